What follows belongs to an exercise in optimizing a design on an open flow for small area, a short achievable clock period and few clock cycles per item; a production flow would make more cautious choices.
At most, simulation tests tie the RTL to the original design; equivalence was not proved.
The runs stand in the order in which they began. Some may have run side by side, so a run need not build on the results above it, and the first need not be the original design.
Some runs may be left out. An edit can pass the tests and still lose a function that they never use.
Only the layout flow was run in runs 3 to 5, 10, 18 to 20, 22, 24, 26, 28, 29, 39, 41, 45, 46 and 48 to 50; the RTL was not checked for function there.
Power and IR drop assume default switching activity.

===== design/flow/design.v =====
`timescale 1ns / 1ps
module decimal_to_bcd #(
    parameter INPUT_WIDTH = 14,
    parameter DECIMAL_DIGITS = 4
)(
    input wire clk_i,
    input wire rst_i,
    input wire start_i,
    input wire [INPUT_WIDTH-1 : 0] binary_i,
    output reg [DECIMAL_DIGITS*4-1 : 0] bcd_o,
    output reg done_o
);
localparam integer W = INPUT_WIDTH + DECIMAL_DIGITS*4 + 4;
reg [W-1:0] sr;
integer i, d;
always @(*) begin
    sr = {{(W-INPUT_WIDTH){1'b0}}, binary_i};
    for (i = 0; i < INPUT_WIDTH; i = i + 1) begin
        for (d = 0; d <= DECIMAL_DIGITS; d = d + 1) begin
            if (sr[INPUT_WIDTH + d*4 +: 4] > 4)
                sr[INPUT_WIDTH + d*4 +: 4] = sr[INPUT_WIDTH + d*4 +: 4] + 4'd3;
        end
        sr = sr << 1;
    end
end
always @(posedge clk_i) begin
    bcd_o <= sr[INPUT_WIDTH +: DECIMAL_DIGITS*4];
end
always @(posedge clk_i or posedge rst_i) begin
    if (rst_i) done_o <= 1'b0;
    else       done_o <= start_i;
end
endmodule

===== design/flow/run.sh =====
#!/bin/bash
# synth_recipe.tcl (not shown) runs the flow's synth.tcl, then flattens the netlist and writes it again
# the make line also repeats each setting of config.mk as NAME=value (left out here)
make -C /OpenROAD-flow-scripts/flow DESIGN_CONFIG=/design/flow/config.mk WORK_HOME=/design/flow/orfs CLKGATE_MAP_FILE= SYNTH_SCRIPT=/design/flow/synth_recipe.tcl finish

===== design/flow/config.mk =====
export PLATFORM = sky130hd
export DESIGN_NAME = decimal_to_bcd
export DESIGN_NICKNAME = decimal_to_bcd
export VERILOG_FILES = /design/flow/design.v
export SDC_FILE = /design/flow/constraint.sdc
export NUM_CORES = 4
export LEC_CHECK = 0
export CAP_MARGIN = 20
export CORE_MARGIN = 2
export CORE_UTILIZATION = 40
export SLEW_MARGIN = 20

===== design/flow/constraint.sdc =====
create_clock -name core_clock -period 10.0 [get_ports {clk_i}]
set_input_delay 2.0000 -clock core_clock [delete_from_list [all_inputs] [get_ports {clk_i}]]
set_output_delay 2.0000 -clock core_clock [all_outputs]
set_load 0.01 [all_outputs]

==> results of run 1 <==
==> registers in the layout, summed over array words and instances, names as in the netlist <==
name,flops
bcd_o,16
done_o,1
==> worst max-delay path: cells and delay by family <==
| kind | cells | cell delay [ns] |
|---|---|---|
| AND/OR/NAND/NOR | 5 | 1.57 |
| AO/OA/AOI/OAI | 9 | 2.40 |
| adder cells (fa/ha/maj) | 6 | 1.43 |
| XOR/XNOR | 3 | 1.12 |
| multiplexers | 1 | 0.21 |
| buffers and inverters | 5 | 0.90 |
==> power groups by stage <==
stage                     logic (mW)  registers [mW]  clock network [mW]
after CTS                       1.33           0.120              0.0839
after global placement          1.29           0.120                   0
after global routing            1.50           0.122              0.0886
after floorplan                 1.01           0.137                   0
final                           1.35           0.120              0.0810
after detailed placement        1.33           0.122                   0
==> synthesized netlist by cell type, types with 5 or more instances <==
cell type and n:
a2111oi_0 7, a211o_1 8, a211oi_1 14, a21o_1 7, a21oi_1 41, a221oi_1 9, a22oi_1 11, a311oi_1 6
a31oi_1 20, a32oi_1 5, and3_1 6, and4_1 5, buf_2 16, buf_4 5, clkbuf_1 35, dfxtp_1 16
ha_1 23, inv_1 26, mux2_2 5, mux2i_1 22, nand2_1 48, nand2b_1 7, nand3_1 27, nand4_1 14
nor2_1 56, nor3_1 32, nor4_1 10, o211ai_1 16, o21ai_0 29, o21ai_1 7, o22ai_1 8, o32a_1 5
o32ai_1 6, xnor2_1 17
==> layer usage <==
| metal | share of wire | global-route usage |
|---|---|---|
| met5 | 0 | 0 |
| met4 | 0.013 | 0.0350 |
| met3 | 0.056 | 0.0213 |
| met2 | 0.47 | 0.349 |
| met1 | 0.47 | 0.297 |
==> logic make-up (layout without fill, tap and decap cells) <==
| kind of cell | Yosys count | count (layout) | synth area share |
|---|---|---|---|
| adders and majority gates | 24 | 24 | 0.0622 |
| DFF | 17 | 17 | 0.0718 |
| muxes | 28 | 28 | 0.0599 |
| and+or+nand+nor | 236 | 236 | 0.249 |
| xor gates and xnor gates | 24 | 24 | 0.0541 |
| buffers and inverters | 86 | 98 | 0.0768 |
| AOI/OAI and AO/OA | 269 | 269 | 0.426 |
==> layout make-up <==
type	instances	area share
multi-input cells	581	0.761
repair buffers	65	0.106
flip-flops and latches	17	0.0639
well taps	147	0.0341
inverters	29	0.0202
clock buffers	3	0.0139
clock inverters	1	0.000927
==> layout by cell type, fill, tap and decap left out, types with 6 or more instances in the layout <==
master,instances
a2111oi_0,7
a211o_1,8
a211oi_1,13
a21o_1,7
a21oi_1,41
a221oi_1,9
a22oi_1,11
a311oi_1,6
a31oi_1,20
and3_1,6
buf_4,32
clkdlybuf4s50_1,33
dfxtp_1,16
ha_1,22
inv_1,26
mux2i_1,22
nand2_1,48
nand2b_1,7
nand3_1,27
nand4_1,14
nor2_1,56
nor3_1,32
nor4_1,10
o211ai_1,16
o21ai_0,29
o21ai_1,7
o22ai_1,8
o32ai_1,6
xnor2_1,16
==> path summary, 6_finish.rpt <==
check                             start        end  slack [ns]  cells after the start
max                        binary_i[12]  bcd_o[14]        0.54                     29
min                               rst_i     done_o        1.89                      2
max in group asynchronous         rst_i     done_o        8.03                      2
min in group core_clock         start_i     done_o        2.20                      1
==> repair_timing <==
action,CTS,global route
gates resized for setup,0,6
hold buffers,0,0
setup endpoints to repair,0,11
endpoints found under the hold margin,0,0
==> per-stage QoR <==
step           worst slack [ns]  hold slack (ns)  std cells   util
2_1_floorplan              1.20             1.73        684      -
3_5_place_dp             0.0703             2.15        839  0.447
6_report                  0.542             1.89        843  0.455
3_3_place_gp              0.271             2.14        839  0.447
5_1_grt                 0.00494             1.89        843  0.455
4_1_cts                   0.263             1.88        843  0.454
==> summary.txt, run 1 <==
Outcome:
- The flow ran to the end and the layout has no timing, DRC or antenna violations.

Power:
- Of the total power, the share spent switching nets is 0.528.
- IR analysis of the VDD net gives a maximum drop of 0.151 mV.
- In this run the power spent charging and discharging nets is 0.819 mW.
- The share of total power dissipated in sequential elements is 0.077.
- The clock share of power is 0.052.
- The total power of the final layout is 1.55 mW.
- Of the total power, combinational logic draws 0.870.
- The total internal power is 0.732 mW.
- The static leakage power is 2.01 nW.
- For this design the ratio of total power to cell area is 287 nW/um^2.

Synthesis:
- The most used flip-flop cell after synthesis is dfxtp_1.
- Sorting the synthesized cells by area gives the leading types as dfxtp_1 (6.7%), ha_1 (6.0%), mux2i_1 (4.6%).
- The synthesized design contains 0 enable-type register cells.
- The mean cell area of the mapped netlist is 7.03 um^2.
- The total of flip-flops plus latches after synthesis is 17.
- The post-synthesis cell type with the largest combined area is dfxtp_1.
- For this run, asynchronously set or reset flops after synthesis account for 0.0588.
- After technology mapping, the gate count stands at 684.
- The post-synthesis instance area is 4810 um^2.
- The number of nets in the synthesized netlist is 724.
- The total of warnings raised by yosys is 1.
- The fraction of synthesized cell area taken by the top area cell type is 0.0666.
- Of the synthesized area, sequential elements account for 0.0718.
- The number of library cell types mapped by synthesis is 94.

Worst setup path:
- The arrival time of the worst setup path is 9.64 ns.
- By startpoint and endpoint, the worst setup path is classified as input port to register.
- Along the worst path, the maximum fanout reaches 11.
- The slowest cell on the critical path is or4_1.
- The required time of the critical path is 10.18 ns.
- Counting stages on the worst path, the most repeated cell is ha_1.
- The startpoint type of the worst setup path is an input port.
- The critical path endpoint category is a register.
- For this run, the slowest stage of the critical path takes 0.64 ns.

STA:
- The tightest slew margin relative to the limit is 0.425.
- The final critical path time including I/O delays and setup is 9.46 ns.
- The final number of hold-violating endpoints came to 0.
- Setup repair after global routing left no endpoint under its margin.
- The final count of negative-setup-slack endpoints is 0.
- The setup TNS is 0 ns.
- The count of pins over their slew limit is 0.
- Based on the critical path, the design can be clocked at up to 106 MHz.
- The part of the cycle the worst path needs is 0.946.
- The measured slew at the worst slew-check pin is 0.861 ns.

Layout:
- 0 antenna diodes ended up in the layout.
- The final-layout fill cell count is 1196.
- The post-synthesis to final-layout area growth is 12.4%.
- The total area of multi-input combinational cells is 4110 um^2.
- The number of nets in the finished design is 737.
- The ratio of cells with drive above 1 in the final layout is 0.108.
- Across the whole layout, storage elements account for 345 um^2.
- The total non-filler cell area in the finished layout is 5400 um^2.

Route:
- For this run, the detailed router's first-pass iteration total came to 5.
- The routed layout has 5580 vias.
- Dividing the detail-routed via count by the number of cells gives 6.62.
- The count of nets left with antenna violations once routing finished came out at 0.
- The average routed wire per standard cell is 16.8 um.
- The post-route DRC violation count is 0.
- The routed wire length is 14100 um.
- The iteration-0 DRC count of the detailed router is 620.

CTS:
- The longest clock path from root to sink contains 2 buffers.
- The TritonCTS clock tree is done.
- The number of buffers added for setup after CTS is 0.
- The clock slew at the register clock pins of the worst setup and hold paths is 0.05 ns.
- In this run, CTS created clock tree buffers numbering 3.
- The TritonCTS sink count is 17.
- Clock tree synthesis selected as its root buffer the cell clkbuf_16.
- CTS built an H-tree with a depth of 1.

Floorplan:
- From bottom edge to top edge, the die measures 114 um.
- For this configuration, the core starts out at a cell density of 0.405.
- The number of primary I/O pins is 34.
- The placeable core area is 11900 um^2.
- The die outline area is 12900 um^2.
- The floorplan step set the die width to 114 um.
- The number of cell rows is 40.

Placed design:
- The placer congestion estimate is 0.931.
- In this run the cell area measured after placement is 5300 um^2.
- The count of buffers inserted at the top-level ports is 33.
- The HPWL reported at the end of detailed placement is 10600 um.

Global routing:
- The first global-routing pass estimated 23400 um of wire.
- The number of antenna violations at the first check in global routing is 0.
- The all-layer global routing usage is 0.209.
- Entering global routing, the biggest net connects 20 pins.
- The number of global-route vias before repair is 4897.
- The remaining global-route overflow is 0.

Job:
- The max-capacitance violation count is 0.

Hold path:
- The path category of the worst min-delay check is input port to async pin.
Testbench counts, summed over its fixed seeds: cycles 2,048, items 2,048.
==> run 2: changes to the inputs <==
==> design/flow/design.v (replaced) <==
`timescale 1ns / 1ps
module decimal_to_bcd #(
    parameter INPUT_WIDTH = 14,
    parameter DECIMAL_DIGITS = 4
)(
    input wire clk_i,
    input wire rst_i,
    input wire start_i,
    input wire [INPUT_WIDTH-1 : 0] binary_i,
    output reg [DECIMAL_DIGITS*4-1 : 0] bcd_o,
    output reg done_o
);
localparam integer W = INPUT_WIDTH + DECIMAL_DIGITS*4 + 4;
reg [INPUT_WIDTH-1:0] binary_val;
always @(posedge clk_i) begin
    binary_val <= binary_i;
end
always @(posedge clk_i or posedge rst_i) begin
    if (rst_i) done_o <= 1'b0;
    else       done_o <= start_i;
end
reg [W-1:0] sr;
integer i, d;
always @(*) begin
    sr = {{(W-INPUT_WIDTH){1'b0}}, binary_val};
    for (i = 0; i < INPUT_WIDTH; i = i + 1) begin
        for (d = 0; d <= DECIMAL_DIGITS; d = d + 1) begin
            if (sr[INPUT_WIDTH + d*4 +: 4] > 4)
                sr[INPUT_WIDTH + d*4 +: 4] = sr[INPUT_WIDTH + d*4 +: 4] + 4'd3;
        end
        sr = sr << 1;
    end
    bcd_o = sr[INPUT_WIDTH +: DECIMAL_DIGITS*4];
end
endmodule
==> run 2 against run 1 <==
Cell area fell by 1.9%. Sequential cell count fell by 2. Die area decreased by 7.6%. Count of clock-buffer cells in the layout unchanged. Total power increased by 22%. Sequential share of layout area is 0.56 points lower. Via count shrank 17%. Final cell count shrank 9.6%. Fmax is 1.4% lower. Worst setup slack got worse by 0.13 ns.
==> summary.txt, run 2 <==
Synthesis:
- In the synthesized netlist the async set-or-reset flop fraction comes to 0.0667.
- For this run, the register share of the synthesized area comes to 0.0689.
- By area the synthesized netlist is led by ha_1 (7.9%), dfxtp_1 (6.3%), nor2_1 (4.9%).
- Synthesis handed over a netlist of 579 instances.
- Yosys mapped the design onto 102 distinct sky130hd cell types.
- In the post-synthesis netlist, the cell with the most instances is nor2_1.
- The flip-flop cell with the highest count after synthesis is dfxtp_1.
- Averaged over all synthesized cells, the footprint is 7.65 um^2.
- The fraction of synthesized cell area taken by the top area cell type is 0.0791.
- The total of warnings raised by yosys is 1.
- The count of flip-flops with a built-in enable after synthesis is 0.
- In this run, synthesis produced a sequential element count of 15.
- By count the netlist is led by nor2_1 (58), a21oi_1 (37), nand2_1 (36), ha_1 (28), o21ai_0 (28).
- The number of nets in the synthesized netlist is 624.
- In this run the cell area of the synthesized design comes to 4430 um^2.
- Of all cell types, the one taking the most synthesized area is ha_1.

STA:
- The final number of hold-violating endpoints came to 0.
- The part of the cycle the worst path needs is 0.959.
- For the final routed database, the setup TNS stands at 0 ns.
- The final critical path time including I/O delays and setup is 9.59 ns.
- The tightest slew margin relative to the limit is 0.489.
- At the pin with the least slew margin, the transition time is 0.765 ns.
- The fmax is 104 MHz.
- The final count of negative-setup-slack endpoints is 0.
- The count of pins over their slew limit was 0.
- In the post-route analysis, the smallest setup slack over all paths is 0.407 ns.

Worst setup path:
- The critical path endpoint category is an output pin.
- The critical path contains buffers and inverters numbering 7 combined.
- STA puts the critical path data required time at 8.00 ns.
- The largest stage delay on the critical path is 0.55 ns.
- The most critical setup path has its startpoint at binary_val[11].
- At the worst endpoint, the arrival time is 7.59 ns.
- The largest individual stage delay along the critical path comes from the cell clkdlybuf4s50_1.
- In this run the number of cells on the critical path is 33.
- The kind of cell with the highest combined delay along the critical path is compound AO/OA/AOI/OAI gates.
- In this run the worst setup path terminates at bcd_o[2].
- The class of the most critical setup path is register to output pin.
- Of all nets on the critical path, the largest fanout is 7.
- The startpoint type of the worst setup path is a register.
- The library cell appearing most often on the critical path is nor2_1.

Floorplan:
- The initial core utilization is 0.408.
- The core region is 10800 um^2.
- Measured along the x axis, the die boundary spans 109 um.
- The number of primary I/O pins is 34.
- The number of cell rows is 38.
- The die covers 11900 um^2.
- The vertical extent of the die is 109 um.

Global routing:
- After global routing the overflow that remains totals 0.
- The number of antenna violations at the first check in global routing came to 0.
- The all-layer global routing usage is 0.199.
- The wire length of the first global-routing pass is 20000 um.
- Entering global routing, the biggest net connects 22 pins.
- The number of global-route vias before repair is 4305.

Layout:
- The leading cell type in the layout, fill and taps excluded is nor2_1.
- The finished layout holds 762 standard cells, fillers aside.
- Leaving out fill and tap cells, the most frequent cells in the layout are nor2_1 (56), buf_4 (38), nand2_1 (36).
- The largest registers in the layout are binary_val x14, done_o x1.
- The final-layout fill cell count is 1071.
- The ratio of cells with drive above 1 in the final layout is 0.235.
- The post-synthesis to final-layout area growth is 19.6%.
- The register ranked first by flip-flop count is binary_val.
- The flip-flop count of the largest register after layout is 14.
- For this run, the post-layout net count is 668.
- The antenna diode count is 0.

Route:
- The post-route DRC violation count is 0.
- Summing over every cut layer, the via total after detailed routing is 4613.
- The count of TritonRoute iterations in the first routing pass is 5.
- The residual antenna-violating net count after detailed routing is 0.
- The routed design has 11900 um of wire.
- Using the TritonRoute via totals, the vias-per-cell ratio works out to 6.05.
- Dividing the detail-routed wire length by the instance count gives 15.6 um.
- The first routing iteration left 314 violations.

Power:
- The proportion of total power due to net switching is 0.498.
- The share of total power dissipated in the clock network is 0.029.
- The static leakage power is 2.04 nW.
- The ratio of total power to cell area is 357 nW/um^2.
- The switching component of the power is 0.942 mW.
- Cell internal power was estimated by the tool at 0.951 mW.
- Of the total power, combinational logic draws 0.933.
- The share of total power dissipated in sequential elements is 0.038.
- The worst-case IR drop observed on VDD is 0.347 mV.
- The total power of the final layout is 1.89 mW.

CTS:
- The number of buffers on the longest clock path is 2.
- Clock-pin slew was measured on the worst setup and hold paths at 0.08 ns.
- The number of buffers inserted during clock tree synthesis is 3.
- TritonCTS built the clock tree.
- The clock drives 15 sinks.
- The root cell of the clock tree is clkbuf_8.
- In this run the number of H-tree levels came out at 1.

Placed design:
- Once placement completed, the tool counted placed cells totaling 753.
- At the placement stage, the worst setup path has a slack of 0.0334 ns.
- The HPWL reported at the end of detailed placement is 8810 um.
- The placer congestion estimate is 0.930.
- Port buffering added 33 buffers.

Outcome:
- The flow ran to the end and the layout has no timing, DRC or antenna violations.

Hold path:
- The min-delay analysis places its worst path in the category input port to async pin.

Job:
- The max-capacitance violation count is 0.
run 2: per-layer routing:
metal  GRT usage  wire length [um]
met4      0.0307               112
met1       0.279              5640
met3      0.0221               478
met2       0.335              5680
met5           0                 0
run 2: cell families after synthesis:
kind of cell / synth area share
xor+xnor: 0.0667
fa+ha+maj: 0.0791
flops: 0.0689
buf+inv: 0.0619
simple gates: 0.247
compound gates: 0.391
mux: 0.0856
run 2: stage by stage:
step           hold WS (ns)  utilization  instance area, um^2
2_1_floorplan          1.73            -                 4430
3_3_place_gp           2.14        0.462                 5010
3_5_place_dp           2.15        0.462                 5010
4_1_cts                1.86        0.472                 5120
5_1_grt                1.87        0.489                 5300
6_report               1.87        0.489                 5300
run 2: power by group through the flow:
stage | clock network [mW] | logic [mW] | registers (mW)
after CTS | 0.0570 | 1.75 | 0.0706
after floorplan | 0 | 1.17 | 0.0665
after global routing | 0.0599 | 1.94 | 0.0721
after detailed placement | 0 | 1.73 | 0.0719
after global placement | 0 | 1.70 | 0.0719
final | 0.0550 | 1.77 | 0.0712
run 2: worst min path at each step:
stage | start | slack [ns] | to | cells past startpoint
floorplan | rst_i | 1.73 | done_o | 1
global placement | rst_i | 2.14 | done_o | 2
detailed placement | rst_i | 2.15 | done_o | 2
CTS | rst_i | 1.86 | done_o | 2
global route | rst_i | 1.87 | done_o | 2
finish | rst_i | 1.87 | done_o | 2
run 2: area by class of cell:
cell class | instances | area (um^2) | share of cell area
clock buffer | 3 | 41.3 | 0.00780
clock inverter | 1 | 5.00 | 0.000945
inverter | 28 | 105 | 0.0198
multi-input combinational | 504 | 4040 | 0.763
sequential | 15 | 309 | 0.0584
tap | 140 | 175 | 0.0331
timing repair buffer | 71 | 618 | 0.117
run 2: timing repair:
action / in CTS / in global routing
setup endpoints to repair: 3 / 15
gates resized for setup: 12 / 27
setup buffers: 2 / 3
hold buffers: 0 / 0
pin swaps: 1 / 7
Testbench counts for the RTL of run 2, summed over its fixed seeds: cycles 2,048, items 2,048.
==> run 3: changes to the inputs <==
==> design/flow/design.v (replaced) <==
`timescale 1ns / 1ps
module decimal_to_bcd #(
    parameter INPUT_WIDTH = 14,
    parameter DECIMAL_DIGITS = 4
)(
    input wire clk_i,
    input wire rst_i,
    input wire start_i,
    input wire [INPUT_WIDTH-1 : 0] binary_i,
    output reg [DECIMAL_DIGITS*4-1 : 0] bcd_o,
    output reg done_o
);
function [3:0] add3;
    input [3:0] d;
    begin
        add3[3] = d[3] | (d[2] & (d[1] | d[0]));
        add3[2] = (d[3] & d[0]) | (d[2] & ~d[1] & ~d[0]);
        add3[1] = (d[1] & (~d[2] | d[0])) | (d[3] & ~d[0]);
        add3[0] = (~d[3] & ~d[2] & d[0]) | (d[2] & d[1] & ~d[0]) | (d[3] & ~d[0]);
    end
endfunction
function [23:0] front;
    input [13:0] b;
    reg [29:0] sr;
    integer i, d;
    begin
        sr = {16'd0, b};
        for (i = 0; i < 6; i = i + 1) begin
            for (d = 0; d < 4; d = d + 1)
                sr[14 + d*4 +: 4] = add3(sr[14 + d*4 +: 4]);
            sr = sr << 1;
        end
        front = sr[29:6];
    end
endfunction
function [15:0] back;
    input [23:0] s;
    reg [29:0] sr;
    integer i, d;
    begin
        sr = {s, 6'd0};
        for (i = 6; i < 14; i = i + 1) begin
            for (d = 0; d < 4; d = d + 1)
                sr[14 + d*4 +: 4] = add3(sr[14 + d*4 +: 4]);
            sr = sr << 1;
        end
        back = sr[29:14];
    end
endfunction
wire [23:0] front_w = front(binary_i);
reg  [14:0] mid;
always @(posedge clk_i) begin
    mid <= front_w[14:0];
end
always @(posedge clk_i or posedge rst_i) begin
    if (rst_i) done_o <= 1'b0;
    else       done_o <= start_i;
end
always @(*) begin
    bcd_o = back({{(24-15){1'b0}}, mid});
end
endmodule
--- a/design/flow/config.mk
+++ b/design/flow/config.mk
@@ -5,6 +5,7 @@
 export SDC_FILE = /design/flow/constraint.sdc
 export NUM_CORES = 4
 export LEC_CHECK = 0
+export ABC_AREA = 1
 export CAP_MARGIN = 20
 export CORE_MARGIN = 2
 export CORE_UTILIZATION = 40
==> run 3 against run 2 <==
Synthesized area fell by 46%. Sequential power rose by 3.7%. Fmax grew 81%. Final cell count decreased by 29%. Die area is 44% lower. Combinational power down 68%. Non-clock buffer count is 38 lower. Clock power down 14%. Core utilization is essentially flat. Worst setup slack better by 4.3 ns. Critical path type unchanged. Highest routed layer unchanged.
==> summary.txt, run 3 <==
Outcome:
- The flow ran to the end and the layout has no timing, DRC or antenna violations.

Route:
- Wires add up to 4850 um.
- For this block, the initial DRC count from the detailed router was 100.
- The count of TritonRoute iterations in the first routing pass is 4.
- The total number of vias is 2601.
- The average routed wire per standard cell is 8.93 um.
- After detailed routing, the number of remaining DRC violations is 0.
- The residual antenna-violating net count after detailed routing is 0.
- In the routed layout, each cell is associated on average with a via count of 4.79.

STA:
- The count of pins over their slew limit is 0.
- The final number of hold-violating endpoints is 0.
- The setup TNS is 0 ns.
- The measured slew at the worst slew-check pin is 0.392 ns.
- Setup repair after global routing left no endpoint under its margin.
- Setup violations remaining at the end of the flow were counted as 0.
- The final worst setup slack is 4.69 ns.
- Headroom to the max-slew limit came out at 0.736.
- The fmax is 188 MHz.
- The clock period could shrink to 5.31 ns.
- Dividing the final minimum period by the clock period gives 0.531.

Placed design:
- The congestion estimate from routability-driven global placement came to 0.844.
- The worst setup timing slack at the placement stage is 4.93 ns.
- The count of buffers inserted at the top-level ports is 33.
- The HPWL reported at the end of detailed placement is 4190 um.
- The number of placed instances, taps included, is 539.

Power:
- IR analysis of the VDD net gives a maximum drop of 0.174 mV.
- Dividing total power by cell area gives a power density of 243 nW/um^2.
- The static leakage power is 1.50 nW.

Floorplan:
- The horizontal die dimension is 81.4 um.
- In this run the vertical extent of the chip is 81.4 um.
- The floorplan step defined a core boundary enclosing 5850 um^2.
- The initial core utilization is 0.410.
- The die outline area is 6630 um^2.
- Row generation in the floorplan step produced 28 rows.
- The number of primary I/O pins is 34.

Worst setup path:
- STA puts the critical path data required time at 8.00 ns.
- The arrival time of the worst setup path is 3.31 ns.
- The class of the most critical setup path is register to output pin.
- The critical path endpoint category is an output pin.
- STA classifies the critical path startpoint as a register.
- Of all nets on the critical path, the largest fanout is 6.

Layout:
- The number of antenna diodes in the final layout is 0.
- The register with the most flip-flops in the layout has 15 of them.
- Counting flops per register, the top entry is mid.
- In the final design database the tool counted 486 nets.
- The post-synthesis to final-layout area growth is 19.2%.
- In the layout the commonest cells are nand2_1 (129), nand3_1 (56), inv_1 (53).
- The final cell count without fillers is 543.
- The end-of-flow core utilization is 0.489.
- The library cell used most frequently in the layout, excluding fill and tap cells, is nand2_1.
- In the final layout, the registers with the most flip-flops are mid x15, done_o x1.
- The ratio of cells with drive above 1 in the final layout is 0.214.

Synthesis:
- The number of nets in the synthesized netlist is 449.
- Of all cell types, the one taking the most synthesized area is nand2_1.
- Ranked by total cell area, the synthesized netlist is headed by nand2_1 (20%), dfxtp_1 (13%), nand3_1 (12%).
- The total of flip-flops plus latches after synthesis is 16.
- The mapped netlist covers 2400 um^2.
- Of all flip-flops after synthesis, the portion carrying an async set or reset was 0.0625.
- For this run, the number of Yosys warnings is 1.
- The most frequent cell after synthesis is nand2_1.
- The number of cells produced by synthesis is 432.
- Each instance of the synthesized netlist takes up on average 5.55 um^2.
- Counting instances in the post-synthesis netlist gives the leading cell types as nand2_1 (129), nand3_1 (56), inv_1 (53), nand2_2 (38), nor2_1 (28).
- The count of flip-flops with a built-in enable after synthesis is 0.
- The post-synthesis sequential area ratio is 0.136.
- The number of library cell types mapped by synthesis is 27.
- Of the post-synthesis cell area, the dominant cell type holds 0.202.
- The flip-flop cell with the highest count after synthesis is dfxtp_1.

Global routing:
- Entering global routing, the biggest net connects 10 pins.
- The number of antenna violations at the first check in global routing is 0.
- The all-layer global routing usage is 0.164.
- The number of global-route vias before repair is 2353.
- The first global-routing pass estimated 9250 um of wire.
- For this run the aggregate overflow at the end of global routing stands at 0.

CTS:
- Hold repair after CTS inserted 0 buffers.
- The maximum level of the CTS H-tree is 1.
- The number of buffers inserted during clock tree synthesis is 3.
- The number of buffers on the longest clock path is 2.
- The post-cts repair resize count is 0.
- Once the clock tree was built, the setup fixing pass inserted 0 buffers.
- CTS placed an instance of clkbuf_8 at the clock tree root.
- After clock tree synthesis, the clock-pin slew on the worst setup and hold paths is 0.06 ns.
- TritonCTS built the clock tree.
- The TritonCTS sink count is 16.

Job:
- Max-cap violations in this run came to 0.

Hold path:
- The worst hold path belongs to the class input port to async pin.
## run 3: cell families after synthesis
family | Yosys count | share of synthesized area
buffers and inverters | 67 | 0.106
and+or+nand+nor | 299 | 0.618
AOI/OAI and AO/OA | 50 | 0.140
DFF | 16 | 0.136
## run 3: layout make-up
class                      count  area [um^2]
inverter                      66          248
sequential                    16          325
timing repair buffer          33          330
multi-input combinational    349         1820
tap                           75         93.8
clock buffer                   4         45.0
fill                         640         2990
## run 3: worst max path at each step
stage                      to     from  slack [ns]
floorplan           bcd_o[15]   mid[8]        5.69
global placement    bcd_o[15]   mid[8]        4.95
detailed placement  bcd_o[15]   mid[8]        4.93
CTS                 bcd_o[15]   mid[8]        4.67
global route        bcd_o[15]  mid[12]        4.20
finish              bcd_o[15]   mid[8]        4.69
## run 3: metal layers
metal  up-vias  GRT usage  part of all wire
met4         0     0.0203            0.0033
met2        27      0.289              0.46
met5         -          0                 0
met1      1107      0.225              0.52
met3         2    0.00879             0.019
li1       1465          -                 -
## run 3: worst max-delay path, cell delays in order, from the launching register on
cell,delay (ns)
dfxtp_1,0.42
inv_2,0.09
nand2_1,0.08
nand2_2,0.07
nand2_4,0.10
nor2_1,0.06
nor2_2,0.12
nand3_1,0.12
a21oi_2,0.24
nand2_1,0.10
nand2_2,0.11
nand2_1,0.08
nand2_1,0.07
nand2_2,0.08
inv_1,0.08
nor2_1,0.06
nand2_1,0.09
nand3_2,0.12
o21ai_2,0.20
nand3b_1,0.12
o21ai_1,0.13
clkdlybuf4s50_1,0.54
## run 3: per-stage QoR
step | power [mW] | area (um^2) | hold WS, ns
floorplan | 0.475 | 2400 | 1.73
global placement | 0.644 | 2820 | 2.14
detailed placement | 0.648 | 2820 | 2.15
CTS | 0.698 | 2860 | 1.89
global route | 0.776 | 2860 | 1.90
finish | 0.694 | 2860 | 1.89
## run 3: power by group
part	switching [mW]	internal, mW	total, mW
Sequential	0.00519	0.0686	0.0738
Combinational	0.335	0.238	0.573
Clock	0.0193	0.0281	0.0474
Total	0.359	0.335	0.694
==> run 4: changes to the inputs <==
--- a/design/flow/design.v
+++ b/design/flow/design.v
@@ -19,27 +19,27 @@
         add3[0] = (~d[3] & ~d[2] & d[0]) | (d[2] & d[1] & ~d[0]) | (d[3] & ~d[0]);
     end
 endfunction
-function [23:0] front;
+function [21:0] front;
     input [13:0] b;
     reg [29:0] sr;
     integer i, d;
     begin
         sr = {16'd0, b};
-        for (i = 0; i < 6; i = i + 1) begin
+        for (i = 0; i < 8; i = i + 1) begin
             for (d = 0; d < 4; d = d + 1)
                 sr[14 + d*4 +: 4] = add3(sr[14 + d*4 +: 4]);
             sr = sr << 1;
         end
-        front = sr[29:6];
+        front = sr[29:8];
     end
 endfunction
 function [15:0] back;
-    input [23:0] s;
+    input [21:0] s;
     reg [29:0] sr;
     integer i, d;
     begin
-        sr = {s, 6'd0};
-        for (i = 6; i < 14; i = i + 1) begin
+        sr = {s, 8'd0};
+        for (i = 8; i < 14; i = i + 1) begin
             for (d = 0; d < 4; d = d + 1)
                 sr[14 + d*4 +: 4] = add3(sr[14 + d*4 +: 4]);
             sr = sr << 1;
@@ -47,16 +47,16 @@
         back = sr[29:14];
     end
 endfunction
-wire [23:0] front_w = front(binary_i);
-reg  [14:0] mid;
+wire [21:0] front_w = front(binary_i);
+reg  [15:0] mid;
 always @(posedge clk_i) begin
-    mid <= front_w[14:0];
+    mid <= front_w[15:0];
 end
 always @(posedge clk_i or posedge rst_i) begin
     if (rst_i) done_o <= 1'b0;
     else       done_o <= start_i;
 end
 always @(*) begin
-    bcd_o = back({{(24-15){1'b0}}, mid});
+    bcd_o = back({{(22-16){1'b0}}, mid});
 end
 endmodule
==> run 4 against run 3 <==
Worst setup slack better by 0.50 ns. Sequential cell count up 1. Largest cell class unchanged. Wire length down 12%. Still clean on timing, DRC and antenna. Global-route usage up 0.063 points. Sequential share of layout area up 2.6 points. Final cell count down 8.3%. Via count down 8.4%. Highest routed layer unchanged. Sequential power up 14%. Hold slack worse by 0.0056 ns. Combinational power down 5.4%. Critical path depth down 4.
==> summary.txt, run 4 <==
Layout:
- The flip-flop count of the largest register after layout is 16.
- The final-layout fill cell count is 535.
- Counting flops per register, the top entry is mid.
- The library cell used most frequently in the layout, excluding fill and tap cells, is nand2_1.
- Excluding fillers, the count of instances in the completed layout stands at 498.
- The number of antenna diodes in the final layout is 0.
- In the final layout, the registers with the most flip-flops are mid x16, done_o x1.
- The number of nets in the finished design is 449.
- In the layout the commonest cells are nand2_1 (149), inv_1 (54), nand3_1 (50).
- The area growth from synthesis to layout is 22.4%.
- The ratio of cells with drive above 1 in the final layout is 0.0673.

STA:
- The final number of hold-violating endpoints was 0.
- The final count of negative-setup-slack endpoints is 0.
- Setup repair after global routing left no endpoint under its margin.
- The tightest slew margin relative to the limit is 0.733.
- The final critical path time including I/O delays and setup is 4.81 ns.
- Dividing the final minimum period by the clock period gives 0.481.
- For the pin with the worst max-slew slack, the measured transition is 0.396 ns.
- The fmax is 208 MHz.
- The count of pins over their slew limit was 0.
- The setup TNS is 0 ns.

CTS:
- TritonCTS built the clock tree.
- The TritonCTS sink count is 17.
- The number of buffers added for setup after CTS is 0.
- The number of buffers inserted during clock tree synthesis is 3.
- CTS built an H-tree with a depth of 1.
- The number of hold buffers added after CTS was 0.
- The number of buffers on the longest clock path is 2.
- After clock tree synthesis, the clock-pin slew on the worst setup and hold paths is 0.07 ns.
- Gates resized during post-CTS repair numbered 0.
- The cell sitting at the root of the clock tree is a clkbuf_8.

Placed design:
- The count of buffers added on input and output ports is 33.
- The HPWL reported at the end of detailed placement is 3670 um.
- The instance count after placement with tap cells included is 494.
- At the end of routability-driven placement, the weighted congestion stood at 0.806.

Synthesis:
- The mean cell area of the mapped netlist is 5.12 um^2.
- In this run the cell area of the synthesized design comes to 2020 um^2.
- By count the netlist is led by nand2_1 (149), inv_1 (54), nand3_1 (50), nor2_1 (43), dfxtp_1 (16).
- The most common cell in the synthesized netlist is nand2_1.
- Summed over all instances, the cell type with the most area after synthesis is nand2_1.
- The post-synthesis sequential area ratio is 0.171.
- In this run, synthesis inferred 0 flip-flops with an integrated enable.
- In the synthesized netlist the dominant register cell turns out to be dfxtp_1.
- The number of library cell types mapped by synthesis is 26.
- The fraction of synthesis flops using an asynchronous set or reset pin is 0.0588.
- Synthesis produced 395 cells.
- Yosys attributes the largest share of cell area to nand2_1 (28%), dfxtp_1 (16%), nand3_1 (12%).
- The total of flip-flops plus latches after synthesis is 17.
- Of the post-synthesis cell area, the dominant cell type holds 0.277.
- The total of warnings raised by yosys is 1.
- The number of nets in the synthesized netlist is 412.

Floorplan:
- The placeable core area is 4790 um^2.
- The initial utilization of the core area, before any placement, comes to 0.422.
- The number of cell rows is 25.
- From bottom edge to top edge, the die measures 75.1 um.
- The floorplan step defined a die boundary enclosing 5640 um^2.
- In this run the horizontal extent of the chip is 75.1 um.
- 34 I/O pins were placed.

Route:
- In this run, the number of DRC markers left after iteration 0 of detailed routing was 68.
- After detailed routing, the number of vias per cell comes to 4.78.
- In this run the remaining antenna-violating nets after routing total 0.
- For this run, the detailed router's first-pass iteration total came to 4.
- The routed wire length is 4250 um.
- For this run, design rule violations remaining after detail routing come to 0.
- The routed layout has 2382 vias.
- In the final routed layout, each cell accounts on average for 8.52 um.

Power:
- The clock share of power is 0.074.
- Of the total power, the share spent switching nets is 0.501.
- The static leakage power is 1.35 nW.
- The combinational power share is 0.801.
- Dividing total power by cell area gives a power density of 274 nW/um^2.
- The switching component of the power is 0.339 mW.
- The total internal power is 0.337 mW.
- VDD sags by at most 0.120 mV.
- The sequential share of power is 0.125.

Worst setup path:
- The worst setup path is captured at an output pin.
- Of all nets on the critical path, the largest fanout is 5.
- The startpoint type of the worst setup path is a register.
- The arrival time of the worst setup path is 2.81 ns.
- The required time of the critical path is 8.00 ns.
- The class of the most critical setup path is register to output pin.

Global routing:
- The maximum number of pins on one net before global-route repair is 10.
- The number of antenna violations at the first check in global routing came to 0.
- Summed over all layers, the global routing overflow is 0.
- The number of global-route vias before repair is 2029.
- The all-layer global routing usage is 0.164.
- The wire length of the first global-routing pass is 7730 um.

Hold path:
- The path class of the tightest hold or removal check is input port to async pin.

Outcome:
- The flow ran to the end and the layout has no timing, DRC or antenna violations.

Job:
- The max-capacitance violation count is 0.
[run 4: layer usage]
metal / GRT usage / share of wire / vias up
li1: - / - / 1337
met1: 0.219 / 0.51 / 1006
met2: 0.289 / 0.46 / 34
met3: 0.0120 / 0.023 / 5
met4: 0.0357 / 0.0090 / 0
met5: 0 / 0 / -
[run 4: area by class of cell]
type	instances	area, um^2	share of cell area
clock buffer	4	45.0	0.0182
tap	67	83.8	0.0339
sequential	17	345	0.140
inverter	57	214	0.0865
timing repair buffer	33	330	0.134
multi-input combinational	320	1450	0.588
[run 4: kinds of logic (layout without fill, tap and decap cells)]
logic type      Yosys count  after routing  synth area share
compound gates           50             50             0.145
buf+inv                  58             94             0.110
flops                    17             17             0.171
simple gates            270            270             0.575
[run 4: worst paths after layout]
path,from,endpoint,cells after the start
min in group core_clock,binary_i[5],mid[5],1
max in group asynchronous,rst_i,done_o,2
worst max-delay path,mid[6],bcd_o[13],17
worst min-delay path,rst_i,done_o,2
[run 4: through the flow]
step | hold slack, ns | util | power (mW) | area, um^2 | setup slack, ns
2_1_floorplan | 1.73 | - | 0.447 | 2020 | 6.16
3_3_place_gp | 2.15 | 0.507 | 0.631 | 2430 | 5.44
3_5_place_dp | 2.15 | 0.507 | 0.632 | 2430 | 5.44
4_1_cts | 1.88 | 0.517 | 0.684 | 2470 | 5.16
5_1_grt | 1.90 | 0.517 | 0.762 | 2470 | 4.78
6_report | 1.88 | 0.517 | 0.676 | 2470 | 5.19
[run 4: worst max-delay path, cell delays in order, from the launching register on]
cell             delay, ns
dfxtp_1               0.39
nor2_1                0.07
nand2_1               0.08
nand2_1               0.07
nand2_1               0.10
inv_1                 0.06
nor2_2                0.13
nand2_2               0.10
o21ai_2               0.21
nand3_1               0.12
nand2_1               0.11
nand2_1               0.11
nor2_1                0.12
nand2_1               0.08
nand2_2               0.10
nand3_1               0.09
nand3_1               0.08
clkdlybuf4s50_1       0.53
[run 4: power groups by stage]
| stage | registers [mW] | clock network, mW | logic [mW] |
|---|---|---|---|
| 5_1_grt | 0.0865 | 0.0546 | 0.620 |
| 2_1_floorplan | 0.0844 | 0 | 0.363 |
| 6_report | 0.0844 | 0.0499 | 0.542 |
| 3_5_place_dp | 0.0860 | 0 | 0.546 |
| 4_1_cts | 0.0845 | 0.0521 | 0.547 |
| 3_3_place_gp | 0.0860 | 0 | 0.545 |
==> run 5: changes to the inputs <==
--- a/design/flow/design.v
+++ b/design/flow/design.v
@@ -19,27 +19,27 @@
         add3[0] = (~d[3] & ~d[2] & d[0]) | (d[2] & d[1] & ~d[0]) | (d[3] & ~d[0]);
     end
 endfunction
-function [21:0] front;
+function [17:0] front;
     input [13:0] b;
     reg [29:0] sr;
     integer i, d;
     begin
         sr = {16'd0, b};
-        for (i = 0; i < 8; i = i + 1) begin
+        for (i = 0; i < 12; i = i + 1) begin
             for (d = 0; d < 4; d = d + 1)
                 sr[14 + d*4 +: 4] = add3(sr[14 + d*4 +: 4]);
             sr = sr << 1;
         end
-        front = sr[29:8];
+        front = sr[29:12];
     end
 endfunction
 function [15:0] back;
-    input [21:0] s;
+    input [17:0] s;
     reg [29:0] sr;
     integer i, d;
     begin
-        sr = {s, 8'd0};
-        for (i = 8; i < 14; i = i + 1) begin
+        sr = {s, 12'd0};
+        for (i = 12; i < 14; i = i + 1) begin
             for (d = 0; d < 4; d = d + 1)
                 sr[14 + d*4 +: 4] = add3(sr[14 + d*4 +: 4]);
             sr = sr << 1;
@@ -47,16 +47,16 @@
         back = sr[29:14];
     end
 endfunction
-wire [21:0] front_w = front(binary_i);
-reg  [15:0] mid;
+wire [17:0] front_w = front(binary_i);
+reg  [16:0] mid;
 always @(posedge clk_i) begin
-    mid <= front_w[15:0];
+    mid <= front_w[16:0];
 end
 always @(posedge clk_i or posedge rst_i) begin
     if (rst_i) done_o <= 1'b0;
     else       done_o <= start_i;
 end
 always @(*) begin
-    bcd_o = back({{(22-16){1'b0}}, mid});
+    bcd_o = back({{(18-17){1'b0}}, mid});
 end
 endmodule
==> run 5 against run 4 <==
Count of clock-buffer cells in the layout stayed put. Sequential share of layout area hardly changed. Fmax is 2.8% higher. Sequential cell count is 1 higher. Critical path type is now input port to register. Highest routed layer unchanged.
==> summary.txt, run 5 <==
Synthesis:
- Of the post-synthesis cell area, the dominant cell type holds 0.217.
- In the synthesized netlist the dominant register cell turns out to be dfxtp_1.
- The fraction of synthesis flops using an asynchronous set or reset pin is 0.0556.
- Synthesis produced 406 cells.
- The share of the Yosys chip area taken by registers is 0.169.
- The post-synthesis cell type with the largest combined area is nand2_1.
- The total of flip-flops plus latches after synthesis is 18.
- The post-synthesis instance area is 2160 um^2.
- The number of nets in the synthesized netlist is 423.
- In this run, synthesis inferred 0 flip-flops with an integrated enable.
- Yosys attributes the largest share of cell area to nand2_1 (22%), dfxtp_1 (16%), nand3_1 (12%).
- After synthesis, the most frequently instantiated cells are nand2_1 (125), inv_1 (63), nand3_1 (53), nor2_1 (41).
- The most frequent cell after synthesis is nand2_1.
- The mean cell area of the mapped netlist is 5.32 um^2.
- For this run, the number of Yosys warnings is 1.
- Counting distinct cell types in the post-synthesis netlist gives 27.

Layout:
- The final cell count without fillers is 512.
- The register with the most flip-flops in the layout has 17 of them.
- The ratio of cells with drive above 1 in the final layout is 0.113.
- The end-of-flow core utilization is 0.507.
- The post-synthesis to final-layout area growth is 21.6%.
- After filler insertion, the fill cell instance count of the layout stands at 513.
- Leaving out fill and tap cells, the most frequent cells in the layout are nand2_1 (125), inv_1 (63), nand3_1 (53).
- The number of nets in the finished design is 460.
- The repair_antennas step left the layout with diodes totalling 0.
- mid holds more flip-flops than any other register.
- The largest registers in the layout are mid x17, done_o x1.
- The leading cell type in the layout, fill and taps excluded is nand2_1.

CTS:
- The post-cts repair resize count is 0.
- For this design, the sink count on the clock tree is 18.
- TritonCTS built the clock tree.
- The number of buffers inserted during clock tree synthesis is 3.
- The clock slew at the register clock pins of the worst setup and hold paths is 0.07 ns.
- The maximum level of the CTS H-tree is 1.
- The number of buffers added for setup after CTS is 0.
- The number of hold buffers added after CTS was 0.
- Counting along the longest clock path gives a buffer depth of 2.
- The root buffer cell chosen for the clock tree is clkbuf_8.

Floorplan:
- The number of primary I/O pins is 34.
- The horizontal die dimension is 77.5 um.
- From bottom edge to top edge, the die measures 77.5 um.
- For this configuration, the core starts out at a cell density of 0.418.
- The floorplan step defined a die boundary enclosing 6000 um^2.
- The number of cell rows is 26.
- In this run the standard cell core region covers 5170 um^2.

Power:
- The static leakage power is 1.44 nW.
- Dividing total power by cell area gives a power density of 230 nW/um^2.
- The combinational power share is 0.718.
- Of the total power, registers draw 0.186.
- Of the total power, the share spent switching nets is 0.474.
- The internal portion of the total power is 0.317 mW.
- The clock share of power is 0.096.
- The switching component of the power is 0.286 mW.
- VDD sags by at most 0.122 mV.

Worst setup path:
- STA classifies the critical path startpoint as an input port.
- The arrival time of the worst setup path is 4.82 ns.
- The class of the most critical setup path is input port to register.
- The required time of the critical path is 10.14 ns.
- The buffers plus inverters on the worst setup path is 4.
- The library cell appearing most often on the critical path is nand2_1.
- The largest stage delay on the critical path is 0.59 ns.
- The critical path endpoint category is a register.
- Among all stages on the critical path, the largest delay is contributed by clkdlybuf4s50_1.
- Of all nets on the critical path, the largest fanout is 7.
- Broken down by cell family, the worst path's largest delay share belongs to simple AND/OR/NAND/NOR gates.

STA:
- Headroom to the max-slew limit came out at 0.747.
- The count of pins over their slew limit is 0.
- Static timing analysis puts the maximum clock frequency at 214 MHz.
- For the pin with the worst max-slew slack, the measured transition is 0.379 ns.
- Setup total negative slack on the finished layout was measured at 0 ns.
- Setup repair after global routing left no endpoint under its margin.
- The part of the cycle the worst path needs is 0.468.
- The final number of hold-violating endpoints is 0.
- The final critical path time including I/O delays and setup is 4.68 ns.
- The final count of negative-setup-slack endpoints is 0.
- Setup slack closes at 5.32 ns.

Placed design:
- Detailed placement finished with a half-perimeter wire length of 3910 um.
- The worst setup timing slack at the placement stage is 5.07 ns.
- The number of placed instances, taps included, is 508.
- During placement, the flow inserted port buffers numbering 33.
- The congestion estimate from routability-driven global placement came to 0.920.

Global routing:
- Entering global routing, the biggest net connects 11 pins.
- The number of antenna violations at the first check in global routing was 0.
- In the global route stage, overall resource usage came out at 0.164.
- The wire length of the first global-routing pass is 8580 um.
- The number of global-route vias before repair is 2182.
- The remaining global-route overflow is 0.

Route:
- The residual antenna-violating net count after detailed routing is 0.
- Using the TritonRoute via totals, the vias-per-cell ratio works out to 4.72.
- The total number of vias is 2417.
- In the final routed layout, each cell accounts on average for 8.95 um.
- For this block, the routed nets add up to 4580 um of wire.
- The count of TritonRoute iterations in the first routing pass is 4.
- The iteration-0 DRC count of the detailed router is 78.
- For this run, design rule violations remaining after detail routing come to 0.

Job:
- The max-capacitance violation count is 0.

Outcome:
- The flow ran to the end and the layout has no timing, DRC or antenna violations.

Hold path:
- In this run the worst hold path is classified as input port to async pin.
## run 5: final timing paths
check | from | to | slack, ns | depth (start not counted)
worst max-delay path | binary_i[13] | mid[7] | 5.32 | 26
worst min-delay path | rst_i | done_o | 1.89 | 2
max in group asynchronous | rst_i | done_o | 8.02 | 2
min in group core_clock | binary_i[2] | mid[2] | 2.19 | 1
## run 5: power groups by stage
stage / Clock [mW] / Combinational (mW) / Sequential, mW
2_1_floorplan: 0 / 0.292 / 0.109
3_3_place_gp: 0 / 0.433 / 0.113
3_5_place_dp: 0 / 0.433 / 0.114
4_1_cts: 0.0609 / 0.434 / 0.112
5_1_grt: 0.0633 / 0.496 / 0.114
6_report: 0.0581 / 0.433 / 0.112
## run 5: cells by family after synthesis
logic type             after synthesis  share of synthesized area
buffers and inverters               78                      0.138
DFF                                 18                      0.169
AOI/OAI and AO/OA                   47                      0.133
and+or+nand+nor                    263                      0.560
## run 5: through the flow
stage | power, mW | cell area, um^2 | hold slack [ns]
6_report | 0.603 | 2630 | 1.89
3_3_place_gp | 0.545 | 2570 | 2.15
4_1_cts | 0.607 | 2630 | 1.89
5_1_grt | 0.674 | 2630 | 1.91
3_5_place_dp | 0.547 | 2570 | 2.15
2_1_floorplan | 0.401 | 2160 | 1.73
## run 5: final cells by class
class / count / area [um^2] / share of cell area
well taps: 70 / 87.6 / 0.0334
flip-flops and latches: 18 / 365 / 0.139
inverters: 77 / 290 / 0.111
multi-input cells: 310 / 1500 / 0.570
clock buffers: 4 / 55.1 / 0.0210
repair buffers: 33 / 330 / 0.126
## run 5: metal layers
layer,track usage,share of wire,up-vias
met1,0.227,0.55,1008
met3,0.0140,0.019,4
met2,0.281,0.43,35
met4,0.0321,0.0072,0
met5,0,0,-
li1,-,-,1370
==> run 6: changes to the inputs <==
--- a/design/flow/design.v
+++ b/design/flow/design.v
@@ -19,27 +19,27 @@
         add3[0] = (~d[3] & ~d[2] & d[0]) | (d[2] & d[1] & ~d[0]) | (d[3] & ~d[0]);
     end
 endfunction
-function [17:0] front;
+function [19:0] front;
     input [13:0] b;
     reg [29:0] sr;
     integer i, d;
     begin
         sr = {16'd0, b};
-        for (i = 0; i < 12; i = i + 1) begin
+        for (i = 0; i < 10; i = i + 1) begin
             for (d = 0; d < 4; d = d + 1)
                 sr[14 + d*4 +: 4] = add3(sr[14 + d*4 +: 4]);
             sr = sr << 1;
         end
-        front = sr[29:12];
+        front = sr[29:10];
     end
 endfunction
 function [15:0] back;
-    input [17:0] s;
+    input [19:0] s;
     reg [29:0] sr;
     integer i, d;
     begin
-        sr = {s, 12'd0};
-        for (i = 12; i < 14; i = i + 1) begin
+        sr = {s, 10'd0};
+        for (i = 10; i < 14; i = i + 1) begin
             for (d = 0; d < 4; d = d + 1)
                 sr[14 + d*4 +: 4] = add3(sr[14 + d*4 +: 4]);
             sr = sr << 1;
@@ -47,7 +47,7 @@
         back = sr[29:14];
     end
 endfunction
-wire [17:0] front_w = front(binary_i);
+wire [19:0] front_w = front(binary_i);
 reg  [16:0] mid;
 always @(posedge clk_i) begin
     mid <= front_w[16:0];
@@ -57,6 +57,6 @@
     else       done_o <= start_i;
 end
 always @(*) begin
-    bcd_o = back({{(18-17){1'b0}}, mid});
+    bcd_o = back({{(20-17){1'b0}}, mid});
 end
 endmodule
==> run 6 against run 5 <==
Worst setup slack lost 0.12 ns. Still clean. Sequential share of layout area grew 1.1 points. Largest cell class unchanged. Critical path type is now register to output pin. Largest power group unchanged. Via count shrank 5.8%. Fmax shrank 2.6%. Wire length shrank 11%. Highest routed layer unchanged. Synthesized area shrank 8.6%. Total power grew 8.5%. Synthesized cell count shrank 6.4%.
==> summary.txt, run 6 <==
Outcome:
- The flow ran to the end and the layout has no timing, DRC or antenna violations.

STA:
- Setup repair after global routing left no endpoint under its margin.
- Adding up every negative setup slack in the final design gives 0 ns.
- The tightest hold path in the finished design has a slack of 1.88 ns.
- The final number of hold-violating endpoints is 0.
- In the post-route analysis, the smallest setup slack over all paths is 5.20 ns.
- The tightest slew margin relative to the limit is 0.684.
- The part of the cycle the worst path needs is 0.480.
- Derived from the worst setup path, the maximum achievable clock frequency is 208 MHz.
- The measured slew at the worst slew-check pin is 0.470 ns.
- The count of pins over their slew limit is 0.
- The worst path in the final design needs a cycle of 4.80 ns, including I/O delays and setup.
- The final count of negative-setup-slack endpoints is 0.

CTS:
- The longest clock path from root to sink contains 2 buffers.
- The number of hold buffers added after CTS was 0.
- Clock-pin slew was measured on the worst setup and hold paths at 0.06 ns.
- The cell sitting at the root of the clock tree is a clkbuf_8.
- CTS built an H-tree with a depth of 1.
- The number of buffers inserted during clock tree synthesis is 3.
- For this design, the sink count on the clock tree is 18.
- Buffers added to address setup during post-CTS repair amount to 0.
- The TritonCTS clock tree is done.
- After clock tree synthesis, the repair step resized 0 gates.

Synthesis:
- The share of the Yosys chip area taken by registers is 0.185.
- A synthesized cell averages 5.19 um^2.
- The synthesized design contains 18 register bits.
- The number of cells produced by synthesis is 380.
- Counting instances in the post-synthesis netlist gives the leading cell types as nand2_1 (87), inv_1 (83), nor2_1 (45), nand3_1 (34), a21oi_1 (23).
- The most frequent cell after synthesis is nand2_1.
- When the netlist entered floorplanning its net count stood at 397.
- The number of library cell types mapped by synthesis is 23.
- The most used flip-flop cell after synthesis is dfxtp_1.
- In this run, synthesis inferred 0 flip-flops with an integrated enable.
- The total of warnings raised by yosys is 1.
- The fraction of synthesized cell area taken by the top area cell type is 0.172.
- The post-synthesis instance area is 1970 um^2.
- By area the synthesized netlist is led by dfxtp_1 (17%), nand2_1 (17%), inv_1 (16%).
- The post-synthesis cell type with the largest combined area is dfxtp_1.
- The fraction of synthesis flops using an asynchronous set or reset pin is 0.0556.

Worst setup path:
- STA classifies the critical path startpoint as a register.
- The arrival time of the worst setup path is 2.80 ns.
- The maximum net fanout on the critical path is 4.
- STA classifies the critical path endpoint as an output pin.
- The required time of the critical path is 8.00 ns.
- The critical path in this run is classified as register to output pin.
- Tracing the worst setup path back leads to its startpoint at mid[6].

Power:
- The total power of the final layout is 0.654 mW.
- Across the VDD grid, the largest voltage drop is 0.163 mV.
- The static leakage power is 1.32 nW.
- The ratio of total power to cell area is 269 nW/um^2.

Layout:
- In the layout the commonest cells are nand2_1 (87), inv_1 (83), nor2_1 (45).
- The register ranked first by flip-flop count is mid.
- The total non-filler cell area in the finished layout is 2430 um^2.
- For this run, the share of the core covered by cells in the final layout is 0.512.
- After the last flow step, the layout net total stands at 434.
- The flip-flop count of the largest register after layout is 17.
- The number of antenna diodes in the final layout is 0.
- The area growth from synthesis to layout is 23.4%.
- The ratio of cells with drive above 1 in the final layout is 0.0721.
- In the final layout, the registers with the most flip-flops are mid x17, done_o x1.
- The filler cells instantiated in the layout total 514.
- The final cell count without fillers is 483.
- Leaving out fill and tap cells, the most frequent cell in the layout is nand2_1.

Global routing:
- The maximum number of pins on one net before global-route repair is 11.
- The wire length of the first global-routing pass is 7260 um.
- The routing usage on met3 is 0.00813.
- Summed over all layers, the global routing overflow is 0.
- The busiest layer in global routing is met2.
- In the global route stage, overall resource usage came out at 0.157.
- The number of antenna violations at the first check in global routing is 0.
- In the global route stage, met2 resource usage came out at 0.283.
- The number of global-route vias before repair is 1946.
- In the global route stage, met1 resource usage came out at 0.205.

Job:
- The max-capacitance violation count is 0.

Route:
- For this run, the detailed router's first-pass iteration total came to 4.
- The iteration-0 DRC count of the detailed router is 64.
- After detailed routing, the number of vias per cell comes to 4.72.
- The count of nets left with antenna violations once routing finished came out at 0.
- The total number of vias is 2278.
- For this run, design rule violations remaining after detail routing come to 0.
- The routed wire length is 4070 um.
- The average routed wire per standard cell is 8.43 um.

Floorplan:
- The die is 74.2 um wide.
- The number of primary I/O pins is 34.
- The core region is 4750 um^2.
- The die is 74.2 um tall.
- The initial core utilization is 0.415.
- The floorplan step defined a die boundary enclosing 5510 um^2.
- The number of cell rows is 25.

Hold path:
- In this run the worst hold path is classified as input port to async pin.

Placed design:
- Routability-driven placement finished with a final weighted congestion of 0.890.
- Summing all placed instances gives a cell area of 2380 um^2.
- Port buffering added 33 buffers.
- The worst setup timing slack at the placement stage is 5.48 ns.
- The wire-length estimate of the detail-placed layout is 3510 um.
- In this run, placement finished with an instance count of 479.
[run 6: cell count changes after synthesis, moves of 5 or more]
cell     before  now
nor2_4        5    0
inv_2        11    6
a21oi_1      17   23
nand2_1     125   87
nand3_2       6    0
inv_1        63   83
nor3_1        6   14
o22ai_1       4   10
nand3_1      53   34
[run 6: logic make-up (layout without fill, tap and decap cells)]
kind of cell           after synthesis  count (layout)  share of synthesized area
AOI/OAI and AO/OA                   61              61                      0.171
buffers and inverters               91             127                      0.175
DFF                                 18              18                      0.185
and+or+nand+nor                    210             210                      0.469
[run 6: routing by layer]
metal	vias up	wire length [um]
met5	-	0
met4	0	39
met3	2	60
met2	27	1930
met1	970	2050
li1	1279	-
[run 6: report_power, final]
group	switching [mW]	internal, mW	total (mW)
registers	0.0109	0.0873	0.0981
logic	0.275	0.223	0.498
clock network	0.0230	0.0349	0.0579
[run 6: critical path: stages (launching register included)]
cell             delay, ns
dfxtp_1               0.31
inv_1                 0.07
nor2_1                0.05
inv_1                 0.07
nor2_1                0.04
nor3_1                0.20
inv_1                 0.11
o31ai_1               0.42
inv_1                 0.12
nor2_1                0.12
o21ai_0               0.12
inv_1                 0.12
nand2_1               0.09
o211ai_1              0.16
clkdlybuf4s50_1       0.55
[run 6: final cells by class]
class	instances	area, um^2	area share
multi-input combinational	271	1260	0.518
tap	67	83.8	0.0344
timing repair buffer	33	330	0.136
sequential	18	365	0.150
clock buffer	4	55.1	0.0226
inverter	90	338	0.139
[run 6: final timing paths]
path	end	cells after the start
worst min-delay path	done_o	2
max in group asynchronous	done_o	2
worst max-delay path	bcd_o[9]	14
min in group core_clock	done_o	1
Testbench counts for the RTL of run 6, summed over its fixed seeds: cycles 2,048, items 2,048.
==> run 7: changes to the inputs <==
==> design/flow/flow/run.sh (new file) <==
#!/bin/bash
# Own layout flow: the standard layout (standard.sh) with
#  - synthesis run through ORFS's own synth script, but with the ABC area
#    script replaced by flow/abc_area.script (combinational mapping only;
#    registers and their names are the standard synthesis's),
#  - the port buffers made from a fast small buffer instead of the default,
set -euo pipefail
W=$(pwd)
BUF=${BUF:-sky130_fd_sc_hd__buf_2}
MARGIN=${MARGIN:-0}
rm -rf "$W/scripts_mod"
cp -r "$FLOW_HOME/scripts" "$W/scripts_mod"
cp "$W/flow/abc_area.script" "$W/scripts_mod/abc_area.script"
bash standard.sh SCRIPTS_DIR="$W/scripts_mod" ABC_AREA=1 synth > "$W/synth.log" 2>&1
bash standard.sh "BUFFER_PORTS_ARGS=-buffer_cell $BUF" SETUP_SLACK_MARGIN=$MARGIN finish > "$W/layout.log" 2>&1
==> design/flow/flow/abc_area.script (new file) <==
strash
balance -l
resub -K 6 -l
rewrite -l
resub -K 6 -N 2 -l
refactor -l
resub -K 8 -l
balance -l
resub -K 8 -N 2 -l
rewrite -l
resub -K 10 -l
rewrite -z -l
resub -K 10 -N 2 -l
balance -l
resub -K 12 -l
refactor -z -l
resub -K 12 -N 2 -l
rewrite -z -l
balance -l
balance -l
resub -K 6 -l
rewrite -l
resub -K 6 -N 2 -l
refactor -l
resub -K 8 -l
balance -l
resub -K 8 -N 2 -l
rewrite -l
resub -K 10 -l
rewrite -z -l
resub -K 10 -N 2 -l
balance -l
resub -K 12 -l
refactor -z -l
resub -K 12 -N 2 -l
rewrite -z -l
balance -l
dch -f
map -a
topo
stime -c
==> design/flow/standard.sh (new file) <==
#!/bin/bash
# synth_recipe.tcl (not shown) runs the flow's synth.tcl, then flattens the netlist and writes it again
# the make line also repeats each setting of config.mk as NAME=value (left out here)
make -C /OpenROAD-flow-scripts/flow DESIGN_CONFIG=/design/flow/config.mk WORK_HOME=/design/flow/orfs CLKGATE_MAP_FILE= SYNTH_SCRIPT=/design/flow/synth_recipe.tcl "${@:-finish}"
removed: design/flow/run.sh
==> run 7 against run 6 <==
Synthesized area shrank 23%. Final cell count down 27%. Total power fell by 16%. Global-route usage is 2.3 points lower. Fmax is 28% lower. Still clean on timing, DRC and antenna. Sequential cell count is the same. Critical endpoint is now mid[6]. Sequential share of layout area grew 5.4 points. Worst setup slack worse by 1.9 ns. Count of clock-buffer cells in the layout did not move.
==> summary.txt, run 7 <==
CTS:
- The count of hold-fix buffers inserted at cts is 0.
- Clock-pin slew was measured on the worst setup and hold paths at 0.06 ns.
- Counting along the longest clock path gives a buffer depth of 2.
- The number of buffers inserted during clock tree synthesis is 3.
- The clock net in this run drives a total of 18 sinks.
- The maximum level of the CTS H-tree is 1.
- TritonCTS built the clock tree.
- The root cell of the clock tree is clkbuf_8.
- Gates resized during post-CTS repair numbered 0.
- Post-CTS timing repair inserted 0 buffers for setup.

Layout:
- The finished cells cover 1790 um^2.
- The ratio of cells with drive above 1 in the final layout is 0.145.
- The final layout contains 322 nets.
- Registers take 365 um^2.
- The top cell types in the final layout, fill and taps aside, are nand2_1 (62), clkinv_1 (59), nor2_1 (36).
- The final-layout fill cell count is 399.
- The antenna diode count is 0.
- The largest registers in the layout are mid x17, done_o x1.
- The flip-flop count of the largest register after layout is 17.
- The register ranked first by flip-flop count is mid.
- The total area of multi-input combinational cells is 925 um^2.
- The post-synthesis to final-layout area growth is 18.0%.
- The leading cell type in the layout, fill and taps excluded is nand2_1.

Synthesis:
- Of all flip-flops after synthesis, the portion carrying an async set or reset was 0.0556.
- The count of flip-flops with a built-in enable after synthesis is 0.
- Synthesis produced 268 cells.
- The post-synthesis sequential area ratio is 0.241.
- The mean cell area of the mapped netlist is 5.67 um^2.
- dfxtp_1 takes more of the synthesized area than any other cell.
- Yosys attributes the largest share of cell area to dfxtp_1 (22%), nand2_1 (15%), clkinv_1 (15%).
- The number of nets in the synthesized netlist is 285.
- Sorting the synthesized cells by how often they occur yields nand2_1 (62), clkinv_1 (59), nor2_1 (36), o21ai_0 (27), a21oi_1 (20).
- The flip-flop cell with the highest count after synthesis is dfxtp_1.
- The total of flip-flops plus latches after synthesis is 18.
- The most frequent cell after synthesis is nand2_1.
- Synthesis instantiated 25 different standard cells from the library.
- For this run, the number of Yosys warnings is 1.
- The fraction of synthesized cell area taken by the top area cell type is 0.224.
- The cell area that synthesis handed to floorplanning was 1520 um^2.

STA:
- The count of pins over their slew limit was 0.
- The setup TNS is 0 ns.
- Setup violations remaining at the end of the flow were counted as 0.
- The final number of hold-violating endpoints came to 0.
- In the finished design, the share of the clock period the worst path needs comes to 0.670.
- For the pin with the worst max-slew slack, the measured transition is 0.396 ns.
- Headroom to the max-slew limit came out at 0.733.
- For this run, the top clock speed supported by timing is 149 MHz.
- The final critical path time including I/O delays and setup is 6.70 ns.
- Setup repair after global routing left no endpoint under its margin.

Global routing:
- The wire length of the first global-routing pass is 4820 um.
- The number of global-route vias before repair is 1253.
- Entering global routing, the biggest net connects 11 pins.
- The number of antenna violations at the first check in global routing is 0.
- Across every metal layer, demand over resource in global routing totals 0.134.
- For this run the aggregate overflow at the end of global routing stands at 0.

Worst setup path:
- The source of the critical timing path is binary_i[13].
- The largest individual stage delay along the critical path comes from the cell o21ai_0.
- The worst setup path is captured at a register.
- The critical path is of the input port to register type.
- STA classifies the critical path startpoint as an input port.
- In this run the worst setup path terminates at mid[6].
- The maximum net fanout on the critical path is 6.
- For this run, the slowest stage of the critical path takes 0.36 ns.
- STA puts the critical path data required time at 10.14 ns.
- The arrival time of the worst setup path is 6.84 ns.
- The library cell appearing most often on the critical path is nand2_1.
- The buffers plus inverters on the worst setup path is 6.
- On the critical path the largest part of the delay comes from compound AO/OA/AOI/OAI gates.
- The logic depth of the worst setup path including buffers is 39.

Placed design:
- The HPWL reported at the end of detailed placement is 2360 um.
- During placement, the flow inserted port buffers numbering 33.
- Summing all placed instances gives a cell area of 1740 um^2.
- The placer congestion estimate is 0.768.

Route:
- The average routed wire per standard cell is 7.70 um.
- The iteration-0 DRC count of the detailed router is 44.
- The post-route DRC violation count is 0.
- The total number of vias is 1621.
- In this run the remaining antenna-violating nets after routing total 0.
- The routed wire length is 2710 um.
- The count of TritonRoute iterations in the first routing pass is 4.
- The via count normalized by instance count is 4.61.

Job:
- The max-capacitance violation count is 0.

Power:
- The worst-case IR drop observed on VDD is 0.0788 mV.
- In this run the static leakage power is 0.805 nW.
- The ratio of total power to cell area is 307 nW/um^2.

Floorplan:
- The die outline area is 4310 um^2.
- 34 I/O pins were placed.
- The floorplan step set the die height to 65.6 um.
- The initial core utilization is 0.415.
- The die is 65.6 um wide.
- The placeable core area is 3660 um^2.
- The floorplan has 22 rows.

Outcome:
- The flow ran to the end and the layout has no timing, DRC or antenna violations.

Hold path:
- The path category of the worst min-delay check is input port to async pin.
## run 7: cell count changes after synthesis, moves of 6 or more
| cell | previous run | this run |
|---|---|---|
| xor2_1 | 0 | 7 |
| nor2_1 | 45 | 36 |
| inv_2 | 6 | 0 |
| inv_1 | 83 | 0 |
| nand4_1 | 9 | 0 |
| nor2_2 | 7 | 0 |
| nand3_1 | 34 | 2 |
| o21ai_0 | 16 | 27 |
| nand2_2 | 12 | 0 |
| nor3_1 | 14 | 3 |
| clkinv_1 | 1 | 59 |
| nand2_1 | 87 | 62 |
## run 7: cell type report
class / instances / share of cell area
multi-input combinational: 190 / 0.516
sequential: 18 / 0.204
inverter: 59 / 0.124
timing repair buffer: 33 / 0.0922
tap: 48 / 0.0335
clock buffer: 4 / 0.0307
## run 7: stage by stage
| stage | setup slack, ns | cells | total power, mW | util | hold slack, ns |
|---|---|---|---|---|---|
| 5_1_grt | 2.59 | 352 | 0.623 | 0.489 | 1.56 |
| 6_report | 3.30 | 352 | 0.551 | 0.489 | 1.57 |
| 3_5_place_dp | 3.00 | 348 | 0.499 | 0.474 | 1.83 |
| 4_1_cts | 3.27 | 352 | 0.557 | 0.489 | 1.56 |
| 3_3_place_gp | 3.11 | 348 | 0.500 | 0.474 | 1.83 |
| 2_1_floorplan | 3.77 | 268 | 0.393 | - | 1.72 |
## run 7: where the power goes
group          switching, mW  internal (mW)
combinational          0.243          0.152
sequential            0.0118         0.0877
clock                 0.0214         0.0349
## run 7: routing by layer
metal | routed length, um | track usage
met1 | 1440 | 0.185
met3 | 60 | 0.0103
met4 | 27 | 0.0547
met5 | 0 | 0
met2 | 1190 | 0.213
## run 7: how the worst min path moves through the flow
| stage | to | depth (start not counted) |
|---|---|---|
| finish | done_o | 2 |
| global route | done_o | 2 |
| CTS | done_o | 2 |
| floorplan | done_o | 1 |
| detailed placement | done_o | 2 |
| global placement | done_o | 2 |
## run 7: kinds of logic (layout without fill, tap and decap cells)
group,after synthesis,after routing,share of synthesized area
AND/OR/NAND/NOR,108,108,0.280
XOR/XNOR,8,8,0.0461
AO/OA/AOI/OAI,73,73,0.275
buffers and inverters,60,96,0.151
flip-flops,18,18,0.241
multiplexers,1,1,0.00741
==> run 8: changes to the inputs <==
--- a/design/flow/flow/run.sh
+++ b/design/flow/flow/run.sh
@@ -7,7 +7,7 @@
 set -euo pipefail
 W=$(pwd)
 BUF=${BUF:-sky130_fd_sc_hd__buf_2}
-MARGIN=${MARGIN:-0}
+MARGIN=${MARGIN:-6}
 rm -rf "$W/scripts_mod"
 cp -r "$FLOW_HOME/scripts" "$W/scripts_mod"
 cp "$W/flow/abc_area.script" "$W/scripts_mod/abc_area.script"
==> run 8 against run 7 <==
Still clean on timing, DRC and antenna. Clock power is 14% higher. Sequential cell count is the same. Total power grew 110%. Cell area up 96%. Die area did not move. Combinational power is 140% higher. Global-route usage rose by 15 points. Core utilization up 47 points. Non-clock buffer count up 102.
==> summary.txt, run 8 <==
Worst setup path:
- The critical path is of the input port to register type.
- The maximum net fanout on the critical path is 4.
- Tracing the worst setup path back leads to its startpoint at binary_i[11].
- The worst setup path is captured at a register.
- STA classifies the critical path startpoint as an input port.
- The largest individual stage delay along the critical path comes from the cell a21oi_1.
- Data on the critical path arrives at its endpoint at 6.55 ns.
- The required time of the critical path is 10.17 ns.
- In this design, the stage delay of the slowest critical-path cell is 0.44 ns.

Global routing:
- Entering global routing, the biggest net connects 11 pins.
- For this run the aggregate overflow at the end of global routing stands at 0.
- The number of antenna violations at the first check in global routing is 0.
- In the global route stage, overall resource usage came out at 0.287.
- The wire length of the first global-routing pass is 9580 um.
- The number of global-route vias before repair came to 2217.

CTS:
- Clock tree synthesis found a total of 18 sinks.
- The TritonCTS clock tree is done.
- Buffers inserted during clock tree synthesis total 3.
- In this run the clock root is driven by a clkbuf_8.
- Counting along the longest clock path gives a buffer depth of 2.
- In this run the number of H-tree levels came out at 1.
- For this design, the CTS-stage hold fixing added 0 buffers.
- The clock slew at the register clock pins of the worst setup and hold paths is 0.08 ns.

STA:
- The worst hold slack is 1.57 ns.
- After routing, the total negative slack on setup checks comes to 0 ns.
- Setup repair after global routing could not meet its margin everywhere.
- The final count of negative-setup-slack endpoints is 0.
- The count of pins over their slew limit came to 0.
- The final critical path time including I/O delays and setup is 6.38 ns.
- The fmax is 157 MHz.
- In this run the tightest slew margin relative to its limit is 0.468.
- After layout, the worst setup slack is 3.62 ns.
- The final number of hold-violating endpoints is 0.
- The measured slew at the worst slew-check pin is 0.797 ns.
- In the finished design, the share of the clock period the worst path needs comes to 0.638.

Job:
- The max-capacitance violation count is 0.

Layout:
- The post-synthesis to final-layout area growth is 131%.
- The final cell count without fillers is 454.
- Once layout is complete, the utilization of the core stands at 0.957.
- Leaving out fill and tap cells, the most frequent cells in the layout are buf_4 (78), buf_2 (28), clkinv_1 (27), nand2_1 (27), buf_6 (27).
- The flip-flop count of the largest register after layout is 17.
- The register cell area after layout is 375 um^2.
- The number of antenna diodes in the final layout is 0.
- The number of nets in the finished design is 424.
- The total non-filler cell area in the finished layout is 3500 um^2.
- The filler cells instantiated in the layout total 88.
- Counting flops per register, the top entry is mid.
- The largest registers in the layout are mid x17, done_o x1.
- Leaving out fill and tap cells, the most frequent cell in the layout is buf_4.
- The ratio of cells with drive above 1 in the final layout is 0.727.
- The total area of multi-input combinational cells is 1660 um^2.

Synthesis:
- For this run, the register share of the synthesized area comes to 0.241.
- Summed over all instances, the cell type with the most area after synthesis is dfxtp_1.
- The count of flip-flops with a built-in enable after synthesis is 0.
- In this run, distinct cell masters in the synthesized netlist total 25.
- By count the netlist is led by nand2_1 (62), clkinv_1 (59), nor2_1 (36), o21ai_0 (27), a21oi_1 (20).
- Each instance of the synthesized netlist takes up on average 5.67 um^2.
- The total of flip-flops plus latches after synthesis is 18.
- The post-synthesis instance area is 1520 um^2.
- The number of nets in the synthesized netlist is 285.
- The fraction of synthesis flops using an asynchronous set or reset pin is 0.0556.
- By area the synthesized netlist is led by dfxtp_1 (22%), nand2_1 (15%), clkinv_1 (15%).
- Of the post-synthesis cell area, the dominant cell type holds 0.224.
- The most frequent cell after synthesis is nand2_1.
- The total of warnings raised by yosys is 1.
- The flip-flop cell with the highest count after synthesis is dfxtp_1.
- The number of cells produced by synthesis is 268.

Floorplan:
- The initial core utilization is 0.415.
- The floorplan step set the die height to 65.6 um.
- The placeable core area is 3660 um^2.
- The number of primary I/O pins is 34.
- The number of cell rows is 22.
- The horizontal die dimension is 65.6 um.
- The die covers 4310 um^2.

Placed design:
- The placer congestion estimate is 0.721.
- OpenSTA, run right after detailed placement, puts the worst setup slack at 3.35 ns.
- Including well taps, the total number of placed cells is 348.
- The count of buffers inserted at the top-level ports is 33.
- The HPWL reported at the end of detailed placement is 2590 um.
- The placed instances occupy a cell area of 1990 um^2.

Route:
- The routed wire length is 9580 um.
- Before antenna repair, the detailed router went through 5 iterations.
- The total number of vias is 2683.
- The iteration-0 DRC count of the detailed router is 271.
- The count of nets left with antenna violations once routing finished came out at 0.
- The post-route DRC violation count is 0.
- The via count normalized by instance count is 5.91.
- The average routed wire per standard cell is 21.1 um.

Power:
- The peak supply drop is 0.138 mV.
- In this run the power density over the cells is 325 nW/um^2.
- The total power of the final layout is 1.14 mW.
- The static leakage power is 1.59 nW.

Outcome:
- The run finished with no timing, DRC or antenna violations.

Hold path:
- In this run the worst hold path is classified as input port to async pin.
-- run 8: worst max path at each step --
stage / to / slack [ns] / cells past startpoint
floorplan: mid[9] / 3.94 / 38
global placement: mid[9] / 3.39 / 39
detailed placement: mid[9] / 3.35 / 39
CTS: mid[9] / 4.39 / 38
global route: mid[9] / 3.58 / 37
finish: mid[9] / 3.62 / 37
-- run 8: cell type report --
cell class	count	area share
multi-input combinational	190	0.474
timing repair buffer	135	0.304
sequential	18	0.107
inverter	59	0.0821
tap	48	0.0171
clock buffer	4	0.0157
-- run 8: worst max-delay path: cells and delay by family --
kind	cells	cell delay, ns
AOI/OAI and AO/OA	8	1.38
buffers and inverters	10	1.07
muxes	1	0.19
xor gates and xnor gates	1	0.14
and+or+nand+nor	17	1.75
-- run 8: kinds of logic after synthesis --
logic type / after synthesis / synth area share
and+or+nand+nor: 108 / 0.280
AOI/OAI and AO/OA: 73 / 0.275
buffers and inverters: 60 / 0.151
DFF: 18 / 0.241
xor gates and xnor gates: 8 / 0.0461
muxes: 1 / 0.00741
-- run 8: report_power, final --
group	internal (mW)	switching, mW
registers	0.0888	0.0238
logic	0.438	0.524
clock network	0.0352	0.0289
-- run 8: timing repair --
| action | 4_1_cts | 5_1_grt |
|---|---|---|
| setup endpoints to repair | 27 | 27 |
| setup buffers | 78 | 24 |
| gates resized for setup | 129 | 68 |
| pin swaps | 62 | 48 |
-- run 8: per-layer routing --
layer  wire (um)  track usage  vias to the layer above
li1            -            -                     1143
met1        3360        0.303                     1270
met2        4730        0.545                      203
met3         696       0.0240                       67
met4         798        0.164                        0
met5           0            0                        -
==> run 9: changes to the inputs <==
==> design/flow/flow/abc_area.script (replaced) <==
strash
balance -l
resub -K 6 -l
rewrite -l
resub -K 6 -N 2 -l
refactor -l
resub -K 8 -l
balance -l
resub -K 8 -N 2 -l
rewrite -l
resub -K 10 -l
rewrite -z -l
resub -K 10 -N 2 -l
balance -l
resub -K 12 -l
refactor -z -l
resub -K 12 -N 2 -l
rewrite -z -l
balance -l
dch -f
map
topo
stime -c
==> run 9 against run 8 <==
Still clean. Total power decreased by 20%. Synthesized cell count increased by 12%. Global-route usage decreased by 7.6 points. Cell area decreased by 13%. Fmax increased by 33%. Core utilization decreased by 19 points. Sequential cell count unchanged. Largest cell class unchanged.
==> summary.txt, run 9 <==
Outcome:
- The run finished with no timing, DRC or antenna violations.

STA:
- Setup violations remaining at the end of the flow were counted as 0.
- For the final routed database, the setup TNS stands at 0 ns.
- The routed design could run at a clock period as short as 4.79 ns.
- The count of pins over their slew limit is 0.
- In the finished design, the share of the clock period the worst path needs comes to 0.479.
- Derived from the worst setup path, the maximum achievable clock frequency is 209 MHz.
- Setup repair after global routing could not meet its margin everywhere.
- The final number of hold-violating endpoints is 0.
- The measured slew at the worst slew-check pin is 0.496 ns.
- Measured against its own limit, the worst slew margin works out to 0.667.

Floorplan:
- The placeable core area is 3970 um^2.
- The initial core utilization is 0.416.
- In this run the core area contains 23 standard-cell rows.
- The number of primary I/O pins is 34.
- The die is 68.2 um tall.
- The die outline area is 4660 um^2.
- The horizontal die dimension is 68.2 um.

Worst setup path:
- The worst setup path is launched from an input port.
- In this design, the stage delay of the slowest critical-path cell is 0.23 ns.
- Walking the worst path, the cells encountered are buf_12, clkinv_8, nand4_1, nand2_2, nor2_2, clkinv_1, nor2_2, o211ai_1, a21oi_2, o22ai_2, nand2_1, o211ai_1, a21oi_2, o22ai_2, nand2_2, o211ai_1, a21oi_2, o22ai_2, a21oi_2, o21ai_2, a21oi_2, o22ai_1.
- In this run the worst path has a maximum fanout of 7.
- The worst setup path is captured at a register.
- The required time of the critical path is 10.14 ns.
- The critical path in this run is classified as input port to register.
- The slowest cell on the critical path is a21oi_2.
- The library cell appearing most often on the critical path is a21oi_2.
- Data on the critical path arrives at its endpoint at 4.93 ns.

Synthesis:
- The count of flip-flops with a built-in enable after synthesis is 0.
- The netlist uses 26 different library cells.
- For this run, the number of Yosys warnings is 1.
- A synthesized cell averages 5.52 um^2.
- The synthesized design contains 18 register bits.
- The fraction of synthesis flops using an asynchronous set or reset pin is 0.0556.
- The most used flip-flop cell after synthesis is dfxtp_1.
- Synthesis produced a netlist whose cell count is 299.
- In the post-synthesis netlist, the biggest area contributors are dfxtp_1 (21%), clkinv_1 (15%), nand2_1 (15%).
- The post-synthesis cell type with the largest combined area is dfxtp_1.
- The post-synthesis instance area is 1650 um^2.
- The fraction of synthesized cell area taken by the top area cell type is 0.206.
- Sorting the synthesized cells by how often they occur yields clkinv_1 (67), nand2_1 (67), nor2_1 (39), a21oi_1 (28), o21ai_0 (22).
- The number of nets handed over by synthesis was 316.
- The post-synthesis sequential area ratio is 0.221.

Power:
- The static leakage power is 1.35 nW.
- Across the VDD grid, the largest voltage drop is 0.118 mV.
- The total power of the final layout is 0.907 mW.
- In this run the power density over the cells is 297 nW/um^2.

Route:
- The residual antenna-violating net count after detailed routing is 0.
- The pre-antenna-repair detailed-routing pass consisted of 5 iterations.
- The post-route DRC violation count is 0.
- The average routed wire per standard cell is 12.4 um.
- Dividing the detail-routed via count by the number of cells gives 5.13.
- The iteration-0 DRC count of the detailed router is 73.
- The routed layout has 2272 vias.
- The routed design has 5520 um of wire.

Layout:
- Measured on the finished design, the core utilization comes to 0.769.
- In the layout the commonest cells are buf_4 (53), nand2_1 (47), clkinv_1 (45).
- The final layout contains 411 nets.
- The largest registers in the layout are mid x17, done_o x1.
- The register cell area after layout is 375 um^2.
- The post-synthesis to final-layout area growth is 85.1%.
- Of the cells placed in the final design, the portion with a size suffix greater than 1 is 0.565.
- The final-layout fill cell count is 292.
- The multi-input combinational cells in the finished layout cover a total of 1570 um^2.
- The register with the most flip-flops in the layout has 17 of them.
- The repair_antennas step left the layout with diodes totalling 0.
- The library cell used most frequently in the layout, excluding fill and tap cells, is buf_4.
- The register ranked first by flip-flop count is mid.

CTS:
- Clock-pin slew was measured on the worst setup and hold paths at 0.07 ns.
- TritonCTS built the clock tree.
- The maximum level of the CTS H-tree is 1.
- Counting every sink on the clock net gives 18.
- The number of buffers on the longest clock path is 2.
- The root cell of the clock tree is clkbuf_8.
- The number of buffers inserted during clock tree synthesis is 3.
- The count of hold-fix buffers inserted at cts is 0.

Job:
- The max-capacitance violation count is 0.

Global routing:
- The maximum number of pins on one net before global-route repair is 11.
- The number of antenna violations at the first check in global routing is 0.
- The number of global-route vias before repair was 2003.
- The all-layer global routing usage is 0.211.
- The remaining global-route overflow is 0.
- The first global-routing pass estimated 7670 um of wire.

Hold path:
- The path category of the worst min-delay check is input port to async pin.

Placed design:
- The count of buffers inserted at the top-level ports is 33.
- After legalization and detailed placement, the total HPWL measured 2990 um.
- At the end of routability-driven placement, the weighted congestion stood at 0.858.
-- run 9: kinds of logic (layout without fill, tap and decap cells) --
family	Yosys count	after routing	synth area share
xor+xnor	6	6	0.0318
simple gates	128	128	0.313
buf+inv	68	162	0.157
compound gates	79	79	0.277
flops	18	18	0.221
-- run 9: worst max-delay path: cells and delay by family --
family	cells	cell delay, ns
buf+inv	3	0.31
compound gates	13	1.80
simple gates	6	0.82
-- run 9: cell type report --
cell class / instances / area share
timing repair buffer: 91 / 0.221
inverter: 67 / 0.104
multi-input combinational: 213 / 0.514
clock buffer: 4 / 0.0180
sequential: 18 / 0.123
tap: 50 / 0.0205
-- run 9: power breakdown --
group	total (mW)	internal [mW]	switching, mW
Combinational	0.744	0.342	0.402
Clock	0.0581	0.0350	0.0232
Sequential	0.105	0.0876	0.0171
Total	0.907	0.465	0.442
-- run 9: layer usage --
layer	GRT usage	part of all wire	routed length (um)	up-vias
met1	0.214	0.36	2000	1047
met4	0.0750	0.028	155	0
met5	0	0	0	-
met2	0.431	0.59	3240	49
li1	-	-	-	1161
met3	0.0230	0.022	120	15
-- run 9: stage by stage --
step | area [um^2] | hold WS (ns) | setup slack [ns] | cells
after floorplan | 1850 | 1.72 | 5.32 | 299
after global placement | 2070 | 1.83 | 4.83 | 381
after detailed placement | 2070 | 1.83 | 4.70 | 381
after CTS | 2840 | 1.56 | 5.33 | 432
after global routing | 3050 | 1.56 | 4.99 | 443
final | 3050 | 1.56 | 5.21 | 443
-- run 9: path summary, 6_finish.rpt --
| path | to | depth (start not counted) | from |
|---|---|---|---|
| max | mid[6] | 22 | binary_i[11] |
| min | done_o | 2 | rst_i |
| max in group asynchronous | done_o | 2 | rst_i |
| min in group core_clock | mid[3] | 1 | binary_i[3] |
-- run 9: timing repair --
item,CTS,global route
gates resized for setup,99,41
cloned,0,0
pin swaps,40,40
endpoints found under the setup margin,27,27
setup buffers,47,11
==> run 10: changes to the inputs <==
--- a/design/flow/design.v
+++ b/design/flow/design.v
@@ -19,27 +19,27 @@
         add3[0] = (~d[3] & ~d[2] & d[0]) | (d[2] & d[1] & ~d[0]) | (d[3] & ~d[0]);
     end
 endfunction
-function [19:0] front;
+function [17:0] front;
     input [13:0] b;
     reg [29:0] sr;
     integer i, d;
     begin
         sr = {16'd0, b};
-        for (i = 0; i < 10; i = i + 1) begin
+        for (i = 0; i < 12; i = i + 1) begin
             for (d = 0; d < 4; d = d + 1)
                 sr[14 + d*4 +: 4] = add3(sr[14 + d*4 +: 4]);
             sr = sr << 1;
         end
-        front = sr[29:10];
+        front = sr[29:12];
     end
 endfunction
 function [15:0] back;
-    input [19:0] s;
+    input [17:0] s;
     reg [29:0] sr;
     integer i, d;
     begin
-        sr = {s, 10'd0};
-        for (i = 10; i < 14; i = i + 1) begin
+        sr = {s, 12'd0};
+        for (i = 12; i < 14; i = i + 1) begin
             for (d = 0; d < 4; d = d + 1)
                 sr[14 + d*4 +: 4] = add3(sr[14 + d*4 +: 4]);
             sr = sr << 1;
@@ -47,7 +47,7 @@
         back = sr[29:14];
     end
 endfunction
-wire [19:0] front_w = front(binary_i);
+wire [17:0] front_w = front(binary_i);
 reg  [16:0] mid;
 always @(posedge clk_i) begin
     mid <= front_w[16:0];
@@ -57,6 +57,6 @@
     else       done_o <= start_i;
 end
 always @(*) begin
-    bcd_o = back({{(20-17){1'b0}}, mid});
+    bcd_o = back({{(18-17){1'b0}}, mid});
 end
 endmodule
--- a/design/flow/flow/run.sh
+++ b/design/flow/flow/run.sh
@@ -7,7 +7,7 @@
 set -euo pipefail
 W=$(pwd)
 BUF=${BUF:-sky130_fd_sc_hd__buf_2}
-MARGIN=${MARGIN:-6}
+MARGIN=${MARGIN:-0}
 rm -rf "$W/scripts_mod"
 cp -r "$FLOW_HOME/scripts" "$W/scripts_mod"
 cp "$W/flow/abc_area.script" "$W/scripts_mod/abc_area.script"
==> design/flow/flow/abc_area.script (replaced) <==
strash
dch
map -B 0.9
topo
buffer -c
upsize -c
dnsize -c
==> run 10 against run 9 <==
Worst setup slack improved by 0.47 ns. Via count rose by 6.9%. First-iteration DRC count grew 59%. Total power shrank 39%. Non-clock buffer count shrank 58. Critical path depth is 1 lower. Critical path type unchanged. Combinational power decreased by 49%.
==> summary.txt, run 10 <==
Outcome:
- The flow ran to the end and the layout has no timing, DRC or antenna violations.

Layout:
- The number of nets in the finished design is 460.
- The largest registers in the layout are mid x17, done_o x1.
- The final-layout fill cell count is 556.
- The flip-flop count of the largest register after layout is 17.
- The register ranked first by flip-flop count is mid.
- The library cells used most frequently in the layout, excluding fill and tap cells, are nand2_1 (125), inv_1 (63), nand3_1 (53).
- The post-synthesis to final-layout area growth is 13.9%.
- In the final layout, the share of cells above drive strength 1 is 0.188.
- The library cell used most frequently in the layout, excluding fill and tap cells, is nand2_1.
- The antenna diode count is 0.

Placed design:
- Routability-driven placement finished with a final weighted congestion of 0.911.
- The worst setup timing slack at the placement stage is 5.47 ns.
- The HPWL reported at the end of detailed placement is 3810 um.
- The count of buffers inserted at the top-level ports is 33.

Power:
- The static leakage power is 1.45 nW.
- The peak supply drop is 0.0996 mV.
- The share of total power dissipated in sequential elements is 0.202.
- Of the total power, the clock network draws 0.104.
- The combinational power share is 0.694.
- Of the total power, the share spent switching nets is 0.514.
- The total power of the final layout is 0.552 mW.
- For this design the ratio of total power to cell area is 224 nW/um^2.
- Internal power comes to 0.268 mW.
- The switching component of the power is 0.284 mW.

STA:
- The final critical path time including I/O delays and setup is 4.32 ns.
- The setup TNS is 0 ns.
- In this run the tightest slew margin relative to its limit is 0.753.
- Setup violations remaining at the end of the flow were counted as 0.
- The final number of hold-violating endpoints came to 0.
- Static timing analysis puts the maximum clock frequency at 232 MHz.
- Setup repair after global routing left no endpoint under its margin.
- At the pin with the least slew margin, the transition time is 0.366 ns.
- The count of pins over their slew limit is 0.
- Hold is met by 1.58 ns.
- The final worst setup slack is 5.68 ns.
- In the finished design, the share of the clock period the worst path needs comes to 0.432.

Synthesis:
- Of the post-synthesis cell area, the dominant cell type holds 0.217.
- Averaged over all synthesized cells, the footprint is 5.32 um^2.
- Counting flops with a built-in enable in the synthesized netlist gives 0.
- For this run, the number of Yosys warnings is 1.
- The post-synthesis cell type with the largest combined area is nand2_1.
- Counting every instance in the synthesized netlist gives 406.
- Ranked by total cell area, the synthesized netlist is headed by nand2_1 (22%), dfxtp_1 (16%), nand3_1 (12%).
- Of all flip-flops after synthesis, the portion carrying an async set or reset was 0.0556.
- After synthesis the cells add up to 2160 um^2.
- Among all flip-flop cells after synthesis, the most frequent one is dfxtp_1.
- By count the netlist is led by nand2_1 (125), inv_1 (63), nand3_1 (53), nor2_1 (41).
- Synthesis instantiated 27 different standard cells from the library.
- The share of the Yosys chip area taken by registers is 0.169.
- The most frequent cell after synthesis is nand2_1.
- The total of flip-flops plus latches after synthesis is 18.
- When the netlist entered floorplanning its net count stood at 423.

Route:
- The residual antenna-violating net count after detailed routing is 0.
- For this run, the detailed router's first-pass iteration total came to 4.
- The total number of vias is 2428.
- The average routed wire per standard cell is 8.71 um.
- The iteration-0 DRC count of the detailed router is 116.
- After detailed routing, the total wire length is 4460 um.
- After detailed routing, the number of remaining DRC violations is 0.
- Using the TritonRoute via totals, the vias-per-cell ratio works out to 4.74.

CTS:
- The TritonCTS clock tree is done.
- The number of buffers inserted during clock tree synthesis is 3.
- No sink is reached through more buffers than the 2 on the longest clock path.
- Gates resized during post-CTS repair numbered 0.
- The clock slew at the register clock pins of the worst setup and hold paths is 0.06 ns.
- The number of setup buffers added after CTS is 0.
- The clock net in this run drives a total of 18 sinks.
- In this run the number of H-tree levels came out at 1.
- The root cell of the clock tree is clkbuf_8.
- The count of hold-fix buffers inserted at cts is 0.

Worst setup path:
- Along the worst path, the maximum fanout reaches 6.
- At the worst endpoint, the required time is 10.14 ns.
- The arrival time of the worst setup path is 4.45 ns.
- The worst setup path is of the input port to register kind.
- The startpoint type of the worst setup path is an input port.
- The critical path endpoint category is a register.

Floorplan:
- The number of cell rows is 26.
- The floorplan step defined a die boundary enclosing 6000 um^2.
- The vertical extent of the die is 77.5 um.
- The die is 77.5 um wide.
- The region available for standard cell placement spans 5170 um^2.
- In this run the count of I/O pins placed on the die edge is 34.
- For this configuration, the core starts out at a cell density of 0.418.

Global routing:
- The number of global-route vias before repair is 2153.
- The maximum number of pins on one net before global-route repair is 11.
- For this run, the total global-route usage over all layers was measured as 0.156.
- The number of antenna violations at the first check in global routing came to 0.
- The remaining global-route overflow is 0.
- The wire length of the first global-routing pass is 8340 um.

Job:
- Max-cap violations in this run came to 0.

Hold path:
- In this run the worst hold path is classified as input port to async pin.
[run 10: cell types whose count changed after synthesis, moves of 12 or more]
cell,delta
nand2_1,+58
clkinv_1,-65
nand2_2,+12
inv_1,+63
nand3_1,+41
[run 10: critical path: stages]
cell and delay (ns):
buf_2 0.13, inv_1 0.12, nand4_1 0.16, nand2_1 0.17
nand2_1 0.11, nor2_2 0.18, nor2_4 0.07, nand3_1 0.12
nand2_1 0.07, o21ai_1 0.16, nand2_1 0.13, nand3_1 0.15
nand3_2 0.13, o21ai_4 0.23, nand2_1 0.11, nand2_1 0.08
nand2_2 0.07, nand2_1 0.09, inv_2 0.03, nand2_1 0.05
nand3_1 0.06
[run 10: worst paths after layout]
check / start / to / slack (ns) / cells after the start
max: binary_i[12] / mid[7] / 5.68 / 21
min in group core_clock: binary_i[1] / mid[1] / 1.85 / 1
min: rst_i / done_o / 1.58 / 2
max in group asynchronous: rst_i / done_o / 8.32 / 2
[run 10: through the flow]
step | cell area (um^2) | cells | util
final | 2460 | 512 | 0.476
after global routing | 2460 | 512 | 0.476
after CTS | 2460 | 512 | 0.476
after detailed placement | 2400 | 508 | 0.465
after global placement | 2400 | 508 | 0.465
after floorplan | 2160 | 406 | -
[run 10: logic make-up (layout without fill, tap and decap cells)]
kind of cell / Yosys count / count (layout) / synth area share
flops: 18 / 18 / 0.169
compound gates: 47 / 47 / 0.133
buf+inv: 78 / 114 / 0.138
simple gates: 263 / 263 / 0.560
[run 10: area by class of cell]
type                            count  area [um^2]  share of cell area
Multi-Input combinational cell    310         1500               0.608
Sequential cell                    18          365               0.149
Inverter                           77          290               0.118
Timing Repair Buffer               33          165              0.0671
Tap cell                           70         87.6              0.0356
Clock buffer                        4         55.1              0.0224
[run 10: routing by layer]
layer	wire, um	track usage	up-vias	share of wire
li1	-	-	1366	-
met1	2460	0.220	1010	0.55
met2	1840	0.264	50	0.41
met3	130	0.00814	2	0.029
met4	29	0.0321	0	0.0065
met5	0	0	-	0
[run 10: power groups by stage]
stage               clock network, mW  registers (mW)  logic, mW
floorplan                           0           0.109      0.292
global placement                    0           0.113      0.380
detailed placement                  0           0.113      0.383
CTS                            0.0600           0.111      0.384
global route                   0.0623           0.115      0.442
finish                         0.0571           0.112      0.383
==> run 11: changes to the inputs <==
--- a/design/flow/design.v
+++ b/design/flow/design.v
@@ -19,27 +19,27 @@
         add3[0] = (~d[3] & ~d[2] & d[0]) | (d[2] & d[1] & ~d[0]) | (d[3] & ~d[0]);
     end
 endfunction
-function [17:0] front;
+function [19:0] front;
     input [13:0] b;
     reg [29:0] sr;
     integer i, d;
     begin
         sr = {16'd0, b};
-        for (i = 0; i < 12; i = i + 1) begin
+        for (i = 0; i < 10; i = i + 1) begin
             for (d = 0; d < 4; d = d + 1)
                 sr[14 + d*4 +: 4] = add3(sr[14 + d*4 +: 4]);
             sr = sr << 1;
         end
-        front = sr[29:12];
+        front = sr[29:10];
     end
 endfunction
 function [15:0] back;
-    input [17:0] s;
+    input [19:0] s;
     reg [29:0] sr;
     integer i, d;
     begin
-        sr = {s, 12'd0};
-        for (i = 12; i < 14; i = i + 1) begin
+        sr = {s, 10'd0};
+        for (i = 10; i < 14; i = i + 1) begin
             for (d = 0; d < 4; d = d + 1)
                 sr[14 + d*4 +: 4] = add3(sr[14 + d*4 +: 4]);
             sr = sr << 1;
@@ -47,7 +47,7 @@
         back = sr[29:14];
     end
 endfunction
-wire [17:0] front_w = front(binary_i);
+wire [19:0] front_w = front(binary_i);
 reg  [16:0] mid;
 always @(posedge clk_i) begin
     mid <= front_w[16:0];
@@ -57,6 +57,6 @@
     else       done_o <= start_i;
 end
 always @(*) begin
-    bcd_o = back({{(18-17){1'b0}}, mid});
+    bcd_o = back({{(20-17){1'b0}}, mid});
 end
 endmodule
==> run 11 against run 10 <==
Cell area shrank 7.7%. Hold slack lost 0.011 ns. Synthesized cell count shrank 6.4%. Largest cell class unchanged. Combinational power grew 13%.
==> summary.txt, run 11 <==
Outcome:
- The flow ran to the end and the layout has no timing, DRC or antenna violations.

STA:
- Across all hold checks on the routed design, the worst slack comes to 1.57 ns.
- Summed over all failing endpoints, the final setup total negative slack is 0 ns.
- The final number of hold-violating endpoints is 0.
- Measured against its own limit, the worst slew margin works out to 0.657.
- The fmax is 224 MHz.
- For the pin with the worst max-slew slack, the measured transition is 0.510 ns.
- The final count of negative-setup-slack endpoints is 0.
- The count of pins over their slew limit is 0.
- Dividing the final minimum period by the clock period gives 0.447.
- For the finished layout, the period the worst path requires is 4.47 ns.
- Setup repair after global routing left no endpoint under its margin.

Route:
- The first routing iteration left 74 violations.
- For this block, the via count after detailed routing is 2261.
- After detailed routing, the number of remaining DRC violations is 0.
- The average routed wire per standard cell is 8.24 um.
- Once detail routing completed, the nets flagged for antenna violations numbered 0.
- The final layout contains routed wiring with a total length of 3980 um.
- The first TritonRoute pass finished after 4 iterations.
- In the routed layout, each cell is associated on average with a via count of 4.68.

CTS:
- For this design, the CTS-stage hold fixing added 0 buffers.
- The TritonCTS clock tree is done.
- After clock tree synthesis, the clock-pin slew on the worst setup and hold paths is 0.06 ns.
- Buffers inserted during clock tree synthesis total 3.
- The number of buffers on the longest clock path is 2.
- Post-CTS timing repair inserted 0 buffers for setup.
- The TritonCTS sink count is 18.
- The number of gates resized after CTS was 0.
- The root cell of the clock tree is clkbuf_8.
- The maximum level of the CTS H-tree is 1.

Floorplan:
- The floorplan step defined a core boundary enclosing 4750 um^2.
- From bottom edge to top edge, the die measures 74.2 um.
- The initial core utilization is 0.415.
- The die is 74.2 um wide.
- The die outline area is 5510 um^2.
- The number of primary I/O pins is 34.
- After floorplanning, the core was divided into 25 placement rows.

Synthesis:
- The cell area that synthesis handed to floorplanning was 1970 um^2.
- After synthesis, the most frequently instantiated cells are nand2_1 (87), inv_1 (83), nor2_1 (45), nand3_1 (34), a21oi_1 (23).
- nand2_1 is the most common cell in the netlist.
- After synthesis, the mean cell area works out to 5.19 um^2.
- Synthesis produced a netlist with a net count of 397.
- For this run, the leading register cell type out of synthesis is dfxtp_1.
- The fraction of synthesized cell area taken by the top area cell type is 0.172.
- The count of flip-flops with a built-in enable after synthesis is 0.
- Yosys attributes the largest share of cell area to dfxtp_1 (17%), nand2_1 (17%), inv_1 (16%).
- The number of different library cells used by synthesis comes to 23.
- The post-synthesis sequential area ratio is 0.185.
- For this run, asynchronously set or reset flops after synthesis account for 0.0556.
- The post-synthesis cell type with the largest combined area is dfxtp_1.
- Synthesis handed over a netlist of 380 instances.
- The total of warnings raised by yosys is 1.
- Counting flops and latches in the post-synthesis netlist gives 18.

Global routing:
- The total overflow left after global routing is 0.
- The wire length of the first global-routing pass is 6790 um.
- The number of antenna violations at the first check in global routing is 0.
- The all-layer global routing usage is 0.147.
- The number of global-route vias before repair is 1842.
- Entering global routing, the biggest net connects 11 pins.

Worst setup path:
- In this design, the critical path's most frequently occurring cell is inv_1.
- The source of the critical timing path is mid[6].
- The startpoint type of the worst setup path is a register.
- The slowest cell on the critical path is o31ai_1.
- STA classifies the critical path endpoint as an output pin.
- The worst setup path is of the register to output pin kind.
- Data arrives at the worst endpoint at 2.47 ns.
- For this run, the slowest stage of the critical path takes 0.45 ns.
- The maximum net fanout on the critical path is 4.
- Traced cell by cell, the critical path runs through inv_1, nor2_1, inv_1, nor2_1, nor3_1, inv_1, o31ai_1, inv_1, nor2_1, o21ai_0, inv_1, nand2_1, o211ai_1, buf_2.
- Data on the critical path is required at its endpoint by 8.00 ns.

Layout:
- In the layout the commonest cells are nand2_1 (87), inv_1 (83), nor2_1 (45).
- The register with the most flip-flops in the layout has 17 of them.
- The antenna diode count is 0.
- The library cell used most frequently in the layout, excluding fill and tap cells, is nand2_1.
- Ranked by flip-flop count, first place goes to mid.
- The largest registers in the layout are mid x17, done_o x1.
- The final cell count without fillers is 483.
- The ratio of cells with drive above 1 in the final layout is 0.151.
- From synthesis to final layout, the design area changed by 15.0%.
- The number of nets in the finished design is 434.

Hold path:
- The worst hold path belongs to the class input port to async pin.

Power:
- Power spread over the standard cell area amounts to 258 nW/um^2.
- For this design the static power due to leakage is 1.33 nW.
- The peak supply drop is 0.126 mV.
- The total power of the final layout is 0.586 mW.

Placed design:
- After legalization and detailed placement, the total HPWL measured 3420 um.
- The count of buffers inserted at the top-level ports is 33.
- The instance count after placement with tap cells included is 479.
- The congestion estimate from routability-driven global placement came to 0.835.

Job:
- The tool flagged a number of max-cap violations equal to 0.
==> run 11: changes by cell type in the layout (fill, tap and decap cells not counted), sizes merged, moves of 2 or more <==
cell    previous run  this run
nand2            138        99
nand3             59        34
inv               74        89
nor3               6        14
o22ai              4        10
a21oi             18        23
o211ai             1         5
clkinv             3         1
nor2              50        52
o21a               2         0
==> run 11: worst paths after layout <==
| path | endpoint | slack, ns |
|---|---|---|
| worst max-delay path | bcd_o[9] | 5.53 |
| worst min-delay path | done_o | 1.57 |
| max in group asynchronous | done_o | 8.34 |
| min in group core_clock | mid[3] | 1.85 |
==> run 11: final cells by class <==
| class | instances | area (um^2) |
|---|---|---|
| clock buffers | 4 | 55.1 |
| fillers | 543 | 2480 |
| inverters | 90 | 338 |
| multi-input cells | 271 | 1260 |
| flip-flops and latches | 18 | 365 |
| well taps | 67 | 83.8 |
| repair buffers | 33 | 165 |
==> run 11: logic make-up after synthesis <==
kind of cell	count (synthesis)	synth area share
AOI/OAI and AO/OA	61	0.171
buffers and inverters	91	0.175
DFF	18	0.185
and+or+nand+nor	210	0.469
==> run 11: power breakdown <==
| part | switching (mW) | internal (mW) |
|---|---|---|
| clock network | 0.0217 | 0.0349 |
| logic | 0.275 | 0.157 |
| registers | 0.0103 | 0.0873 |
| total | 0.307 | 0.279 |
==> run 11: layer usage <==
| metal | vias up | track usage | share of wire |
|---|---|---|---|
| met4 | 0 | 0.0476 | 0.015 |
| met1 | 959 | 0.189 | 0.50 |
| met5 | - | 0 | 0 |
| met2 | 25 | 0.260 | 0.47 |
| met3 | 5 | 0.0122 | 0.018 |
| li1 | 1272 | - | - |
==> run 11: worst max-delay path, delay by kind of cell (launching register included) <==
kind,cells,cell delay [ns]
buffers and inverters,6,0.64
DFF,1,0.31
AOI/OAI and AO/OA,3,0.74
and+or+nand+nor,5,0.51
==> run 11: through the flow <==
stage	utilization	setup WS, ns	cell area, um^2
floorplan	-	6.20	1970
global placement	0.466	5.91	2210
detailed placement	0.466	5.82	2210
CTS	0.477	5.54	2270
global route	0.477	5.31	2270
finish	0.477	5.53	2270
Testbench counts for the RTL of run 11, summed over its fixed seeds: cycles 2,048, items 2,048.
==> run 12: changes to the inputs <==
--- a/design/flow/flow/run.sh
+++ b/design/flow/flow/run.sh
@@ -7,7 +7,7 @@
 set -euo pipefail
 W=$(pwd)
 BUF=${BUF:-sky130_fd_sc_hd__buf_2}
-MARGIN=${MARGIN:-0}
+MARGIN=${MARGIN:-5.8}
 rm -rf "$W/scripts_mod"
 cp -r "$FLOW_HOME/scripts" "$W/scripts_mod"
 cp "$W/flow/abc_area.script" "$W/scripts_mod/abc_area.script"
==> run 12 against run 11 <==
Wire length is 22% higher. Sequential power is 8% higher. Hold slack worse by 0.00072 ns. Non-clock buffer count is 17 higher. Global-route usage is 0.34 points higher. Worst setup slack better by 0.22 ns. Final cell count is 3.5% higher. Critical path type unchanged. Critical endpoint is now bcd_o[4]. Largest cell class unchanged.
==> summary.txt, run 12 <==
Worst setup path:
- The critical path starts at mid[7].
- The largest stage delay on the critical path is 0.36 ns.
- The maximum net fanout on the critical path is 3.
- The critical path is of the register to output pin type.
- The startpoint type of the worst setup path is a register.
- The arrival time of the worst setup path is 2.25 ns.

Layout:
- The antenna diode count is 0.
- After the last flow step, the layout net total stands at 451.
- The total non-filler cell area in the finished layout is 2810 um^2.
- The register ranked first by flip-flop count is mid.
- The ratio of cells with drive above 1 in the final layout is 0.416.
- The library cell used most frequently in the layout, excluding fill and tap cells, is nand2_1.
- In the final layout, the registers with the most flip-flops are mid x17, done_o x1.
- The register with the most flip-flops in the layout has 17 of them.

Route:
- The highest metal layer with signal wires is met4.
- In the routed design, unresolved DRC markers number 0.
- Wire segments on met3 add up to 61 um in the final route.
- The met1 routed wirelength after detailed routing is 2120 um.
- Before antenna repair, the detailed router went through 4 iterations.

CTS:
- The number of buffers inserted during clock tree synthesis is 3.
- The clock slew at the register clock pins of the worst setup and hold paths is 0.06 ns.
- The TritonCTS clock tree is done.
- No sink is reached through more buffers than the 2 on the longest clock path.
- The clock drives 18 sinks.
- CTS placed an instance of clkbuf_8 at the clock tree root.

Job:
- The max-capacitance violation count is 0.

Synthesis:
- By area the synthesized netlist is led by dfxtp_1 (17%), nand2_1 (17%), inv_1 (16%).
- The mean cell area of the mapped netlist is 5.19 um^2.
- Counting flops with a built-in enable in the synthesized netlist gives 0.
- The most frequent cell after synthesis is nand2_1.
- After synthesis the netlist holds a flip-flop and latch count of 18.
- The post-synthesis sequential area ratio is 0.185.
- Counting every net in the synthesized netlist gives 397.
- Summed over all instances, the cell type with the most area after synthesis is dfxtp_1.
- The number of library cell types mapped by synthesis is 23.

Floorplan:
- The placeable core area is 4750 um^2.
- The die outline area is 5510 um^2.
- The initial utilization of the core area, before any placement, comes to 0.415.
- During I/O placement, the number of pins put on the boundary was 34.

Placed design:
- Detailed placement ended at an HPWL of 3420 um.
- OpenSTA, run right after detailed placement, puts the worst setup slack at 5.82 ns.
- The placer congestion estimate is 0.835.
- The post-place instance area is 2210 um^2.
- In this run the tool buffered the top-level ports with 33 buffer cells.

STA:
- In the final timing run, aggregate negative setup slack is 0 ns.
- Setup repair after global routing could not meet its margin everywhere.
- The final critical path time including I/O delays and setup is 4.25 ns.
- The final number of hold-violating endpoints came to 0.
- The final worst setup slack is 5.75 ns.
- Dividing the final minimum period by the clock period gives 0.425.
- The count of pins over their slew limit is 0.
- The tightest slew margin relative to the limit is 0.754.
- At the pin with the least slew margin, the transition time is 0.366 ns.
- Setup violations remaining at the end of the flow were counted as 0.
- The fmax is 236 MHz.

Global routing:
- In the global route stage, met2 resource usage came out at 0.266.
- met2 is the most crowded layer.
- In the global route stage, met3 resource usage came out at 0.0122.
- For this run, the total global-route usage over all layers was measured as 0.150.
- Entering global routing, the biggest net connects 11 pins.
- The number of global-route vias before repair came to 1869.
- The number of antenna violations at the first check in global routing is 0.
- The wire length of the first global-routing pass is 6940 um.
- After global routing the overflow that remains totals 0.

Power:
- Of the total power, the share spent switching nets is 0.524.
- Across the VDD grid, the largest voltage drop is 0.162 mV.
- The total internal power is 0.374 mW.
- In this run the power spent charging and discharging nets is 0.412 mW.
- The sequential share of power is 0.134.
- The share of total power dissipated in combinational logic is 0.794.

Outcome:
- The run finished with no timing, DRC or antenna violations.
==> run 12: changes by cell type in the layout (fill, tap and decap cells not counted), moves of 8 or more <==
cell and delta:
inv_1 -27, nor2_1 -26, inv_2 +24, nor2_2 +17, buf_4 +15, a21oi_1 -11, nor3_1 -11, o21ai_0 -11
nor2_4 +9, a21oi_2 +8, dfxtp_1 -8
==> run 12: timing repair <==
action | in CTS | in global routing
endpoints found under the hold margin | 0 | 0
resized for setup | 17 | 124
setup endpoints to repair | 15 | 15
cloned | 0 | 0
hold buffers | 0 | 0
setup buffers | 0 | 17
pin swaps | 1 | 39
==> run 12: power groups by stage <==
stage	Clock (mW)	Combinational, mW	Sequential (mW)
4_1_cts	0.0586	0.452	0.0981
5_1_grt	0.0624	0.691	0.106
2_1_floorplan	0	0.323	0.0966
3_3_place_gp	0	0.427	0.0988
6_report	0.0570	0.624	0.105
3_5_place_dp	0	0.432	0.0992
==> run 12: layout make-up <==
cell class | count | area, um^2 | area share
tap | 67 | 83.8 | 0.0299
timing repair buffer | 50 | 300 | 0.107
clock buffer | 4 | 55.1 | 0.0196
multi-input combinational | 271 | 1640 | 0.584
sequential | 18 | 383 | 0.136
inverter | 90 | 345 | 0.123
==> run 12: worst max-delay path, delay by kind of cell (launching register included) <==
family | cells | cell delay (ns)
buffers and inverters | 6 | 0.72
AND/OR/NAND/NOR | 5 | 0.66
flip-flops | 1 | 0.36
AO/OA/AOI/OAI | 2 | 0.25
==> run 12: stage by stage <==
stage	util	hold slack [ns]	power [mW]	cells
after global routing	0.590	1.57	0.859	500
after floorplan	-	1.73	0.420	380
after CTS	0.492	1.56	0.608	483
after global placement	0.466	1.83	0.526	479
final	0.590	1.57	0.786	500
after detailed placement	0.466	1.84	0.531	479
==> run 12: final timing paths <==
path | endpoint | slack (ns)
setup / recovery | bcd_o[4] | 5.75
hold / removal | done_o | 1.57
max in group asynchronous | done_o | 8.34
min in group core_clock | mid[3] | 1.85
==> run 12: cell families after synthesis <==
family,count (synthesis),share of synthesized area
AOI/OAI and AO/OA,61,0.171
buffers and inverters,91,0.175
DFF,18,0.185
and+or+nand+nor,210,0.469
==> run 13: changes to the inputs <==
--- a/design/flow/flow/run.sh
+++ b/design/flow/flow/run.sh
@@ -7,7 +7,7 @@
 set -euo pipefail
 W=$(pwd)
 BUF=${BUF:-sky130_fd_sc_hd__buf_2}
-MARGIN=${MARGIN:-5.8}
+MARGIN=${MARGIN:-0}
 rm -rf "$W/scripts_mod"
 cp -r "$FLOW_HOME/scripts" "$W/scripts_mod"
 cp "$W/flow/abc_area.script" "$W/scripts_mod/abc_area.script"
--- a/design/flow/config.mk
+++ b/design/flow/config.mk
@@ -9,4 +9,6 @@
 export CAP_MARGIN = 20
 export CORE_MARGIN = 2
 export CORE_UTILIZATION = 40
+export CTS_CLUSTER_DIAMETER = 100
+export CTS_CLUSTER_SIZE = 30
 export SLEW_MARGIN = 20
==> run 13 against run 12 <==
Core utilization decreased by 11 points. Non-clock buffer count decreased by 17. Count of clock-buffer cells in the layout unchanged. Clock power about the same. Sequential share of layout area increased by 2.4 points. Cell area decreased by 19%. Final cell count decreased by 3.4%. Via count decreased by 7.2%. Critical path type unchanged. Largest power group unchanged.
==> summary.txt, run 13 <==
Outcome:
- The run finished with no timing, DRC or antenna violations.

Layout:
- The register with the most flip-flops in the final layout is mid.
- At the end of the flow, the number of nets in the layout was 434.
- 0 antenna diodes ended up in the layout.
- The largest registers in the layout are mid x17, done_o x1.
- The top cell types in the final layout, fill and taps aside, are nand2_1 (87), inv_1 (83), nor2_1 (45).
- The post-synthesis to final-layout area growth is 15.0%.
- The flip-flop count of the largest register after layout is 17.
- Leaving out fill and tap cells, the most frequent cell in the layout is nand2_1.
- In the final layout, the share of cells above drive strength 1 is 0.151.

Power:
- In this run the power spent charging and discharging nets is 0.307 mW.
- The share of total power dissipated in sequential elements is 0.166.
- Of the total power, the share spent switching nets is 0.524.
- The clock share of power is 0.097.
- Cell internal power was estimated by the tool at 0.279 mW.
- The combinational power share is 0.737.
- Dividing total power by cell area gives a power density of 258 nW/um^2.
- The peak supply drop is 0.126 mV.
- The analysis attributes to cell leakage a power of 1.33 nW.

Synthesis:
- Averaged over all synthesized cells, the footprint is 5.19 um^2.
- The flip-flop cell with the highest count after synthesis is dfxtp_1.
- In this run, synthesis inferred 0 flip-flops with an integrated enable.
- For this run, the number of Yosys warnings is 1.
- The total of flip-flops plus latches after synthesis is 18.
- By area, the combinational part of the netlist is dominated by simple AND/OR/NAND/NOR gates.
- The most frequent cell after synthesis is nand2_1.
- Counting instances in the post-synthesis netlist gives the leading cell types as nand2_1 (87), inv_1 (83), nor2_1 (45), nand3_1 (34), a21oi_1 (23).
- Measured against the total synthesized area, the mux share comes to 0.
- The post-synthesis sequential area ratio is 0.185.
- The number of nets in the synthesized netlist is 397.
- The cell count after synthesis came out at 380.
- Summing every instance area after synthesis gives 1970 um^2.
- The compound-gate portion of the synthesized area was 0.171.
- Of the total synthesized cell area, the portion taken by AND, OR, NAND and NOR gates is 0.469.
- Of the total synthesized cell area, the portion taken by full adders, half adders and majority gates is 0.
- The number of library cell types mapped by synthesis is 23.
- The fraction of synthesized cell area taken by the top area cell type is 0.172.
- Of the total synthesized cell area, the portion taken by XOR and XNOR cells is 0.
- In the synthesized netlist the async set-or-reset flop fraction comes to 0.0556.
- After synthesis, the cell types taking the most area are dfxtp_1 (17%), nand2_1 (17%), inv_1 (16%).
- The post-synthesis cell type with the largest combined area is dfxtp_1.

Worst setup path:
- For the worst setup path, the data required time is 8.00 ns.
- Walking the worst path, the cells encountered are inv_1, nor2_1, inv_1, nor2_1, nor3_1, inv_1, o31ai_1, inv_1, nor2_1, o21ai_0, inv_1, nand2_1, o211ai_1, buf_2.
- In this run the worst path has a maximum fanout of 4.
- At the worst endpoint, the arrival time is 2.47 ns.
- In this design, the stage delay of the slowest critical-path cell is 0.45 ns.
- The critical path endpoint category is an output pin.
- The buffers plus inverters on the worst setup path is 6.
- The kind of cell adding the most delay to the critical path is compound AO/OA/AOI/OAI gates.
- The setup path with the least slack is of type register to output pin.
- The startpoint type of the worst setup path is a register.
- Counting stages on the worst path, the most repeated cell is inv_1.
- The slowest cell on the critical path is o31ai_1.

STA:
- In this run the tightest slew margin relative to its limit is 0.657.
- Of the available clock period, the critical path in the final layout requires 0.447.
- For the pin with the worst max-slew slack, the measured transition is 0.510 ns.
- The worst hold slack is 1.57 ns.
- Setup violations remaining at the end of the flow were counted as 0.
- Derived from the worst setup path, the maximum achievable clock frequency is 224 MHz.
- The count of pins over their slew limit was 0.
- Setup repair after global routing left no endpoint under its margin.
- The final number of hold-violating endpoints is 0.
- The setup TNS is 0 ns.
- The final critical path time including I/O delays and setup is 4.47 ns.

CTS:
- The TritonCTS sink count is 18.
- The cell sitting at the root of the clock tree is a clkbuf_8.
- The clock slew at the register clock pins of the worst setup and hold paths is 0.06 ns.
- The number of gates resized after CTS was 0.
- In this run the number of H-tree levels came out at 1.
- The number of buffers on the longest clock path is 2.
- The number of buffers inserted during clock tree synthesis is 3.
- The number of hold buffers added after CTS was 0.
- The number of buffers added for setup after CTS is 0.
- TritonCTS built the clock tree.

Floorplan:
- From left edge to right edge, the die measures 74.2 um.
- The die covers 5510 um^2.
- The initialized floorplan defines 25 standard-cell rows.
- 34 I/O pins were placed.
- The initial core utilization is 0.415.
- The vertical extent of the die is 74.2 um.
- The placeable core area is 4750 um^2.

Route:
- After detailed routing, the number of vias per cell comes to 4.68.
- The average routed wire per standard cell is 8.24 um.
- The routed layout has 2261 vias.
- The iteration-0 DRC count of the detailed router is 74.
- The post-route DRC violation count is 0.
- The detail route stage leaves a number of antenna-violating nets equal to 0.
- For this block, the routed nets add up to 3980 um of wire.
- The count of TritonRoute iterations in the first routing pass is 4.

Global routing:
- The all-layer global routing usage is 0.147.
- The wire length of the first global-routing pass is 6790 um.
- The number of antenna violations at the first check in global routing is 0.
- Entering global routing, the biggest net connects 11 pins.
- The number of global-route vias before repair is 1842.
- The remaining global-route overflow is 0.

Placed design:
- The HPWL reported at the end of detailed placement is 3420 um.
- The placer congestion estimate is 0.835.
- The count of buffers inserted at the top-level ports is 33.

Job:
- The max-capacitance violation count is 0.

Hold path:
- The path class of the tightest hold or removal check is input port to async pin.
-- run 13: cell counts after synthesis --
Identical to the previous run, type by type.
-- run 13: per-stage QoR --
stage               setup slack [ns]  power (mW)  utilization  cell area [um^2]  instances
floorplan                       6.20       0.420            -              1970        380
global placement                5.91       0.526        0.466              2210        479
detailed placement              5.82       0.531        0.466              2210        479
CTS                             5.54       0.589        0.477              2270        483
global route                    5.31       0.662        0.477              2270        483
finish                          5.53       0.586        0.477              2270        483
-- run 13: final timing paths --
kind,end,from,cells past startpoint
worst max-delay path,bcd_o[9],mid[6],14
worst min-delay path,done_o,rst_i,2
min in group core_clock,mid[3],binary_i[3],1
max in group asynchronous,done_o,rst_i,2
-- run 13: power by group through the flow --
stage / Combinational [mW] / Sequential [mW] / Clock (mW)
6_report: 0.432 / 0.0976 / 0.0567
5_1_grt: 0.500 / 0.0995 / 0.0625
3_3_place_gp: 0.427 / 0.0988 / 0
3_5_place_dp: 0.432 / 0.0992 / 0
2_1_floorplan: 0.323 / 0.0966 / 0
4_1_cts: 0.433 / 0.0976 / 0.0586
-- run 13: final cells by class --
cell class              count  area, um^2
clock buffers               4        55.1
fillers                   543        2480
inverters                  90         338
multi-input cells         271        1260
flip-flops and latches     18         365
well taps                  67        83.8
repair buffers             33         165
-- run 13: cell families after synthesis --
logic type / count (synthesis)
AOI/OAI and AO/OA: 61
buffers and inverters: 91
DFF: 18
and+or+nand+nor: 210
-- run 13: layer usage --
layer,GRT usage,up-vias,wire length (um)
li1,-,1272,-
met1,0.189,959,1990
met2,0.260,25,1860
met3,0.0122,5,70
met4,0.0476,0,61
met5,0,-,0
==> run 14: changes to the inputs <==
--- a/design/flow/config.mk
+++ b/design/flow/config.mk
@@ -8,7 +8,8 @@
 export ABC_AREA = 1
 export CAP_MARGIN = 20
 export CORE_MARGIN = 2
-export CORE_UTILIZATION = 40
+export CORE_UTILIZATION = 70
 export CTS_CLUSTER_DIAMETER = 100
 export CTS_CLUSTER_SIZE = 30
+export PLACE_DENSITY = 0.8
 export SLEW_MARGIN = 20
==> run 14 against run 13 <==
Count of clock-buffer cells in the layout unchanged. Global-route usage increased by 11 points. Non-clock buffer count unchanged. Fmax decreased by 1.7%. Sequential share of layout area increased by 0.47 points. Die area decreased by 41%. Sequential power about the same. Clock power decreased by 23%. Final cell count decreased by 7.5%. Via count increased by 2.7%. Synthesized area unchanged. Hold slack got worse by 0.050 ns. Critical path type unchanged. Critical endpoint unchanged. Largest power group unchanged.
==> summary.txt, run 14 <==
Outcome:
- The run finished with no timing, DRC or antenna violations.

Placed design:
- The HPWL reported at the end of detailed placement is 3350 um.
- Once placement finished, the instance area stood at 2170 um^2.
- Including well taps, the total number of placed cells is 443.
- In this run the tool buffered the top-level ports with 33 buffer cells.
- The placer congestion estimate is 0.778.

Layout:
- From synthesis to final layout, the design area changed by 11.8%.
- The register with the most flip-flops in the layout has 17 of them.
- The ratio of cells with drive above 1 in the final layout is 0.151.
- The library cell used most frequently in the layout, excluding fill and tap cells, is nand2_1.
- The repair_antennas step left the layout with diodes totalling 0.
- The final-layout fill cell count is 220.
- Summing all non-filler instances in the final layout gives an area of 2210 um^2.
- More flip-flops sit in one register than any other, and that register is mid.
- The net count of the finished layout is 434.
- Summing all multi-input logic gate instances after layout gives 1260 um^2.
- The final cell count without fillers is 447.
- The largest registers in the layout are mid x17, done_o x1.
- The register cell area after layout is 365 um^2.
- The top cell types in the final layout, fill and taps aside, are nand2_1 (87), inv_1 (83), nor2_1 (45).

STA:
- Setup violations remaining at the end of the flow were counted as 0.
- The worst pin sits at a relative slew slack of 0.671.
- For this run, the top clock speed supported by timing is 220 MHz.
- Setup repair after global routing left no endpoint under its margin.
- The final critical path time including I/O delays and setup is 4.54 ns.
- The measured slew at the worst slew-check pin is 0.490 ns.
- The count of pins over their slew limit is 0.
- The final number of hold-violating endpoints is 0.
- The part of the cycle the worst path needs is 0.454.
- For the final routed database, the setup TNS stands at 0 ns.

Synthesis:
- The count of flip-flops with a built-in enable after synthesis is 0.
- In the post-synthesis netlist, the cell with the most instances is nand2_1.
- Ranked by total cell area, the synthesized netlist is headed by dfxtp_1 (17%), nand2_1 (17%), inv_1 (16%).
- The number of nets handed over by synthesis was 397.
- After synthesis the cells add up to 1970 um^2.
- The average instance in the mapped netlist occupies 5.19 um^2.
- Of the synthesized area, sequential elements account for 0.185.
- dfxtp_1 takes more of the synthesized area than any other cell.
- Synthesis handed over a netlist of 380 instances.
- In the synthesized netlist, the cells that appear most often are nand2_1 (87), inv_1 (83), nor2_1 (45), nand3_1 (34), a21oi_1 (23).
- Counting distinct cell types in the post-synthesis netlist gives 23.
- After synthesis the netlist holds a flip-flop and latch count of 18.
- The most used flip-flop cell after synthesis is dfxtp_1.
- The fraction of synthesis flops using an asynchronous set or reset pin is 0.0556.
- The total of warnings raised by yosys is 1.
- The fraction of synthesized cell area taken by the top area cell type is 0.172.

CTS:
- The tree is rooted in a clkbuf_4.
- The post-cts repair resize count is 0.
- In this run the post-CTS setup repair buffer count came out at 0.
- The TritonCTS sink count is 18.
- The number of buffers inserted during clock tree synthesis is 3.
- For this design, the CTS-stage hold fixing added 0 buffers.
- CTS built an H-tree with a depth of 1.
- The TritonCTS clock tree is done.
- In this run the deepest clock path goes through 2 buffers.
- The clock slew at the register clock pins of the worst setup and hold paths is 0.10 ns.

Route:
- In the final routed layout, each cell accounts on average for 8.91 um.
- The routed design has 3980 um of wire.
- In this run, the number of DRC markers left after iteration 0 of detailed routing was 86.
- The count of nets left with antenna violations once routing finished came out at 0.
- Dividing the detail-routed via count by the number of cells gives 5.19.
- The detailed router placed 2321 vias in this run.
- The count of TritonRoute iterations in the first routing pass is 4.
- The post-route DRC violation count is 0.

Global routing:
- The maximum number of pins on one net before global-route repair is 11.
- The number of antenna violations at the first check in global routing was 0.
- Global routing finished with a remaining overflow of 0.
- The number of global-route vias before repair is 1945.
- For this run, the total global-route usage over all layers was measured as 0.255.
- The wire length of the first global-routing pass is 7050 um.

Power:
- For this design the static power due to leakage is 1.32 nW.
- The peak supply drop is 0.330 mV.
- The ratio of total power to cell area is 261 nW/um^2.

Floorplan:
- The vertical extent of the die is 57.1 um.
- The number of cell rows is 19.
- The placeable core area is 2710 um^2.
- The number of primary I/O pins is 34.
- The horizontal die dimension is 57.1 um.
- The initial core utilization is 0.728.
- The die covers 3260 um^2.

Job:
- The tool flagged a number of max-cap violations equal to 0.

Worst setup path:
- The worst setup path is captured at an output pin.
- STA puts the critical path data arrival time at 2.54 ns.
- STA puts the critical path data required time at 8.00 ns.
- The critical path is of the register to output pin type.
- Of all nets on the critical path, the largest fanout is 4.
- The startpoint type of the worst setup path is a register.

Hold path:
- The path category of the worst min-delay check is input port to async pin.
-- run 14: cell types whose count changed in the layout (fill, tap and decap cells not counted) --
cell,previous run,this run
clkbuf_4,0,3
clkbuf_8,4,1
-- run 14: cell families (layout without fill, tap and decap cells) --
kind of cell | count (synthesis) | count (layout) | share of synthesized area
buffers and inverters | 91 | 127 | 0.175
flip-flops | 18 | 18 | 0.185
AND/OR/NAND/NOR | 210 | 210 | 0.469
AO/OA/AOI/OAI | 61 | 61 | 0.171
-- run 14: worst paths after layout --
path / slack (ns) / from / cells past startpoint / endpoint
min in group core_clock: 1.80 / binary_i[4] / 1 / mid[4]
max in group asynchronous: 8.39 / rst_i / 2 / done_o
min: 1.52 / rst_i / 2 / done_o
max: 5.46 / mid[6] / 14 / bcd_o[9]
-- run 14: final cells by class --
class / count / area share
multi-input combinational: 271 / 0.572
sequential: 18 / 0.166
inverter: 90 / 0.153
timing repair buffer: 33 / 0.0749
tap: 31 / 0.0176
clock buffer: 4 / 0.0164
-- run 14: report_power, final --
part	switching, mW	leakage (nW)	total, mW	internal [mW]
Clock	0.0214	0.0210	0.0436	0.0222
Combinational	0.278	1.15	0.435	0.157
Sequential	0.0106	0.154	0.0978	0.0872
Total	0.310	1.32	0.576	0.266
-- run 14: per-stage QoR --
stage | hold WS, ns | utilization | setup slack (ns) | total power [mW]
CTS | 1.51 | 0.814 | 5.49 | 0.575
detailed placement | 1.84 | 0.801 | 5.83 | 0.531
finish | 1.52 | 0.814 | 5.46 | 0.576
floorplan | 1.73 | - | 6.20 | 0.420
global route | 1.51 | 0.814 | 5.20 | 0.644
global placement | 1.83 | 0.801 | 5.96 | 0.517
-- run 14: worst max-delay path, stage by stage, from the launching register on --
cell and delay (ns):
dfxtp_1 0.33, inv_1 0.07, nor2_1 0.06, inv_1 0.07
nor2_1 0.04, nor3_1 0.21, inv_1 0.12, o31ai_1 0.44
inv_1 0.12, nor2_1 0.12, o21ai_0 0.13, inv_1 0.13
nand2_1 0.10, o211ai_1 0.16, buf_2 0.15
-- run 14: routing by layer --
metal	track usage	wire length [um]	part of all wire
met4	0.0831	48	0.012
met3	0.0136	102	0.026
met5	0	0	0
met2	0.466	1950	0.49
met1	0.318	1880	0.47
==> run 15: changes to the inputs <==
--- a/design/flow/flow/run.sh
+++ b/design/flow/flow/run.sh
@@ -8,8 +8,9 @@
 W=$(pwd)
 BUF=${BUF:-sky130_fd_sc_hd__buf_2}
 MARGIN=${MARGIN:-0}
+CTS="-sink_clustering_enable -repair_clock_nets -dont_use_dummy_load -root_buf sky130_fd_sc_hd__clkbuf_8 -buf_list sky130_fd_sc_hd__clkbuf_8 -sink_clustering_size 30 -sink_clustering_max_diameter 200"
 rm -rf "$W/scripts_mod"
 cp -r "$FLOW_HOME/scripts" "$W/scripts_mod"
 cp "$W/flow/abc_area.script" "$W/scripts_mod/abc_area.script"
 bash standard.sh SCRIPTS_DIR="$W/scripts_mod" ABC_AREA=1 synth > "$W/synth.log" 2>&1
-bash standard.sh "BUFFER_PORTS_ARGS=-buffer_cell $BUF" SETUP_SLACK_MARGIN=$MARGIN finish > "$W/layout.log" 2>&1
+bash standard.sh "BUFFER_PORTS_ARGS=-buffer_cell $BUF" "CTS_ARGS=$CTS" SETUP_SLACK_MARGIN=$MARGIN finish > "$W/layout.log" 2>&1
--- a/design/flow/config.mk
+++ b/design/flow/config.mk
@@ -8,8 +8,5 @@
 export ABC_AREA = 1
 export CAP_MARGIN = 20
 export CORE_MARGIN = 2
-export CORE_UTILIZATION = 70
-export CTS_CLUSTER_DIAMETER = 100
-export CTS_CLUSTER_SIZE = 30
-export PLACE_DENSITY = 0.8
+export CORE_UTILIZATION = 40
 export SLEW_MARGIN = 20
==> run 15 against run 14 <==
Fmax rose by 1.7%. Global-route usage shrank 11 points. Sequential cell count stayed put. Non-clock buffer count is the same. Worst setup slack improved by 0.077 ns. Critical endpoint unchanged. Largest cell class unchanged. Highest routed layer unchanged.
==> summary.txt, run 15 <==
Outcome:
- The flow ran to the end and the layout has no timing, DRC or antenna violations.

CTS:
- Hold repair after CTS inserted 0 buffers.
- The number of buffers on the longest clock path is 2.
- The number of buffers added for setup after CTS is 0.
- TritonCTS created 3 clock buffers.
- The root cell of the clock tree is clkbuf_8.
- In this run the number of H-tree levels came out at 1.
- TritonCTS built the clock tree.
- The TritonCTS sink count is 18.
- The post-cts repair resize count is 0.
- Clock-pin slew was measured on the worst setup and hold paths at 0.06 ns.

STA:
- Setup total negative slack on the finished layout was measured at 0 ns.
- Measured against its own limit, the worst slew margin works out to 0.657.
- The final critical path time including I/O delays and setup is 4.47 ns.
- For the pin with the worst max-slew slack, the measured transition is 0.510 ns.
- In the finished design, the share of the clock period the worst path needs comes to 0.447.
- The final number of hold-violating endpoints is 0.
- Based on the critical path, the design can be clocked at up to 224 MHz.
- Setup violations remaining at the end of the flow were counted as 0.
- Setup repair after global routing left no endpoint under its margin.
- The count of pins over their slew limit was 0.

Job:
- The tool flagged a number of max-cap violations equal to 0.

Route:
- The iteration-0 DRC count of the detailed router is 77.
- For this run, design rule violations remaining after detail routing come to 0.
- The detail route stage leaves a number of antenna-violating nets equal to 0.
- Using the TritonRoute via totals, the vias-per-cell ratio works out to 4.68.
- The average routed wire per standard cell is 8.27 um.
- The total number of vias is 2258.
- For this run, the detailed router's first-pass iteration total came to 4.
- The routed wire length is 3990 um.

Layout:
- The area growth from synthesis to layout is 14.3%.
- Summing all multi-input logic gate instances after layout gives 1260 um^2.
- The largest registers in the layout are mid x17, done_o x1.
- The number of nets in the finished design is 434.
- The register cell area after layout is 365 um^2.
- The final-layout fill cell count is 543.
- The register with the most flip-flops in the final layout is mid.
- The ratio of cells with drive above 1 in the final layout is 0.149.
- The flip-flop count of the largest register after layout is 17.
- In the layout the commonest cells are nand2_1 (87), inv_1 (83), nor2_1 (45).
- The number of antenna diodes in the final layout is 0.
- The leading cell type in the layout, fill and taps excluded is nand2_1.

Synthesis:
- The most frequent cell after synthesis is nand2_1.
- Synthesis produced a netlist with a net count of 397.
- The number of library cell types mapped by synthesis is 23.
- By count the netlist is led by nand2_1 (87), inv_1 (83), nor2_1 (45), nand3_1 (34), a21oi_1 (23).
- The total of warnings raised by yosys is 1.
- The largest total area in the synthesized netlist belongs to dfxtp_1.
- The fraction of synthesis flops using an asynchronous set or reset pin is 0.0556.
- For this run, the leading register cell type out of synthesis is dfxtp_1.
- Of the synthesized area, sequential elements account for 0.185.
- Synthesis inferred 18 register bits.
- By area the synthesized netlist is led by dfxtp_1 (17%), nand2_1 (17%), inv_1 (16%).
- The count of flip-flops with a built-in enable after synthesis is 0.
- Synthesis produced 380 cells.
- After synthesis, the mean cell area works out to 5.19 um^2.
- The fraction of synthesized cell area taken by the top area cell type is 0.172.
- In this run the cell area of the synthesized design comes to 1970 um^2.

Worst setup path:
- The worst setup path is captured at an output pin.
- STA puts the critical path data required time at 8.00 ns.
- The kind of cell adding the most delay to the critical path is compound AO/OA/AOI/OAI gates.
- In this run the worst path has a maximum fanout of 4.
- The largest stage delay on the critical path is 0.45 ns.
- Counting both buffers and inverters, the worst setup path holds a total of 6.
- The startpoint type of the worst setup path is a register.
- The class of the most critical setup path is register to output pin.
- Walking the worst path, the cells encountered are inv_1, nor2_1, inv_1, nor2_1, nor3_1, inv_1, o31ai_1, inv_1, nor2_1, o21ai_0, inv_1, nand2_1, o211ai_1, buf_2.
- The slowest cell on the critical path is o31ai_1.
- The arrival time of the worst setup path is 2.47 ns.
- The cell that appears most often on the critical path is inv_1.

Floorplan:
- The number of primary I/O pins is 34.
- In this run the standard cell core region covers 4750 um^2.
- The die outline area is 5510 um^2.
- The number of cell rows is 25.
- The initial core utilization is 0.415.
- The vertical extent of the die is 74.2 um.
- The horizontal die dimension is 74.2 um.

Placed design:
- The placer congestion estimate is 0.835.
- The wire-length estimate of the detail-placed layout is 3420 um.
- The count of buffers added on input and output ports is 33.

Power:
- The total power of the final layout is 0.577 mW.
- The peak supply drop is 0.126 mV.
- The static leakage power is 1.33 nW.
- In this run the power density over the cells is 256 nW/um^2.

Global routing:
- The number of antenna violations at the first check in global routing is 0.
- The number of global-route vias before repair came to 1843.
- In the global route stage, overall resource usage came out at 0.147.
- The first global-routing pass estimated 6790 um of wire.
- For this run the aggregate overflow at the end of global routing stands at 0.
- The maximum number of pins on one net before global-route repair is 11.

Hold path:
- The path class of the tightest hold or removal check is input port to async pin.
## run 15: routing by layer
| layer | vias to the layer above | track usage | routed length (um) |
|---|---|---|---|
| met5 | - | 0 | 0 |
| met4 | 0 | 0.0536 | 64 |
| met3 | 5 | 0.0122 | 70 |
| met2 | 25 | 0.259 | 1850 |
| met1 | 956 | 0.189 | 2000 |
| li1 | 1272 | - | - |
## run 15: worst max path at each step
stage	from	end	slack, ns	cells past startpoint
finish	mid[6]	bcd_o[9]	5.53	14
global route	mid[8]	bcd_o[7]	5.31	13
CTS	mid[6]	bcd_o[9]	5.53	14
detailed placement	mid[6]	bcd_o[9]	5.82	14
global placement	mid[6]	bcd_o[9]	5.91	14
floorplan	mid[6]	bcd_o[9]	6.20	13
## run 15: cell families after synthesis
| logic type | after synthesis | share of synthesized area |
|---|---|---|
| compound gates | 61 | 0.171 |
| buf+inv | 91 | 0.175 |
| flops | 18 | 0.185 |
| simple gates | 210 | 0.469 |
## run 15: stage by stage
step	hold WS [ns]	util	instance area [um^2]	setup slack, ns	std cells
6_report	1.57	0.474	2260	5.53	482
5_1_grt	1.57	0.474	2260	5.31	482
4_1_cts	1.56	0.474	2260	5.53	482
3_5_place_dp	1.84	0.466	2210	5.82	479
3_3_place_gp	1.83	0.466	2210	5.91	479
2_1_floorplan	1.73	-	1970	6.20	380
## run 15: where the power goes
part	internal [mW]	switching, mW	leakage (nW)
combinational	0.157	0.275	1.15
sequential	0.0873	0.0103	0.154
clock	0.0267	0.0205	0.0216
total	0.271	0.306	1.33
## run 15: area by class of cell
cell class | instances | share of cell area
Inverter | 90 | 0.150
Tap cell | 67 | 0.0372
Multi-Input combinational cell | 271 | 0.560
Sequential cell | 18 | 0.162
Clock buffer | 3 | 0.0183
Timing Repair Buffer | 33 | 0.0732
==> run 16: changes to the inputs <==
--- a/design/flow/flow/run.sh
+++ b/design/flow/flow/run.sh
@@ -8,7 +8,7 @@
 W=$(pwd)
 BUF=${BUF:-sky130_fd_sc_hd__buf_2}
 MARGIN=${MARGIN:-0}
-CTS="-sink_clustering_enable -repair_clock_nets -dont_use_dummy_load -root_buf sky130_fd_sc_hd__clkbuf_8 -buf_list sky130_fd_sc_hd__clkbuf_8 -sink_clustering_size 30 -sink_clustering_max_diameter 200"
+CTS="-sink_clustering_enable -repair_clock_nets -dont_use_dummy_load -sink_clustering_size 30 -sink_clustering_max_diameter 200"
 rm -rf "$W/scripts_mod"
 cp -r "$FLOW_HOME/scripts" "$W/scripts_mod"
 cp "$W/flow/abc_area.script" "$W/scripts_mod/abc_area.script"
==> run 16 against run 15 <==
Wire length is the same. Die area stayed put. Largest cell class unchanged. Sequential cell count unchanged. Global-route usage did not move. Fmax stayed put. Count of clock-buffer cells in the layout stayed put. Critical path depth is the same. Critical path type unchanged. Critical endpoint unchanged.
==> summary.txt, run 16 <==
Synthesis:
- After synthesis, the netlist uses 23 different library cells.
- Sorting the synthesized cells by how often they occur yields nand2_1 (87), inv_1 (83), nor2_1 (45), nand3_1 (34), a21oi_1 (23).
- Synthesis handed over a netlist of 380 instances.
- The flip-flop cell with the highest count after synthesis is dfxtp_1.
- The count of flip-flops with a built-in enable after synthesis is 0.
- The total of flip-flops plus latches after synthesis is 18.
- Summed over all instances, the cell type with the most area after synthesis is dfxtp_1.
- Of the post-synthesis cell area, the dominant cell type holds 0.172.
- The post-synthesis instance area is 1970 um^2.
- The post-synthesis sequential area ratio is 0.185.
- The most frequent cell after synthesis is nand2_1.
- The fraction of synthesis flops using an asynchronous set or reset pin is 0.0556.
- Yosys attributes the largest share of cell area to dfxtp_1 (17%), nand2_1 (17%), inv_1 (16%).
- The total of warnings raised by yosys is 1.
- The mean cell area of the mapped netlist is 5.19 um^2.
- The number of nets in the synthesized netlist is 397.

STA:
- Setup violations remaining at the end of the flow were counted as 0.
- The setup TNS is 0 ns.
- The fmax is 224 MHz.
- Of the available clock period, the critical path in the final layout requires 0.447.
- The count of pins over their slew limit is 0.
- The final number of hold-violating endpoints is 0.
- On the final layout, the worst hold slack is 1.57 ns.
- The tightest slew margin relative to the limit is 0.657.
- Counting I/O delays and the setup requirement, the final critical path takes 4.47 ns.
- The measured slew at the worst slew-check pin is 0.510 ns.
- Setup repair after global routing left no endpoint under its margin.

Worst setup path:
- STA classifies the critical path startpoint as a register.
- The class of the most critical setup path is register to output pin.
- For the worst setup path, the data required time is 8.00 ns.
- The library cell appearing most often on the critical path is inv_1.
- The critical path endpoint category is an output pin.
- The slowest stage of the critical path is the o31ai_1 cell.
- In this run the worst path has a maximum fanout of 4.
- The critical path goes through inv_1, nor2_1, inv_1, nor2_1, nor3_1, inv_1, o31ai_1, inv_1, nor2_1, o21ai_0, inv_1, nand2_1, o211ai_1, buf_2.
- Data arrives at the worst endpoint at 2.47 ns.
- The largest stage delay on the critical path is 0.45 ns.

Global routing:
- The number of global-route vias before repair is 1843.
- Global routing finished with a remaining overflow of 0.
- The all-layer global routing usage is 0.147.
- The first global-routing pass estimated 6790 um of wire.
- Entering global routing, the biggest net connects 11 pins.
- The number of antenna violations at the first check in global routing is 0.

Layout:
- The finished layout holds 482 standard cells, fillers aside.
- The largest registers in the layout are mid x17, done_o x1.
- In the layout the commonest cells are nand2_1 (87), inv_1 (83), nor2_1 (45).
- The ratio of cells with drive above 1 in the final layout is 0.149.
- The post-synthesis to final-layout area growth is 14.3%.
- Counting flops per register, the top entry is mid.
- The end-of-flow core utilization is 0.474.
- The number of nets in the finished design is 434.
- The register with the most flip-flops in the layout has 17 of them.
- With fillers left out, the area of the finished cells amounts to 2260 um^2.
- 0 antenna diodes ended up in the layout.
- Counting the fill cells in the layout gives 543.
- Leaving out fill and tap cells, the most frequent cell in the layout is nand2_1.

CTS:
- TritonCTS built the clock tree.
- The tree is rooted in a clkbuf_8.
- Clock-pin slew was measured on the worst setup and hold paths at 0.06 ns.
- Counting along the longest clock path gives a buffer depth of 2.
- The number of buffers added for setup after CTS is 0.
- The tree built by TritonCTS fans out to 18 sinks.
- After clock tree synthesis, the flow added hold-fix buffers numbering 0.
- The number of clock buffers added by TritonCTS is 3.
- The maximum level of the CTS H-tree is 1.
- Once the clock tree was built, the resizer swapped 0 gates to a different size.

Power:
- The static leakage power is 1.33 nW.
- For this design the ratio of total power to cell area is 256 nW/um^2.
- The worst-case IR drop observed on VDD is 0.126 mV.

Placed design:
- Once detailed placement completed, the half-perimeter wirelength came to 3420 um.
- The instance count after placement with tap cells included is 479.
- At the end of routability-driven placement, the weighted congestion stood at 0.835.
- The placed instances occupy a cell area of 2210 um^2.
- The count of buffers inserted at the top-level ports is 33.

Route:
- The pre-antenna-repair detailed-routing pass consisted of 4 iterations.
- In this run, the number of DRC markers left after iteration 0 of detailed routing was 77.
- The routed wire length is 3990 um.
- The via count normalized by instance count is 4.68.
- In the routed design, unresolved DRC markers number 0.
- The residual antenna-violating net count after detailed routing is 0.
- After detailed routing, the average wire length per cell comes to 8.27 um.
- The detailed router placed 2258 vias in this run.

Hold path:
- The path category of the worst min-delay check is input port to async pin.

Outcome:
- The run finished with no timing, DRC or antenna violations.

Floorplan:
- The die covers 5510 um^2.
- The horizontal die dimension is 74.2 um.
- The region available for standard cell placement spans 4750 um^2.
- The floorplan has 25 rows.
- The vertical extent of the die is 74.2 um.
- For this design the top-level I/O count stands at 34.
- The initial core utilization is 0.415.

Job:
- The max-capacitance violation count is 0.
run 16: per-layer routing:
| layer | global-route usage | wire length (um) | vias up | part of all wire |
|---|---|---|---|---|
| met1 | 0.189 | 2000 | 956 | 0.50 |
| met2 | 0.259 | 1850 | 25 | 0.46 |
| met4 | 0.0536 | 64 | 0 | 0.016 |
| li1 | - | - | 1272 | - |
| met5 | 0 | 0 | - | 0 |
| met3 | 0.0122 | 70 | 5 | 0.018 |
run 16: logic make-up (layout without fill, tap and decap cells):
group,count (synthesis),count (layout),synth area share
AO/OA/AOI/OAI,61,61,0.171
flip-flops,18,18,0.185
AND/OR/NAND/NOR,210,210,0.469
buffers and inverters,91,126,0.175
run 16: stage by stage:
| stage | power (mW) | setup slack [ns] |
|---|---|---|
| after floorplan | 0.420 | 6.20 |
| after global placement | 0.526 | 5.91 |
| after detailed placement | 0.531 | 5.82 |
| after CTS | 0.580 | 5.53 |
| after global routing | 0.653 | 5.31 |
| final | 0.577 | 5.53 |
run 16: power breakdown:
group | internal, mW | total [mW] | switching [mW]
logic | 0.157 | 0.432 | 0.275
registers | 0.0873 | 0.0976 | 0.0103
clock network | 0.0267 | 0.0472 | 0.0205
total | 0.271 | 0.577 | 0.306
run 16: path summary, 6_finish.rpt:
path,start,to,slack (ns),depth (start not counted)
setup / recovery,mid[6],bcd_o[9],5.53,14
hold / removal,rst_i,done_o,1.57,2
max in group asynchronous,rst_i,done_o,8.34,2
min in group core_clock,binary_i[3],mid[3],1.85,1
run 16: worst max-delay path: cells and delay by family, from the launching register on:
family	cells	cell delay (ns)
compound gates	3	0.74
flops	1	0.31
buf+inv	6	0.64
simple gates	5	0.51
run 16: cell type report:
type                            count  area (um^2)  area share
Inverter                           90          338       0.150
Tap cell                           67         83.8      0.0372
Sequential cell                    18          365       0.162
Multi-Input combinational cell    271         1260       0.560
Timing Repair Buffer               33          165      0.0732
Clock buffer                        3         41.3      0.0183
==> run 17: changes to the inputs <==
==> design/flow/flow/abc_area.script (replaced) <==
strash
balance -l
resub -K 6 -l
rewrite -l
resub -K 6 -N 2 -l
refactor -l
resub -K 8 -l
balance -l
resub -K 8 -N 2 -l
rewrite -l
resub -K 10 -l
rewrite -z -l
resub -K 10 -N 2 -l
balance -l
resub -K 12 -l
refactor -z -l
resub -K 12 -N 2 -l
rewrite -z -l
balance -l
dch -f
map -B 0.9
topo
buffer -c
upsize -c
dnsize -c
==> run 17 against run 16 <==
Critical path depth grew 22. Global-route usage is 0.67 points lower. Sequential cell count is the same. Clock power fell by 2%. Sequential share of layout area increased by 2.6 points. Worst setup slack got worse by 0.35 ns. Cell area down 14%. Count of clock-buffer cells in the layout did not move. Die area fell by 14%. Hold slack better by 0.0015 ns. Core utilization is 0.69 points higher. Wire length shrank 21%. Largest power group unchanged.
==> summary.txt, run 17 <==
Layout:
- mid holds more flip-flops than any other register.
- In the final design database the tool counted 351 nets.
- From synthesis to final layout, the design area changed by 15.6%.
- The flip-flop count of the largest register after layout is 17.
- 0 antenna diodes ended up in the layout.
- The largest registers in the layout are mid x17, done_o x1.
- In the final layout, the share of cells above drive strength 1 is 0.214.
- The leading cell type in the layout, fill and taps excluded is nand2_1.
- The library cells used most frequently in the layout, excluding fill and tap cells, are nand2_1 (82), inv_1 (52), buf_2 (33).

Route:
- For this run, design rule violations remaining after detail routing come to 0.
- The total number of vias is 1764.
- Dividing the detail-routed wire length by the instance count gives 8.22 um.
- The residual antenna-violating net count after detailed routing is 0.
- Before antenna repair, the detailed router went through 4 iterations.
- For this block, the routed nets add up to 3140 um of wire.
- The via count normalized by instance count is 4.62.
- The iteration-0 DRC count of the detailed router is 31.

Global routing:
- The maximum number of pins on one net before global-route repair is 11.
- The routing usage on met3 is 0.00974.
- For this run, the total global-route usage over all layers was measured as 0.141.
- The number of global-route vias before repair is 1410.
- The met2 global-route usage is 0.250.
- The wire length of the first global-routing pass is 5290 um.
- The number of antenna violations at the first check in global routing is 0.
- The busiest layer in global routing is met2.
- The global-route met1 utilization is 0.175.
- The remaining global-route overflow is 0.

Synthesis:
- The post-synthesis cell type with the largest combined area is dfxtp_1.
- For this run, the number of Yosys warnings is 1.
- The fraction of synthesis flops using an asynchronous set or reset pin is 0.0556.
- The mean cell area of the mapped netlist is 5.65 um^2.
- The number of nets in the synthesized netlist is 314.
- Among all cell types in the netlist, the one instantiated most often is nand2_1.
- Sorting the synthesized cells by how often they occur yields nand2_1 (82), inv_1 (52), nor2_1 (25), nand2_2 (19), dfxtp_1 (17).
- In this run, synthesis inferred 0 flip-flops with an integrated enable.
- After synthesis the cells add up to 1680 um^2.
- For this run, the register share of the synthesized area comes to 0.218.
- Of the post-synthesis cell area, the dominant cell type holds 0.203.
- After synthesis the netlist holds a flip-flop and latch count of 18.
- By area the synthesized netlist is led by dfxtp_1 (20%), nand2_1 (18%), inv_1 (12%).
- After technology mapping, the gate count stands at 297.
- Yosys mapped the design onto 29 distinct sky130hd cell types.
- The most used flip-flop cell after synthesis is dfxtp_1.

CTS:
- The number of buffers inserted during clock tree synthesis is 3.
- The number of buffers on the longest clock path is 2.
- The number of buffers added for setup after CTS is 0.
- After clock tree synthesis, the repair step resized 0 gates.
- Clock-pin slew was measured on the worst setup and hold paths at 0.06 ns.
- The count of hold-fix buffers inserted at cts is 0.
- The maximum level of the CTS H-tree is 1.
- The TritonCTS clock tree is done.
- The root cell of the clock tree is clkbuf_8.
- The TritonCTS sink count is 18.

Floorplan:
- The die outline area is 4730 um^2.
- The placeable core area is 4030 um^2.
- The initial core utilization is 0.416.
- The horizontal die dimension is 68.8 um.
- Row generation in the floorplan step produced 23 rows.
- In this run the count of I/O pins placed on the die edge is 34.
- The vertical extent of the die is 68.8 um.

STA:
- In the finished design, the share of the clock period the worst path needs comes to 0.482.
- The final number of hold-violating endpoints is 0.
- The count of pins over their slew limit is 0.
- Adding up every negative setup slack in the final design gives 0 ns.
- Across all hold checks on the routed design, the worst slack comes to 1.57 ns.
- Setup repair after global routing left no endpoint under its margin.
- Counting I/O delays and the setup requirement, the final critical path takes 4.82 ns.
- The fmax is 207 MHz.
- In this run the tightest slew margin relative to its limit is 0.732.
- Setup violations remaining at the end of the flow were counted as 0.
- The measured slew at the worst slew-check pin is 0.396 ns.

Placed design:
- The placer congestion estimate is 0.783.
- The count of buffers inserted at the top-level ports is 33.
- The HPWL reported at the end of detailed placement is 2750 um.

Hold path:
- The path category of the worst min-delay check is input port to async pin.

Worst setup path:
- The arrival time of the worst setup path is 4.97 ns.
- The largest stage delay on the critical path is 0.17 ns.
- The required time of the critical path is 10.15 ns.
- The class of the most critical setup path is input port to register.
- Among all stages on the critical path, the largest delay is contributed by nor2b_1.
- The worst setup path is launched from an input port.
- The library cell appearing most often on the critical path is nand2_2.
- The critical path endpoint category is a register.
- The maximum net fanout on the critical path is 6.

Power:
- IR analysis of the VDD net gives a maximum drop of 0.0801 mV.
- For this design the ratio of total power to cell area is 265 nW/um^2.
- The static leakage power is 1.09 nW.

Job:
- The max-capacitance violation count is 0.

Outcome:
- The flow ran to the end and the layout has no timing, DRC or antenna violations.
-- run 17: report_power, final --
part	leakage, nW	internal (mW)	switching, mW
logic	0.912	0.143	0.229
registers	0.154	0.0864	0.00925
clock network	0.0216	0.0266	0.0198
-- run 17: critical path, delay by kind of cell --
kind | cells | cell delay, ns
buf+inv | 1 | 0.13
compound gates | 3 | 0.23
simple gates | 32 | 2.60
-- run 17: layer usage --
metal	wire length, um	share of wire
met4	27	0.0086
met3	61	0.019
met2	1440	0.46
met1	1620	0.51
met5	0	0
-- run 17: final timing paths --
check | end | from | depth (start not counted)
worst max-delay path | mid[6] | binary_i[12] | 36
max in group asynchronous | done_o | rst_i | 2
min in group core_clock | mid[1] | binary_i[1] | 1
worst min-delay path | done_o | rst_i | 2
-- run 17: logic make-up after synthesis --
family,share of synthesized area
flip-flops,0.218
AND/OR/NAND/NOR,0.402
XOR/XNOR,0.0313
AO/OA/AOI/OAI,0.210
buffers and inverters,0.139
-- run 17: metrics by stage --
step | util | setup slack [ns] | cell area (um^2) | cells | power, mW
6_report | 0.481 | 5.18 | 1940 | 382 | 0.514
2_1_floorplan | - | 5.40 | 1680 | 297 | 0.373
3_5_place_dp | 0.471 | 4.91 | 1900 | 379 | 0.473
3_3_place_gp | 0.471 | 4.98 | 1900 | 379 | 0.471
5_1_grt | 0.481 | 4.76 | 1940 | 382 | 0.583
4_1_cts | 0.481 | 5.17 | 1940 | 382 | 0.521
-- run 17: cell type report --
| cell class | instances | area (um^2) |
|---|---|---|
| Timing Repair Buffer | 33 | 165 |
| Multi-Input combinational cell | 218 | 1080 |
| Clock buffer | 3 | 41.3 |
| Fill cell | 436 | 2090 |
| Sequential cell | 18 | 365 |
| Inverter | 60 | 225 |
| Tap cell | 50 | 62.6 |
==> run 18: changes to the inputs <==
==> design/flow/design.v (replaced) <==
`timescale 1ns / 1ps
module decimal_to_bcd #(
    parameter INPUT_WIDTH = 14,
    parameter DECIMAL_DIGITS = 4
)(
    input wire clk_i,
    input wire rst_i,
    input wire start_i,
    input wire [INPUT_WIDTH-1 : 0] binary_i,
    output reg [DECIMAL_DIGITS*4-1 : 0] bcd_o,
    output reg done_o
);
function [5:0] dstep;
    input [4:0] s;
    input c;
    begin
        dstep[0] = (s[0] & ~c) | (s[2] & c);
        dstep[1] = (s[0] & c)  | (s[3] & ~c);
        dstep[2] = (s[1] & ~c) | (s[3] & c);
        dstep[3] = (s[1] & c)  | (s[4] & ~c);
        dstep[4] = (s[2] & ~c) | (s[4] & c);
        dstep[5] = s[3] | s[4] | (s[2] & c);
    end
endfunction
function [3:0] tobcd;
    input [4:0] s;
    input c;
    begin
        tobcd = {s[4], s[2] | s[3], s[1] | s[3], c};
    end
endfunction
function [5:0] frombcd;
    input [3:0] d;
    begin
        frombcd[5] = d[3] | (d[2] & (d[1] | d[0]));                
        frombcd[0] = (~d[3] & ~d[2] & ~d[1] & ~d[0]) | (d[2] & ~d[1] & d[0]);   
        frombcd[1] = (~d[3] & ~d[2] & ~d[1] & d[0]) | (d[2] & d[1] & ~d[0]);    
        frombcd[2] = (~d[3] & ~d[2] & d[1] & ~d[0]) | (d[2] & d[1] & d[0]);     
        frombcd[3] = (~d[2] & d[1] & d[0]) | (d[3] & ~d[0]);                    
        frombcd[4] = (d[2] & ~d[1] & ~d[0]) | (d[3] & d[0]);                    
    end
endfunction
reg  [4:0]  fs [0:3];
reg  [3:0]  fh;
reg  [5:0]  t;
reg  [15:0] front_bcd;
reg  [16:0] mid;
wire [17:0] midp = {{1{1'b0}}, mid};
reg  [4:0]  bs [0:3];
reg  [3:0]  bh;
integer i, j;
always @(*) begin
    for (j = 0; j < 4; j = j + 1) begin
        fs[j] = 5'b00001;
        fh[j] = 1'b0;
    end
    for (i = 0; i < 11; i = i + 1) begin
        for (j = 3; j >= 0; j = j - 1) begin
            t = dstep(fs[j], (j == 0) ? binary_i[13 - i] : fh[j-1]);
            fs[j] = t[4:0];
            fh[j] = t[5];
        end
    end
    front_bcd[3:0] = tobcd(fs[0], binary_i[2]);
    for (j = 1; j < 4; j = j + 1)
        front_bcd[j*4 +: 4] = tobcd(fs[j], fh[j-1]);
end
always @(posedge clk_i) begin
    mid <= {front_bcd[14:0], binary_i[1:0]};
end
always @(posedge clk_i or posedge rst_i) begin
    if (rst_i) done_o <= 1'b0;
    else       done_o <= start_i;
end
always @(*) begin
    for (j = 0; j < 4; j = j + 1) begin
        t = frombcd(midp[2 + j*4 +: 4]);
        bs[j] = t[4:0];
        bh[j] = t[5];
    end
    for (i = 0; i < 1; i = i + 1) begin
        for (j = 3; j >= 0; j = j - 1) begin
            t = dstep(bs[j], (j == 0) ? mid[1 - i] : bh[j-1]);
            bs[j] = t[4:0];
            bh[j] = t[5];
        end
    end
    bcd_o[3:0] = tobcd(bs[0], mid[0]);
    for (j = 1; j < 4; j = j + 1)
        bcd_o[j*4 +: 4] = tobcd(bs[j], bh[j-1]);
end
endmodule
==> run 18 against run 17 <==
Sequential share of layout area decreased by 2.7 points. Hold slack got worse by 1.0 ns. Non-clock buffer count decreased by 1. Sequential power increased by 29%. Critical path depth decreased by 13. Highest routed layer unchanged. Final cell count increased by 21%. Total power increased by 5.6%. Via count increased by 20%. Largest cell class unchanged. Die area increased by 19%. First-iteration DRC count increased by 110%.
==> summary.txt, run 18 <==
Global routing:
- The first global-routing pass estimated 7060 um of wire.
- The maximum number of pins on one net before global-route repair is 10.
- The number of antenna violations at the first check in global routing is 0.
- The number of global-route vias before repair is 1812.

CTS:
- After clock tree synthesis, the flow added hold-fix buffers numbering 0.
- Counting the buffers created by CTS gives 3.
- In this run the clock root is driven by a clkbuf_8.
- The TritonCTS clock tree is done.
- The clock drives 18 sinks.
- Clock-pin slew was measured on the worst setup and hold paths at 0.06 ns.
- The post-cts repair resize count is 0.
- The maximum level of the CTS H-tree is 1.
- After clock tree synthesis, the setup repair step added 0 buffers.

Outcome:
- The flow ran to the end and the layout has no timing, DRC or antenna violations.

Worst setup path:
- The maximum net fanout on the critical path is 5.
- For the worst setup path, the data required time is 10.15 ns.
- The worst setup path is captured at a register.
- Walking the worst path, the cells encountered are buf_2, inv_2, nand2_1, nand4_1, nand2_1, nor2_2, nand2_1, inv_2, nand2_1, nand3b_1, nand3_1, nand2_1, nand2_1, nor2_2, nand2_1, nand2_2, nand2_2, nand3_1, nand2_1, nor2_2, nand2_2, nand2_1, nand2_1.
- STA puts the critical path data arrival time at 4.21 ns.
- The startpoint type of the worst setup path is an input port.
- The number of buffers and inverters on the critical path is 3.
- The slowest stage of the critical path is the nor2_2 cell.
- The critical path is of the input port to register type.

Route:
- The via count normalized by instance count is 4.61.
- The total number of vias is 2124.
- The iteration-0 DRC count of the detailed router is 64.
- The routed wire length is 4000 um.
- The post-route DRC violation count is 0.
- The residual antenna-violating net count after detailed routing is 0.

Power:
- Overall power consumption after layout is estimated at 0.543 mW.
- IR analysis of the VDD net gives a maximum drop of 0.129 mV.
- The switching component of the power is 0.276 mW.
- The ratio of total power to cell area is 239 nW/um^2.
- Of the total power, the share spent switching nets is 0.508.
- The total internal power is 0.267 mW.
- In this run the static leakage power is 1.29 nW.
- The share of total power dissipated in combinational logic is 0.685.
- The clock share of power is 0.088.

Synthesis:
- The total of flip-flops plus latches after synthesis is 18.
- Each instance of the synthesized netlist takes up on average 5.55 um^2.
- The fraction of synthesis flops using an asynchronous set or reset pin is 0.0556.
- Yosys mapped a number of flops with a built-in enable equal to 0.
- The netlist uses 29 different library cells.
- Ranked by total cell area, the synthesized netlist is headed by nand2_1 (21%), dfxtp_1 (17%), nand3_1 (9.4%).
- In the synthesized netlist the dominant register cell turns out to be dfxtp_1.
- Among all cell types in the netlist, the one instantiated most often is nand2_1.
- The share of the Yosys chip area taken by registers is 0.181.
- Synthesis handed over a netlist of 364 instances.

Floorplan:
- The number of primary I/O pins is 34.
- The die is 75.1 um wide.
- The vertical extent of the die is 75.1 um.
- The core region is 4790 um^2.
- The die outline area is 5630 um^2.
- The floorplan has 25 rows.

STA:
- Setup repair after global routing left no endpoint under its margin.
- The final count of negative-setup-slack endpoints is 0.
- The fmax is 246 MHz.
- The part of the cycle the worst path needs is 0.407.
- The setup TNS is 0 ns.
- The count of pins over their slew limit was 0.
- At the pin with the least slew margin, the transition time is 0.558 ns.

Hold path:
- The path class of the tightest hold or removal check is register to register.

Placed design:
- The HPWL reported at the end of detailed placement is 3450 um.

Layout:
- The largest registers in the layout are mid x17, done_o x1.
- The register with the most flip-flops in the layout has 17 of them.
- The post-synthesis to final-layout area growth is 12.3%.
- Leaving out fill and tap cells, the most frequent cells in the layout are nand2_1 (113), inv_1 (49), nand3_1 (38).
- The antenna diode count is 0.
- The number of nets in the finished design is 413.
- The library cell used most frequently in the layout, excluding fill and tap cells, is nand2_1.

Job:
- The max-capacitance violation count is 0.
## run 18: cell count changes after synthesis, sizes merged, moves of 5 or more
cell / before / now
a21oi: 13 / 8
inv: 59 / 64
nand2: 102 / 132
nand3: 15 / 45
nor2: 26 / 35
o22ai: 11 / 4
## run 18: final timing paths
check                                  start      end  slack, ns  cells after the start
worst max-delay path            binary_i[13]  mid[11]       5.93                     23
worst min-delay path                  mid[1]   mid[5]       0.54                      2
worst max register to register        mid[5]   mid[3]       8.84                      4
worst min register to register        mid[1]   mid[5]       0.54                      2
max in group asynchronous              rst_i   done_o       8.34                      2
min in group asynchronous              rst_i   done_o       1.57                      2
## run 18: area by class of cell
cell class	instances	area (um^2)
tap	67	83.8
timing repair buffer	32	160
inverter	65	244
multi-input combinational	276	1370
sequential	18	365
clock buffer	3	41.3
fill	535	2520
## run 18: power by group through the flow
| stage | combinational (mW) | sequential, mW | clock [mW] |
|---|---|---|---|
| after global routing | 0.432 | 0.128 | 0.0531 |
| after detailed placement | 0.375 | 0.124 | 0 |
| final | 0.372 | 0.123 | 0.0480 |
| after CTS | 0.376 | 0.123 | 0.0498 |
| after floorplan | 0.292 | 0.118 | 0 |
| after global placement | 0.371 | 0.124 | 0 |
## run 18: logic make-up (layout without fill, tap and decap cells)
| group | after synthesis | after routing | synth area share |
|---|---|---|---|
| buffers and inverters | 70 | 100 | 0.139 |
| flip-flops | 18 | 18 | 0.181 |
| AND/OR/NAND/NOR | 233 | 233 | 0.559 |
| AO/OA/AOI/OAI | 43 | 43 | 0.121 |
## run 18: metal layers
metal	vias to the layer above	track usage	wire length (um)
li1	1213	-	-
met1	877	0.200	1990
met2	30	0.266	1820
met3	4	0.0134	118
met4	0	0.0536	65
met5	-	0	0
## run 18: stage by stage
step / util / worst slack [ns] / hold WS [ns] / instance area, um^2 / instances
2_1_floorplan: - / 6.12 / 0.507 / 2020 / 364
3_3_place_gp: 0.465 / 5.71 / 0.548 / 2230 / 458
3_5_place_dp: 0.465 / 5.67 / 0.537 / 2230 / 458
4_1_cts: 0.474 / 5.92 / 0.549 / 2270 / 461
5_1_grt: 0.474 / 5.60 / 0.592 / 2270 / 461
6_report: 0.474 / 5.93 / 0.543 / 2270 / 461
## run 18: worst min-delay path, stage by stage (launching register included)
cell,delay [ns]
dfxtp_1,0.35
nand2_1,0.08
o31ai_1,0.06
==> run 19: changes to the inputs <==
--- a/design/flow/design.v
+++ b/design/flow/design.v
@@ -45,7 +45,7 @@
 reg  [5:0]  t;
 reg  [15:0] front_bcd;
 reg  [16:0] mid;
-wire [17:0] midp = {{1{1'b0}}, mid};
+wire [18:0] midp = {{2{1'b0}}, mid};
 reg  [4:0]  bs [0:3];
 reg  [3:0]  bh;
 integer i, j;
@@ -54,19 +54,19 @@
         fs[j] = 5'b00001;
         fh[j] = 1'b0;
     end
-    for (i = 0; i < 11; i = i + 1) begin
+    for (i = 0; i < 10; i = i + 1) begin
         for (j = 3; j >= 0; j = j - 1) begin
             t = dstep(fs[j], (j == 0) ? binary_i[13 - i] : fh[j-1]);
             fs[j] = t[4:0];
             fh[j] = t[5];
         end
     end
-    front_bcd[3:0] = tobcd(fs[0], binary_i[2]);
+    front_bcd[3:0] = tobcd(fs[0], binary_i[3]);
     for (j = 1; j < 4; j = j + 1)
         front_bcd[j*4 +: 4] = tobcd(fs[j], fh[j-1]);
 end
 always @(posedge clk_i) begin
-    mid <= {front_bcd[14:0], binary_i[1:0]};
+    mid <= {front_bcd[13:0], binary_i[2:0]};
 end
 always @(posedge clk_i or posedge rst_i) begin
     if (rst_i) done_o <= 1'b0;
@@ -74,13 +74,13 @@
 end
 always @(*) begin
     for (j = 0; j < 4; j = j + 1) begin
-        t = frombcd(midp[2 + j*4 +: 4]);
+        t = frombcd(midp[3 + j*4 +: 4]);
         bs[j] = t[4:0];
         bh[j] = t[5];
     end
-    for (i = 0; i < 1; i = i + 1) begin
+    for (i = 0; i < 2; i = i + 1) begin
         for (j = 3; j >= 0; j = j - 1) begin
-            t = dstep(bs[j], (j == 0) ? mid[1 - i] : bh[j-1]);
+            t = dstep(bs[j], (j == 0) ? mid[2 - i] : bh[j-1]);
             bs[j] = t[4:0];
             bh[j] = t[5];
         end
==> design/flow/flow/abc_area.script (replaced) <==
strash
&get -n
&dch -f
&nf -R 1000
&put
topo
buffer -c
upsize -c
dnsize -c
==> run 19 against run 18 <==
Wire length is 12% lower. First-iteration DRC count decreased by 28%. Clock skew hardly changed. Core utilization is 1.4 points lower.
==> summary.txt, run 19 <==
Power:
- For this design the static power due to leakage is 0.861 nW.
- The share of total power dissipated in sequential elements is 0.246.
- The switching component of the power is 0.224 mW.
- The combinational power share is 0.652.
- The total internal power is 0.251 mW.
- In this run the power density over the cells is 234 nW/um^2.
- Of the total power, the clock network draws 0.102.

Job:
- Across the run, the number of max-cap violations was 0.

Synthesis:
- The synthesized netlist occupies a cell area of 1860 um^2.
- Counting flops and latches in the post-synthesis netlist gives 18.
- nand2_1 is the most common cell in the netlist.
- dfxtp_1 takes more of the synthesized area than any other cell.
- Counting flops with a built-in enable in the synthesized netlist gives 0.
- For this run, the number of Yosys warnings is 8.
- The flip-flop cell with the highest count after synthesis is dfxtp_1.
- After technology mapping, the gate count stands at 276.
- Of the post-synthesis cell area, the dominant cell type holds 0.183.

Floorplan:
- The initial core utilization is 0.421.
- Row generation in the floorplan step produced 24 rows.
- The placeable core area is 4410 um^2.
- The horizontal die dimension is 72.1 um.
- 34 I/O pins were placed.
- The die outline area is 5200 um^2.

Layout:
- The repair_antennas step left the layout with diodes totalling 0.
- Counting flops per register, the top entry is mid.
- The number of nets in the finished design is 315.
- The total non-filler cell area in the finished layout is 2030 um^2.
- The end-of-flow core utilization is 0.460.
- The layout has 459 filler cells.
- The library cells used most frequently in the layout, excluding fill and tap cells, are nand2_1 (44), nor2_1 (38), buf_2 (32).
- The post-synthesis to final-layout area growth is 9.30%.
- The register with the most flip-flops in the layout has 17 of them.
- The largest registers in the layout are mid x17, done_o x1.
- Excluding fillers, the count of instances in the completed layout stands at 348.

Worst setup path:
- For the worst flop-to-flop path, the logic depth is 6.
- The critical register-to-register path endpoint is mid[4].
- STA classifies the critical path endpoint as a register.
- The required time of the critical path is 10.12 ns.
- For this design, the slowest cell found on the critical path is or3_1.
- In this run the register-to-register setup slack is 8.36 ns.
- The largest stage delay on the critical path is 0.34 ns.
- The setup path with the least slack is of type input port to register.
- The signal on the critical path passes through buf_2, nor3_1, a21oi_2, a21oi_1, nor2_1, a21oi_2, nand2_1, nand2_1, o21ai_1, mux2_4, o21ai_1, nor2_1, or3_1.

STA:
- The count of pins over their slew limit is 0.
- The final count of negative-setup-slack endpoints is 0.
- Adding up every negative setup slack in the final design gives 0 ns.
- The final number of hold-violating endpoints was 0.
- The fmax is 230 MHz.
- The final worst setup slack is 5.65 ns.
- The routed design could run at a clock period as short as 4.35 ns.
- Hold is met by 0.539 ns.

Global routing:
- The remaining global-route overflow is 0.
- The number of global-route vias before repair is 1571.
- The first global-routing pass estimated 6360 um of wire.
- For this run, the total global-route usage over all layers was measured as 0.146.

Hold path:
- The worst min-delay path endpoint is mid[6].
- Counting instances, the worst hold path has a depth of 1.

Route:
- For this block, the routed nets add up to 3520 um of wire.
- The total number of vias is 1786.
- After detailed routing, the number of remaining DRC violations is 0.
- After the first detailed-routing iteration, the DRC count stood at 46.
- After detailed routing, the number of vias per cell comes to 5.13.

CTS:
- Buffers inserted to repair hold after CTS numbered 0.
- The number of buffers added for setup after CTS is 0.
- The number of buffers inserted during clock tree synthesis is 3.
- The tree built by TritonCTS fans out to 18 sinks.
- The post-cts repair resize count is 0.

Placed design:
- The placer congestion estimate is 0.766.
- The wire-length estimate of the detail-placed layout is 2920 um.
- The count of buffers inserted at the top-level ports is 32.

Outcome:
- The flow ran to the end and the layout has no timing, DRC or antenna violations.
[run 19: cell types whose count changed after synthesis, moves of 17 or more]
| cell | before | now |
|---|---|---|
| nand2_1 | 113 | 44 |
| nand3_1 | 38 | 10 |
| nand2_2 | 17 | 0 |
| a21oi_1 | 8 | 29 |
| inv_1 | 49 | 6 |
[run 19: logic make-up after synthesis]
family,synth area share
muxes,0.101
AOI/OAI and AO/OA,0.315
buffers and inverters,0.0647
and+or+nand+nor,0.322
DFF,0.197
[run 19: worst max-delay path by stage]
stage / start / to / slack [ns] / cells past startpoint
finish: binary_i[11] / mid[9] / 5.65 / 13
global route: binary_i[11] / mid[12] / 5.22 / 14
CTS: binary_i[11] / mid[9] / 5.63 / 13
detailed placement: binary_i[11] / mid[9] / 5.37 / 13
global placement: binary_i[11] / mid[13] / 5.42 / 14
floorplan: binary_i[11] / mid[9] / 5.76 / 14
[run 19: worst max-delay path, delay by kind of cell]
kind | cells | cell delay, ns
AND/OR/NAND/NOR | 6 | 1.11
AO/OA/AOI/OAI | 5 | 0.86
multiplexers | 1 | 0.33
buffers and inverters | 1 | 0.16
[run 19: cell type report]
class	count	area (um^2)	share of cell area
Timing Repair Buffer	32	160	0.0789
Multi-Input combinational cell	236	1370	0.676
Inverter	7	26.3	0.0129
Tap cell	52	65.1	0.0321
Clock buffer	3	41.3	0.0203
Sequential cell	18	365	0.180
[run 19: power by group through the flow]
| stage | Combinational [mW] | Sequential, mW | Clock, mW |
|---|---|---|---|
| 2_1_floorplan | 0.249 | 0.108 | 0 |
| 3_3_place_gp | 0.308 | 0.118 | 0 |
| 3_5_place_dp | 0.312 | 0.118 | 0 |
| 4_1_cts | 0.313 | 0.117 | 0.0502 |
| 5_1_grt | 0.352 | 0.123 | 0.0538 |
| 6_report | 0.310 | 0.117 | 0.0482 |
[run 19: routing by layer]
| layer | global-route usage | routed length, um | up-vias |
|---|---|---|---|
| li1 | - | - | 1004 |
| met1 | 0.185 | 1720 | 753 |
| met2 | 0.256 | 1680 | 24 |
| met3 | 0.0139 | 71 | 5 |
| met4 | 0.0545 | 46 | 0 |
| met5 | 0 | 0 | - |
==> run 20: changes to the inputs <==
==> design/flow/flow/abc_area.script (replaced) <==
strash
balance -l
resub -K 6 -l
rewrite -l
resub -K 6 -N 2 -l
refactor -l
resub -K 8 -l
balance -l
resub -K 8 -N 2 -l
rewrite -l
resub -K 10 -l
rewrite -z -l
resub -K 10 -N 2 -l
balance -l
resub -K 12 -l
refactor -z -l
resub -K 12 -N 2 -l
rewrite -z -l
balance -l
dch -f
map -B 0.9
topo
buffer -c
upsize -c
dnsize -c
==> run 20 against run 19 <==
Critical path type is now register to output pin. Largest power group unchanged. Critical path depth fell by 4. Final cell count rose by 32%. Global-route usage rose by 0.29 points. Clock skew barely moved. Core utilization rose by 0.95 points. Die area rose by 6.4%.
==> summary.txt, run 20 <==
Layout:
- The final cell count without fillers is 460.
- mid holds more flip-flops than any other register.
- In the final layout, the share of cells above drive strength 1 is 0.183.
- The flip-flop count of the largest register after layout is 17.
- After filler insertion, the fill cell instance count of the layout stands at 559.
- In the layout the commonest cells are nand2_1 (118), inv_1 (54), nand3_1 (43).
- In the final layout, the registers with the most flip-flops are mid x17, done_o x1.

Global routing:
- The remaining global-route overflow is 0.
- The first global-routing pass estimated 6850 um of wire.
- The number of global-route vias before repair came to 1808.
- The maximum number of pins on one net before global-route repair is 11.
- Across every metal layer, demand over resource in global routing totals 0.149.

Synthesis:
- The fraction of synthesis flops using an asynchronous set or reset pin is 0.0556.
- Yosys instantiated no cell more often than nand2_1.
- The flip-flop cell with the highest count after synthesis is dfxtp_1.
- The total of flip-flops plus latches after synthesis is 18.
- The average instance in the mapped netlist occupies 5.46 um^2.
- The share of synthesized area in the top cell type comes to 0.223.
- The number of library cell types mapped by synthesis is 28.
- In this run the cell area of the synthesized design comes to 1980 um^2.
- The post-synthesis cell type with the largest combined area is nand2_1.
- The number of nets in the synthesized netlist is 380.
- Of the synthesized area, sequential elements account for 0.184.

Route:
- The routed layout has 2153 vias.
- The residual antenna-violating net count after detailed routing is 0.
- For this block, the routed nets add up to 3960 um of wire.
- After detailed routing, the average wire length per cell comes to 8.60 um.
- The via count normalized by instance count is 4.68.
- In this run, the number of DRC markers left after iteration 0 of detailed routing was 56.
- In the routed design, unresolved DRC markers number 0.
- The first detailed-routing pass took 4 iterations.

Floorplan:
- During I/O placement, the number of pins put on the boundary was 34.
- The vertical extent of the die is 74.4 um.
- After floorplanning, the core was divided into 25 placement rows.
- The horizontal die dimension is 74.4 um.
- The initial core utilization is 0.417.

Placed design:
- The instance count after placement with tap cells included is 457.
- Port buffering added 32 buffers.
- The HPWL reported at the end of detailed placement is 3460 um.
- The worst setup timing slack at the placement stage is 5.95 ns.

Power:
- Cell internal power was estimated by the tool at 0.244 mW.
- Summed over all cells, the static leakage comes to 1.26 nW.
- The sequential share of power is 0.207.
- The combinational power share is 0.697.

CTS:
- In this run, CTS created clock tree buffers numbering 3.
- The clock passes through at most 2 buffers.
- The count of hold-fix buffers inserted at cts is 0.
- The TritonCTS clock tree is done.

Worst setup path:
- The critical path is of the register to output pin type.
- The arrival time of the worst setup path is 1.99 ns.
- In this run the worst setup path terminates at bcd_o[5].
- The critical path starts at mid[6].
- STA classifies the critical path endpoint as an output pin.
- The startpoint identified for the worst register-to-register timing path is mid[6].
- Measured in cells, the most critical reg-to-reg path has a length of 9.
- The buffers plus inverters on the worst setup path is 4.
- The critical register-to-register path endpoint is mid[5].
- The largest individual stage delay along the critical path comes from the cell o21ai_0.

STA:
- The final worst setup slack is 6.01 ns.
- After routing, the total negative slack on setup checks comes to 0 ns.
- The final number of hold-violating endpoints is 0.
- The measured slew at the worst slew-check pin is 0.436 ns.
- The worst path needs 3.99 ns of the cycle, external delays included.
- The count of pins over their slew limit came to 0.
- Dividing the final minimum period by the clock period gives 0.399.
- The fmax is 251 MHz.
- Setup repair after global routing left no endpoint under its margin.
- The final count of negative-setup-slack endpoints is 0.

Job:
- Across the run, the number of max-cap violations was 0.

Outcome:
- The run finished with no timing, DRC or antenna violations.

Hold path:
- The path category of the worst min-delay check is register to register.
==> run 20: cell count changes in the layout (fill, tap and decap cells not counted), sizes merged, moves of 6 or more <==
cell,previous run,this run
a21oi,37,7
inv,7,61
mux2,6,0
mux2i,10,0
nand2,44,131
nand2b,6,0
nand3,10,47
nor2,39,32
nor2b,11,0
==> run 20: metal layers <==
| layer | track usage | wire length, um | vias up |
|---|---|---|---|
| li1 | - | - | 1219 |
| met1 | 0.175 | 1850 | 902 |
| met2 | 0.287 | 1970 | 28 |
| met3 | 0.00542 | 91 | 4 |
| met4 | 0.0496 | 43 | 0 |
| met5 | 0 | 0 | - |
==> run 20: final cells by class <==
class                      count  area, um^2  area share
clock buffer                   3        41.3      0.0185
inverter                      61         229       0.103
multi-input combinational    279        1350       0.606
sequential                    18         365       0.164
tap                           67        83.8      0.0376
timing repair buffer          32         160      0.0718
==> run 20: power by group through the flow <==
stage	combinational (mW)	clock, mW	sequential, mW
after global routing	0.403	0.0534	0.107
after global placement	0.347	0	0.105
final	0.348	0.0479	0.103
after CTS	0.352	0.0502	0.104
after detailed placement	0.351	0	0.105
after floorplan	0.268	0	0.102
==> run 20: worst min-delay path by stage <==
| stage | startpoint | end | slack [ns] | cells past startpoint |
|---|---|---|---|---|
| after floorplan | mid[1] | mid[4] | 0.51 | 1 |
| after global placement | mid[1] | mid[4] | 0.54 | 1 |
| after detailed placement | mid[1] | mid[4] | 0.55 | 1 |
| after CTS | mid[1] | mid[4] | 0.56 | 1 |
| after global routing | mid[1] | mid[6] | 0.61 | 2 |
| final | mid[1] | mid[4] | 0.56 | 1 |
==> run 20: cells by family after synthesis <==
logic type	count (synthesis)	share of synthesized area
AO/OA/AOI/OAI	56	0.167
buffers and inverters	66	0.134
flip-flops	18	0.184
AND/OR/NAND/NOR	223	0.515
==> run 20: metrics by stage <==
step / util / area, um^2 / power [mW]
5_1_grt: 0.469 / 2230 / 0.564
3_3_place_gp: 0.461 / 2190 / 0.451
3_5_place_dp: 0.461 / 2190 / 0.456
6_report: 0.469 / 2230 / 0.500
4_1_cts: 0.469 / 2230 / 0.506
2_1_floorplan: - / 1980 / 0.371
==> run 21: changes to the inputs <==
==> design/flow/design.v (replaced) <==
`timescale 1ns / 1ps
module decimal_to_bcd #(
    parameter INPUT_WIDTH = 14,
    parameter DECIMAL_DIGITS = 4
)(
    input wire clk_i,
    input wire rst_i,
    input wire start_i,
    input wire [INPUT_WIDTH-1 : 0] binary_i,
    output reg [DECIMAL_DIGITS*4-1 : 0] bcd_o,
    output reg done_o
);
function [3:0] add3;
    input [3:0] d;
    begin
        add3[3] = d[3] | (d[2] & (d[1] | d[0]));
        add3[2] = (d[3] & d[0]) | (d[2] & ~d[1] & ~d[0]);
        add3[1] = (d[1] & (~d[2] | d[0])) | (d[3] & ~d[0]);
        add3[0] = (~d[3] & ~d[2] & d[0]) | (d[2] & d[1] & ~d[0]) | (d[3] & ~d[0]);
    end
endfunction
function [19:0] front;
    input [13:0] b;
    reg [29:0] sr;
    integer i, d;
    begin
        sr = {16'd0, b};
        for (i = 0; i < 10; i = i + 1) begin
            for (d = 0; d < 4; d = d + 1)
                sr[14 + d*4 +: 4] = add3(sr[14 + d*4 +: 4]);
            sr = sr << 1;
        end
        front = sr[29:10];
    end
endfunction
function [15:0] back;
    input [19:0] s;
    reg [29:0] sr;
    integer i, d;
    begin
        sr = {s, 10'd0};
        for (i = 10; i < 14; i = i + 1) begin
            for (d = 0; d < 4; d = d + 1)
                sr[14 + d*4 +: 4] = add3(sr[14 + d*4 +: 4]);
            sr = sr << 1;
        end
        back = sr[29:14];
    end
endfunction
wire [19:0] front_w = front(binary_i);
reg  [16:0] mid;
always @(posedge clk_i) begin
    mid <= front_w[16:0];
end
always @(posedge clk_i or posedge rst_i) begin
    if (rst_i) done_o <= 1'b0;
    else       done_o <= start_i;
end
always @(*) begin
    bcd_o = back({{(20-17){1'b0}}, mid});
end
endmodule
--- a/design/flow/flow/run.sh
+++ b/design/flow/flow/run.sh
@@ -6,7 +6,7 @@
 #  - the port buffers made from a fast small buffer instead of the default,
 set -euo pipefail
 W=$(pwd)
-BUF=${BUF:-sky130_fd_sc_hd__buf_2}
+BUF=${BUF:-sky130_fd_sc_hd__buf_1}
 MARGIN=${MARGIN:-0}
 CTS="-sink_clustering_enable -repair_clock_nets -dont_use_dummy_load -sink_clustering_size 30 -sink_clustering_max_diameter 200"
 rm -rf "$W/scripts_mod"
==> design/flow/flow/abc_area.script (replaced) <==
strash
dch
map -B 0.9
topo
buffer -c
upsize -c
dnsize -c
==> run 21 against run 20 <==
Largest power group unchanged. Synthesized area is 0.50% lower. Wire length down 3.2%. Die area shrank 0.47%. Via count is 3.7% higher. Hold slack improved by 0.98 ns. Highest routed layer unchanged. Critical endpoint unchanged.
==> summary.txt, run 21 <==
Synthesis:
- The post-synthesis cell type with the largest combined area is dfxtp_1.
- The count of flip-flops with a built-in enable after synthesis is 0.
- Of the total synthesized cell area, the portion taken by XOR and XNOR cells is 0.
- For this run, the number of Yosys warnings is 1.
- The most frequent cell after synthesis is nand2_1.
- The mux share of post-synthesis cell area is 0.
- The number of nets in the synthesized netlist is 397.
- Of the total synthesized cell area, the portion taken by AND, OR, NAND and NOR gates is 0.469.
- For this run, the leading register cell type out of synthesis is dfxtp_1.
- The number of library cell types mapped by synthesis is 23.
- The post-synthesis sequential area ratio is 0.185.
- The post-synthesis instance area is 1970 um^2.
- Sorting the synthesized cells by area gives the leading types as dfxtp_1 (17%), nand2_1 (17%), inv_1 (16%).
- Counting flops and latches in the post-synthesis netlist gives 18.
- After synthesis, the largest family of logic cells by area is simple AND/OR/NAND/NOR gates.
- The fraction of synthesized cell area taken by the top area cell type is 0.172.
- Counting flops with an async set or reset pin after synthesis yields a share of 0.0556.
- Of the total synthesized cell area, the portion taken by full adders, half adders and majority gates is 0.
- After technology mapping, the gate count stands at 380.
- The compound-gate portion of the synthesized area came to 0.171.
- The mean cell area of the mapped netlist is 5.19 um^2.
- In the synthesized netlist, the cells that appear most often are nand2_1 (87), inv_1 (83), nor2_1 (45), nand3_1 (34), a21oi_1 (23).

Power:
- The switching component of the power is 0.308 mW.
- The proportion of total power due to net switching is 0.549.
- The total internal power is 0.253 mW.
- The clock share of power is 0.084.
- The worst-case IR drop observed on VDD is 0.106 mV.
- Of the total power, registers draw 0.173.
- The total power of the final layout is 0.561 mW.
- The combinational power share is 0.743.
- In this run the power density over the cells is 253 nW/um^2.
- The analysis attributes to cell leakage a power of 1.23 nW.

Layout:
- In the layout the commonest cells are nand2_1 (87), inv_1 (83), nor2_1 (45).
- The repair_antennas step left the layout with diodes totalling 0.
- The register with the most flip-flops in the layout has 17 of them.
- The final cell count without fillers is 482.
- The largest registers in the layout are mid x17, done_o x1.
- The ratio of cells with drive above 1 in the final layout is 0.0699.
- Relative to the synthesized area, the layout overhead comes to 12.2%.
- Leaving out fill and tap cells, the most frequent cell in the layout is nand2_1.
- The net count of the finished layout is 434.
- mid holds more flip-flops than any other register.

Global routing:
- The maximum number of pins on one net before global-route repair is 11.
- The all-layer global routing usage is 0.145.
- The number of antenna violations at the first check in global routing is 0.
- The first global-routing pass estimated 6720 um of wire.
- The number of global-route vias before repair was 1797.
- The total overflow left after global routing is 0.

Placed design:
- The number of placed instances, taps included, is 479.
- The HPWL reported at the end of detailed placement is 3250 um.
- The placer congestion estimate is 0.863.
- Buffers placed on the I/O ports in this run total 33.

CTS:
- The TritonCTS clock tree is done.
- The number of buffers added for setup after CTS is 0.
- In this run the number of H-tree levels came out at 1.
- The number of buffers inserted during clock tree synthesis is 3.
- The number of buffers on the longest clock path is 2.
- CTS saw 18 sinks.
- Once the clock tree was built, the resizer swapped 0 gates to a different size.
- The root buffer cell chosen for the clock tree is clkbuf_8.
- The clock slew at the register clock pins of the worst setup and hold paths is 0.06 ns.
- Hold repair after CTS inserted 0 buffers.

Worst setup path:
- The worst setup path is of the register to output pin kind.
- The critical path endpoint category is an output pin.
- The maximum net fanout on the critical path is 4.
- The largest single stage delay on the critical path is 0.44 ns.
- The number of buffers and inverters on the critical path is 3.
- The startpoint type of the worst setup path is a register.
- The slowest cell on the critical path is o31ai_1.
- Walking the worst path, the cells encountered are nor2_1, inv_1, nor2_1, nor3_1, inv_1, o31ai_1, nand2_1, o211ai_1, nand3_1, o211ai_1, buf_1.
- The arrival time of the worst setup path is 2.42 ns.
- The kind of cell with the highest combined delay along the critical path is compound AO/OA/AOI/OAI gates.
- The required time of the critical path is 8.00 ns.

STA:
- Setup violations remaining at the end of the flow were counted as 0.
- The count of pins over their slew limit is 0.
- For the final routed database, the setup TNS stands at 0 ns.
- The final number of hold-violating endpoints is 0.
- Setup repair after global routing left no endpoint under its margin.
- Derived from the worst setup path, the maximum achievable clock frequency is 226 MHz.
- At the pin with the least slew margin, the transition time is 0.497 ns.
- After layout, the minimum clock period comes to 4.42 ns.
- The tightest slew margin relative to the limit is 0.666.
- The part of the cycle the worst path needs is 0.442.

Route:
- The total number of vias is 2233.
- The via count normalized by instance count is 4.63.
- The routed wire length is 3830 um.
- Once detail routing completed, the nets flagged for antenna violations numbered 0.
- The detailed router finished its first iteration with 84 violations.
- The first detailed-routing pass took 4 iterations.
- The post-route DRC violation count is 0.
- The average routed wire per standard cell is 7.94 um.

Floorplan:
- The floorplan has 25 rows.
- 34 I/O pins were placed.
- The placeable core area is 4750 um^2.
- For this configuration, the core starts out at a cell density of 0.415.
- The die covers 5510 um^2.
- The die is 74.2 um tall.
- The horizontal die dimension is 74.2 um.

Outcome:
- The flow ran to the end and the layout has no timing, DRC or antenna violations.

Job:
- The max-capacitance violation count is 0.

Hold path:
- In this run the worst hold path is classified as input port to async pin.
run 21: cell types whose count changed after synthesis, sizes merged, moves of 5 or more:
cell   before  now
o21ai      39   21
a21oi       7   23
nor3        6   14
nor2       32   52
nand4       4    9
nand2     131   99
nand3      47   34
inv        61   89
o22ai       0   10
run 21: kinds of logic after synthesis:
kind of cell	Yosys count
simple gates	210
flops	18
buf+inv	91
compound gates	61
run 21: final timing paths:
check                             from        to  slack (ns)  cells after the start
max in group asynchronous        rst_i    done_o        8.37                      2
min in group core_clock    binary_i[1]    mid[1]        1.84                      1
hold / removal                   rst_i    done_o        1.54                      2
setup / recovery                mid[4]  bcd_o[5]        5.58                     11
run 21: per-stage QoR:
stage | area [um^2] | hold WS (ns) | util | setup WS [ns]
2_1_floorplan | 1970 | 1.73 | - | 6.20
3_3_place_gp | 2170 | 1.81 | 0.457 | 5.88
3_5_place_dp | 2170 | 1.81 | 0.457 | 5.86
4_1_cts | 2210 | 1.54 | 0.466 | 5.58
5_1_grt | 2210 | 1.55 | 0.466 | 5.22
6_report | 2210 | 1.54 | 0.466 | 5.58
run 21: layout make-up:
class | count | area [um^2]
fillers | 555 | 2540
repair buffers | 33 | 124
flip-flops and latches | 18 | 365
multi-input cells | 271 | 1260
clock buffers | 3 | 41.3
inverters | 90 | 338
well taps | 67 | 83.8
run 21: power by group through the flow:
stage / clock, mW / combinational, mW / sequential (mW)
after floorplan: 0 / 0.323 / 0.0966
after global routing: 0.0526 / 0.484 / 0.0994
after CTS: 0.0494 / 0.418 / 0.0972
final: 0.0469 / 0.417 / 0.0971
after global placement: 0 / 0.409 / 0.0987
after detailed placement: 0 / 0.417 / 0.0984
run 21: layer usage:
layer  share of wire  vias up  GRT usage
met5               0        -          0
met4           0.015        0     0.0476
met3           0.022        5    0.00813
met2            0.45       27      0.253
met1            0.51      924      0.190
li1                -     1277          -
Testbench counts for the RTL of run 21, summed over its fixed seeds: cycles 2,048, items 2,048.
==> run 22: changes to the inputs <==
--- a/design/flow/design.v
+++ b/design/flow/design.v
@@ -19,27 +19,27 @@
         add3[0] = (~d[3] & ~d[2] & d[0]) | (d[2] & d[1] & ~d[0]) | (d[3] & ~d[0]);
     end
 endfunction
-function [19:0] front;
+function [18:0] front;
     input [13:0] b;
     reg [29:0] sr;
     integer i, d;
     begin
         sr = {16'd0, b};
-        for (i = 0; i < 10; i = i + 1) begin
+        for (i = 0; i < 11; i = i + 1) begin
             for (d = 0; d < 4; d = d + 1)
                 sr[14 + d*4 +: 4] = add3(sr[14 + d*4 +: 4]);
             sr = sr << 1;
         end
-        front = sr[29:10];
+        front = sr[29:11];
     end
 endfunction
 function [15:0] back;
-    input [19:0] s;
+    input [18:0] s;
     reg [29:0] sr;
     integer i, d;
     begin
-        sr = {s, 10'd0};
-        for (i = 10; i < 14; i = i + 1) begin
+        sr = {s, 11'd0};
+        for (i = 11; i < 14; i = i + 1) begin
             for (d = 0; d < 4; d = d + 1)
                 sr[14 + d*4 +: 4] = add3(sr[14 + d*4 +: 4]);
             sr = sr << 1;
@@ -47,7 +47,7 @@
         back = sr[29:14];
     end
 endfunction
-wire [19:0] front_w = front(binary_i);
+wire [18:0] front_w = front(binary_i);
 reg  [16:0] mid;
 always @(posedge clk_i) begin
     mid <= front_w[16:0];
@@ -57,6 +57,6 @@
     else       done_o <= start_i;
 end
 always @(*) begin
-    bcd_o = back({{(20-17){1'b0}}, mid});
+    bcd_o = back({{(19-17){1'b0}}, mid});
 end
 endmodule
==> run 22 against run 21 <==
Via count rose by 6.3%. First-iteration DRC count is 7.1% lower. Sequential cell count unchanged. Worst setup slack improved by 0.41 ns. Fmax rose by 10%. Sequential power up 9%. Non-clock buffer count unchanged. Combinational power fell by 5.3%. Critical endpoint is now mid[11]. Largest power group unchanged.
==> summary.txt, run 22 <==
CTS:
- The maximum level of the CTS H-tree is 1.
- The clock passes through at most 2 buffers.
- The TritonCTS sink count is 18.
- TritonCTS built the clock tree.
- After clock tree synthesis, the clock-pin slew on the worst setup and hold paths is 0.06 ns.
- The number of buffers added for setup after CTS is 0.
- The count of hold-fix buffers inserted at cts is 0.
- The root cell of the clock tree is clkbuf_8.
- Buffers inserted during clock tree synthesis total 3.
- The number of gates resized after CTS was 0.

Layout:
- The library cells used most frequently in the layout, excluding fill and tap cells, are nand2_1 (98), inv_1 (78), nand3_1 (43), nor2_1 (43), buf_1 (33).
- Counting flops per register, the top entry is mid.
- The flip-flop count of the largest register after layout is 17.
- The total area of multi-input combinational cells is 1450 um^2.
- The register cell area after layout is 365 um^2.
- The final-layout fill cell count is 606.
- The leading cell type in the layout, fill and taps excluded is nand2_1.
- The post-synthesis to final-layout area growth is 11.4%.
- The net count of the finished layout is 451.
- The ratio of cells with drive above 1 in the final layout is 0.127.
- In the final layout, the registers with the most flip-flops are mid x17, done_o x1.
- The number of antenna diodes in the final layout is 0.

STA:
- The final count of negative-setup-slack endpoints is 0.
- The part of the cycle the worst path needs is 0.401.
- Timing would allow up to 250 MHz.
- The setup TNS is 0 ns.
- The tightest slew margin relative to the limit is 0.768.
- The final number of hold-violating endpoints was 0.
- Setup repair after global routing left no endpoint under its margin.
- The count of pins over their slew limit is 0.
- The final critical path time including I/O delays and setup is 4.01 ns.
- At the pin with the least slew margin, the transition time is 0.345 ns.

Synthesis:
- Of all cell types, the one taking the most synthesized area is nand2_1.
- The post-synthesis instance area is 2160 um^2.
- The simple-gate share of the synthesized area is 0.542.
- Synthesis inferred 18 register bits.
- The largest family of logic cells by synthesized area is simple AND/OR/NAND/NOR gates.
- The total of warnings raised by yosys is 1.
- The share of synthesized area in the top cell type comes to 0.171.
- The post-synthesis adder-cell area fraction is 0.
- The number of library cell types mapped by synthesis is 29.
- In the synthesized netlist, the cells that appear most often are nand2_1 (98), inv_1 (78), nand3_1 (43), nor2_1 (43), nand2_2 (20).
- The number of nets in the synthesized netlist is 414.
- The mean cell area of the mapped netlist is 5.43 um^2.
- The post-synthesis sequential area ratio is 0.169.
- The compound-gate portion of the synthesized area is 0.130.
- Of all flip-flops after synthesis, the portion carrying an async set or reset was 0.0556.
- In the post-synthesis netlist, the biggest area contributors are nand2_1 (17%), dfxtp_1 (16%), inv_1 (14%).
- The number of cells produced by synthesis is 397.
- The flip-flop cell with the highest count after synthesis is dfxtp_1.
- The post-synthesis xor/xnor area fraction is 0.
- The most common cell in the synthesized netlist is nand2_1.
- The mux share of post-synthesis cell area is 0.
- Yosys mapped a number of flops with a built-in enable equal to 0.

Floorplan:
- The placeable core area is 5140 um^2.
- The floorplan step set the die width to 77.4 um.
- In this run the vertical extent of the chip is 77.4 um.
- The number of primary I/O pins is 34.
- The number of cell rows is 26.
- The initial core utilization is 0.420.
- The die outline area is 6000 um^2.

Global routing:
- The number of global-route vias before repair was 2129.
- The remaining global-route overflow is 0.
- The first global-routing pass estimated 7980 um of wire.
- Entering global routing, the biggest net connects 10 pins.
- The number of antenna violations at the first check in global routing was 0.
- Across every metal layer, demand over resource in global routing totals 0.151.

Worst setup path:
- In this run the worst path has a maximum fanout of 7.
- In this design, the stage delay of the slowest critical-path cell is 0.23 ns.
- The class of the most critical setup path is input port to register.
- The worst setup path is captured at a register.
- STA puts the critical path data arrival time at 4.15 ns.
- The library cell appearing most often on the critical path is nand2_1.
- The slowest cell on the critical path is buf_1.
- The required time of the critical path is 10.14 ns.
- The signal on the critical path passes through buf_1, inv_2, a21oi_2, nand2_1, nand2_2, inv_2, nor2_8, inv_2, o21ai_2, nand2_2, nand2_2, nand2_2, nor2_1, nor2_1, nand2_1, nand2_1, nor2_2, inv_1, nand2_1, nand3_1, nand2_1, nand2_1.
- The startpoint type of the worst setup path is an input port.

Route:
- The average routed wire per standard cell is 8.29 um.
- In the routed design, unresolved DRC markers number 0.
- The total number of vias is 2373.
- In this run, the number of DRC markers left after iteration 0 of detailed routing was 78.
- The first TritonRoute pass finished after 4 iterations.
- Using the TritonRoute via totals, the vias-per-cell ratio works out to 4.73.
- The routed wire length is 4160 um.
- The residual antenna-violating net count after detailed routing is 0.

Placed design:
- At the end of routability-driven placement, the weighted congestion stood at 0.906.
- The count of buffers inserted at the top-level ports is 33.
- After legalization and detailed placement, the total HPWL measured 3610 um.

Power:
- IR analysis of the VDD net gives a maximum drop of 0.114 mV.
- The static leakage power is 1.37 nW.
- The ratio of total power to cell area is 229 nW/um^2.
- Overall power consumption after layout is estimated at 0.549 mW.

Outcome:
- The flow ran to the end and the layout has no timing, DRC or antenna violations.

Job:
- The tool flagged a number of max-cap violations equal to 0.

Hold path:
- The path category of the worst min-delay check is input port to async pin.
-- run 22: metrics by stage --
| stage | hold slack, ns | instance area, um^2 | utilization | cells | setup WS (ns) |
|---|---|---|---|---|---|
| global route | 1.55 | 2400 | 0.467 | 502 | 5.62 |
| CTS | 1.54 | 2400 | 0.467 | 502 | 6.01 |
| finish | 1.55 | 2400 | 0.467 | 502 | 5.99 |
| detailed placement | 1.81 | 2360 | 0.459 | 499 | 5.75 |
| global placement | 1.81 | 2360 | 0.459 | 499 | 5.74 |
| floorplan | 1.73 | 2160 | - | 397 | 6.23 |
-- run 22: cell families (layout without fill, tap and decap cells) --
family,after synthesis,after routing
and+or+nand+nor,240,240
buffers and inverters,90,125
AOI/OAI and AO/OA,49,49
DFF,18,18
-- run 22: final timing paths --
check | slack, ns | end | startpoint
setup / recovery | 5.99 | mid[11] | binary_i[13]
max in group asynchronous | 8.36 | done_o | rst_i
min in group core_clock | 1.84 | mid[2] | binary_i[2]
hold / removal | 1.55 | done_o | rst_i
-- run 22: final cells by class --
| class | instances | area share |
|---|---|---|
| Clock buffer | 3 | 0.0172 |
| Sequential cell | 18 | 0.152 |
| Timing Repair Buffer | 33 | 0.0516 |
| Tap cell | 70 | 0.0365 |
| Inverter | 89 | 0.139 |
| Multi-Input combinational cell | 289 | 0.604 |
-- run 22: worst max-delay path, delay by kind of cell --
| family | cells | cell delay [ns] |
|---|---|---|
| buffers and inverters | 5 | 0.50 |
| AND/OR/NAND/NOR | 15 | 1.42 |
| AO/OA/AOI/OAI | 2 | 0.23 |
-- run 22: routing by layer --
layer,track usage,wire (um),share of wire
met5,0,0,0
met4,0.0464,53,0.013
met3,0.0128,123,0.030
met2,0.278,1990,0.48
met1,0.185,1990,0.48
-- run 22: where the power goes --
part / internal, mW / switching [mW] / total [mW]
registers: 0.0922 / 0.0138 / 0.106
logic: 0.133 / 0.262 / 0.395
clock network: 0.0267 / 0.0213 / 0.0479
==> run 23: changes to the inputs <==
--- a/design/flow/design.v
+++ b/design/flow/design.v
@@ -19,27 +19,27 @@
         add3[0] = (~d[3] & ~d[2] & d[0]) | (d[2] & d[1] & ~d[0]) | (d[3] & ~d[0]);
     end
 endfunction
-function [18:0] front;
+function [19:0] front;
     input [13:0] b;
     reg [29:0] sr;
     integer i, d;
     begin
         sr = {16'd0, b};
-        for (i = 0; i < 11; i = i + 1) begin
+        for (i = 0; i < 10; i = i + 1) begin
             for (d = 0; d < 4; d = d + 1)
                 sr[14 + d*4 +: 4] = add3(sr[14 + d*4 +: 4]);
             sr = sr << 1;
         end
-        front = sr[29:11];
+        front = sr[29:10];
     end
 endfunction
 function [15:0] back;
-    input [18:0] s;
+    input [19:0] s;
     reg [29:0] sr;
     integer i, d;
     begin
-        sr = {s, 11'd0};
-        for (i = 11; i < 14; i = i + 1) begin
+        sr = {s, 10'd0};
+        for (i = 10; i < 14; i = i + 1) begin
             for (d = 0; d < 4; d = d + 1)
                 sr[14 + d*4 +: 4] = add3(sr[14 + d*4 +: 4]);
             sr = sr << 1;
@@ -47,7 +47,7 @@
         back = sr[29:14];
     end
 endfunction
-wire [18:0] front_w = front(binary_i);
+wire [19:0] front_w = front(binary_i);
 reg  [16:0] mid;
 always @(posedge clk_i) begin
     mid <= front_w[16:0];
@@ -57,6 +57,6 @@
     else       done_o <= start_i;
 end
 always @(*) begin
-    bcd_o = back({{(19-17){1'b0}}, mid});
+    bcd_o = back({{(20-17){1'b0}}, mid});
 end
 endmodule
==> design/flow/flow/abc_area.script (replaced) <==
strash
&get -n
&dch -f
&nf -R 1000
&put
topo
buffer -c
upsize -c
dnsize -c
==> run 23 against run 22 <==
Non-clock buffer count unchanged. Final cell count down 27%. Sequential power down 6%. Clock power down 2%. Largest cell class unchanged. Still clean.
==> summary.txt, run 23 <==
CTS:
- The number of buffers on the longest clock path is 2.
- The count of hold-fix buffers inserted at cts is 0.
- The clock slew at the register clock pins of the worst setup and hold paths is 0.06 ns.
- The maximum level of the CTS H-tree is 1.
- The number of buffers added for setup after CTS is 0.
- The TritonCTS sink count is 18.
- Buffers inserted during clock tree synthesis total 3.
- The post-cts repair resize count is 0.
- In this run the clock root is driven by a clkbuf_8.
- TritonCTS built the clock tree.

Floorplan:
- The die is 70.6 um tall.
- The number of primary I/O pins is 34.
- The horizontal die dimension is 70.6 um.
- The number of cell rows is 24.
- For this configuration, the core starts out at a cell density of 0.410.
- The die outline area is 4980 um^2.
- The placeable core area is 4320 um^2.

Global routing:
- The global-route met1 utilization is 0.193.
- The all-layer global routing usage is 0.142.
- The number of global-route vias before repair is 1574.
- The wire length of the first global-routing pass is 6160 um.
- The layer flagged by global routing as most heavily used is met2.
- In the global route stage, met2 resource usage came out at 0.236.
- The maximum number of pins on one net before global-route repair is 11.
- The number of antenna violations at the first check in global routing came to 0.
- The routing usage on met3 is 0.0142.
- The remaining global-route overflow is 0.

Outcome:
- The flow ran to the end and the layout has no timing, DRC or antenna violations.

Layout:
- For this run, the post-layout net count is 333.
- The antenna diode count is 0.
- The flip-flop count of the largest register after layout is 17.
- The total non-filler cell area in the finished layout is 1990 um^2.
- Counting flops per register, the top entry is mid.
- Of the cells placed in the final design, the portion with a size suffix greater than 1 is 0.0860.
- The post-synthesis to final-layout area growth is 12.4%.
- The library cell used most frequently in the layout, excluding fill and tap cells, is nor2_1.
- Leaving out fill and tap cells, the most frequent cells in the layout are nor2_1 (49), nand2_1 (33), buf_1 (33).
- The largest registers in the layout are mid x17, done_o x1.

Power:
- For this design the static power due to leakage is 0.805 nW.
- The ratio of total power to cell area is 262 nW/um^2.
- The peak supply drop is 0.106 mV.

Synthesis:
- For this run, asynchronously set or reset flops after synthesis account for 0.0556.
- The flip-flop cell with the highest count after synthesis is dfxtp_1.
- In this run, distinct cell masters in the synthesized netlist total 47.
- The post-synthesis cell type with the largest combined area is dfxtp_1.
- For this run, the number of Yosys warnings is 1.
- The number of cells produced by synthesis is 280.
- The post-synthesis instance area is 1770 um^2.
- Dividing the synthesized area by the synthesized cell count gives 6.33 um^2.
- The fraction of synthesized cell area taken by the top area cell type is 0.192.
- In this run, synthesis produced a sequential element count of 18.
- After synthesis, the most frequently instantiated cells are nor2_1 (49), nand2_1 (33), o21ai_0 (24), inv_1 (18), dfxtp_1 (17).
- The post-synthesis sequential area ratio is 0.206.
- The most frequent cell after synthesis is nor2_1.
- The number of nets in the synthesized netlist is 297.
- The count of flip-flops with a built-in enable after synthesis is 0.
- In the post-synthesis netlist, the biggest area contributors are dfxtp_1 (19%), nor2_1 (10%), nand2_1 (7.0%).

STA:
- The count of pins over their slew limit is 0.
- The final number of hold-violating endpoints is 0.
- The final critical path time including I/O delays and setup is 4.63 ns.
- Setup repair after global routing left no endpoint under its margin.
- The part of the cycle the worst path needs is 0.463.
- Setup violations remaining at the end of the flow were counted as 0.
- The worst pin sits at a relative slew slack of 0.521.
- Derived from the worst setup path, the maximum achievable clock frequency is 216 MHz.
- At the pin with the least slew margin, the transition time is 0.709 ns.
- The setup TNS is 0 ns.

Worst setup path:
- The largest stage delay on the critical path is 0.40 ns.
- The arrival time of the worst setup path is 2.63 ns.
- The required time of the critical path is 8.00 ns.
- The critical path goes through nand2b_1, nor2_1, a21oi_1, nor2_1, a211oi_1, a21oi_1, or2_2, or2_2, o211ai_1, buf_1.
- STA classifies the critical path endpoint as an output pin.
- The worst setup path is launched from a register.
- Of all nets on the critical path, the largest fanout is 5.
- The critical path is of the register to output pin type.
- The slowest stage of the critical path belongs to the cell dfxtp_1.

Hold path:
- The path class of the tightest hold or removal check is input port to async pin.

Placed design:
- The placer congestion estimate is 0.740.
- In this run the cell area measured after placement is 1950 um^2.
- Buffers placed on the I/O ports in this run total 33.
- The HPWL after detailed placement is 2780 um.

Route:
- The post-route DRC violation count is 0.
- In the final routed layout, each cell accounts on average for 9.22 um.
- Summed over all layers, the routed wires come to 3370 um.
- The via count normalized by instance count is 5.19.
- The first detailed-routing pass took 4 iterations.
- The total number of vias is 1898.
- The iteration-0 DRC count of the detailed router is 36.
- In this run the remaining antenna-violating nets after routing total 0.

Job:
- The max-capacitance violation count is 0.
==> run 23: changes by cell type after synthesis, moves of 9 or more <==
| cell | previous run | this run |
|---|---|---|
| nand2_1 | 98 | 33 |
| o21ai_0 | 14 | 24 |
| inv_2 | 10 | 0 |
| inv_1 | 78 | 18 |
| nand3_1 | 43 | 11 |
| nand2b_1 | 0 | 9 |
| nand4_1 | 9 | 0 |
| nand2_2 | 20 | 0 |
==> run 23: power by group <==
| group | internal (mW) | switching, mW |
|---|---|---|
| combinational | 0.143 | 0.231 |
| sequential | 0.0867 | 0.0136 |
| clock | 0.0266 | 0.0205 |
==> run 23: worst paths after layout <==
| kind | start | to | slack (ns) |
|---|---|---|---|
| max | mid[8] | bcd_o[9] | 5.37 |
| min in group core_clock | binary_i[1] | mid[1] | 1.84 |
| max in group asynchronous | rst_i | done_o | 8.36 |
| min | rst_i | done_o | 1.55 |
==> run 23: cell families (layout without fill, tap and decap cells) <==
family,after synthesis,after routing,synth area share
compound gates,93,93,0.337
buf+inv,20,54,0.0445
flops,18,18,0.206
mux,1,1,0.00565
simple gates,148,148,0.406
==> run 23: layout make-up <==
class / instances / area [um^2]
clock buffers: 3 / 41.3
fillers: 460 / 2330
inverters: 18 / 67.6
multi-input cells: 242 / 1330
flip-flops and latches: 18 / 365
well taps: 52 / 65.1
repair buffers: 33 / 124
==> run 23: critical path, delay by kind of cell (launching register included) <==
family,cells,cell delay [ns]
buffers and inverters,1,0.17
DFF,1,0.40
and+or+nand+nor,5,0.96
AOI/OAI and AO/OA,4,0.85
==> run 23: stage by stage <==
step                      setup WS, ns  cells  total power, mW   util  hold slack [ns]
after global routing              5.09    366            0.591  0.461             1.54
final                             5.37    366            0.521  0.461             1.55
after detailed placement          5.26    363            0.475  0.451             1.81
after global placement            5.25    363            0.470  0.451             1.81
after floorplan                   5.72    280            0.391      -             1.73
after CTS                         5.37    366            0.525  0.461             1.54
==> run 23: per-layer routing <==
metal	share of wire	wire length (um)
met4	0.0080	27
met5	0	0
met3	0.021	72
met1	0.52	1740
met2	0.45	1530
Testbench counts for the RTL of run 23, summed over its fixed seeds: cycles 2,048, items 2,048.
==> run 24: changes to the inputs <==
--- a/design/flow/design.v
+++ b/design/flow/design.v
@@ -19,44 +19,45 @@
         add3[0] = (~d[3] & ~d[2] & d[0]) | (d[2] & d[1] & ~d[0]) | (d[3] & ~d[0]);
     end
 endfunction
-function [19:0] front;
+function [20:0] front;
     input [13:0] b;
     reg [29:0] sr;
     integer i, d;
     begin
         sr = {16'd0, b};
-        for (i = 0; i < 10; i = i + 1) begin
+        for (i = 0; i < 9; i = i + 1) begin
             for (d = 0; d < 4; d = d + 1)
                 sr[14 + d*4 +: 4] = add3(sr[14 + d*4 +: 4]);
             sr = sr << 1;
         end
-        front = sr[29:10];
+        front = sr[29:9];
     end
 endfunction
 function [15:0] back;
-    input [19:0] s;
+    input [20:0] s;
     reg [29:0] sr;
     integer i, d;
     begin
-        sr = {s, 10'd0};
-        for (i = 10; i < 14; i = i + 1) begin
+        sr = {s, 9'd0};
+        for (i = 9; i < 14; i = i + 1) begin
             for (d = 0; d < 4; d = d + 1)
-                sr[14 + d*4 +: 4] = add3(sr[14 + d*4 +: 4]);
+                if (i > 8)
+                    sr[14 + d*4 +: 4] = add3(sr[14 + d*4 +: 4]);
             sr = sr << 1;
         end
         back = sr[29:14];
     end
 endfunction
-wire [19:0] front_w = front(binary_i);
-reg  [16:0] mid;
+wire [20:0] front_w = front(binary_i);
+reg  [15:0] mid;
 always @(posedge clk_i) begin
-    mid <= front_w[16:0];
+    mid <= front_w[15:0];
 end
 always @(posedge clk_i or posedge rst_i) begin
     if (rst_i) done_o <= 1'b0;
     else       done_o <= start_i;
 end
 always @(*) begin
-    bcd_o = back({{(20-17){1'b0}}, mid});
+    bcd_o = back({{(21-16){1'b0}}, mid});
 end
 endmodule
==> design/flow/flow/abc_area.script (replaced) <==
strash
dch
map -B 0.9
topo
buffer -c
upsize -c
dnsize -c
==> run 24 against run 23 <==
Still clean. Final cell count is 41% higher. Fmax increased by 9.4%. Hold slack lost 0.0016 ns. Critical path depth up 3. Largest power group unchanged.
==> summary.txt, run 24 <==
CTS:
- After clock tree synthesis, the setup repair step added 0 buffers.
- After clock tree synthesis, the flow added hold-fix buffers numbering 0.
- The post-cts repair resize count is 0.
- CTS built an H-tree with a depth of 1.
- The TritonCTS clock tree is done.
- No sink is reached through more buffers than the 2 on the longest clock path.
- Clock-pin slew was measured on the worst setup and hold paths at 0.06 ns.
- The number of buffers inserted during clock tree synthesis is 3.
- The tree built by TritonCTS fans out to 17 sinks.
- In this run the clock root is driven by a clkbuf_8.

Route:
- The count of TritonRoute iterations in the first routing pass is 5.
- The residual antenna-violating net count after detailed routing is 0.
- In the final routed layout, each cell accounts on average for 8.50 um.
- Dividing the detail-routed via count by the number of cells gives 4.74.
- The post-route DRC violation count is 0.
- The detailed router finished its first iteration with 92 violations.
- The final layout contains routed wiring with a total length of 4380 um.
- The total number of vias is 2441.

Global routing:
- The first global-routing pass estimated 8250 um of wire.
- For this run, the total global-route usage over all layers was measured as 0.157.
- Entering global routing, the biggest net connects 10 pins.
- The number of antenna violations at the first check in global routing was 0.
- The number of global-route vias before repair is 2159.
- For this run the aggregate overflow at the end of global routing stands at 0.

Layout:
- The largest registers in the layout are mid x16, done_o x1.
- Relative to the synthesized area, the layout overhead comes to 11.3%.
- The ratio of cells with drive above 1 in the final layout is 0.133.
- The flip-flop count of the largest register after layout is 16.
- Leaving out fill and tap cells, the most frequent cell in the layout is nand2_1.
- The number of nets in the finished design is 464.
- Summing all non-filler instances in the final layout gives an area of 2410 um^2.
- After filler insertion, the fill cell instance count of the layout stands at 572.
- The antenna diode count is 0.
- The final cell count without fillers is 515.
- More flip-flops sit in one register than any other, and that register is mid.
- In the layout the commonest cells are nand2_1 (140), nand3_1 (59), inv_1 (54).

STA:
- The final critical path time including I/O delays and setup is 4.23 ns.
- Setup repair after global routing left no endpoint under its margin.
- For this run, the top clock speed supported by timing is 237 MHz.
- The final worst setup slack is 5.77 ns.
- The part of the cycle the worst path needs is 0.423.
- The count of pins over their slew limit is 0.
- The final count of negative-setup-slack endpoints is 0.
- The final number of hold-violating endpoints is 0.
- The measured slew at the worst slew-check pin is 0.348 ns.
- The setup TNS is 0 ns.
- In this run the tightest slew margin relative to its limit is 0.765.

Placed design:
- The congestion estimate from routability-driven global placement came to 0.822.
- OpenSTA, run right after detailed placement, puts the worst setup slack at 6.02 ns.
- Once placement finished, the instance area stood at 2370 um^2.
- Counting tap cells, the placed design contains a total of 512 instances.
- The HPWL reported at the end of detailed placement is 3780 um.
- The count of buffers inserted at the top-level ports is 33.

Synthesis:
- The biggest area contributor in the post-synthesis netlist is nand2_1.
- In the post-synthesis netlist, the biggest area contributors are nand2_1 (24%), dfxtp_1 (15%), nand3_1 (14%).
- The number of cells produced by synthesis is 410.
- The average instance in the mapped netlist occupies 5.28 um^2.
- The share of synthesized area in the top cell type comes to 0.243.
- The count of flip-flops with a built-in enable after synthesis is 0.
- The number of nets in the synthesized netlist is 427.
- For this run, asynchronously set or reset flops after synthesis account for 0.0588.
- For this run, the number of Yosys warnings is 1.
- The post-synthesis instance area is 2160 um^2.
- The most used flip-flop cell after synthesis is dfxtp_1.
- The most frequent cell after synthesis is nand2_1.
- Of the synthesized area, sequential elements account for 0.160.
- By count the netlist is led by nand2_1 (140), nand3_1 (59), inv_1 (54), nor2_1 (42), dfxtp_1 (16).
- The number of library cell types mapped by synthesis is 23.
- After synthesis the netlist holds a flip-flop and latch count of 17.

Hold path:
- The path category of the worst min-delay check is input port to async pin.

Worst setup path:
- The startpoint type of the worst setup path is a register.
- The cell that appears most often on the critical path is nand2_1.
- The signal on the critical path passes through nor2_2, a21boi_2, nand2_1, nand2_1, nand2_1, o21ai_2, nand2_1, nand2_1, nand2_1, inv_1, nand3_1, nand3_1, buf_1.
- The class of the most critical setup path is register to output pin.
- The buffers plus inverters on the worst setup path is 2.
- The worst setup path is captured at an output pin.
- In this run the worst path has a maximum fanout of 5.
- The slowest cell on the critical path is dfxtp_1.
- The kind of cell adding the most delay to the critical path is simple AND/OR/NAND/NOR gates.
- The arrival time of the worst setup path is 2.23 ns.
- At the worst endpoint, the required time is 8.00 ns.
- For this run, the slowest stage of the critical path takes 0.42 ns.

Floorplan:
- The die outline area is 6010 um^2.
- The die is 77.5 um wide.
- The placeable core area is 5170 um^2.
- The number of cell rows is 26.
- The die is 77.5 um tall.
- The number of primary I/O pins is 34.
- The initial core utilization is 0.418.

Power:
- The ratio of total power to cell area is 249 nW/um^2.
- Summed over all cells, the static leakage comes to 1.34 nW.
- The peak supply drop is 0.128 mV.
- Summing internal, switching and leakage power gives 0.600 mW.

Job:
- The max-capacitance violation count is 0.

Outcome:
- The run finished with no timing, DRC or antenna violations.
-- run 24: cell types whose count changed after synthesis, sizes merged, moves of 9 or more --
cell,delta
inv,+45
nor3,-12
nand2b,-9
nand4,+14
nand3,+52
nand2,+121
o21ai,-9
-- run 24: final cells by class --
class | instances | area, um^2 | share of cell area
Timing Repair Buffer | 33 | 124 | 0.0514
Sequential cell | 17 | 345 | 0.143
Tap cell | 70 | 87.6 | 0.0364
Clock buffer | 3 | 41.3 | 0.0171
Inverter | 63 | 236 | 0.0982
Multi-Input combinational cell | 329 | 1570 | 0.654
-- run 24: how the worst max path moves through the flow --
| stage | cells past startpoint | slack, ns | start | end |
|---|---|---|---|---|
| after floorplan | 14 | 6.35 | mid[11] | bcd_o[11] |
| after global placement | 13 | 6.06 | mid[9] | bcd_o[9] |
| after detailed placement | 13 | 6.02 | mid[9] | bcd_o[9] |
| after CTS | 13 | 5.76 | mid[9] | bcd_o[9] |
| after global routing | 13 | 5.47 | mid[9] | bcd_o[9] |
| final | 13 | 5.77 | mid[9] | bcd_o[9] |
-- run 24: per-layer routing --
metal  track usage  routed length (um)
met4        0.0429                  48
met3        0.0140                  86
met2         0.277                2000
met1         0.204                2250
met5             0                   0
-- run 24: kinds of logic (layout without fill, tap and decap cells) --
group                  Yosys count  after routing  share of synthesized area
DFF                             17             17                      0.160
buffers and inverters           64             99                      0.113
AOI/OAI and AO/OA               44             44                      0.137
and+or+nand+nor                285            285                      0.591
-- run 24: through the flow --
step	util	hold WS, ns
2_1_floorplan	-	1.73
3_3_place_gp	0.458	1.81
3_5_place_dp	0.458	1.81
4_1_cts	0.466	1.54
5_1_grt	0.466	1.55
6_report	0.466	1.55
-- run 24: where the power goes --
group	switching, mW	internal, mW
Combinational	0.312	0.152
Clock	0.0205	0.0267
Sequential	0.00967	0.0786
Total	0.342	0.257
==> run 25: changes to the inputs <==
==> design/flow/design.v (replaced) <==
`timescale 1ns / 1ps
module decimal_to_bcd #(
    parameter INPUT_WIDTH = 14,
    parameter DECIMAL_DIGITS = 4
)(
    input wire clk_i,
    input wire rst_i,
    input wire start_i,
    input wire [INPUT_WIDTH-1 : 0] binary_i,
    output reg [DECIMAL_DIGITS*4-1 : 0] bcd_o,
    output reg done_o
);
function [3:0] add3;
    input [3:0] d;
    begin
        add3[3] = d[3] | (d[2] & (d[1] | d[0]));
        add3[2] = (d[3] & d[0]) | (d[2] & ~d[1] & ~d[0]);
        add3[1] = (d[1] & (~d[2] | d[0])) | (d[3] & ~d[0]);
        add3[0] = (~d[3] & ~d[2] & d[0]) | (d[2] & d[1] & ~d[0]) | (d[3] & ~d[0]);
    end
endfunction
function [19:0] front;
    input [13:0] b;
    reg [29:0] sr;
    integer i, d;
    begin
        sr = {16'd0, b};
        for (i = 0; i < 10; i = i + 1) begin
            for (d = 0; d < 4; d = d + 1)
                sr[14 + d*4 +: 4] = add3(sr[14 + d*4 +: 4]);
            sr = sr << 1;
        end
        front = sr[29:10];
    end
endfunction
function [15:0] back;
    input [19:0] s;
    reg [29:0] sr;
    integer i, d;
    begin
        sr = {s, 10'd0};
        for (i = 10; i < 14; i = i + 1) begin
            for (d = 0; d < 4; d = d + 1)
                sr[14 + d*4 +: 4] = add3(sr[14 + d*4 +: 4]);
            sr = sr << 1;
        end
        back = sr[29:14];
    end
endfunction
wire [19:0] front_w = front(binary_i);
reg  [16:0] mid;
always @(posedge clk_i) begin
    mid <= front_w[16:0];
end
always @(posedge clk_i or posedge rst_i) begin
    if (rst_i) done_o <= 1'b0;
    else       done_o <= start_i;
end
always @(*) begin
    bcd_o = back({{(20-17){1'b0}}, mid});
end
endmodule
==> design/flow/flow/abc_area.script (replaced) <==
strash
balance -l
resub -K 6 -l
rewrite -l
resub -K 6 -N 2 -l
refactor -l
resub -K 8 -l
balance -l
resub -K 8 -N 2 -l
rewrite -l
resub -K 10 -l
rewrite -z -l
resub -K 10 -N 2 -l
balance -l
resub -K 12 -l
refactor -z -l
resub -K 12 -N 2 -l
rewrite -z -l
balance -l
dch -f
map -B 0.9
topo
buffer -c
upsize -c
dnsize -c
==> run 25 against run 24 <==
Sequential cell count grew 1. Synthesized cell count is 28% lower. Via count is 28% lower. Sequential share of layout area rose by 4.9 points. Critical path depth up 22. Global-route usage decreased by 2.4 points. Fmax is 13% lower. First-iteration DRC count shrank 45%. Non-clock buffer count stayed put. Worst setup slack got worse by 0.60 ns. Hold slack worse by 0.00080 ns.
==> summary.txt, run 25 <==
Route:
- The routed wire length is 2960 um.
- The average routed wire per standard cell is 7.75 um.
- The iteration-0 DRC count of the detailed router is 51.
- The routed layout has 1759 vias.
- The via count normalized by instance count is 4.60.
- The pre-antenna-repair detailed-routing pass consisted of 4 iterations.
- The residual antenna-violating net count after detailed routing is 0.
- After detailed routing, the number of remaining DRC violations is 0.

Floorplan:
- The initial core utilization is 0.416.
- The floorplan has 23 rows.
- The die outline area is 4730 um^2.
- The die is 68.8 um wide.
- The vertical extent of the die is 68.8 um.
- 34 I/O pins were placed.
- The placeable core area is 4030 um^2.

Synthesis:
- The share of synthesized area in the top cell type comes to 0.203.
- The synthesized netlist occupies a cell area of 1680 um^2.
- The commonest cells after synthesis are nand2_1 (82), inv_1 (52), nor2_1 (25), nand2_2 (19), dfxtp_1 (17).
- The number of library cell types mapped by synthesis is 29.
- The synthesized design contains 18 register bits.
- After synthesis, the share of flip-flops with an asynchronous set or reset is 0.0556.
- The number of cells produced by synthesis is 297.
- The largest family of logic cells by synthesized area is simple AND/OR/NAND/NOR gates.
- The simple-gate share of the synthesized area is 0.402.
- The number of nets in the synthesized netlist is 314.
- For this run, the number of Yosys warnings is 1.
- The post-synthesis sequential area ratio is 0.218.
- dfxtp_1 takes more of the synthesized area than any other cell.
- Counting flops with a built-in enable in the synthesized netlist gives 0.
- The mux share of post-synthesis cell area is 0.
- The mean cell area of the mapped netlist is 5.65 um^2.
- Of the total synthesized cell area, the portion taken by XOR and XNOR cells is 0.0313.
- The post-synthesis adder-cell area fraction is 0.
- The compound-gate portion of the synthesized area was 0.210.
- Yosys instantiated no cell more often than nand2_1.
- In the synthesized netlist the dominant register cell turns out to be dfxtp_1.
- By area the synthesized netlist is led by dfxtp_1 (20%), nand2_1 (18%), inv_1 (12%).

Worst setup path:
- Counting both buffers and inverters, the worst setup path holds a total of 2.
- The largest stage delay on the critical path is 0.16 ns.
- The kind of cell adding the most delay to the critical path is simple AND/OR/NAND/NOR gates.
- The slowest cell on the critical path is nor2_2.
- The cell that appears most often on the critical path is nand2_2.
- The arrival time of the worst setup path is 4.98 ns.
- The maximum net fanout on the critical path is 8.
- The startpoint type of the worst setup path is an input port.
- The required time of the critical path is 10.14 ns.
- The critical path endpoint category is a register.
- The class of the most critical setup path is input port to register.

STA:
- Based on the critical path, the design can be clocked at up to 207 MHz.
- Setup violations remaining at the end of the flow were counted as 0.
- The count of pins over their slew limit is 0.
- The measured slew at the worst slew-check pin is 0.417 ns.
- The final number of hold-violating endpoints is 0.
- Adding up every negative setup slack in the final design gives 0 ns.
- The part of the cycle the worst path needs is 0.483.
- The worst path in the final design needs a cycle of 4.83 ns, including I/O delays and setup.
- The tightest slew margin relative to the limit is 0.720.
- Setup repair after global routing left no endpoint under its margin.

CTS:
- The number of buffers added for setup after CTS is 0.
- The number of buffers inserted during clock tree synthesis is 3.
- TritonCTS built the clock tree.
- The number of gates resized after CTS was 0.
- In this run the number of H-tree levels came out at 1.
- After clock tree synthesis, the clock-pin slew on the worst setup and hold paths is 0.06 ns.
- The number of buffers on the longest clock path is 2.
- The count of hold-fix buffers inserted at cts is 0.
- The tree is rooted in a clkbuf_8.
- Counting every sink on the clock net gives 18.

Power:
- The static leakage power is 0.991 nW.
- Across the VDD grid, the largest voltage drop is 0.101 mV.
- The ratio of total power to cell area is 262 nW/um^2.

Layout:
- In the final layout, the multi-input gates occupy 1080 um^2.
- In the layout the commonest cells are nand2_1 (82), inv_1 (52), buf_1 (33).
- In the final layout, the share of cells above drive strength 1 is 0.114.
- The register ranked first by flip-flop count is mid.
- The number of antenna diodes in the final layout is 0.
- Leaving out fill and tap cells, the most frequent cell in the layout is nand2_1.
- The post-synthesis to final-layout area growth is 13.1%.
- The number of nets in the finished design is 351.
- The end-of-flow core utilization is 0.471.
- The largest registers in the layout are mid x17, done_o x1.
- The final-layout fill cell count is 453.
- The register cell area after layout is 365 um^2.
- The flip-flop count of the largest register after layout is 17.

Global routing:
- The all-layer global routing usage is 0.133.
- Global routing finished with a remaining overflow of 0.
- The number of antenna violations at the first check in global routing is 0.
- The maximum number of pins on one net before global-route repair is 11.
- The first global-routing pass estimated 4990 um of wire.
- The number of global-route vias before repair is 1385.

Placed design:
- The HPWL reported at the end of detailed placement is 2600 um.
- The placer congestion estimate is 0.754.
- The count of buffers inserted at the top-level ports is 33.

Outcome:
- The flow ran to the end and the layout has no timing, DRC or antenna violations.

Job:
- Max-cap violations in this run came to 0.

Hold path:
- The tightest min-delay check is of the input port to async pin type.
## run 25: cell types whose count changed in the layout (fill, tap and decap cells not counted), moves of 5 or more
cell / before / now
nand3_1: 59 / 15
nor2_2: 9 / 1
o22ai_1: 1 / 11
o21ai_2: 13 / 0
nor2_1: 42 / 25
nand4_1: 14 / 3
nand2_1: 140 / 82
a21oi_1: 8 / 13
o21ai_0: 8 / 13
nand2_2: 14 / 19
## run 25: area by class of cell
type / instances / share of cell area
Clock buffer: 3 / 0.0218
Inverter: 60 / 0.119
Multi-Input combinational cell: 218 / 0.569
Sequential cell: 18 / 0.192
Tap cell: 50 / 0.0330
Timing Repair Buffer: 33 / 0.0653
## run 25: per-layer routing
layer | up-vias | wire length, um | track usage
li1 | 1017 | - | -
met3 | 2 | 52 | 0.00974
met1 | 719 | 1530 | 0.166
met5 | - | 0 | 0
met4 | 0 | 27 | 0.0515
met2 | 21 | 1350 | 0.236
## run 25: metrics by stage
stage | hold WS, ns | total power, mW | cell area (um^2) | setup WS, ns | instances
2_1_floorplan | 1.73 | 0.373 | 1680 | 5.40 | 297
3_3_place_gp | 1.81 | 0.453 | 1860 | 4.95 | 379
3_5_place_dp | 1.81 | 0.455 | 1860 | 4.90 | 379
4_1_cts | 1.54 | 0.502 | 1900 | 5.16 | 382
5_1_grt | 1.56 | 0.568 | 1900 | 4.79 | 382
6_report | 1.55 | 0.496 | 1900 | 5.17 | 382
## run 25: cells by family after synthesis
family	after synthesis
AOI/OAI and AO/OA	59
xor gates and xnor gates	6
buffers and inverters	61
and+or+nand+nor	153
DFF	18
## run 25: path summary, 6_finish.rpt
path / cells after the start / endpoint / startpoint / slack [ns]
worst max-delay path: 35 / mid[6] / binary_i[12] / 5.17
worst min-delay path: 2 / done_o / rst_i / 1.55
max in group asynchronous: 2 / done_o / rst_i / 8.37
min in group core_clock: 1 / mid[2] / binary_i[2] / 1.84
## run 25: power breakdown
part	total (mW)	switching [mW]	internal (mW)
logic	0.355	0.230	0.125
registers	0.0952	0.00889	0.0864
clock network	0.0463	0.0197	0.0266
total	0.496	0.259	0.238
Testbench counts for the RTL of run 25, summed over its fixed seeds: cycles 2,048, items 2,048.
==> run 26: changes to the inputs <==
--- a/design/flow/design.v
+++ b/design/flow/design.v
@@ -19,44 +19,45 @@
         add3[0] = (~d[3] & ~d[2] & d[0]) | (d[2] & d[1] & ~d[0]) | (d[3] & ~d[0]);
     end
 endfunction
-function [19:0] front;
+function [20:0] front;
     input [13:0] b;
     reg [29:0] sr;
     integer i, d;
     begin
         sr = {16'd0, b};
-        for (i = 0; i < 10; i = i + 1) begin
+        for (i = 0; i < 9; i = i + 1) begin
             for (d = 0; d < 4; d = d + 1)
                 sr[14 + d*4 +: 4] = add3(sr[14 + d*4 +: 4]);
             sr = sr << 1;
         end
-        front = sr[29:10];
+        front = sr[29:9];
     end
 endfunction
 function [15:0] back;
-    input [19:0] s;
+    input [20:0] s;
     reg [29:0] sr;
     integer i, d;
     begin
-        sr = {s, 10'd0};
-        for (i = 10; i < 14; i = i + 1) begin
+        sr = {s, 9'd0};
+        for (i = 9; i < 14; i = i + 1) begin
             for (d = 0; d < 4; d = d + 1)
-                sr[14 + d*4 +: 4] = add3(sr[14 + d*4 +: 4]);
+                if (i > 8)
+                    sr[14 + d*4 +: 4] = add3(sr[14 + d*4 +: 4]);
             sr = sr << 1;
         end
         back = sr[29:14];
     end
 endfunction
-wire [19:0] front_w = front(binary_i);
-reg  [16:0] mid;
+wire [20:0] front_w = front(binary_i);
+reg  [15:0] mid;
 always @(posedge clk_i) begin
-    mid <= front_w[16:0];
+    mid <= front_w[15:0];
 end
 always @(posedge clk_i or posedge rst_i) begin
     if (rst_i) done_o <= 1'b0;
     else       done_o <= start_i;
 end
 always @(*) begin
-    bcd_o = back({{(20-17){1'b0}}, mid});
+    bcd_o = back({{(21-16){1'b0}}, mid});
 end
 endmodule
==> design/flow/flow/abc_area.script (replaced) <==
strash
&get -n
&dch -f
&nf -R 1000
&put
topo
buffer -c
upsize -c
dnsize -c
==> run 26 against run 25 <==
Clock power decreased by 3%. Total power increased by 18%. Synthesized area increased by 6.5%. Synthesized cell count decreased by 6.7%. Via count increased by 5.7%. Largest cell class unchanged.
==> summary.txt, run 26 <==
Placed design:
- Buffers placed on the I/O ports in this run total 33.
- The instance count after placement with tap cells included is 360.
- The HPWL reported at the end of detailed placement is 2760 um.
- Once placement finished, the instance area stood at 1960 um^2.
- The placer congestion estimate is 0.780.

Worst setup path:
- The startpoint type of the worst setup path is a register.
- Following the worst setup path forward leads to its endpoint at bcd_o[6].
- The arrival time of the worst setup path is 2.73 ns.
- The required time of the critical path is 8.00 ns.
- The class of the most critical setup path is register to output pin.
- Of all nets on the critical path, the largest fanout is 5.
- The source of the critical timing path is mid[8].
- The critical path endpoint category is an output pin.

Route:
- The via count normalized by instance count is 5.12.
- The first routing iteration left 48 violations.
- The residual antenna-violating net count after detailed routing is 0.
- Wires add up to 3270 um.
- The total number of vias is 1859.
- The first detailed-routing pass ran for 4 iterations.
- For this run, design rule violations remaining after detail routing come to 0.
- The average routed wire per standard cell is 9.02 um.

Global routing:
- The number of global-route vias before repair is 1547.
- The maximum number of pins on one net before global-route repair is 10.
- The first global-routing pass estimated 5900 um of wire.
- The number of antenna violations at the first check in global routing is 0.
- The remaining global-route overflow is 0.
- The all-layer global routing usage is 0.135.

Synthesis:
- The post-synthesis cell type with the largest combined area is dfxtp_1.
- Yosys mapped a number of flops with a built-in enable equal to 0.
- The fraction of synthesis flops using an asynchronous set or reset pin is 0.0588.
- Synthesis inferred 17 register bits.
- When the netlist entered floorplanning its net count stood at 294.
- The number of library cell types mapped by synthesis is 46.
- The number of cells produced by synthesis is 277.
- The cell area that synthesis handed to floorplanning was 1790 um^2.
- In the post-synthesis netlist, the biggest area contributors are dfxtp_1 (18%), nor2_1 (11%), o21ai_1 (5.0%).
- Among all flip-flop cells after synthesis, the most frequent one is dfxtp_1.
- The post-synthesis sequential area ratio is 0.193.
- The total of warnings raised by yosys is 1.
- In this run the mean area of a mapped cell was 6.45 um^2.
- By count the netlist is led by nor2_1 (50), nand2_1 (22), inv_1 (18), o21ai_1 (18), dfxtp_1 (16).
- The fraction of synthesized cell area taken by the top area cell type is 0.179.
- Among all cell types in the netlist, the one instantiated most often is nor2_1.

Layout:
- The finished cells cover 2010 um^2.
- The post-synthesis to final-layout area growth is 12.3%.
- The finished layout holds 363 standard cells, fillers aside.
- The largest registers in the layout are mid x16, done_o x1.
- The number of antenna diodes in the final layout is 0.
- In the layout the commonest cells are nor2_1 (50), buf_1 (33), nand2_1 (22).
- For this run, the post-layout net count is 330.
- The flip-flop count of the largest register after layout is 16.
- The library cell used most frequently in the layout, excluding fill and tap cells, is nor2_1.
- More flip-flops sit in one register than any other, and that register is mid.
- In the final layout, the share of cells above drive strength 1 is 0.0997.

CTS:
- The post-cts repair resize count is 0.
- The number of buffers added for setup after CTS is 0.
- The clock slew at the register clock pins of the worst setup and hold paths is 0.05 ns.
- The longest clock path from root to sink contains 2 buffers.
- TritonCTS created 3 clock buffers.
- The root cell of the clock tree is clkbuf_8.
- The maximum level of the CTS H-tree is 1.
- The number of hold buffers added after CTS was 0.
- For this design, the sink count on the clock tree is 17.
- TritonCTS built the clock tree.

Power:
- The analysis attributes to cell leakage a power of 0.803 nW.
- Power spread over the standard cell area amounts to 291 nW/um^2.
- IR analysis of the VDD net gives a maximum drop of 0.0990 mV.

STA:
- The measured slew at the worst slew-check pin is 0.519 ns.
- The worst hold slack is 1.56 ns.
- The final count of negative-setup-slack endpoints is 0.
- The tightest slew margin relative to the limit is 0.650.
- Dividing the final minimum period by the clock period gives 0.473.
- The final number of hold-violating endpoints is 0.
- The count of pins over their slew limit was 0.
- Setup repair after global routing left no endpoint under its margin.
- Static timing analysis puts the maximum clock frequency at 212 MHz.
- The final critical path time including I/O delays and setup is 4.73 ns.
- The setup TNS is 0 ns.

Floorplan:
- The initial core utilization is 0.413.
- The die outline area is 5020 um^2.
- The die is 70.8 um wide.
- In this run the core area contains 24 standard-cell rows.
- The number of primary I/O pins is 34.
- Measured along the y axis, the die boundary spans 70.8 um.
- The placeable core area is 4320 um^2.

Outcome:
- The run finished with no timing, DRC or antenna violations.

Hold path:
- The path category of the worst min-delay check is input port to async pin.

Job:
- The max-capacitance violation count is 0.
-- run 26: logic make-up after synthesis --
logic type      share of synthesized area
simple gates                        0.387
compound gates                      0.357
buf+inv                            0.0504
flops                               0.193
mux                                0.0119
-- run 26: worst min-delay path by stage --
stage	end	startpoint	cells after the start	slack (ns)
3_5_place_dp	done_o	rst_i	2	1.81
3_3_place_gp	done_o	rst_i	2	1.81
2_1_floorplan	done_o	rst_i	1	1.73
5_1_grt	done_o	rst_i	2	1.57
4_1_cts	done_o	rst_i	2	1.55
6_report	done_o	rst_i	2	1.56
-- run 26: layout make-up --
class | instances | area [um^2]
Tap cell | 52 | 65.1
Fill cell | 475 | 2320
Timing Repair Buffer | 33 | 124
Inverter | 21 | 78.8
Multi-Input combinational cell | 237 | 1350
Clock buffer | 3 | 41.3
Sequential cell | 17 | 345
-- run 26: worst max-delay path, cell delays in order, from the launching register on --
cell and delay (ns):
dfxtp_1 0.38, nor2b_1 0.22, a21oi_2 0.07, nor2_1 0.20
inv_2 0.04, a21oi_1 0.24, nor2_1 0.10, inv_1 0.06
o22ai_1 0.05, a31oi_1 0.29, nor2b_1 0.18, o21ai_1 0.13
or2_1 0.28, o21ai_1 0.07, buf_1 0.16
-- run 26: power by group --
part,internal [mW],leakage [nW],switching [mW]
Sequential,0.0793,0.146,0.0116
Clock,0.0266,0.0216,0.0183
Combinational,0.172,0.635,0.277
Total,0.278,0.803,0.307
-- run 26: metrics by stage --
step	total power [mW]	util	setup slack (ns)
floorplan	0.448	-	5.75
global placement	0.538	0.454	5.58
detailed placement	0.543	0.454	5.55
CTS	0.591	0.464	5.28
global route	0.657	0.464	4.96
finish	0.585	0.464	5.27
-- run 26: routing by layer --
layer / up-vias / share of wire / GRT usage
met5: - / 0 / 0
met1: 788 / 0.52 / 0.187
met2: 19 / 0.45 / 0.223
met3: 2 / 0.024 / 0.0128
met4: 0 / 0.0070 / 0.0440
li1: 1050 / - / -
==> run 27: changes to the inputs <==
==> design/flow/design.v (replaced) <==
`timescale 1ns / 1ps
module decimal_to_bcd #(
    parameter INPUT_WIDTH = 14,
    parameter DECIMAL_DIGITS = 4
)(
    input wire clk_i,
    input wire rst_i,
    input wire start_i,
    input wire [INPUT_WIDTH-1 : 0] binary_i,
    output reg [DECIMAL_DIGITS*4-1 : 0] bcd_o,
    output reg done_o
);
function [3:0] add3;
    input [3:0] d;
    begin
        add3[3] = d[3] | (d[2] & (d[1] | d[0]));
        add3[2] = (d[3] & d[0]) | (d[2] & ~d[1] & ~d[0]);
        add3[1] = (d[1] & (~d[2] | d[0])) | (d[3] & ~d[0]);
        add3[0] = (~d[3] & ~d[2] & d[0]) | (d[2] & d[1] & ~d[0]) | (d[3] & ~d[0]);
    end
endfunction
function [19:0] front;
    input [13:0] b;
    reg [29:0] sr;
    integer i, d;
    begin
        sr = {16'd0, b};
        for (i = 0; i < 10; i = i + 1) begin
            for (d = 0; d < 4; d = d + 1)
                sr[14 + d*4 +: 4] = add3(sr[14 + d*4 +: 4]);
            sr = sr << 1;
        end
        front = sr[29:10];
    end
endfunction
function [15:0] back;
    input [19:0] s;
    reg [29:0] sr;
    integer i, d;
    begin
        sr = {s, 10'd0};
        for (i = 10; i < 14; i = i + 1) begin
            for (d = 0; d < 4; d = d + 1)
                sr[14 + d*4 +: 4] = add3(sr[14 + d*4 +: 4]);
            sr = sr << 1;
        end
        back = sr[29:14];
    end
endfunction
wire [19:0] front_w = front(binary_i);
reg  [16:0] mid;
always @(posedge clk_i) begin
    mid <= front_w[16:0];
end
always @(posedge clk_i or posedge rst_i) begin
    if (rst_i) done_o <= 1'b0;
    else       done_o <= start_i;
end
always @(*) begin
    bcd_o = back({{(20-17){1'b0}}, mid});
end
endmodule
--- a/design/flow/flow/run.sh
+++ b/design/flow/flow/run.sh
@@ -7,7 +7,7 @@
 set -euo pipefail
 W=$(pwd)
 BUF=${BUF:-sky130_fd_sc_hd__buf_1}
-MARGIN=${MARGIN:-0}
+MARGIN=${MARGIN:-5.3}
 CTS="-sink_clustering_enable -repair_clock_nets -dont_use_dummy_load -sink_clustering_size 30 -sink_clustering_max_diameter 200"
 rm -rf "$W/scripts_mod"
 cp -r "$FLOW_HOME/scripts" "$W/scripts_mod"
==> design/flow/flow/abc_area.script (replaced) <==
strash
balance -l
resub -K 6 -l
rewrite -l
resub -K 6 -N 2 -l
refactor -l
resub -K 8 -l
balance -l
resub -K 8 -N 2 -l
rewrite -l
resub -K 10 -l
rewrite -z -l
resub -K 10 -N 2 -l
balance -l
resub -K 12 -l
refactor -z -l
resub -K 12 -N 2 -l
rewrite -z -l
balance -l
dch -f
map -B 0.9
topo
buffer -c
upsize -c
dnsize -c
==> run 27 against run 26 <==
Count of clock-buffer cells in the layout did not move. Clock power increased by 4%. Die area is 5.8% lower. Final cell count is 11% higher. Sequential share of layout area decreased by 0.79 points. Sequential power grew 5.9%. Combinational power fell by 8.2%. Wire length increased by 9.5%. Global-route usage about the same. Largest power group unchanged.
==> summary.txt, run 27 <==
Power:
- The static leakage power is 1.15 nW.
- The worst-case IR drop observed on VDD is 0.118 mV.
- The switching component of the power is 0.283 mW.
- The total internal power is 0.273 mW.
- The combinational power share is 0.742.
- The share of total power dissipated in the clock network is 0.084.
- The share of total power dissipated in sequential elements is 0.174.
- The proportion of total power due to net switching is 0.509.
- The completed layout was analyzed and its total power is 0.555 mW.
- The ratio of total power to cell area is 249 nW/um^2.

Global routing:
- The wire length of the first global-routing pass is 5110 um.
- In the global route stage, overall resource usage came out at 0.135.
- The number of global-route vias before repair is 1429.
- The number of antenna violations at the first check in global routing is 0.
- Entering global routing, the biggest net connects 11 pins.
- The remaining global-route overflow is 0.

Floorplan:
- In this run the horizontal extent of the chip is 68.8 um.
- In this run the core area contains 23 standard-cell rows.
- The initial core utilization is 0.416.
- The vertical extent of the die is 68.8 um.
- The placeable core area is 4030 um^2.
- The die outline area is 4730 um^2.
- The number of primary I/O pins is 34.

STA:
- Setup repair after global routing could not meet its margin everywhere.
- The clock period could shrink to 4.58 ns.
- The measured slew at the worst slew-check pin is 0.308 ns.
- The tightest slew margin relative to the limit is 0.793.
- Derived from the worst setup path, the maximum achievable clock frequency is 218 MHz.
- The part of the cycle the worst path needs is 0.458.
- The final number of hold-violating endpoints came to 0.
- The final count of negative-setup-slack endpoints is 0.
- The setup TNS is 0 ns.
- The count of pins over their slew limit came to 0.

CTS:
- CTS saw 18 sinks.
- After clock tree synthesis, the flow added hold-fix buffers numbering 0.
- In this run the number of H-tree levels came out at 1.
- The number of buffers inserted during clock tree synthesis is 3.
- The clock slew at the register clock pins of the worst setup and hold paths is 0.06 ns.
- The tree is rooted in a clkbuf_8.
- The number of buffers on the longest clock path is 2.
- The TritonCTS clock tree is done.

Worst setup path:
- The arrival time of the worst setup path is 4.73 ns.
- The required time of the critical path is 10.14 ns.
- The maximum net fanout on the critical path is 6.
- STA classifies the critical path startpoint as an input port.
- The library cell appearing most often on the critical path is nand2_2.
- The largest stage delay on the critical path is 0.31 ns.
- The slowest stage of the critical path is the or2_2 cell.
- The class of the most critical setup path is input port to register.
- The kind of cell adding the most delay to the critical path is simple AND/OR/NAND/NOR gates.
- The buffers plus inverters on the worst setup path is 2.
- STA classifies the critical path endpoint as a register.

Placed design:
- The HPWL reported at the end of detailed placement is 2600 um.
- The placer congestion estimate is 0.754.
- The count of buffers inserted at the top-level ports is 33.

Synthesis:
- Ranked by total cell area, the synthesized netlist is headed by dfxtp_1 (20%), nand2_1 (18%), inv_1 (12%).
- The most frequent cell after synthesis is nand2_1.
- For this run, the number of Yosys warnings is 1.
- The post-synthesis sequential area ratio is 0.218.
- The total of flip-flops plus latches after synthesis is 18.
- The count of flip-flops with a built-in enable after synthesis is 0.
- The number of nets in the synthesized netlist is 314.
- The number of cells produced by synthesis is 297.
- The synthesized design spends more area on one cell type than any other, namely dfxtp_1.
- Synthesis instantiated 29 different standard cells from the library.
- After synthesis, the mean cell area works out to 5.65 um^2.
- By count the netlist is led by nand2_1 (82), inv_1 (52), nor2_1 (25), nand2_2 (19), dfxtp_1 (17).
- The flip-flop cell with the highest count after synthesis is dfxtp_1.
- The share of synthesized area in the top cell type comes to 0.203.
- The fraction of synthesis flops using an asynchronous set or reset pin is 0.0556.
- The mapped netlist covers 1680 um^2.

Route:
- Dividing the detail-routed wire length by the instance count gives 8.92 um.
- The count of TritonRoute iterations in the first routing pass is 4.
- In the routed layout, each cell is associated on average with a via count of 4.71.
- Summing over every cut layer, the via total after detailed routing is 1892.
- The post-route DRC violation count is 0.
- The first routing iteration left 60 violations.
- The routed wire length is 3590 um.
- In this run the remaining antenna-violating nets after routing total 0.

Layout:
- 0 antenna diodes ended up in the layout.
- The largest registers in the layout are mid x17, done_o x1.
- The flip-flop count of the largest register after layout is 17.
- The post-synthesis to final-layout area growth is 33.0%.
- Ranked by flip-flop count, first place goes to mid.
- The leading cell type in the layout, fill and taps excluded is nand2_1.
- Of the cells placed in the final design, the portion with a size suffix greater than 1 is 0.270.
- The number of nets in the finished design is 371.
- In the layout the commonest cells are nand2_1 (69), inv_1 (50), nand2_2 (28), buf_1 (28), nor2_1 (22).

Hold path:
- The path category of the worst min-delay check is input port to async pin.

Job:
- The max-capacitance violation count is 0.

Outcome:
- The run finished with no timing, DRC or antenna violations.
-- run 27: changes by cell type in the layout (fill, tap and decap cells not counted), sizes merged, moves of 5 or more --
cell / change
nor2: -26
a22oi: -5
or2: -8
nor2b: -10
o22ai: +5
nor3: -5
nand2b: -15
inv: +38
o21ai: -11
and3: -6
a21oi: -7
nand2: +80
buf: +17
o21a: -6
-- run 27: path summary, 6_finish.rpt --
check / from / endpoint / slack, ns / depth (start not counted)
min: rst_i / done_o / 1.55 / 2
max: binary_i[13] / mid[6] / 5.42 / 32
min in group core_clock: binary_i[2] / mid[2] / 1.84 / 1
max in group asynchronous: rst_i / done_o / 8.37 / 2
-- run 27: per-stage QoR --
step	area (um^2)	hold WS, ns	setup WS [ns]	utilization	cells
after floorplan	1680	1.73	5.40	-	297
after global placement	1860	1.81	4.95	0.461	379
after detailed placement	1860	1.81	4.90	0.461	379
after CTS	1950	1.54	5.33	0.483	384
after global routing	2230	1.56	5.21	0.554	402
final	2230	1.55	5.42	0.554	402
-- run 27: per-layer routing --
metal  vias up  part of all wire  GRT usage
li1       1057                 -          -
met1       812              0.46      0.167
met2        21              0.52      0.244
met3         2             0.016    0.00974
met4         0            0.0075     0.0515
met5         -                 0          0
-- run 27: area by class of cell --
cell class                      count  area [um^2]
Clock buffer                        3         41.3
Fill cell                         419         1800
Inverter                           60          228
Multi-Input combinational cell    218         1240
Sequential cell                    18          367
Tap cell                           50         62.6
Timing Repair Buffer               53          295
-- run 27: kinds of logic (layout without fill, tap and decap cells) --
logic type | Yosys count | after routing | synth area share
flip-flops | 18 | 18 | 0.218
AND/OR/NAND/NOR | 153 | 153 | 0.402
XOR/XNOR | 6 | 6 | 0.0313
AO/OA/AOI/OAI | 59 | 59 | 0.210
buffers and inverters | 61 | 116 | 0.139
-- run 27: power groups by stage --
stage          sequential [mW]  clock [mW]  combinational (mW)
2_1_floorplan           0.0949           0               0.278
3_3_place_gp            0.0970           0               0.356
3_5_place_dp            0.0970           0               0.358
4_1_cts                 0.0954      0.0480               0.363
5_1_grt                 0.0980      0.0507               0.478
6_report                0.0964      0.0466               0.412
-- run 27: timing repair --
action                                 CTS  global route
endpoints found under the hold margin    0             0
gates resized for setup                 10            47
setup buffers                            2            18
pin swaps                                3            33
setup endpoints to repair                5            21
Testbench counts for the RTL of run 27, summed over its fixed seeds: cycles 2,048, items 2,048.
==> run 28: changes to the inputs <==
==> design/flow/design.v (replaced) <==
`timescale 1ns / 1ps
module decimal_to_bcd #(
    parameter INPUT_WIDTH = 14,
    parameter DECIMAL_DIGITS = 4
)(
    input wire clk_i,
    input wire rst_i,
    input wire start_i,
    input wire [INPUT_WIDTH-1 : 0] binary_i,
    output reg [DECIMAL_DIGITS*4-1 : 0] bcd_o,
    output reg done_o
);
function [3:0] dstep;
    input [2:0] q;
    input c;
    begin
        dstep[3] = q[2] | (c & q[1]) | (q[0] & q[1]);
        dstep[2] = (~c & ~q[0] & q[1]) | (c & q[2]);
        dstep[1] = (q[0] & ~q[1]) | (~c & q[2]) | (c & q[0]);
        dstep[0] = (c & ~q[1] & ~q[2]) | (~c & q[2]) | (~c & q[0] & q[1]);
    end
endfunction
function [3:0] tobcd;
    input [2:0] q;
    input c;
    begin
        tobcd[3] = q[2];
        tobcd[2] = q[1];
        tobcd[1] = q[0];
        tobcd[0] = c;
    end
endfunction
function [15:0] front;
    input [13:0] b;
    reg [11:0] q;
    reg [3:0] h, c, t;
    integer i, j;
    begin
        q = 12'd0;
        h = 4'd0;
        for (i = 0; i < 10; i = i + 1) begin
            c = {h[2:0], b[13 - i]};
            for (j = 0; j < 4; j = j + 1) begin
                t = dstep(q[j*3 +: 3], c[j]);
                q[j*3 +: 3] = t[2:0];
                h[j] = t[3];
            end
        end
        c = {h[2:0], b[3]};
        for (j = 0; j < 4; j = j + 1)
            front[j*4 +: 4] = {q[j*3 +: 3], c[j]};
    end
endfunction
function [15:0] back;
    input [18:0] m;
    reg [11:0] q;
    reg [3:0] h, c, t;
    integer i, j;
    begin
        for (j = 0; j < 4; j = j + 1) begin
            t = dstep(m[3 + j*4 + 1 +: 3], m[3 + j*4]);
            q[j*3 +: 3] = t[2:0];
            h[j] = t[3];
        end
        for (i = 0; i < 2; i = i + 1) begin
            c = {h[2:0], m[2 - i]};
            for (j = 0; j < 4; j = j + 1) begin
                t = dstep(q[j*3 +: 3], c[j]);
                q[j*3 +: 3] = t[2:0];
                h[j] = t[3];
            end
        end
        c = {h[2:0], m[0]};
        for (j = 0; j < 4; j = j + 1)
            back[j*4 +: 4] = tobcd(q[j*3 +: 3], c[j]);
    end
endfunction
wire [15:0] front_w = front(binary_i);
reg  [16:0] mid;
always @(posedge clk_i) begin
    mid <= {front_w[13], front_w[12], front_w[11], front_w[10], front_w[9], front_w[8], front_w[7], front_w[6], front_w[5], front_w[4], front_w[3], front_w[2], front_w[1], front_w[0], binary_i[2:0]};
end
always @(posedge clk_i or posedge rst_i) begin
    if (rst_i) done_o <= 1'b0;
    else       done_o <= start_i;
end
wire [18:0] midx = {1'b0, 1'b0, mid[16], mid[15], mid[14], mid[13], mid[12], mid[11], mid[10], mid[9], mid[8], mid[7], mid[6], mid[5], mid[4], mid[3], mid[2:0]};
always @(*) bcd_o = back(midx);
endmodule
--- a/design/flow/flow/run.sh
+++ b/design/flow/flow/run.sh
@@ -7,7 +7,7 @@
 set -euo pipefail
 W=$(pwd)
 BUF=${BUF:-sky130_fd_sc_hd__buf_1}
-MARGIN=${MARGIN:-5.3}
+MARGIN=${MARGIN:-0}
 CTS="-sink_clustering_enable -repair_clock_nets -dont_use_dummy_load -sink_clustering_size 30 -sink_clustering_max_diameter 200"
 rm -rf "$W/scripts_mod"
 cp -r "$FLOW_HOME/scripts" "$W/scripts_mod"
==> run 28 against run 27 <==
Still clean on timing, DRC and antenna. Total power rose by 7.0%. Via count grew 5.9%. Die area rose by 9.1%. Non-clock buffer count fell by 20. Final cell count rose by 5.0%. Sequential cell count is the same. Worst setup slack better by 0.22 ns. Sequential power increased by 15%. Critical path depth is 6 lower. Clock power up 2%. Combinational power rose by 5.8%. Largest cell class unchanged.
==> summary.txt, run 28 <==
Synthesis:
- Sorting the synthesized cells by how often they occur yields nand2_1 (110), inv_1 (55), nand3_1 (30), nor2_1 (25), o21ai_0 (23).
- The synthesized design contains 18 register bits.
- Sorting the synthesized cells by area gives the leading types as nand2_1 (22%), dfxtp_1 (19%), inv_1 (11%).
- Each instance of the synthesized netlist takes up on average 5.49 um^2.
- Of the post-synthesis cell area, the dominant cell type holds 0.224.
- The number of nets in the synthesized netlist is 352.
- Synthesis handed over a netlist of 335 instances.
- The flip-flop cell with the highest count after synthesis is dfxtp_1.
- The fraction of synthesis flops using an asynchronous set or reset pin is 0.0556.
- The number of library cell types mapped by synthesis is 29.
- The post-synthesis sequential area ratio is 0.199.
- Counting flops with a built-in enable in the synthesized netlist gives 0.

Route:
- For this run, design rule violations remaining after detail routing come to 0.
- After detailed routing, the average wire length per cell comes to 8.05 um.
- After the first detailed-routing iteration, the DRC count stood at 70.
- The via count normalized by instance count is 4.75.
- The total number of vias is 2004.
- The routed wire length is 3400 um.
- The residual antenna-violating net count after detailed routing is 0.

STA:
- In the post-route analysis, the smallest setup slack over all paths is 5.64 ns.
- Setup repair after global routing left no endpoint under its margin.
- The tightest slew margin relative to the limit is 0.730.
- Summed over all failing endpoints, the final setup total negative slack is 0 ns.
- The fmax is 229 MHz.
- Setup violations remaining at the end of the flow were counted as 0.
- Of the available clock period, the critical path in the final layout requires 0.436.
- The final critical path time including I/O delays and setup is 4.36 ns.
- The count of pins over their slew limit was 0.

Power:
- The ratio of total power to cell area is 288 nW/um^2.
- The completed layout was analyzed and its total power is 0.594 mW.
- For this design the static power due to leakage is 1.18 nW.
- IR analysis of the VDD net gives a maximum drop of 0.101 mV.

Outcome:
- The flow ran to the end and the layout has no timing, DRC or antenna violations.

Global routing:
- The first global-routing pass estimated 6200 um of wire.
- The all-layer global routing usage is 0.141.
- The number of antenna violations at the first check in global routing is 0.

Placed design:
- Input and output buffers added on the ports amount to 33.
- After detailed placement, the total cell area comes to 2020 um^2.
- The worst setup timing slack at the placement stage is 5.36 ns.
- The HPWL reported at the end of detailed placement is 3000 um.

Hold path:
- The path category of the worst min-delay check is input port to async pin.

Layout:
- The ratio of cells with drive above 1 in the final layout is 0.114.
- Relative to the synthesized area, the layout overhead comes to 12.1%.
- The flip-flop count of the largest register after layout is 17.
- The final-layout fill cell count is 486.
- The repair_antennas step left the layout with diodes totalling 0.
- The top cell types in the final layout, fill and taps aside, are nand2_1 (110), inv_1 (55), buf_1 (33).
- Summing all multi-input logic gate instances after layout gives 1230 um^2.
- At the end of the flow, the number of nets in the layout was 389.
- Leaving out fill and tap cells, the most frequent cell in the layout is nand2_1.

CTS:
- TritonCTS built the clock tree.
- The post-cts repair resize count is 0.
- In this run the post-CTS setup repair buffer count came out at 0.
- The count of hold-fix buffers inserted at cts is 0.
- CTS saw 18 sinks.
- CTS built an H-tree with a depth of 1.
- The root buffer cell chosen for the clock tree is clkbuf_8.
- The number of buffers on the longest clock path is 2.

Worst setup path:
- The cell that appears most often on the critical path is nand2_1.
- At the worst endpoint, the arrival time is 4.50 ns.
- The class of the most critical setup path is input port to register.
- The critical path endpoint category is a register.
- The required time of the critical path is 10.14 ns.
- Of all nets on the critical path, the largest fanout is 5.
- The largest stage delay on the critical path is 0.19 ns.

Floorplan:
- The floorplan step set the die height to 71.8 um.
- The initial utilization of the core area, before any placement, comes to 0.420.
- In this run the core area contains 24 standard-cell rows.
- The horizontal die dimension is 71.8 um.
- In this run the count of I/O pins placed on the die edge is 34.

Job:
- Max-cap violations in this run came to 0.
[run 28: cell count changes after synthesis, moves of 3 or more]
cell / previous run / this run
o21ai_1: 12 / 2
o21ai_0: 13 / 23
nand3_1: 15 / 30
nand3_2: 0 / 7
xor2_1: 4 / 0
inv_1: 52 / 55
nand2_1: 82 / 110
o22ai_1: 11 / 8
o211ai_2: 3 / 0
nand2_2: 19 / 12
nand4_1: 3 / 7
a22oi_1: 0 / 5
a21oi_1: 13 / 5
[run 28: critical path: cells and delay by family]
family                 cells  cell delay, ns
AND/OR/NAND/NOR           21            1.90
buffers and inverters      3            0.29
AO/OA/AOI/OAI              2            0.32
[run 28: through the flow]
| stage | hold WS (ns) | utilization | std cells |
|---|---|---|---|
| global route | 1.56 | 0.470 | 422 |
| detailed placement | 1.81 | 0.461 | 419 |
| floorplan | 1.73 | - | 335 |
| global placement | 1.81 | 0.461 | 419 |
| CTS | 1.54 | 0.470 | 422 |
| finish | 1.54 | 0.470 | 422 |
[run 28: cells by family (layout without fill, tap and decap cells)]
kind of cell,after synthesis,in the layout,synth area share
AND/OR/NAND/NOR,203,203,0.510
AO/OA/AOI/OAI,49,49,0.157
flip-flops,18,18,0.199
buffers and inverters,65,100,0.135
[run 28: per-layer routing]
layer | wire length (um) | track usage | vias to the layer above | share of wire
met5 | 0 | 0 | - | 0
met2 | 1570 | 0.245 | 30 | 0.46
met3 | 78 | 0.0127 | 4 | 0.023
met4 | 42 | 0.0440 | 0 | 0.012
li1 | - | - | 1143 | -
met1 | 1710 | 0.184 | 827 | 0.50
[run 28: report_power, final]
group / switching [mW] / internal [mW]
Sequential: 0.0151 / 0.0960
Clock: 0.0207 / 0.0267
Combinational: 0.284 / 0.152
[run 28: layout make-up]
| type | count | share of cell area |
|---|---|---|
| multi-input combinational | 252 | 0.595 |
| sequential | 18 | 0.177 |
| inverter | 64 | 0.117 |
| timing repair buffer | 33 | 0.0601 |
| tap | 52 | 0.0316 |
| clock buffer | 3 | 0.0200 |
[run 28: final timing paths]
| kind | start | slack, ns | to | cells after the start |
|---|---|---|---|---|
| setup / recovery | binary_i[11] | 5.64 | mid[8] | 26 |
| min in group core_clock | binary_i[3] | 1.84 | mid[3] | 1 |
| max in group asynchronous | rst_i | 8.37 | done_o | 2 |
| hold / removal | rst_i | 1.54 | done_o | 2 |
==> run 29: changes to the inputs <==
--- a/design/flow/design.v
+++ b/design/flow/design.v
@@ -14,18 +14,18 @@
     input [2:0] q;
     input c;
     begin
-        dstep[3] = q[2] | (c & q[1]) | (q[0] & q[1]);
-        dstep[2] = (~c & ~q[0] & q[1]) | (c & q[2]);
-        dstep[1] = (q[0] & ~q[1]) | (~c & q[2]) | (c & q[0]);
-        dstep[0] = (c & ~q[1] & ~q[2]) | (~c & q[2]) | (~c & q[0] & q[1]);
+        dstep[3] = q[2] | (c & q[1]);
+        dstep[2] = (~c & q[1]) | (c & q[0] & ~q[2]) | (~q[0] & q[2]);
+        dstep[1] = (~c & q[0] & ~q[2]) | (c & q[0] & q[2]);
+        dstep[0] = (c & ~q[1] & ~q[2]) | (~c & q[2]);
     end
 endfunction
 function [3:0] tobcd;
     input [2:0] q;
     input c;
     begin
-        tobcd[3] = q[2];
-        tobcd[2] = q[1];
+        tobcd[3] = (~q[0] & q[2]);
+        tobcd[2] = q[1] | (q[0] & q[2]);
         tobcd[1] = q[0];
         tobcd[0] = c;
     end
==> design/flow/flow/abc_area.script (replaced) <==
strash
&get -n
&dch -f
&nf -R 1000
&put
topo
buffer -c
upsize -c
dnsize -c
==> run 29 against run 28 <==
Non-clock buffer count did not move. Fmax down 12%. Via count shrank 20%. Critical path type unchanged. Cell area down 10%. Die area decreased by 11%. Wire length down 17%. Still clean. Highest routed layer unchanged. Synthesized cell count shrank 29%. Count of clock-buffer cells in the layout did not move. First-iteration DRC count fell by 31%. Final cell count is 23% lower. Critical path depth shrank 9.
==> summary.txt, run 29 <==
CTS:
- The number of buffers inserted during clock tree synthesis is 3.
- Gates resized during post-CTS repair numbered 0.
- The number of hold buffers added after CTS was 0.
- The TritonCTS sink count is 18.
- In this run the clock root is driven by a clkbuf_8.
- TritonCTS built the clock tree.
- The maximum level of the CTS H-tree is 1.
- The number of setup buffers added after CTS is 0.
- The clock passes through at most 2 buffers.
- After clock tree synthesis, the clock-pin slew on the worst setup and hold paths is 0.06 ns.

STA:
- The worst path needs 4.95 ns of the cycle, external delays included.
- Of the available clock period, the critical path in the final layout requires 0.495.
- The final count of negative-setup-slack endpoints is 0.
- For this run, the top clock speed supported by timing is 202 MHz.
- The count of pins over their slew limit came to 0.
- The setup TNS is 0 ns.
- The final number of hold-violating endpoints is 0.
- At the pin with the least slew margin, the transition time is 0.448 ns.
- The tightest slew margin relative to the limit is 0.701.
- Setup repair after global routing left no endpoint under its margin.

Placed design:
- Buffers placed on the I/O ports in this run total 33.
- The congestion estimate from routability-driven global placement came to 0.692.
- The HPWL reported at the end of detailed placement is 2330 um.

Synthesis:
- The most used flip-flop cell after synthesis is dfxtp_1.
- The fraction of synthesis flops using an asynchronous set or reset pin is 0.0556.
- The number of library cell types mapped by synthesis is 42.
- The total of flip-flops plus latches after synthesis is 18.
- The count of flip-flops with a built-in enable after synthesis is 0.
- The mean cell area of the mapped netlist is 6.81 um^2.
- Summing every instance area after synthesis gives 1630 um^2.
- Sorting the synthesized cells by area gives the leading types as dfxtp_1 (21%), nand2_1 (7.8%), nor2_1 (6.5%).
- The number of cells produced by synthesis is 239.
- Of the post-synthesis cell area, the dominant cell type holds 0.209.
- The post-synthesis cell type with the largest combined area is dfxtp_1.
- The total of warnings raised by yosys is 1.
- The number of nets in the synthesized netlist is 256.
- After synthesis, the most frequently instantiated cells are nand2_1 (34), nor2_1 (28), inv_1 (26), dfxtp_1 (17), a21oi_1 (16).
- The post-synthesis sequential area ratio is 0.225.
- Among all cell types in the netlist, the one instantiated most often is nand2_1.

Layout:
- The leading cell type in the layout, fill and taps excluded is nand2_1.
- The number of nets in the finished design is 293.
- The largest registers in the layout are mid x17, done_o x1.
- In the final layout, the share of cells above drive strength 1 is 0.0803.
- The flip-flop count of the largest register after layout is 17.
- The number of antenna diodes in the final layout is 0.
- The post-synthesis to final-layout area growth is 13.5%.
- The layout has 442 filler cells.
- The register ranked first by flip-flop count is mid.
- In the layout the commonest cells are nand2_1 (34), buf_1 (33), nor2_1 (28).

Route:
- The residual antenna-violating net count after detailed routing is 0.
- The count of TritonRoute iterations in the first routing pass is 4.
- The final route contains 1607 vias.
- The final layout contains routed wiring with a total length of 2830 um.
- In the routed design, unresolved DRC markers number 0.
- The average routed wire per standard cell is 8.72 um.
- In this run, the number of DRC markers left after iteration 0 of detailed routing was 48.
- Dividing the detail-routed via count by the number of cells gives 4.96.

Floorplan:
- From bottom edge to top edge, the die measures 67.8 um.
- In this run the core area contains 23 standard-cell rows.
- From left edge to right edge, the die measures 67.8 um.
- The number of primary I/O pins is 34.
- The placeable core area is 3940 um^2.
- The initial utilization of the core area, before any placement, comes to 0.413.
- The die outline area is 4590 um^2.

Worst setup path:
- The arrival time of the worst setup path is 5.08 ns.
- The kind of cell adding the most delay to the critical path is compound AO/OA/AOI/OAI gates.
- Of all nets on the critical path, the largest fanout is 6.
- The largest stage delay on the critical path is 0.33 ns.
- The setup path with the least slack is of type input port to register.
- The source of the critical timing path is binary_i[12].
- The startpoint type of the worst setup path is an input port.
- STA classifies the critical path endpoint as a register.
- The required time of the critical path is 10.13 ns.
- The buffers plus inverters on the worst setup path is 2.
- Walking the worst path, the cells encountered are buf_1, o21ai_2, nand2_2, xor2_1, a31oi_1, inv_1, a221oi_4, xor2_1, and2_2, a21o_2, nand2_1, o22ai_1, a21oi_1, o22ai_1, a31oi_1, a21oi_1, a221o_1.
- Among all stages on the critical path, the largest delay is contributed by a221oi_4.

Hold path:
- The path class of the tightest hold or removal check is input port to async pin.

Global routing:
- The number of global-route vias before repair is 1262.
- The maximum number of pins on one net before global-route repair is 10.
- The first global-routing pass estimated 4860 um of wire.
- The remaining global-route overflow is 0.
- The number of antenna violations at the first check in global routing is 0.
- The all-layer global routing usage is 0.131.

Outcome:
- The run finished with no timing, DRC or antenna violations.

Job:
- Max-cap violations in this run came to 0.
==> run 29: final cells by class <==
cell class	count	area, um^2	area share
clock buffers	3	41.3	0.0224
repair buffers	33	124	0.0671
well taps	50	62.6	0.0339
flip-flops and latches	18	365	0.198
inverters	26	97.6	0.0528
multi-input cells	194	1160	0.626
==> run 29: worst max-delay path by stage <==
stage / endpoint / slack, ns / depth (start not counted)
2_1_floorplan: mid[10] / 5.26 / 16
3_3_place_gp: mid[10] / 4.85 / 17
3_5_place_dp: mid[10] / 4.81 / 17
4_1_cts: mid[10] / 5.07 / 17
5_1_grt: mid[4] / 4.67 / 19
6_report: mid[10] / 5.05 / 17
==> run 29: cells by family after synthesis <==
kind of cell,share of synthesized area
AOI/OAI and AO/OA,0.312
buffers and inverters,0.0646
DFF,0.225
muxes,0.00615
and+or+nand+nor,0.302
xor gates and xnor gates,0.0915
==> run 29: routing by layer <==
metal	GRT usage	part of all wire	routed length [um]	vias to the layer above
met5	0	0	0	-
met1	0.178	0.52	1480	673
li1	-	-	-	907
met2	0.212	0.43	1220	25
met3	0.0100	0.034	96	2
met4	0.0600	0.011	32	0
==> run 29: metrics by stage <==
stage	worst slack, ns	area (um^2)	hold WS [ns]	utilization	std cells
floorplan	5.26	1630	1.73	-	239
global placement	4.85	1810	1.80	0.458	321
detailed placement	4.81	1810	1.81	0.458	321
CTS	5.07	1850	1.54	0.468	324
global route	4.67	1850	1.57	0.468	324
finish	5.05	1850	1.55	0.468	324
Power of run 29 is not shown: the default activity estimate is doubtful for this run.
==> run 30: changes to the inputs <==
==> design/flow/design.v (replaced) <==
`timescale 1ns / 1ps
module decimal_to_bcd #(
    parameter INPUT_WIDTH = 14,
    parameter DECIMAL_DIGITS = 4
)(
    input wire clk_i,
    input wire rst_i,
    input wire start_i,
    input wire [INPUT_WIDTH-1 : 0] binary_i,
    output reg [DECIMAL_DIGITS*4-1 : 0] bcd_o,
    output reg done_o
);
function [3:0] add3;
    input [3:0] d;
    begin
        add3[3] = d[3] | (d[2] & (d[1] | d[0]));
        add3[2] = (d[3] & d[0]) | (d[2] & ~d[1] & ~d[0]);
        add3[1] = (d[1] & (~d[2] | d[0])) | (d[3] & ~d[0]);
        add3[0] = (~d[3] & ~d[2] & d[0]) | (d[2] & d[1] & ~d[0]) | (d[3] & ~d[0]);
    end
endfunction
function [19:0] front;
    input [13:0] b;
    reg [29:0] sr;
    integer i, d;
    begin
        sr = {16'd0, b};
        for (i = 0; i < 10; i = i + 1) begin
            for (d = 0; d < 4; d = d + 1)
                sr[14 + d*4 +: 4] = add3(sr[14 + d*4 +: 4]);
            sr = sr << 1;
        end
        front = sr[29:10];
    end
endfunction
function [15:0] back;
    input [19:0] s;
    reg [29:0] sr;
    integer i, d;
    begin
        sr = {s, 10'd0};
        for (i = 10; i < 14; i = i + 1) begin
            for (d = 0; d < 4; d = d + 1)
                sr[14 + d*4 +: 4] = add3(sr[14 + d*4 +: 4]);
            sr = sr << 1;
        end
        back = sr[29:14];
    end
endfunction
wire [19:0] front_w = front(binary_i);
reg  [16:0] mid;
always @(posedge clk_i) begin
    mid <= front_w[16:0];
end
always @(posedge clk_i or posedge rst_i) begin
    if (rst_i) done_o <= 1'b0;
    else       done_o <= start_i;
end
always @(*) begin
    bcd_o = back({{(20-17){1'b0}}, mid});
end
endmodule
--- a/design/flow/flow/run.sh
+++ b/design/flow/flow/run.sh
@@ -8,7 +8,7 @@
 W=$(pwd)
 BUF=${BUF:-sky130_fd_sc_hd__buf_1}
 MARGIN=${MARGIN:-0}
-CTS="-sink_clustering_enable -repair_clock_nets -dont_use_dummy_load -sink_clustering_size 30 -sink_clustering_max_diameter 200"
+CTS="-sink_clustering_enable -repair_clock_nets -dont_use_dummy_load -root_buf sky130_fd_sc_hd__clkbuf_4 -buf_list sky130_fd_sc_hd__clkbuf_4 -sink_clustering_size 30 -sink_clustering_max_diameter 500"
 rm -rf "$W/scripts_mod"
 cp -r "$FLOW_HOME/scripts" "$W/scripts_mod"
 cp "$W/flow/abc_area.script" "$W/scripts_mod/abc_area.script"
==> design/flow/flow/abc_area.script (replaced) <==
strash
balance -l
resub -K 6 -l
rewrite -l
resub -K 6 -N 2 -l
refactor -l
resub -K 8 -l
balance -l
resub -K 8 -N 2 -l
rewrite -l
resub -K 10 -l
rewrite -z -l
resub -K 10 -N 2 -l
balance -l
resub -K 12 -l
refactor -z -l
resub -K 12 -N 2 -l
rewrite -z -l
balance -l
dch -f
map -B 0.9
topo
buffer -c
upsize -c
dnsize -c
==> run 30 against run 29 <==
First-iteration DRC count grew 15%. Hold slack lost 0.048 ns. Non-clock buffer count is the same. Count of clock-buffer cells in the layout is the same. Cell area grew 1.8%. Synthesized cell count grew 24%.
==> summary.txt, run 30 <==
Floorplan:
- The core region is 4030 um^2.
- During I/O placement, the number of pins put on the boundary was 34.
- The die outline area is 4730 um^2.
- From left edge to right edge, the die measures 68.8 um.
- For this configuration, the core starts out at a cell density of 0.416.
- The vertical extent of the die is 68.8 um.
- The initialized floorplan defines 23 standard-cell rows.

Worst setup path:
- On the critical path, the stage with the largest delay is an instance of nor2_2.
- STA classifies the critical path endpoint as a register.
- The class of the most critical setup path is input port to register.
- The largest stage delay on the critical path is 0.16 ns.
- STA puts the critical path data required time at 10.23 ns.
- The startpoint type of the worst setup path is an input port.
- The arrival time of the worst setup path is 5.02 ns.
- The maximum net fanout on the critical path is 8.
- The library cell appearing most often on the critical path is nand2_2.

Route:
- The total number of vias is 1750.
- Dividing the detail-routed via count by the number of cells gives 4.58.
- After detailed routing, the average wire length per cell comes to 7.70 um.
- After the first detailed-routing iteration, the DRC count stood at 55.
- The routed wire length is 2940 um.
- In this run the remaining antenna-violating nets after routing total 0.
- The post-route DRC violation count is 0.
- The count of TritonRoute iterations in the first routing pass is 4.

Global routing:
- The first global-routing pass estimated 4970 um of wire.
- The remaining global-route overflow is 0.
- Across every metal layer, demand over resource in global routing totals 0.132.
- The number of antenna violations at the first check in global routing is 0.
- The number of global-route vias before repair is 1382.
- The maximum number of pins on one net before global-route repair is 11.

Synthesis:
- Sorting the synthesized cells by area gives the leading types as dfxtp_1 (20%), nand2_1 (18%), inv_1 (12%).
- Sorting the synthesized cells by how often they occur yields nand2_1 (82), inv_1 (52), nor2_1 (25), nand2_2 (19), dfxtp_1 (17).
- By area, the combinational part of the netlist is dominated by simple AND/OR/NAND/NOR gates.
- Of the total synthesized cell area, the portion taken by full adders, half adders and majority gates is 0.
- The count of flip-flops with a built-in enable after synthesis is 0.
- The simple-gate share of the synthesized area is 0.402.
- The share of the Yosys chip area taken by registers is 0.218.
- The post-synthesis xor/xnor area fraction is 0.0313.
- The post-synthesis cell type with the largest combined area is dfxtp_1.
- After synthesis, the share of flip-flops with an asynchronous set or reset is 0.0556.
- For this run, the number of Yosys warnings is 1.
- The fraction of synthesized cell area taken by the top area cell type is 0.203.
- The total of flip-flops plus latches after synthesis is 18.
- The flip-flop cell with the highest count after synthesis is dfxtp_1.
- The number of library cell types mapped by synthesis is 29.
- The cell count after synthesis came out at 297.
- The post-synthesis instance area is 1680 um^2.
- The compound-gate portion of the synthesized area is 0.210.
- The portion of synthesized area spent on multiplexers is 0.
- Averaged over all synthesized cells, the footprint is 5.65 um^2.
- When the netlist entered floorplanning its net count stood at 314.
- nand2_1 is the most common cell in the netlist.

CTS:
- The root cell of the clock tree is clkbuf_4.
- Clock-pin slew was measured on the worst setup and hold paths at 0.10 ns.
- The number of clock buffers added by TritonCTS is 3.
- The count of hold-fix buffers inserted at cts is 0.
- The clock drives 18 sinks.
- After clock tree synthesis, the setup repair step added 0 buffers.
- Post-CTS repair changed the size of 0 cells.
- The number of buffers on the longest clock path is 2.
- TritonCTS built the clock tree.
- The maximum level of the CTS H-tree is 1.

Power:
- In this run the power density over the cells is 256 nW/um^2.
- The total power of the final layout is 0.482 mW.
- The sequential share of power is 0.197.
- The switching component of the power is 0.257 mW.
- The clock share of power is 0.067.
- In this run the static leakage power is 0.983 nW.
- Cell internal power was estimated by the tool at 0.225 mW.
- The peak supply drop is 0.0985 mV.
- The combinational power share is 0.736.
- The proportion of total power due to net switching is 0.533.

Layout:
- The post-synthesis to final-layout area growth is 12.0%.
- The largest registers in the layout are mid x17, done_o x1.
- The leading cell type in the layout, fill and taps excluded is nand2_1.
- At the end of the flow, the number of nets in the layout was 351.
- The library cells used most frequently in the layout, excluding fill and tap cells, are nand2_1 (82), inv_1 (52), buf_1 (33).
- The flip-flop count of the largest register after layout is 17.
- The final-layout fill cell count is 455.
- The antenna diode count is 0.
- The ratio of cells with drive above 1 in the final layout is 0.114.
- The register ranked first by flip-flop count is mid.

STA:
- The part of the cycle the worst path needs is 0.479.
- The count of pins over their slew limit is 0.
- The fmax is 209 MHz.
- The final number of hold-violating endpoints was 0.
- The worst pin sits at a relative slew slack of 0.720.
- The measured slew at the worst slew-check pin is 0.417 ns.
- Summed over all failing endpoints, the final setup total negative slack is 0 ns.
- Setup repair after global routing left no endpoint under its margin.
- Setup violations remaining at the end of the flow were counted as 0.
- The worst path needs 4.79 ns of the cycle, external delays included.

Hold path:
- The path category of the worst min-delay check is input port to async pin.

Job:
- Across the run, the number of max-cap violations was 0.

Outcome:
- The run finished with no timing, DRC or antenna violations.

Placed design:
- The count of buffers inserted at the top-level ports is 33.
- At the end of routability-driven placement, the weighted congestion stood at 0.754.
- Summed over all nets, the half-perimeter wirelength after detailed placement is 2600 um.
==> run 30: worst max-delay path, delay by kind of cell <==
family	cells	cell delay, ns
simple gates	31	2.68
buf+inv	2	0.17
compound gates	3	0.19
==> run 30: layer usage <==
layer | track usage | up-vias | wire [um]
li1 | - | 1017 | -
met3 | 0.00487 | 2 | 58
met1 | 0.166 | 709 | 1520
met2 | 0.236 | 22 | 1340
met5 | 0 | - | 0
met4 | 0.0515 | 0 | 27
==> run 30: kinds of logic (layout without fill, tap and decap cells) <==
kind of cell / count (synthesis) / in the layout
and+or+nand+nor: 153 / 153
buffers and inverters: 61 / 96
AOI/OAI and AO/OA: 59 / 59
DFF: 18 / 18
xor gates and xnor gates: 6 / 6
==> run 30: metrics by stage <==
step           std cells   util  worst slack [ns]  hold slack (ns)  instance area (um^2)
6_report             382  0.466              5.21             1.50                  1880
5_1_grt              382  0.466              4.84             1.50                  1880
4_1_cts              382  0.466              5.21             1.49                  1880
3_5_place_dp         379  0.461              4.90             1.81                  1860
3_3_place_gp         379  0.461              4.95             1.81                  1860
2_1_floorplan        297      -              5.40             1.73                  1680
==> run 30: power groups by stage <==
| stage | clock network (mW) | registers [mW] | logic (mW) |
|---|---|---|---|
| floorplan | 0 | 0.0949 | 0.278 |
| global placement | 0 | 0.0970 | 0.356 |
| detailed placement | 0 | 0.0970 | 0.358 |
| CTS | 0.0339 | 0.0953 | 0.359 |
| global route | 0.0363 | 0.0967 | 0.421 |
| finish | 0.0321 | 0.0951 | 0.355 |
==> run 30: area by class of cell <==
class | instances | area [um^2] | share of cell area
clock buffer | 3 | 22.5 | 0.0120
inverter | 60 | 225 | 0.120
multi-input combinational | 218 | 1080 | 0.575
sequential | 18 | 365 | 0.194
tap | 50 | 62.6 | 0.0333
timing repair buffer | 33 | 124 | 0.0659
==> run 30: worst paths after layout <==
| kind | from | to | slack, ns | cells after the start |
|---|---|---|---|---|
| min in group core_clock | binary_i[2] | mid[2] | 1.80 | 1 |
| worst max-delay path | binary_i[12] | mid[6] | 5.21 | 36 |
| worst min-delay path | rst_i | done_o | 1.50 | 2 |
| max in group asynchronous | rst_i | done_o | 8.41 | 2 |
Testbench counts for the RTL of run 30, summed over its fixed seeds: cycles 2,048, items 2,048.
==> run 31: changes to the inputs <==
--- a/design/flow/flow/run.sh
+++ b/design/flow/flow/run.sh
@@ -8,7 +8,7 @@
 W=$(pwd)
 BUF=${BUF:-sky130_fd_sc_hd__buf_1}
 MARGIN=${MARGIN:-0}
-CTS="-sink_clustering_enable -repair_clock_nets -dont_use_dummy_load -root_buf sky130_fd_sc_hd__clkbuf_4 -buf_list sky130_fd_sc_hd__clkbuf_4 -sink_clustering_size 30 -sink_clustering_max_diameter 500"
+CTS="-repair_clock_nets -dont_use_dummy_load -root_buf sky130_fd_sc_hd__clkbuf_8 -buf_list sky130_fd_sc_hd__clkbuf_8"
 rm -rf "$W/scripts_mod"
 cp -r "$FLOW_HOME/scripts" "$W/scripts_mod"
 cp "$W/flow/abc_area.script" "$W/scripts_mod/abc_area.script"
==> run 31 against run 30 <==
Still clean. Combinational power about the same. Clock power grew 44%. Die area stayed put. Fmax down 0.87%. Non-clock buffer count unchanged. Sequential share of layout area fell by 0.19 points. Sequential power is essentially flat. Synthesized area did not move. First-iteration DRC count is 7.3% lower. Critical endpoint unchanged. Largest cell class unchanged. Largest power group unchanged.
==> summary.txt, run 31 <==
Floorplan:
- For this configuration, the core starts out at a cell density of 0.416.
- The floorplan step set the die height to 68.8 um.
- The die is 68.8 um wide.
- The floorplan step defined a die boundary enclosing 4730 um^2.
- The number of primary I/O pins is 34.
- In this run the standard cell core region covers 4030 um^2.
- The number of cell rows is 23.

Layout:
- The ratio of cells with drive above 1 in the final layout is 0.114.
- Leaving out fill and tap cells, the most frequent cell in the layout is nand2_1.
- The register ranked first by flip-flop count is mid.
- The final layout contains 351 nets.
- Compared with the post-synthesis result, the final layout area differs by 13.1%.
- In the layout the commonest cells are nand2_1 (82), inv_1 (52), buf_1 (33).
- The largest registers in the layout are mid x17, done_o x1.
- The antenna diode count is 0.
- The flip-flop count of the largest register after layout is 17.

CTS:
- The count of hold-fix buffers inserted at cts is 0.
- Once the clock tree was built, the setup fixing pass inserted 0 buffers.
- Clock-pin slew was measured on the worst setup and hold paths at 0.06 ns.
- The post-cts repair resize count is 0.
- The number of buffers inserted during clock tree synthesis is 3.
- CTS built an H-tree with a depth of 1.
- The clock net in this run drives a total of 18 sinks.
- Counting along the longest clock path gives a buffer depth of 2.
- Clock tree synthesis selected as its root buffer the cell clkbuf_8.
- The TritonCTS clock tree is done.

Synthesis:
- Summing every instance area after synthesis gives 1680 um^2.
- In the post-synthesis netlist, the biggest area contributors are dfxtp_1 (20%), nand2_1 (18%), inv_1 (12%).
- Yosys mapped a number of flops with a built-in enable equal to 0.
- The number of nets in the synthesized netlist is 314.
- The fraction of synthesis flops using an asynchronous set or reset pin is 0.0556.
- After synthesis the netlist holds a flip-flop and latch count of 18.
- For this run, the number of Yosys warnings is 1.
- The post-synthesis cell type with the largest combined area is dfxtp_1.
- The mean cell area of the mapped netlist is 5.65 um^2.
- After technology mapping, the gate count stands at 297.
- The most frequent cell after synthesis is nand2_1.
- The fraction of synthesized cell area taken by the top area cell type is 0.203.
- The flip-flop cell with the highest count after synthesis is dfxtp_1.
- Yosys mapped the design onto 29 distinct sky130hd cell types.
- The post-synthesis sequential area ratio is 0.218.
- In the synthesized netlist, the cells that appear most often are nand2_1 (82), inv_1 (52), nor2_1 (25), nand2_2 (19), dfxtp_1 (17).

Placed design:
- The worst setup timing slack at the placement stage is 4.90 ns.
- The HPWL reported at the end of detailed placement is 2600 um.
- Port buffering added 33 buffers.
- Routability-driven placement finished with a final weighted congestion of 0.754.

Global routing:
- The number of global-route vias before repair is 1385.
- The wire length of the first global-routing pass is 4990 um.
- The all-layer global routing usage is 0.133.
- The remaining global-route overflow is 0.
- The maximum number of pins on one net before global-route repair is 11.
- The number of antenna violations at the first check in global routing came to 0.

STA:
- Adding up every negative setup slack in the final design gives 0 ns.
- The final number of hold-violating endpoints is 0.
- Setup repair after global routing left no endpoint under its margin.
- Setup violations remaining at the end of the flow were counted as 0.
- The worst pin sits at a relative slew slack of 0.720.
- The part of the cycle the worst path needs is 0.483.
- Setup slack on the critical path of the routed design comes to 5.17 ns.
- The fmax is 207 MHz.
- The measured slew at the worst slew-check pin is 0.417 ns.
- The final critical path time including I/O delays and setup is 4.83 ns.
- The count of pins over their slew limit is 0.

Route:
- The count of TritonRoute iterations in the first routing pass is 4.
- The via count normalized by instance count is 4.60.
- The residual antenna-violating net count after detailed routing is 0.
- For this run, design rule violations remaining after detail routing come to 0.
- After detailed routing, the total wire length is 2960 um.
- In this run, the number of DRC markers left after iteration 0 of detailed routing was 51.
- The average routed wire per standard cell is 7.75 um.
- The total number of vias is 1759.

Power:
- The peak supply drop is 0.101 mV.
- The ratio of total power to cell area is 262 nW/um^2.
- Summed over all cells, the static leakage comes to 0.991 nW.

Worst setup path:
- The class of the most critical setup path is input port to register.
- On the worst path, the slowest cell contributes a delay of 0.16 ns.
- The startpoint type of the worst setup path is an input port.
- The worst setup path is captured at a register.
- The slowest stage of the critical path belongs to the cell nor2_2.
- The maximum net fanout on the critical path is 8.
- The required time of the critical path is 10.14 ns.
- In this design, the critical path's most frequently occurring cell is nand2_2.
- At the worst endpoint, the arrival time is 4.98 ns.

Outcome:
- The flow ran to the end and the layout has no timing, DRC or antenna violations.

Hold path:
- The path category of the worst min-delay check is input port to async pin.

Job:
- Max-cap violations in this run came to 0.
run 31: cell counts after synthesis:
No cell type changed its count.
run 31: how the worst max path moves through the flow:
| stage | start | cells after the start | to |
|---|---|---|---|
| after CTS | binary_i[12] | 35 | mid[6] |
| final | binary_i[12] | 35 | mid[6] |
| after global routing | binary_i[12] | 36 | mid[6] |
| after floorplan | binary_i[12] | 35 | mid[6] |
| after detailed placement | binary_i[12] | 35 | mid[6] |
| after global placement | binary_i[12] | 32 | mid[5] |
run 31: per-stage QoR:
step	hold slack [ns]	cells	utilization	power, mW	area (um^2)
floorplan	1.73	297	-	0.373	1680
global placement	1.81	379	0.461	0.453	1860
detailed placement	1.81	379	0.461	0.455	1860
CTS	1.54	382	0.471	0.502	1900
global route	1.56	382	0.471	0.568	1900
finish	1.55	382	0.471	0.496	1900
run 31: per-layer routing:
layer  up-vias  routed length, um  global-route usage
li1       1017                  -                   -
met1       719               1530               0.166
met2        21               1350               0.236
met3         2                 52             0.00974
met4         0                 27              0.0515
met5         -                  0                   0
run 31: cell families after synthesis:
group           Yosys count  share of synthesized area
buf+inv                  61                      0.139
simple gates            153                      0.402
compound gates           59                      0.210
flops                    18                      0.218
xor+xnor                  6                     0.0313
run 31: layout make-up:
class / instances / area [um^2]
fill: 453 / 2130
multi-input combinational: 218 / 1080
sequential: 18 / 365
inverter: 60 / 225
timing repair buffer: 33 / 124
tap: 50 / 62.6
clock buffer: 3 / 41.3
run 31: where the power goes:
group	leakage, nW	internal [mW]	switching, mW
logic	0.815	0.125	0.230
clock network	0.0216	0.0266	0.0197
registers	0.154	0.0864	0.00889
run 31: critical path, delay by kind of cell:
family                 cells  cell delay, ns
AO/OA/AOI/OAI              3            0.19
buffers and inverters      2            0.17
AND/OR/NAND/NOR           30            2.62
==> run 32: changes to the inputs <==
==> design/flow/design.v (replaced) <==
`timescale 1ns / 1ps
module decimal_to_bcd #(
    parameter INPUT_WIDTH = 14,
    parameter DECIMAL_DIGITS = 4
)(
    input wire clk_i,
    input wire rst_i,
    input wire start_i,
    input wire [INPUT_WIDTH-1 : 0] binary_i,
    output reg [DECIMAL_DIGITS*4-1 : 0] bcd_o,
    output reg done_o
);
function [3:0] dstep;
    input [2:0] q;
    input c;
    begin
        dstep[3] = q[2] | (c & q[1]);
        dstep[2] = (~c & q[1]) | (c & q[0] & ~q[2]) | (~q[0] & q[2]);
        dstep[1] = (~c & q[0] & ~q[2]) | (c & q[0] & q[2]);
        dstep[0] = (c & ~q[1] & ~q[2]) | (~c & q[2]);
    end
endfunction
function [3:0] tobcd;
    input [2:0] q;
    input c;
    begin
        tobcd[3] = (~q[0] & q[2]);
        tobcd[2] = q[1] | (q[0] & q[2]);
        tobcd[1] = q[0];
        tobcd[0] = c;
    end
endfunction
function [15:0] front;
    input [13:0] b;
    reg [11:0] q;
    reg [3:0] h, c, t;
    integer i, j;
    begin
        q = 12'd0;
        h = 4'd0;
        for (i = 0; i < 9; i = i + 1) begin
            c = {h[2:0], b[13 - i]};
            for (j = 0; j < 4; j = j + 1) begin
                t = dstep(q[j*3 +: 3], c[j]);
                q[j*3 +: 3] = t[2:0];
                h[j] = t[3];
            end
        end
        c = {h[2:0], b[4]};
        for (j = 0; j < 4; j = j + 1)
            front[j*4 +: 4] = {q[j*3 +: 3], c[j]};
    end
endfunction
function [15:0] back;
    input [19:0] m;
    reg [11:0] q;
    reg [3:0] h, c, t;
    integer i, j;
    begin
        for (j = 0; j < 4; j = j + 1) begin
            t = dstep(m[4 + j*4 + 1 +: 3], m[4 + j*4]);
            q[j*3 +: 3] = t[2:0];
            h[j] = t[3];
        end
        for (i = 0; i < 3; i = i + 1) begin
            c = {h[2:0], m[3 - i]};
            for (j = 0; j < 4; j = j + 1) begin
                t = dstep(q[j*3 +: 3], c[j]);
                q[j*3 +: 3] = t[2:0];
                h[j] = t[3];
            end
        end
        c = {h[2:0], m[0]};
        for (j = 0; j < 4; j = j + 1)
            back[j*4 +: 4] = tobcd(q[j*3 +: 3], c[j]);
    end
endfunction
wire [15:0] front_w = front(binary_i);
reg  [16:0] mid;
always @(posedge clk_i) begin
    mid <= {front_w[12], front_w[11], front_w[10], front_w[9], front_w[8], front_w[7], front_w[6], front_w[5], front_w[4], front_w[3], front_w[2], front_w[1], front_w[0], binary_i[3:0]};
end
always @(posedge clk_i or posedge rst_i) begin
    if (rst_i) done_o <= 1'b0;
    else       done_o <= start_i;
end
wire [19:0] midx = {1'b0, 1'b0, 1'b0, mid[16], mid[15], mid[14], mid[13], mid[12], mid[11], mid[10], mid[9], mid[8], mid[7], mid[6], mid[5], mid[4], mid[3:0]};
always @(*) bcd_o = back(midx);
endmodule
--- a/design/flow/flow/run.sh
+++ b/design/flow/flow/run.sh
@@ -8,7 +8,7 @@
 W=$(pwd)
 BUF=${BUF:-sky130_fd_sc_hd__buf_1}
 MARGIN=${MARGIN:-0}
-CTS="-repair_clock_nets -dont_use_dummy_load -root_buf sky130_fd_sc_hd__clkbuf_8 -buf_list sky130_fd_sc_hd__clkbuf_8"
+CTS="-sink_clustering_enable -repair_clock_nets -dont_use_dummy_load -sink_clustering_size 30 -sink_clustering_max_diameter 200"
 rm -rf "$W/scripts_mod"
 cp -r "$FLOW_HOME/scripts" "$W/scripts_mod"
 cp "$W/flow/abc_area.script" "$W/scripts_mod/abc_area.script"
==> design/flow/flow/abc_area.script (replaced) <==
strash
&get -n
&dch -f
&nf -R 1000
&put
topo
buffer -c
upsize -c
dnsize -c
==> run 32 against run 31 <==
Still clean. Via count shrank 7.3%. Synthesized cell count is 21% lower. Wire length fell by 2.0%. Cell area is 2.4% lower. First-iteration DRC count fell by 2.0%. Sequential share of layout area up 0.47 points. Final cell count down 16%. Hold slack better by 0.0032 ns. Sequential cell count stayed put. Synthesized area fell by 2.7%. Largest cell class unchanged.
==> summary.txt, run 32 <==
STA:
- Measured against its own limit, the worst slew margin works out to 0.600.
- Setup repair after global routing left no endpoint under its margin.
- The measured slew at the worst slew-check pin is 0.595 ns.
- The count of pins over their slew limit is 0.
- The part of the cycle the worst path needs is 0.465.
- The final count of negative-setup-slack endpoints is 0.
- The setup TNS is 0 ns.
- The final number of hold-violating endpoints is 0.
- The fmax is 215 MHz.
- The final critical path time including I/O delays and setup is 4.65 ns.

Floorplan:
- The initial utilization of the core area, before any placement, comes to 0.411.
- In this run the horizontal extent of the chip is 67.9 um.
- The die outline area is 4610 um^2.
- The core region is 3970 um^2.
- The number of primary I/O pins is 34.
- The vertical extent of the die is 67.9 um.
- The number of cell rows is 23.

Global routing:
- The first global-routing pass estimated 4820 um of wire.
- The maximum number of pins on one net before global-route repair is 11.
- The all-layer global routing usage is 0.130.
- Global routing finished with a remaining overflow of 0.
- The number of global-route vias before repair is 1265.
- The number of antenna violations at the first check in global routing is 0.

Worst setup path:
- The maximum net fanout on the critical path is 6.
- The required time of the critical path is 10.13 ns.
- At the worst endpoint, the arrival time is 4.78 ns.
- The critical path endpoint category is a register.
- The class of the most critical setup path is input port to register.
- The startpoint type of the worst setup path is an input port.

Synthesis:
- Counting every net in the synthesized netlist gives 252.
- By area the synthesized netlist is led by dfxtp_1 (21%), nor2_1 (7.4%), nand2_1 (6.9%).
- For this run, the number of Yosys warnings is 1.
- The mux share of post-synthesis cell area is 0.0192.
- The share of synthesized area in the top cell type comes to 0.208.
- In this run the mean area of a mapped cell was 6.95 um^2.
- The largest total area in the synthesized netlist belongs to dfxtp_1.
- The largest family of logic cells by synthesized area is compound AO/OA/AOI/OAI gates.
- The most frequent cell after synthesis is nor2_1.
- By count the netlist is led by nor2_1 (32), nand2_1 (30), inv_1 (22), o21ai_0 (18).
- The flip-flop cell with the highest count after synthesis is dfxtp_1.
- Of the total synthesized cell area, the portion taken by AND, OR, NAND and NOR gates is 0.274.
- The compound-gate portion of the synthesized area is 0.337.
- In this run, synthesis inferred 0 flip-flops with an integrated enable.
- Synthesis instantiated 42 different standard cells from the library.
- Of the total synthesized cell area, the portion taken by full adders, half adders and majority gates is 0.
- Counting flops and latches in the post-synthesis netlist gives 18.
- Of the total synthesized cell area, the portion taken by XOR and XNOR cells is 0.0904.
- The fraction of synthesis flops using an asynchronous set or reset pin is 0.0556.
- After synthesis the cells add up to 1630 um^2.
- For this run, the register share of the synthesized area comes to 0.224.
- In the synthesized netlist, the number of instances is 235.

Layout:
- The final cell count without fillers is 320.
- Relative to the synthesized area, the layout overhead comes to 13.5%.
- The antenna diode count is 0.
- In the layout the commonest cells are buf_1 (33), nor2_1 (32), nand2_1 (30).
- The ratio of cells with drive above 1 in the final layout is 0.0593.
- The largest registers in the layout are mid x17, done_o x1.
- The flip-flop count of the largest register after layout is 17.
- The number of nets in the finished design is 289.
- The register ranked first by flip-flop count is mid.
- The total non-filler cell area in the finished layout is 1850 um^2.
- Leaving out fill and tap cells, the most frequent cell in the layout is buf_1.

Route:
- The first routing iteration left 50 violations.
- Before antenna repair, the detailed router went through 4 iterations.
- After detailed routing, the number of vias per cell comes to 5.10.
- The final layout contains routed wiring with a total length of 2900 um.
- The total number of vias is 1631.
- The detail route stage leaves a number of antenna-violating nets equal to 0.
- The average routed wire per standard cell is 9.06 um.
- The post-route DRC violation count is 0.

CTS:
- The TritonCTS sink count is 18.
- After clock tree synthesis, the clock-pin slew on the worst setup and hold paths is 0.06 ns.
- The root cell of the clock tree is clkbuf_8.
- TritonCTS created 3 clock buffers.
- The maximum level of the CTS H-tree is 1.
- The number of setup buffers added after CTS is 0.
- The post-cts repair resize count is 0.
- In this run the deepest clock path goes through 2 buffers.
- The TritonCTS clock tree is done.
- After clock tree synthesis, the flow added hold-fix buffers numbering 0.

Outcome:
- The run finished with no timing, DRC or antenna violations.

Placed design:
- The post-place instance area is 1810 um^2.
- The count of buffers inserted at the top-level ports is 33.
- The placer congestion estimate is 0.724.
- The number of placed instances, taps included, is 317.
- The HPWL after detailed placement is 2430 um.

Hold path:
- The path category of the worst min-delay check is input port to async pin.

Job:
- The tool flagged a number of max-cap violations equal to 0.
[run 32: worst max-delay path: stages]
cell and delay, ns:
buf_1 0.18, nand2_1 0.10, mux2_2 0.33, a31oi_1 0.28, o21ai_4 0.14, xnor2_2 0.25
nand2_1 0.10, o22ai_2 0.19, a31oi_4 0.07, or2_1 0.25, and3_1 0.22, a21oi_1 0.31
nor3_1 0.10, a221o_1 0.26
[run 32: cells by family (layout without fill, tap and decap cells)]
family                 after synthesis  after routing
AO/OA/AOI/OAI                       77             77
XOR/XNOR                            16             16
buffers and inverters               23             58
flip-flops                          18             18
multiplexers                         3              3
AND/OR/NAND/NOR                     98             98
[run 32: layout make-up]
cell class,instances,area [um^2]
clock buffers,3,41.3
repair buffers,33,124
well taps,50,62.6
multi-input cells,194,1180
inverters,22,82.6
fillers,415,2120
flip-flops and latches,18,365
[run 32: worst max path at each step]
stage | cells after the start | end | slack (ns) | from
global placement | 15 | mid[11] | 5.14 | binary_i[12]
finish | 14 | mid[11] | 5.35 | binary_i[12]
CTS | 14 | mid[11] | 5.35 | binary_i[12]
detailed placement | 14 | mid[11] | 5.11 | binary_i[12]
floorplan | 12 | mid[11] | 5.51 | binary_i[11]
global route | 16 | mid[11] | 5.08 | binary_i[12]
[run 32: per-layer routing]
layer	wire length (um)	global-route usage	vias to the layer above
li1	-	-	901
met1	1380	0.154	712
met2	1440	0.239	16
met3	51	0.00987	2
met4	27	0.0600	0
met5	0	0	-
[run 32: stage by stage]
step / setup slack [ns] / hold slack [ns] / util
floorplan: 5.51 / 1.73 / -
global placement: 5.14 / 1.81 / 0.456
detailed placement: 5.11 / 1.81 / 0.456
CTS: 5.35 / 1.54 / 0.467
global route: 5.08 / 1.56 / 0.467
finish: 5.35 / 1.55 / 0.467
Testbench counts for the RTL of run 32, summed over its fixed seeds: cycles 2,048, items 2,048.
Power of run 32 is not shown: default switching activity piles up to over one toggle a cycle in this logic, so the estimate is an artifact.
==> run 33: changes to the inputs <==
--- a/design/flow/design.v
+++ b/design/flow/design.v
@@ -14,19 +14,19 @@
     input [2:0] q;
     input c;
     begin
-        dstep[3] = q[2] | (c & q[1]);
-        dstep[2] = (~c & q[1]) | (c & q[0] & ~q[2]) | (~q[0] & q[2]);
-        dstep[1] = (~c & q[0] & ~q[2]) | (c & q[0] & q[2]);
-        dstep[0] = (c & ~q[1] & ~q[2]) | (~c & q[2]);
+        dstep[3] = (c & q[0]) | q[1];
+        dstep[2] = (~c & q[1]) | (c & ~q[0] & ~q[1]);
+        dstep[1] = (~c & q[0]) | (q[1] & ~q[2]) | (c & ~q[1] & q[2]);
+        dstep[0] = (c & q[1] & q[2]) | (~c & ~q[1] & q[2]);
     end
 endfunction
 function [3:0] tobcd;
     input [2:0] q;
     input c;
     begin
-        tobcd[3] = (~q[0] & q[2]);
-        tobcd[2] = q[1] | (q[0] & q[2]);
-        tobcd[1] = q[0];
+        tobcd[3] = (q[1] & ~q[2]);
+        tobcd[2] = q[0] | (q[1] & q[2]);
+        tobcd[1] = q[2];
         tobcd[0] = c;
     end
 endfunction
==> design/flow/flow/run.sh (replaced) <==
#!/bin/bash
# Own layout flow: the standard layout (standard.sh), changed in three ways:
#  - synthesis is ORFS's own synth script (standard.sh synth) with ORFS's ABC
#    area script swapped for flow/abc_area.script; only the combinational
#    mapping changes, the registers and their names are the standard ones;
#  - the port buffers use the smallest buffer instead of the default cell;
#  - clock tree synthesis runs without the dummy load cell.
# Each make run writes its full output to a log file here (ORFS also keeps
# its per-step logs under orfs/logs).
set -euo pipefail
W=$(pwd)
BUF=sky130_fd_sc_hd__buf_1
CTS="-sink_clustering_enable -repair_clock_nets -dont_use_dummy_load -sink_clustering_size 30 -sink_clustering_max_diameter 200"
rm -rf "$W/scripts_mod"
cp -r "$FLOW_HOME/scripts" "$W/scripts_mod"
cp "$W/flow/abc_area.script" "$W/scripts_mod/abc_area.script"
bash standard.sh SCRIPTS_DIR="$W/scripts_mod" ABC_AREA=1 synth > "$W/synth.log" 2>&1
bash standard.sh "BUFFER_PORTS_ARGS=-buffer_cell $BUF" "CTS_ARGS=$CTS" finish > "$W/layout.log" 2>&1
==> design/flow/flow/abc_area.script (replaced) <==
strash
&get -n
&dch -f
&nf -R 1000
&put
topo
dnsize -c
==> run 33 against run 32 <==
Still clean on timing, DRC and antenna. Synthesized area decreased by 4.5%. Wire length decreased by 4.8%. Worst setup slack got worse by 0.14 ns. Die area decreased by 4.3%. Critical path depth unchanged. Final cell count increased by 1.9%. Sequential share of layout area increased by 0.85 points. Count of clock-buffer cells in the layout unchanged. First-iteration DRC count increased by 16%. Global-route usage increased by 0.32 points. Hold slack got worse by 0.0027 ns. Largest cell class unchanged.
==> summary.txt, run 33 <==
Outcome:
- The flow ran to the end and the layout has no timing, DRC or antenna violations.

Layout:
- The largest registers in the layout are mid x17, done_o x1.
- The antenna diode count is 0.
- The register ranked first by flip-flop count is mid.
- The area growth from synthesis to layout is 14.0%.
- The final layout contains 297 nets.
- The register with the most flip-flops in the layout has 17 of them.
- In the final layout, the share of cells above drive strength 1 is 0.0108.
- The leading cell type in the layout, fill and taps excluded is nand2_1.
- Leaving out fill and tap cells, the most frequent cells in the layout are nand2_1 (42), nor2_1 (33), buf_1 (33).

Global routing:
- For this run, global-route usage on met3 was measured as 0.0102.
- The first global-routing pass estimated 4890 um of wire.
- Entering global routing, the biggest net connects 11 pins.
- The met2 global-route usage is 0.219.
- The number of global-route vias before repair is 1279.
- The number of antenna violations at the first check in global routing is 0.
- The global routing stage identified its most utilized layer as met2.
- The all-layer global routing usage is 0.134.
- The total overflow left after global routing is 0.
- For met1 alone, demand over resource in global routing was 0.180.

CTS:
- Hold repair after CTS inserted 0 buffers.
- The post-cts repair resize count is 0.
- The maximum level of the CTS H-tree is 1.
- Once the clock tree was built, the setup fixing pass inserted 0 buffers.
- Clock tree synthesis selected as its root buffer the cell clkbuf_8.
- The clock slew at the register clock pins of the worst setup and hold paths is 0.06 ns.
- The clock passes through at most 2 buffers.
- TritonCTS built the clock tree.
- The number of buffers inserted during clock tree synthesis is 3.
- Counting every sink on the clock net gives 18.

Hold path:
- The min-delay analysis places its worst path in the category input port to async pin.

Synthesis:
- In this run, distinct cell masters in the synthesized netlist total 34.
- The fraction of synthesis flops using an asynchronous set or reset pin is 0.0556.
- For this run, the number of Yosys warnings is 1.
- Sorting the synthesized cells by how often they occur yields nand2_1 (42), nor2_1 (33), o21ai_0 (25), a21oi_1 (22), dfxtp_1 (17).
- In the synthesized netlist, the number of instances is 243.
- Each instance of the synthesized netlist takes up on average 6.42 um^2.
- Yosys mapped a number of flops with a built-in enable equal to 0.
- The number of nets in the synthesized netlist is 260.
- The share of synthesized area in the top cell type comes to 0.218.
- The most frequent cell after synthesis is nand2_1.
- Sorting the synthesized cells by area gives the leading types as dfxtp_1 (22%), nand2_1 (10%), o21ai_0 (8.0%).
- The mapped netlist covers 1560 um^2.
- Counting flops and latches in the post-synthesis netlist gives 18.
- The post-synthesis sequential area ratio is 0.234.
- The flip-flop cell with the highest count after synthesis is dfxtp_1.
- The post-synthesis cell type with the largest combined area is dfxtp_1.

STA:
- The measured slew at the worst slew-check pin is 0.477 ns.
- The fmax is 209 MHz.
- The count of pins over their slew limit is 0.
- The final number of hold-violating endpoints is 0.
- The final count of negative-setup-slack endpoints is 0.
- The part of the cycle the worst path needs is 0.479.
- Setup repair after global routing left no endpoint under its margin.
- The final critical path time including I/O delays and setup is 4.79 ns.
- Headroom to the max-slew limit came out at 0.679.
- The setup TNS is 0 ns.

Route:
- The detail route stage leaves a number of antenna-violating nets equal to 0.
- After detailed routing, the average wire length per cell comes to 8.47 um.
- The post-route DRC violation count is 0.
- The via count normalized by instance count is 5.00.
- The routed wire length is 2760 um.
- The iteration-0 DRC count of the detailed router is 58.
- The final route contains 1631 vias.
- The first TritonRoute pass finished after 4 iterations.

Floorplan:
- The number of cell rows is 22.
- The core region is 3720 um^2.
- The number of primary I/O pins is 34.
- The vertical extent of the die is 66.4 um.
- The die is 66.4 um wide.
- The initial core utilization is 0.420.
- The die covers 4410 um^2.

Worst setup path:
- The slowest cell on the critical path is dfxtp_1.
- The largest single stage delay on the critical path is 0.38 ns.
- The critical path endpoint category is an output pin.
- For the worst setup path, the data arrival time is 2.79 ns.
- Traced cell by cell, the critical path runs through nand2b_1, nand2_1, o21a_1, a21oi_1, o21ai_0, a31oi_1, and2_0, o21ai_0, o21ai_0, xnor2_1, a21oi_1, nand2_1, nand2_1, buf_1.
- The worst setup path is launched from a register.
- The maximum net fanout on the critical path is 5.
- For the worst setup path, the data required time is 8.00 ns.
- The critical path runs through a total of 14 cells.
- The kind of cell adding the most delay to the critical path is compound AO/OA/AOI/OAI gates.
- Counting both buffers and inverters, the worst setup path holds a total of 1.
- By startpoint and endpoint, the worst setup path is classified as register to output pin.

Job:
- Across the run, the number of max-cap violations was 0.

Placed design:
- The congestion estimate from routability-driven global placement came to 0.783.
- The HPWL reported at the end of detailed placement is 2340 um.
- In this run the tool buffered the top-level ports with 33 buffer cells.
-- run 33: stage by stage --
step,cell area (um^2),cells,setup WS (ns),hold WS [ns],util
floorplan,1560,243,5.48,1.72,-
global placement,1740,323,5.07,1.81,0.467
detailed placement,1740,323,5.00,1.81,0.467
CTS,1780,326,5.18,1.54,0.478
global route,1780,326,4.82,1.55,0.478
finish,1780,326,5.21,1.55,0.478
-- run 33: kinds of logic (layout without fill, tap and decap cells) --
kind of cell / Yosys count / in the layout / share of synthesized area
simple gates: 124 / 124 / 0.370
compound gates: 75 / 75 / 0.288
flops: 18 / 18 / 0.234
buf+inv: 13 / 48 / 0.0337
xor+xnor: 12 / 12 / 0.0674
mux: 1 / 1 / 0.00642
-- run 33: worst paths after layout --
| path | endpoint | slack, ns | from |
|---|---|---|---|
| max | bcd_o[2] | 5.21 | mid[6] |
| min in group core_clock | mid[4] | 1.84 | binary_i[4] |
| min | done_o | 1.55 | rst_i |
| max in group asynchronous | done_o | 8.37 | rst_i |
-- run 33: area by class of cell --
class / instances / area, um^2
Multi-Input combinational cell: 212 / 1140
Inverter: 12 / 45.0
Fill cell: 414 / 1940
Timing Repair Buffer: 33 / 124
Clock buffer: 3 / 41.3
Sequential cell: 18 / 365
Tap cell: 48 / 60.1
-- run 33: layer usage --
layer | vias up | share of wire | routed length, um
li1 | 917 | - | -
met1 | 693 | 0.53 | 1480
met2 | 19 | 0.43 | 1190
met3 | 2 | 0.022 | 60
met4 | 0 | 0.012 | 33
met5 | - | 0 | 0
Testbench counts for the RTL of run 33, summed over its fixed seeds: cycles 2,048, items 2,048.
Power of run 33 is left out for the same reason.
==> run 34: changes to the inputs <==
--- a/design/flow/design.v
+++ b/design/flow/design.v
@@ -14,19 +14,19 @@
     input [2:0] q;
     input c;
     begin
-        dstep[3] = (c & q[0]) | q[1];
-        dstep[2] = (~c & q[1]) | (c & ~q[0] & ~q[1]);
-        dstep[1] = (~c & q[0]) | (q[1] & ~q[2]) | (c & ~q[1] & q[2]);
-        dstep[0] = (c & q[1] & q[2]) | (~c & ~q[1] & q[2]);
+        dstep[3] = q[2] | (c & q[1]);
+        dstep[2] = (~c & q[1]) | (c & q[0] & ~q[2]) | (~q[0] & q[2]);
+        dstep[1] = (~c & q[0] & ~q[2]) | (c & q[0] & q[2]);
+        dstep[0] = (c & ~q[1] & ~q[2]) | (~c & q[2]);
     end
 endfunction
 function [3:0] tobcd;
     input [2:0] q;
     input c;
     begin
-        tobcd[3] = (q[1] & ~q[2]);
-        tobcd[2] = q[0] | (q[1] & q[2]);
-        tobcd[1] = q[2];
+        tobcd[3] = (~q[0] & q[2]);
+        tobcd[2] = q[1] | (q[0] & q[2]);
+        tobcd[1] = q[0];
         tobcd[0] = c;
     end
 endfunction
--- a/design/flow/flow/run.sh
+++ b/design/flow/flow/run.sh
@@ -4,13 +4,13 @@
 #    area script swapped for flow/abc_area.script; only the combinational
 #    mapping changes, the registers and their names are the standard ones;
 #  - the port buffers use the smallest buffer instead of the default cell;
-#  - clock tree synthesis runs without the dummy load cell.
+#  - clock tree synthesis uses clkbuf_4 cells and no dummy load cell.
 # Each make run writes its full output to a log file here (ORFS also keeps
 # its per-step logs under orfs/logs).
 set -euo pipefail
 W=$(pwd)
 BUF=sky130_fd_sc_hd__buf_1
-CTS="-sink_clustering_enable -repair_clock_nets -dont_use_dummy_load -sink_clustering_size 30 -sink_clustering_max_diameter 200"
+CTS="-sink_clustering_enable -repair_clock_nets -dont_use_dummy_load -root_buf sky130_fd_sc_hd__clkbuf_4 -buf_list sky130_fd_sc_hd__clkbuf_4 -sink_clustering_size 30 -sink_clustering_max_diameter 500"
 rm -rf "$W/scripts_mod"
 cp -r "$FLOW_HOME/scripts" "$W/scripts_mod"
 cp "$W/flow/abc_area.script" "$W/scripts_mod/abc_area.script"
==> design/flow/flow/abc_area.script (replaced) <==
strash
&get -n
&dch -f
&nf -R 1000
&put
topo
buffer -c
upsize -c
dnsize -c
==> run 34 against run 33 <==
Still clean. First-iteration DRC count decreased by 5.2%. Non-clock buffer count stayed put. Synthesized area increased by 4.7%. Synthesized cell count fell by 3.3%. Critical path depth fell by 2. Hold slack got worse by 0.043 ns. Count of clock-buffer cells in the layout unchanged. Final cell count shrank 1.8%. Fmax up 3.0%. Global-route usage decreased by 0.42 points. Sequential share of layout area fell by 0.65 points. Critical path type unchanged. Largest cell class unchanged.
==> summary.txt, run 34 <==
Layout:
- The largest registers in the layout are mid x17, done_o x1.
- The total non-filler cell area in the finished layout is 1830 um^2.
- The number of nets in the finished design is 289.
- Relative to the synthesized area, the layout overhead comes to 12.3%.
- The leading cell type in the layout, fill and taps excluded is buf_1.
- Ranked by flip-flop count, first place goes to mid.
- Leaving out fill and tap cells, the most frequent cells in the layout are buf_1 (33), nor2_1 (32), nand2_1 (30).
- The flip-flop count of the largest register after layout is 17.
- The number of antenna diodes in the final layout is 0.
- Of the cells placed in the final design, the portion with a size suffix greater than 1 is 0.0593.

Route:
- The total number of vias is 1631.
- The routed design uses 1440 um of met2 wire.
- The highest metal layer with signal wires is met4.
- The iteration-0 DRC count of the detailed router is 55.
- The count of TritonRoute iterations in the first routing pass is 4.
- The post-route DRC violation count is 0.
- Detailed routing placed a total of 51 um of wire on met3.
- The met1 routed wirelength after detailed routing is 1370 um.
- The average routed wire per standard cell is 9.05 um.
- Once detail routing completed, the nets flagged for antenna violations numbered 0.
- The routed wire length is 2900 um.
- The via count normalized by instance count is 5.10.

Floorplan:
- In this run the horizontal extent of the chip is 67.9 um.
- For this design the top-level I/O count stands at 34.
- Measured along the y axis, the die boundary spans 67.9 um.
- The initial utilization of the core area, before any placement, comes to 0.411.
- The die covers 4610 um^2.
- The number of cell rows is 23.
- The floorplan step defined a core boundary enclosing 3970 um^2.

Placed design:
- The placer congestion estimate is 0.724.
- Prior to clock tree synthesis, the placed netlist has a worst setup slack of 5.11 ns.
- Once placement finished, the instance area stood at 1810 um^2.
- The HPWL reported at the end of detailed placement is 2430 um.
- The count of buffers inserted at the top-level ports is 33.

STA:
- For the finished layout, the period the worst path requires is 4.65 ns.
- The setup TNS is 0 ns.
- The final worst setup slack is 5.35 ns.
- The final count of negative-setup-slack endpoints is 0.
- The count of pins over their slew limit was 0.
- Of the available clock period, the critical path in the final layout requires 0.465.
- The final number of hold-violating endpoints is 0.
- Derived from the worst setup path, the maximum achievable clock frequency is 215 MHz.
- Hold is met by 1.50 ns.
- The measured slew at the worst slew-check pin is 0.595 ns.
- Headroom to the max-slew limit came out at 0.600.
- Setup repair after global routing left no endpoint under its margin.

Worst setup path:
- The critical path in this run is classified as register to output pin.
- At the worst endpoint, the required time is 8.00 ns.
- STA puts the critical path data arrival time at 2.65 ns.
- STA classifies the critical path startpoint as a register.
- In this run the worst path has a maximum fanout of 5.
- The critical path endpoint category is an output pin.

CTS:
- The number of buffers on the longest clock path is 2.
- For this design, the CTS-stage hold fixing added 0 buffers.
- The number of buffers inserted during clock tree synthesis is 3.
- The root cell of the clock tree is clkbuf_4.
- Counting every sink on the clock net gives 18.
- Post-CTS timing repair inserted 0 buffers for setup.
- CTS built an H-tree with a depth of 1.
- The TritonCTS clock tree is done.
- Clock-pin slew was measured on the worst setup and hold paths at 0.09 ns.
- The number of gates resized after CTS was 0.

Outcome:
- The flow ran to the end and the layout has no timing, DRC or antenna violations.

Synthesis:
- Among all cell types in the netlist, the one instantiated most often is nor2_1.
- Yosys attributes the largest share of cell area to dfxtp_1 (21%), nor2_1 (7.4%), nand2_1 (6.9%).
- The count of flip-flops with a built-in enable after synthesis is 0.
- The fraction of synthesis flops using an asynchronous set or reset pin is 0.0556.
- The largest family of logic cells by synthesized area is compound AO/OA/AOI/OAI gates.
- The simple-gate share of the synthesized area is 0.274.
- The portion of synthesized area spent on multiplexers is 0.0192.
- The mean cell area of the mapped netlist is 6.95 um^2.
- When the netlist entered floorplanning its net count stood at 252.
- The commonest cells after synthesis are nor2_1 (32), nand2_1 (30), inv_1 (22), o21ai_0 (18).
- The compound-gate portion of the synthesized area is 0.337.
- Yosys mapped the design onto 42 distinct sky130hd cell types.
- The post-synthesis adder-cell area fraction is 0.
- dfxtp_1 takes more of the synthesized area than any other cell.
- The flip-flop cell with the highest count after synthesis is dfxtp_1.
- For this run, the number of Yosys warnings is 1.
- The post-synthesis instance area is 1630 um^2.
- The total of flip-flops plus latches after synthesis is 18.
- Counting every instance in the synthesized netlist gives 235.
- The post-synthesis sequential area ratio is 0.224.
- The post-synthesis xor/xnor area fraction is 0.0904.
- Of the post-synthesis cell area, the dominant cell type holds 0.208.

Job:
- The max-capacitance violation count is 0.

Global routing:
- The all-layer global routing usage is 0.129.
- The first global-routing pass estimated 4810 um of wire.
- The maximum number of pins on one net before global-route repair is 11.
- Global routing finished with a remaining overflow of 0.
- The number of global-route vias before repair is 1262.
- The number of antenna violations at the first check in global routing is 0.

Hold path:
- The min-delay analysis places its worst path in the category input port to async pin.
run 34: cell count changes in the layout (fill, tap and decap cells not counted), moves of 5 or more:
cell and change:
nand2b_1 -10, nand2_1 -12, inv_1 +22, clkinv_1 -12, and2_0 -6, and2_1 +7
o21ai_0 -7, a21oi_1 -5
run 34: cell families after synthesis:
logic type      after synthesis
flops                        18
mux                           3
xor+xnor                     16
simple gates                 98
buf+inv                      23
compound gates               77
run 34: through the flow:
step                 util  cells
floorplan               -    235
global placement    0.456    317
detailed placement  0.456    317
CTS                 0.462    320
global route        0.462    320
finish              0.462    320
run 34: worst max-delay path: stages (launching register included):
cell	delay (ns)
dfxtp_1	0.36
inv_1	0.06
o21ai_0	0.06
o21ai_0	0.07
o21ai_0	0.22
o31ai_1	0.60
a22oi_1	0.14
o31a_1	0.17
nand2_1	0.10
nand3_1	0.10
a22oi_1	0.23
o22ai_1	0.11
buf_1	0.13
run 34: worst max path at each step:
stage / endpoint / from / depth (start not counted)
6_report: bcd_o[6] / mid[8] / 12
5_1_grt: bcd_o[10] / mid[12] / 13
4_1_cts: bcd_o[6] / mid[8] / 12
3_5_place_dp: mid[11] / binary_i[12] / 14
3_3_place_gp: mid[11] / binary_i[12] / 15
2_1_floorplan: mid[11] / binary_i[11] / 12
run 34: area by class of cell:
type	instances	area, um^2
Fill cell	420	2140
Multi-Input combinational cell	194	1180
Sequential cell	18	365
Timing Repair Buffer	33	124
Inverter	22	82.6
Tap cell	50	62.6
Clock buffer	3	22.5
run 34: metal layers:
metal,vias to the layer above,track usage
met2,16,0.239
li1,902,-
met5,-,0
met1,711,0.154
met4,0,0.0600
met3,2,0.00493
Testbench counts for the RTL of run 34, summed over its fixed seeds: cycles 2,048, items 2,048.
Power of run 34 is left out for the same reason.
==> run 35: changes to the inputs <==
--- a/design/flow/flow/run.sh
+++ b/design/flow/flow/run.sh
@@ -15,4 +15,4 @@
 cp -r "$FLOW_HOME/scripts" "$W/scripts_mod"
 cp "$W/flow/abc_area.script" "$W/scripts_mod/abc_area.script"
 bash standard.sh SCRIPTS_DIR="$W/scripts_mod" ABC_AREA=1 synth > "$W/synth.log" 2>&1
-bash standard.sh "BUFFER_PORTS_ARGS=-buffer_cell $BUF" "CTS_ARGS=$CTS" finish > "$W/layout.log" 2>&1
+bash standard.sh "BUFFER_PORTS_ARGS=-buffer_cell $BUF" "CTS_ARGS=$CTS" SETUP_SLACK_MARGIN=5.6 SETUP_MOVE_SEQUENCE=sizeup,swap SKIP_GATE_CLONING=1 SKIP_LAST_GASP=1 finish > "$W/layout.log" 2>&1
==> run 35 against run 34 <==
Synthesized area unchanged. Die area unchanged. Largest cell class unchanged. Via count increased by 2.6%. Sequential share of layout area decreased by 3.0 points. Fmax increased by 3.6%. First-iteration DRC count decreased by 31%. Still clean. Core utilization increased by 9.4 points. Final cell count unchanged.
==> summary.txt, run 35 <==
Placed design:
- Counting tap cells, the placed design contains a total of 317 instances.
- Routability-driven placement finished with a final weighted congestion of 0.726.
- The count of buffers inserted at the top-level ports is 33.
- Timing analysis after detailed placement gives a worst setup slack of 4.92 ns.
- Summed over all nets, the half-perimeter wirelength after detailed placement is 2500 um.

STA:
- The part of the cycle the worst path needs is 0.449.
- The final count of negative-setup-slack endpoints is 0.
- The tightest slew margin relative to the limit is 0.651.
- The final worst setup slack is 5.51 ns.
- For the pin with the worst max-slew slack, the measured transition is 0.523 ns.
- Static timing analysis puts the maximum clock frequency at 223 MHz.
- The count of pins over their slew limit is 0.
- The final critical path time including I/O delays and setup is 4.49 ns.
- After routing, the total negative slack on setup checks comes to 0 ns.
- Setup repair after global routing could not meet its margin everywhere.
- The final number of hold-violating endpoints came to 0.
- The worst hold slack is 1.51 ns.

Route:
- Wires add up to 3210 um.
- Once detail routing completed, the nets flagged for antenna violations numbered 0.
- The post-route DRC violation count is 0.
- In the final routed layout, each cell accounts on average for 10.0 um.
- The detailed router finished its first iteration with 38 violations.
- The first detailed-routing pass ran for 4 iterations.
- Across all layers, the routed design uses 1674 vias.
- The via count normalized by instance count is 5.23.

Worst setup path:
- In this run the worst path has a maximum fanout of 6.
- STA classifies the critical path startpoint as an input port.
- The most critical setup path has its startpoint at binary_i[12].
- The class of the most critical setup path is input port to register.
- The critical path endpoint category is a register.
- In this run the worst setup path terminates at mid[7].
- STA puts the critical path data arrival time at 4.64 ns.
- The required time of the critical path is 10.16 ns.

Layout:
- The largest registers in the layout are mid x17, done_o x1.
- The top cell types in the final layout, fill and taps aside, are nor2_1 (29), nand2_1 (25), buf_1 (25).
- The leading cell type in the layout, fill and taps excluded is nor2_1.
- The antenna diode count is 0.
- The number of nets in the finished design is 289.
- Counting flops per register, the top entry is mid.
- The flip-flop count of the largest register after layout is 17.
- The post-synthesis to final-layout area growth is 35.1%.
- Of the cells placed in the final design, the portion with a size suffix greater than 1 is 0.300.
- The final cell count without fillers is 320.

Floorplan:
- The horizontal die dimension is 67.9 um.
- The initial core utilization is 0.411.
- Pin placement for this block handled 34 I/O pins.
- The placeable core area is 3970 um^2.
- The vertical extent of the die is 67.9 um.
- The number of cell rows is 23.
- The die outline area is 4610 um^2.

Synthesis:
- The number of library cell types mapped by synthesis is 42.
- For this run, the register share of the synthesized area comes to 0.224.
- For this run, the number of Yosys warnings is 1.
- nor2_1 is the most common cell in the netlist.
- The mean cell area of the mapped netlist is 6.95 um^2.
- When the netlist entered floorplanning its net count stood at 252.
- The synthesized design contains 0 enable-type register cells.
- The total of flip-flops plus latches after synthesis is 18.
- The post-synthesis instance area is 1630 um^2.
- The most used flip-flop cell after synthesis is dfxtp_1.
- The commonest cells after synthesis are nor2_1 (32), nand2_1 (30), inv_1 (22), o21ai_0 (18).
- The number of cells produced by synthesis is 235.
- Of the post-synthesis cell area, the dominant cell type holds 0.208.
- The post-synthesis cell type with the largest combined area is dfxtp_1.
- The fraction of synthesis flops using an asynchronous set or reset pin is 0.0556.
- After synthesis, the cell types taking the most area are dfxtp_1 (21%), nor2_1 (7.4%), nand2_1 (6.9%).

Job:
- Across the run, the number of max-cap violations was 0.

Global routing:
- The first global-routing pass estimated 5380 um of wire.
- Across every metal layer, demand over resource in global routing totals 0.145.
- The remaining global-route overflow is 0.
- The number of antenna violations at the first check in global routing was 0.
- The number of global-route vias before repair is 1393.
- The maximum number of pins on one net before global-route repair is 11.

CTS:
- The number of clock buffers added by TritonCTS is 3.
- Buffers inserted to repair hold after CTS numbered 0.
- Clock-pin slew was measured on the worst setup and hold paths at 0.09 ns.
- CTS saw 18 sinks.
- In this run the number of H-tree levels came out at 1.
- Counting along the longest clock path gives a buffer depth of 2.
- The cell sitting at the root of the clock tree is a clkbuf_4.
- TritonCTS built the clock tree.

Hold path:
- The tightest min-delay check is of the input port to async pin type.

Outcome:
- The flow ran to the end and the layout has no timing, DRC or antenna violations.
[run 35: cell counts after synthesis]
No cell type changed its count.
[run 35: critical path, stage by stage]
cell,delay (ns)
buf_12,0.12
nor3b_4,0.30
a31oi_4,0.08
xnor2_2,0.18
and2_4,0.18
nand2_4,0.07
o32ai_4,0.09
a21oi_4,0.27
o22ai_4,0.11
a31oi_4,0.27
nand2_2,0.10
o21a_4,0.23
a221oi_4,0.37
nand2b_4,0.19
o221ai_2,0.08
[run 35: area by class of cell]
| class | instances | area (um^2) |
|---|---|---|
| Sequential cell | 18 | 373 |
| Clock buffer | 3 | 22.5 |
| Fill cell | 396 | 1770 |
| Inverter | 22 | 82.6 |
| Tap cell | 50 | 62.6 |
| Multi-Input combinational cell | 194 | 1500 |
| Timing Repair Buffer | 33 | 165 |
[run 35: per-layer routing]
metal | vias to the layer above | part of all wire | global-route usage | wire [um]
met3 | 4 | 0.016 | 0.00493 | 51
met1 | 756 | 0.45 | 0.177 | 1450
met5 | - | 0 | 0 | 0
met4 | 0 | 0.013 | 0.0525 | 42
met2 | 16 | 0.52 | 0.268 | 1670
li1 | 898 | - | - | -
[run 35: cell families (layout without fill, tap and decap cells)]
kind of cell | count (synthesis) | in the layout | synth area share
mux | 3 | 3 | 0.0192
simple gates | 98 | 98 | 0.274
xor+xnor | 16 | 16 | 0.0904
buf+inv | 23 | 58 | 0.0552
compound gates | 77 | 77 | 0.337
flops | 18 | 18 | 0.224
[run 35: worst min-delay path by stage]
stage / end / slack (ns)
6_report: done_o / 1.51
5_1_grt: done_o / 1.50
4_1_cts: done_o / 1.49
3_5_place_dp: done_o / 1.81
3_3_place_gp: done_o / 1.81
2_1_floorplan: done_o / 1.73
[run 35: timing repair]
item,CTS,global route
endpoints found under the setup margin,21,22
endpoints found under the hold margin,0,0
buffers inserted,0,0
resized for setup,40,41
pin swaps,16,10
[run 35: through the flow]
step           utilization  instance area, um^2
2_1_floorplan            -                 1730
3_3_place_gp         0.481                 1910
3_5_place_dp         0.481                 1910
4_1_cts              0.519                 2060
5_1_grt              0.555                 2210
6_report             0.555                 2210
Power of run 35 is left out for the same reason.
==> run 36: changes to the inputs <==
==> design/flow/flow/run.sh (replaced) <==
#!/bin/bash
# Own layout flow: the standard layout (standard.sh), changed in three ways:
#  - synthesis is ORFS's own synth script (standard.sh synth) with ORFS's ABC
#    area script swapped for flow/abc_area.script; only the combinational
#    mapping changes, the registers and their names are the standard ones;
#  - the port buffers use the smallest buffer instead of the default cell;
#  - clock tree synthesis runs without the dummy load cell.
# Each make run writes its full output to a log file here (ORFS also keeps
# its per-step logs under orfs/logs).
set -euo pipefail
W=$(pwd)
BUF=sky130_fd_sc_hd__buf_1
CTS="-sink_clustering_enable -repair_clock_nets -dont_use_dummy_load -sink_clustering_size 30 -sink_clustering_max_diameter 200"
rm -rf "$W/scripts_mod"
cp -r "$FLOW_HOME/scripts" "$W/scripts_mod"
cp "$W/flow/abc_area.script" "$W/scripts_mod/abc_area.script"
bash standard.sh SCRIPTS_DIR="$W/scripts_mod" ABC_AREA=1 synth > "$W/synth.log" 2>&1
bash standard.sh "BUFFER_PORTS_ARGS=-buffer_cell $BUF" "CTS_ARGS=$CTS" finish > "$W/layout.log" 2>&1
==> design/flow/flow/abc_area.script (replaced) <==
strash
&get -n
&dch -f
&nf -R 1000
&put
topo
dnsize -c
==> run 36 against run 35 <==
Non-clock buffer count unchanged. Critical path depth is the same. Via count is 4.5% lower. Highest routed layer unchanged. Sequential cell count unchanged. Still clean on timing, DRC and antenna. Cell area is 20% lower. Hold slack improved by 0.051 ns.
==> summary.txt, run 36 <==
Floorplan:
- The placeable core area is 3690 um^2.
- From left edge to right edge, the die measures 66.3 um.
- The initial core utilization is 0.421.
- The vertical extent of the die is 66.3 um.
- The die covers 4400 um^2.
- The initialized floorplan defines 22 standard-cell rows.
- The number of primary I/O pins is 34.

Route:
- The iteration-0 DRC count of the detailed router is 56.
- After detailed routing, the number of remaining DRC violations is 0.
- The via count normalized by instance count is 5.03.
- Summed over all layers, the routed wires come to 2890 um.
- The average routed wire per standard cell is 9.08 um.
- The final route contains 1599 vias.
- The count of TritonRoute iterations in the first routing pass is 4.
- In this run the remaining antenna-violating nets after routing total 0.

Worst setup path:
- The critical path goes through buf_1, nand2_1, a31oi_1, nand2_1, o21ai_0, o32ai_1, a21oi_1, o22ai_1, a31oi_1, nand3_1, o211ai_1, nor3_1, a221oi_1, nand2b_1, o221ai_1.
- The kind of cell adding the most delay to the critical path is compound AO/OA/AOI/OAI gates.
- For this run, the slowest stage of the critical path takes 0.45 ns.
- The arrival time of the worst setup path is 5.33 ns.
- STA classifies the critical path startpoint as an input port.
- The slowest cell on the critical path is a221oi_1.
- The setup path with the least slack is of type input port to register.
- Together, buffers and inverters on the worst path number 1.
- The required time of the critical path is 10.11 ns.
- Of all nets on the critical path, the largest fanout is 6.
- STA classifies the critical path endpoint as a register.

CTS:
- Post-CTS timing repair inserted 0 buffers for setup.
- The number of buffers on the longest clock path is 2.
- The maximum level of the CTS H-tree is 1.
- The clock drives 18 sinks.
- The post-cts repair resize count is 0.
- The root cell of the clock tree is clkbuf_8.
- Buffers inserted during clock tree synthesis total 3.
- The clock slew at the register clock pins of the worst setup and hold paths is 0.06 ns.
- For this design, the CTS-stage hold fixing added 0 buffers.
- TritonCTS built the clock tree.

Job:
- Max-cap violations in this run came to 0.

Global routing:
- The first global-routing pass estimated 4870 um of wire.
- The number of global-route vias before repair is 1241.
- The all-layer global routing usage is 0.138.
- Entering global routing, the biggest net connects 11 pins.
- Summed over all layers, the global routing overflow is 0.
- For this run, global-route usage on met3 was measured as 0.0153.
- The number of antenna violations at the first check in global routing was 0.
- The busiest layer in global routing is met2.
- The global-route met1 utilization is 0.181.
- The met2 global-route usage is 0.223.

Synthesis:
- After synthesis, the netlist uses 34 different library cells.
- By count the netlist is led by nor2_1 (32), nand2_1 (30), clkinv_1 (22), a21oi_1 (19), o21ai_0 (19).
- The number of cells produced by synthesis is 235.
- In the post-synthesis netlist, the biggest area contributors are dfxtp_1 (22%), nor2_1 (7.7%), xnor2_1 (7.3%).
- The count of flip-flops with a built-in enable after synthesis is 0.
- dfxtp_1 takes more of the synthesized area than any other cell.
- The post-synthesis sequential area ratio is 0.235.
- After synthesis the netlist holds a flip-flop and latch count of 18.
- The number of nets in the synthesized netlist is 252.
- For this run, the number of Yosys warnings is 1.
- The mean cell area of the mapped netlist is 6.61 um^2.
- The post-synthesis instance area is 1550 um^2.
- Yosys instantiated no cell more often than nor2_1.
- Of the post-synthesis cell area, the dominant cell type holds 0.219.
- The flip-flop cell with the highest count after synthesis is dfxtp_1.
- The fraction of synthesis flops using an asynchronous set or reset pin is 0.0556.

Layout:
- The ratio of cells with drive above 1 in the final layout is 0.0111.
- The largest registers in the layout are mid x17, done_o x1.
- In the layout the commonest cells are buf_1 (33), nor2_1 (32), nand2_1 (30).
- The antenna diode count is 0.
- The leading cell type in the layout, fill and taps excluded is buf_1.
- The final cell count without fillers is 318.
- The register with the most flip-flops in the layout has 17 of them.
- From synthesis to final layout, the design area changed by 14.0%.
- In the final design database the tool counted 289 nets.
- The register with the most flip-flops in the final layout is mid.

STA:
- At the pin with the least slew margin, the transition time is 0.654 ns.
- Setup repair after global routing left no endpoint under its margin.
- For this run, the top clock speed supported by timing is 192 MHz.
- The final number of hold-violating endpoints was 0.
- For the final routed database, the setup TNS stands at 0 ns.
- Setup violations remaining at the end of the flow were counted as 0.
- The count of pins over their slew limit came to 0.
- The worst path needs 5.22 ns of the cycle, external delays included.
- The part of the cycle the worst path needs is 0.522.
- The tightest slew margin relative to the limit is 0.560.

Placed design:
- The count of buffers inserted at the top-level ports is 33.
- The HPWL reported at the end of detailed placement is 2380 um.
- The placer congestion estimate is 0.749.
- The instance count after placement with tap cells included is 315.

Hold path:
- The path category of the worst min-delay check is input port to async pin.

Outcome:
- The run finished with no timing, DRC or antenna violations.
run 36: logic make-up (layout without fill, tap and decap cells):
family	after synthesis	after routing	share of synthesized area
DFF	18	18	0.235
buffers and inverters	23	58	0.0580
and+or+nand+nor	98	98	0.285
xor gates and xnor gates	16	16	0.0902
AOI/OAI and AO/OA	77	77	0.312
muxes	3	3	0.0201
run 36: final cells by class:
| cell class | count | area [um^2] |
|---|---|---|
| clock buffer | 3 | 41.3 |
| fill | 391 | 1920 |
| inverter | 22 | 82.6 |
| multi-input combinational | 194 | 1100 |
| sequential | 18 | 365 |
| tap | 48 | 60.1 |
| timing repair buffer | 33 | 124 |
run 36: path summary, 6_finish.rpt:
path | endpoint | cells past startpoint | slack (ns) | from
min in group core_clock | mid[3] | 1 | 1.84 | binary_i[3]
max in group asynchronous | done_o | 2 | 8.35 | rst_i
hold / removal | done_o | 2 | 1.56 | rst_i
setup / recovery | mid[7] | 15 | 4.78 | binary_i[12]
run 36: through the flow:
stage	hold slack, ns	util	setup WS (ns)	area (um^2)
floorplan	1.72	-	5.14	1550
global placement	1.81	0.469	4.70	1730
detailed placement	1.82	0.469	4.55	1730
CTS	1.56	0.480	4.81	1770
global route	1.56	0.480	4.24	1770
finish	1.56	0.480	4.78	1770
run 36: per-layer routing:
metal | routed length [um] | share of wire | up-vias
li1 | - | - | 894
met1 | 1490 | 0.52 | 673
met2 | 1240 | 0.43 | 27
met3 | 89 | 0.031 | 5
met4 | 65 | 0.023 | 0
met5 | 0 | 0 | -
Power of run 36 is left out for the same reason.
==> run 37: changes to the inputs <==
==> design/flow/flow/run.sh (replaced) <==
#!/bin/bash
# Own layout flow: the standard layout (standard.sh), changed in three ways:
#  - synthesis is ORFS's own synth script (standard.sh synth) with ORFS's ABC
#    area script swapped for flow/abc_area.script; only the combinational
#    mapping changes, the registers and their names are the standard ones;
#  - the port buffers use the smallest buffer instead of the default cell;
#  - clock tree synthesis uses clkbuf_4 cells and no dummy load cell.
# Each make run writes its full output to a log file here (ORFS also keeps
# its per-step logs under orfs/logs).
set -euo pipefail
W=$(pwd)
BUF=sky130_fd_sc_hd__buf_1
CTS="-sink_clustering_enable -repair_clock_nets -dont_use_dummy_load -root_buf sky130_fd_sc_hd__clkbuf_4 -buf_list sky130_fd_sc_hd__clkbuf_4 -sink_clustering_size 30 -sink_clustering_max_diameter 500"
rm -rf "$W/scripts_mod"
cp -r "$FLOW_HOME/scripts" "$W/scripts_mod"
cp "$W/flow/abc_area.script" "$W/scripts_mod/abc_area.script"
bash standard.sh SCRIPTS_DIR="$W/scripts_mod" ABC_AREA=1 synth > "$W/synth.log" 2>&1
bash standard.sh "BUFFER_PORTS_ARGS=-buffer_cell $BUF" "CTS_ARGS=$CTS" SETUP_SLACK_MARGIN=5.9 SETUP_MOVE_SEQUENCE=sizeup,swap SKIP_GATE_CLONING=1 SKIP_LAST_GASP=1 finish > "$W/layout.log" 2>&1
==> design/flow/flow/abc_area.script (replaced) <==
strash
&get -n
&dch -f
&nf -R 1000
&put
topo
buffer -c
upsize -c
dnsize -c
==> run 37 against run 36 <==
Critical path depth unchanged. First-iteration DRC count down 21%. Sequential share of layout area down 4.2 points. Cell area up 32%. Via count up 6.3%. Critical endpoint unchanged. Highest routed layer unchanged.
==> summary.txt, run 37 <==
Synthesis:
- The most common cell in the synthesized netlist is nor2_1.
- Each instance of the synthesized netlist takes up on average 6.95 um^2.
- The number of nets in the synthesized netlist is 252.
- The post-synthesis sequential area ratio is 0.224.
- The post-synthesis instance area is 1630 um^2.
- Ranked by instance count, the synthesized netlist is headed by nor2_1 (32), nand2_1 (30), inv_1 (22), o21ai_0 (18).
- The total of flip-flops plus latches after synthesis is 18.
- Yosys attributes the largest share of cell area to dfxtp_1 (21%), nor2_1 (7.4%), nand2_1 (6.9%).
- The flip-flop cell with the highest count after synthesis is dfxtp_1.
- The fraction of synthesized cell area taken by the top area cell type is 0.208.
- The post-synthesis cell type with the largest combined area is dfxtp_1.
- The number of different library cells used by synthesis comes to 42.
- The number of cells produced by synthesis is 235.
- The count of flip-flops with a built-in enable after synthesis is 0.
- In the synthesized netlist the async set-or-reset flop fraction comes to 0.0556.
- The total of warnings raised by yosys is 1.

Layout:
- More flip-flops sit in one register than any other, and that register is mid.
- The largest registers in the layout are mid x17, done_o x1.
- The final-layout fill cell count is 382.
- In the layout the commonest cells are nor2_1 (31), nand2_1 (25), buf_1 (22).
- The post-synthesis to final-layout area growth is 42.8%.
- Leaving out fill and tap cells, the most frequent cell in the layout is nor2_1.
- Once layout is complete, the utilization of the core stands at 0.587.
- The number of antenna diodes in the final layout is 0.
- The ratio of cells with drive above 1 in the final layout is 0.337.
- The flip-flop count of the largest register after layout is 17.
- In the final design database the tool counted 289 nets.

Hold path:
- The worst hold path belongs to the class input port to async pin.

STA:
- Timing would allow up to 220 MHz.
- Measured against its own limit, the worst slew margin works out to 0.663.
- Setup violations remaining at the end of the flow were counted as 0.
- For the final routed database, the setup TNS stands at 0 ns.
- Setup repair after global routing could not meet its margin everywhere.
- The count of pins over their slew limit is 0.
- The final number of hold-violating endpoints was 0.
- For the pin with the worst max-slew slack, the measured transition is 0.506 ns.
- Of the available clock period, the critical path in the final layout requires 0.454.
- The final critical path time including I/O delays and setup is 4.54 ns.

Worst setup path:
- The worst setup path is launched from an input port.
- The setup path with the least slack is of type input port to register.
- The source of the critical timing path is binary_i[12].
- The required time of the critical path is 10.16 ns.
- Along the worst path, the maximum fanout reaches 6.
- For the worst setup path, the data arrival time is 4.70 ns.
- The critical path endpoint category is a register.

CTS:
- Counting every sink on the clock net gives 18.
- The number of buffers on the longest clock path is 2.
- TritonCTS created 3 clock buffers.
- The TritonCTS clock tree is done.
- After clock tree synthesis, the clock-pin slew on the worst setup and hold paths is 0.09 ns.
- The number of buffers added for setup after CTS is 0.
- CTS built an H-tree with a depth of 1.
- CTS placed an instance of clkbuf_4 at the clock tree root.
- The count of hold-fix buffers inserted at cts is 0.

Placed design:
- The placer congestion estimate is 0.675.
- Port buffering added 33 buffers.
- The HPWL after detailed placement is 2510 um.

Floorplan:
- The die covers 4610 um^2.
- The number of cell rows is 23.
- The placeable core area is 3970 um^2.
- The number of primary I/O pins is 34.
- Measured along the x axis, the die boundary spans 67.9 um.
- The vertical extent of the die is 67.9 um.
- The initial utilization of the core area, before any placement, comes to 0.411.

Global routing:
- The number of antenna violations at the first check in global routing was 0.
- Entering global routing, the biggest net connects 11 pins.
- The wire length of the first global-routing pass is 5730 um.
- The all-layer global routing usage is 0.153.
- The remaining global-route overflow is 0.
- The number of global-route vias before repair came to 1488.

Route:
- The residual antenna-violating net count after detailed routing is 0.
- The first routing iteration left 44 violations.
- The via count normalized by instance count is 5.31.
- In the final routed layout, each cell accounts on average for 11.0 um.
- The total number of vias is 1699.
- The count of TritonRoute iterations in the first routing pass is 4.
- After detailed routing, the total wire length is 3530 um.
- In the routed design, unresolved DRC markers number 0.

Outcome:
- The run finished with no timing, DRC or antenna violations.

Job:
- Max-cap violations in this run came to 0.
## run 37: cell count changes after synthesis, sizes merged
cell,previous run,this run
clkinv,22,0
inv,0,22
## run 37: path summary, 6_finish.rpt
kind	endpoint	slack, ns	cells past startpoint
min	done_o	1.50	2
min in group core_clock	mid[0]	1.80	1
max	mid[7]	5.46	15
max in group asynchronous	done_o	8.41	2
## run 37: kinds of logic (layout without fill, tap and decap cells)
kind of cell / count (synthesis) / in the layout / share of synthesized area
AOI/OAI and AO/OA: 77 / 77 / 0.337
xor gates and xnor gates: 16 / 16 / 0.0904
buffers and inverters: 23 / 58 / 0.0552
DFF: 18 / 18 / 0.224
muxes: 3 / 3 / 0.0192
and+or+nand+nor: 98 / 98 / 0.274
## run 37: area by class of cell
| type | instances | area, um^2 | share of cell area |
|---|---|---|---|
| multi-input combinational | 194 | 1600 | 0.688 |
| sequential | 18 | 383 | 0.164 |
| timing repair buffer | 33 | 175 | 0.0751 |
| inverter | 22 | 85.1 | 0.0365 |
| tap | 50 | 62.6 | 0.0268 |
| clock buffer | 3 | 22.5 | 0.00966 |
## run 37: critical path: stages
cell and delay (ns):
buf_12 0.12, nor3b_4 0.30, a31oi_4 0.10, xnor2_4 0.19, and2_4 0.18, nand2_4 0.07
o32ai_4 0.09, a21oi_4 0.26, o22ai_4 0.13, a31oi_4 0.27, nand2_2 0.12, o21a_4 0.26
a221oi_4 0.35, nand2b_4 0.19, o221ai_2 0.08
## run 37: per-stage QoR
| stage | worst slack, ns | instance area (um^2) | cells | hold WS, ns |
|---|---|---|---|---|
| floorplan | 5.60 | 1740 | 235 | 1.73 |
| global placement | 4.98 | 1910 | 317 | 1.81 |
| detailed placement | 4.91 | 1910 | 317 | 1.81 |
| CTS | 5.56 | 2150 | 320 | 1.49 |
| global route | 5.31 | 2330 | 320 | 1.50 |
| finish | 5.46 | 2330 | 320 | 1.50 |
## run 37: layer usage
layer | up-vias | global-route usage | wire (um) | part of all wire
met3 | 4 | 0.0115 | 54 | 0.015
li1 | 898 | - | - | -
met2 | 27 | 0.286 | 1930 | 0.55
met5 | - | 0 | 0 | 0
met1 | 770 | 0.185 | 1500 | 0.43
met4 | 0 | 0.0500 | 41 | 0.012
## run 37: what timing repair did
item,in CTS,in global routing
endpoints found under the setup margin,27,27
resized for setup,65,41
hold endpoints to repair,0,0
pin swaps,16,19
Power of run 37 is left out for the same reason.
==> run 38: changes to the inputs <==
--- a/design/flow/design.v
+++ b/design/flow/design.v
@@ -14,19 +14,19 @@
     input [2:0] q;
     input c;
     begin
-        dstep[3] = q[2] | (c & q[1]);
-        dstep[2] = (~c & q[1]) | (c & q[0] & ~q[2]) | (~q[0] & q[2]);
-        dstep[1] = (~c & q[0] & ~q[2]) | (c & q[0] & q[2]);
-        dstep[0] = (c & ~q[1] & ~q[2]) | (~c & q[2]);
+        dstep[3] = (c & q[0]) | q[1];
+        dstep[2] = (~c & q[1]) | (c & ~q[0] & ~q[1]);
+        dstep[1] = (~c & q[0]) | (q[1] & ~q[2]) | (c & ~q[1] & q[2]);
+        dstep[0] = (c & q[1] & q[2]) | (~c & ~q[1] & q[2]);
     end
 endfunction
 function [3:0] tobcd;
     input [2:0] q;
     input c;
     begin
-        tobcd[3] = (~q[0] & q[2]);
-        tobcd[2] = q[1] | (q[0] & q[2]);
-        tobcd[1] = q[0];
+        tobcd[3] = (q[1] & ~q[2]);
+        tobcd[2] = q[0] | (q[1] & q[2]);
+        tobcd[1] = q[2];
         tobcd[0] = c;
     end
 endfunction
==> design/flow/flow/run.sh (replaced) <==
#!/bin/bash
# Own layout flow: the standard layout (standard.sh), changed in three ways:
#  - synthesis is ORFS's own synth script (standard.sh synth) with ORFS's ABC
#    area script swapped for flow/abc_area.script; only the combinational
#    mapping changes, the registers and their names are the standard ones;
#  - the port buffers use the smallest buffer instead of the default cell;
#  - clock tree synthesis runs without the dummy load cell.
# Each make run writes its full output to a log file here (ORFS also keeps
# its per-step logs under orfs/logs).
set -euo pipefail
W=$(pwd)
BUF=sky130_fd_sc_hd__buf_1
CTS="-sink_clustering_enable -repair_clock_nets -dont_use_dummy_load -sink_clustering_size 30 -sink_clustering_max_diameter 200"
rm -rf "$W/scripts_mod"
cp -r "$FLOW_HOME/scripts" "$W/scripts_mod"
cp "$W/flow/abc_area.script" "$W/scripts_mod/abc_area.script"
bash standard.sh SCRIPTS_DIR="$W/scripts_mod" ABC_AREA=1 synth > "$W/synth.log" 2>&1
bash standard.sh "BUFFER_PORTS_ARGS=-buffer_cell $BUF" "CTS_ARGS=$CTS" finish > "$W/layout.log" 2>&1
==> run 38 against run 37 <==
Global-route usage decreased by 2.0 points. Sequential share of layout area increased by 3.3 points. Still clean on timing, DRC and antenna. Non-clock buffer count unchanged. Hold slack improved by 0.035 ns. Highest routed layer unchanged. Critical endpoint is now bcd_o[2].
==> summary.txt, run 38 <==
Outcome:
- The run finished with no timing, DRC or antenna violations.

Route:
- The iteration-0 DRC count of the detailed router is 39.
- The post-route DRC violation count is 0.
- The count of TritonRoute iterations in the first routing pass is 4.
- The count of nets left with antenna violations once routing finished came out at 0.
- The total number of vias is 1623.
- Using the TritonRoute via totals, the vias-per-cell ratio works out to 4.95.
- Wires add up to 2810 um.
- After detailed routing, the average wire length per cell comes to 8.56 um.

Worst setup path:
- Counting buffers and inverters, the worst setup path is 14 cells deep.
- The maximum net fanout on the critical path is 5.
- The largest stage delay on the critical path is 0.39 ns.
- STA classifies the critical path startpoint as a register.
- The endpoint of the most critical setup path is bcd_o[2].
- Counting both buffers and inverters, the worst setup path holds a total of 1.
- Data on the critical path is required at its endpoint by 8.00 ns.
- Data arrives at the worst endpoint at 2.73 ns.
- The setup path with the least slack is of type register to output pin.
- The signal on the critical path passes through nand2b_1, nand2_1, o21a_1, a21oi_1, o21ai_0, a31oi_1, and2_1, o21ai_0, o21ai_0, xnor2_1, a21oi_1, nand2_1, nand2_1, buf_1.
- The slowest stage of the critical path is the dfxtp_1 cell.
- The source of the critical timing path is mid[6].
- In this design, the largest share of critical-path delay is due to compound AO/OA/AOI/OAI gates.
- The critical path endpoint category is an output pin.

Synthesis:
- The most frequent cell after synthesis is nand2_1.
- The post-synthesis instance area is 1640 um^2.
- After synthesis, the mean cell area works out to 6.73 um^2.
- The total of flip-flops plus latches after synthesis is 18.
- The fraction of synthesized cell area taken by the top area cell type is 0.208.
- Yosys mapped the design onto 51 distinct sky130hd cell types.
- Yosys attributes the largest share of cell area to dfxtp_1 (21%), nand2_1 (9.2%), nor2_1 (7.3%).
- Yosys mapped a number of flops with a built-in enable equal to 0.
- Synthesis handed over a netlist of 243 instances.
- After synthesis, the most frequently instantiated cells are nand2_1 (40), nor2_1 (32), o21ai_0 (23), a21oi_1 (19), dfxtp_1 (17).
- The largest total area in the synthesized netlist belongs to dfxtp_1.
- The number of nets handed over by synthesis was 260.
- For this run, the number of Yosys warnings is 1.
- The post-synthesis sequential area ratio is 0.223.
- For this run, the leading register cell type out of synthesis is dfxtp_1.
- For this run, asynchronously set or reset flops after synthesis account for 0.0556.

Placed design:
- The count of buffers added on input and output ports is 33.
- Counting tap cells, the placed design contains a total of 325 instances.
- The congestion estimate from routability-driven global placement came to 0.723.
- The HPWL reported at the end of detailed placement is 2400 um.
- The post-place instance area is 1810 um^2.

CTS:
- In this run, post-CTS hold repair placed 0 buffers.
- TritonCTS created 3 clock buffers.
- After clock tree synthesis, the clock-pin slew on the worst setup and hold paths is 0.06 ns.
- The number of buffers added for setup after CTS is 0.
- The TritonCTS clock tree is done.
- The post-cts repair resize count is 0.
- Counting along the longest clock path gives a buffer depth of 2.
- The root cell of the clock tree is clkbuf_8.
- Clock tree synthesis found a total of 18 sinks.
- The maximum level of the CTS H-tree is 1.

STA:
- The count of pins over their slew limit is 0.
- Setup total negative slack on the finished layout was measured at 0 ns.
- At the pin with the least slew margin, the transition time is 0.479 ns.
- Setup violations remaining at the end of the flow were counted as 0.
- The final number of hold-violating endpoints came to 0.
- The tightest slew margin relative to the limit is 0.677.
- The final critical path time including I/O delays and setup is 4.73 ns.
- Of the available clock period, the critical path in the final layout requires 0.473.
- Setup repair after global routing left no endpoint under its margin.
- Timing would allow up to 211 MHz.

Layout:
- The library cells used most frequently in the layout, excluding fill and tap cells, are nand2_1 (40), buf_1 (33), nor2_1 (32).
- The flip-flop count of the largest register after layout is 17.
- The register with the most flip-flops in the final layout is mid.
- The library cell used most frequently in the layout, excluding fill and tap cells, is nand2_1.
- From synthesis to final layout, the design area changed by 13.5%.
- The total non-filler cell area in the finished layout is 1860 um^2.
- In the final layout, the registers with the most flip-flops are mid x17, done_o x1.
- In the final layout, the share of cells above drive strength 1 is 0.0935.
- The number of antenna diodes in the final layout is 0.
- The net count of the finished layout is 297.
- The final cell count without fillers is 328.

Floorplan:
- The number of primary I/O pins is 34.
- The number of cell rows is 23.
- The vertical extent of the die is 67.9 um.
- The die outline area is 4620 um^2.
- The placeable core area is 3970 um^2.
- The horizontal die dimension is 67.9 um.
- The initial core utilization is 0.412.

Global routing:
- The wire length of the first global-routing pass is 5000 um.
- The number of global-route vias before repair came to 1338.
- The number of antenna violations at the first check in global routing was 0.
- The remaining global-route overflow is 0.
- The all-layer global routing usage is 0.133.
- Entering global routing, the biggest net connects 11 pins.

Job:
- The max-capacitance violation count is 0.

Hold path:
- The path class of the tightest hold or removal check is input port to async pin.
run 38: cell count changes after synthesis, moves of 5 or more:
cell and delta:
nand2b_1 +8, nand2_1 +10, inv_1 -12, o21ai_0 +5
run 38: final cells by class:
| cell class | count | area (um^2) |
|---|---|---|
| Clock buffer | 3 | 41.3 |
| Fill cell | 427 | 2120 |
| Inverter | 12 | 46.3 |
| Multi-Input combinational cell | 212 | 1220 |
| Sequential cell | 18 | 365 |
| Tap cell | 50 | 62.6 |
| Timing Repair Buffer | 33 | 124 |
run 38: routing by layer:
metal | track usage | part of all wire
met5 | 0 | 0
met4 | 0.0600 | 0.014
met3 | 0.00987 | 0.022
met2 | 0.233 | 0.46
met1 | 0.166 | 0.50
run 38: worst min path at each step:
stage                     cells after the start  slack, ns  start     end
after floorplan                               1       1.73  rst_i  done_o
after global placement                        2       1.81  rst_i  done_o
after detailed placement                      2       1.81  rst_i  done_o
after CTS                                     2       1.53  rst_i  done_o
after global routing                          2       1.55  rst_i  done_o
final                                         2       1.54  rst_i  done_o
run 38: logic make-up (layout without fill, tap and decap cells):
logic type	Yosys count	after routing	synth area share
XOR/XNOR	12	12	0.0643
buffers and inverters	13	48	0.0329
multiplexers	1	1	0.00612
AND/OR/NAND/NOR	124	124	0.370
AO/OA/AOI/OAI	75	75	0.304
flip-flops	18	18	0.223
run 38: stage by stage:
stage | setup WS (ns) | util | hold slack [ns]
finish | 5.27 | 0.467 | 1.54
CTS | 5.23 | 0.467 | 1.53
detailed placement | 5.24 | 0.457 | 1.81
global route | 4.83 | 0.467 | 1.55
floorplan | 5.76 | - | 1.73
global placement | 5.29 | 0.457 | 1.81
Testbench counts for the RTL of run 38, summed over its fixed seeds: cycles 2,048, items 2,048.
Power of run 38 is not shown: the default activity estimate is doubtful for this run.
==> run 39: changes to the inputs <==
--- a/design/flow/design.v
+++ b/design/flow/design.v
@@ -14,19 +14,19 @@
     input [2:0] q;
     input c;
     begin
-        dstep[3] = (c & q[0]) | q[1];
-        dstep[2] = (~c & q[1]) | (c & ~q[0] & ~q[1]);
-        dstep[1] = (~c & q[0]) | (q[1] & ~q[2]) | (c & ~q[1] & q[2]);
-        dstep[0] = (c & q[1] & q[2]) | (~c & ~q[1] & q[2]);
+        dstep[3] = (c & q[2]) | q[0];
+        dstep[2] = (c & q[0] & q[1]) | (~c & ~q[0] & q[1]);
+        dstep[1] = (~c & q[0]) | (c & ~q[0] & ~q[2]);
+        dstep[0] = (q[0] & ~q[1]) | (~c & q[2]) | (c & ~q[0] & q[1]);
     end
 endfunction
 function [3:0] tobcd;
     input [2:0] q;
     input c;
     begin
-        tobcd[3] = (q[1] & ~q[2]);
-        tobcd[2] = q[0] | (q[1] & q[2]);
-        tobcd[1] = q[2];
+        tobcd[3] = (q[0] & ~q[1]);
+        tobcd[2] = q[2] | (q[0] & q[1]);
+        tobcd[1] = q[1];
         tobcd[0] = c;
     end
 endfunction
--- a/design/flow/flow/run.sh
+++ b/design/flow/flow/run.sh
@@ -4,13 +4,13 @@
 #    area script swapped for flow/abc_area.script; only the combinational
 #    mapping changes, the registers and their names are the standard ones;
 #  - the port buffers use the smallest buffer instead of the default cell;
-#  - clock tree synthesis runs without the dummy load cell.
+#  - clock tree synthesis uses clkbuf_4 cells and no dummy load cell.
 # Each make run writes its full output to a log file here (ORFS also keeps
 # its per-step logs under orfs/logs).
 set -euo pipefail
 W=$(pwd)
 BUF=sky130_fd_sc_hd__buf_1
-CTS="-sink_clustering_enable -repair_clock_nets -dont_use_dummy_load -sink_clustering_size 30 -sink_clustering_max_diameter 200"
+CTS="-sink_clustering_enable -repair_clock_nets -dont_use_dummy_load -root_buf sky130_fd_sc_hd__clkbuf_4 -buf_list sky130_fd_sc_hd__clkbuf_4 -sink_clustering_size 30 -sink_clustering_max_diameter 500"
 rm -rf "$W/scripts_mod"
 cp -r "$FLOW_HOME/scripts" "$W/scripts_mod"
 cp "$W/flow/abc_area.script" "$W/scripts_mod/abc_area.script"
==> design/flow/flow/abc_area.script (replaced) <==
strash
&get -n
&dch -f
&nf -p -C 32 -F 8 -R 1000
&put
topo
buffer -c
upsize -c
dnsize -c
==> run 39 against run 38 <==
Critical path depth up 1. Sequential share of layout area up 0.067 points. Critical path type is now input port to register. Hold slack worse by 0.038 ns. Sequential cell count unchanged. Final cell count down 5.2%. Wire length down 1.3%. Worst setup slack worse by 0.047 ns. Fmax down 0.98%. Core utilization down 0.16 points. Synthesized area up 0.77%. Global-route usage down 1.3 points. Cell area down 0.34%.
==> summary.txt, run 39 <==
Synthesis:
- The share of synthesized area in the top cell type comes to 0.207.
- After synthesis, the mean cell area works out to 7.29 um^2.
- After synthesis, the cell types taking the most area are dfxtp_1 (21%), xnor2_1 (6.4%), nand2_1 (5.9%).
- After synthesis, the share of flip-flops with an asynchronous set or reset is 0.0556.
- The total of flip-flops plus latches after synthesis is 18.
- The largest family of logic cells by synthesized area is compound AO/OA/AOI/OAI gates.
- The post-synthesis cell type with the largest combined area is dfxtp_1.
- The number of library cell types mapped by synthesis is 50.
- The post-synthesis adder-cell area fraction is 0.
- For this run, the number of Yosys warnings is 1.
- Counting instances in the post-synthesis netlist gives the leading cell types as nand2_1 (26), nor2_1 (26), inv_1 (18), dfxtp_1 (17), a21oi_1 (16).
- The share of the Yosys chip area taken by registers is 0.222.
- Yosys mapped a number of flops with a built-in enable equal to 0.
- Synthesis handed over a netlist of 226 instances.
- The mux share of post-synthesis cell area is 0.0190.
- Counting every net in the synthesized netlist gives 243.
- The compound-gate portion of the synthesized area is 0.315.
- The post-synthesis xor/xnor area fraction is 0.0904.
- In the synthesized netlist the dominant register cell turns out to be dfxtp_1.
- Of the total synthesized cell area, the portion taken by AND, OR, NAND and NOR gates is 0.308.
- The mapped netlist covers 1650 um^2.

STA:
- The final number of hold-violating endpoints is 0.
- Summed over all failing endpoints, the final setup total negative slack is 0 ns.
- The final worst setup slack is 5.22 ns.
- The part of the cycle the worst path needs is 0.478.
- The measured slew at the worst slew-check pin is 0.494 ns.
- Setup repair after global routing left no endpoint under its margin.
- The count of pins over their slew limit came to 0.
- Across all hold checks on the routed design, the worst slack comes to 1.50 ns.
- Static timing analysis puts the maximum clock frequency at 209 MHz.
- The final critical path time including I/O delays and setup is 4.78 ns.
- Setup violations remaining at the end of the flow were counted as 0.
- The tightest slew margin relative to the limit is 0.667.

Worst setup path:
- The startpoint type of the worst setup path is an input port.
- The source of the critical timing path is binary_i[12].
- STA classifies the critical path endpoint as a register.
- The required time of the critical path is 10.18 ns.
- The worst setup path is of the input port to register kind.
- The maximum net fanout on the critical path is 7.
- At the worst endpoint, the arrival time is 4.95 ns.

Outcome:
- The flow ran to the end and the layout has no timing, DRC or antenna violations.

Job:
- Across the run, the number of max-cap violations was 0.

Global routing:
- The remaining global-route overflow is 0.
- In the global route stage, met3 resource usage came out at 0.00493.
- The maximum number of pins on one net before global-route repair is 11.
- The all-layer global routing usage is 0.120.
- The busiest layer in global routing is met2.
- The wire length of the first global-routing pass is 4470 um.
- The global-route met1 utilization is 0.156.
- The number of antenna violations at the first check in global routing is 0.
- For met2 alone, demand over resource in global routing was 0.199.
- The number of global-route vias before repair is 1183.

Layout:
- For this run, the post-layout net count is 280.
- Counting flops per register, the top entry is mid.
- The leading cell type in the layout, fill and taps excluded is buf_1.
- The library cells used most frequently in the layout, excluding fill and tap cells, are buf_1 (33), nand2_1 (26), nor2_1 (26).
- The register with the most flip-flops in the layout has 17 of them.
- The ratio of cells with drive above 1 in the final layout is 0.0920.
- The post-synthesis to final-layout area growth is 12.2%.
- The largest registers in the layout are mid x17, done_o x1.
- The total non-filler cell area in the finished layout is 1850 um^2.
- The antenna diode count is 0.

Route:
- Using the TritonRoute via totals, the vias-per-cell ratio works out to 5.03.
- The first routing iteration left 31 violations.
- The detail route stage leaves a number of antenna-violating nets equal to 0.
- Detailed routing inserted a total of 1564 vias.
- The average routed wire per standard cell is 8.91 um.
- The post-route DRC violation count is 0.
- The count of TritonRoute iterations in the first routing pass is 4.
- The routed wire length is 2770 um.

Floorplan:
- The die covers 4650 um^2.
- From bottom edge to top edge, the die measures 68.2 um.
- The floorplan step set the die width to 68.2 um.
- 34 I/O pins were placed.
- For this configuration, the core starts out at a cell density of 0.415.
- The floorplan has 23 rows.
- The placeable core area is 3970 um^2.

CTS:
- Counting along the longest clock path gives a buffer depth of 2.
- Clock-pin slew was measured on the worst setup and hold paths at 0.09 ns.
- CTS built an H-tree with a depth of 1.
- Clock tree synthesis found a total of 18 sinks.
- The number of buffers inserted during clock tree synthesis is 3.
- Once the clock tree was built, the resizer swapped 0 gates to a different size.
- The count of hold-fix buffers inserted at cts is 0.
- The root cell of the clock tree is clkbuf_4.
- The number of buffers added for setup after CTS is 0.
- The TritonCTS clock tree is done.

Placed design:
- The worst setup timing slack at the placement stage is 4.89 ns.
- In this run the cell area measured after placement is 1830 um^2.
- The count of buffers inserted at the top-level ports is 33.
- The HPWL after detailed placement is 2310 um.
- At the end of routability-driven placement, the weighted congestion stood at 0.789.

Hold path:
- The path category of the worst min-delay check is input port to async pin.
## run 39: cell types whose count changed after synthesis, sizes merged, moves of 5 or more
cell	previous run	this run
nand3	9	4
nand2b	15	7
nor2	33	27
o21ai	25	11
a21oi	22	17
and2	6	11
o22ai	1	7
inv	11	18
nand2	42	26
nor2b	3	9
## run 39: layer usage
layer,part of all wire,vias to the layer above
met1,0.51,668
met3,0.021,2
met2,0.46,19
met5,0,-
li1,-,875
met4,0.012,0
## run 39: how the worst max path moves through the flow
| stage | end |
|---|---|
| CTS | mid[6] |
| global route | mid[5] |
| floorplan | mid[6] |
| global placement | mid[6] |
| detailed placement | mid[6] |
| finish | mid[6] |
## run 39: area by class of cell
| cell class | count | area, um^2 |
|---|---|---|
| inverter | 18 | 67.6 |
| multi-input combinational | 189 | 1210 |
| fill | 412 | 2120 |
| sequential | 18 | 365 |
| timing repair buffer | 33 | 124 |
| tap | 50 | 62.6 |
| clock buffer | 3 | 22.5 |
## run 39: worst max-delay path, cell delays in order
cell      delay, ns
buf_1          0.24
nand2_1        0.13
a31oi_2        0.29
xnor2_1        0.17
nand2_1        0.15
o31ai_2        0.42
nand2b_4       0.23
nor2_2         0.05
a211oi_4       0.29
xnor2_1        0.18
nand2_1        0.18
a21oi_2        0.22
o31ai_4        0.11
xor2_1         0.16
nor2b_1        0.14
## run 39: cell families (layout without fill, tap and decap cells)
group / count (synthesis) / after routing
flops: 18 / 18
xor+xnor: 17 / 17
mux: 3 / 3
compound gates: 71 / 71
buf+inv: 19 / 54
simple gates: 98 / 98
## run 39: through the flow
stage | instances | util
2_1_floorplan | 226 | -
3_3_place_gp | 308 | 0.460
3_5_place_dp | 308 | 0.460
4_1_cts | 311 | 0.466
5_1_grt | 311 | 0.466
6_report | 311 | 0.466
Power of run 39 is left out: the tool's default activity adds up to more than one toggle a clock period on the data nets, which glitch-free logic cannot reach.
==> run 40: changes to the inputs <==
--- a/design/flow/design.v
+++ b/design/flow/design.v
@@ -14,19 +14,19 @@
     input [2:0] q;
     input c;
     begin
-        dstep[3] = (c & q[2]) | q[0];
-        dstep[2] = (c & q[0] & q[1]) | (~c & ~q[0] & q[1]);
-        dstep[1] = (~c & q[0]) | (c & ~q[0] & ~q[2]);
-        dstep[0] = (q[0] & ~q[1]) | (~c & q[2]) | (c & ~q[0] & q[1]);
+        dstep[3] = q[2] | (c & q[1]);
+        dstep[2] = (~c & q[1]) | (c & q[0] & ~q[2]) | (~q[0] & q[2]);
+        dstep[1] = (~c & q[0] & ~q[2]) | (c & q[0] & q[2]);
+        dstep[0] = (c & ~q[1] & ~q[2]) | (~c & q[2]);
     end
 endfunction
 function [3:0] tobcd;
     input [2:0] q;
     input c;
     begin
-        tobcd[3] = (q[0] & ~q[1]);
-        tobcd[2] = q[2] | (q[0] & q[1]);
-        tobcd[1] = q[1];
+        tobcd[3] = (~q[0] & q[2]);
+        tobcd[2] = q[1] | (q[0] & q[2]);
+        tobcd[1] = q[0];
         tobcd[0] = c;
     end
 endfunction
==> design/flow/flow/abc_area.script (replaced) <==
strash
&get -n
&dch -f
&nf -R 1000
&put
topo
buffer -c
upsize -c
dnsize -c
--- a/design/flow/config.mk
+++ b/design/flow/config.mk
@@ -9,4 +9,5 @@
 export CAP_MARGIN = 20
 export CORE_MARGIN = 2
 export CORE_UTILIZATION = 40
+export GPL_TIMING_DRIVEN = 1
 export SLEW_MARGIN = 20
==> run 40 against run 39 <==
Final cell count grew 2.9%. Count of clock-buffer cells in the layout is the same. Via count grew 4.3%. Cell area shrank 0.81%. Sequential share of layout area grew 0.16 points. Wire length grew 4.5%. Non-clock buffer count is the same. Die area shrank 0.86%. Critical path type is now register to output pin. Largest cell class unchanged.
==> summary.txt, run 40 <==
Floorplan:
- In this run the horizontal extent of the chip is 67.9 um.
- The initial utilization of the core area, before any placement, comes to 0.411.
- The number of primary I/O pins is 34.
- In this run the core area contains 23 standard-cell rows.
- The die outline area is 4610 um^2.
- The die is 67.9 um tall.
- After floorplanning, the core was sized to cover 3970 um^2.

Synthesis:
- The flip-flop cell with the highest count after synthesis is dfxtp_1.
- The mean cell area of the mapped netlist is 6.95 um^2.
- The number of library cell types mapped by synthesis is 42.
- The synthesized netlist occupies a cell area of 1630 um^2.
- The largest total area in the synthesized netlist belongs to dfxtp_1.
- In this run, synthesis inferred 0 flip-flops with an integrated enable.
- The total of flip-flops plus latches after synthesis is 18.
- For this run, asynchronously set or reset flops after synthesis account for 0.0556.
- After synthesis, the most frequently instantiated cells are nor2_1 (32), nand2_1 (30), inv_1 (22), o21ai_0 (18).
- By area the synthesized netlist is led by dfxtp_1 (21%), nor2_1 (7.4%), nand2_1 (6.9%).
- The number of cells produced by synthesis is 235.
- The share of synthesized area in the top cell type comes to 0.208.
- The number of nets in the synthesized netlist is 252.
- The total of warnings raised by yosys is 1.
- By instance count, the leading cell after synthesis is nor2_1.
- The post-synthesis sequential area ratio is 0.224.

Hold path:
- The path class of the tightest hold or removal check is input port to async pin.

Worst setup path:
- Counting both buffers and inverters, the worst setup path holds a total of 2.
- The worst setup path is of the register to output pin kind.
- The startpoint type of the worst setup path is a register.
- The kind of cell adding the most delay to the critical path is compound AO/OA/AOI/OAI gates.
- The arrival time of the worst setup path is 2.65 ns.
- The slowest cell on the critical path is o31ai_1.
- On the worst path, the slowest cell contributes a delay of 0.60 ns.
- The maximum net fanout on the critical path is 5.
- Walking the worst path, the cells encountered are inv_1, o21ai_0, o21ai_0, o21ai_0, o31ai_1, a22oi_1, o31a_1, nand2_1, nand3_1, a22oi_1, o22ai_1, buf_1.
- For the worst setup path, the data required time is 8.00 ns.
- The library cell appearing most often on the critical path is o21ai_0.
- The critical path endpoint category is an output pin.

CTS:
- The post-cts repair resize count is 0.
- The TritonCTS sink count is 18.
- CTS built an H-tree with a depth of 1.
- TritonCTS built the clock tree.
- In this run the deepest clock path goes through 2 buffers.
- In this run the post-CTS setup repair buffer count came out at 0.
- The count of hold-fix buffers inserted at cts is 0.
- The root cell of the clock tree is clkbuf_4.
- After clock tree synthesis, the clock-pin slew on the worst setup and hold paths is 0.09 ns.
- The number of buffers inserted during clock tree synthesis is 3.

Route:
- The routed design uses 1440 um of met2 wire.
- The iteration-0 DRC count of the detailed router is 55.
- The residual antenna-violating net count after detailed routing is 0.
- The met3 wire length is 51 um.
- Dividing the detail-routed wire length by the instance count gives 9.05 um.
- The total number of vias is 1631.
- The post-route DRC violation count is 0.
- For this block, wires on met1 add up to 1370 um.
- The routed wire length is 2900 um.
- After detailed routing, no signal wire sits above met4.
- After detailed routing, the number of vias per cell comes to 5.10.
- The count of TritonRoute iterations in the first routing pass is 4.

Global routing:
- The number of antenna violations at the first check in global routing was 0.
- Global routing finished with a remaining overflow of 0.
- For this run, the total global-route usage over all layers was measured as 0.129.
- Entering global routing, the biggest net connects 11 pins.
- The number of global-route vias before repair is 1262.
- The first global-routing pass estimated 4810 um of wire.

Layout:
- The register with the most flip-flops in the layout has 17 of them.
- The library cells used most frequently in the layout, excluding fill and tap cells, are buf_1 (33), nor2_1 (32), nand2_1 (30).
- The number of nets in the finished design is 289.
- In the final layout, the share of cells above drive strength 1 is 0.0593.
- The post-synthesis to final-layout area growth is 12.3%.
- The library cell used most frequently in the layout, excluding fill and tap cells, is buf_1.
- The register ranked first by flip-flop count is mid.
- The largest registers in the layout are mid x17, done_o x1.
- The finished layout holds 320 standard cells, fillers aside.
- The number of antenna diodes in the final layout is 0.
- For this run, the share of the core covered by cells in the final layout is 0.462.

Placed design:
- The placer congestion estimate is 0.724.
- The count of buffers inserted at the top-level ports is 33.
- The instance count after placement with tap cells included is 317.
- The HPWL reported at the end of detailed placement is 2430 um.

Job:
- Across the run, the number of max-cap violations was 0.

STA:
- The setup TNS is 0 ns.
- Setup repair after global routing left no endpoint under its margin.
- The fmax is 215 MHz.
- Measured against its own limit, the worst slew margin works out to 0.600.
- The final number of hold-violating endpoints was 0.
- Across all hold checks on the routed design, the worst slack comes to 1.50 ns.
- The count of pins over their slew limit is 0.
- At the pin with the least slew margin, the transition time is 0.595 ns.
- In the finished design, the share of the clock period the worst path needs comes to 0.465.
- Setup violations remaining at the end of the flow were counted as 0.
- For the finished layout, the period the worst path requires is 4.65 ns.

Outcome:
- The run finished with no timing, DRC or antenna violations.
==> run 40: metrics by stage <==
| stage | worst slack [ns] | cell area (um^2) |
|---|---|---|
| floorplan | 5.51 | 1630 |
| global placement | 5.14 | 1810 |
| detailed placement | 5.11 | 1810 |
| CTS | 5.33 | 1830 |
| global route | 5.04 | 1830 |
| finish | 5.35 | 1830 |
==> run 40: final timing paths <==
check	startpoint	end	depth (start not counted)
setup / recovery	mid[8]	bcd_o[6]	12
hold / removal	rst_i	done_o	2
max in group asynchronous	rst_i	done_o	2
min in group core_clock	binary_i[1]	mid[1]	1
==> run 40: cells by family after synthesis <==
logic type / Yosys count / synth area share
simple gates: 98 / 0.274
flops: 18 / 0.224
compound gates: 77 / 0.337
mux: 3 / 0.0192
buf+inv: 23 / 0.0552
xor+xnor: 16 / 0.0904
==> run 40: routing by layer <==
layer	up-vias	track usage
met5	-	0
met2	16	0.239
met3	2	0.00493
met1	711	0.154
li1	902	-
met4	0	0.0600
==> run 40: layout make-up <==
cell class	instances	area, um^2
well taps	50	62.6
flip-flops and latches	18	365
repair buffers	33	124
clock buffers	3	22.5
inverters	22	82.6
multi-input cells	194	1180
fillers	420	2140
Testbench counts for the RTL of run 40, summed over its fixed seeds: cycles 2,048, items 2,048.
Power of run 40 is left out for the same reason.
==> run 41: changes to the inputs <==
--- a/design/flow/design.v
+++ b/design/flow/design.v
@@ -14,19 +14,19 @@
     input [2:0] q;
     input c;
     begin
-        dstep[3] = q[2] | (c & q[1]);
-        dstep[2] = (~c & q[1]) | (c & q[0] & ~q[2]) | (~q[0] & q[2]);
-        dstep[1] = (~c & q[0] & ~q[2]) | (c & q[0] & q[2]);
-        dstep[0] = (c & ~q[1] & ~q[2]) | (~c & q[2]);
+        dstep[3] = (c & q[2]) | q[0];
+        dstep[2] = (c & q[0] & q[1]) | (~c & ~q[0] & q[1]);
+        dstep[1] = (~c & q[0]) | (c & ~q[0] & ~q[2]);
+        dstep[0] = (q[0] & ~q[1]) | (~c & q[2]) | (c & ~q[0] & q[1]);
     end
 endfunction
 function [3:0] tobcd;
     input [2:0] q;
     input c;
     begin
-        tobcd[3] = (~q[0] & q[2]);
-        tobcd[2] = q[1] | (q[0] & q[2]);
-        tobcd[1] = q[0];
+        tobcd[3] = (q[0] & ~q[1]);
+        tobcd[2] = q[2] | (q[0] & q[1]);
+        tobcd[1] = q[1];
         tobcd[0] = c;
     end
 endfunction
==> design/flow/flow/abc_area.script (replaced) <==
strash; balance -l; resub -K 6 -l; rewrite -l; resub -K 6 -N 2 -l; refactor -l; resub -K 8 -l; balance -l; resub -K 8 -N 2 -l; rewrite -l; resub -K 10 -l; rewrite -z -l; resub -K 10 -N 2 -l; balance -l; resub -K 12 -l; refactor -z -l; resub -K 12 -N 2 -l; rewrite -z -l; balance -l; balance -l; resub -K 6 -l; rewrite -l; resub -K 6 -N 2 -l; refactor -l; resub -K 8 -l; balance -l; resub -K 8 -N 2 -l; rewrite -l; resub -K 10 -l; rewrite -z -l; resub -K 10 -N 2 -l; balance -l; resub -K 12 -l; refactor -z -l; resub -K 12 -N 2 -l; rewrite -z -l; balance -l; dch -f; map -a; topo; stime -c
--- a/design/flow/config.mk
+++ b/design/flow/config.mk
@@ -9,5 +9,4 @@
 export CAP_MARGIN = 20
 export CORE_MARGIN = 2
 export CORE_UTILIZATION = 40
-export GPL_TIMING_DRIVEN = 1
 export SLEW_MARGIN = 20
==> run 41 against run 40 <==
Worst setup slack worse by 0.46 ns. Sequential share of layout area up 1.1 points. Critical path depth up 11. Sequential cell count unchanged. Fmax down 9.1%. Cell area down 5.3%.
==> summary.txt, run 41 <==
Outcome:
- The run finished with no timing, DRC or antenna violations.

Floorplan:
- The die covers 4360 um^2.
- In this run the standard cell core region covers 3690 um^2.
- The die is 66 um tall.
- 34 I/O pins were placed.
- The initial core utilization is 0.417.
- The number of cell rows is 22.
- The horizontal die dimension is 66 um.

STA:
- The final number of hold-violating endpoints was 0.
- The measured slew at the worst slew-check pin is 0.704 ns.
- Timing would allow up to 195 MHz.
- The part of the cycle the worst path needs is 0.512.
- The worst pin sits at a relative slew slack of 0.526.
- The count of pins over their slew limit is 0.
- Counting I/O delays and the setup requirement, the final critical path takes 5.12 ns.
- The worst hold slack is 1.50 ns.
- Setup violations remaining at the end of the flow were counted as 0.
- For the final routed database, the setup TNS stands at 0 ns.
- Setup repair after global routing left no endpoint under its margin.

Worst setup path:
- STA classifies the critical path startpoint as an input port.
- The library cell appearing most often on the critical path is clkinv_1.
- Counting both buffers and inverters, the worst setup path holds a total of 8.
- Among cell families on the critical path, the largest total delay comes from compound AO/OA/AOI/OAI gates.
- The critical path goes through buf_1, clkinv_1, nor3_1, a21oi_1, clkinv_1, nor2_1, a221o_2, clkinv_1, nand2_1, clkinv_1, nand3_1, nand2_1, clkinv_1, nand2_1, a21oi_1, nor2_1, clkinv_1, o21ai_0, nor2_1, a21oi_1, clkinv_1, o21ai_0, nor2_1.
- The arrival time of the worst setup path is 5.29 ns.
- The largest stage delay on the critical path is 0.45 ns.
- By startpoint and endpoint, the worst setup path is classified as input port to register.
- In this run the number of cells on the critical path is 23.
- The critical path endpoint category is a register.
- Of all nets on the critical path, the largest fanout is 6.
- Data on the critical path is required at its endpoint by 10.18 ns.
- The slowest cell on the critical path is o21ai_0.

Layout:
- The register ranked first by flip-flop count is mid.
- The register with the most flip-flops in the layout has 17 of them.
- The number of nets in the finished design is 330.
- Leaving out fill and tap cells, the most frequent cells in the layout are clkinv_1 (61), nor2_1 (57), nand2_1 (46).
- Of the cells placed in the final design, the portion with a size suffix greater than 1 is 0.0257.
- The final-layout fill cell count is 416.
- The post-synthesis to final-layout area growth is 12.9%.
- The leading cell type in the layout, fill and taps excluded is clkinv_1.
- The total non-filler cell area in the finished layout is 1740 um^2.
- The repair_antennas step left the layout with diodes totalling 0.
- The largest registers in the layout are mid x17, done_o x1.

CTS:
- CTS built an H-tree with a depth of 1.
- The root cell of the clock tree is clkbuf_4.
- The clock slew at the register clock pins of the worst setup and hold paths is 0.09 ns.
- The number of setup buffers added after CTS is 0.
- No sink is reached through more buffers than the 2 on the longest clock path.
- The count of hold-fix buffers inserted at cts is 0.
- Counting the buffers created by CTS gives 3.
- TritonCTS built the clock tree.
- The number of gates resized after CTS was 0.
- The TritonCTS sink count is 18.

Synthesis:
- The post-synthesis instance area is 1540 um^2.
- Synthesis inferred 18 register bits.
- The fraction of synthesized cell area taken by the top area cell type is 0.221.
- By instance count, the leading cell after synthesis is clkinv_1.
- By area the synthesized netlist is led by dfxtp_1 (22%), clkinv_1 (15%), nor2_1 (14%).
- The fraction of synthesis flops using an asynchronous set or reset pin is 0.0556.
- The synthesized netlist contains 27 unique library cells.
- The number of cells produced by synthesis is 276.
- The synthesized design contains 0 enable-type register cells.
- Summed over all instances, the cell type with the most area after synthesis is dfxtp_1.
- The total of warnings raised by yosys is 1.
- The post-synthesis sequential area ratio is 0.238.
- In the synthesized netlist the dominant register cell turns out to be dfxtp_1.
- The number of nets in the synthesized netlist is 293.
- After synthesis, the most frequently instantiated cells are clkinv_1 (61), nor2_1 (57), nand2_1 (46), a21oi_1 (22), o21ai_0 (22).
- In this run the mean area of a mapped cell was 5.57 um^2.

Route:
- Dividing the detail-routed wire length by the instance count gives 7.81 um.
- The residual antenna-violating net count after detailed routing is 0.
- The via count normalized by instance count is 4.70.
- The routed wire length is 2810 um.
- The pre-antenna-repair detailed-routing pass consisted of 4 iterations.
- The post-route DRC violation count is 0.
- The total number of vias is 1688.
- The iteration-0 DRC count of the detailed router is 32.

Global routing:
- Global routing finished with a remaining overflow of 0.
- In this run the most used layer during global routing was met2.
- The met2 global-route usage is 0.254.
- The maximum number of pins on one net before global-route repair is 11.
- The number of global-route vias before repair is 1430.
- In the global route stage, met3 resource usage came out at 0.0204.
- The number of antenna violations at the first check in global routing is 0.
- For met1 alone, demand over resource in global routing was 0.183.
- The all-layer global routing usage is 0.146.
- The first global-routing pass estimated 5250 um of wire.

Placed design:
- After detailed placement, the total cell area comes to 1710 um^2.
- The placer congestion estimate is 0.724.
- The HPWL reported at the end of detailed placement is 2460 um.
- Buffers placed on the I/O ports in this run total 33.

Hold path:
- The path category of the worst min-delay check is input port to async pin.

Job:
- Max-cap violations in this run came to 0.
run 41: changes by cell type in the layout (fill, tap and decap cells not counted), moves of 4 or more:
cell / before / now
xnor2_1: 12 / 0
a21o_1: 7 / 0
inv_1: 22 / 0
nand2b_1: 5 / 0
and2_1: 7 / 0
clkinv_1: 0 / 61
o21ai_0: 18 / 22
nor2_1: 32 / 57
nand2_1: 30 / 46
nand3_1: 11 / 16
a21oi_1: 17 / 22
run 41: layout make-up:
type / count / area (um^2) / area share
multi-input cells: 196 / 936 / 0.539
flip-flops and latches: 18 / 365 / 0.210
inverters: 61 / 229 / 0.132
repair buffers: 33 / 124 / 0.0713
well taps: 48 / 60.1 / 0.0346
clock buffers: 3 / 22.5 / 0.0130
run 41: final timing paths:
kind                              start     end  slack [ns]
max in group asynchronous         rst_i  done_o        8.42
max                        binary_i[13]  mid[7]        4.88
min                               rst_i  done_o        1.50
min in group core_clock     binary_i[0]  mid[0]        1.80
run 41: stage by stage:
step | std cells | setup WS [ns] | util
after floorplan | 276 | 5.29 | -
after global placement | 356 | 4.69 | 0.465
after detailed placement | 356 | 4.62 | 0.465
after CTS | 359 | 4.90 | 0.471
after global routing | 359 | 4.32 | 0.471
final | 359 | 4.88 | 0.471
run 41: logic make-up (layout without fill, tap and decap cells):
group | after synthesis | count (layout) | share of synthesized area
AO/OA/AOI/OAI | 61 | 61 | 0.231
flip-flops | 18 | 18 | 0.238
multiplexers | 1 | 1 | 0.00732
XOR/XNOR | 6 | 6 | 0.0342
buffers and inverters | 62 | 97 | 0.154
AND/OR/NAND/NOR | 128 | 128 | 0.336
run 41: metal layers:
metal	vias up	routed length, um
met5	-	0
met4	0	35
met3	4	94
met2	31	1250
met1	693	1430
li1	960	-
Power of run 41 is not shown: the default activity estimate is doubtful for this run.
==> run 42: changes to the inputs <==
--- a/design/flow/design.v
+++ b/design/flow/design.v
@@ -14,19 +14,19 @@
     input [2:0] q;
     input c;
     begin
-        dstep[3] = (c & q[2]) | q[0];
-        dstep[2] = (c & q[0] & q[1]) | (~c & ~q[0] & q[1]);
-        dstep[1] = (~c & q[0]) | (c & ~q[0] & ~q[2]);
-        dstep[0] = (q[0] & ~q[1]) | (~c & q[2]) | (c & ~q[0] & q[1]);
+        dstep[3] = q[2] | (c & q[1]);
+        dstep[2] = (~c & q[1]) | (c & q[0] & ~q[2]) | (~q[0] & q[2]);
+        dstep[1] = (~c & q[0] & ~q[2]) | (c & q[0] & q[2]);
+        dstep[0] = (c & ~q[1] & ~q[2]) | (~c & q[2]);
     end
 endfunction
 function [3:0] tobcd;
     input [2:0] q;
     input c;
     begin
-        tobcd[3] = (q[0] & ~q[1]);
-        tobcd[2] = q[2] | (q[0] & q[1]);
-        tobcd[1] = q[1];
+        tobcd[3] = (~q[0] & q[2]);
+        tobcd[2] = q[1] | (q[0] & q[2]);
+        tobcd[1] = q[0];
         tobcd[0] = c;
     end
 endfunction
==> design/flow/flow/abc_area.script (replaced) <==
strash
&get -n
&dch -f
&nf -R 1000
&put
topo
buffer -c
upsize -c
dnsize -c
--- a/design/flow/config.mk
+++ b/design/flow/config.mk
@@ -8,5 +8,6 @@
 export ABC_AREA = 1
 export CAP_MARGIN = 20
 export CORE_MARGIN = 2
-export CORE_UTILIZATION = 40
+export CORE_UTILIZATION = 60
+export PLACE_DENSITY = 0.75
 export SLEW_MARGIN = 20
==> run 42 against run 41 <==
Synthesized cell count decreased by 15%. Via count fell by 2.7%. Wire length increased by 1.0%. Global-route usage rose by 4.3 points. Cell area grew 4.2%. Synthesized area grew 6.2%. Non-clock buffer count did not move. Die area decreased by 28%. Final cell count down 16%. Critical endpoint is now mid[11].
==> summary.txt, run 42 <==
Outcome:
- The run finished with no timing, DRC or antenna violations.

CTS:
- In this run the number of H-tree levels came out at 1.
- The TritonCTS sink count is 18.
- The post-cts repair resize count is 0.
- After clock tree synthesis, the flow added hold-fix buffers numbering 0.
- Counting along the longest clock path gives a buffer depth of 2.
- The number of setup buffers added after CTS is 0.
- The number of buffers inserted during clock tree synthesis is 3.
- The cell sitting at the root of the clock tree is a clkbuf_4.
- After clock tree synthesis, the clock-pin slew on the worst setup and hold paths is 0.09 ns.
- The TritonCTS clock tree is done.

Synthesis:
- In this run, synthesis inferred 0 flip-flops with an integrated enable.
- Dividing the synthesized area by the synthesized cell count gives 6.95 um^2.
- The post-synthesis instance area is 1630 um^2.
- The share of synthesized area in the top cell type comes to 0.208.
- In the synthesized netlist the async set-or-reset flop fraction comes to 0.0556.
- For this run, the number of Yosys warnings is 1.
- The commonest cells after synthesis are nor2_1 (32), nand2_1 (30), inv_1 (22), o21ai_0 (18).
- nor2_1 is the most common cell in the netlist.
- The post-synthesis sequential area ratio is 0.224.
- The number of nets in the synthesized netlist is 252.
- The synthesized design spends more area on one cell type than any other, namely dfxtp_1.
- The number of library cell types mapped by synthesis is 42.
- In the post-synthesis netlist, the biggest area contributors are dfxtp_1 (21%), nor2_1 (7.4%), nand2_1 (6.9%).
- In this run, synthesis produced a sequential element count of 18.
- The number of cells produced by synthesis is 235.
- For this run, the leading register cell type out of synthesis is dfxtp_1.

Layout:
- The repair_antennas step left the layout with diodes totalling 0.
- After the last flow step, the layout net total stands at 289.
- More flip-flops sit in one register than any other, and that register is mid.
- In the layout the commonest cells are buf_1 (33), nor2_1 (32), nand2_1 (30).
- The final cell count without fillers is 300.
- After routing the design area is 1810 um^2.
- The leading cell type in the layout, fill and taps excluded is buf_1.
- Of the cells placed in the final design, the portion with a size suffix greater than 1 is 0.0593.
- Relative to the synthesized area, the layout overhead comes to 10.8%.
- The register with the most flip-flops in the layout has 17 of them.
- The largest registers in the layout are mid x17, done_o x1.

Floorplan:
- Row generation in the floorplan step produced 18 rows.
- 34 I/O pins were placed.
- The vertical extent of the die is 56.2 um.
- The floorplan step set the die width to 56.2 um.
- The die outline area is 3150 um^2.
- The initial utilization of the core area, before any placement, comes to 0.647.
- The region available for standard cell placement spans 2520 um^2.

Placed design:
- The post-place instance area is 1790 um^2.
- The HPWL reported at the end of detailed placement is 2380 um.
- The count of buffers added on input and output ports is 33.
- Counting tap cells, the placed design contains a total of 297 instances.
- At the end of routability-driven placement, the weighted congestion stood at 0.810.

Route:
- The total number of vias is 1642.
- The iteration-0 DRC count of the detailed router is 69.
- The via count normalized by instance count is 5.47.
- The count of TritonRoute iterations in the first routing pass is 4.
- In the routed design, unresolved DRC markers number 0.
- In this run the remaining antenna-violating nets after routing total 0.
- The average routed wire per standard cell is 9.44 um.
- The routed wire length is 2830 um.

Worst setup path:
- The critical path goes through buf_1, nor3b_1, a31oi_1, xnor2_1, and2_4, nand2_1, o32ai_1, a21oi_4, o22ai_2, a31oi_4, or2_1, and3_1, a21oi_1, nor3_1, a221o_1.
- The required time of the critical path is 10.18 ns.
- For this design, the slowest cell found on the critical path is a21oi_1.
- The arrival time of the worst setup path is 4.82 ns.
- The critical path is of the input port to register type.
- The startpoint type of the worst setup path is an input port.
- STA classifies the critical path endpoint as a register.
- In this run the worst path has a maximum fanout of 6.
- The largest stage delay on the critical path is 0.32 ns.

STA:
- The part of the cycle the worst path needs is 0.465.
- Setup repair after global routing left no endpoint under its margin.
- The routed design could run at a clock period as short as 4.65 ns.
- For the pin with the worst max-slew slack, the measured transition is 0.595 ns.
- The setup TNS is 0 ns.
- The final number of hold-violating endpoints is 0.
- The final count of negative-setup-slack endpoints is 0.
- The worst pin sits at a relative slew slack of 0.600.
- The fmax is 215 MHz.
- The count of pins over their slew limit is 0.

Hold path:
- The path category of the worst min-delay check is input port to async pin.

Global routing:
- The number of antenna violations at the first check in global routing is 0.
- In the global route stage, overall resource usage came out at 0.189.
- The number of global-route vias before repair is 1373.
- The wire length of the first global-routing pass is 5120 um.
- For met1 alone, demand over resource in global routing was 0.238.
- The layer flagged by global routing as most heavily used is met2.
- For this run, global-route usage on met3 was measured as 0.0209.
- Global routing finished with a remaining overflow of 0.
- The met2 global-route usage is 0.339.
- The maximum number of pins on one net before global-route repair is 11.

Job:
- The max-capacitance violation count is 0.
## run 42: how the worst max path moves through the flow
stage                          end  slack (ns)    startpoint
after detailed placement   mid[11]        5.06  binary_i[12]
final                      mid[11]        5.35  binary_i[12]
after floorplan            mid[11]        5.51  binary_i[11]
after global routing      bcd_o[6]        5.00        mid[8]
after global placement     mid[11]        5.13  binary_i[12]
after CTS                 bcd_o[6]        5.33        mid[8]
## run 42: worst max-delay path, delay by kind of cell
kind,cells,cell delay (ns)
compound gates,7,1.27
xor+xnor,1,0.30
buf+inv,1,0.13
simple gates,6,1.10
## run 42: metrics by stage
step           utilization  hold WS [ns]  setup WS (ns)
2_1_floorplan            -          1.73           5.51
3_3_place_gp         0.708          1.81           5.13
3_5_place_dp         0.708          1.81           5.06
4_1_cts              0.717          1.49           5.33
5_1_grt              0.717          1.50           5.00
6_report             0.717          1.50           5.35
## run 42: final cells by class
cell class | instances | area, um^2
clock buffer | 3 | 22.5
fill | 233 | 713
inverter | 22 | 82.6
multi-input combinational | 194 | 1180
sequential | 18 | 365
tap | 30 | 37.5
timing repair buffer | 33 | 124
## run 42: logic make-up (layout without fill, tap and decap cells)
| kind of cell | Yosys count | after routing | synth area share |
|---|---|---|---|
| buffers and inverters | 23 | 58 | 0.0552 |
| and+or+nand+nor | 98 | 98 | 0.274 |
| AOI/OAI and AO/OA | 77 | 77 | 0.337 |
| muxes | 3 | 3 | 0.0192 |
| xor gates and xnor gates | 16 | 16 | 0.0904 |
| DFF | 18 | 18 | 0.224 |
## run 42: layer usage
metal | routed length (um) | up-vias
met2 | 1340 | 30
li1 | - | 898
met1 | 1370 | 709
met3 | 85 | 5
met5 | 0 | -
met4 | 39 | 0
Testbench counts for the RTL of run 42, summed over its fixed seeds: cycles 2,048, items 2,048.
Power of run 42 is left out: the tool's default activity adds up to more than one toggle a clock period on the data nets, which glitch-free logic cannot reach.
==> run 43: changes to the inputs <==
--- a/design/flow/design.v
+++ b/design/flow/design.v
@@ -14,19 +14,19 @@
     input [2:0] q;
     input c;
     begin
-        dstep[3] = q[2] | (c & q[1]);
-        dstep[2] = (~c & q[1]) | (c & q[0] & ~q[2]) | (~q[0] & q[2]);
-        dstep[1] = (~c & q[0] & ~q[2]) | (c & q[0] & q[2]);
-        dstep[0] = (c & ~q[1] & ~q[2]) | (~c & q[2]);
+        dstep[3] = (c & q[0]) | q[1];
+        dstep[2] = (~c & q[1]) | (c & ~q[0] & ~q[1]);
+        dstep[1] = (~c & q[0]) | (q[1] & ~q[2]) | (c & ~q[1] & q[2]);
+        dstep[0] = (c & q[1] & q[2]) | (~c & ~q[1] & q[2]);
     end
 endfunction
 function [3:0] tobcd;
     input [2:0] q;
     input c;
     begin
-        tobcd[3] = (~q[0] & q[2]);
-        tobcd[2] = q[1] | (q[0] & q[2]);
-        tobcd[1] = q[0];
+        tobcd[3] = (q[1] & ~q[2]);
+        tobcd[2] = q[0] | (q[1] & q[2]);
+        tobcd[1] = q[2];
         tobcd[0] = c;
     end
 endfunction
==> design/flow/flow/abc_area.script (replaced) <==
strash; balance -l; resub -K 6 -l; rewrite -l; resub -K 6 -N 2 -l; refactor -l; resub -K 8 -l; balance -l; resub -K 8 -N 2 -l; rewrite -l; resub -K 10 -l; rewrite -z -l; resub -K 10 -N 2 -l; balance -l; resub -K 12 -l; refactor -z -l; resub -K 12 -N 2 -l; rewrite -z -l; balance -l; balance -l; resub -K 6 -l; rewrite -l; resub -K 6 -N 2 -l; refactor -l; resub -K 8 -l; balance -l; resub -K 8 -N 2 -l; rewrite -l; resub -K 10 -l; rewrite -z -l; resub -K 10 -N 2 -l; balance -l; resub -K 12 -l; refactor -z -l; resub -K 12 -N 2 -l; rewrite -z -l; balance -l; dch -f; map -a; topo; stime -c
--- a/design/flow/config.mk
+++ b/design/flow/config.mk
@@ -8,6 +8,5 @@
 export ABC_AREA = 1
 export CAP_MARGIN = 20
 export CORE_MARGIN = 2
-export CORE_UTILIZATION = 60
-export PLACE_DENSITY = 0.75
+export CORE_UTILIZATION = 40
 export SLEW_MARGIN = 20
==> run 43 against run 42 <==
Core utilization is 24 points lower. Wire length about the same. Synthesized area shrank 2.0%. Still clean. Non-clock buffer count unchanged. Sequential share of layout area up 0.11 points. Count of clock-buffer cells in the layout unchanged. Cell area shrank 0.55%. Sequential cell count is the same. Critical endpoint is now mid[5]. Fmax decreased by 12%. Die area is 43% higher. Synthesized cell count up 25%. Global-route usage fell by 4.5 points.
==> summary.txt, run 43 <==
Layout:
- The total area of multi-input combinational cells is 998 um^2.
- Leaving out fill and tap cells, the most frequent cells in the layout are nand2_1 (66), clkinv_1 (61), nor2_1 (56).
- The ratio of cells with drive above 1 in the final layout is 0.0274.
- For this run, the post-layout net count is 347.
- The flip-flop count of the largest register after layout is 17.
- Registers take 365 um^2.
- The leading cell type in the layout, fill and taps excluded is nand2_1.
- From synthesis to final layout, the design area changed by 12.4%.
- The register ranked first by flip-flop count is mid.
- The largest registers in the layout are mid x17, done_o x1.
- The repair_antennas step left the layout with diodes totalling 0.
- The final-layout fill cell count is 417.

STA:
- The part of the cycle the worst path needs is 0.525.
- The final count of negative-setup-slack endpoints is 0.
- The fmax is 190 MHz.
- The setup TNS is 0 ns.
- The final critical path time including I/O delays and setup is 5.25 ns.
- Setup repair after global routing left no endpoint under its margin.
- Headroom to the max-slew limit came out at 0.695.
- The final number of hold-violating endpoints was 0.
- The count of pins over their slew limit is 0.
- For the pin with the worst max-slew slack, the measured transition is 0.453 ns.

Floorplan:
- The horizontal die dimension is 67.3 um.
- The core region is 3740 um^2.
- The initial utilization of the core area, before any placement, comes to 0.427.
- The vertical extent of the die is 67.3 um.
- In this run the count of I/O pins placed on the die edge is 34.
- The number of cell rows is 22.
- The die covers 4520 um^2.

Worst setup path:
- The class of the most critical setup path is input port to register.
- The maximum net fanout on the critical path is 6.
- On the critical path, the stage with the largest delay is an instance of o21ai_0.
- The library cell appearing most often on the critical path is clkinv_1.
- The worst setup path is launched from an input port.
- The arrival time of the worst setup path is 5.48 ns.
- The buffers plus inverters on the worst setup path is 5.
- The largest stage delay on the critical path is 0.39 ns.
- Walking the worst path, the cells encountered are buf_1, clkinv_1, nor3_1, a21oi_1, clkinv_1, a31oi_1, nand2_1, o21ai_0, or2_2, a21oi_1, nor2_1, o21ai_0, a21oi_1, nand3_1, nand3_1, clkinv_1, o211ai_1, nand2_1, nand2_1, and2_2, clkinv_1, nor2_1.
- The kind of cell adding the most delay to the critical path is compound AO/OA/AOI/OAI gates.
- STA puts the critical path data required time at 10.23 ns.
- STA classifies the critical path endpoint as a register.

CTS:
- Clock tree synthesis selected as its root buffer the cell clkbuf_4.
- After clock tree synthesis, the clock-pin slew on the worst setup and hold paths is 0.10 ns.
- Buffers added to address setup during post-CTS repair amount to 0.
- The clock passes through at most 2 buffers.
- The number of buffers inserted during clock tree synthesis is 3.
- TritonCTS built the clock tree.
- After clock tree synthesis, the flow added hold-fix buffers numbering 0.
- CTS built an H-tree with a depth of 1.
- Counting every sink on the clock net gives 18.
- Once the clock tree was built, the resizer swapped 0 gates to a different size.

Hold path:
- The path category of the worst min-delay check is input port to async pin.

Route:
- The residual antenna-violating net count after detailed routing is 0.
- The routed design has 2830 um of wire.
- After detailed routing, the number of vias per cell comes to 4.59.
- In the final routed layout, each cell accounts on average for 7.54 um.
- The iteration-0 DRC count of the detailed router is 51.
- The total number of vias is 1724.
- The count of TritonRoute iterations in the first routing pass is 4.
- For this run, design rule violations remaining after detail routing come to 0.

Global routing:
- The maximum number of pins on one net before global-route repair is 11.
- The number of global-route vias before repair is 1432.
- Global routing finished with a remaining overflow of 0.
- For this run, the total global-route usage over all layers was measured as 0.145.
- The number of antenna violations at the first check in global routing is 0.
- The first global-routing pass estimated 5280 um of wire.

Synthesis:
- Sorting the synthesized cells by area gives the leading types as dfxtp_1 (21%), nand2_1 (15%), clkinv_1 (14%).
- The flip-flop cell with the highest count after synthesis is dfxtp_1.
- When the netlist entered floorplanning its net count stood at 310.
- Summing every instance area after synthesis gives 1600 um^2.
- In this run, synthesis inferred 0 flip-flops with an integrated enable.
- The total of warnings raised by yosys is 1.
- The mean cell area of the mapped netlist is 5.46 um^2.
- The number of library cell types mapped by synthesis is 26.
- The commonest cells after synthesis are nand2_1 (66), clkinv_1 (61), nor2_1 (56).
- The total of flip-flops plus latches after synthesis is 18.
- The share of synthesized area in the top cell type comes to 0.213.
- The post-synthesis sequential area ratio is 0.228.
- The number of cells produced by synthesis is 293.
- The most frequent cell after synthesis is nand2_1.
- The synthesized design spends more area on one cell type than any other, namely dfxtp_1.
- Of all flip-flops after synthesis, the portion carrying an async set or reset was 0.0556.

Placed design:
- The placer congestion estimate is 0.822.
- Port buffering added 33 buffers.
- The HPWL reported at the end of detailed placement is 2520 um.

Job:
- Max-cap violations in this run came to 0.

Outcome:
- The run finished with no timing, DRC or antenna violations.
## run 43: area by class of cell
cell class	count	area share
tap	48	0.0334
multi-input combinational	213	0.555
inverter	61	0.127
clock buffer	3	0.0125
sequential	18	0.203
timing repair buffer	33	0.0688
## run 43: kinds of logic after synthesis
kind of cell,Yosys count,synth area share
buffers and inverters,62,0.148
AOI/OAI and AO/OA,51,0.192
and+or+nand+nor,157,0.405
DFF,18,0.228
xor gates and xnor gates,5,0.0274
## run 43: through the flow
step | setup WS [ns] | util | cells | area, um^2 | hold WS (ns)
6_report | 4.75 | 0.481 | 376 | 1800 | 1.52
5_1_grt | 4.14 | 0.481 | 376 | 1800 | 1.50
4_1_cts | 4.76 | 0.481 | 376 | 1800 | 1.51
3_5_place_dp | 4.47 | 0.475 | 373 | 1780 | 1.81
3_3_place_gp | 4.61 | 0.475 | 373 | 1780 | 1.81
2_1_floorplan | 5.09 | - | 293 | 1600 | 1.72
## run 43: layer usage
metal | wire [um] | global-route usage | vias up
li1 | - | - | 1011
met5 | 0 | 0 | -
met3 | 57 | 0.0100 | 2
met4 | 33 | 0.0612 | 0
met2 | 1230 | 0.264 | 21
met1 | 1520 | 0.174 | 690
## run 43: worst paths after layout
kind                         startpoint      to  slack (ns)  depth (start not counted)
worst max-delay path       binary_i[13]  mid[5]        4.75                         22
min in group core_clock     binary_i[2]  mid[2]        1.80                          1
worst min-delay path              rst_i  done_o        1.52                          2
max in group asynchronous         rst_i  done_o        8.40                          2
Testbench counts for the RTL of run 43, summed over its fixed seeds: cycles 2,048, items 2,048.
Power of run 43 is not shown: the default activity estimate is doubtful for this run.
==> run 44: changes to the inputs <==
==> design/flow/flow/abc_area.script (replaced) <==
strash
&get -n
&dch -f
&nf -R 1000
&put
topo
dnsize -c
==> run 44 against run 43 <==
Still clean on timing, DRC and antenna. Core utilization decreased by 0.76 points. Final cell count is 13% lower. Hold slack worse by 0.026 ns. Synthesized area shrank 2.6%. Wire length down 2.6%. Fmax rose by 8.5%. Synthesized cell count down 17%. Sequential share of layout area up 0.48 points. Global-route usage shrank 1.1 points. First-iteration DRC count fell by 12%. Critical path type is now register to output pin. Highest routed layer unchanged.
==> summary.txt, run 44 <==
Floorplan:
- In this run the count of I/O pins placed on the die edge is 34.
- The die outline area is 4410 um^2.
- The initial core utilization is 0.420.
- Row generation in the floorplan step produced 22 rows.
- The total area inside the core boundary comes to 3720 um^2.
- The horizontal die dimension is 66.4 um.
- The vertical extent of the die is 66.4 um.

STA:
- The setup TNS is 0 ns.
- The measured slew at the worst slew-check pin is 0.477 ns.
- The final number of hold-violating endpoints is 0.
- Derived from the worst setup path, the maximum achievable clock frequency is 206 MHz.
- The smallest clock period supported by the final layout is computed as 4.84 ns.
- The final count of negative-setup-slack endpoints is 0.
- In the finished design, the share of the clock period the worst path needs comes to 0.484.
- The count of pins over their slew limit came to 0.
- Setup repair after global routing left no endpoint under its margin.
- The worst pin sits at a relative slew slack of 0.679.

Synthesis:
- The compound-gate portion of the synthesized area is 0.288.
- The simple-gate share of the synthesized area is 0.370.
- The mux share of post-synthesis cell area is 0.00642.
- The number of nets in the synthesized netlist is 260.
- The cell area that synthesis handed to floorplanning was 1560 um^2.
- Of the total synthesized cell area, the portion taken by XOR and XNOR cells is 0.0674.
- By count the netlist is led by nand2_1 (42), nor2_1 (33), o21ai_0 (25), a21oi_1 (22), dfxtp_1 (17).
- The count of flip-flops with a built-in enable after synthesis is 0.
- The number of library cell types mapped by synthesis is 34.
- Counting every instance in the synthesized netlist gives 243.
- The flip-flop cell with the highest count after synthesis is dfxtp_1.
- The mean cell area of the mapped netlist is 6.42 um^2.
- Counting flops and latches in the post-synthesis netlist gives 18.
- The share of synthesized area in the top cell type comes to 0.218.
- The post-synthesis sequential area ratio is 0.234.
- Yosys attributes the largest share of cell area to dfxtp_1 (22%), nand2_1 (10%), o21ai_0 (8.0%).
- Of the total synthesized cell area, the portion taken by full adders, half adders and majority gates is 0.
- Of all flip-flops after synthesis, the portion carrying an async set or reset was 0.0556.
- The total of warnings raised by yosys is 1.
- After synthesis, the largest family of logic cells by area is simple AND/OR/NAND/NOR gates.
- The most frequent cell after synthesis is nand2_1.
- dfxtp_1 takes more of the synthesized area than any other cell.

CTS:
- The tree built by TritonCTS fans out to 18 sinks.
- The clock slew at the register clock pins of the worst setup and hold paths is 0.10 ns.
- Post-CTS repair changed the size of 0 cells.
- In this run the number of H-tree levels came out at 1.
- The number of buffers inserted during clock tree synthesis is 3.
- After clock tree synthesis, the flow added hold-fix buffers numbering 0.
- TritonCTS built the clock tree.
- The root cell of the clock tree is clkbuf_4.
- The number of setup buffers added after CTS is 0.
- Counting along the longest clock path gives a buffer depth of 2.

Worst setup path:
- The signal on the critical path passes through nand2b_1, nand2_1, o21a_1, a21oi_1, o21ai_0, a31oi_1, and2_0, o21ai_0, o21ai_0, xnor2_1, a21oi_1, nand2_1, nand2_1, buf_1.
- The critical path endpoint category is an output pin.
- Data on the critical path arrives at its endpoint at 2.84 ns.
- On the worst path, the slowest cell contributes a delay of 0.39 ns.
- The slowest cell on the critical path is dfxtp_1.
- At the worst endpoint, the required time is 8.00 ns.
- The maximum net fanout on the critical path is 5.
- The startpoint type of the worst setup path is a register.
- The class of the most critical setup path is register to output pin.

Job:
- Across the run, the number of max-cap violations was 0.

Layout:
- The largest registers in the layout are mid x17, done_o x1.
- Counting flops per register, the top entry is mid.
- The finished layout holds 326 standard cells, fillers aside.
- The register cell area after layout is 365 um^2.
- The post-synthesis to final-layout area growth is 12.8%.
- The number of nets in the finished design is 297.
- The leading cell type in the layout, fill and taps excluded is nand2_1.
- The ratio of cells with drive above 1 in the final layout is 0.0108.
- The register with the most flip-flops in the layout has 17 of them.
- The final-layout fill cell count is 418.
- 0 antenna diodes ended up in the layout.
- The total area of multi-input combinational cells is 1140 um^2.
- The library cells used most frequently in the layout, excluding fill and tap cells, are nand2_1 (42), nor2_1 (33), buf_1 (33).

Hold path:
- In this run the worst hold path is classified as input port to async pin.

Global routing:
- The number of antenna violations at the first check in global routing is 0.
- The maximum number of pins on one net before global-route repair is 11.
- The remaining global-route overflow is 0.
- The number of global-route vias before repair is 1275.
- The all-layer global routing usage is 0.134.
- The wire length of the first global-routing pass is 4910 um.

Route:
- The average routed wire per standard cell is 8.46 um.
- The post-route DRC violation count is 0.
- The total number of vias is 1632.
- The count of TritonRoute iterations in the first routing pass is 4.
- Once detail routing completed, the nets flagged for antenna violations numbered 0.
- The iteration-0 DRC count of the detailed router is 45.
- After detailed routing, the number of vias per cell comes to 5.01.
- The final layout contains routed wiring with a total length of 2760 um.

Placed design:
- The instance count after placement with tap cells included is 323.
- In this run the tool buffered the top-level ports with 33 buffer cells.
- The HPWL reported at the end of detailed placement is 2340 um.
- The placer congestion estimate is 0.783.

Outcome:
- The run finished with no timing, DRC or antenna violations.
run 44: worst max-delay path: cells and delay by family (launching register included):
kind                   cells  cell delay, ns
AO/OA/AOI/OAI              7            1.28
AND/OR/NAND/NOR            5            0.58
flip-flops                 1            0.39
XOR/XNOR                   1            0.16
buffers and inverters      1            0.15
run 44: routing by layer:
layer  part of all wire  global-route usage  up-vias
met3              0.022              0.0102        2
met5                  0                   0        -
met1               0.54               0.181      693
met4             0.0098              0.0536        0
li1                   -                   -      916
met2               0.43               0.218       21
run 44: cell type report:
cell class / count / area share
multi-input combinational: 212 / 0.649
sequential: 18 / 0.208
timing repair buffer: 33 / 0.0705
tap: 48 / 0.0342
inverter: 12 / 0.0256
clock buffer: 3 / 0.0128
run 44: logic make-up (layout without fill, tap and decap cells):
group,Yosys count,in the layout
flip-flops,18,18
AND/OR/NAND/NOR,124,124
multiplexers,1,1
buffers and inverters,13,48
XOR/XNOR,12,12
AO/OA/AOI/OAI,75,75
run 44: final timing paths:
path / end / start / slack [ns]
min in group core_clock: mid[1] / binary_i[1] / 1.80
max in group asynchronous: done_o / rst_i / 8.42
hold / removal: done_o / rst_i / 1.50
setup / recovery: bcd_o[2] / mid[6] / 5.16
run 44: metrics by stage:
step / utilization / cell area [um^2] / hold WS, ns / setup WS (ns)
global placement: 0.467 / 1740 / 1.81 / 5.07
floorplan: - / 1560 / 1.72 / 5.48
detailed placement: 0.467 / 1740 / 1.81 / 5.00
finish: 0.473 / 1760 / 1.50 / 5.16
global route: 0.473 / 1760 / 1.48 / 4.76
CTS: 0.473 / 1760 / 1.49 / 5.13
Power of run 44 is not shown: default switching activity piles up to over one toggle a cycle in this logic, so the estimate is an artifact.
==> run 45: changes to the inputs <==
--- a/design/flow/design.v
+++ b/design/flow/design.v
@@ -14,19 +14,19 @@
     input [2:0] q;
     input c;
     begin
-        dstep[3] = (c & q[0]) | q[1];
-        dstep[2] = (~c & q[1]) | (c & ~q[0] & ~q[1]);
-        dstep[1] = (~c & q[0]) | (q[1] & ~q[2]) | (c & ~q[1] & q[2]);
-        dstep[0] = (c & q[1] & q[2]) | (~c & ~q[1] & q[2]);
+        dstep[3] = q[1] | (q[0] & q[2]) | (c & q[2]);
+        dstep[2] = (c & q[0] & ~q[1]) | (~c & q[0] & ~q[2]);
+        dstep[1] = (c & q[1]) | (~c & ~q[0] & q[2]);
+        dstep[0] = (c & ~q[2]) | q[1] | (~c & q[2]);
     end
 endfunction
 function [3:0] tobcd;
     input [2:0] q;
     input c;
     begin
-        tobcd[3] = (q[1] & ~q[2]);
-        tobcd[2] = q[0] | (q[1] & q[2]);
-        tobcd[1] = q[2];
+        tobcd[3] = q[1];
+        tobcd[2] = q[2];
+        tobcd[1] = (q[0] & ~q[1]);
         tobcd[0] = c;
     end
 endfunction
==> run 45 against run 44 <==
Cell area down 4.2%. Hold slack improved by 0.0091 ns. Sequential share of layout area up 0.91 points. Via count decreased by 6.2%. Worst setup slack improved by 0.36 ns. Global-route usage decreased by 0.27 points. Fmax grew 8.1%. Sequential cell count unchanged. Critical path type unchanged. Largest cell class unchanged.
==> summary.txt, run 45 <==
Outcome:
- The run finished with no timing, DRC or antenna violations.

Power:
- Total power for the finished layout comes to 0.524 mW.
- In this run the static leakage power is 0.658 nW.
- The peak supply drop is 0.0786 mV.
- Dividing total power by cell area gives a power density of 311 nW/um^2.

Layout:
- At the end of the flow the core is filled with cells to 0.467.
- The number of nets in the finished design is 285.
- The flip-flop count of the largest register after layout is 17.
- The final-layout fill cell count is 380.
- The multi-input combinational cells in the finished layout cover a total of 1070 um^2.
- The largest registers in the layout are mid x17, done_o x1.
- In the layout the commonest cells are nand2_1 (38), buf_1 (33), nor2_1 (30).
- Across the whole layout, storage elements account for 365 um^2.
- The leading cell type in the layout, fill and taps excluded is nand2_1.
- Counting flops per register, the top entry is mid.
- The ratio of cells with drive above 1 in the final layout is 0.0114.
- The antenna diode count is 0.
- Relative to the synthesized area, the layout overhead comes to 13.1%.

Global routing:
- Entering global routing, the biggest net connects 11 pins.
- The number of global-route vias before repair is 1211.
- The remaining global-route overflow is 0.
- The wire length of the first global-routing pass is 4600 um.
- The number of antenna violations at the first check in global routing came to 0.
- The all-layer global routing usage is 0.131.

Synthesis:
- Measured against the total synthesized area, the mux share comes to 0.
- The post-synthesis adder-cell area fraction is 0.0252.
- Of the total synthesized cell area, the portion taken by AND, OR, NAND and NOR gates is 0.372.
- Yosys instantiated no cell more often than nand2_1.
- By count the netlist is led by nand2_1 (38), nor2_1 (30), o21ai_0 (23), a21oi_1 (18), dfxtp_1 (17).
- The largest family of logic cells by synthesized area is simple AND/OR/NAND/NOR gates.
- In this run, synthesis produced a sequential element count of 18.
- The flip-flop cell with the highest count after synthesis is dfxtp_1.
- The fraction of synthesis flops using an asynchronous set or reset pin is 0.0556.
- The number of nets in the synthesized netlist is 249.
- The count of flip-flops with a built-in enable after synthesis is 0.
- The fraction of synthesized cell area taken by the top area cell type is 0.229.
- For this run, the number of Yosys warnings is 1.
- Summed over all instances, the cell type with the most area after synthesis is dfxtp_1.
- After synthesis, the cell types taking the most area are dfxtp_1 (23%), nand2_1 (9.6%), o21ai_0 (7.7%).
- Synthesis produced 229 cells.
- The compound-gate portion of the synthesized area is 0.301.
- The post-synthesis sequential area ratio is 0.245.
- The post-synthesis instance area is 1490 um^2.
- The post-synthesis xor/xnor area fraction is 0.0235.
- Averaged over all synthesized cells, the footprint is 6.50 um^2.
- The synthesized netlist contains 33 unique library cells.

STA:
- Measured against its own limit, the worst slew margin works out to 0.591.
- Hold is met by 1.50 ns.
- The measured slew at the worst slew-check pin is 0.608 ns.
- The final worst setup slack is 5.52 ns.
- Dividing the final minimum period by the clock period gives 0.448.
- The final critical path time including I/O delays and setup is 4.48 ns.
- The final count of negative-setup-slack endpoints is 0.
- The setup TNS is 0 ns.
- The final number of hold-violating endpoints is 0.
- The count of pins over their slew limit is 0.
- The fmax is 223 MHz.
- Setup repair after global routing left no endpoint under its margin.

Placed design:
- The worst setup timing slack at the placement stage is 5.39 ns.
- Buffers placed on the I/O ports in this run total 33.
- The HPWL reported at the end of detailed placement is 2180 um.
- Routability-driven placement finished with a final weighted congestion of 0.740.

Worst setup path:
- The slowest cell on the critical path is dfxtp_1.
- The maximum net fanout on the critical path is 4.
- The largest stage delay on the critical path is 0.33 ns.
- The arrival time of the worst setup path is 2.48 ns.
- The critical path endpoint category is an output pin.
- Walking the worst path, the cells encountered are or2_0, a21oi_1, nor2_1, nor3_1, nor2_1, o21ai_0, or2_0, o21ai_0, a31oi_1, buf_1.
- The critical path is of the register to output pin type.
- The startpoint type of the worst setup path is a register.
- The required time of the critical path is 8.00 ns.

Floorplan:
- In this run the horizontal extent of the chip is 65.0 um.
- The number of primary I/O pins is 34.
- The floorplan step set the die height to 65.0 um.
- The number of cell rows is 22.
- After floorplanning, the core was sized to cover 3610 um^2.
- The initial utilization of the core area, before any placement, comes to 0.413.
- The floorplan step defined a die boundary enclosing 4230 um^2.

Route:
- The post-route DRC violation count is 0.
- The first detailed-routing pass took 4 iterations.
- The iteration-0 DRC count of the detailed router is 48.
- The routed wire length is 2570 um.
- The average routed wire per standard cell is 8.28 um.
- In the routed layout, each cell is associated on average with a via count of 4.92.
- The detail route stage leaves a number of antenna-violating nets equal to 0.
- Detailed routing inserted a total of 1531 vias.

CTS:
- The post-cts repair resize count is 0.
- The clock slew at the register clock pins of the worst setup and hold paths is 0.09 ns.
- In this run, post-CTS hold repair placed 0 buffers.
- The root cell of the clock tree is clkbuf_4.
- The TritonCTS clock tree is done.
- The number of buffers on the longest clock path is 2.
- Clock tree synthesis inserted a total of 3 buffers.
- Post-CTS timing repair inserted 0 buffers for setup.
- The TritonCTS sink count is 18.
- CTS built an H-tree with a depth of 1.

Job:
- The max-capacitance violation count is 0.

Hold path:
- In this run the worst hold path is classified as input port to async pin.
-- run 45: worst max-delay path: cells and delay by family (launching register included) --
family,cells,cell delay [ns]
buffers and inverters,1,0.16
AND/OR/NAND/NOR,5,0.92
AO/OA/AOI/OAI,4,0.77
flip-flops,1,0.33
-- run 45: cells by family after synthesis --
| logic type | after synthesis |
|---|---|
| compound gates | 73 |
| buf+inv | 12 |
| fa+ha+maj | 3 |
| xor+xnor | 4 |
| simple gates | 119 |
| flops | 18 |
-- run 45: layer usage --
layer | up-vias | track usage | routed length [um]
li1 | 882 | - | -
met1 | 628 | 0.179 | 1410
met2 | 19 | 0.207 | 1050
met3 | 2 | 0.0156 | 79
met4 | 0 | 0.0547 | 38
met5 | - | 0 | 0
-- run 45: layout make-up --
class                      count  share of cell area
tap                           48              0.0357
sequential                    18               0.217
timing repair buffer          33              0.0736
inverter                      10              0.0223
clock buffer                   3              0.0134
multi-input combinational    199               0.638
-- run 45: final timing paths --
kind                              from       end  slack (ns)
setup / recovery                mid[8]  bcd_o[9]        5.52
max in group asynchronous        rst_i    done_o        8.42
min in group core_clock    binary_i[2]    mid[2]        1.80
hold / removal                   rst_i    done_o        1.50
-- run 45: per-stage QoR --
| step | std cells | area, um^2 |
|---|---|---|
| final | 311 | 1680 |
| after global routing | 311 | 1680 |
| after CTS | 311 | 1680 |
| after detailed placement | 308 | 1660 |
| after global placement | 308 | 1660 |
| after floorplan | 229 | 1490 |
-- run 45: power by group --
group,switching [mW],internal [mW]
clock network,0.0179,0.0139
logic,0.236,0.153
registers,0.0138,0.0895
==> run 46: changes to the inputs <==
--- a/design/flow/design.v
+++ b/design/flow/design.v
@@ -14,19 +14,19 @@
     input [2:0] q;
     input c;
     begin
-        dstep[3] = q[1] | (q[0] & q[2]) | (c & q[2]);
-        dstep[2] = (c & q[0] & ~q[1]) | (~c & q[0] & ~q[2]);
-        dstep[1] = (c & q[1]) | (~c & ~q[0] & q[2]);
-        dstep[0] = (c & ~q[2]) | q[1] | (~c & q[2]);
+        dstep[3] = (c & q[2]) | q[0] | (q[1] & q[2]);
+        dstep[2] = (c & ~q[0] & q[1]) | (~c & q[1] & ~q[2]);
+        dstep[1] = (c & ~q[2]) | q[0] | (~c & q[2]);
+        dstep[0] = (c & q[0]) | (~c & ~q[1] & q[2]);
     end
 endfunction
 function [3:0] tobcd;
     input [2:0] q;
     input c;
     begin
-        tobcd[3] = q[1];
+        tobcd[3] = q[0];
         tobcd[2] = q[2];
-        tobcd[1] = (q[0] & ~q[1]);
+        tobcd[1] = (~q[0] & q[1]);
         tobcd[0] = c;
     end
 endfunction
==> run 46 against run 45 <==
Non-clock buffer count unchanged. Largest power group unchanged. Combinational power down 2%. Synthesized cell count down 2.2%. Sequential power about the same. Total power down 1.2%. Global-route usage up 0.46 points. Sequential cell count unchanged.
==> summary.txt, run 46 <==
Outcome:
- The run finished with no timing, DRC or antenna violations.

STA:
- The fmax is 214 MHz.
- The final critical path time including I/O delays and setup is 4.67 ns.
- Setup violations remaining at the end of the flow were counted as 0.
- The final number of hold-violating endpoints is 0.
- For the final routed database, the setup TNS stands at 0 ns.
- The count of pins over their slew limit came to 0.
- In the post-route analysis, the smallest setup slack over all paths is 5.33 ns.
- Setup repair after global routing left no endpoint under its margin.
- The measured slew at the worst slew-check pin is 0.601 ns.
- In the finished design, the share of the clock period the worst path needs comes to 0.467.
- The tightest slew margin relative to the limit is 0.595.

Global routing:
- The number of antenna violations at the first check in global routing is 0.
- The maximum number of pins on one net before global-route repair is 11.
- Across every metal layer, demand over resource in global routing totals 0.135.
- The number of global-route vias before repair is 1263.
- The remaining global-route overflow is 0.
- The wire length of the first global-routing pass is 4710 um.

CTS:
- The tree built by TritonCTS fans out to 18 sinks.
- The TritonCTS clock tree is done.
- The number of buffers added for setup after CTS is 0.
- After clock tree synthesis, the clock-pin slew on the worst setup and hold paths is 0.09 ns.
- The maximum level of the CTS H-tree is 1.
- CTS placed an instance of clkbuf_4 at the clock tree root.
- The number of buffers inserted during clock tree synthesis is 3.
- The clock passes through at most 2 buffers.
- The post-cts repair resize count is 0.
- The count of hold-fix buffers inserted at cts is 0.

Floorplan:
- The die is 64.5 um tall.
- After floorplanning, the core was sized to cover 3420 um^2.
- The horizontal die dimension is 64.5 um.
- The die outline area is 4160 um^2.
- The initial utilization of the core area, before any placement, comes to 0.428.
- The number of primary I/O pins is 34.
- The number of cell rows is 21.

Job:
- The max-capacitance violation count is 0.

Layout:
- The largest registers in the layout are mid x17, done_o x1.
- The layout has 370 filler cells.
- The number of antenna diodes in the final layout is 0.
- After routing the design area is 1660 um^2.
- The top cell types in the final layout, fill and taps aside, are nand2_1 (36), buf_1 (33), nor2_1 (31).
- The area growth from synthesis to layout is 13.2%.
- The flip-flop count of the largest register after layout is 17.
- Counting flops per register, the top entry is mid.
- Across the whole layout, storage elements account for 365 um^2.
- The leading cell type in the layout, fill and taps excluded is nand2_1.
- The ratio of cells with drive above 1 in the final layout is 0.0116.
- In the final layout, the multi-input gates occupy 1060 um^2.
- Leaving out filler cells and counting taps, the final layout contains 304.
- The final layout contains 280 nets.

Route:
- The met1 routed wirelength after detailed routing is 1310 um.
- The average routed wire per standard cell is 8.55 um.
- For this block, the routed nets add up to 2600 um of wire.
- The iteration-0 DRC count of the detailed router is 36.
- After detailed routing, the met2 layer carries 1190 um of wire.
- Once detail routing completed, the nets flagged for antenna violations numbered 0.
- The first TritonRoute pass finished after 4 iterations.
- The routed layout has 1548 vias.
- The post-route DRC violation count is 0.
- Using the TritonRoute via totals, the vias-per-cell ratio works out to 5.09.
- The met3 wire length is 60 um.
- The highest metal layer with signal wires is met4.

Worst setup path:
- The critical path goes through nand2b_1, clkinv_1, nor3_1, and2_0, o21ai_0, nor3b_1, a31oi_1, or2_0, o21ai_0, a31oi_1, buf_1.
- The arrival time of the worst setup path is 2.67 ns.
- In this run the worst path has a maximum fanout of 6.
- The required time of the critical path is 8.00 ns.
- The worst setup path is of the register to output pin kind.
- The slowest cell on the critical path is dfxtp_1.
- The worst setup path is launched from a register.
- The worst setup path is captured at an output pin.
- The largest stage delay on the critical path is 0.40 ns.

Power:
- The static leakage power is 0.635 nW.
- The ratio of total power to cell area is 312 nW/um^2.
- The total power of the final layout is 0.517 mW.
- The peak supply drop is 0.0738 mV.

Synthesis:
- Counting flops with an async set or reset pin after synthesis yields a share of 0.0556.
- Counting every net in the synthesized netlist gives 244.
- After synthesis the netlist holds a flip-flop and latch count of 18.
- nand2_1 is the most common cell in the netlist.
- Sorting the synthesized cells by area gives the leading types as dfxtp_1 (23%), o21ai_0 (9.6%), nand2_1 (9.2%).
- The post-synthesis instance area is 1460 um^2.
- For this run, the number of Yosys warnings is 1.
- The post-synthesis sequential area ratio is 0.250.
- The commonest cells after synthesis are nand2_1 (36), nor2_1 (31), o21ai_0 (28), dfxtp_1 (17), a21oi_1 (14).
- In the synthesized netlist the dominant register cell turns out to be dfxtp_1.
- The synthesized design contains 0 enable-type register cells.
- The fraction of synthesized cell area taken by the top area cell type is 0.233.
- A synthesized cell averages 6.53 um^2.
- Summed over all instances, the cell type with the most area after synthesis is dfxtp_1.
- The number of library cell types mapped by synthesis is 33.
- The number of cells produced by synthesis is 224.

Placed design:
- The HPWL reported at the end of detailed placement is 2190 um.
- Summing all placed instances gives a cell area of 1630 um^2.
- The instance count after placement with tap cells included is 301.
- The worst setup timing slack at the placement stage is 5.25 ns.
- During placement, the flow inserted port buffers numbering 33.
- At the end of routability-driven placement, the weighted congestion stood at 0.731.

Hold path:
- The path category of the worst min-delay check is input port to async pin.
==> run 46: through the flow <==
stage | hold slack [ns] | utilization
2_1_floorplan | 1.72 | -
3_3_place_gp | 1.81 | 0.478
3_5_place_dp | 1.81 | 0.478
4_1_cts | 1.50 | 0.485
5_1_grt | 1.49 | 0.485
6_report | 1.51 | 0.485
==> run 46: final cells by class <==
cell class                      instances  share of cell area
Multi-Input combinational cell        196               0.638
Timing Repair Buffer                   33              0.0748
Clock buffer                            3              0.0136
Inverter                                8              0.0181
Sequential cell                        18               0.221
Tap cell                               46              0.0348
==> run 46: power breakdown <==
part           total, mW  internal [mW]  switching, mW  leakage [nW]
clock network     0.0322         0.0139         0.0183        0.0138
registers          0.103         0.0896         0.0134         0.154
logic              0.382          0.149          0.233         0.467
total              0.517          0.252          0.265         0.635
==> run 46: critical path: cells and delay by family, from the launching register on <==
family | cells | cell delay [ns]
AND/OR/NAND/NOR | 5 | 1.22
AO/OA/AOI/OAI | 4 | 0.57
buffers and inverters | 2 | 0.21
flip-flops | 1 | 0.40
==> run 46: kinds of logic (layout without fill, tap and decap cells) <==
family / Yosys count / after routing / share of synthesized area
DFF: 18 / 18 / 0.250
xor gates and xnor gates: 3 / 3 / 0.0180
adders and majority gates: 3 / 3 / 0.0257
buffers and inverters: 10 / 44 / 0.0282
and+or+nand+nor: 117 / 117 / 0.376
AOI/OAI and AO/OA: 73 / 73 / 0.303
==> run 46: final timing paths <==
kind	from	to	slack, ns
setup / recovery	mid[8]	bcd_o[9]	5.33
hold / removal	rst_i	done_o	1.51
min in group core_clock	binary_i[1]	mid[1]	1.80
max in group asynchronous	rst_i	done_o	8.41
==> run 46: layer usage <==
metal  vias to the layer above  track usage
met5                         -            0
met4                         0       0.0559
li1                        868            -
met1                       657        0.172
met2                        21        0.237
met3                         2       0.0104
==> run 47: changes to the inputs <==
--- a/design/flow/design.v
+++ b/design/flow/design.v
@@ -14,19 +14,19 @@
     input [2:0] q;
     input c;
     begin
-        dstep[3] = (c & q[2]) | q[0] | (q[1] & q[2]);
-        dstep[2] = (c & ~q[0] & q[1]) | (~c & q[1] & ~q[2]);
-        dstep[1] = (c & ~q[2]) | q[0] | (~c & q[2]);
-        dstep[0] = (c & q[0]) | (~c & ~q[1] & q[2]);
+        dstep[3] = q[2] | (c & q[1]) | (q[0] & q[1]);
+        dstep[2] = (c & q[2]) | (~c & ~q[0] & q[1]);
+        dstep[1] = (c & q[0] & ~q[2]) | (~c & q[0] & ~q[1]);
+        dstep[0] = q[2] | (~c & q[1]) | (c & ~q[1]);
     end
 endfunction
 function [3:0] tobcd;
     input [2:0] q;
     input c;
     begin
-        tobcd[3] = q[0];
-        tobcd[2] = q[2];
-        tobcd[1] = (~q[0] & q[1]);
+        tobcd[3] = q[2];
+        tobcd[2] = q[1];
+        tobcd[1] = (q[0] & ~q[2]);
         tobcd[0] = c;
     end
 endfunction
==> run 47 against run 46 <==
Still clean on timing, DRC and antenna. Total power is 1.5% lower. Hold slack gained 0.0015 ns. Synthesized cell count unchanged. First-iteration DRC count increased by 8.3%. Final cell count is the same. Cell area decreased by 0.38%. Fmax grew 4.1%. Critical path type is now input port to register. Highest routed layer unchanged.
==> summary.txt, run 47 <==
CTS:
- The number of hold buffers added after CTS was 0.
- The post-cts repair resize count is 0.
- The number of buffers added for setup after CTS is 0.
- TritonCTS built the clock tree.
- The number of buffers on the longest clock path is 2.
- Clock-pin slew was measured on the worst setup and hold paths at 0.09 ns.
- The TritonCTS sink count is 18.
- The maximum level of the CTS H-tree is 1.
- The number of buffers inserted during clock tree synthesis is 3.
- The root cell of the clock tree is clkbuf_4.

Hold path:
- The path category of the worst min-delay check is input port to async pin.

Layout:
- The leading cell type in the layout, fill and taps excluded is nand2_1.
- mid holds more flip-flops than any other register.
- The register with the most flip-flops in the layout has 17 of them.
- The antenna diode count is 0.
- Compared with the post-synthesis result, the final layout area differs by 13.2%.
- Measured on the finished design, the core utilization comes to 0.483.
- The top cell types in the final layout, fill and taps aside, are nand2_1 (35), buf_1 (33), nor2_1 (30).
- The register cell area after layout is 365 um^2.
- In the final layout, the registers with the most flip-flops are mid x17, done_o x1.
- The total area of multi-input combinational cells is 1040 um^2.
- The number of nets in the finished design is 280.
- The total non-filler cell area in the finished layout is 1650 um^2.
- The final cell count without fillers is 304.
- After filler insertion, the fill cell instance count of the layout stands at 385.
- The ratio of cells with drive above 1 in the final layout is 0.0116.

Placed design:
- The count of buffers inserted at the top-level ports is 33.
- The instance count after placement with tap cells included is 301.
- At the end of routability-driven placement, the weighted congestion stood at 0.737.
- The HPWL reported at the end of detailed placement is 2160 um.
- Once placement finished, the instance area stood at 1630 um^2.

Synthesis:
- In the post-synthesis netlist, the biggest area contributors are dfxtp_1 (23%), o21ai_0 (10%), nand2_1 (9.0%).
- The mean cell area of the mapped netlist is 6.50 um^2.
- The synthesized netlist contains 34 unique library cells.
- The total of flip-flops plus latches after synthesis is 18.
- Of the synthesized area, sequential elements account for 0.251.
- The count of flip-flops with a built-in enable after synthesis is 0.
- Synthesis produced a netlist whose cell count is 224.
- In the synthesized netlist the dominant register cell turns out to be dfxtp_1.
- Summing every instance area after synthesis gives 1460 um^2.
- The number of nets in the synthesized netlist is 244.
- The total of warnings raised by yosys is 1.
- Of the post-synthesis cell area, the dominant cell type holds 0.234.
- The most frequent cell after synthesis is nand2_1.
- Sorting the synthesized cells by how often they occur yields nand2_1 (35), nor2_1 (30), o21ai_0 (29), dfxtp_1 (17), a21oi_1 (12).
- Of all cell types, the one taking the most synthesized area is dfxtp_1.
- For this run, asynchronously set or reset flops after synthesis account for 0.0556.

Route:
- The via count normalized by instance count is 5.01.
- The residual antenna-violating net count after detailed routing is 0.
- The routed wire length is 2510 um.
- After detailed routing, the number of remaining DRC violations is 0.
- For this block, the via count after detailed routing is 1523.
- After detailed routing, the average wire length per cell comes to 8.26 um.
- The iteration-0 DRC count of the detailed router is 39.
- For this run, the detailed router's first-pass iteration total came to 4.

Worst setup path:
- The critical path endpoint category is a register.
- The startpoint type of the worst setup path is an input port.
- The cell that appears most often on the critical path is nor2_1.
- The critical path goes through buf_1, nand2b_1, nor2_1, nand2_1, o211ai_1, or2_0, nand3_1, o21ai_0, nor2_1, o21bai_1, nor2_1, or3_1, or2_0, and3_1.
- The slowest cell on the critical path is or3_1.
- Data on the critical path is required at its endpoint by 10.17 ns.
- The largest single stage delay on the critical path is 0.38 ns.
- The maximum net fanout on the critical path is 5.
- The class of the most critical setup path is input port to register.
- STA puts the critical path data arrival time at 4.66 ns.

Global routing:
- For this run, the total global-route usage over all layers was measured as 0.132.
- The number of antenna violations at the first check in global routing is 0.
- The wire length of the first global-routing pass is 4550 um.
- The number of global-route vias before repair is 1212.
- Entering global routing, the biggest net connects 11 pins.
- The remaining global-route overflow is 0.

Power:
- The total power of the final layout is 0.510 mW.
- The analysis attributes to cell leakage a power of 0.637 nW.
- The peak supply drop is 0.0931 mV.
- The ratio of total power to cell area is 309 nW/um^2.

STA:
- The measured slew at the worst slew-check pin is 0.446 ns.
- The worst path in the final design needs a cycle of 4.49 ns, including I/O delays and setup.
- The count of pins over their slew limit is 0.
- The fmax is 223 MHz.
- In this run the tightest slew margin relative to its limit is 0.700.
- The part of the cycle the worst path needs is 0.449.
- Setup repair after global routing left no endpoint under its margin.
- The setup TNS is 0 ns.
- The final number of hold-violating endpoints is 0.
- The final count of negative-setup-slack endpoints is 0.

Floorplan:
- The total area inside the core boundary comes to 3420 um^2.
- For this configuration, the core starts out at a cell density of 0.426.
- The die is 64.3 um tall.
- The number of primary I/O pins is 34.
- From left edge to right edge, the die measures 64.3 um.
- The die covers 4140 um^2.
- The number of cell rows is 21.

Job:
- Max-cap violations in this run came to 0.

Outcome:
- The flow ran to the end and the layout has no timing, DRC or antenna violations.
## run 47: cell types whose count changed after synthesis, moves of 2 or more
cell and change:
clkinv_1 +3, and2_0 -2, and4_1 +2, nand2b_1 +2, a21oi_1 -2, o31ai_1 -3
## run 47: worst paths after layout
check / start / end / cells past startpoint
setup / recovery: binary_i[11] / mid[10] / 14
hold / removal: rst_i / done_o / 2
max in group asynchronous: rst_i / done_o / 2
min in group core_clock: binary_i[1] / mid[1] / 1
## run 47: power by group
part / internal, mW / leakage [nW] / switching [mW] / total [mW]
clock: 0.0139 / 0.0138 / 0.0180 / 0.0320
sequential: 0.0900 / 0.154 / 0.0148 / 0.105
combinational: 0.146 / 0.469 / 0.227 / 0.373
## run 47: worst max-delay path: cells and delay by family
family                 cells  cell delay [ns]
AO/OA/AOI/OAI              3             0.71
buffers and inverters      1             0.08
AND/OR/NAND/NOR           10             1.88
## run 47: final cells by class
type                       count  share of cell area
multi-input combinational    193               0.630
sequential                    18               0.222
timing repair buffer          33              0.0751
tap                           46              0.0349
inverter                      11              0.0250
clock buffer                   3              0.0137
## run 47: per-layer routing
metal	share of wire	vias to the layer above	wire (um)	global-route usage
met5	0	-	0	0
met4	0.014	0	34	0.0638
met3	0.019	2	48	0.0158
met2	0.47	17	1190	0.221
met1	0.49	648	1240	0.168
li1	-	856	-	-
## run 47: through the flow
stage	setup WS (ns)	hold WS, ns
after CTS	5.52	1.49
after global routing	5.19	1.49
after global placement	5.35	1.81
after floorplan	5.54	1.72
after detailed placement	5.23	1.81
final	5.51	1.51
## run 47: cells by family (layout without fill, tap and decap cells)
logic type      count (synthesis)  count (layout)  synth area share
flops                          18              18             0.251
xor+xnor                        3               3            0.0180
compound gates                 67              67             0.272
buf+inv                        13              47            0.0361
simple gates                  120             120             0.397
fa+ha+maj                       3               3            0.0258
Testbench counts for the RTL of run 47, summed over its fixed seeds: cycles 2,048, items 2,048.
==> run 48: changes to the inputs <==
--- a/design/flow/design.v
+++ b/design/flow/design.v
@@ -38,7 +38,7 @@
     begin
         q = 12'd0;
         h = 4'd0;
-        for (i = 0; i < 9; i = i + 1) begin
+        for (i = 0; i < 10; i = i + 1) begin
             c = {h[2:0], b[13 - i]};
             for (j = 0; j < 4; j = j + 1) begin
                 t = dstep(q[j*3 +: 3], c[j]);
@@ -46,24 +46,24 @@
                 h[j] = t[3];
             end
         end
-        c = {h[2:0], b[4]};
+        c = {h[2:0], b[3]};
         for (j = 0; j < 4; j = j + 1)
             front[j*4 +: 4] = {q[j*3 +: 3], c[j]};
     end
 endfunction
 function [15:0] back;
-    input [19:0] m;
+    input [18:0] m;
     reg [11:0] q;
     reg [3:0] h, c, t;
     integer i, j;
     begin
         for (j = 0; j < 4; j = j + 1) begin
-            t = dstep(m[4 + j*4 + 1 +: 3], m[4 + j*4]);
+            t = dstep(m[3 + j*4 + 1 +: 3], m[3 + j*4]);
             q[j*3 +: 3] = t[2:0];
             h[j] = t[3];
         end
-        for (i = 0; i < 3; i = i + 1) begin
-            c = {h[2:0], m[3 - i]};
+        for (i = 0; i < 2; i = i + 1) begin
+            c = {h[2:0], m[2 - i]};
             for (j = 0; j < 4; j = j + 1) begin
                 t = dstep(q[j*3 +: 3], c[j]);
                 q[j*3 +: 3] = t[2:0];
@@ -78,12 +78,12 @@
 wire [15:0] front_w = front(binary_i);
 reg  [16:0] mid;
 always @(posedge clk_i) begin
-    mid <= {front_w[12], front_w[11], front_w[10], front_w[9], front_w[8], front_w[7], front_w[6], front_w[5], front_w[4], front_w[3], front_w[2], front_w[1], front_w[0], binary_i[3:0]};
+    mid <= {front_w[13], front_w[12], front_w[11], front_w[10], front_w[9], front_w[8], front_w[7], front_w[6], front_w[5], front_w[4], front_w[3], front_w[2], front_w[1], front_w[0], binary_i[2:0]};
 end
 always @(posedge clk_i or posedge rst_i) begin
     if (rst_i) done_o <= 1'b0;
     else       done_o <= start_i;
 end
-wire [19:0] midx = {1'b0, 1'b0, 1'b0, mid[16], mid[15], mid[14], mid[13], mid[12], mid[11], mid[10], mid[9], mid[8], mid[7], mid[6], mid[5], mid[4], mid[3:0]};
+wire [18:0] midx = {1'b0, 1'b0, mid[16], mid[15], mid[14], mid[13], mid[12], mid[11], mid[10], mid[9], mid[8], mid[7], mid[6], mid[5], mid[4], mid[3], mid[2:0]};
 always @(*) bcd_o = back(midx);
 endmodule
==> design/flow/flow/abc_area.script (replaced) <==
strash
&get -n
&dch -f
&nf -p -C 32 -F 8 -R 1000
&put
topo
buffer -c
upsize -c
dnsize -c
==> run 48 against run 47 <==
Clock power is 4% higher. Critical path depth grew 1. Combinational power is 4% lower. Die area grew 6.1%. Sequential share of layout area down 1.2 points. Synthesized cell count is 2.2% lower. Hold slack got worse by 0.010 ns. Non-clock buffer count unchanged. Via count up 2.0%. Final cell count shrank 0.99%. Fmax increased by 1.6%. Largest power group unchanged.
==> summary.txt, run 48 <==
Outcome:
- The flow ran to the end and the layout has no timing, DRC or antenna violations.

Route:
- The routed layout has 1554 vias.
- The count of TritonRoute iterations in the first routing pass is 4.
- The iteration-0 DRC count of the detailed router is 72.
- For this block, the routed nets add up to 2690 um of wire.
- Using the TritonRoute via totals, the vias-per-cell ratio works out to 5.16.
- The residual antenna-violating net count after detailed routing is 0.
- After detailed routing, the number of remaining DRC violations is 0.
- In the final routed layout, each cell accounts on average for 8.93 um.

Synthesis:
- The post-synthesis instance area is 1550 um^2.
- The most used flip-flop cell after synthesis is dfxtp_1.
- For this run, the number of Yosys warnings is 1.
- Each instance of the synthesized netlist takes up on average 7.08 um^2.
- The fraction of synthesized cell area taken by the top area cell type is 0.219.
- The number of cells produced by synthesis is 219.
- The fraction of synthesis flops using an asynchronous set or reset pin is 0.0556.
- The post-synthesis cell type with the largest combined area is dfxtp_1.
- The commonest cells after synthesis are nor2_1 (29), nand2_1 (27), o21ai_0 (18), dfxtp_1 (17), nand2b_1 (16).
- Ranked by total cell area, the synthesized netlist is headed by dfxtp_1 (22%), nor2_1 (7.0%), nand2_1 (6.5%).
- By instance count, the leading cell after synthesis is nor2_1.
- Counting flops and latches in the post-synthesis netlist gives 18.
- The number of nets in the synthesized netlist is 239.
- The count of flip-flops with a built-in enable after synthesis is 0.
- After synthesis, the netlist uses 44 different library cells.
- The post-synthesis sequential area ratio is 0.235.

CTS:
- Buffers inserted during clock tree synthesis total 3.
- The tree is rooted in a clkbuf_4.
- The maximum level of the CTS H-tree is 1.
- The number of hold buffers added after CTS was 0.
- The clock slew at the register clock pins of the worst setup and hold paths is 0.10 ns.
- After clock tree synthesis, the setup repair step added 0 buffers.
- TritonCTS built the clock tree.
- The TritonCTS sink count is 18.
- The number of buffers on the longest clock path is 2.
- Once the clock tree was built, the resizer swapped 0 gates to a different size.

Power:
- VDD sags by at most 0.0730 mV.
- Power spread over the standard cell area amounts to 288 nW/um^2.
- For this design the static power due to leakage is 0.711 nW.

Floorplan:
- The die outline area is 4390 um^2.
- The number of primary I/O pins is 34.
- The vertical extent of the die is 66.3 um.
- The horizontal die dimension is 66.3 um.
- The initial core utilization is 0.421.
- Row generation in the floorplan step produced 22 rows.
- The placeable core area is 3690 um^2.

Layout:
- The register with the most flip-flops in the layout has 17 of them.
- For this run, the post-layout net count is 275.
- The register ranked first by flip-flop count is mid.
- The leading cell type in the layout, fill and taps excluded is buf_1.
- The largest registers in the layout are mid x17, done_o x1.
- After filler insertion, the fill cell instance count of the layout stands at 399.
- Of the cells placed in the final design, the portion with a size suffix greater than 1 is 0.0988.
- The top cell types in the final layout, fill and taps aside, are buf_1 (33), nor2_1 (29), nand2_1 (27).
- 0 antenna diodes ended up in the layout.
- The finished layout holds 301 standard cells, fillers aside.
- For this run, the share of the core covered by cells in the final layout is 0.474.
- From synthesis to final layout, the design area changed by 12.6%.

STA:
- The tightest slew margin relative to the limit is 0.744.
- The final number of hold-violating endpoints is 0.
- The count of pins over their slew limit is 0.
- At the pin with the least slew margin, the transition time is 0.380 ns.
- Setup violations remaining at the end of the flow were counted as 0.
- Dividing the final minimum period by the clock period gives 0.442.
- The fmax is 226 MHz.
- Setup repair after global routing left no endpoint under its margin.
- The final critical path time including I/O delays and setup is 4.42 ns.
- The setup TNS is 0 ns.

Worst setup path:
- For this run, the slowest stage of the critical path takes 0.35 ns.
- STA puts the critical path data required time at 10.17 ns.
- The class of the most critical setup path is input port to register.
- The buffers plus inverters on the worst setup path is 1.
- The critical path goes through buf_1, ha_1, o31a_1, nand2b_4, nand3_4, a21oi_1, o21ai_1, nor2_1, o21bai_2, or2_4, nand3_2, or2_1, o21a_1, nand2b_1, and3_1.
- In this run the worst path has a maximum fanout of 5.
- The arrival time of the worst setup path is 4.58 ns.
- The kind of cell adding the most delay to the critical path is simple AND/OR/NAND/NOR gates.
- The startpoint type of the worst setup path is an input port.
- The worst setup path is captured at a register.
- The slowest stage of the critical path is the o31a_1 cell.

Global routing:
- The remaining global-route overflow is 0.
- The number of antenna violations at the first check in global routing is 0.
- In the global route stage, overall resource usage came out at 0.128.
- Entering global routing, the biggest net connects 11 pins.
- The wire length of the first global-routing pass is 4650 um.
- The number of global-route vias before repair is 1257.

Hold path:
- The path category of the worst min-delay check is input port to async pin.

Placed design:
- The count of buffers inserted at the top-level ports is 33.
- The instance count after placement with tap cells included is 298.
- Detailed placement finished with a half-perimeter wire length of 2290 um.
- The placer congestion estimate is 0.750.

Job:
- The max-capacitance violation count is 0.
## run 48: cell types whose count changed after synthesis, moves of 4 or more
cell / previous run / this run
nand2b_1: 10 / 16
a21oi_1: 12 / 8
o21ai_0: 29 / 18
o21a_1: 4 / 9
inv_1: 0 / 6
or2_0: 8 / 0
clkinv_1: 11 / 0
nand2_1: 35 / 27
o21ai_1: 0 / 7
or2_2: 0 / 4
and2_0: 5 / 0
## run 48: path summary, 6_finish.rpt
path | start | endpoint | slack, ns | cells past startpoint
worst max-delay path | binary_i[13] | mid[9] | 5.58 | 15
max in group asynchronous | rst_i | done_o | 8.42 | 2
min in group core_clock | binary_i[1] | mid[1] | 1.80 | 1
worst min-delay path | rst_i | done_o | 1.50 | 2
## run 48: cell type report
class,count,area [um^2],share of cell area
Clock buffer,3,22.5,0.0129
Sequential cell,18,365,0.209
Tap cell,48,60.1,0.0344
Inverter,6,22.5,0.0129
Timing Repair Buffer,33,124,0.0709
Multi-Input combinational cell,193,1150,0.660
## run 48: power by group
| group | internal (mW) | switching, mW |
|---|---|---|
| combinational | 0.146 | 0.213 |
| sequential | 0.0950 | 0.0165 |
| clock | 0.0139 | 0.0192 |
| total | 0.255 | 0.249 |
## run 48: logic make-up after synthesis
| logic type | synth area share |
|---|---|
| adders and majority gates | 0.0242 |
| AOI/OAI and AO/OA | 0.316 |
| buffers and inverters | 0.0218 |
| DFF | 0.235 |
| xor gates and xnor gates | 0.0113 |
| and+or+nand+nor | 0.391 |
## run 48: routing by layer
layer	up-vias	global-route usage	share of wire
met5	-	0	0
met4	0	0.0459	0.0078
met3	2	0.00511	0.023
met2	20	0.221	0.45
met1	674	0.167	0.52
li1	858	-	-
## run 48: through the flow
| step | setup WS (ns) | power, mW | cell area [um^2] | hold slack [ns] |
|---|---|---|---|---|
| 6_report | 5.58 | 0.504 | 1750 | 1.50 |
| 5_1_grt | 5.40 | 0.564 | 1750 | 1.49 |
| 4_1_cts | 5.59 | 0.509 | 1750 | 1.49 |
| 3_5_place_dp | 5.30 | 0.474 | 1720 | 1.81 |
| 3_3_place_gp | 5.34 | 0.473 | 1720 | 1.81 |
| 2_1_floorplan | 5.49 | 0.389 | 1550 | 1.73 |
==> run 49: changes to the inputs <==
==> design/flow/design.v (replaced) <==
`timescale 1ns / 1ps
module decimal_to_bcd #(
    parameter INPUT_WIDTH = 14,
    parameter DECIMAL_DIGITS = 4
)(
    input wire clk_i,
    input wire rst_i,
    input wire start_i,
    input wire [INPUT_WIDTH-1 : 0] binary_i,
    output reg [DECIMAL_DIGITS*4-1 : 0] bcd_o,
    output reg done_o
);
function [3:0] dstep;
    input [2:0] q;
    input c;
    begin
        dstep[3] = (c & q[1]) | (q[0] & q[1]);
        dstep[2] = (q[0] & ~q[1]) | (~c & q[0] & ~q[2]) | (c & q[0] & q[2]);
        dstep[1] = (~c & ~q[0] & q[2]) | (c & q[0]) | (q[0] & ~q[2]);
        dstep[0] = (~c & q[1]) | (c & ~q[2]);
    end
endfunction
function [3:0] tobcd;
    input [2:0] q;
    input c;
    begin
        tobcd[3] = (q[1] & ~q[2]);
        tobcd[2] = q[2];
        tobcd[1] = (q[0] & ~q[1]) | (q[0] & q[2]);
        tobcd[0] = c;
    end
endfunction
function [15:0] front;
    input [13:0] b;
    reg [11:0] q;
    reg [3:0] h, c, t;
    integer i, j;
    begin
        q = 12'd0;
        h = 4'd0;
        for (i = 0; i < 9; i = i + 1) begin
            c = {h[2:0], b[13 - i]};
            for (j = 0; j < 4; j = j + 1) begin
                t = dstep(q[j*3 +: 3], c[j]);
                q[j*3 +: 3] = t[2:0];
                h[j] = t[3];
            end
        end
        c = {h[2:0], b[4]};
        for (j = 0; j < 4; j = j + 1)
            front[j*4 +: 4] = {q[j*3 +: 3], c[j]};
    end
endfunction
function [15:0] back;
    input [19:0] m;
    reg [11:0] q;
    reg [3:0] h, c, t;
    integer i, j;
    begin
        for (j = 0; j < 4; j = j + 1) begin
            t = dstep(m[4 + j*4 + 1 +: 3], m[4 + j*4]);
            q[j*3 +: 3] = t[2:0];
            h[j] = t[3];
        end
        for (i = 0; i < 3; i = i + 1) begin
            c = {h[2:0], m[3 - i]};
            for (j = 0; j < 4; j = j + 1) begin
                t = dstep(q[j*3 +: 3], c[j]);
                q[j*3 +: 3] = t[2:0];
                h[j] = t[3];
            end
        end
        c = {h[2:0], m[0]};
        for (j = 0; j < 4; j = j + 1)
            back[j*4 +: 4] = tobcd(q[j*3 +: 3], c[j]);
    end
endfunction
wire [15:0] front_w = front(binary_i);
reg  [16:0] mid;
always @(posedge clk_i) begin
    mid <= {front_w[12], front_w[11], front_w[10], front_w[9], front_w[8], front_w[7], front_w[6], front_w[5], front_w[4], front_w[3], front_w[2], front_w[1], front_w[0], binary_i[3:0]};
end
always @(posedge clk_i or posedge rst_i) begin
    if (rst_i) done_o <= 1'b0;
    else       done_o <= start_i;
end
wire [19:0] midx = {1'b0, 1'b0, 1'b0, mid[16], mid[15], mid[14], mid[13], mid[12], mid[11], mid[10], mid[9], mid[8], mid[7], mid[6], mid[5], mid[4], mid[3:0]};
always @(*) bcd_o = back(midx);
endmodule
==> design/flow/flow/abc_area.script (replaced) <==
strash
&get -n
&dch -f
&nf -R 1000
&put
topo
dnsize -c
==> run 49 against run 48 <==
Synthesized area down 3.1%. Sequential share of layout area up 0.54 points. Die area down 2.9%. Still clean. Core utilization down 0.49 points. Critical path type is now register to output pin. Wire length down 10%. Worst setup slack worse by 0.12 ns. Via count down 9.1%.
==> summary.txt, run 49 <==
Worst setup path:
- The kind of cell with the highest combined delay along the critical path is compound AO/OA/AOI/OAI gates.
- The class of the most critical setup path is register to output pin.
- The largest single stage delay on the critical path is 0.43 ns.
- The signal on the critical path passes through xnor2_1, o21ai_0, xor2_1, o21ai_0, xor2_1, o21ai_0, nand4_1, o31ai_1, nor2_1, buf_1.
- The library cell appearing most often on the critical path is o21ai_0.
- The startpoint type of the worst setup path is a register.
- The buffers plus inverters on the worst setup path is 1.
- The slowest cell on the critical path is dfxtp_1.
- The required time of the critical path is 8.00 ns.
- The worst setup path is captured at an output pin.
- The maximum net fanout on the critical path is 5.
- The arrival time of the worst setup path is 2.53 ns.

Floorplan:
- The core region is 3630 um^2.
- The floorplan has 22 rows.
- The initial core utilization is 0.414.
- The vertical extent of the die is 65.3 um.
- The die outline area is 4270 um^2.
- The number of primary I/O pins is 34.
- The die is 65.3 um wide.

Global routing:
- The number of antenna violations at the first check in global routing is 0.
- The remaining global-route overflow is 0.
- The wire length of the first global-routing pass is 4330 um.
- Across every metal layer, demand over resource in global routing totals 0.123.
- The maximum number of pins on one net before global-route repair is 11.
- The number of global-route vias before repair is 1151.

STA:
- The final count of negative-setup-slack endpoints is 0.
- For the finished layout, the period the worst path requires is 4.53 ns.
- Setup repair after global routing left no endpoint under its margin.
- At the pin with the least slew margin, the transition time is 0.522 ns.
- Static timing analysis puts the maximum clock frequency at 221 MHz.
- Headroom to the max-slew limit came out at 0.648.
- The setup TNS is 0 ns.
- The final number of hold-violating endpoints is 0.
- The count of pins over their slew limit is 0.
- Dividing the final minimum period by the clock period gives 0.453.

CTS:
- The count of hold-fix buffers inserted at cts is 0.
- Clock-pin slew was measured on the worst setup and hold paths at 0.09 ns.
- The number of clock buffers added by TritonCTS is 3.
- The TritonCTS sink count is 18.
- In this run the post-CTS setup repair buffer count came out at 0.
- The maximum level of the CTS H-tree is 1.
- The root cell of the clock tree is clkbuf_4.
- Counting along the longest clock path gives a buffer depth of 2.
- The TritonCTS clock tree is done.
- The post-cts repair resize count is 0.

Synthesis:
- By instance count, the leading cell after synthesis is nor2_1.
- The fraction of synthesized cell area taken by the top area cell type is 0.226.
- The total of flip-flops plus latches after synthesis is 18.
- Summing every instance area after synthesis gives 1500 um^2.
- The compound-gate portion of the synthesized area was 0.219.
- The share of the Yosys chip area taken by registers is 0.243.
- Of the total synthesized cell area, the portion taken by AND, OR, NAND and NOR gates is 0.264.
- Counting instances in the post-synthesis netlist gives the leading cell types as nor2_1 (38), nand2_1 (35), o21ai_0 (23), xnor2_1 (22), dfxtp_1 (17).
- The synthesized netlist contains 29 unique library cells.
- After synthesis, the share of cell area in mux cells is 0.0549.
- Yosys mapped a number of flops with a built-in enable equal to 0.
- After synthesis, the cell types taking the most area are dfxtp_1 (23%), xnor2_1 (13%), nor2_1 (9.5%).
- For this run, asynchronously set or reset flops after synthesis account for 0.0556.
- The largest family of logic cells by synthesized area is simple AND/OR/NAND/NOR gates.
- The mean cell area of the mapped netlist is 6.93 um^2.
- The total of warnings raised by yosys is 1.
- The flip-flop cell with the highest count after synthesis is dfxtp_1.
- In the synthesized netlist, the number of instances is 217.
- The largest total area in the synthesized netlist belongs to dfxtp_1.
- Of the total synthesized cell area, the portion taken by full adders, half adders and majority gates is 0.
- Synthesis produced a netlist with a net count of 234.
- The post-synthesis xor/xnor area fraction is 0.192.

Route:
- Wires add up to 2410 um.
- The first detailed-routing pass took 4 iterations.
- The post-route DRC violation count is 0.
- Once detail routing completed, the nets flagged for antenna violations numbered 0.
- The via count normalized by instance count is 4.71.
- Summing over every cut layer, the via total after detailed routing is 1412.
- The iteration-0 DRC count of the detailed router is 56.
- Dividing the detail-routed wire length by the instance count gives 8.05 um.

Layout:
- Leaving out fill and tap cells, the most frequent cell in the layout is nor2_1.
- The post-synthesis to final-layout area growth is 13.2%.
- In the layout the commonest cells are nor2_1 (38), nand2_1 (35), buf_1 (33).
- The flip-flop count of the largest register after layout is 17.
- After the last flow step, the layout net total stands at 271.
- The antenna diode count is 0.
- The ratio of cells with drive above 1 in the final layout is 0.0119.
- The register with the most flip-flops in the final layout is mid.
- The largest registers in the layout are mid x17, done_o x1.

Job:
- Across the run, the number of max-cap violations was 0.

Placed design:
- The HPWL reported at the end of detailed placement is 2050 um.
- The count of buffers inserted at the top-level ports is 33.
- Routability-driven placement finished with a final weighted congestion of 0.682.

Outcome:
- The run finished with no timing, DRC or antenna violations.

Hold path:
- The tightest min-delay check is of the input port to async pin type.
## run 49: cell types whose count changed in the layout (fill, tap and decap cells not counted), sizes merged, moves of 5 or more
cell	change
xnor2	+21
a21boi	+7
nor2	+8
o21a	-6
nand3	-14
inv	-6
xor2	+10
nand2b	-9
o21ai	-5
nand2	+7
clkinv	+9
or2	-7
mux2i	+6
## run 49: layer usage
metal | vias to the layer above | share of wire | global-route usage
li1 | 800 | - | -
met5 | - | 0 | 0
met3 | 5 | 0.030 | 0.0103
met2 | 21 | 0.45 | 0.205
met1 | 586 | 0.50 | 0.157
met4 | 0 | 0.023 | 0.0625
## run 49: kinds of logic after synthesis
group / Yosys count
buffers and inverters: 10
multiplexers: 8
flip-flops: 18
XOR/XNOR: 33
AO/OA/AOI/OAI: 55
AND/OR/NAND/NOR: 93
## run 49: cell type report
cell class	count	area [um^2]
fillers	415	1930
multi-input cells	189	1100
flip-flops and latches	18	365
repair buffers	33	124
well taps	48	60.1
inverters	9	33.8
clock buffers	3	22.5
## run 49: stage by stage
step / cell area [um^2] / std cells / util / setup WS, ns / hold WS, ns
floorplan: 1500 / 217 / - / 5.76 / 1.72
global placement: 1680 / 297 / 0.462 / 5.42 / 1.81
detailed placement: 1680 / 297 / 0.462 / 5.36 / 1.81
CTS: 1700 / 300 / 0.469 / 5.42 / 1.49
global route: 1700 / 300 / 0.469 / 5.12 / 1.49
finish: 1700 / 300 / 0.469 / 5.47 / 1.50
## run 49: how the worst max path moves through the flow
| stage | end | depth (start not counted) | startpoint |
|---|---|---|---|
| after floorplan | mid[7] | 15 | binary_i[11] |
| after global placement | mid[7] | 16 | binary_i[11] |
| after detailed placement | mid[7] | 16 | binary_i[11] |
| after CTS | bcd_o[1] | 10 | mid[4] |
| after global routing | bcd_o[1] | 10 | mid[4] |
| final | bcd_o[1] | 10 | mid[4] |
Power of run 49 is not shown: the default activity estimate is doubtful for this run.
==> run 50: changes to the inputs <==
==> design/flow/design.v: back to that of run 48 <==
==> design/flow/flow/abc_area.script (replaced) <==
strash
&get -n
&dch -f
&nf -R 1000
&put
topo
buffer -c
upsize -c
dnsize -c
==> run 50 against run 49 <==
Still clean on timing, DRC and antenna. Core utilization up 0.23 points. First-iteration DRC count shrank 39%. Critical path depth up 6. Sequential cell count did not move. Highest routed layer unchanged.
==> summary.txt, run 50 <==
STA:
- For this run, the top clock speed supported by timing is 224 MHz.
- The final number of hold-violating endpoints is 0.
- In this run the tightest slew margin relative to its limit is 0.746.
- Summed over all failing endpoints, the final setup total negative slack is 0 ns.
- For the pin with the worst max-slew slack, the measured transition is 0.378 ns.
- Setup violations remaining at the end of the flow were counted as 0.
- The part of the cycle the worst path needs is 0.447.
- The worst path in the final design needs a cycle of 4.47 ns, including I/O delays and setup.
- The count of pins over their slew limit was 0.
- Setup repair after global routing left no endpoint under its margin.

Synthesis:
- Of the synthesized area, sequential elements account for 0.239.
- The most frequent cell after synthesis is nand2_1.
- The total of flip-flops plus latches after synthesis is 18.
- For this run, the number of Yosys warnings is 1.
- In the synthesized netlist, the cells that appear most often are nand2_1 (37), nor2_1 (24), dfxtp_1 (17), nand3_1 (15), o21ai_0 (14).
- Counting flops with an async set or reset pin after synthesis yields a share of 0.0556.
- Yosys mapped a number of flops with a built-in enable equal to 0.
- The mean cell area of the mapped netlist is 6.86 um^2.
- The post-synthesis instance area is 1530 um^2.
- The number of nets in the synthesized netlist is 243.
- The number of cells produced by synthesis is 223.
- The flip-flop cell with the highest count after synthesis is dfxtp_1.
- The post-synthesis cell type with the largest combined area is dfxtp_1.
- Ranked by total cell area, the synthesized netlist is headed by dfxtp_1 (22%), nand2_1 (9.1%), nor2_1 (5.9%).
- The fraction of synthesized cell area taken by the top area cell type is 0.223.
- The number of library cell types mapped by synthesis is 41.

Route:
- The total number of vias is 1520.
- The iteration-0 DRC count of the detailed router is 34.
- The final layout contains routed wiring with a total length of 2640 um.
- The average routed wire per standard cell is 8.64 um.
- The residual antenna-violating net count after detailed routing is 0.
- Using the TritonRoute via totals, the vias-per-cell ratio works out to 4.98.
- Before antenna repair, the detailed router went through 5 iterations.
- After detailed routing, the number of remaining DRC violations is 0.

CTS:
- Clock-pin slew was measured on the worst setup and hold paths at 0.09 ns.
- The maximum level of the CTS H-tree is 1.
- The TritonCTS sink count is 18.
- For this design, the CTS-stage hold fixing added 0 buffers.
- The root cell of the clock tree is clkbuf_4.
- TritonCTS built the clock tree.
- Gates resized during post-CTS repair numbered 0.
- The number of setup buffers added after CTS is 0.
- The number of buffers inserted during clock tree synthesis is 3.
- The number of buffers on the longest clock path is 2.

Layout:
- The flip-flop count of the largest register after layout is 17.
- In the final layout, the registers with the most flip-flops are mid x17, done_o x1.
- The number of nets in the finished design is 279.
- The library cell used most frequently in the layout, excluding fill and tap cells, is nand2_1.
- Compared with the post-synthesis result, the final layout area differs by 12.8%.
- The register ranked first by flip-flop count is mid.
- The number of antenna diodes in the final layout is 0.
- Leaving out filler cells and counting taps, the final layout contains 305.
- Of the cells placed in the final design, the portion with a size suffix greater than 1 is 0.0973.
- The library cells used most frequently in the layout, excluding fill and tap cells, are nand2_1 (37), buf_1 (33), nor2_1 (24).
- The final-layout fill cell count is 402.

Power:
- The ratio of total power to cell area is 293 nW/um^2.
- The switching component of the power is 0.245 mW.
- The share of total power dissipated in combinational logic is 0.720.
- The worst-case IR drop observed on VDD is 0.0707 mV.
- Of the total power, registers draw 0.219.
- Cell internal power was estimated by the tool at 0.260 mW.
- The clock share of power is 0.061.
- For this design the static power due to leakage is 0.730 nW.
- The proportion of total power due to net switching is 0.485.

Floorplan:
- The number of primary I/O pins is 34.
- For this configuration, the core starts out at a cell density of 0.418.
- The die is 65.8 um tall.
- The die outline area is 4330 um^2.
- The placeable core area is 3660 um^2.
- From left edge to right edge, the die measures 65.8 um.
- The number of cell rows is 22.

Placed design:
- The instance count after placement with tap cells included is 302.
- The placer congestion estimate is 0.719.
- The HPWL reported at the end of detailed placement is 2320 um.
- Buffers placed on the I/O ports in this run total 33.

Hold path:
- The path category of the worst min-delay check is input port to async pin.

Global routing:
- The wire length of the first global-routing pass is 4990 um.
- The maximum number of pins on one net before global-route repair is 11.
- The number of global-route vias before repair is 1330.
- Summed over all layers, the global routing overflow is 0.
- For this run, the total global-route usage over all layers was measured as 0.139.
- The number of antenna violations at the first check in global routing came to 0.

Worst setup path:
- The signal on the critical path passes through buf_1, ha_1, o31ai_2, nand2_1, o211ai_2, nor2_1, a211o_1, nor2_2, inv_1, a21o_1, nand2b_1, nand3_2, or2_2, nor2_1, o21ai_0, and3_1.
- The cell that appears most often on the critical path is nor2_1.
- The maximum net fanout on the critical path is 4.
- STA puts the critical path data arrival time at 4.64 ns.
- The startpoint type of the worst setup path is an input port.
- On the critical path, the stage with the largest delay is an instance of ha_1.
- The critical path endpoint category is a register.
- The class of the most critical setup path is input port to register.
- The largest stage delay on the critical path is 0.33 ns.
- The required time of the critical path is 10.18 ns.

Outcome:
- The flow ran to the end and the layout has no timing, DRC or antenna violations.

Job:
- The max-capacitance violation count is 0.
[run 50: worst paths after layout]
kind                               from     end  slack, ns  cells after the start
min in group core_clock     binary_i[1]  mid[1]       1.81                      1
hold / removal                    rst_i  done_o       1.53                      2
setup / recovery           binary_i[13]  mid[9]       5.53                     16
max in group asynchronous         rst_i  done_o       8.38                      2
[run 50: layout make-up]
cell class | count | area [um^2] | area share
clock buffer | 3 | 22.5 | 0.0131
tap | 48 | 60.1 | 0.0348
inverter | 9 | 33.8 | 0.0196
timing repair buffer | 33 | 124 | 0.0718
multi-input combinational | 194 | 1120 | 0.649
sequential | 18 | 365 | 0.212
[run 50: kinds of logic after synthesis]
group           after synthesis  synth area share
simple gates                123             0.406
flops                        18             0.239
compound gates               67             0.295
fa+ha+maj                     3            0.0246
xor+xnor                      1           0.00573
buf+inv                      11            0.0295
[run 50: through the flow]
step                      hold WS (ns)  utilization  setup slack (ns)  cell area, um^2  total power [mW]
after floorplan                   1.73            -              5.42             1530             0.392
after global placement            1.81        0.465              5.27             1700             0.473
after detailed placement          1.82        0.465              5.24             1700             0.481
after CTS                         1.52        0.471              5.53             1720             0.513
after global routing              1.52        0.471              5.20             1720             0.572
final                             1.53        0.471              5.53             1720             0.505
[run 50: worst max-delay path, delay by kind of cell]
family          cells  cell delay (ns)
buf+inv             2             0.14
fa+ha+maj           1             0.33
compound gates      5             0.98
simple gates        8             1.19
[run 50: layer usage]
layer / vias to the layer above / global-route usage / routed length (um)
met5: - / 0 / 0
li1: 851 / - / -
met2: 23 / 0.249 / 1230
met3: 2 / 0.0136 / 82
met1: 644 / 0.169 / 1300
met4: 0 / 0.0573 / 27
[run 50: power by group through the flow]
| stage | combinational [mW] | clock, mW | sequential (mW) |
|---|---|---|---|
| 3_5_place_dp | 0.368 | 0 | 0.113 |
| 4_1_cts | 0.369 | 0.0323 | 0.111 |
| 3_3_place_gp | 0.360 | 0 | 0.112 |
| 2_1_floorplan | 0.283 | 0 | 0.109 |
| 6_report | 0.364 | 0.0308 | 0.111 |
| 5_1_grt | 0.421 | 0.0363 | 0.114 |
==> run 51: changes to the inputs <==
--- a/design/flow/design.v
+++ b/design/flow/design.v
@@ -38,7 +38,7 @@
     begin
         q = 12'd0;
         h = 4'd0;
-        for (i = 0; i < 10; i = i + 1) begin
+        for (i = 0; i < 9; i = i + 1) begin
             c = {h[2:0], b[13 - i]};
             for (j = 0; j < 4; j = j + 1) begin
                 t = dstep(q[j*3 +: 3], c[j]);
@@ -46,24 +46,24 @@
                 h[j] = t[3];
             end
         end
-        c = {h[2:0], b[3]};
+        c = {h[2:0], b[4]};
         for (j = 0; j < 4; j = j + 1)
             front[j*4 +: 4] = {q[j*3 +: 3], c[j]};
     end
 endfunction
 function [15:0] back;
-    input [18:0] m;
+    input [19:0] m;
     reg [11:0] q;
     reg [3:0] h, c, t;
     integer i, j;
     begin
         for (j = 0; j < 4; j = j + 1) begin
-            t = dstep(m[3 + j*4 + 1 +: 3], m[3 + j*4]);
+            t = dstep(m[4 + j*4 + 1 +: 3], m[4 + j*4]);
             q[j*3 +: 3] = t[2:0];
             h[j] = t[3];
         end
-        for (i = 0; i < 2; i = i + 1) begin
-            c = {h[2:0], m[2 - i]};
+        for (i = 0; i < 3; i = i + 1) begin
+            c = {h[2:0], m[3 - i]};
             for (j = 0; j < 4; j = j + 1) begin
                 t = dstep(q[j*3 +: 3], c[j]);
                 q[j*3 +: 3] = t[2:0];
@@ -78,12 +78,12 @@
 wire [15:0] front_w = front(binary_i);
 reg  [16:0] mid;
 always @(posedge clk_i) begin
-    mid <= {front_w[13], front_w[12], front_w[11], front_w[10], front_w[9], front_w[8], front_w[7], front_w[6], front_w[5], front_w[4], front_w[3], front_w[2], front_w[1], front_w[0], binary_i[2:0]};
+    mid <= {front_w[12], front_w[11], front_w[10], front_w[9], front_w[8], front_w[7], front_w[6], front_w[5], front_w[4], front_w[3], front_w[2], front_w[1], front_w[0], binary_i[3:0]};
 end
 always @(posedge clk_i or posedge rst_i) begin
     if (rst_i) done_o <= 1'b0;
     else       done_o <= start_i;
 end
-wire [18:0] midx = {1'b0, 1'b0, mid[16], mid[15], mid[14], mid[13], mid[12], mid[11], mid[10], mid[9], mid[8], mid[7], mid[6], mid[5], mid[4], mid[3], mid[2:0]};
+wire [19:0] midx = {1'b0, 1'b0, 1'b0, mid[16], mid[15], mid[14], mid[13], mid[12], mid[11], mid[10], mid[9], mid[8], mid[7], mid[6], mid[5], mid[4], mid[3:0]};
 always @(*) bcd_o = back(midx);
 endmodule
--- a/design/flow/flow/run.sh
+++ b/design/flow/flow/run.sh
@@ -15,4 +15,7 @@
 cp -r "$FLOW_HOME/scripts" "$W/scripts_mod"
 cp "$W/flow/abc_area.script" "$W/scripts_mod/abc_area.script"
 bash standard.sh SCRIPTS_DIR="$W/scripts_mod" ABC_AREA=1 synth > "$W/synth.log" 2>&1
-bash standard.sh "BUFFER_PORTS_ARGS=-buffer_cell $BUF" "CTS_ARGS=$CTS" finish > "$W/layout.log" 2>&1
+ARGS=("BUFFER_PORTS_ARGS=-buffer_cell $BUF" "CTS_ARGS=$CTS")
+bash standard.sh "${ARGS[@]}" cts > "$W/layout_cts.log" 2>&1
+bash standard.sh "${ARGS[@]}" SETUP_SLACK_MARGIN=5.6 SETUP_MOVE_SEQUENCE=sizeup,swap SKIP_GATE_CLONING=1 SKIP_LAST_GASP=1 grt > "$W/layout_grt.log" 2>&1
+bash standard.sh "${ARGS[@]}" finish > "$W/layout.log" 2>&1
==> design/flow/flow/abc_area.script (replaced) <==
strash
&get -n
&dch -f
&nf -R 1000
&put
topo
dnsize -c
==> run 51 against run 50 <==
Die area shrank 4.5%. Combinational power grew 19%. Cell area grew 7.8%. Sequential cell count is the same. Final cell count shrank 0.33%. Core utilization grew 7.3 points. Sequential share of layout area shrank 1.3 points. Total power grew 13%. Synthesized area shrank 4.7%. Clock power grew 3%. Wire length grew 3.8%. First-iteration DRC count grew 35%. Highest routed layer unchanged.
==> summary.txt, run 51 <==
Synthesis:
- Synthesis inferred 18 register bits.
- The number of library cell types mapped by synthesis is 34.
- Of all flip-flops after synthesis, the portion carrying an async set or reset was 0.0556.
- The post-synthesis cell type with the largest combined area is dfxtp_1.
- The post-synthesis instance area is 1460 um^2.
- The total of warnings raised by yosys is 1.
- Synthesis produced a netlist with a net count of 244.
- The most frequent cell after synthesis is nand2_1.

Power:
- The combinational power share is 0.754.
- Of the total power, the clock network draws 0.055.
- The internal power of the cells totals 0.285 mW.
- The ratio of total power to cell area is 308 nW/um^2.
- The static leakage power is 0.723 nW.
- Of the total power, the share spent switching nets is 0.502.
- The worst-case IR drop observed on VDD is 0.0961 mV.
- The share of total power dissipated in sequential elements is 0.190.

Floorplan:
- The floorplan has 21 rows.
- The vertical extent of the die is 64.3 um.
- The horizontal die dimension is 64.3 um.
- The initial core utilization is 0.426.
- The die outline area is 4140 um^2.
- The core region is 3420 um^2.

Layout:
- The non-clock inverter total of the final layout is 11.
- At the end of the flow the core is filled with cells to 0.544.
- Leaving out fill and tap cells, the most frequent cells in the layout are nand2_1 (34), buf_1 (30), nor2_1 (21).
- The antenna diode count is 0.
- The share of final layout cell area taken by non-clock buffers is 0.0687.
- The register with the most flip-flops in the layout has 17 of them.
- Clock buffers in the final layout number 3.
- The area growth from synthesis to layout is 27.6%.
- The area-dominant cell class after layout is multi-input combinational cells.
- The register ranked first by flip-flop count is mid.
- In the final layout, flip-flops and latches occupy 369 um^2.
- The area fraction of clock buffers and clock inverters is 0.0121.
- Of the cells placed in the final design, the portion with a size suffix greater than 1 is 0.190.
- The total area of multi-input combinational cells is 1240 um^2.

Global routing:
- The maximum number of pins on one net before global-route repair is 11.
- The all-layer global routing usage is 0.132.
- Global routing finished with a remaining overflow of 0.

Worst setup path:
- Data arrives at the worst endpoint at 2.27 ns.
- The required time of the critical path is 8.00 ns.
- The slowest cell on the critical path is or3_1.
- STA classifies the critical path endpoint as an output pin.
- The source of the critical timing path is mid[8].
- The worst setup path is of the register to output pin kind.
- The startpoint type of the worst setup path is a register.

CTS:
- Hold repair after CTS inserted 0 buffers.
- Clock tree synthesis found a total of 18 sinks.
- TritonCTS created 3 clock buffers.
- The TritonCTS clock tree is done.

Placed design:
- The placer congestion estimate is 0.737.
- Buffers placed on the I/O ports in this run total 33.

Job:
- Max-cap violations in this run came to 0.

STA:
- Based on the critical path, the design can be clocked at up to 234 MHz.
- Setup violations remaining at the end of the flow were counted as 0.
- Setup repair after global routing could not meet its margin everywhere.
- The worst hold slack is 1.51 ns.
- The measured slew at the worst slew-check pin is 0.400 ns.
- The routed design could run at a clock period as short as 4.27 ns.
- The count of pins over their slew limit is 0.
- The final number of hold-violating endpoints is 0.

Route:
- After detailed routing, the total wire length is 2740 um.
- The highest metal layer with signal wires is met4.
- In the routed layout, each cell is associated on average with a via count of 5.17.
- The routed layout has 1573 vias.
- The iteration-0 DRC count of the detailed router is 46.
- The residual antenna-violating net count after detailed routing is 0.
- The average routed wire per standard cell is 9.00 um.
- For this run, design rule violations remaining after detail routing come to 0.

Outcome:
- The run finished with no timing, DRC or antenna violations.

Hold path:
- The path category of the worst min-delay check is input port to async pin.
## run 51: cell types whose count changed after synthesis, sizes merged, moves of 5 or more
cell,previous run,this run
nor3,0,5
clkinv,0,11
o21ai,21,29
or2,14,8
inv,9,0
nand3,16,10
o21a,9,4
## run 51: metal layers
layer | GRT usage | vias up
li1 | - | 858
met2 | 0.221 | 15
met1 | 0.168 | 698
met5 | 0 | -
met4 | 0.0638 | 0
met3 | 0.0158 | 2
## run 51: power groups by stage
stage | Sequential [mW] | Combinational [mW] | Clock, mW
2_1_floorplan | 0.103 | 0.289 | 0
3_3_place_gp | 0.106 | 0.374 | 0
3_5_place_dp | 0.107 | 0.376 | 0
4_1_cts | 0.105 | 0.377 | 0.0339
5_1_grt | 0.112 | 0.495 | 0.0363
6_report | 0.109 | 0.432 | 0.0318
## run 51: worst max-delay path: cells and delay by family, from the launching register on
| family | cells | cell delay (ns) |
|---|---|---|
| AND/OR/NAND/NOR | 6 | 1.34 |
| AO/OA/AOI/OAI | 2 | 0.17 |
| flip-flops | 1 | 0.34 |
| buffers and inverters | 1 | 0.13 |
## run 51: metrics by stage
step,std cells,setup WS (ns),area (um^2),power (mW)
3_3_place_gp,301,5.35,1630,0.480
6_report,304,5.73,1860,0.573
4_1_cts,304,5.52,1650,0.516
3_5_place_dp,301,5.23,1630,0.483
5_1_grt,304,5.54,1860,0.643
2_1_floorplan,224,5.54,1460,0.392
## run 51: kinds of logic (layout without fill, tap and decap cells)
logic type	after synthesis	count (layout)	share of synthesized area
compound gates	67	67	0.272
xor+xnor	3	3	0.0180
fa+ha+maj	3	3	0.0258
buf+inv	13	47	0.0361
flops	18	18	0.251
simple gates	120	120	0.397
## run 51: worst min-delay path by stage
stage / to / slack [ns] / start
6_report: done_o / 1.51 / rst_i
5_1_grt: done_o / 1.48 / rst_i
4_1_cts: done_o / 1.49 / rst_i
3_5_place_dp: done_o / 1.81 / rst_i
3_3_place_gp: done_o / 1.81 / rst_i
2_1_floorplan: done_o / 1.72 / rst_i
## run 51: timing repair
action | 4_1_cts | 5_1_grt
setup buffers | 0 | 0
gates resized for setup | 0 | 74
setup endpoints to repair | 0 | 24
Testbench counts for the RTL of run 51, summed over its fixed seeds: cycles 2,048, items 2,048.
==> run 52: changes to the inputs <==
--- a/design/flow/flow/run.sh
+++ b/design/flow/flow/run.sh
@@ -17,5 +17,5 @@
 bash standard.sh SCRIPTS_DIR="$W/scripts_mod" ABC_AREA=1 synth > "$W/synth.log" 2>&1
 ARGS=("BUFFER_PORTS_ARGS=-buffer_cell $BUF" "CTS_ARGS=$CTS")
 bash standard.sh "${ARGS[@]}" cts > "$W/layout_cts.log" 2>&1
-bash standard.sh "${ARGS[@]}" SETUP_SLACK_MARGIN=5.6 SETUP_MOVE_SEQUENCE=sizeup,swap SKIP_GATE_CLONING=1 SKIP_LAST_GASP=1 grt > "$W/layout_grt.log" 2>&1
+bash standard.sh "${ARGS[@]}" SETUP_SLACK_MARGIN=5.8 SETUP_MOVE_SEQUENCE=sizeup,swap SKIP_GATE_CLONING=1 SKIP_LAST_GASP=1 grt > "$W/layout_grt.log" 2>&1
 bash standard.sh "${ARGS[@]}" finish > "$W/layout.log" 2>&1
==> run 52 against run 51 <==
Still clean on timing, DRC and antenna. Global-route usage unchanged. Count of clock-buffer cells in the layout unchanged. Via count up 0.70%. Synthesized cell count unchanged. Sequential power up 5%. Synthesized area unchanged. Sequential share of layout area down 1.7 points. Core utilization up 6.2 points. Hold slack worse by 0.0050 ns. Critical path type is now input port to register. Highest routed layer unchanged.
==> summary.txt, run 52 <==
Route:
- The final route contains 1584 vias.
- In the final routed layout, each cell accounts on average for 9.68 um.
- The via count normalized by instance count is 5.21.
- In the routed design, unresolved DRC markers number 0.
- The residual antenna-violating net count after detailed routing is 0.
- For this block, the routed nets add up to 2940 um of wire.
- The count of TritonRoute iterations in the first routing pass is 4.
- The iteration-0 DRC count of the detailed router is 40.

CTS:
- For this design, the sink count on the clock tree is 18.
- The number of buffers on the longest clock path is 2.
- After clock tree synthesis, the clock-pin slew on the worst setup and hold paths is 0.09 ns.
- In this run, CTS created clock tree buffers numbering 3.
- The maximum level of the CTS H-tree is 1.
- The root cell of the clock tree is clkbuf_4.
- The TritonCTS clock tree is done.
- The count of hold-fix buffers inserted at cts is 0.

Synthesis:
- Synthesis produced 224 cells.
- The commonest cells after synthesis are nand2_1 (35), nor2_1 (30), o21ai_0 (29), dfxtp_1 (17), a21oi_1 (12).
- After synthesis, the cell types taking the most area are dfxtp_1 (23%), o21ai_0 (10%), nand2_1 (9.0%).
- The most frequent cell after synthesis is nand2_1.
- The post-synthesis instance area is 1460 um^2.
- The mean cell area of the mapped netlist is 6.50 um^2.
- For this run, the register share of the synthesized area comes to 0.251.
- In this run, synthesis inferred 0 flip-flops with an integrated enable.
- When the netlist entered floorplanning its net count stood at 244.
- The flip-flop cell with the highest count after synthesis is dfxtp_1.
- For this run, asynchronously set or reset flops after synthesis account for 0.0556.
- For this run, the number of Yosys warnings is 1.
- The fraction of synthesized cell area taken by the top area cell type is 0.234.
- The synthesized design contains 18 register bits.
- The synthesized design spends more area on one cell type than any other, namely dfxtp_1.
- The number of library cell types mapped by synthesis is 34.

Layout:
- Leaving out filler cells and counting taps, the final layout contains 304.
- In the layout the commonest cells are nand2_1 (29), buf_1 (22), nor2_1 (20).
- The number of nets in the finished design is 280.
- The register with the most flip-flops in the layout has 17 of them.
- The finished cells cover 2070 um^2.
- The register ranked first by flip-flop count is mid.
- In the final layout, the share of cells above drive strength 1 is 0.349.
- The antenna diode count is 0.
- The leading cell type in the layout, fill and taps excluded is nand2_1.
- The largest registers in the layout are mid x17, done_o x1.
- The post-synthesis to final-layout area growth is 42.0%.

Global routing:
- The number of global-route vias before repair is 1212.
- Entering global routing, the biggest net connects 11 pins.
- The remaining global-route overflow is 0.
- The met2 global-route usage is 0.221.
- met2 is the most crowded layer.
- The wire length of the first global-routing pass is 4550 um.
- In the global route stage, met1 resource usage came out at 0.168.
- In the global route stage, met3 resource usage came out at 0.0158.
- The all-layer global routing usage is 0.132.
- The number of antenna violations at the first check in global routing is 0.

Placed design:
- The count of buffers inserted at the top-level ports is 33.
- The HPWL reported at the end of detailed placement is 2160 um.
- OpenSTA, run right after detailed placement, puts the worst setup slack at 5.23 ns.
- The placer congestion estimate is 0.737.
- After detailed placement, the total cell area comes to 1630 um^2.
- Counting tap cells, the placed design contains a total of 301 instances.

Floorplan:
- The die covers 4140 um^2.
- In this run the standard cell core region covers 3420 um^2.
- The floorplan step set the die height to 64.3 um.
- In this run the horizontal extent of the chip is 64.3 um.
- The initial core utilization is 0.426.
- The initialized floorplan defines 21 standard-cell rows.
- The number of primary I/O pins is 34.

STA:
- The tightest slew margin relative to the limit is 0.733.
- In the final timing run, aggregate negative setup slack is 0 ns.
- The count of pins over their slew limit is 0.
- Across all hold checks on the routed design, the worst slack comes to 1.50 ns.
- Dividing the final minimum period by the clock period gives 0.430.
- At the pin with the least slew margin, the transition time is 0.398 ns.
- The fmax is 232 MHz.
- The final number of hold-violating endpoints was 0.
- The final count of negative-setup-slack endpoints is 0.
- Setup repair after global routing could not meet its margin everywhere.
- Subtracting the final worst setup slack from the clock period gives 4.30 ns.
- The final worst setup slack is 5.70 ns.

Worst setup path:
- The arrival time of the worst setup path is 4.48 ns.
- The kind of cell adding the most delay to the critical path is simple AND/OR/NAND/NOR gates.
- The largest stage delay on the critical path is 0.39 ns.
- By startpoint and endpoint, the worst setup path is classified as input port to register.
- The critical path endpoint category is a register.
- The required time of the critical path is 10.17 ns.
- STA classifies the critical path startpoint as an input port.
- The maximum net fanout on the critical path is 5.
- On the critical path, the stage with the largest delay is an instance of o211ai_1.
- The buffers plus inverters on the worst setup path is 1.
- The signal on the critical path passes through buf_6, nand2b_4, nor2_4, nand2_2, o211ai_1, or2_4, nand3_4, o211ai_1, o21bai_2, nor2b_4, or3_4, or2_4, and3_4.

Power:
- The ratio of total power to cell area is 321 nW/um^2.
- VDD sags by at most 0.0968 mV.
- The static leakage power is 0.824 nW.

Hold path:
- The path class of the tightest hold or removal check is input port to async pin.

Outcome:
- The run finished with no timing, DRC or antenna violations.

Job:
- The max-capacitance violation count is 0.
==> run 52: cell counts after synthesis <==
Identical to the previous run, type by type.
==> run 52: logic make-up (layout without fill, tap and decap cells) <==
kind of cell / after synthesis / count (layout) / share of synthesized area
buf+inv: 13 / 47 / 0.0361
xor+xnor: 3 / 3 / 0.0180
compound gates: 67 / 67 / 0.272
flops: 18 / 18 / 0.251
simple gates: 120 / 120 / 0.397
fa+ha+maj: 3 / 3 / 0.0258
==> run 52: area by class of cell <==
type	count	area (um^2)
timing repair buffer	33	156
multi-input combinational	193	1410
sequential	18	377
fill	335	1350
tap	46	57.6
inverter	11	41.3
clock buffer	3	22.5
==> run 52: worst max path at each step <==
stage,startpoint,to,slack (ns),cells past startpoint
3_3_place_gp,binary_i[11],mid[10],5.35,14
3_5_place_dp,binary_i[11],mid[10],5.23,14
4_1_cts,binary_i[11],mid[10],5.52,14
5_1_grt,binary_i[11],mid[10],5.51,13
2_1_floorplan,binary_i[13],mid[10],5.54,12
6_report,binary_i[11],mid[10],5.70,13
==> run 52: what timing repair did <==
action / in CTS / in global routing
buffers inserted: 0 / 0
endpoints found under the setup margin: 0 / 27
resized for setup: 0 / 143
==> run 52: where the power goes <==
part | leakage (nW) | switching [mW] | internal [mW]
Clock | 0.0138 | 0.0185 | 0.0140
Sequential | 0.155 | 0.0212 | 0.0926
Combinational | 0.655 | 0.281 | 0.236
Total | 0.824 | 0.320 | 0.343
==> run 52: metrics by stage <==
stage / power (mW) / util
after floorplan: 0.392 / -
after detailed placement: 0.483 / 0.476
after CTS: 0.516 / 0.483
after global routing: 0.735 / 0.605
final: 0.663 / 0.605
after global placement: 0.480 / 0.476
==> run 52: routing by layer <==
metal	share of wire	wire length, um	vias to the layer above
li1	-	-	855
met1	0.44	1300	710
met2	0.53	1550	17
met3	0.018	53	2
met4	0.012	34	0
met5	0	0	-
==> run 53: changes to the inputs <==
--- a/design/flow/flow/run.sh
+++ b/design/flow/flow/run.sh
@@ -15,7 +15,4 @@
 cp -r "$FLOW_HOME/scripts" "$W/scripts_mod"
 cp "$W/flow/abc_area.script" "$W/scripts_mod/abc_area.script"
 bash standard.sh SCRIPTS_DIR="$W/scripts_mod" ABC_AREA=1 synth > "$W/synth.log" 2>&1
-ARGS=("BUFFER_PORTS_ARGS=-buffer_cell $BUF" "CTS_ARGS=$CTS")
-bash standard.sh "${ARGS[@]}" cts > "$W/layout_cts.log" 2>&1
-bash standard.sh "${ARGS[@]}" SETUP_SLACK_MARGIN=5.8 SETUP_MOVE_SEQUENCE=sizeup,swap SKIP_GATE_CLONING=1 SKIP_LAST_GASP=1 grt > "$W/layout_grt.log" 2>&1
-bash standard.sh "${ARGS[@]}" finish > "$W/layout.log" 2>&1
+bash standard.sh "BUFFER_PORTS_ARGS=-buffer_cell $BUF" "CTS_ARGS=$CTS" finish > "$W/layout.log" 2>&1
==> design/flow/flow/abc_area.script (replaced) <==
strash
&get -n
&dch -f
&nf -R 1000
&put
topo
buffer -c
upsize -c
dnsize -c
==> run 53 against run 52 <==
Wire length down 14%. Critical path type is now register to output pin. Final cell count up 0.66%. Combinational power down 26%. Sequential share of layout area up 2.8 points. Global-route usage down 1.1 points. Synthesized cell count unchanged.
==> summary.txt, run 53 <==
Synthesis:
- For this run, the number of Yosys warnings is 1.
- After synthesis, the share of flip-flops with an asynchronous set or reset is 0.0556.
- The mean cell area of the mapped netlist is 6.88 um^2.
- Of the synthesized area, sequential elements account for 0.237.
- By area the synthesized netlist is led by dfxtp_1 (22%), nand2_1 (8.0%), o21ai_0 (7.5%).
- The count of flip-flops with a built-in enable after synthesis is 0.
- When the netlist entered floorplanning its net count stood at 244.
- By count the netlist is led by nand2_1 (33), nor2_1 (24), o21ai_0 (23), dfxtp_1 (17), a21oi_1 (11).
- Of the post-synthesis cell area, the dominant cell type holds 0.221.
- The post-synthesis cell type with the largest combined area is dfxtp_1.
- The post-synthesis instance area is 1540 um^2.
- The number of cells produced by synthesis is 224.
- The most frequent cell after synthesis is nand2_1.
- The total of flip-flops plus latches after synthesis is 18.
- The number of library cell types mapped by synthesis is 49.
- Among all flip-flop cells after synthesis, the most frequent one is dfxtp_1.

STA:
- The count of pins over their slew limit is 0.
- The final critical path time including I/O delays and setup is 4.47 ns.
- Hold timing on the final database bottoms out at a slack of 1.51 ns.
- The measured slew at the worst slew-check pin is 0.436 ns.
- The fmax is 224 MHz.
- The final count of negative-setup-slack endpoints is 0.
- In the finished design, the share of the clock period the worst path needs comes to 0.447.
- The tightest slew margin relative to the limit is 0.707.
- The setup TNS is 0 ns.
- The final number of hold-violating endpoints is 0.
- Setup repair after global routing left no endpoint under its margin.

CTS:
- Once the clock tree was built, the setup fixing pass inserted 0 buffers.
- The root cell of the clock tree is clkbuf_4.
- The clock slew at the register clock pins of the worst setup and hold paths is 0.09 ns.
- The number of buffers inserted during clock tree synthesis is 3.
- CTS built an H-tree with a depth of 1.
- The count of hold-fix buffers inserted at cts is 0.
- The TritonCTS clock tree is done.
- Gates resized during post-CTS repair numbered 0.
- No sink is reached through more buffers than the 2 on the longest clock path.
- The TritonCTS sink count is 18.

Worst setup path:
- STA puts the critical path data required time at 8.00 ns.
- STA classifies the critical path startpoint as a register.
- Of all nets on the critical path, the largest fanout is 4.
- The worst setup path is of the register to output pin kind.
- In this run the worst setup path begins at mid[4].
- The critical path endpoint category is an output pin.
- Traced cell by cell, the critical path runs through nand2b_1, nand2_1, nor3b_1, a211oi_1, nor2_1, a21oi_1, o21bai_1, or2_2, o21ai_0, a31oi_1, buf_1.
- The slowest cell on the critical path is nor3b_1.
- Data arrives at the worst endpoint at 2.47 ns.
- For this run, the slowest stage of the critical path takes 0.37 ns.

Layout:
- The flip-flop count of the largest register after layout is 17.
- The register ranked first by flip-flop count is mid.
- The post-synthesis to final-layout area growth is 12.7%.
- The number of antenna diodes in the final layout is 0.
- The number of nets in the finished design is 280.
- Once layout is done, the placed cells without fillers occupy 1740 um^2.
- In the final layout, the share of cells above drive strength 1 is 0.112.
- The largest registers in the layout are mid x17, done_o x1.
- In the layout the commonest cells are nand2_1 (33), buf_1 (33), nor2_1 (24).

Power:
- The ratio of total power to cell area is 300 nW/um^2.
- The static leakage power is 0.719 nW.
- IR analysis of the VDD net gives a maximum drop of 0.104 mV.
- Total power for the finished layout comes to 0.521 mW.

Floorplan:
- The initial core utilization is 0.418.
- For this design the top-level I/O count stands at 34.
- The region available for standard cell placement spans 3690 um^2.
- After floorplanning, the core was divided into 22 placement rows.
- The die covers 4370 um^2.
- The die is 66.1 um wide.
- The vertical extent of the die is 66.1 um.

Global routing:
- The number of global-route vias before repair is 1171.
- The wire length of the first global-routing pass is 4340 um.
- The number of antenna violations at the first check in global routing is 0.
- Entering global routing, the biggest net connects 11 pins.
- The remaining global-route overflow is 0.
- The all-layer global routing usage is 0.121.

Placed design:
- The count of buffers inserted at the top-level ports is 33.
- The placer congestion estimate is 0.710.
- The post-place instance area is 1710 um^2.
- The HPWL reported at the end of detailed placement is 2150 um.

Route:
- In the final routed layout, each cell accounts on average for 8.28 um.
- The residual antenna-violating net count after detailed routing is 0.
- The routed wire length is 2530 um.
- The total number of vias is 1532.
- The via count normalized by instance count is 5.01.
- For this run, design rule violations remaining after detail routing come to 0.
- The count of TritonRoute iterations in the first routing pass is 4.
- The iteration-0 DRC count of the detailed router is 49.

Hold path:
- The min-delay analysis places its worst path in the category input port to async pin.

Outcome:
- The run finished with no timing, DRC or antenna violations.

Job:
- The max-capacitance violation count is 0.
[run 53: cell types whose count changed in the layout (fill, tap and decap cells not counted), moves of 6 or more]
cell,change
buf_1,+11
clkinv_1,-9
inv_1,+10
nand2b_1,+6
o21ai_0,+11
o21ai_2,-7
[run 53: worst paths after layout]
kind | to | slack, ns | cells past startpoint
setup / recovery | bcd_o[1] | 5.53 | 11
hold / removal | done_o | 1.51 | 2
max in group asynchronous | done_o | 8.41 | 2
min in group core_clock | mid[1] | 1.80 | 1
[run 53: worst max-delay path, delay by kind of cell (launching register included)]
family                 cells  cell delay, ns
flip-flops                 1            0.36
AO/OA/AOI/OAI              5            0.62
buffers and inverters      1            0.14
AND/OR/NAND/NOR            5            1.06
[run 53: power by group]
part           internal, mW  total (mW)  switching [mW]
sequential           0.0900       0.104          0.0141
combinational         0.153       0.384           0.231
clock                0.0139      0.0323          0.0184
[run 53: metal layers]
metal	track usage	share of wire	vias up	routed length, um
met5	0	0	-	0
met4	0.0536	0.014	0	36
met1	0.155	0.51	644	1290
met3	0.0119	0.022	4	56
met2	0.204	0.45	17	1150
li1	-	-	867	-
[run 53: metrics by stage]
stage                     setup WS, ns  std cells  utilization
after global routing              5.24        306        0.471
after global placement            5.55        303        0.465
after CTS                         5.51        306        0.471
after detailed placement          5.50        303        0.465
after floorplan                   5.67        224            -
final                             5.53        306        0.471
[run 53: cell type report]
class | count | area [um^2]
repair buffers | 33 | 124
flip-flops and latches | 18 | 365
fillers | 406 | 1950
clock buffers | 3 | 22.5
well taps | 48 | 60.1
inverters | 11 | 41.3
multi-input cells | 193 | 1120
[run 53: cells by family after synthesis]
logic type / synth area share
simple gates: 0.411
compound gates: 0.277
flops: 0.237
buf+inv: 0.0341
xor+xnor: 0.0170
fa+ha+maj: 0.0244
==> run 54: changes to the inputs <==
==> design/flow/flow/abc_area.script (replaced) <==
strash
&get -n
&dch -f
&nf -p -C 32 -F 8 -R 1000
&put
topo
buffer -c
upsize -c
dnsize -c
==> run 54 against run 53 <==
Still clean. Final cell count shrank 3.6%. Synthesized cell count shrank 4.9%. Clock power grew 3%. Global-route usage grew 1.9 points. Largest power group unchanged.
==> summary.txt, run 54 <==
Outcome:
- The run finished with no timing, DRC or antenna violations.

Layout:
- The repair_antennas step left the layout with diodes totalling 0.
- The end-of-flow core utilization is 0.468.
- After routing the design area is 1700 um^2.
- The register ranked first by flip-flop count is mid.
- The leading cell type in the layout, fill and taps excluded is buf_1.
- The post-synthesis to final-layout area growth is 13.0%.
- The flip-flop count of the largest register after layout is 17.
- In the final layout, the share of cells above drive strength 1 is 0.0931.
- The final cell count without fillers is 295.
- The largest registers in the layout are mid x17, done_o x1.
- In the layout the commonest cells are buf_1 (33), nand2_1 (29), nor2_1 (23).
- The number of nets in the finished design is 269.

Global routing:
- Across every metal layer, demand over resource in global routing totals 0.140.
- The number of antenna violations at the first check in global routing is 0.
- The remaining global-route overflow is 0.
- The number of global-route vias before repair is 1283.
- The wire length of the first global-routing pass is 5020 um.
- Entering global routing, the biggest net connects 11 pins.

Synthesis:
- The number of nets in the synthesized netlist is 233.
- For this run, the leading register cell type out of synthesis is dfxtp_1.
- Dividing the synthesized area by the synthesized cell count gives 7.07 um^2.
- The total of flip-flops plus latches after synthesis is 18.
- The number of cells produced by synthesis is 213.
- The total of warnings raised by yosys is 1.
- Counting distinct cell types in the post-synthesis netlist gives 47.
- The most common cell in the synthesized netlist is nand2_1.
- After synthesis, the share of flip-flops with an asynchronous set or reset is 0.0556.
- Counting instances in the post-synthesis netlist gives the leading cell types as nand2_1 (29), nor2_1 (23), o21ai_0 (22), dfxtp_1 (17), nand2b_1 (10).
- After synthesis, the cell types taking the most area are dfxtp_1 (23%), o21ai_0 (7.3%), nand2_1 (7.2%).
- The post-synthesis sequential area ratio is 0.243.
- The fraction of synthesized cell area taken by the top area cell type is 0.226.
- The post-synthesis cell type with the largest combined area is dfxtp_1.
- In this run, synthesis inferred 0 flip-flops with an integrated enable.
- The post-synthesis instance area is 1510 um^2.

Worst setup path:
- The critical path goes through nand2b_1, nor3b_1, nand2_1, a31o_2, nand2_1, nand3_1, or3_1, o21ai_0, a31oi_1, buf_1.
- The worst setup path is of the register to output pin kind.
- The arrival time of the worst setup path is 2.51 ns.
- The worst setup path is captured at an output pin.
- The startpoint type of the worst setup path is a register.
- The maximum net fanout on the critical path is 5.
- The largest single stage delay on the critical path is 0.38 ns.
- The slowest cell on the critical path is dfxtp_1.
- The buffers plus inverters on the worst setup path is 1.
- The kind of cell adding the most delay to the critical path is simple AND/OR/NAND/NOR gates.
- Counting stages on the worst path, the most repeated cell is nand2_1.
- For the worst setup path, the data required time is 8.00 ns.

Placed design:
- Counting tap cells, the placed design contains a total of 292 instances.
- The HPWL reported at the end of detailed placement is 2180 um.
- The count of buffers added on input and output ports is 33.
- In this run the cell area measured after placement is 1680 um^2.
- Routability-driven placement finished with a final weighted congestion of 0.742.
- The worst setup timing slack at the placement stage is 5.68 ns.

STA:
- Dividing the final minimum period by the clock period gives 0.451.
- The count of pins over their slew limit is 0.
- The measured slew at the worst slew-check pin is 0.461 ns.
- The setup TNS is 0 ns.
- Headroom to the max-slew limit came out at 0.690.
- The final number of hold-violating endpoints is 0.
- The worst path meets setup with 5.49 ns of slack.
- Subtracting the final worst setup slack from the clock period gives 4.51 ns.
- Setup repair after global routing left no endpoint under its margin.
- The final count of negative-setup-slack endpoints is 0.
- The fmax is 222 MHz.

CTS:
- The number of buffers on the longest clock path is 2.
- The maximum level of the CTS H-tree is 1.
- The root cell of the clock tree is clkbuf_4.
- The count of hold-fix buffers inserted at cts is 0.
- The number of buffers added for setup after CTS is 0.
- In this run, CTS created clock tree buffers numbering 3.
- Counting every sink on the clock net gives 18.
- Clock-pin slew was measured on the worst setup and hold paths at 0.09 ns.
- The TritonCTS clock tree is done.
- Post-CTS repair changed the size of 0 cells.

Floorplan:
- The placeable core area is 3630 um^2.
- The vertical extent of the die is 65.4 um.
- The initial core utilization is 0.415.
- Row generation in the floorplan step produced 22 rows.
- The die outline area is 4270 um^2.
- The die is 65.4 um wide.
- 34 I/O pins were placed.

Power:
- The static leakage power is 0.695 nW.
- The peak supply drop is 0.100 mV.
- The ratio of total power to cell area is 306 nW/um^2.

Route:
- The total number of vias is 1501.
- For this block, the routed nets add up to 2660 um of wire.
- The via count normalized by instance count is 5.09.
- The post-route DRC violation count is 0.
- The count of TritonRoute iterations in the first routing pass is 4.
- After the first detailed-routing iteration, the DRC count stood at 48.
- The count of nets left with antenna violations once routing finished came out at 0.
- The average routed wire per standard cell is 9.01 um.

Hold path:
- The min-delay analysis places its worst path in the category input port to async pin.

Job:
- The tool flagged a number of max-cap violations equal to 0.
## run 54: changes by cell type in the layout (fill, tap and decap cells not counted), sizes merged, moves of 2 or more
cell / previous run / this run
a21oi: 12 / 9
and2: 5 / 2
inv: 11 / 6
nand2: 35 / 30
nand3: 10 / 12
nand3b: 2 / 0
nor2: 30 / 25
nor2b: 3 / 5
nor3b: 1 / 4
o21bai: 4 / 6
## run 54: path summary, 6_finish.rpt
path / cells past startpoint / to / slack [ns] / startpoint
max in group asynchronous: 2 / done_o / 8.42 / rst_i
max: 10 / bcd_o[13] / 5.49 / mid[8]
min: 2 / done_o / 1.50 / rst_i
min in group core_clock: 1 / mid[4] / 1.80 / binary_i[4]
## run 54: area by class of cell
class | instances | area [um^2]
tap | 48 | 60.1
multi-input combinational | 187 | 1110
sequential | 18 | 365
fill | 403 | 1930
clock buffer | 3 | 22.5
inverter | 6 | 22.5
timing repair buffer | 33 | 124
## run 54: cell families (layout without fill, tap and decap cells)
group,Yosys count,after routing,synth area share
AOI/OAI and AO/OA,71,71,0.305
xor gates and xnor gates,1,1,0.00582
adders and majority gates,3,3,0.0249
buffers and inverters,8,42,0.0224
DFF,18,18,0.243
muxes,1,1,0.00664
and+or+nand+nor,111,111,0.393
## run 54: metal layers
layer / global-route usage / wire [um]
met2: 0.239 / 1240
met3: 0.00514 / 44
met5: 0 / 0
met1: 0.184 / 1350
met4: 0.0625 / 27
## run 54: where the power goes
part           switching (mW)  internal, mW
Combinational           0.230         0.153
Clock                  0.0193        0.0140
Sequential             0.0147        0.0897
## run 54: per-stage QoR
stage          hold slack [ns]  power [mW]
2_1_floorplan             1.73       0.400
3_3_place_gp              1.81       0.488
3_5_place_dp              1.81       0.490
4_1_cts                   1.49       0.524
5_1_grt                   1.49       0.591
6_report                  1.50       0.521
==> run 55: changes to the inputs <==
==> design/flow/flow/abc_area.script (replaced) <==
strash
dch -f
&get -n
&dch -f
&nf -R 1000
&put
topo
dnsize -c
==> run 55 against run 54 <==
Highest routed layer unchanged. Die area is 2.2% lower. Critical path type unchanged. Sequential cell count stayed put. First-iteration DRC count stayed put. Via count is 0.20% lower. Fmax is 2.1% lower. Worst setup slack worse by 0.096 ns. Sequential power hardly changed. Synthesized area is 2.3% lower. Wire length is 5.5% lower. Hold slack worse by 0.00079 ns. Total power is 5.2% lower.
==> summary.txt, run 55 <==
Floorplan:
- The vertical extent of the die is 64.7 um.
- The die outline area is 4180 um^2.
- The number of cell rows is 22.
- The number of primary I/O pins is 34.
- The initial core utilization is 0.408.
- The core region is 3610 um^2.
- The die is 64.7 um wide.

Synthesis:
- A synthesized cell averages 6.51 um^2.
- Yosys mapped a number of flops with a built-in enable equal to 0.
- By area the synthesized netlist is led by dfxtp_1 (23%), o21ai_0 (11%), nand2_1 (7.4%).
- The post-synthesis cell type with the largest combined area is dfxtp_1.
- Synthesis handed over a netlist of 226 instances.
- Of the post-synthesis cell area, the dominant cell type holds 0.231.
- The post-synthesis sequential area ratio is 0.248.
- The most frequent cell after synthesis is o21ai_0.
- The number of nets handed over by synthesis was 246.
- In the synthesized netlist the dominant register cell turns out to be dfxtp_1.
- After synthesis, the most frequently instantiated cells are o21ai_0 (32), nand2_1 (29), nor2_1 (27), dfxtp_1 (17), a21oi_1 (15).
- The fraction of synthesis flops using an asynchronous set or reset pin is 0.0556.
- The synthesized netlist occupies a cell area of 1470 um^2.
- For this run, the number of Yosys warnings is 1.
- The total of flip-flops plus latches after synthesis is 18.
- The number of library cell types mapped by synthesis is 32.

Layout:
- The largest registers in the layout are mid x17, done_o x1.
- The register cell area after layout is 365 um^2.
- The flip-flop count of the largest register after layout is 17.
- Relative to the synthesized area, the layout overhead comes to 13.3%.
- Leaving out filler cells and counting taps, the final layout contains 308.
- The total non-filler cell area in the finished layout is 1670 um^2.
- Summing all multi-input logic gate instances after layout gives 1050 um^2.
- The end-of-flow core utilization is 0.462.
- The register ranked first by flip-flop count is mid.
- The ratio of cells with drive above 1 in the final layout is 0.0115.
- At the end of the flow, the number of nets in the layout was 282.
- The antenna diode count is 0.
- The top cell types in the final layout, fill and taps aside, are buf_1 (33), o21ai_0 (32), nand2_1 (29).
- The leading cell type in the layout, fill and taps excluded is buf_1.
- The final-layout fill cell count is 404.

Route:
- For this run, the detailed router's first-pass iteration total came to 4.
- The routed wire length is 2510 um.
- In the final routed layout, each cell accounts on average for 8.15 um.
- The iteration-0 DRC count of the detailed router is 48.
- After detailed routing, the number of vias per cell comes to 4.86.
- In the routed design, unresolved DRC markers number 0.
- The residual antenna-violating net count after detailed routing is 0.
- The total number of vias is 1498.

Worst setup path:
- The arrival time of the worst setup path is 2.61 ns.
- The buffers plus inverters on the worst setup path is 1.
- The signal on the critical path passes through o21ai_0, nand2b_1, or3b_1, o21ai_0, nor2_1, o21ai_0, or2_0, o21ai_0, a31oi_1, buf_1.
- The library cell appearing most often on the critical path is o21ai_0.
- The largest stage delay on the critical path is 0.44 ns.
- Of all nets on the critical path, the largest fanout is 4.
- The slowest cell on the critical path is or3b_1.
- The required time of the critical path is 8.00 ns.
- The worst setup path is captured at an output pin.
- The worst setup path is launched from a register.
- The cell family contributing the most delay on the critical path is compound AO/OA/AOI/OAI gates.
- The class of the most critical setup path is register to output pin.

Placed design:
- The HPWL reported at the end of detailed placement is 2150 um.
- The count of buffers inserted at the top-level ports is 33.
- The instance count after placement with tap cells included is 305.
- Routability-driven placement finished with a final weighted congestion of 0.742.
- The placed instances occupy a cell area of 1640 um^2.

CTS:
- After clock tree synthesis, the clock-pin slew on the worst setup and hold paths is 0.09 ns.
- No sink is reached through more buffers than the 2 on the longest clock path.
- The root cell of the clock tree is clkbuf_4.
- The TritonCTS sink count is 18.
- CTS built an H-tree with a depth of 1.
- The post-cts repair resize count is 0.
- TritonCTS built the clock tree.
- The number of buffers added for setup after CTS is 0.
- The number of clock buffers added by TritonCTS is 3.
- For this design, the CTS-stage hold fixing added 0 buffers.

Power:
- The ratio of total power to cell area is 296 nW/um^2.
- The peak supply drop is 0.0830 mV.
- The analysis attributes to cell leakage a power of 0.662 nW.

STA:
- Setup violations remaining at the end of the flow were counted as 0.
- The setup TNS is 0 ns.
- In this run the tightest slew margin relative to its limit is 0.688.
- The worst path in the final design needs a cycle of 4.61 ns, including I/O delays and setup.
- The count of pins over their slew limit is 0.
- The measured slew at the worst slew-check pin is 0.468 ns.
- Setup repair after global routing left no endpoint under its margin.
- In the finished design, the share of the clock period the worst path needs comes to 0.461.
- The fmax is 217 MHz.
- The final number of hold-violating endpoints is 0.

Global routing:
- Entering global routing, the biggest net connects 11 pins.
- The first global-routing pass estimated 4440 um of wire.
- Global routing finished with a remaining overflow of 0.
- The number of global-route vias before repair is 1174.
- The number of antenna violations at the first check in global routing came to 0.
- In the global route stage, overall resource usage came out at 0.126.

Outcome:
- The run finished with no timing, DRC or antenna violations.

Hold path:
- The path category of the worst min-delay check is input port to async pin.

Job:
- The max-capacitance violation count is 0.
[run 55: final cells by class]
cell class                 count  area share
inverter                      13      0.0293
multi-input combinational    193       0.628
clock buffer                   3      0.0135
sequential                    18       0.219
timing repair buffer          33      0.0743
tap                           48      0.0360
[run 55: path summary, 6_finish.rpt]
| kind | endpoint | from | cells past startpoint |
|---|---|---|---|
| worst max-delay path | bcd_o[9] | mid[8] | 10 |
| worst min-delay path | done_o | rst_i | 2 |
| max in group asynchronous | done_o | rst_i | 2 |
| min in group core_clock | mid[2] | binary_i[2] | 1 |
[run 55: per-stage QoR]
step                      worst slack, ns  hold slack (ns)  power [mW]
after global routing                 5.02             1.48       0.557
after floorplan                      5.65             1.72       0.379
after detailed placement             5.36             1.81       0.464
after CTS                            5.36             1.49       0.498
final                                5.39             1.50       0.494
after global placement               5.40             1.81       0.463
[run 55: kinds of logic after synthesis]
logic type	share of synthesized area
adders and majority gates	0.0323
AOI/OAI and AO/OA	0.286
DFF	0.248
buffers and inverters	0.0408
and+or+nand+nor	0.393
[run 55: layer usage]
layer  vias up  wire length (um)  track usage
met5         -                 0            0
met3         2                37      0.00521
met2        14              1170        0.214
met1       624              1280        0.168
li1        858                 -            -
met4         0                17       0.0559
[run 55: power breakdown]
| part | leakage [nW] | internal, mW | switching, mW |
|---|---|---|---|
| clock network | 0.0138 | 0.0140 | 0.0187 |
| registers | 0.154 | 0.0897 | 0.0129 |
| logic | 0.494 | 0.140 | 0.218 |
| total | 0.662 | 0.244 | 0.250 |

-- separate check: timing with driven ports --
No port has a modelled driver above. Below, the same layouts with a new extraction and two added sets of constraints. Step 1 sets driving cells, clkbuf_16 on the clock port and buf_2 on the other inputs (assumed; they add their load-dependent delay and slew). Step 2 moves the port delays by t, midway between the first and last clock arrival at a register: inputs arrive t later, outputs are due t later. That takes back most of the time a late clock gives input paths. Three values: ideal, step 1, step 2; two values: the first two.
run	t, ns	setup slack, ns	hold WS [ns]	clock arrival spread, ns
run 1	0.278	0.542 / 0.551 / 0.273	1.886 / 1.876 / 2.154	0.003 / 0.002
run 2	0.286	0.407 / 0.378 / 0.664	1.866 / 1.856 / 2.143	0.004 / 0.005
run 3	0.260	4.692 / 4.670 / 4.930	1.886 / 1.885 / 2.145	0.007 / 0.007
run 4	0.268	5.192 / 5.171 / 5.438	1.881 / 1.882 / 2.149	0.008 / 0.007
run 5	0.269	5.322 / 5.320 / 5.051	1.891 / 1.895 / 2.164	0.006 / 0.006
run 6	0.273	5.199 / 5.172 / 5.445	1.881 / 1.877 / 2.150	0.004 / 0.004
run 7	0.268	3.295 / 3.298 / 3.031	1.568 / 1.563 / 1.830	0.005 / 0.005
run 8	0.291	3.618 / 3.586 / 3.295	1.566 / 1.562 / 1.853	0.004 / 0.004
run 9	0.274	5.210 / 5.165 / 4.892	1.560 / 1.555 / 1.829	0.007 / 0.007
run 10	0.269	5.684 / 5.691 / 5.422	1.580 / 1.578 / 1.847	0.002 / 0.002
run 11	0.273	5.533 / 5.507 / 5.779	1.570 / 1.562 / 1.835	0.004 / 0.003
run 12	0.275	5.754 / 5.726 / 6.001	1.569 / 1.560 / 1.835	0.004 / 0.003
run 13	0.273	5.533 / 5.507 / 5.779	1.570 / 1.562 / 1.835	0.004 / 0.003
run 14	0.315	5.455 / 5.432 / 5.747	1.519 / 1.515 / 1.829	0.003 / 0.003
run 15	0.271	5.532 / 5.506 / 5.777	1.569 / 1.561 / 1.832	0.009 / 0.008
run 16	0.271	5.532 / 5.506 / 5.777	1.569 / 1.561 / 1.832	0.009 / 0.008
run 17	0.264	5.180 / 5.183 / 4.920	1.570 / 1.569 / 1.833	0.010 / 0.011
run 18	0.272	5.932 / 5.939 / 5.668	0.543 / 0.543 / 0.543	0.001 / 0.001
run 19	0.269	5.649 / 5.654 / 5.385	0.539 / 0.539 / 0.539	0.015 / 0.016
run 20	0.269	6.009 / 5.984 / 5.932	0.561 / 0.561 / 0.561	0.014 / 0.013
run 21	0.268	5.585 / 5.561 / 5.828	1.545 / 1.542 / 1.810	0.007 / 0.007
run 22	0.268	5.993 / 5.994 / 5.727	1.550 / 1.548 / 1.815	0.003 / 0.003
run 23	0.265	5.375 / 5.351 / 5.243	1.548 / 1.544 / 1.809	0.003 / 0.004
run 24	0.269	5.772 / 5.748 / 6.016	1.546 / 1.542 / 1.811	0.006 / 0.007
run 25	0.263	5.167 / 5.169 / 4.906	1.545 / 1.545 / 1.808	0.012 / 0.011
run 26	0.260	5.274 / 5.250 / 5.510	1.557 / 1.553 / 1.813	0.001 / 0.000
run 27	0.263	5.417 / 5.414 / 5.151	1.546 / 1.546 / 1.809	0.010 / 0.010
run 28	0.267	5.640 / 5.639 / 5.372	1.542 / 1.540 / 1.806	0.009 / 0.009
run 29	0.265	5.048 / 5.052 / 4.787	1.549 / 1.547 / 1.812	0.001 / 0.002
run 30	0.292	5.209 / 5.209 / 4.917	1.501 / 1.504 / 1.796	0.019 / 0.019
run 31	0.263	5.167 / 5.169 / 4.906	1.545 / 1.545 / 1.808	0.012 / 0.011
run 32	0.264	5.346 / 5.346 / 5.082	1.549 / 1.545 / 1.809	0.005 / 0.006
run 33	0.266	5.208 / 5.182 / 4.990	1.546 / 1.540 / 1.806	0.009 / 0.009
run 34	0.296	5.348 / 5.327 / 5.086	1.503 / 1.502 / 1.798	0.012 / 0.012
run 35	0.290	5.511 / 5.483 / 5.192	1.508 / 1.507 / 1.798	0.011 / 0.011
run 36	0.270	4.784 / 4.787 / 4.517	1.559 / 1.553 / 1.823	0.009 / 0.008
run 37	0.290	5.456 / 5.422 / 5.132	1.504 / 1.505 / 1.795	0.016 / 0.016
run 38	0.268	5.270 / 5.247 / 5.221	1.539 / 1.538 / 1.806	0.011 / 0.011
run 39	0.295	5.223 / 5.223 / 4.928	1.501 / 1.499 / 1.794	0.014 / 0.014
run 40	0.296	5.348 / 5.327 / 5.086	1.503 / 1.502 / 1.798	0.012 / 0.012
run 41	0.301	4.883 / 4.884 / 4.583	1.498 / 1.496 / 1.797	0.012 / 0.012
run 42	0.305	5.355 / 5.335 / 5.051	1.496 / 1.494 / 1.799	0.006 / 0.006
run 43	0.296	4.745 / 4.748 / 4.452	1.521 / 1.519 / 1.815	0.015 / 0.015
run 44	0.298	5.155 / 5.134 / 4.994	1.495 / 1.493 / 1.792	0.018 / 0.017
run 45	0.295	5.520 / 5.496 / 5.316	1.505 / 1.501 / 1.796	0.014 / 0.014
run 46	0.294	5.331 / 5.309 / 5.233	1.506 / 1.505 / 1.799	0.014 / 0.015
run 47	0.295	5.513 / 5.512 / 5.220	1.507 / 1.505 / 1.800	0.010 / 0.010
run 48	0.294	5.585 / 5.585 / 5.290	1.497 / 1.498 / 1.793	0.021 / 0.021
run 49	0.301	5.467 / 5.444 / 5.384	1.501 / 1.498 / 1.800	0.008 / 0.009
run 50	0.286	5.533 / 5.535 / 5.248	1.535 / 1.533 / 1.820	0.010 / 0.011
run 51	0.295	5.731 / 5.709 / 5.449	1.508 / 1.505 / 1.800	0.011 / 0.010
run 52	0.297	5.697 / 5.686 / 5.389	1.503 / 1.500 / 1.797	0.014 / 0.013
run 53	0.296	5.535 / 5.513 / 5.493	1.505 / 1.503 / 1.799	0.014 / 0.014
run 54	0.301	5.490 / 5.469 / 5.676	1.499 / 1.498 / 1.799	0.009 / 0.009
run 55	0.296	5.394 / 5.376 / 5.367	1.498 / 1.500 / 1.797	0.013 / 0.013
After both steps setup and hold are still met in every run listed. For run 37, which loses most, drivers alone change the setup slack by -0.034 ns; drivers and shift together by -0.324 ns.
